This is an optimization exercise on Yosys and OpenROAD, whose aim is small area, a short achievable clock period and few clock cycles, not a production implementation. RTL that was checked went through simulation tests only; none was proved equivalent to the original. Order is by start time. A run may have started before the one above it ended, and the first run may already hold edits. Not every run is shown, and edits may drop behaviour that the tests do not exercise. The RTL of runs 3, 4, 17 and 18 was laid out without a check of its function.

**flow/config.mk**
```make
export PLATFORM = sky130hd
export DESIGN_NAME = axi_matrix_accelerator
export DESIGN_NICKNAME = axi_matrix_accelerator
export VERILOG_FILES = /design/flow/design.v
export SDC_FILE = /design/flow/constraint.sdc
export NUM_CORES = 4
export LEC_CHECK = 0
export CAP_MARGIN = 20
export CORE_MARGIN = 2
export CORE_UTILIZATION = 45
export SLEW_MARGIN = 20
```
**flow/constraint.sdc**
```tcl
create_clock -name core_clock -period 11.0 [get_ports {clk}]
set_input_delay 2.2000 -clock core_clock [delete_from_list [all_inputs] [get_ports {clk}]]
set_output_delay 2.2000 -clock core_clock [all_outputs]
set_load 0.01 [all_outputs]
```
**flow/design.v**
```verilog
module mac #(
    parameter DATA_W = 8,
    parameter ACC_W = 32
)(
    input  logic clk,
    input  logic rst_n,         
    input  logic en,
    input  logic clear,
    input  logic signed [DATA_W-1:0] a,
    input  logic signed [DATA_W-1:0] b,
    output logic signed [ACC_W-1:0] acc
);
    logic signed [2*DATA_W-1:0] mul;
    logic signed [ACC_W-1:0] acc_next;
    assign mul = a * b;
    assign acc_next = acc + mul[ACC_W-1:0];
    always_ff @(posedge clk) begin
        if (!rst_n || clear) begin
            acc <= '0;
        end else if(en) begin
            acc <= acc_next;
        end
    end
endmodule
module mac_array_mxn #(
    parameter DATA_W = 8,
    parameter ACC_W = 32,
    parameter M = 2,          
    parameter N = 2
)(
    input  logic clk,
    input  logic rst_n,         
    input  logic en,
    input  logic clear,
    input  logic [M-1:0][N-1:0][DATA_W-1:0] a,
    input  logic [M-1:0][N-1:0][DATA_W-1:0] b,
    output logic [M-1:0][N-1:0][ACC_W-1:0]  acc
);
    genvar i, j;
    generate
        for (i=0; i<M; i++) begin : g_row
            for (j=0; j<N; j++) begin : g_col
                mac #(.DATA_W(DATA_W), .ACC_W(ACC_W)) u_mac (
                    .clk(clk),
                    .rst_n(rst_n),
                    .en(en),
                    .clear(clear),
                    .a(a[i][j]),
                    .b(b[i][j]),
                    .acc(acc[i][j])
                );
            end
        end
    endgenerate
endmodule
module matmul_datapath #(
    parameter DATA_W = 16,
    parameter ACC_W = 32,
    parameter M = 2,
    parameter N = 2,
    parameter K = 2
)(
    input logic clk,
    input logic rst_n,
    input logic en,
    input logic clear,
    input logic [$clog2(K)-1:0] k,
    input  logic [M-1:0][K-1:0][DATA_W-1:0] A,
    input  logic [K-1:0][N-1:0][DATA_W-1:0] B,
    output logic [M-1:0][N-1:0][ACC_W-1:0]  C
);
    logic [M-1:0][N-1:0][DATA_W-1:0] a_mac;
    logic [M-1:0][N-1:0][DATA_W-1:0] b_mac;
    always_comb begin
        for (int i=0; i<M; ++i) begin
            for (int j=0; j<N; ++j) begin
                a_mac[i][j] = A[i][k];
                b_mac[i][j] = B[k][j];
            end
        end
    end
    mac_array_mxn #(
        .DATA_W(DATA_W), .ACC_W(ACC_W), .M(M), .N(N)
    ) mac_array (
        .clk(clk),
        .rst_n(rst_n),
        .en(en),
        .clear(clear),
        .a(a_mac),
        .b(b_mac),
        .acc(C)
    );
endmodule
module compute_wrapper #(
    parameter DATA_W = 32,
    parameter M_MAX =  2,
    parameter K_MAX =  4,
    parameter N_MAX =  2
) (
    input logic clk,
    input logic rst_n,
    input logic [DATA_W-1:0] s_axis_a_tdata,
    input logic             s_axis_a_tvalid,
    output logic            s_axis_a_tready,
    input logic             s_axis_a_tlast,
    input logic [DATA_W-1:0] s_axis_b_tdata,
    input logic             s_axis_b_tvalid,
    output logic            s_axis_b_tready,
    input logic             s_axis_b_tlast,
    output logic [DATA_W-1:0] m_axis_c_tdata,
    output logic             m_axis_c_tvalid,
    input logic              m_axis_c_tready,
    output logic             m_axis_c_tlast,
    input logic [DATA_W-1:0] cfg_m,
    input logic [DATA_W-1:0] cfg_k,
    input logic [DATA_W-1:0] cfg_n,
    input logic        start,
    output logic       done
);
    localparam MW = $clog2(M_MAX);
    localparam KW = $clog2(K_MAX);
    localparam NW = $clog2(N_MAX);
    logic [M_MAX-1:0][K_MAX-1:0][DATA_W-1:0] A_buf;
    logic [K_MAX-1:0][N_MAX-1:0][DATA_W-1:0] B_buf;
    logic [M_MAX-1:0][N_MAX-1:0][DATA_W-1:0] C_buf;
    logic [KW-1:0] k_cnt;
    logic [MW-1:0] a_row;
    logic [KW-1:0] a_col;
    logic [KW-1:0] b_row;
    logic [NW-1:0] b_col;
    logic [MW-1:0] c_row;
    logic [NW-1:0] c_col;
    logic [DATA_W-1:0] c_data_reg;
    logic              c_valid_reg;
    logic              c_last_reg;
    logic done_pulse;        
    logic done_reg;          
    typedef enum logic [2:0] {
        IDLE,
        LOAD_A,
        LOAD_B,
        PREPARE,
        COMPUTE,
        OUTPUT,
        DONE
    } state_t;
    state_t state, next_state;
    always_ff @(posedge clk or negedge rst_n) begin
        if (!rst_n) begin
            state <= IDLE;
        end else begin
            state <= next_state;
        end
    end
    always_comb begin
        s_axis_a_tready =   0;
        s_axis_b_tready =   0;
        next_state = state;
        case (state)
            IDLE    :   begin
                if (start)
                    next_state = LOAD_A;
            end
            LOAD_A  :   begin
                s_axis_a_tready = 1;
                s_axis_b_tready = 0;
                if (s_axis_a_tvalid && s_axis_a_tready && s_axis_a_tlast)
                    next_state = LOAD_B;
            end
            LOAD_B  :   begin
                s_axis_a_tready = 0;
                s_axis_b_tready = 1;
                if (s_axis_b_tvalid && s_axis_b_tready && s_axis_b_tlast)
                    next_state = PREPARE;
            end
            PREPARE :   begin
                next_state = COMPUTE;
            end
            COMPUTE :   begin
                if ({{(DATA_W-KW){1'b0}}, k_cnt} == cfg_k-1)
                    next_state = OUTPUT;
            end
            OUTPUT  :   begin
                if (m_axis_c_tready &&  m_axis_c_tvalid && m_axis_c_tlast) begin
                    next_state = DONE;
                end
            end
            DONE    :   begin
                if (!start)
                    next_state = IDLE;
            end
            default :   next_state = IDLE;
        endcase
    end
    always_ff @(posedge clk or negedge rst_n) begin
        if (!rst_n) begin
            a_row <= 0;
            a_col <= 0;
            b_row <= 0;
            b_col <= 0;
            c_row <= 0;
            c_col <= 0;
            k_cnt <= 0;
        end else begin
            case (state)
                LOAD_A  :
                    if (s_axis_a_tvalid && s_axis_a_tready) begin
                        if (s_axis_a_tlast) begin
                            a_row <= 0;
                            a_col <= 0;
                        end else if ({{(DATA_W-KW){1'b0}}, a_col} == cfg_k-1) begin
                            a_row <= a_row + 1;
                            a_col <= 0;
                        end else
                            a_col <= a_col + 1;
                    end
                LOAD_B  :
                    if (s_axis_b_tvalid && s_axis_b_tready) begin
                        if (s_axis_b_tlast) begin
                            b_row <= 0;
                            b_col <= 0;
                        end else if ({{(DATA_W-NW){1'b0}}, b_col} == cfg_n-1) begin
                            b_row <= b_row + 1;
                            b_col <= 0;
                        end else
                            b_col <= b_col + 1;
                    end
                COMPUTE :
                    k_cnt   <=  k_cnt + 1;
                OUTPUT  :
                    if (m_axis_c_tvalid && m_axis_c_tready) begin
                        if ({{(DATA_W-NW){1'b0}}, c_col} == cfg_n-1) begin
                            c_row <= c_row + 1;
                            c_col <= 0;
                        end else
                            c_col <= c_col + 1;
                    end
                default: begin
                    a_row <= 0;
                    a_col <= 0;
                    b_row <= 0;
                    b_col <= 0;
                    c_row <= 0;
                    c_col <= 0;
                    k_cnt <= 0;
                end
            endcase
        end
    end
    always_ff @(posedge clk) begin
        if (state == LOAD_A && s_axis_a_tvalid && s_axis_a_tready)
            A_buf[a_row][a_col] <= s_axis_a_tdata;
        if (state == LOAD_B && s_axis_b_tvalid && s_axis_b_tready)
            B_buf[b_row][b_col] <= s_axis_b_tdata;
    end
    always_ff @(posedge clk or negedge rst_n) begin
        if (!rst_n) begin
            c_data_reg  <= '0;
            c_valid_reg <= 0;
            c_last_reg  <= 0;
        end else begin
            if (state == OUTPUT && !c_valid_reg && m_axis_c_tready) begin
                c_data_reg  <= C_buf[c_row][c_col];
                c_valid_reg <= 1;
                c_last_reg  <= ({{(DATA_W-MW){1'b0}}, c_row} == cfg_m-1) &&
                               ({{(DATA_W-NW){1'b0}}, c_col} == cfg_n-1);
            end
            else if (c_valid_reg && m_axis_c_tready) begin
                c_valid_reg <= 0;
                c_last_reg  <= 0;
            end
        end
    end
    assign m_axis_c_tdata   = c_data_reg;
    assign m_axis_c_tvalid  = c_valid_reg;
    assign m_axis_c_tlast   = c_last_reg;
    always_ff @(posedge clk or negedge rst_n) begin
        if (!rst_n)
            done_pulse <= 0;
        else
            done_pulse <= (state == OUTPUT) && m_axis_c_tvalid && m_axis_c_tready && m_axis_c_tlast;
    end
    always_ff @(posedge clk or negedge rst_n) begin
        if (!rst_n) begin
            done_reg <= 1'b0;
        end else if (start) begin
            done_reg <= 1'b0;
        end else if (done_pulse) begin
            done_reg <= 1'b1;
        end
    end
    assign done = done_reg;
    matmul_datapath #(
        .DATA_W (DATA_W),
        .ACC_W  (DATA_W),
        .M(M_MAX),
        .N(N_MAX),
        .K(K_MAX)
    ) u_matmul (
        .clk   (clk),
        .rst_n (rst_n),
        .en    (state == COMPUTE),
        .clear (state == PREPARE),
        .k     (k_cnt),
        .A     (A_buf),
        .B     (B_buf),
        .C     (C_buf)
    );
endmodule
module axi_lite_ctrl_wrapper #(
    parameter DATA_W = 32,
    parameter ADDR_W = 32
)(
    input   logic   clk,
    input   logic   rst_n,
    input   logic [ADDR_W-1:0]  s_axi_awaddr,
    input   logic s_axi_awvalid,
    output   logic s_axi_awready,
    input   logic [DATA_W-1:0]  s_axi_wdata,
    input   logic s_axi_wvalid,
    output   logic s_axi_wready,
    output   logic s_axi_bvalid,
    output   logic [1:0] s_axi_bresp,
    input   logic s_axi_bready,
    input  logic [ADDR_W-1:0]    s_axi_araddr,
    input  logic       s_axi_arvalid,
    output logic       s_axi_arready,
    output logic [DATA_W-1:0]    s_axi_rdata,
    output logic [1:0] s_axi_rresp,
    output logic       s_axi_rvalid,
    input  logic       s_axi_rready,
    output logic [DATA_W-1:0] cfg_m,
    output logic [DATA_W-1:0] cfg_k,
    output logic [DATA_W-1:0] cfg_n,
    output logic    start,
    input  logic    done
);
    logic [DATA_W-1:0] ctrl_reg;
    logic [DATA_W-1:0] status_reg;
    logic [DATA_W-1:0] cfg_m_reg;
    logic [DATA_W-1:0] cfg_n_reg;
    logic [DATA_W-1:0] cfg_k_reg;
    logic write_fire, write_ok, read_ok;
    logic aw_hs, w_hs, ar_hs;
    logic [DATA_W-1:0] read_data;
    always_comb begin
        aw_hs = s_axi_awvalid &&  s_axi_awready;
        w_hs = s_axi_wvalid &&  s_axi_wready;
        write_fire = aw_hs && w_hs;
        write_ok =  (s_axi_awaddr == 32'h00) ||
                    (s_axi_awaddr == 32'h08) ||
                    (s_axi_awaddr == 32'h0C) ||
                    (s_axi_awaddr == 32'h10);
        ar_hs = s_axi_arvalid &&  s_axi_arready;
    end
    always_ff @(posedge clk or negedge rst_n) begin
        if (!rst_n) begin
            ctrl_reg    <= 32'd0;
            cfg_m_reg   <= 32'd0;
            cfg_n_reg   <= 32'd0;
            cfg_k_reg   <= 32'd0;
        end
        else begin
            if (start)
                ctrl_reg[0] <= 1'b0;
            if (aw_hs && w_hs) begin
                case (s_axi_awaddr[7:0])
                    8'h00   : ctrl_reg <= s_axi_wdata;
                    8'h08   : cfg_m_reg <= s_axi_wdata;
                    8'h0C   : cfg_k_reg <= s_axi_wdata;
                    8'h10   : cfg_n_reg <= s_axi_wdata;
                    default : ;
                endcase
            end
        end
    end
    typedef enum logic [1:0] {
        W_IDLE,
        W_RESP
    } wstate_t;
    wstate_t wstate, next_wstate;
    always_ff @(posedge clk or negedge rst_n) begin
        if (!rst_n) begin
            wstate <= W_IDLE;
        end else begin
            wstate <= next_wstate;
        end
    end
    always_comb begin
        s_axi_awready   =   0;
        s_axi_wready    =   0;
        s_axi_bvalid    =   0;
        next_wstate     = wstate;
        case (wstate)
            W_IDLE  :   begin
                s_axi_awready   = 1;
                s_axi_wready    = 1;
                if (aw_hs && w_hs) begin
                    next_wstate = W_RESP;
                end
            end
            W_RESP  :   begin
                s_axi_bvalid    = 1;
                if (s_axi_bready) begin
                    next_wstate = W_IDLE;
                end
            end
            default :   next_wstate = W_IDLE;
        endcase
    end
    logic [1:0] bresp_reg;
    always_ff @(posedge clk or negedge rst_n) begin
        if (!rst_n) begin
            bresp_reg   <= 2'b0;
        end
        else if (write_fire) begin
            bresp_reg   <= write_ok ? 2'b00 : 2'b10;
        end
    end
    assign s_axi_bresp = bresp_reg;
    always_comb begin
        read_data = 32'd0;
        read_ok   = 1'b1;
        case (s_axi_araddr[7:0])
            8'h00: read_data = ctrl_reg;
            8'h04: read_data = status_reg;
            8'h08: read_data = cfg_m_reg;
            8'h0C: read_data = cfg_k_reg;
            8'h10: read_data = cfg_n_reg;
            default: begin
            read_data = 32'd0;
            read_ok   = 1'b0;
            end
        endcase
    end
    typedef enum logic {
        R_IDLE,
        R_DATA
    } rstate_t;
    rstate_t rstate, next_rstate;
    always_ff @(posedge clk or negedge rst_n) begin
        if (!rst_n)
            rstate <= R_IDLE;
        else
            rstate <= next_rstate;
    end
    always_comb begin
        s_axi_arready = 0;
        s_axi_rvalid  = 0;
        next_rstate      = rstate;
        case (rstate)
            R_IDLE: begin
                s_axi_arready = 1;
                if (ar_hs) begin
                    next_rstate = R_DATA;
                end
            end
            R_DATA: begin
                s_axi_rvalid = 1;
                if (s_axi_rready) begin
                    next_rstate = R_IDLE;
                end
            end
        endcase
    end
    logic [1:0] rresp_reg;
    always_ff @(posedge clk or negedge rst_n) begin
        if (!rst_n) begin
            rresp_reg   <= 2'b0;
            s_axi_rdata <= 32'd0;
        end
        else if (ar_hs) begin
            rresp_reg   <= read_ok ? 2'b00 : 2'b10;
            s_axi_rdata <= read_data;
        end
    end
    assign s_axi_rresp = rresp_reg;
    assign cfg_m = cfg_m_reg;
    assign cfg_k = cfg_k_reg;
    assign cfg_n = cfg_n_reg;
    assign start = ctrl_reg[0];
    always_ff @(posedge clk or negedge rst_n) begin
        if (!rst_n)
            status_reg      <= 32'd0;
        else if (start)
            status_reg[0]   <= 1'b0;     
        else if (done)
            status_reg[0]   <= 1'b1;       
    end
endmodule
module axi_matrix_accelerator #(
    parameter ADDR_W = 32,
    parameter DATA_W = 32
) (
    input  logic clk,
    input  logic rst_n,
    input  logic [ADDR_W-1:0] s_axi_awaddr,
    input  logic        s_axi_awvalid,
    output logic        s_axi_awready,
    input  logic [DATA_W-1:0] s_axi_wdata,
    input  logic        s_axi_wvalid,
    output logic        s_axi_wready,
    output logic        s_axi_bvalid,
    output logic [1:0]  s_axi_bresp,
    input  logic        s_axi_bready,
    input  logic [ADDR_W-1:0] s_axi_araddr,
    input  logic        s_axi_arvalid,
    output logic        s_axi_arready,
    output logic [DATA_W-1:0] s_axi_rdata,
    output logic [1:0]  s_axi_rresp,
    output logic        s_axi_rvalid,
    input  logic        s_axi_rready,
    input  logic [DATA_W-1:0] s_axis_a_tdata,
    input  logic        s_axis_a_tvalid,
    output logic        s_axis_a_tready,
    input  logic        s_axis_a_tlast,
    input  logic [DATA_W-1:0] s_axis_b_tdata,
    input  logic        s_axis_b_tvalid,
    output logic        s_axis_b_tready,
    input  logic        s_axis_b_tlast,
    output logic [DATA_W-1:0] m_axis_c_tdata,
    output logic        m_axis_c_tvalid,
    input  logic        m_axis_c_tready,
    output logic        m_axis_c_tlast
);
    logic        start;
    logic        done;
    logic [DATA_W-1:0] cfg_m;
    logic [DATA_W-1:0] cfg_n;
    logic [DATA_W-1:0] cfg_k;
    axi_lite_ctrl_wrapper #(
        .DATA_W (DATA_W),
        .ADDR_W (ADDR_W)
    ) u_ctrl (
        .clk            (clk),
        .rst_n          (rst_n),
        .s_axi_awaddr   (s_axi_awaddr),
        .s_axi_awvalid  (s_axi_awvalid),
        .s_axi_awready  (s_axi_awready),
        .s_axi_wdata    (s_axi_wdata),
        .s_axi_wvalid   (s_axi_wvalid),
        .s_axi_wready   (s_axi_wready),
        .s_axi_bvalid   (s_axi_bvalid),
        .s_axi_bresp    (s_axi_bresp),
        .s_axi_bready   (s_axi_bready),
        .s_axi_araddr   (s_axi_araddr),
        .s_axi_arvalid  (s_axi_arvalid),
        .s_axi_arready  (s_axi_arready),
        .s_axi_rdata    (s_axi_rdata),
        .s_axi_rresp    (s_axi_rresp),
        .s_axi_rvalid   (s_axi_rvalid),
        .s_axi_rready   (s_axi_rready),
        .cfg_m          (cfg_m),
        .cfg_k          (cfg_k),
        .cfg_n          (cfg_n),
        .start          (start),
        .done           (done)
    );
    compute_wrapper #(
        .DATA_W (DATA_W)
    ) u_compute (
        .clk                (clk),
        .rst_n              (rst_n),
        .s_axis_a_tdata     (s_axis_a_tdata),
        .s_axis_a_tvalid    (s_axis_a_tvalid),
        .s_axis_a_tready    (s_axis_a_tready),
        .s_axis_a_tlast     (s_axis_a_tlast),
        .s_axis_b_tdata     (s_axis_b_tdata),
        .s_axis_b_tvalid    (s_axis_b_tvalid),
        .s_axis_b_tready    (s_axis_b_tready),
        .s_axis_b_tlast     (s_axis_b_tlast),
        .m_axis_c_tdata     (m_axis_c_tdata),
        .m_axis_c_tvalid    (m_axis_c_tvalid),
        .m_axis_c_tready    (m_axis_c_tready),
        .m_axis_c_tlast     (m_axis_c_tlast),
        .cfg_m          (cfg_m),
        .cfg_k          (cfg_k),
        .cfg_n          (cfg_n),
        .start          (start),
        .done           (done)
    );
endmodule
```
**flow/run.sh**
```bash
#!/bin/bash
# synth_recipe.tcl (not shown) runs the flow's synth.tcl, then flattens the netlist and writes it again
# the make line also repeats each setting of config.mk as NAME=value (left out here)
make -C /OpenROAD-flow-scripts/flow DESIGN_CONFIG=/design/flow/config.mk WORK_HOME=/design/flow/orfs CLKGATE_MAP_FILE= SYNTH_SCRIPT=/design/flow/synth_recipe.tcl finish
```
==> reports/summary.txt, run 1 <==
clock tree from TritonCTS: yes
vias in the first global route: 85.7k
chip height: 494 um
EDFF count, synth: 512
Slew HR: 17.3%
HP Class: reg -> reg
IO Pins: 249
# clock sinks: 854
Worst setup EP type: flip-flop
post-route clock period utilization: 94.8%
Mapped Cells: 11.2k
pin count of the biggest net entering global routing: 165
Area growth syn-to-layout: 9.88%
Synth async-reset ratio: 25.1%
Slew @ Worst Pin: 1240 ps
Mapped Avg Cell Area: 9.67 um2
Final Skew: 149 ps
WHS Path Cells: 2
Via Count: 83.9k
PortBufs: 222
drt total wl: 393,000 um
1st-iter DRT viols: 9,123
Max Cap Viol: 0
register area share after synthesis: 21.6%
# setup viols final: 0
fmax: 0.0959 GHz
hold_buf cts: 0
Fin. Hold Viols: 0
Clock Latency Late Sink: 870 ps
Finished Core Util: 49.8%
die area: 244,000 um2
post-DR vias/cell: 5.82
H-tree levels: 3
Critical Path Fanout Max: 30
Netlist cell types: 82
drc violations: 0
CP peak stage delay: 840 ps
synth top area cells: fa_1 32%, edfxtp_1 14%, inv_1 7.5%
share of cells above drive strength 1: 9.04%
cell taking the most area after synthesis: fa_1
die width: 494 um
Layout Nets: 13.7k
TritonCTS buffer count: 104
Clock Tree Buf Depth: 3
final cell count without fillers: 14.4k
Yosys reg bits: 854
Std-Cell Rows: 179
Worst-path clk slew: 70 ps
core area: 238,000 um2
global-route wire length before repair: 578,000 um
RSZ-0062 raised after global routing: false
Avg WL per Cell: 27.2 um
type of origin of the critical path: flip-flop
CP most frequent cell: fa_1
YS warnings: 4
CTS Root Cell: clkbuf_16
setup tns final: 0 ps
initial antenna violation count: 31
Tmin final: 10,430 ps
Yosys top cell area share: 32.5%
Starting Density: 45.3%
Worst R2R Start: u_compute.k_cnt[0]
critical path class: reg -> reg
placed cells: 14.2k
CTS resizes: 0
Slew Viols, Final: 0
reg2reg setup slack: 570 ps
Synth Flop Type: edfxtp_1
setup bufs post-CTS: 0
detailed placement HPWL: 295,000 um
FF-to-FF path depth: 30
Routed Antenna Nets: 0
GRT Total Usage: 32.5%
status: timing/DRC/antenna clean
CP Data Arrival Time: 11,230 ps
Synth Cell Area: 108,000 um2
GRT overflow: 0
Slowest cell on crit path: dfrtp_4
Placer Congestion: 0.990
fill cell count: 22.1k
TritonRoute pass-1 iters: 7
worst path required time: 11,800 ps
## cell usage after synthesis (6+ instances only)
library cell,n
inv_1,2151
fa_1,1752
nand2_1,1413
nor2_1,1342
ha_1,619
clkbuf_1,518
edfxtp_1,512
a22o_1,402
xnor2_1,272
o21ai_0,257
mux2_2,253
dfrtp_1,214
a21oi_1,189
mux4_2,154
dfxtp_1,128
mux2i_1,122
buf_1,86
and2_1,69
xor2_1,62
o21ai_1,61
nor2b_1,58
nor3_1,50
nand3_1,49
a21o_1,46
nand2b_1,45
a222oi_1,31
nor4_1,25
o21a_1,24
a211oi_1,23
buf_2,21
or3_1,20
and3_1,18
a31oi_1,14
nand4_1,14
or2_2,14
o21bai_1,13
buf_4,12
o31ai_1,11
xnor3_1,10
or4_1,7
nand3b_1,6
o211ai_1,6
## cell type report
type | count | area, um2 | area share [%]
sequential | 854 | 23300 | 19.6
multi-input combinational | 7524 | 74900 | 63.1
tap | 3167 | 3960 | 3.34
timing repair buffer | 517 | 4790 | 4.04
inverter | 2152 | 8090 | 6.82
clock buffer | 136 | 2910 | 2.45
antenna | 21 | 52.6 | 0.0443
clock inverter | 55 | 651 | 0.548
## logic make-up after synthesis
family | count (synthesis) | share of synthesized area (%)
buf+inv | 2790 | 9.77
fa+ha+maj | 2372 | 39.7
simple gates | 3150 | 11.8
flops | 854 | 21.6
xor+xnor | 344 | 2.92
compound gates | 1126 | 7.23
other cells | 1 | 0.00347
mux | 530 | 7.00
## critical path, delay by kind of cell, from the launching register on
family	cells	cell delay [ps]
buffers and inverters	8	1310
AO/OA/AOI/OAI	8	3080
XOR/XNOR	1	580
AND/OR/NAND/NOR	3	430
adder cells (fa/ha/maj)	9	3640
multiplexers	1	400
flip-flops	1	840
## stage by stage
stage               hold slack (ps)  cell area [um2]  setup WS (ps)
floorplan                       437           108000           1680
global placement                447           115000           1120
detailed placement              461           115000           1050
CTS                             471           119000           1010
global route                    488           119000            347
finish                          475           119000            574
## per-layer routing
| metal | track usage (%) | vias up | wire [um] |
|---|---|---|---|
| met5 | 0 | - | 160 |
| met4 | 17.6 | 22 | 26400 |
| met3 | 9.77 | 878 | 48700 |
| met2 | 47.6 | 4858 | 168000 |
| met1 | 43.4 | 43100 | 150000 |
| li1 | - | 35000 | - |
## layout by cell type, fill, tap and decap left out, types with 21 or more instances in the layout
cell	instances
a211oi_1	23
a21o_1	46
a21oi_1	189
a222oi_1	31
a22o_1	402
and2_1	69
buf_12	27
buf_4	266
clkbuf_16	109
clkdlybuf4s50_1	221
dfrtp_1	210
dfxtp_1	128
diode_2	21
edfxtp_1	512
fa_1	1752
ha_1	618
inv_1	2150
mux2_2	253
mux2i_1	118
mux4_2	154
nand2_1	1406
nand2b_1	45
nand3_1	45
nor2_1	1332
nor2b_1	58
nor3_1	40
nor4_1	23
o21a_1	24
o21ai_0	228
o21ai_2	45
o21ai_4	33
xnor2_1	272
xor2_1	62
## how the worst max path moves through the flow
stage          cells past startpoint          startpoint        end  slack, ps
2_1_floorplan                     35  u_compute.k_cnt[0]  flip-flop       1680
3_3_place_gp                      30  u_compute.k_cnt[0]  flip-flop       1120
3_5_place_dp                      30  u_compute.k_cnt[0]  flip-flop       1050
4_1_cts                           31  u_compute.k_cnt[0]  flip-flop       1010
5_1_grt                           30  u_compute.k_cnt[0]  flip-flop        350
6_report                          30  u_compute.k_cnt[0]  flip-flop        570
Testbench counts, summed over its fixed seeds: cycles 15,226.
Power of run 1 is left out: the tool's default activity adds up to more than one toggle a clock period on the data nets, which glitch-free logic cannot reach.
==> run 2: changes to the inputs <==
==> flow/design.v (replaced) <==
module mac (
    input  logic [31:0] a,
    input  logic [15:0] one,
    input  logic [15:0] two,
    input  logic [15:0] neg,
    output logic [2-1:0][31:0] rows
);
    wire pp_0_0 = ((one[0] & a[0]) | (two[0] & 1'b0)) ^ neg[0];
    wire pp_0_1 = ((one[0] & a[1]) | (two[0] & a[0])) ^ neg[0];
    wire pp_0_2 = ((one[0] & a[2]) | (two[0] & a[1])) ^ neg[0];
    wire pp_0_3 = ((one[0] & a[3]) | (two[0] & a[2])) ^ neg[0];
    wire pp_0_4 = ((one[0] & a[4]) | (two[0] & a[3])) ^ neg[0];
    wire pp_0_5 = ((one[0] & a[5]) | (two[0] & a[4])) ^ neg[0];
    wire pp_0_6 = ((one[0] & a[6]) | (two[0] & a[5])) ^ neg[0];
    wire pp_0_7 = ((one[0] & a[7]) | (two[0] & a[6])) ^ neg[0];
    wire pp_0_8 = ((one[0] & a[8]) | (two[0] & a[7])) ^ neg[0];
    wire pp_0_9 = ((one[0] & a[9]) | (two[0] & a[8])) ^ neg[0];
    wire pp_0_10 = ((one[0] & a[10]) | (two[0] & a[9])) ^ neg[0];
    wire pp_0_11 = ((one[0] & a[11]) | (two[0] & a[10])) ^ neg[0];
    wire pp_0_12 = ((one[0] & a[12]) | (two[0] & a[11])) ^ neg[0];
    wire pp_0_13 = ((one[0] & a[13]) | (two[0] & a[12])) ^ neg[0];
    wire pp_0_14 = ((one[0] & a[14]) | (two[0] & a[13])) ^ neg[0];
    wire pp_0_15 = ((one[0] & a[15]) | (two[0] & a[14])) ^ neg[0];
    wire pp_0_16 = ((one[0] & a[16]) | (two[0] & a[15])) ^ neg[0];
    wire pp_0_17 = ((one[0] & a[17]) | (two[0] & a[16])) ^ neg[0];
    wire pp_0_18 = ((one[0] & a[18]) | (two[0] & a[17])) ^ neg[0];
    wire pp_0_19 = ((one[0] & a[19]) | (two[0] & a[18])) ^ neg[0];
    wire pp_0_20 = ((one[0] & a[20]) | (two[0] & a[19])) ^ neg[0];
    wire pp_0_21 = ((one[0] & a[21]) | (two[0] & a[20])) ^ neg[0];
    wire pp_0_22 = ((one[0] & a[22]) | (two[0] & a[21])) ^ neg[0];
    wire pp_0_23 = ((one[0] & a[23]) | (two[0] & a[22])) ^ neg[0];
    wire pp_0_24 = ((one[0] & a[24]) | (two[0] & a[23])) ^ neg[0];
    wire pp_0_25 = ((one[0] & a[25]) | (two[0] & a[24])) ^ neg[0];
    wire pp_0_26 = ((one[0] & a[26]) | (two[0] & a[25])) ^ neg[0];
    wire pp_0_27 = ((one[0] & a[27]) | (two[0] & a[26])) ^ neg[0];
    wire pp_0_28 = ((one[0] & a[28]) | (two[0] & a[27])) ^ neg[0];
    wire pp_0_29 = ((one[0] & a[29]) | (two[0] & a[28])) ^ neg[0];
    wire pp_0_30 = ((one[0] & a[30]) | (two[0] & a[29])) ^ neg[0];
    wire pp_0_31 = ((one[0] & a[31]) | (two[0] & a[30])) ^ neg[0];
    wire pp_1_0 = ((one[1] & a[0]) | (two[1] & 1'b0)) ^ neg[1];
    wire pp_1_1 = ((one[1] & a[1]) | (two[1] & a[0])) ^ neg[1];
    wire pp_1_2 = ((one[1] & a[2]) | (two[1] & a[1])) ^ neg[1];
    wire pp_1_3 = ((one[1] & a[3]) | (two[1] & a[2])) ^ neg[1];
    wire pp_1_4 = ((one[1] & a[4]) | (two[1] & a[3])) ^ neg[1];
    wire pp_1_5 = ((one[1] & a[5]) | (two[1] & a[4])) ^ neg[1];
    wire pp_1_6 = ((one[1] & a[6]) | (two[1] & a[5])) ^ neg[1];
    wire pp_1_7 = ((one[1] & a[7]) | (two[1] & a[6])) ^ neg[1];
    wire pp_1_8 = ((one[1] & a[8]) | (two[1] & a[7])) ^ neg[1];
    wire pp_1_9 = ((one[1] & a[9]) | (two[1] & a[8])) ^ neg[1];
    wire pp_1_10 = ((one[1] & a[10]) | (two[1] & a[9])) ^ neg[1];
    wire pp_1_11 = ((one[1] & a[11]) | (two[1] & a[10])) ^ neg[1];
    wire pp_1_12 = ((one[1] & a[12]) | (two[1] & a[11])) ^ neg[1];
    wire pp_1_13 = ((one[1] & a[13]) | (two[1] & a[12])) ^ neg[1];
    wire pp_1_14 = ((one[1] & a[14]) | (two[1] & a[13])) ^ neg[1];
    wire pp_1_15 = ((one[1] & a[15]) | (two[1] & a[14])) ^ neg[1];
    wire pp_1_16 = ((one[1] & a[16]) | (two[1] & a[15])) ^ neg[1];
    wire pp_1_17 = ((one[1] & a[17]) | (two[1] & a[16])) ^ neg[1];
    wire pp_1_18 = ((one[1] & a[18]) | (two[1] & a[17])) ^ neg[1];
    wire pp_1_19 = ((one[1] & a[19]) | (two[1] & a[18])) ^ neg[1];
    wire pp_1_20 = ((one[1] & a[20]) | (two[1] & a[19])) ^ neg[1];
    wire pp_1_21 = ((one[1] & a[21]) | (two[1] & a[20])) ^ neg[1];
    wire pp_1_22 = ((one[1] & a[22]) | (two[1] & a[21])) ^ neg[1];
    wire pp_1_23 = ((one[1] & a[23]) | (two[1] & a[22])) ^ neg[1];
    wire pp_1_24 = ((one[1] & a[24]) | (two[1] & a[23])) ^ neg[1];
    wire pp_1_25 = ((one[1] & a[25]) | (two[1] & a[24])) ^ neg[1];
    wire pp_1_26 = ((one[1] & a[26]) | (two[1] & a[25])) ^ neg[1];
    wire pp_1_27 = ((one[1] & a[27]) | (two[1] & a[26])) ^ neg[1];
    wire pp_1_28 = ((one[1] & a[28]) | (two[1] & a[27])) ^ neg[1];
    wire pp_1_29 = ((one[1] & a[29]) | (two[1] & a[28])) ^ neg[1];
    wire pp_2_0 = ((one[2] & a[0]) | (two[2] & 1'b0)) ^ neg[2];
    wire pp_2_1 = ((one[2] & a[1]) | (two[2] & a[0])) ^ neg[2];
    wire pp_2_2 = ((one[2] & a[2]) | (two[2] & a[1])) ^ neg[2];
    wire pp_2_3 = ((one[2] & a[3]) | (two[2] & a[2])) ^ neg[2];
    wire pp_2_4 = ((one[2] & a[4]) | (two[2] & a[3])) ^ neg[2];
    wire pp_2_5 = ((one[2] & a[5]) | (two[2] & a[4])) ^ neg[2];
    wire pp_2_6 = ((one[2] & a[6]) | (two[2] & a[5])) ^ neg[2];
    wire pp_2_7 = ((one[2] & a[7]) | (two[2] & a[6])) ^ neg[2];
    wire pp_2_8 = ((one[2] & a[8]) | (two[2] & a[7])) ^ neg[2];
    wire pp_2_9 = ((one[2] & a[9]) | (two[2] & a[8])) ^ neg[2];
    wire pp_2_10 = ((one[2] & a[10]) | (two[2] & a[9])) ^ neg[2];
    wire pp_2_11 = ((one[2] & a[11]) | (two[2] & a[10])) ^ neg[2];
    wire pp_2_12 = ((one[2] & a[12]) | (two[2] & a[11])) ^ neg[2];
    wire pp_2_13 = ((one[2] & a[13]) | (two[2] & a[12])) ^ neg[2];
    wire pp_2_14 = ((one[2] & a[14]) | (two[2] & a[13])) ^ neg[2];
    wire pp_2_15 = ((one[2] & a[15]) | (two[2] & a[14])) ^ neg[2];
    wire pp_2_16 = ((one[2] & a[16]) | (two[2] & a[15])) ^ neg[2];
    wire pp_2_17 = ((one[2] & a[17]) | (two[2] & a[16])) ^ neg[2];
    wire pp_2_18 = ((one[2] & a[18]) | (two[2] & a[17])) ^ neg[2];
    wire pp_2_19 = ((one[2] & a[19]) | (two[2] & a[18])) ^ neg[2];
    wire pp_2_20 = ((one[2] & a[20]) | (two[2] & a[19])) ^ neg[2];
    wire pp_2_21 = ((one[2] & a[21]) | (two[2] & a[20])) ^ neg[2];
    wire pp_2_22 = ((one[2] & a[22]) | (two[2] & a[21])) ^ neg[2];
    wire pp_2_23 = ((one[2] & a[23]) | (two[2] & a[22])) ^ neg[2];
    wire pp_2_24 = ((one[2] & a[24]) | (two[2] & a[23])) ^ neg[2];
    wire pp_2_25 = ((one[2] & a[25]) | (two[2] & a[24])) ^ neg[2];
    wire pp_2_26 = ((one[2] & a[26]) | (two[2] & a[25])) ^ neg[2];
    wire pp_2_27 = ((one[2] & a[27]) | (two[2] & a[26])) ^ neg[2];
    wire pp_3_0 = ((one[3] & a[0]) | (two[3] & 1'b0)) ^ neg[3];
    wire pp_3_1 = ((one[3] & a[1]) | (two[3] & a[0])) ^ neg[3];
    wire pp_3_2 = ((one[3] & a[2]) | (two[3] & a[1])) ^ neg[3];
    wire pp_3_3 = ((one[3] & a[3]) | (two[3] & a[2])) ^ neg[3];
    wire pp_3_4 = ((one[3] & a[4]) | (two[3] & a[3])) ^ neg[3];
    wire pp_3_5 = ((one[3] & a[5]) | (two[3] & a[4])) ^ neg[3];
    wire pp_3_6 = ((one[3] & a[6]) | (two[3] & a[5])) ^ neg[3];
    wire pp_3_7 = ((one[3] & a[7]) | (two[3] & a[6])) ^ neg[3];
    wire pp_3_8 = ((one[3] & a[8]) | (two[3] & a[7])) ^ neg[3];
    wire pp_3_9 = ((one[3] & a[9]) | (two[3] & a[8])) ^ neg[3];
    wire pp_3_10 = ((one[3] & a[10]) | (two[3] & a[9])) ^ neg[3];
    wire pp_3_11 = ((one[3] & a[11]) | (two[3] & a[10])) ^ neg[3];
    wire pp_3_12 = ((one[3] & a[12]) | (two[3] & a[11])) ^ neg[3];
    wire pp_3_13 = ((one[3] & a[13]) | (two[3] & a[12])) ^ neg[3];
    wire pp_3_14 = ((one[3] & a[14]) | (two[3] & a[13])) ^ neg[3];
    wire pp_3_15 = ((one[3] & a[15]) | (two[3] & a[14])) ^ neg[3];
    wire pp_3_16 = ((one[3] & a[16]) | (two[3] & a[15])) ^ neg[3];
    wire pp_3_17 = ((one[3] & a[17]) | (two[3] & a[16])) ^ neg[3];
    wire pp_3_18 = ((one[3] & a[18]) | (two[3] & a[17])) ^ neg[3];
    wire pp_3_19 = ((one[3] & a[19]) | (two[3] & a[18])) ^ neg[3];
    wire pp_3_20 = ((one[3] & a[20]) | (two[3] & a[19])) ^ neg[3];
    wire pp_3_21 = ((one[3] & a[21]) | (two[3] & a[20])) ^ neg[3];
    wire pp_3_22 = ((one[3] & a[22]) | (two[3] & a[21])) ^ neg[3];
    wire pp_3_23 = ((one[3] & a[23]) | (two[3] & a[22])) ^ neg[3];
    wire pp_3_24 = ((one[3] & a[24]) | (two[3] & a[23])) ^ neg[3];
    wire pp_3_25 = ((one[3] & a[25]) | (two[3] & a[24])) ^ neg[3];
    wire pp_4_0 = ((one[4] & a[0]) | (two[4] & 1'b0)) ^ neg[4];
    wire pp_4_1 = ((one[4] & a[1]) | (two[4] & a[0])) ^ neg[4];
    wire pp_4_2 = ((one[4] & a[2]) | (two[4] & a[1])) ^ neg[4];
    wire pp_4_3 = ((one[4] & a[3]) | (two[4] & a[2])) ^ neg[4];
    wire pp_4_4 = ((one[4] & a[4]) | (two[4] & a[3])) ^ neg[4];
    wire pp_4_5 = ((one[4] & a[5]) | (two[4] & a[4])) ^ neg[4];
    wire pp_4_6 = ((one[4] & a[6]) | (two[4] & a[5])) ^ neg[4];
    wire pp_4_7 = ((one[4] & a[7]) | (two[4] & a[6])) ^ neg[4];
    wire pp_4_8 = ((one[4] & a[8]) | (two[4] & a[7])) ^ neg[4];
    wire pp_4_9 = ((one[4] & a[9]) | (two[4] & a[8])) ^ neg[4];
    wire pp_4_10 = ((one[4] & a[10]) | (two[4] & a[9])) ^ neg[4];
    wire pp_4_11 = ((one[4] & a[11]) | (two[4] & a[10])) ^ neg[4];
    wire pp_4_12 = ((one[4] & a[12]) | (two[4] & a[11])) ^ neg[4];
    wire pp_4_13 = ((one[4] & a[13]) | (two[4] & a[12])) ^ neg[4];
    wire pp_4_14 = ((one[4] & a[14]) | (two[4] & a[13])) ^ neg[4];
    wire pp_4_15 = ((one[4] & a[15]) | (two[4] & a[14])) ^ neg[4];
    wire pp_4_16 = ((one[4] & a[16]) | (two[4] & a[15])) ^ neg[4];
    wire pp_4_17 = ((one[4] & a[17]) | (two[4] & a[16])) ^ neg[4];
    wire pp_4_18 = ((one[4] & a[18]) | (two[4] & a[17])) ^ neg[4];
    wire pp_4_19 = ((one[4] & a[19]) | (two[4] & a[18])) ^ neg[4];
    wire pp_4_20 = ((one[4] & a[20]) | (two[4] & a[19])) ^ neg[4];
    wire pp_4_21 = ((one[4] & a[21]) | (two[4] & a[20])) ^ neg[4];
    wire pp_4_22 = ((one[4] & a[22]) | (two[4] & a[21])) ^ neg[4];
    wire pp_4_23 = ((one[4] & a[23]) | (two[4] & a[22])) ^ neg[4];
    wire pp_5_0 = ((one[5] & a[0]) | (two[5] & 1'b0)) ^ neg[5];
    wire pp_5_1 = ((one[5] & a[1]) | (two[5] & a[0])) ^ neg[5];
    wire pp_5_2 = ((one[5] & a[2]) | (two[5] & a[1])) ^ neg[5];
    wire pp_5_3 = ((one[5] & a[3]) | (two[5] & a[2])) ^ neg[5];
    wire pp_5_4 = ((one[5] & a[4]) | (two[5] & a[3])) ^ neg[5];
    wire pp_5_5 = ((one[5] & a[5]) | (two[5] & a[4])) ^ neg[5];
    wire pp_5_6 = ((one[5] & a[6]) | (two[5] & a[5])) ^ neg[5];
    wire pp_5_7 = ((one[5] & a[7]) | (two[5] & a[6])) ^ neg[5];
    wire pp_5_8 = ((one[5] & a[8]) | (two[5] & a[7])) ^ neg[5];
    wire pp_5_9 = ((one[5] & a[9]) | (two[5] & a[8])) ^ neg[5];
    wire pp_5_10 = ((one[5] & a[10]) | (two[5] & a[9])) ^ neg[5];
    wire pp_5_11 = ((one[5] & a[11]) | (two[5] & a[10])) ^ neg[5];
    wire pp_5_12 = ((one[5] & a[12]) | (two[5] & a[11])) ^ neg[5];
    wire pp_5_13 = ((one[5] & a[13]) | (two[5] & a[12])) ^ neg[5];
    wire pp_5_14 = ((one[5] & a[14]) | (two[5] & a[13])) ^ neg[5];
    wire pp_5_15 = ((one[5] & a[15]) | (two[5] & a[14])) ^ neg[5];
    wire pp_5_16 = ((one[5] & a[16]) | (two[5] & a[15])) ^ neg[5];
    wire pp_5_17 = ((one[5] & a[17]) | (two[5] & a[16])) ^ neg[5];
    wire pp_5_18 = ((one[5] & a[18]) | (two[5] & a[17])) ^ neg[5];
    wire pp_5_19 = ((one[5] & a[19]) | (two[5] & a[18])) ^ neg[5];
    wire pp_5_20 = ((one[5] & a[20]) | (two[5] & a[19])) ^ neg[5];
    wire pp_5_21 = ((one[5] & a[21]) | (two[5] & a[20])) ^ neg[5];
    wire pp_6_0 = ((one[6] & a[0]) | (two[6] & 1'b0)) ^ neg[6];
    wire pp_6_1 = ((one[6] & a[1]) | (two[6] & a[0])) ^ neg[6];
    wire pp_6_2 = ((one[6] & a[2]) | (two[6] & a[1])) ^ neg[6];
    wire pp_6_3 = ((one[6] & a[3]) | (two[6] & a[2])) ^ neg[6];
    wire pp_6_4 = ((one[6] & a[4]) | (two[6] & a[3])) ^ neg[6];
    wire pp_6_5 = ((one[6] & a[5]) | (two[6] & a[4])) ^ neg[6];
    wire pp_6_6 = ((one[6] & a[6]) | (two[6] & a[5])) ^ neg[6];
    wire pp_6_7 = ((one[6] & a[7]) | (two[6] & a[6])) ^ neg[6];
    wire pp_6_8 = ((one[6] & a[8]) | (two[6] & a[7])) ^ neg[6];
    wire pp_6_9 = ((one[6] & a[9]) | (two[6] & a[8])) ^ neg[6];
    wire pp_6_10 = ((one[6] & a[10]) | (two[6] & a[9])) ^ neg[6];
    wire pp_6_11 = ((one[6] & a[11]) | (two[6] & a[10])) ^ neg[6];
    wire pp_6_12 = ((one[6] & a[12]) | (two[6] & a[11])) ^ neg[6];
    wire pp_6_13 = ((one[6] & a[13]) | (two[6] & a[12])) ^ neg[6];
    wire pp_6_14 = ((one[6] & a[14]) | (two[6] & a[13])) ^ neg[6];
    wire pp_6_15 = ((one[6] & a[15]) | (two[6] & a[14])) ^ neg[6];
    wire pp_6_16 = ((one[6] & a[16]) | (two[6] & a[15])) ^ neg[6];
    wire pp_6_17 = ((one[6] & a[17]) | (two[6] & a[16])) ^ neg[6];
    wire pp_6_18 = ((one[6] & a[18]) | (two[6] & a[17])) ^ neg[6];
    wire pp_6_19 = ((one[6] & a[19]) | (two[6] & a[18])) ^ neg[6];
    wire pp_7_0 = ((one[7] & a[0]) | (two[7] & 1'b0)) ^ neg[7];
    wire pp_7_1 = ((one[7] & a[1]) | (two[7] & a[0])) ^ neg[7];
    wire pp_7_2 = ((one[7] & a[2]) | (two[7] & a[1])) ^ neg[7];
    wire pp_7_3 = ((one[7] & a[3]) | (two[7] & a[2])) ^ neg[7];
    wire pp_7_4 = ((one[7] & a[4]) | (two[7] & a[3])) ^ neg[7];
    wire pp_7_5 = ((one[7] & a[5]) | (two[7] & a[4])) ^ neg[7];
    wire pp_7_6 = ((one[7] & a[6]) | (two[7] & a[5])) ^ neg[7];
    wire pp_7_7 = ((one[7] & a[7]) | (two[7] & a[6])) ^ neg[7];
    wire pp_7_8 = ((one[7] & a[8]) | (two[7] & a[7])) ^ neg[7];
    wire pp_7_9 = ((one[7] & a[9]) | (two[7] & a[8])) ^ neg[7];
    wire pp_7_10 = ((one[7] & a[10]) | (two[7] & a[9])) ^ neg[7];
    wire pp_7_11 = ((one[7] & a[11]) | (two[7] & a[10])) ^ neg[7];
    wire pp_7_12 = ((one[7] & a[12]) | (two[7] & a[11])) ^ neg[7];
    wire pp_7_13 = ((one[7] & a[13]) | (two[7] & a[12])) ^ neg[7];
    wire pp_7_14 = ((one[7] & a[14]) | (two[7] & a[13])) ^ neg[7];
    wire pp_7_15 = ((one[7] & a[15]) | (two[7] & a[14])) ^ neg[7];
    wire pp_7_16 = ((one[7] & a[16]) | (two[7] & a[15])) ^ neg[7];
    wire pp_7_17 = ((one[7] & a[17]) | (two[7] & a[16])) ^ neg[7];
    wire pp_8_0 = ((one[8] & a[0]) | (two[8] & 1'b0)) ^ neg[8];
    wire pp_8_1 = ((one[8] & a[1]) | (two[8] & a[0])) ^ neg[8];
    wire pp_8_2 = ((one[8] & a[2]) | (two[8] & a[1])) ^ neg[8];
    wire pp_8_3 = ((one[8] & a[3]) | (two[8] & a[2])) ^ neg[8];
    wire pp_8_4 = ((one[8] & a[4]) | (two[8] & a[3])) ^ neg[8];
    wire pp_8_5 = ((one[8] & a[5]) | (two[8] & a[4])) ^ neg[8];
    wire pp_8_6 = ((one[8] & a[6]) | (two[8] & a[5])) ^ neg[8];
    wire pp_8_7 = ((one[8] & a[7]) | (two[8] & a[6])) ^ neg[8];
    wire pp_8_8 = ((one[8] & a[8]) | (two[8] & a[7])) ^ neg[8];
    wire pp_8_9 = ((one[8] & a[9]) | (two[8] & a[8])) ^ neg[8];
    wire pp_8_10 = ((one[8] & a[10]) | (two[8] & a[9])) ^ neg[8];
    wire pp_8_11 = ((one[8] & a[11]) | (two[8] & a[10])) ^ neg[8];
    wire pp_8_12 = ((one[8] & a[12]) | (two[8] & a[11])) ^ neg[8];
    wire pp_8_13 = ((one[8] & a[13]) | (two[8] & a[12])) ^ neg[8];
    wire pp_8_14 = ((one[8] & a[14]) | (two[8] & a[13])) ^ neg[8];
    wire pp_8_15 = ((one[8] & a[15]) | (two[8] & a[14])) ^ neg[8];
    wire pp_9_0 = ((one[9] & a[0]) | (two[9] & 1'b0)) ^ neg[9];
    wire pp_9_1 = ((one[9] & a[1]) | (two[9] & a[0])) ^ neg[9];
    wire pp_9_2 = ((one[9] & a[2]) | (two[9] & a[1])) ^ neg[9];
    wire pp_9_3 = ((one[9] & a[3]) | (two[9] & a[2])) ^ neg[9];
    wire pp_9_4 = ((one[9] & a[4]) | (two[9] & a[3])) ^ neg[9];
    wire pp_9_5 = ((one[9] & a[5]) | (two[9] & a[4])) ^ neg[9];
    wire pp_9_6 = ((one[9] & a[6]) | (two[9] & a[5])) ^ neg[9];
    wire pp_9_7 = ((one[9] & a[7]) | (two[9] & a[6])) ^ neg[9];
    wire pp_9_8 = ((one[9] & a[8]) | (two[9] & a[7])) ^ neg[9];
    wire pp_9_9 = ((one[9] & a[9]) | (two[9] & a[8])) ^ neg[9];
    wire pp_9_10 = ((one[9] & a[10]) | (two[9] & a[9])) ^ neg[9];
    wire pp_9_11 = ((one[9] & a[11]) | (two[9] & a[10])) ^ neg[9];
    wire pp_9_12 = ((one[9] & a[12]) | (two[9] & a[11])) ^ neg[9];
    wire pp_9_13 = ((one[9] & a[13]) | (two[9] & a[12])) ^ neg[9];
    wire pp_10_0 = ((one[10] & a[0]) | (two[10] & 1'b0)) ^ neg[10];
    wire pp_10_1 = ((one[10] & a[1]) | (two[10] & a[0])) ^ neg[10];
    wire pp_10_2 = ((one[10] & a[2]) | (two[10] & a[1])) ^ neg[10];
    wire pp_10_3 = ((one[10] & a[3]) | (two[10] & a[2])) ^ neg[10];
    wire pp_10_4 = ((one[10] & a[4]) | (two[10] & a[3])) ^ neg[10];
    wire pp_10_5 = ((one[10] & a[5]) | (two[10] & a[4])) ^ neg[10];
    wire pp_10_6 = ((one[10] & a[6]) | (two[10] & a[5])) ^ neg[10];
    wire pp_10_7 = ((one[10] & a[7]) | (two[10] & a[6])) ^ neg[10];
    wire pp_10_8 = ((one[10] & a[8]) | (two[10] & a[7])) ^ neg[10];
    wire pp_10_9 = ((one[10] & a[9]) | (two[10] & a[8])) ^ neg[10];
    wire pp_10_10 = ((one[10] & a[10]) | (two[10] & a[9])) ^ neg[10];
    wire pp_10_11 = ((one[10] & a[11]) | (two[10] & a[10])) ^ neg[10];
    wire pp_11_0 = ((one[11] & a[0]) | (two[11] & 1'b0)) ^ neg[11];
    wire pp_11_1 = ((one[11] & a[1]) | (two[11] & a[0])) ^ neg[11];
    wire pp_11_2 = ((one[11] & a[2]) | (two[11] & a[1])) ^ neg[11];
    wire pp_11_3 = ((one[11] & a[3]) | (two[11] & a[2])) ^ neg[11];
    wire pp_11_4 = ((one[11] & a[4]) | (two[11] & a[3])) ^ neg[11];
    wire pp_11_5 = ((one[11] & a[5]) | (two[11] & a[4])) ^ neg[11];
    wire pp_11_6 = ((one[11] & a[6]) | (two[11] & a[5])) ^ neg[11];
    wire pp_11_7 = ((one[11] & a[7]) | (two[11] & a[6])) ^ neg[11];
    wire pp_11_8 = ((one[11] & a[8]) | (two[11] & a[7])) ^ neg[11];
    wire pp_11_9 = ((one[11] & a[9]) | (two[11] & a[8])) ^ neg[11];
    wire pp_12_0 = ((one[12] & a[0]) | (two[12] & 1'b0)) ^ neg[12];
    wire pp_12_1 = ((one[12] & a[1]) | (two[12] & a[0])) ^ neg[12];
    wire pp_12_2 = ((one[12] & a[2]) | (two[12] & a[1])) ^ neg[12];
    wire pp_12_3 = ((one[12] & a[3]) | (two[12] & a[2])) ^ neg[12];
    wire pp_12_4 = ((one[12] & a[4]) | (two[12] & a[3])) ^ neg[12];
    wire pp_12_5 = ((one[12] & a[5]) | (two[12] & a[4])) ^ neg[12];
    wire pp_12_6 = ((one[12] & a[6]) | (two[12] & a[5])) ^ neg[12];
    wire pp_12_7 = ((one[12] & a[7]) | (two[12] & a[6])) ^ neg[12];
    wire pp_13_0 = ((one[13] & a[0]) | (two[13] & 1'b0)) ^ neg[13];
    wire pp_13_1 = ((one[13] & a[1]) | (two[13] & a[0])) ^ neg[13];
    wire pp_13_2 = ((one[13] & a[2]) | (two[13] & a[1])) ^ neg[13];
    wire pp_13_3 = ((one[13] & a[3]) | (two[13] & a[2])) ^ neg[13];
    wire pp_13_4 = ((one[13] & a[4]) | (two[13] & a[3])) ^ neg[13];
    wire pp_13_5 = ((one[13] & a[5]) | (two[13] & a[4])) ^ neg[13];
    wire pp_14_0 = ((one[14] & a[0]) | (two[14] & 1'b0)) ^ neg[14];
    wire pp_14_1 = ((one[14] & a[1]) | (two[14] & a[0])) ^ neg[14];
    wire pp_14_2 = ((one[14] & a[2]) | (two[14] & a[1])) ^ neg[14];
    wire pp_14_3 = ((one[14] & a[3]) | (two[14] & a[2])) ^ neg[14];
    wire pp_15_0 = ((one[15] & a[0]) | (two[15] & 1'b0)) ^ neg[15];
    wire pp_15_1 = ((one[15] & a[1]) | (two[15] & a[0])) ^ neg[15];
    wire s1 = pp_0_24 ^ pp_1_22;
    wire c2 = pp_0_24 & pp_1_22;
    wire s3 = pp_0_25 ^ pp_1_23;
    wire c4 = pp_0_25 & pp_1_23;
    wire s5 = pp_0_26 ^ pp_1_24 ^ pp_2_22;
    wire c6 = (pp_0_26 & pp_1_24) | (pp_0_26 & pp_2_22) | (pp_1_24 & pp_2_22);
    wire s7 = pp_3_20 ^ pp_4_18;
    wire c8 = pp_3_20 & pp_4_18;
    wire s9 = pp_0_27 ^ pp_1_25 ^ pp_2_23;
    wire c10 = (pp_0_27 & pp_1_25) | (pp_0_27 & pp_2_23) | (pp_1_25 & pp_2_23);
    wire s11 = pp_3_21 ^ pp_4_19;
    wire c12 = pp_3_21 & pp_4_19;
    wire s13 = pp_0_28 ^ pp_1_26 ^ pp_2_24;
    wire c14 = (pp_0_28 & pp_1_26) | (pp_0_28 & pp_2_24) | (pp_1_26 & pp_2_24);
    wire s15 = pp_3_22 ^ pp_4_20 ^ pp_5_18;
    wire c16 = (pp_3_22 & pp_4_20) | (pp_3_22 & pp_5_18) | (pp_4_20 & pp_5_18);
    wire s17 = pp_6_16 ^ pp_7_14;
    wire c18 = pp_6_16 & pp_7_14;
    wire s19 = pp_0_29 ^ pp_1_27 ^ pp_2_25;
    wire c20 = (pp_0_29 & pp_1_27) | (pp_0_29 & pp_2_25) | (pp_1_27 & pp_2_25);
    wire s21 = pp_3_23 ^ pp_4_21 ^ pp_5_19;
    wire c22 = (pp_3_23 & pp_4_21) | (pp_3_23 & pp_5_19) | (pp_4_21 & pp_5_19);
    wire s23 = pp_6_17 ^ pp_7_15;
    wire c24 = pp_6_17 & pp_7_15;
    wire s25 = pp_0_30 ^ pp_1_28 ^ pp_2_26;
    wire c26 = (pp_0_30 & pp_1_28) | (pp_0_30 & pp_2_26) | (pp_1_28 & pp_2_26);
    wire s27 = pp_3_24 ^ pp_4_22 ^ pp_5_20;
    wire c28 = (pp_3_24 & pp_4_22) | (pp_3_24 & pp_5_20) | (pp_4_22 & pp_5_20);
    wire s29 = pp_6_18 ^ pp_7_16 ^ pp_8_14;
    wire c30 = (pp_6_18 & pp_7_16) | (pp_6_18 & pp_8_14) | (pp_7_16 & pp_8_14);
    wire s31 = pp_9_12 ^ pp_10_10;
    wire c32 = pp_9_12 & pp_10_10;
    wire s33 = pp_0_31 ^ pp_1_29 ^ pp_2_27;
    wire s34 = pp_3_25 ^ pp_4_23 ^ pp_5_21;
    wire s35 = pp_6_19 ^ pp_7_17 ^ pp_8_15;
    wire s36 = pp_9_13 ^ pp_10_11;
    wire s37 = pp_0_16 ^ pp_1_14;
    wire c38 = pp_0_16 & pp_1_14;
    wire s39 = pp_0_17 ^ pp_1_15;
    wire c40 = pp_0_17 & pp_1_15;
    wire s41 = pp_0_18 ^ pp_1_16 ^ pp_2_14;
    wire c42 = (pp_0_18 & pp_1_16) | (pp_0_18 & pp_2_14) | (pp_1_16 & pp_2_14);
    wire s43 = pp_3_12 ^ pp_4_10;
    wire c44 = pp_3_12 & pp_4_10;
    wire s45 = pp_0_19 ^ pp_1_17 ^ pp_2_15;
    wire c46 = (pp_0_19 & pp_1_17) | (pp_0_19 & pp_2_15) | (pp_1_17 & pp_2_15);
    wire s47 = pp_3_13 ^ pp_4_11;
    wire c48 = pp_3_13 & pp_4_11;
    wire s49 = pp_0_20 ^ pp_1_18 ^ pp_2_16;
    wire c50 = (pp_0_20 & pp_1_18) | (pp_0_20 & pp_2_16) | (pp_1_18 & pp_2_16);
    wire s51 = pp_3_14 ^ pp_4_12 ^ pp_5_10;
    wire c52 = (pp_3_14 & pp_4_12) | (pp_3_14 & pp_5_10) | (pp_4_12 & pp_5_10);
    wire s53 = pp_6_8 ^ pp_7_6;
    wire c54 = pp_6_8 & pp_7_6;
    wire s55 = pp_0_21 ^ pp_1_19 ^ pp_2_17;
    wire c56 = (pp_0_21 & pp_1_19) | (pp_0_21 & pp_2_17) | (pp_1_19 & pp_2_17);
    wire s57 = pp_3_15 ^ pp_4_13 ^ pp_5_11;
    wire c58 = (pp_3_15 & pp_4_13) | (pp_3_15 & pp_5_11) | (pp_4_13 & pp_5_11);
    wire s59 = pp_6_9 ^ pp_7_7;
    wire c60 = pp_6_9 & pp_7_7;
    wire s61 = pp_0_22 ^ pp_1_20 ^ pp_2_18;
    wire c62 = (pp_0_22 & pp_1_20) | (pp_0_22 & pp_2_18) | (pp_1_20 & pp_2_18);
    wire s63 = pp_3_16 ^ pp_4_14 ^ pp_5_12;
    wire c64 = (pp_3_16 & pp_4_14) | (pp_3_16 & pp_5_12) | (pp_4_14 & pp_5_12);
    wire s65 = pp_6_10 ^ pp_7_8 ^ pp_8_6;
    wire c66 = (pp_6_10 & pp_7_8) | (pp_6_10 & pp_8_6) | (pp_7_8 & pp_8_6);
    wire s67 = pp_9_4 ^ pp_10_2;
    wire c68 = pp_9_4 & pp_10_2;
    wire s69 = pp_0_23 ^ pp_1_21 ^ pp_2_19;
    wire c70 = (pp_0_23 & pp_1_21) | (pp_0_23 & pp_2_19) | (pp_1_21 & pp_2_19);
    wire s71 = pp_3_17 ^ pp_4_15 ^ pp_5_13;
    wire c72 = (pp_3_17 & pp_4_15) | (pp_3_17 & pp_5_13) | (pp_4_15 & pp_5_13);
    wire s73 = pp_6_11 ^ pp_7_9 ^ pp_8_7;
    wire c74 = (pp_6_11 & pp_7_9) | (pp_6_11 & pp_8_7) | (pp_7_9 & pp_8_7);
    wire s75 = pp_9_5 ^ pp_10_3;
    wire c76 = pp_9_5 & pp_10_3;
    wire s77 = s1 ^ pp_2_20 ^ pp_3_18;
    wire c78 = (s1 & pp_2_20) | (s1 & pp_3_18) | (pp_2_20 & pp_3_18);
    wire s79 = pp_4_16 ^ pp_5_14 ^ pp_6_12;
    wire c80 = (pp_4_16 & pp_5_14) | (pp_4_16 & pp_6_12) | (pp_5_14 & pp_6_12);
    wire s81 = pp_7_10 ^ pp_8_8 ^ pp_9_6;
    wire c82 = (pp_7_10 & pp_8_8) | (pp_7_10 & pp_9_6) | (pp_8_8 & pp_9_6);
    wire s83 = pp_10_4 ^ pp_11_2 ^ pp_12_0;
    wire c84 = (pp_10_4 & pp_11_2) | (pp_10_4 & pp_12_0) | (pp_11_2 & pp_12_0);
    wire s85 = c2 ^ s3 ^ pp_2_21;
    wire c86 = (c2 & s3) | (c2 & pp_2_21) | (s3 & pp_2_21);
    wire s87 = pp_3_19 ^ pp_4_17 ^ pp_5_15;
    wire c88 = (pp_3_19 & pp_4_17) | (pp_3_19 & pp_5_15) | (pp_4_17 & pp_5_15);
    wire s89 = pp_6_13 ^ pp_7_11 ^ pp_8_9;
    wire c90 = (pp_6_13 & pp_7_11) | (pp_6_13 & pp_8_9) | (pp_7_11 & pp_8_9);
    wire s91 = pp_9_7 ^ pp_10_5 ^ pp_11_3;
    wire c92 = (pp_9_7 & pp_10_5) | (pp_9_7 & pp_11_3) | (pp_10_5 & pp_11_3);
    wire s93 = c4 ^ s5 ^ s7;
    wire c94 = (c4 & s5) | (c4 & s7) | (s5 & s7);
    wire s95 = pp_5_16 ^ pp_6_14 ^ pp_7_12;
    wire c96 = (pp_5_16 & pp_6_14) | (pp_5_16 & pp_7_12) | (pp_6_14 & pp_7_12);
    wire s97 = pp_8_10 ^ pp_9_8 ^ pp_10_6;
    wire c98 = (pp_8_10 & pp_9_8) | (pp_8_10 & pp_10_6) | (pp_9_8 & pp_10_6);
    wire s99 = pp_11_4 ^ pp_12_2 ^ pp_13_0;
    wire c100 = (pp_11_4 & pp_12_2) | (pp_11_4 & pp_13_0) | (pp_12_2 & pp_13_0);
    wire s101 = c6 ^ c8 ^ s9;
    wire c102 = (c6 & c8) | (c6 & s9) | (c8 & s9);
    wire s103 = s11 ^ pp_5_17 ^ pp_6_15;
    wire c104 = (s11 & pp_5_17) | (s11 & pp_6_15) | (pp_5_17 & pp_6_15);
    wire s105 = pp_7_13 ^ pp_8_11 ^ pp_9_9;
    wire c106 = (pp_7_13 & pp_8_11) | (pp_7_13 & pp_9_9) | (pp_8_11 & pp_9_9);
    wire s107 = pp_10_7 ^ pp_11_5 ^ pp_12_3;
    wire c108 = (pp_10_7 & pp_11_5) | (pp_10_7 & pp_12_3) | (pp_11_5 & pp_12_3);
    wire s109 = c10 ^ c12 ^ s13;
    wire c110 = (c10 & c12) | (c10 & s13) | (c12 & s13);
    wire s111 = s15 ^ s17 ^ pp_8_12;
    wire c112 = (s15 & s17) | (s15 & pp_8_12) | (s17 & pp_8_12);
    wire s113 = pp_9_10 ^ pp_10_8 ^ pp_11_6;
    wire c114 = (pp_9_10 & pp_10_8) | (pp_9_10 & pp_11_6) | (pp_10_8 & pp_11_6);
    wire s115 = pp_12_4 ^ pp_13_2 ^ pp_14_0;
    wire c116 = (pp_12_4 & pp_13_2) | (pp_12_4 & pp_14_0) | (pp_13_2 & pp_14_0);
    wire s117 = c14 ^ c16 ^ c18;
    wire c118 = (c14 & c16) | (c14 & c18) | (c16 & c18);
    wire s119 = s19 ^ s21 ^ s23;
    wire c120 = (s19 & s21) | (s19 & s23) | (s21 & s23);
    wire s121 = pp_8_13 ^ pp_9_11 ^ pp_10_9;
    wire c122 = (pp_8_13 & pp_9_11) | (pp_8_13 & pp_10_9) | (pp_9_11 & pp_10_9);
    wire s123 = pp_11_7 ^ pp_12_5 ^ pp_13_3;
    wire c124 = (pp_11_7 & pp_12_5) | (pp_11_7 & pp_13_3) | (pp_12_5 & pp_13_3);
    wire s125 = c20 ^ c22 ^ c24;
    wire c126 = (c20 & c22) | (c20 & c24) | (c22 & c24);
    wire s127 = s25 ^ s27 ^ s29;
    wire c128 = (s25 & s27) | (s25 & s29) | (s27 & s29);
    wire s129 = s31 ^ pp_11_8 ^ pp_12_6;
    wire c130 = (s31 & pp_11_8) | (s31 & pp_12_6) | (pp_11_8 & pp_12_6);
    wire s131 = pp_13_4 ^ pp_14_2 ^ pp_15_0;
    wire c132 = (pp_13_4 & pp_14_2) | (pp_13_4 & pp_15_0) | (pp_14_2 & pp_15_0);
    wire s133 = c26 ^ c28 ^ c30;
    wire s134 = c32 ^ s33 ^ s34;
    wire s135 = s35 ^ s36 ^ pp_11_9;
    wire s136 = pp_12_7 ^ pp_13_5 ^ pp_14_3;
    wire s137 = pp_0_10 ^ pp_1_8;
    wire c138 = pp_0_10 & pp_1_8;
    wire s139 = pp_0_11 ^ pp_1_9;
    wire c140 = pp_0_11 & pp_1_9;
    wire s141 = pp_0_12 ^ pp_1_10 ^ pp_2_8;
    wire c142 = (pp_0_12 & pp_1_10) | (pp_0_12 & pp_2_8) | (pp_1_10 & pp_2_8);
    wire s143 = pp_3_6 ^ pp_4_4;
    wire c144 = pp_3_6 & pp_4_4;
    wire s145 = pp_0_13 ^ pp_1_11 ^ pp_2_9;
    wire c146 = (pp_0_13 & pp_1_11) | (pp_0_13 & pp_2_9) | (pp_1_11 & pp_2_9);
    wire s147 = pp_3_7 ^ pp_4_5;
    wire c148 = pp_3_7 & pp_4_5;
    wire s149 = pp_0_14 ^ pp_1_12 ^ pp_2_10;
    wire c150 = (pp_0_14 & pp_1_12) | (pp_0_14 & pp_2_10) | (pp_1_12 & pp_2_10);
    wire s151 = pp_3_8 ^ pp_4_6 ^ pp_5_4;
    wire c152 = (pp_3_8 & pp_4_6) | (pp_3_8 & pp_5_4) | (pp_4_6 & pp_5_4);
    wire s153 = pp_6_2 ^ pp_7_0;
    wire c154 = pp_6_2 & pp_7_0;
    wire s155 = pp_0_15 ^ pp_1_13 ^ pp_2_11;
    wire c156 = (pp_0_15 & pp_1_13) | (pp_0_15 & pp_2_11) | (pp_1_13 & pp_2_11);
    wire s157 = pp_3_9 ^ pp_4_7 ^ pp_5_5;
    wire c158 = (pp_3_9 & pp_4_7) | (pp_3_9 & pp_5_5) | (pp_4_7 & pp_5_5);
    wire s159 = pp_6_3 ^ pp_7_1;
    wire c160 = pp_6_3 & pp_7_1;
    wire s161 = s37 ^ pp_2_12 ^ pp_3_10;
    wire c162 = (s37 & pp_2_12) | (s37 & pp_3_10) | (pp_2_12 & pp_3_10);
    wire s163 = pp_4_8 ^ pp_5_6 ^ pp_6_4;
    wire c164 = (pp_4_8 & pp_5_6) | (pp_4_8 & pp_6_4) | (pp_5_6 & pp_6_4);
    wire s165 = pp_7_2 ^ pp_8_0 ^ neg[8];
    wire c166 = (pp_7_2 & pp_8_0) | (pp_7_2 & neg[8]) | (pp_8_0 & neg[8]);
    wire s167 = c38 ^ s39 ^ pp_2_13;
    wire c168 = (c38 & s39) | (c38 & pp_2_13) | (s39 & pp_2_13);
    wire s169 = pp_3_11 ^ pp_4_9 ^ pp_5_7;
    wire c170 = (pp_3_11 & pp_4_9) | (pp_3_11 & pp_5_7) | (pp_4_9 & pp_5_7);
    wire s171 = pp_6_5 ^ pp_7_3 ^ pp_8_1;
    wire c172 = (pp_6_5 & pp_7_3) | (pp_6_5 & pp_8_1) | (pp_7_3 & pp_8_1);
    wire s173 = c40 ^ s41 ^ s43;
    wire c174 = (c40 & s41) | (c40 & s43) | (s41 & s43);
    wire s175 = pp_5_8 ^ pp_6_6 ^ pp_7_4;
    wire c176 = (pp_5_8 & pp_6_6) | (pp_5_8 & pp_7_4) | (pp_6_6 & pp_7_4);
    wire s177 = pp_8_2 ^ pp_9_0 ^ neg[9];
    wire c178 = (pp_8_2 & pp_9_0) | (pp_8_2 & neg[9]) | (pp_9_0 & neg[9]);
    wire s179 = c42 ^ c44 ^ s45;
    wire c180 = (c42 & c44) | (c42 & s45) | (c44 & s45);
    wire s181 = s47 ^ pp_5_9 ^ pp_6_7;
    wire c182 = (s47 & pp_5_9) | (s47 & pp_6_7) | (pp_5_9 & pp_6_7);
    wire s183 = pp_7_5 ^ pp_8_3 ^ pp_9_1;
    wire c184 = (pp_7_5 & pp_8_3) | (pp_7_5 & pp_9_1) | (pp_8_3 & pp_9_1);
    wire s185 = c46 ^ c48 ^ s49;
    wire c186 = (c46 & c48) | (c46 & s49) | (c48 & s49);
    wire s187 = s51 ^ s53 ^ pp_8_4;
    wire c188 = (s51 & s53) | (s51 & pp_8_4) | (s53 & pp_8_4);
    wire s189 = pp_9_2 ^ pp_10_0 ^ neg[10];
    wire c190 = (pp_9_2 & pp_10_0) | (pp_9_2 & neg[10]) | (pp_10_0 & neg[10]);
    wire s191 = c50 ^ c52 ^ c54;
    wire c192 = (c50 & c52) | (c50 & c54) | (c52 & c54);
    wire s193 = s55 ^ s57 ^ s59;
    wire c194 = (s55 & s57) | (s55 & s59) | (s57 & s59);
    wire s195 = pp_8_5 ^ pp_9_3 ^ pp_10_1;
    wire c196 = (pp_8_5 & pp_9_3) | (pp_8_5 & pp_10_1) | (pp_9_3 & pp_10_1);
    wire s197 = c56 ^ c58 ^ c60;
    wire c198 = (c56 & c58) | (c56 & c60) | (c58 & c60);
    wire s199 = s61 ^ s63 ^ s65;
    wire c200 = (s61 & s63) | (s61 & s65) | (s63 & s65);
    wire s201 = s67 ^ pp_11_0 ^ neg[11];
    wire c202 = (s67 & pp_11_0) | (s67 & neg[11]) | (pp_11_0 & neg[11]);
    wire s203 = c62 ^ c64 ^ c66;
    wire c204 = (c62 & c64) | (c62 & c66) | (c64 & c66);
    wire s205 = c68 ^ s69 ^ s71;
    wire c206 = (c68 & s69) | (c68 & s71) | (s69 & s71);
    wire s207 = s73 ^ s75 ^ pp_11_1;
    wire c208 = (s73 & s75) | (s73 & pp_11_1) | (s75 & pp_11_1);
    wire s209 = c70 ^ c72 ^ c74;
    wire c210 = (c70 & c72) | (c70 & c74) | (c72 & c74);
    wire s211 = c76 ^ s77 ^ s79;
    wire c212 = (c76 & s77) | (c76 & s79) | (s77 & s79);
    wire s213 = s81 ^ s83 ^ neg[12];
    wire c214 = (s81 & s83) | (s81 & neg[12]) | (s83 & neg[12]);
    wire s215 = c78 ^ c80 ^ c82;
    wire c216 = (c78 & c80) | (c78 & c82) | (c80 & c82);
    wire s217 = c84 ^ s85 ^ s87;
    wire c218 = (c84 & s85) | (c84 & s87) | (s85 & s87);
    wire s219 = s89 ^ s91 ^ pp_12_1;
    wire c220 = (s89 & s91) | (s89 & pp_12_1) | (s91 & pp_12_1);
    wire s221 = c86 ^ c88 ^ c90;
    wire c222 = (c86 & c88) | (c86 & c90) | (c88 & c90);
    wire s223 = c92 ^ s93 ^ s95;
    wire c224 = (c92 & s93) | (c92 & s95) | (s93 & s95);
    wire s225 = s97 ^ s99 ^ neg[13];
    wire c226 = (s97 & s99) | (s97 & neg[13]) | (s99 & neg[13]);
    wire s227 = c94 ^ c96 ^ c98;
    wire c228 = (c94 & c96) | (c94 & c98) | (c96 & c98);
    wire s229 = c100 ^ s101 ^ s103;
    wire c230 = (c100 & s101) | (c100 & s103) | (s101 & s103);
    wire s231 = s105 ^ s107 ^ pp_13_1;
    wire c232 = (s105 & s107) | (s105 & pp_13_1) | (s107 & pp_13_1);
    wire s233 = c102 ^ c104 ^ c106;
    wire c234 = (c102 & c104) | (c102 & c106) | (c104 & c106);
    wire s235 = c108 ^ s109 ^ s111;
    wire c236 = (c108 & s109) | (c108 & s111) | (s109 & s111);
    wire s237 = s113 ^ s115 ^ neg[14];
    wire c238 = (s113 & s115) | (s113 & neg[14]) | (s115 & neg[14]);
    wire s239 = c110 ^ c112 ^ c114;
    wire c240 = (c110 & c112) | (c110 & c114) | (c112 & c114);
    wire s241 = c116 ^ s117 ^ s119;
    wire c242 = (c116 & s117) | (c116 & s119) | (s117 & s119);
    wire s243 = s121 ^ s123 ^ pp_14_1;
    wire c244 = (s121 & s123) | (s121 & pp_14_1) | (s123 & pp_14_1);
    wire s245 = c118 ^ c120 ^ c122;
    wire c246 = (c118 & c120) | (c118 & c122) | (c120 & c122);
    wire s247 = c124 ^ s125 ^ s127;
    wire c248 = (c124 & s125) | (c124 & s127) | (s125 & s127);
    wire s249 = s129 ^ s131 ^ neg[15];
    wire c250 = (s129 & s131) | (s129 & neg[15]) | (s131 & neg[15]);
    wire s251 = c126 ^ c128 ^ c130;
    wire s252 = c132 ^ s133 ^ s134;
    wire s253 = s135 ^ s136 ^ pp_15_1;
    wire s254 = pp_0_6 ^ pp_1_4;
    wire c255 = pp_0_6 & pp_1_4;
    wire s256 = pp_0_7 ^ pp_1_5;
    wire c257 = pp_0_7 & pp_1_5;
    wire s258 = pp_0_8 ^ pp_1_6 ^ pp_2_4;
    wire c259 = (pp_0_8 & pp_1_6) | (pp_0_8 & pp_2_4) | (pp_1_6 & pp_2_4);
    wire s260 = pp_3_2 ^ pp_4_0;
    wire c261 = pp_3_2 & pp_4_0;
    wire s262 = pp_0_9 ^ pp_1_7 ^ pp_2_5;
    wire c263 = (pp_0_9 & pp_1_7) | (pp_0_9 & pp_2_5) | (pp_1_7 & pp_2_5);
    wire s264 = pp_3_3 ^ pp_4_1;
    wire c265 = pp_3_3 & pp_4_1;
    wire s266 = s137 ^ pp_2_6 ^ pp_3_4;
    wire c267 = (s137 & pp_2_6) | (s137 & pp_3_4) | (pp_2_6 & pp_3_4);
    wire s268 = pp_4_2 ^ pp_5_0 ^ neg[5];
    wire c269 = (pp_4_2 & pp_5_0) | (pp_4_2 & neg[5]) | (pp_5_0 & neg[5]);
    wire s270 = c138 ^ s139 ^ pp_2_7;
    wire c271 = (c138 & s139) | (c138 & pp_2_7) | (s139 & pp_2_7);
    wire s272 = pp_3_5 ^ pp_4_3 ^ pp_5_1;
    wire c273 = (pp_3_5 & pp_4_3) | (pp_3_5 & pp_5_1) | (pp_4_3 & pp_5_1);
    wire s274 = c140 ^ s141 ^ s143;
    wire c275 = (c140 & s141) | (c140 & s143) | (s141 & s143);
    wire s276 = pp_5_2 ^ pp_6_0 ^ neg[6];
    wire c277 = (pp_5_2 & pp_6_0) | (pp_5_2 & neg[6]) | (pp_6_0 & neg[6]);
    wire s278 = c142 ^ c144 ^ s145;
    wire c279 = (c142 & c144) | (c142 & s145) | (c144 & s145);
    wire s280 = s147 ^ pp_5_3 ^ pp_6_1;
    wire c281 = (s147 & pp_5_3) | (s147 & pp_6_1) | (pp_5_3 & pp_6_1);
    wire s282 = c146 ^ c148 ^ s149;
    wire c283 = (c146 & c148) | (c146 & s149) | (c148 & s149);
    wire s284 = s151 ^ s153 ^ neg[7];
    wire c285 = (s151 & s153) | (s151 & neg[7]) | (s153 & neg[7]);
    wire s286 = c150 ^ c152 ^ c154;
    wire c287 = (c150 & c152) | (c150 & c154) | (c152 & c154);
    wire s288 = s155 ^ s157 ^ s159;
    wire c289 = (s155 & s157) | (s155 & s159) | (s157 & s159);
    wire s290 = c156 ^ c158 ^ c160;
    wire c291 = (c156 & c158) | (c156 & c160) | (c158 & c160);
    wire s292 = s161 ^ s163 ^ s165;
    wire c293 = (s161 & s163) | (s161 & s165) | (s163 & s165);
    wire s294 = c162 ^ c164 ^ c166;
    wire c295 = (c162 & c164) | (c162 & c166) | (c164 & c166);
    wire s296 = s167 ^ s169 ^ s171;
    wire c297 = (s167 & s169) | (s167 & s171) | (s169 & s171);
    wire s298 = c168 ^ c170 ^ c172;
    wire c299 = (c168 & c170) | (c168 & c172) | (c170 & c172);
    wire s300 = s173 ^ s175 ^ s177;
    wire c301 = (s173 & s175) | (s173 & s177) | (s175 & s177);
    wire s302 = c174 ^ c176 ^ c178;
    wire c303 = (c174 & c176) | (c174 & c178) | (c176 & c178);
    wire s304 = s179 ^ s181 ^ s183;
    wire c305 = (s179 & s181) | (s179 & s183) | (s181 & s183);
    wire s306 = c180 ^ c182 ^ c184;
    wire c307 = (c180 & c182) | (c180 & c184) | (c182 & c184);
    wire s308 = s185 ^ s187 ^ s189;
    wire c309 = (s185 & s187) | (s185 & s189) | (s187 & s189);
    wire s310 = c186 ^ c188 ^ c190;
    wire c311 = (c186 & c188) | (c186 & c190) | (c188 & c190);
    wire s312 = s191 ^ s193 ^ s195;
    wire c313 = (s191 & s193) | (s191 & s195) | (s193 & s195);
    wire s314 = c192 ^ c194 ^ c196;
    wire c315 = (c192 & c194) | (c192 & c196) | (c194 & c196);
    wire s316 = s197 ^ s199 ^ s201;
    wire c317 = (s197 & s199) | (s197 & s201) | (s199 & s201);
    wire s318 = c198 ^ c200 ^ c202;
    wire c319 = (c198 & c200) | (c198 & c202) | (c200 & c202);
    wire s320 = s203 ^ s205 ^ s207;
    wire c321 = (s203 & s205) | (s203 & s207) | (s205 & s207);
    wire s322 = c204 ^ c206 ^ c208;
    wire c323 = (c204 & c206) | (c204 & c208) | (c206 & c208);
    wire s324 = s209 ^ s211 ^ s213;
    wire c325 = (s209 & s211) | (s209 & s213) | (s211 & s213);
    wire s326 = c210 ^ c212 ^ c214;
    wire c327 = (c210 & c212) | (c210 & c214) | (c212 & c214);
    wire s328 = s215 ^ s217 ^ s219;
    wire c329 = (s215 & s217) | (s215 & s219) | (s217 & s219);
    wire s330 = c216 ^ c218 ^ c220;
    wire c331 = (c216 & c218) | (c216 & c220) | (c218 & c220);
    wire s332 = s221 ^ s223 ^ s225;
    wire c333 = (s221 & s223) | (s221 & s225) | (s223 & s225);
    wire s334 = c222 ^ c224 ^ c226;
    wire c335 = (c222 & c224) | (c222 & c226) | (c224 & c226);
    wire s336 = s227 ^ s229 ^ s231;
    wire c337 = (s227 & s229) | (s227 & s231) | (s229 & s231);
    wire s338 = c228 ^ c230 ^ c232;
    wire c339 = (c228 & c230) | (c228 & c232) | (c230 & c232);
    wire s340 = s233 ^ s235 ^ s237;
    wire c341 = (s233 & s235) | (s233 & s237) | (s235 & s237);
    wire s342 = c234 ^ c236 ^ c238;
    wire c343 = (c234 & c236) | (c234 & c238) | (c236 & c238);
    wire s344 = s239 ^ s241 ^ s243;
    wire c345 = (s239 & s241) | (s239 & s243) | (s241 & s243);
    wire s346 = c240 ^ c242 ^ c244;
    wire c347 = (c240 & c242) | (c240 & c244) | (c242 & c244);
    wire s348 = s245 ^ s247 ^ s249;
    wire c349 = (s245 & s247) | (s245 & s249) | (s247 & s249);
    wire s350 = c246 ^ c248 ^ c250;
    wire s351 = s251 ^ s252 ^ s253;
    wire s352 = pp_0_4 ^ pp_1_2;
    wire c353 = pp_0_4 & pp_1_2;
    wire s354 = pp_0_5 ^ pp_1_3;
    wire c355 = pp_0_5 & pp_1_3;
    wire s356 = s254 ^ pp_2_2 ^ pp_3_0;
    wire c357 = (s254 & pp_2_2) | (s254 & pp_3_0) | (pp_2_2 & pp_3_0);
    wire s358 = c255 ^ s256 ^ pp_2_3;
    wire c359 = (c255 & s256) | (c255 & pp_2_3) | (s256 & pp_2_3);
    wire s360 = c257 ^ s258 ^ s260;
    wire c361 = (c257 & s258) | (c257 & s260) | (s258 & s260);
    wire s362 = c259 ^ c261 ^ s262;
    wire c363 = (c259 & c261) | (c259 & s262) | (c261 & s262);
    wire s364 = c263 ^ c265 ^ s266;
    wire c365 = (c263 & c265) | (c263 & s266) | (c265 & s266);
    wire s366 = c267 ^ c269 ^ s270;
    wire c367 = (c267 & c269) | (c267 & s270) | (c269 & s270);
    wire s368 = c271 ^ c273 ^ s274;
    wire c369 = (c271 & c273) | (c271 & s274) | (c273 & s274);
    wire s370 = c275 ^ c277 ^ s278;
    wire c371 = (c275 & c277) | (c275 & s278) | (c277 & s278);
    wire s372 = c279 ^ c281 ^ s282;
    wire c373 = (c279 & c281) | (c279 & s282) | (c281 & s282);
    wire s374 = c283 ^ c285 ^ s286;
    wire c375 = (c283 & c285) | (c283 & s286) | (c285 & s286);
    wire s376 = c287 ^ c289 ^ s290;
    wire c377 = (c287 & c289) | (c287 & s290) | (c289 & s290);
    wire s378 = c291 ^ c293 ^ s294;
    wire c379 = (c291 & c293) | (c291 & s294) | (c293 & s294);
    wire s380 = c295 ^ c297 ^ s298;
    wire c381 = (c295 & c297) | (c295 & s298) | (c297 & s298);
    wire s382 = c299 ^ c301 ^ s302;
    wire c383 = (c299 & c301) | (c299 & s302) | (c301 & s302);
    wire s384 = c303 ^ c305 ^ s306;
    wire c385 = (c303 & c305) | (c303 & s306) | (c305 & s306);
    wire s386 = c307 ^ c309 ^ s310;
    wire c387 = (c307 & c309) | (c307 & s310) | (c309 & s310);
    wire s388 = c311 ^ c313 ^ s314;
    wire c389 = (c311 & c313) | (c311 & s314) | (c313 & s314);
    wire s390 = c315 ^ c317 ^ s318;
    wire c391 = (c315 & c317) | (c315 & s318) | (c317 & s318);
    wire s392 = c319 ^ c321 ^ s322;
    wire c393 = (c319 & c321) | (c319 & s322) | (c321 & s322);
    wire s394 = c323 ^ c325 ^ s326;
    wire c395 = (c323 & c325) | (c323 & s326) | (c325 & s326);
    wire s396 = c327 ^ c329 ^ s330;
    wire c397 = (c327 & c329) | (c327 & s330) | (c329 & s330);
    wire s398 = c331 ^ c333 ^ s334;
    wire c399 = (c331 & c333) | (c331 & s334) | (c333 & s334);
    wire s400 = c335 ^ c337 ^ s338;
    wire c401 = (c335 & c337) | (c335 & s338) | (c337 & s338);
    wire s402 = c339 ^ c341 ^ s342;
    wire c403 = (c339 & c341) | (c339 & s342) | (c341 & s342);
    wire s404 = c343 ^ c345 ^ s346;
    wire c405 = (c343 & c345) | (c343 & s346) | (c345 & s346);
    wire s406 = c347 ^ c349 ^ s350;
    wire s407 = pp_0_2 ^ pp_1_0;
    wire c408 = pp_0_2 & pp_1_0;
    wire s409 = pp_0_3 ^ pp_1_1;
    wire c410 = pp_0_3 & pp_1_1;
    wire s411 = s352 ^ pp_2_0 ^ neg[2];
    wire c412 = (s352 & pp_2_0) | (s352 & neg[2]) | (pp_2_0 & neg[2]);
    wire s413 = c353 ^ s354 ^ pp_2_1;
    wire c414 = (c353 & s354) | (c353 & pp_2_1) | (s354 & pp_2_1);
    wire s415 = c355 ^ s356 ^ neg[3];
    wire c416 = (c355 & s356) | (c355 & neg[3]) | (s356 & neg[3]);
    wire s417 = c357 ^ s358 ^ pp_3_1;
    wire c418 = (c357 & s358) | (c357 & pp_3_1) | (s358 & pp_3_1);
    wire s419 = c359 ^ s360 ^ neg[4];
    wire c420 = (c359 & s360) | (c359 & neg[4]) | (s360 & neg[4]);
    wire s421 = c361 ^ s362 ^ s264;
    wire c422 = (c361 & s362) | (c361 & s264) | (s362 & s264);
    wire s423 = c363 ^ s364 ^ s268;
    wire c424 = (c363 & s364) | (c363 & s268) | (s364 & s268);
    wire s425 = c365 ^ s366 ^ s272;
    wire c426 = (c365 & s366) | (c365 & s272) | (s366 & s272);
    wire s427 = c367 ^ s368 ^ s276;
    wire c428 = (c367 & s368) | (c367 & s276) | (s368 & s276);
    wire s429 = c369 ^ s370 ^ s280;
    wire c430 = (c369 & s370) | (c369 & s280) | (s370 & s280);
    wire s431 = c371 ^ s372 ^ s284;
    wire c432 = (c371 & s372) | (c371 & s284) | (s372 & s284);
    wire s433 = c373 ^ s374 ^ s288;
    wire c434 = (c373 & s374) | (c373 & s288) | (s374 & s288);
    wire s435 = c375 ^ s376 ^ s292;
    wire c436 = (c375 & s376) | (c375 & s292) | (s376 & s292);
    wire s437 = c377 ^ s378 ^ s296;
    wire c438 = (c377 & s378) | (c377 & s296) | (s378 & s296);
    wire s439 = c379 ^ s380 ^ s300;
    wire c440 = (c379 & s380) | (c379 & s300) | (s380 & s300);
    wire s441 = c381 ^ s382 ^ s304;
    wire c442 = (c381 & s382) | (c381 & s304) | (s382 & s304);
    wire s443 = c383 ^ s384 ^ s308;
    wire c444 = (c383 & s384) | (c383 & s308) | (s384 & s308);
    wire s445 = c385 ^ s386 ^ s312;
    wire c446 = (c385 & s386) | (c385 & s312) | (s386 & s312);
    wire s447 = c387 ^ s388 ^ s316;
    wire c448 = (c387 & s388) | (c387 & s316) | (s388 & s316);
    wire s449 = c389 ^ s390 ^ s320;
    wire c450 = (c389 & s390) | (c389 & s320) | (s390 & s320);
    wire s451 = c391 ^ s392 ^ s324;
    wire c452 = (c391 & s392) | (c391 & s324) | (s392 & s324);
    wire s453 = c393 ^ s394 ^ s328;
    wire c454 = (c393 & s394) | (c393 & s328) | (s394 & s328);
    wire s455 = c395 ^ s396 ^ s332;
    wire c456 = (c395 & s396) | (c395 & s332) | (s396 & s332);
    wire s457 = c397 ^ s398 ^ s336;
    wire c458 = (c397 & s398) | (c397 & s336) | (s398 & s336);
    wire s459 = c399 ^ s400 ^ s340;
    wire c460 = (c399 & s400) | (c399 & s340) | (s400 & s340);
    wire s461 = c401 ^ s402 ^ s344;
    wire c462 = (c401 & s402) | (c401 & s344) | (s402 & s344);
    wire s463 = c403 ^ s404 ^ s348;
    wire c464 = (c403 & s404) | (c403 & s348) | (s404 & s348);
    wire s465 = c405 ^ s406 ^ s351;
    assign rows[0] = {c464, c462, c460, c458, c456, c454, c452, c450, c448, c446, c444, c442, c440, c438, c436, c434, c432, c430, c428, c426, c424, c422, c420, c418, c416, c414, c412, c410, c408, s407, pp_0_1, pp_0_0};
    assign rows[1] = {s465, s463, s461, s459, s457, s455, s453, s451, s449, s447, s445, s443, s441, s439, s437, s435, s433, s431, s429, s427, s425, s423, s421, s419, s417, s415, s413, s411, s409, neg[1], 1'b0, neg[0]};
endmodule
module mac_array_mxn (
    input  logic        clk,
    input  logic        we,
    input  logic        n2,
    input  logic [31:0] d,
    output logic [31:0] cur
);
    logic [31:0] oth;
    always_ff @(posedge clk) begin
        if (we) begin
            cur <= n2 ? oth : d;
            oth <= d;
        end
    end
endmodule
module matmul_datapath (
    input  logic        clk,
    input  logic        adv,
    input  logic        v2,       
    input  logic        n2,       
    input  logic        f2,       
    input  logic [31:0] a,
    input  logic [15:0] one,
    input  logic [15:0] two,
    input  logic [15:0] neg,
    output logic [31:0] res       
);
    logic [1:0][31:0] rows, rows_q;
    logic [31:0] acc_cur;
    mac u_mul (
        .a    (a),
        .one  (one),
        .two  (two),
        .neg  (neg),
        .rows (rows)
    );
    always_ff @(posedge clk)
        if (adv) rows_q <= rows;
    wire [31:0] base = f2 ? 32'd0 : acc_cur;
    assign res = base + rows_q[0] + rows_q[1];
    mac_array_mxn u_acc (
        .clk (clk),
        .we  (adv & v2),
        .n2  (n2),
        .d   (res),
        .cur (acc_cur)
    );
endmodule
module compute_wrapper (
    input  logic        clk,
    input  logic        rst_n,
    input  logic [31:0] s_axis_a_tdata,
    input  logic        s_axis_a_tvalid,
    output logic        s_axis_a_tready,
    input  logic        s_axis_a_tlast,
    input  logic [31:0] s_axis_b_tdata,
    input  logic        s_axis_b_tvalid,
    output logic        s_axis_b_tready,
    input  logic        s_axis_b_tlast,
    output logic [31:0] m_axis_c_tdata,
    output logic        m_axis_c_tvalid,
    input  logic        m_axis_c_tready,
    output logic        m_axis_c_tlast,
    input  logic [31:0] cfg_m,
    input  logic [31:0] cfg_k,
    input  logic [31:0] cfg_n,
    output logic        job_end
);
    wire       m2    = cfg_m[1];
    wire       n2    = cfg_n[1];
    wire [1:0] klast = cfg_k[1:0] - 2'd1;
    wire [3:0] kn    = n2 ? {cfg_k[2:0], 1'b0} : {1'b0, cfg_k[2:0]};
    logic       i_q, j_q, idone_q, a_have_q, a_rdy_q, b_rdy_q;
    logic [1:0] k_q;
    logic [3:0] b_cnt_q;
    logic       v1_q, f1_q, l1_q, t1_q;
    logic       v2_q, f2_q, l2_q, t2_q;
    logic       ov_q, ol_q, sv_q, sl_q;
    logic [31:0] bstore [8];
    logic [31:0] op_a;
    logic [15:0] one_q, two_q, neg_q;
    logic [31:0] out_q, skid_q;
    wire adv = ~sv_q;
    wire a_hs  = s_axis_a_tvalid & a_rdy_q;
    wire b_hs  = s_axis_b_tvalid & b_rdy_q;
    wire [2:0] idx     = n2 ? {k_q, j_q} : {1'b0, k_q};
    wire       b_port  = (b_cnt_q == {1'b0, idx});
    wire       b_ok    = (b_cnt_q > {1'b0, idx}) | (b_port & b_hs);
    wire       a_ok    = a_have_q | a_hs;
    wire       issue   = adv & ~idone_q & a_ok & b_ok;
    wire       j_end   = ~n2 | j_q;
    wire       k_end   = (k_q == klast);
    wire       i_end   = ~m2 | i_q;
    wire pop  = ov_q & m_axis_c_tready;
    assign job_end = pop & ol_q;
    logic       i_d, j_d, idone_d, a_have_d, b_rdy_d, sv_d;
    logic [1:0] k_d;
    logic [3:0] b_cnt_d;
    always_comb begin
        i_d = i_q; j_d = j_q; k_d = k_q; idone_d = idone_q;
        a_have_d = a_have_q; b_cnt_d = b_cnt_q;
        if (issue) begin
            if (!j_end)
                j_d = 1'b1;
            else begin
                j_d = 1'b0;
                if (!k_end)
                    k_d = k_q + 2'd1;
                else begin
                    k_d = 2'd0;
                    if (!i_end) i_d = 1'b1;
                    else        idone_d = 1'b1;
                end
            end
        end
        if (issue & j_end)
            a_have_d = 1'b0;
        else if (a_hs)
            a_have_d = 1'b1;
        if (b_hs)
            b_cnt_d = b_cnt_q + 4'd1;
        b_rdy_d = b_cnt_d < kn;
        if (job_end) begin
            i_d = 1'b0; j_d = 1'b0; k_d = 2'd0; idone_d = 1'b0;
            a_have_d = 1'b0; b_cnt_d = 4'd0; b_rdy_d = 1'b1;
        end
    end
    always_ff @(posedge clk or negedge rst_n) begin
        if (!rst_n) begin
            i_q <= 1'b0; j_q <= 1'b0; k_q <= 2'd0; idone_q <= 1'b0;
            a_have_q <= 1'b0; b_cnt_q <= 4'd0; b_rdy_q <= 1'b0;
            a_rdy_q <= 1'b1;
        end else begin
            i_q <= i_d; j_q <= j_d; k_q <= k_d; idone_q <= idone_d;
            a_have_q <= a_have_d; b_cnt_q <= b_cnt_d; b_rdy_q <= b_rdy_d;
            a_rdy_q <= ~idone_d & ~a_have_d & ~sv_d;
        end
    end
    always_ff @(posedge clk) begin
        if (b_hs)
            bstore[b_cnt_q[2:0]] <= s_axis_b_tdata;
        if (a_hs)
            op_a <= s_axis_a_tdata;
    end
    wire [31:0] b_op = b_port ? s_axis_b_tdata : bstore[idx];
    logic [15:0] one_d, two_d, neg_d;
    always_comb begin
        for (int r = 0; r < 16; r++) begin
            logic x2, x1, x0;
            x2 = b_op[2*r+1];
            x1 = b_op[2*r];
            x0 = (r == 0) ? 1'b0 : b_op[2*r-1];
            one_d[r] = x1 ^ x0;
            two_d[r] = (x2 & ~x1 & ~x0) | (~x2 & x1 & x0);
            neg_d[r] = x2 & ~(x1 & x0);
        end
    end
    always_ff @(posedge clk) begin
        if (adv) begin
            one_q <= one_d;
            two_q <= two_d;
            neg_q <= neg_d;
        end
    end
    always_ff @(posedge clk or negedge rst_n) begin
        if (!rst_n) begin
            v1_q <= 1'b0; f1_q <= 1'b0; l1_q <= 1'b0; t1_q <= 1'b0;
            v2_q <= 1'b0; f2_q <= 1'b0; l2_q <= 1'b0; t2_q <= 1'b0;
        end else if (adv) begin
            v1_q <= issue;
            f1_q <= (k_q == 2'd0);
            l1_q <= k_end;
            t1_q <= k_end & j_end & i_end;
            v2_q <= v1_q;
            f2_q <= f1_q;
            l2_q <= l1_q;
            t2_q <= t1_q;
        end
    end
    logic [31:0] res;
    matmul_datapath u_dp (
        .clk   (clk),
        .adv   (adv),
        .v2    (v2_q),
        .n2    (n2),
        .f2    (f2_q),
        .a     (op_a),
        .one   (one_q),
        .two   (two_q),
        .neg   (neg_q),
        .res   (res)
    );
    wire push = adv & v2_q & l2_q;
    assign sv_d = sv_q ? ~pop : (push & ov_q & ~pop);
    always_ff @(posedge clk or negedge rst_n) begin
        if (!rst_n) begin
            ov_q <= 1'b0; ol_q <= 1'b0; sv_q <= 1'b0; sl_q <= 1'b0;
        end else begin
            sv_q <= sv_d;
            if (sv_q) begin
                if (pop) ol_q <= sl_q;
            end else if (push) begin
                if (!ov_q || pop) begin
                    ov_q <= 1'b1;
                    ol_q <= t2_q;
                end else
                    sl_q <= t2_q;
            end else if (pop)
                ov_q <= 1'b0;
        end
    end
    always_ff @(posedge clk) begin
        if (sv_q) begin
            if (pop) out_q <= skid_q;
        end else if (push) begin
            if (!ov_q || pop) out_q <= res;
            else              skid_q <= res;
        end
    end
    assign s_axis_a_tready = a_rdy_q;
    assign s_axis_b_tready = b_rdy_q;
    assign m_axis_c_tvalid = ov_q;
    assign m_axis_c_tdata  = out_q;
    assign m_axis_c_tlast  = ol_q;
endmodule
module axi_lite_ctrl_wrapper (
    input  logic        clk,
    input  logic        rst_n,
    input  logic [31:0] s_axi_awaddr,
    input  logic        s_axi_awvalid,
    output logic        s_axi_awready,
    input  logic [31:0] s_axi_wdata,
    input  logic        s_axi_wvalid,
    output logic        s_axi_wready,
    output logic        s_axi_bvalid,
    output logic [1:0]  s_axi_bresp,
    input  logic        s_axi_bready,
    input  logic [31:0] s_axi_araddr,
    input  logic        s_axi_arvalid,
    output logic        s_axi_arready,
    output logic [31:0] s_axi_rdata,
    output logic [1:0]  s_axi_rresp,
    output logic        s_axi_rvalid,
    input  logic        s_axi_rready,
    output logic [31:0] cfg_m,
    output logic [31:0] cfg_k,
    output logic [31:0] cfg_n,
    input  logic        job_end       
);
    logic [31:1] ctrl_q;
    logic [31:0] cfg_m_q, cfg_k_q, cfg_n_q;
    logic        done_q;
    logic        bvalid_q, bresp_q, awready_q, arready_q;
    logic        rpend_q, rvalid_q, rresp_q, rdone_q;
    logic [4:0]  rsel_q;      
    logic [31:0] rdata_q;
    wire wr = s_axi_awvalid & s_axi_wvalid & awready_q;
    wire [7:0] wa = s_axi_awaddr[7:0];
    wire full_ok = (s_axi_awaddr[31:5] == 27'd0) &&
                   (s_axi_awaddr[4:0] == 5'h00 || s_axi_awaddr[4:0] == 5'h08 ||
                    s_axi_awaddr[4:0] == 5'h0C || s_axi_awaddr[4:0] == 5'h10);
    wire start = wr && wa == 8'h00 && s_axi_wdata[0];
    always_ff @(posedge clk or negedge rst_n) begin
        if (!rst_n) begin
            ctrl_q  <= '0;
            cfg_m_q <= '0;
            cfg_k_q <= '0;
            cfg_n_q <= '0;
        end else if (wr) begin
            case (wa)
                8'h00: ctrl_q  <= s_axi_wdata[31:1];
                8'h08: cfg_m_q <= s_axi_wdata;
                8'h0C: cfg_k_q <= s_axi_wdata;
                8'h10: cfg_n_q <= s_axi_wdata;
                default: ;
            endcase
        end
    end
    always_ff @(posedge clk or negedge rst_n) begin
        if (!rst_n) begin
            bvalid_q  <= 1'b0;
            awready_q <= 1'b1;
            bresp_q   <= 1'b0;
            done_q    <= 1'b0;
        end else begin
            if (wr) begin
                bvalid_q  <= 1'b1;
                awready_q <= 1'b0;
                bresp_q   <= ~full_ok;
            end else if (s_axi_bready) begin
                bvalid_q  <= 1'b0;
                awready_q <= 1'b1;
            end
            if (start)
                done_q <= 1'b0;
            else if (job_end)
                done_q <= 1'b1;
        end
    end
    wire ar = s_axi_arvalid & arready_q;
    wire rvalid_d = rpend_q | (rvalid_q & ~s_axi_rready);
    wire [7:0] ra = s_axi_araddr[7:0];
    always_ff @(posedge clk or negedge rst_n) begin
        if (!rst_n) begin
            rpend_q   <= 1'b0;
            rvalid_q  <= 1'b0;
            arready_q <= 1'b1;
        end else begin
            rpend_q   <= ar;
            rvalid_q  <= rvalid_d;
            arready_q <= ~ar & ~rvalid_d;
        end
    end
    always_ff @(posedge clk) begin
        if (ar) begin
            rsel_q  <= {ra == 8'h10, ra == 8'h0C, ra == 8'h08, ra == 8'h04, ra == 8'h00};
            rdone_q <= done_q;
        end
        if (rpend_q) begin
            rdata_q <= ({32{rsel_q[0]}} & {ctrl_q, 1'b0}) |
                       ({32{rsel_q[1]}} & {31'd0, rdone_q}) |
                       ({32{rsel_q[2]}} & cfg_m_q) |
                       ({32{rsel_q[3]}} & cfg_k_q) |
                       ({32{rsel_q[4]}} & cfg_n_q);
            rresp_q <= ~|rsel_q;
        end
    end
    assign s_axi_awready = awready_q;
    assign s_axi_wready  = awready_q;
    assign s_axi_bvalid  = bvalid_q;
    assign s_axi_bresp   = {bresp_q, 1'b0};
    assign s_axi_arready = arready_q;
    assign s_axi_rvalid  = rvalid_q;
    assign s_axi_rdata   = rdata_q;
    assign s_axi_rresp   = {rresp_q, 1'b0};
    assign cfg_m = cfg_m_q;
    assign cfg_k = cfg_k_q;
    assign cfg_n = cfg_n_q;
endmodule
module axi_matrix_accelerator #(
    parameter ADDR_W = 32,
    parameter DATA_W = 32
) (
    input  logic clk,
    input  logic rst_n,
    input  logic [ADDR_W-1:0] s_axi_awaddr,
    input  logic        s_axi_awvalid,
    output logic        s_axi_awready,
    input  logic [DATA_W-1:0] s_axi_wdata,
    input  logic        s_axi_wvalid,
    output logic        s_axi_wready,
    output logic        s_axi_bvalid,
    output logic [1:0]  s_axi_bresp,
    input  logic        s_axi_bready,
    input  logic [ADDR_W-1:0] s_axi_araddr,
    input  logic        s_axi_arvalid,
    output logic        s_axi_arready,
    output logic [DATA_W-1:0] s_axi_rdata,
    output logic [1:0]  s_axi_rresp,
    output logic        s_axi_rvalid,
    input  logic        s_axi_rready,
    input  logic [DATA_W-1:0] s_axis_a_tdata,
    input  logic        s_axis_a_tvalid,
    output logic        s_axis_a_tready,
    input  logic        s_axis_a_tlast,
    input  logic [DATA_W-1:0] s_axis_b_tdata,
    input  logic        s_axis_b_tvalid,
    output logic        s_axis_b_tready,
    input  logic        s_axis_b_tlast,
    output logic [DATA_W-1:0] m_axis_c_tdata,
    output logic        m_axis_c_tvalid,
    input  logic        m_axis_c_tready,
    output logic        m_axis_c_tlast
);
    logic [DATA_W-1:0] cfg_m;
    logic [DATA_W-1:0] cfg_k;
    logic [DATA_W-1:0] cfg_n;
    logic              job_end;
    axi_lite_ctrl_wrapper u_ctrl (
        .clk            (clk),
        .rst_n          (rst_n),
        .s_axi_awaddr   (s_axi_awaddr),
        .s_axi_awvalid  (s_axi_awvalid),
        .s_axi_awready  (s_axi_awready),
        .s_axi_wdata    (s_axi_wdata),
        .s_axi_wvalid   (s_axi_wvalid),
        .s_axi_wready   (s_axi_wready),
        .s_axi_bvalid   (s_axi_bvalid),
        .s_axi_bresp    (s_axi_bresp),
        .s_axi_bready   (s_axi_bready),
        .s_axi_araddr   (s_axi_araddr),
        .s_axi_arvalid  (s_axi_arvalid),
        .s_axi_arready  (s_axi_arready),
        .s_axi_rdata    (s_axi_rdata),
        .s_axi_rresp    (s_axi_rresp),
        .s_axi_rvalid   (s_axi_rvalid),
        .s_axi_rready   (s_axi_rready),
        .cfg_m          (cfg_m),
        .cfg_k          (cfg_k),
        .cfg_n          (cfg_n),
        .job_end        (job_end)
    );
    compute_wrapper u_compute (
        .clk                (clk),
        .rst_n              (rst_n),
        .s_axis_a_tdata     (s_axis_a_tdata),
        .s_axis_a_tvalid    (s_axis_a_tvalid),
        .s_axis_a_tready    (s_axis_a_tready),
        .s_axis_a_tlast     (s_axis_a_tlast),
        .s_axis_b_tdata     (s_axis_b_tdata),
        .s_axis_b_tvalid    (s_axis_b_tvalid),
        .s_axis_b_tready    (s_axis_b_tready),
        .s_axis_b_tlast     (s_axis_b_tlast),
        .m_axis_c_tdata     (m_axis_c_tdata),
        .m_axis_c_tvalid    (m_axis_c_tvalid),
        .m_axis_c_tready    (m_axis_c_tready),
        .m_axis_c_tlast     (m_axis_c_tlast),
        .cfg_m              (cfg_m),
        .cfg_k              (cfg_k),
        .cfg_n              (cfg_n),
        .job_end            (job_end)
    );
endmodule
==> flow/flow/run.sh (new file) <==
#!/bin/bash
set -euo pipefail
MARGIN=$(cat flow/margin.txt)
bash standard.sh SETUP_SLACK_MARGIN=$MARGIN finish > make_finish.log 2>&1
==> flow/flow/margin.txt (new file) <==
7.5
==> flow/standard.sh (new file) <==
#!/bin/bash
# synth_recipe.tcl (not shown) runs the flow's synth.tcl, then flattens the netlist and writes it again
# the make line also repeats each setting of config.mk as NAME=value (left out here)
make -C /OpenROAD-flow-scripts/flow DESIGN_CONFIG=/design/flow/config.mk WORK_HOME=/design/flow/orfs CLKGATE_MAP_FILE= SYNTH_SCRIPT=/design/flow/synth_recipe.tcl "${@:-finish}"
--- a/flow/config.mk
+++ b/flow/config.mk
@@ -5,6 +5,7 @@
 export SDC_FILE = /design/flow/constraint.sdc
 export NUM_CORES = 4
 export LEC_CHECK = 0
+export ABC_CLOCK_PERIOD_IN_PS = 3500
 export CAP_MARGIN = 20
 export CORE_MARGIN = 2
 export CORE_UTILIZATION = 45
removed: flow/run.sh
==> reports/summary.txt, run 2 <==
Fin. Hold Viols: 0 (unchanged)
chip height: 304 um (-38%)
critical path class: reg -> reg
post-DR vias/cell: 5.76 (-0.97%)
status: timing/DRC/antenna clean
share of cells above drive strength 1: 29.6% (+21 points)
drc violations: 0 (unchanged)
cell taking the most area after synthesis: edfxtp_1
# clock sinks: 724 (-15%)
setup tns final: 0 ps (unchanged)
Starting Density: 45.2% (-0.059 points)
Critical Path Fanout Max: 7 (-77%)
RSZ-0062 raised after global routing: true
H-tree levels: 3 (unchanged)
type of origin of the critical path: flip-flop
Clock Latency Late Sink: 640 ps (-230 ps)
M1 GR Usage: 31.8% (-12 points)
# setup viols final: 0 (unchanged)
CP Data Arrival Time: 4960 ps (-6270 ps)
GRT Total Usage: 24.4% (-8.1 points)
most frequent cells in the layout: 566 x edfxtp_1, 271 x a22oi_1, 185 x xnor2_1
HP Class: reg -> reg
Mapped Avg Cell Area: 13.4 um2 (+39%)
most frequent cell after synthesis: edfxtp_1
global-route wire length before repair: 173,000 um (-70%)
1st-iter DRT viols: 2,412 (-74%)
Synth top cells by count: 566 x edfxtp_1, 320 x a22oi_1, 231 x inv_1
Placer Congestion: 0.886 (-10%)
GRT overflow: 0 (unchanged)
die area: 92,600 um2 (-62%)
clock tree from TritonCTS: yes
Std-Cell Rows: 110 (-39%)
pin count of the biggest net entering global routing: 82 (-50%)
Yosys top cell area share: 41.9% (+9.4 points)
CTS Root Cell: clkbuf_16
Netlist cell types: 66 (-20%)
Slew @ Worst Pin: 1060 ps (-176 ps)
die width: 304 um (-38%)
post-route clock period utilization: 41.7% (-53 points)
Max Cap Viol: 0 (unchanged)
Final Skew: 32.8 ps (-116 ps)
Via Count: 26.8k (-68%)
register area share after synthesis: 51.6% (+30 points)
vias in the first global route: 27.9k (-67%)
PortBufs: 220 (-0.90%)
drt total wl: 116,000 um (-70%)
worst path required time: 11,370 ps (-430 ps)
Clock Tree Buf Depth: 3 (unchanged)
Slew HR: 29.3% (+12 points)
max reg flops: 256
synth top area cells: edfxtp_1 42%, fa_1 11%, dfrtp_1 9.6%
Routed Antenna Nets: 0 (unchanged)
Layout Nets: 3,877 (-72%)
TritonCTS buffer count: 80 (-23%)
Area growth syn-to-layout: 25.9%
Synth Flop Type: edfxtp_1
EDFF count, synth: 566 (+11%)
Yosys reg bits: 724 (-15%)
IO Pins: 249 (unchanged)
Tmin final: 4590 ps (-5840 ps)
grt peak-use layer: met2
TritonRoute pass-1 iters: 6 (-1)
detailed placement HPWL: 68,700 um (-77%)
Worst-path clk slew: 60 ps (about the same)
initial antenna violation count: 7 (-77%)
most common cell after layout, fill and taps aside: edfxtp_1
YS warnings: 4 (unchanged)
Synth async-reset ratio: 21.8% (-3.2 points)
reg2reg setup slack: 6410 ps (+5840 ps)
met3 Usage GRT: 3.87% (-5.9 points)
grt met2 use: 41.3% (-6.3 points)
Worst setup EP type: flip-flop
Finished Core Util: 57.0% (+7.2 points)
core area: 89,700 um2 (-62%)
Mapped Cells: 3,032 (-73%)
hold_buf cts: 0 (unchanged)
fmax: 0.218 GHz (+130%)
Slew Viols, Final: 0 (unchanged)
Avg WL per Cell: 25.0 um (-8.2%)
Synth Cell Area: 40,600 um2 (-62%)
[run 2: changes by cell type after synthesis, sizes merged, moves of 368 or more]
cell and delta:
ha -536, fa -1532, inv -1921, a22o -402
nor2 -1246, nand2 -1279, clkbuf -368
[run 2: logic make-up (layout without fill, tap and decap cells)]
group / Yosys count / in the layout / share of synthesized area (%)
AND/OR/NAND/NOR: 395 / 400 / 4.53
buffers and inverters: 456 / 885 / 4.46
XOR/XNOR: 330 / 330 / 7.12
adder cells (fa/ha/maj): 303 / 303 / 13.4
flip-flops: 724 / 724 / 51.6
other: 1 / 5 / 0.00924
multiplexers: 260 / 260 / 9.12
AO/OA/AOI/OAI: 563 / 563 / 9.74
[run 2: per-stage QoR]
stage                     cell area [um2]  hold slack, ps  cells  setup WS (ps)
after global placement              44300             443   4265           5400
after floorplan                     41400             424   3033           6640
final                               51100             440   4646           6410
after detailed placement            44400             447   4268           5650
after global routing                51100             449   4646           6240
after CTS                           49600             437   4572           6360
[run 2: worst paths after layout]
path / start / endpoint / depth (start not counted)
max in group asynchronous: rst_n / u_compute.a_rdy_q / 3
hold / removal: u_ctrl.done_q / u_ctrl.rdone_q / 0
min in group asynchronous: rst_n / u_ctrl.cfg_k_q[7] / 1
setup reg to reg: u_compute.two_q[5] / u_compute.u_dp.rows_q[63] / 16
hold reg to reg: u_ctrl.done_q / u_ctrl.rdone_q / 0
setup / recovery: u_compute.two_q[5] / u_compute.u_dp.rows_q[63] / 16
[run 2: per-layer routing]
metal / share of wire, % / vias up / routed length [um]
li1: - / 11700 / -
met1: 40 / 13900 / 46500
met2: 50 / 906 / 58500
met3: 5.6 / 268 / 6550
met4: 3.9 / 6 / 4510
met5: 0.033 / - / 38
[run 2: what timing repair did]
| action | CTS | global route |
|---|---|---|
| setup buffers | 140 | 66 |
| cloned | 17 | 4 |
| setup endpoints to repair | 382 | 285 |
| pin swaps | 96 | 166 |
| gates resized for setup | 482 | 281 |
[run 2: area by class of cell]
| class | count | area, um2 |
|---|---|---|
| fillers | 7180 | 38600 |
| flip-flops and latches | 724 | 21000 |
| multi-input cells | 1858 | 19900 |
| repair buffers | 506 | 5260 |
| clock buffers | 105 | 2190 |
| well taps | 1176 | 1470 |
| inverters | 232 | 886 |
| clock inverters | 42 | 427 |
| diodes | 3 | 7.51 |
[run 2: worst max-delay path, stage by stage (launching register included)]
cell and delay, ps:
edfxtp_1 430, buf_12 170, a22oi_2 160, xor2_1 210, fa_1 460, fa_1 520, inv_1 50, fa_2 520
inv_2 40, fa_2 390, fa_2 350, xor2_1 170, xnor2_1 220, xnor2_1 160, xnor2_1 160, xnor2_1 160
xnor2_1 120
Testbench counts for the RTL of run 2, summed over its fixed seeds: cycles 9,492.
Power of run 2 is left out for the same reason.
==> run 3: too many edits to list; what changed since run 2 <==
flow/design.v: 1170 -> 1554 lines; modules unchanged: 4
  mac: edited, 747 -> 688 lines, shown in part
  mac_sum: new, 438 lines, not shown
  matmul_datapath: edited, 33 -> 38 lines
==> module mac as of run 3, first 33 of 688 lines <==
module mac (
    input  logic [31:0] a,
    input  logic [15:0] one,
    input  logic [15:0] two,
    input  logic [15:0] neg,
    output logic [89:0] cs
);
    wire m1 = ((one[0] & a[0]) | (two[0] & 1'b0)) ^ neg[0];
    wire m2 = ((one[0] & a[1]) | (two[0] & a[0])) ^ neg[0];
    wire m3 = ((one[0] & a[2]) | (two[0] & a[1])) ^ neg[0];
    wire m4 = ((one[0] & a[3]) | (two[0] & a[2])) ^ neg[0];
    wire m5 = ((one[0] & a[4]) | (two[0] & a[3])) ^ neg[0];
    wire m6 = ((one[0] & a[5]) | (two[0] & a[4])) ^ neg[0];
    wire m7 = ((one[0] & a[6]) | (two[0] & a[5])) ^ neg[0];
    wire m8 = ((one[0] & a[7]) | (two[0] & a[6])) ^ neg[0];
    wire m9 = ((one[0] & a[8]) | (two[0] & a[7])) ^ neg[0];
    wire m10 = ((one[0] & a[9]) | (two[0] & a[8])) ^ neg[0];
    wire m11 = ((one[0] & a[10]) | (two[0] & a[9])) ^ neg[0];
    wire m12 = ((one[0] & a[11]) | (two[0] & a[10])) ^ neg[0];
    wire m13 = ((one[0] & a[12]) | (two[0] & a[11])) ^ neg[0];
    wire m14 = ((one[0] & a[13]) | (two[0] & a[12])) ^ neg[0];
    wire m15 = ((one[0] & a[14]) | (two[0] & a[13])) ^ neg[0];
    wire m16 = ((one[0] & a[15]) | (two[0] & a[14])) ^ neg[0];
    wire m17 = ((one[0] & a[16]) | (two[0] & a[15])) ^ neg[0];
    wire m18 = ((one[0] & a[17]) | (two[0] & a[16])) ^ neg[0];
    wire m19 = ((one[0] & a[18]) | (two[0] & a[17])) ^ neg[0];
    wire m20 = ((one[0] & a[19]) | (two[0] & a[18])) ^ neg[0];
    wire m21 = ((one[0] & a[20]) | (two[0] & a[19])) ^ neg[0];
    wire m22 = ((one[0] & a[21]) | (two[0] & a[20])) ^ neg[0];
    wire m23 = ((one[0] & a[22]) | (two[0] & a[21])) ^ neg[0];
    wire m24 = ((one[0] & a[23]) | (two[0] & a[22])) ^ neg[0];
    wire m25 = ((one[0] & a[24]) | (two[0] & a[23])) ^ neg[0];
    wire m26 = ((one[0] & a[25]) | (two[0] & a[24])) ^ neg[0];
==> module matmul_datapath as of run 3 <==
module matmul_datapath (
    input  logic        clk,
    input  logic        adv,
    input  logic        v2,       
    input  logic        n2,       
    input  logic        f2,       
    input  logic [31:0] a,
    input  logic [15:0] one,
    input  logic [15:0] two,
    input  logic [15:0] neg,
    output logic [31:0] res       
);
    localparam int NB = 90;    
    logic [NB-1:0] cs, cs_q;
    logic [31:0] acc_cur;
    mac u_mul (
        .a    (a),
        .one  (one),
        .two  (two),
        .neg  (neg),
        .cs   (cs)
    );
    always_ff @(posedge clk)
        if (adv) cs_q <= cs;
    wire [31:0] base = f2 ? 32'd0 : acc_cur;
    mac_sum u_sum (
        .base (base),
        .cs   (cs_q),
        .sum  (res)
    );
    mac_array_mxn u_acc (
        .clk (clk),
        .we  (adv & v2),
        .n2  (n2),
        .d   (res),
        .cur (acc_cur)
    );
endmodule
==> reports/summary.txt, run 3 <==
Slew HR: 35.1% (+5.8 points)
Post-Synth Adder-Cell Area: 13.3% (-0.11 points)
type of origin of the critical path: flip-flop
share of cells above drive strength 1: 29.2% (-0.34 points)
synth top area cells: edfxtp_1 43%, fa_1 11%, dfrtp_1 9.4%
Worst-path clk slew: 70 ps (about the same)
die area: 93,800 um2 (+1.3%)
Std-Cell Rows: 110 (unchanged)
HP Start: u_ctrl.done_q
Netlist cell types: 70 (+6.1%)
register area share after synthesis: 52.9% (+1.3 points)
critical path class: reg -> reg
Synth async-reset ratio: 21.0% (-0.78 points)
Placer Congestion: 0.870 (-1.8%)
detailed placement HPWL: 68,600 um (-0.14%)
Critical Path Fanout Max: 4 (-3)
max reg flops: 256 (unchanged)
Yosys reg bits: 751 (+3.7%)
status: timing/DRC/antenna clean
hold_buf cts: 0 (unchanged)
Avg WL per Cell: 25.1 um (+0.41%)
pin count of the biggest net entering global routing: 107 (+30%)
delay-heaviest family, CP: adder cells
mux cell area share after synthesis: 8.53% (-0.58 points)
TritonCTS buffer count: 82 (+2.5%)
most frequent cell after synthesis: edfxtp_1
most frequent cells in the layout: 593 x edfxtp_1, 293 x a22oi_1, 192 x xnor2_1
HP Class: reg -> reg
post-route clock period utilization: 40.6% (-1.1 points)
GRT Total Usage: 24.7% (+0.33 points)
cell taking the most area after synthesis: edfxtp_1
chip height: 306 um (+0.62%)
drc violations: 0 (unchanged)
CP peak stage delay: 530 ps (about the same)
last element of the critical path: u_compute.u_dp.cs_q[89]
XOR/XNOR share of the synthesized area: 7.14% (+0.017 points)
PortBufs: 220 (unchanged)
TritonRoute pass-1 iters: 8 (+2)
Routed Antenna Nets: 0 (unchanged)
Via Count: 26.5k (-0.89%)
# setup viols final: 0 (unchanged)
GRT overflow: 0 (unchanged)
post-DR vias/cell: 5.75 (about the same)
EDFF count, synth: 593 (+4.8%)
post-synthesis simple-gate area fraction: 4.17% (-0.36 points)
fmax: 0.224 GHz (+2.7%)
Clock Tree Buf Depth: 3 (unchanged)
Mapped Cells: 3,010 (-0.73%)
Clock Latency Late Sink: 670 ps (+30 ps)
Worst setup EP type: flip-flop
Synth top cells by count: 593 x edfxtp_1, 321 x a22oi_1, 220 x fa_1
Tmin final: 4470 ps (-121 ps)
Slew @ Worst Pin: 974 ps (-84.7 ps)
Critical Path, Cell by Cell: buf_6, a22oi_2, xnor2_2, fa_1, fa_2, fa_1, fa_2, fa_2, xor2_1, xnor2_1, xnor2_1, xnor2_1, xnor2_1, xnor2_2
Crit Reg-Reg Endpoint: u_compute.u_dp.cs_q[89]
clock tree from TritonCTS: yes
CP Data Arrival Time: 4860 ps (-100 ps)
Final Skew: 31.4 ps (-1.32 ps)
drt total wl: 116,000 um (-0.39%)
post-synthesis compound-gate area fraction: 9.63% (-0.12 points)
largest family of logic cells by synthesized area: adder cells
RSZ-0062 raised after global routing: true
fill cell count: 7,161 (-0.26%)
vias in the first global route: 28.0k (+0.22%)
Worst R2R Start: u_compute.op_a[24]
Fin. Hold Viols: 0 (unchanged)
Max Cap Viol: 0 (unchanged)
1st-iter DRT viols: 2,208 (-8.5%)
WP depth: 14 (-2)
CP Launch Point: u_compute.op_a[24]
H-tree levels: 3 (unchanged)
# clock sinks: 751 (+3.7%)
most common cell after layout, fill and taps aside: edfxtp_1
IO Pins: 249 (unchanged)
Buf/Inv on CP: 1 (-2)
setup tns final: 0 ps (unchanged)
Synth Cell Area: 41,100 um2 (+1.3%)
reg2reg setup slack: 6530 ps (+120 ps)
Layout Nets: 3,838 (-1.0%)
Yosys top cell area share: 43.3% (+1.4 points)
Area growth syn-to-layout: 25.0%
CP most frequent cell: xnor2_1
initial antenna violation count: 6 (-1)
Synth Flop Type: edfxtp_1
CTS Root Cell: clkbuf_16
worst path required time: 11,390 ps (+20 ps)
Mapped Avg Cell Area: 13.7 um2 (+2.0%)
die width: 306 um (+0.62%)
YS warnings: 4 (unchanged)
FF-to-FF path depth: 14 (-2)
Slowest cell on crit path: fa_1
core area: 90,300 um2 (+0.61%)
Starting Density: 45.5% (+0.30 points)
global-route wire length before repair: 175,000 um (+1.3%)
Slew Viols, Final: 0 (unchanged)
[run 3: kinds of logic after synthesis]
| logic type | count (synthesis) |
|---|---|
| adder cells (fa/ha/maj) | 305 |
| XOR/XNOR | 335 |
| buffers and inverters | 447 |
| AO/OA/AOI/OAI | 548 |
| AND/OR/NAND/NOR | 371 |
| other | 1 |
| flip-flops | 751 |
| multiplexers | 252 |
[run 3: what timing repair did]
action | 4_1_cts | 5_1_grt
setup buffers | 142 | 37
endpoints found under the setup margin | 403 | 266
resized for setup | 620 | 125
pin swaps | 104 | 95
gates cloned | 25 | 0
[run 3: routing by layer]
metal / global-route usage [%] / vias to the layer above / wire, um / share of wire [%]
li1: - / 11600 / - / -
met1: 31.7 / 13700 / 45400 / 39
met2: 42.4 / 993 / 59000 / 51
met3: 3.63 / 251 / 6590 / 5.7
met4: 9.69 / 2 / 4560 / 3.9
met5: 0 / - / 13 / 0.011
[run 3: final cells by class]
| cell class | instances | area [um2] | area share [%] |
|---|---|---|---|
| sequential | 751 | 21800 | 42.3 |
| multi-input combinational | 1818 | 19600 | 38.2 |
| timing repair buffer | 479 | 4950 | 9.62 |
| clock buffer | 97 | 2130 | 4.14 |
| tap | 1176 | 1470 | 2.86 |
| inverter | 229 | 873 | 1.70 |
| clock inverter | 55 | 594 | 1.16 |
| antenna | 4 | 10.0 | 0.0195 |
[run 3: through the flow]
stage | hold WS, ps | instance area (um2) | std cells | setup slack, ps | utilization (%)
after floorplan | 424 | 42100 | 3011 | 6800 | -
after global placement | 442 | 45100 | 4249 | 5820 | 49.9
after global routing | 466 | 51400 | 4609 | 6390 | 56.9
final | 456 | 51400 | 4609 | 6530 | 56.9
after detailed placement | 449 | 45100 | 4249 | 5710 | 49.9
after CTS | 457 | 50600 | 4568 | 6560 | 56.1
[run 3: how the worst min path moves through the flow]
stage / endpoint / cells past startpoint
finish: u_ctrl.rdone_q / 0
CTS: u_ctrl.rdone_q / 0
global route: u_ctrl.rdone_q / 0
floorplan: u_compute.u_dp.cs_q[16] / 0
detailed placement: u_ctrl.rdone_q / 0
global placement: u_ctrl.rdone_q / 0
Power of run 3 is left out for the same reason.
==> run 4: changes to the inputs <==
--- a/flow/design.v
+++ b/flow/design.v
@@ -3,7 +3,7 @@
     input  logic [15:0] one,
     input  logic [15:0] two,
     input  logic [15:0] neg,
-    output logic [89:0] cs
+    output logic [61:0] cs
 );
     wire m1 = ((one[0] & a[0]) | (two[0] & 1'b0)) ^ neg[0];
     wire m2 = ((one[0] & a[1]) | (two[0] & a[0])) ^ neg[0];
@@ -670,459 +670,460 @@
     wire m663 = (m601 & m603) | (m601 & m604) | (m603 & m604);
     wire m664 = m605 ^ m607 ^ m608;
     wire m665 = (m605 & m607) | (m605 & m608) | (m607 & m608);
-    wire m666 = m299 ^ m301;
-    wire m667 = m303 ^ m305;
-    wire m668 = m666 ^ m667;
-    wire m669 = m273 ^ m395;
-    wire m670 = m397 ^ m399;
-    wire m671 = m401 ^ m668;
-    wire m672 = m669 ^ m670;
-    wire m673 = m671 ^ m511;
-    wire m674 = m513 ^ m515;
-    wire m675 = m672 ^ m673;
-    wire m676 = m674 ^ m609;
-    wire m677 = m611 ^ m675;
-    wire m678 = m676 ^ m677;
-    wire m679 = m665 ^ m678;
-    assign cs = {m679, m610, m664, m663, m606, m662, m661, m602, m660, m659, m598, m658, m657, m594, m656, m655, m590, m654, m653, m586, m652, m651, m582, m650, m649, m578, m648, m647, m574, m646, m645, m570, m644, m643, m566, m642, m641, m562, m640, m639, m558, m638, m637, m554, m636, m635, m550, m634, m633, m546, m632, m631, m542, m630, m629, m538, m628, m627, m534, m626, m625, m530, m624, m623, m526, m622, m621, neg[4], m620, m619, m92, m618, m617, neg[3], m616, m615, m64, m614, m613, neg[2], m63, m612, m34, m4, neg[1], m33, m3, m2, neg[0], m1};
+    wire m666 = m3 ^ m33;
+    wire m667 = m3 & m33;
+    wire m668 = m4 ^ m34;
+    wire m669 = m4 & m34;
+    wire m670 = m612 ^ m63 ^ neg[2];
+    wire m671 = (m612 & m63) | (m612 & neg[2]) | (m63 & neg[2]);
+    wire m672 = m613 ^ m614 ^ m64;
+    wire m673 = (m613 & m614) | (m613 & m64) | (m614 & m64);
+    wire m674 = m615 ^ m616 ^ neg[3];
+    wire m675 = (m615 & m616) | (m615 & neg[3]) | (m616 & neg[3]);
+    wire m676 = m617 ^ m618 ^ m92;
+    wire m677 = (m617 & m618) | (m617 & m92) | (m618 & m92);
+    wire m678 = m619 ^ m620 ^ neg[4];
+    wire m679 = (m619 & m620) | (m619 & neg[4]) | (m620 & neg[4]);
+    wire m680 = m621 ^ m622 ^ m526;
+    wire m681 = (m621 & m622) | (m621 & m526) | (m622 & m526);
+    wire m682 = m623 ^ m624 ^ m530;
+    wire m683 = (m623 & m624) | (m623 & m530) | (m624 & m530);
+    wire m684 = m625 ^ m626 ^ m534;
+    wire m685 = (m625 & m626) | (m625 & m534) | (m626 & m534);
+    wire m686 = m627 ^ m628 ^ m538;
+    wire m687 = (m627 & m628) | (m627 & m538) | (m628 & m538);
+    wire m688 = m629 ^ m630 ^ m542;
+    wire m689 = (m629 & m630) | (m629 & m542) | (m630 & m542);
+    wire m690 = m631 ^ m632 ^ m546;
+    wire m691 = (m631 & m632) | (m631 & m546) | (m632 & m546);
+    wire m692 = m633 ^ m634 ^ m550;
+    wire m693 = (m633 & m634) | (m633 & m550) | (m634 & m550);
+    wire m694 = m635 ^ m636 ^ m554;
+    wire m695 = (m635 & m636) | (m635 & m554) | (m636 & m554);
+    wire m696 = m637 ^ m638 ^ m558;
+    wire m697 = (m637 & m638) | (m637 & m558) | (m638 & m558);
+    wire m698 = m639 ^ m640 ^ m562;
+    wire m699 = (m639 & m640) | (m639 & m562) | (m640 & m562);
+    wire m700 = m641 ^ m642 ^ m566;
+    wire m701 = (m641 & m642) | (m641 & m566) | (m642 & m566);
+    wire m702 = m643 ^ m644 ^ m570;
+    wire m703 = (m643 & m644) | (m643 & m570) | (m644 & m570);
+    wire m704 = m645 ^ m646 ^ m574;
+    wire m705 = (m645 & m646) | (m645 & m574) | (m646 & m574);
+    wire m706 = m647 ^ m648 ^ m578;
+    wire m707 = (m647 & m648) | (m647 & m578) | (m648 & m578);
+    wire m708 = m649 ^ m650 ^ m582;
+    wire m709 = (m649 & m650) | (m649 & m582) | (m650 & m582);
+    wire m710 = m651 ^ m652 ^ m586;
+    wire m711 = (m651 & m652) | (m651 & m586) | (m652 & m586);
+    wire m712 = m653 ^ m654 ^ m590;
+    wire m713 = (m653 & m654) | (m653 & m590) | (m654 & m590);
+    wire m714 = m655 ^ m656 ^ m594;
+    wire m715 = (m655 & m656) | (m655 & m594) | (m656 & m594);
+    wire m716 = m657 ^ m658 ^ m598;
+    wire m717 = (m657 & m658) | (m657 & m598) | (m658 & m598);
+    wire m718 = m659 ^ m660 ^ m602;
+    wire m719 = (m659 & m660) | (m659 & m602) | (m660 & m602);
+    wire m720 = m661 ^ m662 ^ m606;
+    wire m721 = (m661 & m662) | (m661 & m606) | (m662 & m606);
+    wire m722 = m663 ^ m664 ^ m610;
+    wire m723 = (m663 & m664) | (m663 & m610) | (m664 & m610);
+    wire m724 = m299 ^ m301;
+    wire m725 = m303 ^ m305;
+    wire m726 = m724 ^ m725;
+    wire m727 = m273 ^ m395;
+    wire m728 = m397 ^ m399;
+    wire m729 = m401 ^ m726;
+    wire m730 = m727 ^ m728;
+    wire m731 = m729 ^ m511;
+    wire m732 = m513 ^ m515;
+    wire m733 = m730 ^ m731;
+    wire m734 = m732 ^ m609;
+    wire m735 = m611 ^ m733;
+    wire m736 = m734 ^ m735;
+    wire m737 = m665 ^ m736;
+    wire m738 = m737 ^ m723;
+    assign cs = {m738, m722, m721, m720, m719, m718, m717, m716, m715, m714, m713, m712, m711, m710, m709, m708, m707, m706, m705, m704, m703, m702, m701, m700, m699, m698, m697, m696, m695, m694, m693, m692, m691, m690, m689, m688, m687, m686, m685, m684, m683, m682, m681, m680, m679, m678, m677, m676, m675, m674, m673, m672, m671, m670, m669, m668, m667, neg[1], m666, m2, neg[0], m1};
 endmodule
 module mac_sum (
     input  logic [31:0] base,
-    input  logic [89:0] cs,
+    input  logic [61:0] cs,
     output logic [31:0] sum
 );
-    wire t1 = base[2] ^ cs[3];
-    wire t2 = base[2] & cs[3];
-    wire t3 = base[3] ^ cs[6];
-    wire t4 = base[3] & cs[6];
-    wire t5 = base[4] ^ cs[8] ^ cs[9];
-    wire t6 = (base[4] & cs[8]) | (base[4] & cs[9]) | (cs[8] & cs[9]);
-    wire t7 = base[5] ^ cs[11] ^ cs[12];
-    wire t8 = (base[5] & cs[11]) | (base[5] & cs[12]) | (cs[11] & cs[12]);
-    wire t9 = base[6] ^ cs[14] ^ cs[15];
-    wire t10 = (base[6] & cs[14]) | (base[6] & cs[15]) | (cs[14] & cs[15]);
-    wire t11 = base[7] ^ cs[17] ^ cs[18];
-    wire t12 = (base[7] & cs[17]) | (base[7] & cs[18]) | (cs[17] & cs[18]);
-    wire t13 = base[8] ^ cs[20] ^ cs[21];
-    wire t14 = (base[8] & cs[20]) | (base[8] & cs[21]) | (cs[20] & cs[21]);
-    wire t15 = base[9] ^ cs[23] ^ cs[24];
-    wire t16 = (base[9] & cs[23]) | (base[9] & cs[24]) | (cs[23] & cs[24]);
-    wire t17 = base[10] ^ cs[26] ^ cs[27];
-    wire t18 = (base[10] & cs[26]) | (base[10] & cs[27]) | (cs[26] & cs[27]);
-    wire t19 = base[11] ^ cs[29] ^ cs[30];
-    wire t20 = (base[11] & cs[29]) | (base[11] & cs[30]) | (cs[29] & cs[30]);
-    wire t21 = base[12] ^ cs[32] ^ cs[33];
-    wire t22 = (base[12] & cs[32]) | (base[12] & cs[33]) | (cs[32] & cs[33]);
-    wire t23 = base[13] ^ cs[35] ^ cs[36];
-    wire t24 = (base[13] & cs[35]) | (base[13] & cs[36]) | (cs[35] & cs[36]);
-    wire t25 = base[14] ^ cs[38] ^ cs[39];
-    wire t26 = (base[14] & cs[38]) | (base[14] & cs[39]) | (cs[38] & cs[39]);
-    wire t27 = base[15] ^ cs[41] ^ cs[42];
-    wire t28 = (base[15] & cs[41]) | (base[15] & cs[42]) | (cs[41] & cs[42]);
-    wire t29 = base[16] ^ cs[44] ^ cs[45];
-    wire t30 = (base[16] & cs[44]) | (base[16] & cs[45]) | (cs[44] & cs[45]);
-    wire t31 = base[17] ^ cs[47] ^ cs[48];
-    wire t32 = (base[17] & cs[47]) | (base[17] & cs[48]) | (cs[47] & cs[48]);
-    wire t33 = base[18] ^ cs[50] ^ cs[51];
-    wire t34 = (base[18] & cs[50]) | (base[18] & cs[51]) | (cs[50] & cs[51]);
-    wire t35 = base[19] ^ cs[53] ^ cs[54];
-    wire t36 = (base[19] & cs[53]) | (base[19] & cs[54]) | (cs[53] & cs[54]);
-    wire t37 = base[20] ^ cs[56] ^ cs[57];
-    wire t38 = (base[20] & cs[56]) | (base[20] & cs[57]) | (cs[56] & cs[57]);
-    wire t39 = base[21] ^ cs[59] ^ cs[60];
-    wire t40 = (base[21] & cs[59]) | (base[21] & cs[60]) | (cs[59] & cs[60]);
-    wire t41 = base[22] ^ cs[62] ^ cs[63];
-    wire t42 = (base[22] & cs[62]) | (base[22] & cs[63]) | (cs[62] & cs[63]);
-    wire t43 = base[23] ^ cs[65] ^ cs[66];
-    wire t44 = (base[23] & cs[65]) | (base[23] & cs[66]) | (cs[65] & cs[66]);
-    wire t45 = base[24] ^ cs[68] ^ cs[69];
-    wire t46 = (base[24] & cs[68]) | (base[24] & cs[69]) | (cs[68] & cs[69]);
-    wire t47 = base[25] ^ cs[71] ^ cs[72];
-    wire t48 = (base[25] & cs[71]) | (base[25] & cs[72]) | (cs[71] & cs[72]);
-    wire t49 = base[26] ^ cs[74] ^ cs[75];
-    wire t50 = (base[26] & cs[74]) | (base[26] & cs[75]) | (cs[74] & cs[75]);
-    wire t51 = base[27] ^ cs[77] ^ cs[78];
-    wire t52 = (base[27] & cs[77]) | (base[27] & cs[78]) | (cs[77] & cs[78]);
-    wire t53 = base[28] ^ cs[80] ^ cs[81];
-    wire t54 = (base[28] & cs[80]) | (base[28] & cs[81]) | (cs[80] & cs[81]);
-    wire t55 = base[29] ^ cs[83] ^ cs[84];
-    wire t56 = (base[29] & cs[83]) | (base[29] & cs[84]) | (cs[83] & cs[84]);
-    wire t57 = base[30] ^ cs[86] ^ cs[87];
-    wire t58 = (base[30] & cs[86]) | (base[30] & cs[87]) | (cs[86] & cs[87]);
-    wire t59 = base[0] ^ cs[0];
-    wire t60 = base[0] & cs[0];
-    wire t61 = base[1] ^ cs[2];
-    wire t62 = base[1] & cs[2];
-    wire t63 = t1 ^ cs[4] ^ cs[5];
-    wire t64 = (t1 & cs[4]) | (t1 & cs[5]) | (cs[4] & cs[5]);
-    wire t65 = t2 ^ t3 ^ cs[7];
-    wire t66 = (t2 & t3) | (t2 & cs[7]) | (t3 & cs[7]);
-    wire t67 = t4 ^ t5 ^ cs[10];
-    wire t68 = (t4 & t5) | (t4 & cs[10]) | (t5 & cs[10]);
-    wire t69 = t6 ^ t7 ^ cs[13];
-    wire t70 = (t6 & t7) | (t6 & cs[13]) | (t7 & cs[13]);
-    wire t71 = t8 ^ t9 ^ cs[16];
-    wire t72 = (t8 & t9) | (t8 & cs[16]) | (t9 & cs[16]);
-    wire t73 = t10 ^ t11 ^ cs[19];
-    wire t74 = (t10 & t11) | (t10 & cs[19]) | (t11 & cs[19]);
-    wire t75 = t12 ^ t13 ^ cs[22];
-    wire t76 = (t12 & t13) | (t12 & cs[22]) | (t13 & cs[22]);
-    wire t77 = t14 ^ t15 ^ cs[25];
-    wire t78 = (t14 & t15) | (t14 & cs[25]) | (t15 & cs[25]);
-    wire t79 = t16 ^ t17 ^ cs[28];
-    wire t80 = (t16 & t17) | (t16 & cs[28]) | (t17 & cs[28]);
-    wire t81 = t18 ^ t19 ^ cs[31];
-    wire t82 = (t18 & t19) | (t18 & cs[31]) | (t19 & cs[31]);
-    wire t83 = t20 ^ t21 ^ cs[34];
-    wire t84 = (t20 & t21) | (t20 & cs[34]) | (t21 & cs[34]);
-    wire t85 = t22 ^ t23 ^ cs[37];
-    wire t86 = (t22 & t23) | (t22 & cs[37]) | (t23 & cs[37]);
-    wire t87 = t24 ^ t25 ^ cs[40];
-    wire t88 = (t24 & t25) | (t24 & cs[40]) | (t25 & cs[40]);
-    wire t89 = t26 ^ t27 ^ cs[43];
-    wire t90 = (t26 & t27) | (t26 & cs[43]) | (t27 & cs[43]);
-    wire t91 = t28 ^ t29 ^ cs[46];
-    wire t92 = (t28 & t29) | (t28 & cs[46]) | (t29 & cs[46]);
-    wire t93 = t30 ^ t31 ^ cs[49];
-    wire t94 = (t30 & t31) | (t30 & cs[49]) | (t31 & cs[49]);
-    wire t95 = t32 ^ t33 ^ cs[52];
-    wire t96 = (t32 & t33) | (t32 & cs[52]) | (t33 & cs[52]);
-    wire t97 = t34 ^ t35 ^ cs[55];
-    wire t98 = (t34 & t35) | (t34 & cs[55]) | (t35 & cs[55]);
-    wire t99 = t36 ^ t37 ^ cs[58];
-    wire t100 = (t36 & t37) | (t36 & cs[58]) | (t37 & cs[58]);
-    wire t101 = t38 ^ t39 ^ cs[61];
-    wire t102 = (t38 & t39) | (t38 & cs[61]) | (t39 & cs[61]);
-    wire t103 = t40 ^ t41 ^ cs[64];
-    wire t104 = (t40 & t41) | (t40 & cs[64]) | (t41 & cs[64]);
-    wire t105 = t42 ^ t43 ^ cs[67];
-    wire t106 = (t42 & t43) | (t42 & cs[67]) | (t43 & cs[67]);
-    wire t107 = t44 ^ t45 ^ cs[70];
-    wire t108 = (t44 & t45) | (t44 & cs[70]) | (t45 & cs[70]);
-    wire t109 = t46 ^ t47 ^ cs[73];
-    wire t110 = (t46 & t47) | (t46 & cs[73]) | (t47 & cs[73]);
-    wire t111 = t48 ^ t49 ^ cs[76];
-    wire t112 = (t48 & t49) | (t48 & cs[76]) | (t49 & cs[76]);
-    wire t113 = t50 ^ t51 ^ cs[79];
-    wire t114 = (t50 & t51) | (t50 & cs[79]) | (t51 & cs[79]);
-    wire t115 = t52 ^ t53 ^ cs[82];
-    wire t116 = (t52 & t53) | (t52 & cs[82]) | (t53 & cs[82]);
-    wire t117 = t54 ^ t55 ^ cs[85];
-    wire t118 = (t54 & t55) | (t54 & cs[85]) | (t55 & cs[85]);
-    wire t119 = t56 ^ t57 ^ cs[88];
-    wire t120 = (t56 & t57) | (t56 & cs[88]) | (t57 & cs[88]);
-    wire t121 = t59 & cs[1];
-    wire t122 = t59 ^ cs[1];
+    wire t1 = base[0] ^ cs[0];
+    wire t2 = base[0] & cs[0];
+    wire t3 = base[1] ^ cs[2];
+    wire t4 = base[1] & cs[2];
+    wire t5 = base[2] ^ cs[3] ^ cs[4];
+    wire t6 = (base[2] & cs[3]) | (base[2] & cs[4]) | (cs[3] & cs[4]);
+    wire t7 = base[3] ^ cs[5] ^ cs[6];
+    wire t8 = (base[3] & cs[5]) | (base[3] & cs[6]) | (cs[5] & cs[6]);
+    wire t9 = base[4] ^ cs[7] ^ cs[8];
+    wire t10 = (base[4] & cs[7]) | (base[4] & cs[8]) | (cs[7] & cs[8]);
+    wire t11 = base[5] ^ cs[9] ^ cs[10];
+    wire t12 = (base[5] & cs[9]) | (base[5] & cs[10]) | (cs[9] & cs[10]);
+    wire t13 = base[6] ^ cs[11] ^ cs[12];
+    wire t14 = (base[6] & cs[11]) | (base[6] & cs[12]) | (cs[11] & cs[12]);
+    wire t15 = base[7] ^ cs[13] ^ cs[14];
+    wire t16 = (base[7] & cs[13]) | (base[7] & cs[14]) | (cs[13] & cs[14]);
+    wire t17 = base[8] ^ cs[15] ^ cs[16];
+    wire t18 = (base[8] & cs[15]) | (base[8] & cs[16]) | (cs[15] & cs[16]);
+    wire t19 = base[9] ^ cs[17] ^ cs[18];
+    wire t20 = (base[9] & cs[17]) | (base[9] & cs[18]) | (cs[17] & cs[18]);
+    wire t21 = base[10] ^ cs[19] ^ cs[20];
+    wire t22 = (base[10] & cs[19]) | (base[10] & cs[20]) | (cs[19] & cs[20]);
+    wire t23 = base[11] ^ cs[21] ^ cs[22];
+    wire t24 = (base[11] & cs[21]) | (base[11] & cs[22]) | (cs[21] & cs[22]);
+    wire t25 = base[12] ^ cs[23] ^ cs[24];
+    wire t26 = (base[12] & cs[23]) | (base[12] & cs[24]) | (cs[23] & cs[24]);
+    wire t27 = base[13] ^ cs[25] ^ cs[26];
+    wire t28 = (base[13] & cs[25]) | (base[13] & cs[26]) | (cs[25] & cs[26]);
+    wire t29 = base[14] ^ cs[27] ^ cs[28];
+    wire t30 = (base[14] & cs[27]) | (base[14] & cs[28]) | (cs[27] & cs[28]);
+    wire t31 = base[15] ^ cs[29] ^ cs[30];
+    wire t32 = (base[15] & cs[29]) | (base[15] & cs[30]) | (cs[29] & cs[30]);
+    wire t33 = base[16] ^ cs[31] ^ cs[32];
+    wire t34 = (base[16] & cs[31]) | (base[16] & cs[32]) | (cs[31] & cs[32]);
+    wire t35 = base[17] ^ cs[33] ^ cs[34];
+    wire t36 = (base[17] & cs[33]) | (base[17] & cs[34]) | (cs[33] & cs[34]);
+    wire t37 = base[18] ^ cs[35] ^ cs[36];
+    wire t38 = (base[18] & cs[35]) | (base[18] & cs[36]) | (cs[35] & cs[36]);
+    wire t39 = base[19] ^ cs[37] ^ cs[38];
+    wire t40 = (base[19] & cs[37]) | (base[19] & cs[38]) | (cs[37] & cs[38]);
+    wire t41 = base[20] ^ cs[39] ^ cs[40];
+    wire t42 = (base[20] & cs[39]) | (base[20] & cs[40]) | (cs[39] & cs[40]);
+    wire t43 = base[21] ^ cs[41] ^ cs[42];
+    wire t44 = (base[21] & cs[41]) | (base[21] & cs[42]) | (cs[41] & cs[42]);
+    wire t45 = base[22] ^ cs[43] ^ cs[44];
+    wire t46 = (base[22] & cs[43]) | (base[22] & cs[44]) | (cs[43] & cs[44]);
+    wire t47 = base[23] ^ cs[45] ^ cs[46];
+    wire t48 = (base[23] & cs[45]) | (base[23] & cs[46]) | (cs[45] & cs[46]);
+    wire t49 = base[24] ^ cs[47] ^ cs[48];
+    wire t50 = (base[24] & cs[47]) | (base[24] & cs[48]) | (cs[47] & cs[48]);
+    wire t51 = base[25] ^ cs[49] ^ cs[50];
+    wire t52 = (base[25] & cs[49]) | (base[25] & cs[50]) | (cs[49] & cs[50]);
+    wire t53 = base[26] ^ cs[51] ^ cs[52];
+    wire t54 = (base[26] & cs[51]) | (base[26] & cs[52]) | (cs[51] & cs[52]);
+    wire t55 = base[27] ^ cs[53] ^ cs[54];
+    wire t56 = (base[27] & cs[53]) | (base[27] & cs[54]) | (cs[53] & cs[54]);
+    wire t57 = base[28] ^ cs[55] ^ cs[56];
+    wire t58 = (base[28] & cs[55]) | (base[28] & cs[56]) | (cs[55] & cs[56]);
+    wire t59 = base[29] ^ cs[57] ^ cs[58];
+    wire t60 = (base[29] & cs[57]) | (base[29] & cs[58]) | (cs[57] & cs[58]);
+    wire t61 = base[30] ^ cs[59] ^ cs[60];
+    wire t62 = (base[30] & cs[59]) | (base[30] & cs[60]) | (cs[59] & cs[60]);
+    wire t63 = t1 & cs[1];
+    wire t64 = t1 ^ cs[1];
+    wire t65 = t2 & t3;
+    wire t66 = t2 ^ t3;
+    wire t67 = t4 & t5;
+    wire t68 = t4 ^ t5;
+    wire t69 = t6 & t7;
+    wire t70 = t6 ^ t7;
+    wire t71 = t8 & t9;
+    wire t72 = t8 ^ t9;
+    wire t73 = t10 & t11;
+    wire t74 = t10 ^ t11;
+    wire t75 = t12 & t13;
+    wire t76 = t12 ^ t13;
+    wire t77 = t14 & t15;
+    wire t78 = t14 ^ t15;
+    wire t79 = t16 & t17;
+    wire t80 = t16 ^ t17;
+    wire t81 = t18 & t19;
+    wire t82 = t18 ^ t19;
+    wire t83 = t20 & t21;
+    wire t84 = t20 ^ t21;
+    wire t85 = t22 & t23;
+    wire t86 = t22 ^ t23;
+    wire t87 = t24 & t25;
+    wire t88 = t24 ^ t25;
+    wire t89 = t26 & t27;
+    wire t90 = t26 ^ t27;
+    wire t91 = t28 & t29;
+    wire t92 = t28 ^ t29;
+    wire t93 = t30 & t31;
+    wire t94 = t30 ^ t31;
+    wire t95 = t32 & t33;
+    wire t96 = t32 ^ t33;
+    wire t97 = t34 & t35;
+    wire t98 = t34 ^ t35;
+    wire t99 = t36 & t37;
+    wire t100 = t36 ^ t37;
+    wire t101 = t38 & t39;
+    wire t102 = t38 ^ t39;
+    wire t103 = t40 & t41;
+    wire t104 = t40 ^ t41;
+    wire t105 = t42 & t43;
+    wire t106 = t42 ^ t43;
+    wire t107 = t44 & t45;
+    wire t108 = t44 ^ t45;
+    wire t109 = t46 & t47;
+    wire t110 = t46 ^ t47;
+    wire t111 = t48 & t49;
+    wire t112 = t48 ^ t49;
+    wire t113 = t50 & t51;
+    wire t114 = t50 ^ t51;
+    wire t115 = t52 & t53;
+    wire t116 = t52 ^ t53;
+    wire t117 = t54 & t55;
+    wire t118 = t54 ^ t55;
+    wire t119 = t56 & t57;
+    wire t120 = t56 ^ t57;
+    wire t121 = t58 & t59;
+    wire t122 = t58 ^ t59;
     wire t123 = t60 & t61;
     wire t124 = t60 ^ t61;
-    wire t125 = t62 & t63;
-    wire t126 = t62 ^ t63;
-    wire t127 = t64 & t65;
-    wire t128 = t64 ^ t65;
-    wire t129 = t66 & t67;
-    wire t130 = t66 ^ t67;
-    wire t131 = t68 & t69;
-    wire t132 = t68 ^ t69;
-    wire t133 = t70 & t71;
-    wire t134 = t70 ^ t71;
-    wire t135 = t72 & t73;
-    wire t136 = t72 ^ t73;
-    wire t137 = t74 & t75;
-    wire t138 = t74 ^ t75;
-    wire t139 = t76 & t77;
-    wire t140 = t76 ^ t77;
-    wire t141 = t78 & t79;
-    wire t142 = t78 ^ t79;
-    wire t143 = t80 & t81;
-    wire t144 = t80 ^ t81;
-    wire t145 = t82 & t83;
-    wire t146 = t82 ^ t83;
-    wire t147 = t84 & t85;
-    wire t148 = t84 ^ t85;
-    wire t149 = t86 & t87;
-    wire t150 = t86 ^ t87;
-    wire t151 = t88 & t89;
-    wire t152 = t88 ^ t89;
-    wire t153 = t90 & t91;
-    wire t154 = t90 ^ t91;
-    wire t155 = t92 & t93;
-    wire t156 = t92 ^ t93;
-    wire t157 = t94 & t95;
-    wire t158 = t94 ^ t95;
-    wire t159 = t96 & t97;
-    wire t160 = t96 ^ t97;
-    wire t161 = t98 & t99;
-    wire t162 = t98 ^ t99;
-    wire t163 = t100 & t101;
-    wire t164 = t100 ^ t101;
-    wire t165 = t102 & t103;
-    wire t166 = t102 ^ t103;
-    wire t167 = t104 & t105;
-    wire t168 = t104 ^ t105;
-    wire t169 = t106 & t107;
-    wire t170 = t106 ^ t107;
-    wire t171 = t108 & t109;
-    wire t172 = t108 ^ t109;
-    wire t173 = t110 & t111;
-    wire t174 = t110 ^ t111;
-    wire t175 = t112 & t113;
-    wire t176 = t112 ^ t113;
-    wire t177 = t114 & t115;
-    wire t178 = t114 ^ t115;
-    wire t179 = t116 & t117;
-    wire t180 = t116 ^ t117;
-    wire t181 = t118 & t119;
-    wire t182 = t118 ^ t119;
-    wire t183 = t123 | (t124 & t121);
-    wire t184 = t125 | (t126 & t123);
-    wire t185 = t126 & t124;
-    wire t186 = t127 | (t128 & t125);
-    wire t187 = t128 & t126;
-    wire t188 = t129 | (t130 & t127);
-    wire t189 = t130 & t128;
-    wire t190 = t131 | (t132 & t129);
-    wire t191 = t132 & t130;
-    wire t192 = t133 | (t134 & t131);
-    wire t193 = t134 & t132;
-    wire t194 = t135 | (t136 & t133);
-    wire t195 = t136 & t134;
-    wire t196 = t137 | (t138 & t135);
-    wire t197 = t138 & t136;
-    wire t198 = t139 | (t140 & t137);
-    wire t199 = t140 & t138;
-    wire t200 = t141 | (t142 & t139);
-    wire t201 = t142 & t140;
-    wire t202 = t143 | (t144 & t141);
-    wire t203 = t144 & t142;
-    wire t204 = t145 | (t146 & t143);
-    wire t205 = t146 & t144;
-    wire t206 = t147 | (t148 & t145);
-    wire t207 = t148 & t146;
-    wire t208 = t149 | (t150 & t147);
-    wire t209 = t150 & t148;
-    wire t210 = t151 | (t152 & t149);
-    wire t211 = t152 & t150;
-    wire t212 = t153 | (t154 & t151);
-    wire t213 = t154 & t152;
-    wire t214 = t155 | (t156 & t153);
-    wire t215 = t156 & t154;
-    wire t216 = t157 | (t158 & t155);
-    wire t217 = t158 & t156;
-    wire t218 = t159 | (t160 & t157);
-    wire t219 = t160 & t158;
-    wire t220 = t161 | (t162 & t159);
-    wire t221 = t162 & t160;
-    wire t222 = t163 | (t164 & t161);
-    wire t223 = t164 & t162;
-    wire t224 = t165 | (t166 & t163);
-    wire t225 = t166 & t164;
-    wire t226 = t167 | (t168 & t165);
-    wire t227 = t168 & t166;
-    wire t228 = t169 | (t170 & t167);
-    wire t229 = t170 & t168;
-    wire t230 = t171 | (t172 & t169);
-    wire t231 = t172 & t170;
-    wire t232 = t173 | (t174 & t171);
-    wire t233 = t174 & t172;
-    wire t234 = t175 | (t176 & t173);
-    wire t235 = t176 & t174;
-    wire t236 = t177 | (t178 & t175);
-    wire t237 = t178 & t176;
-    wire t238 = t179 | (t180 & t177);
-    wire t239 = t180 & t178;
-    wire t240 = t181 | (t182 & t179);
-    wire t241 = t182 & t180;
-    wire t242 = t184 | (t185 & t121);
-    wire t243 = t186 | (t187 & t183);
-    wire t244 = t188 | (t189 & t184);
-    wire t245 = t189 & t185;
-    wire t246 = t190 | (t191 & t186);
-    wire t247 = t191 & t187;
-    wire t248 = t192 | (t193 & t188);
-    wire t249 = t193 & t189;
-    wire t250 = t194 | (t195 & t190);
-    wire t251 = t195 & t191;
-    wire t252 = t196 | (t197 & t192);
-    wire t253 = t197 & t193;
-    wire t254 = t198 | (t199 & t194);
-    wire t255 = t199 & t195;
-    wire t256 = t200 | (t201 & t196);
-    wire t257 = t201 & t197;
-    wire t258 = t202 | (t203 & t198);
-    wire t259 = t203 & t199;
-    wire t260 = t204 | (t205 & t200);
-    wire t261 = t205 & t201;
-    wire t262 = t206 | (t207 & t202);
-    wire t263 = t207 & t203;
-    wire t264 = t208 | (t209 & t204);
-    wire t265 = t209 & t205;
-    wire t266 = t210 | (t211 & t206);
-    wire t267 = t211 & t207;
-    wire t268 = t212 | (t213 & t208);
-    wire t269 = t213 & t209;
-    wire t270 = t214 | (t215 & t210);
-    wire t271 = t215 & t211;
-    wire t272 = t216 | (t217 & t212);
-    wire t273 = t217 & t213;
-    wire t274 = t218 | (t219 & t214);
-    wire t275 = t219 & t215;
-    wire t276 = t220 | (t221 & t216);
-    wire t277 = t221 & t217;
-    wire t278 = t222 | (t223 & t218);
-    wire t279 = t223 & t219;
-    wire t280 = t224 | (t225 & t220);
-    wire t281 = t225 & t221;
-    wire t282 = t226 | (t227 & t222);
-    wire t283 = t227 & t223;
-    wire t284 = t228 | (t229 & t224);
-    wire t285 = t229 & t225;
-    wire t286 = t230 | (t231 & t226);
-    wire t287 = t231 & t227;
-    wire t288 = t232 | (t233 & t228);
-    wire t289 = t233 & t229;
-    wire t290 = t234 | (t235 & t230);
-    wire t291 = t235 & t231;
-    wire t292 = t236 | (t237 & t232);
-    wire t293 = t237 & t233;
-    wire t294 = t238 | (t239 & t234);
-    wire t295 = t239 & t235;
-    wire t296 = t240 | (t241 & t236);
-    wire t297 = t241 & t237;
-    wire t298 = t244 | (t245 & t121);
-    wire t299 = t246 | (t247 & t183);
-    wire t300 = t248 | (t249 & t242);
-    wire t301 = t250 | (t251 & t243);
-    wire t302 = t252 | (t253 & t244);
-    wire t303 = t253 & t245;
-    wire t304 = t254 | (t255 & t246);
-    wire t305 = t255 & t247;
-    wire t306 = t256 | (t257 & t248);
-    wire t307 = t257 & t249;
-    wire t308 = t258 | (t259 & t250);
-    wire t309 = t259 & t251;
-    wire t310 = t260 | (t261 & t252);
-    wire t311 = t261 & t253;
-    wire t312 = t262 | (t263 & t254);
-    wire t313 = t263 & t255;
-    wire t314 = t264 | (t265 & t256);
-    wire t315 = t265 & t257;
-    wire t316 = t266 | (t267 & t258);
-    wire t317 = t267 & t259;
-    wire t318 = t268 | (t269 & t260);
-    wire t319 = t269 & t261;
-    wire t320 = t270 | (t271 & t262);
-    wire t321 = t271 & t263;
-    wire t322 = t272 | (t273 & t264);
-    wire t323 = t273 & t265;
-    wire t324 = t274 | (t275 & t266);
-    wire t325 = t275 & t267;
-    wire t326 = t276 | (t277 & t268);
-    wire t327 = t277 & t269;
-    wire t328 = t278 | (t279 & t270);
-    wire t329 = t279 & t271;
-    wire t330 = t280 | (t281 & t272);
-    wire t331 = t281 & t273;
-    wire t332 = t282 | (t283 & t274);
-    wire t333 = t283 & t275;
-    wire t334 = t284 | (t285 & t276);
-    wire t335 = t285 & t277;
-    wire t336 = t286 | (t287 & t278);
-    wire t337 = t287 & t279;
-    wire t338 = t288 | (t289 & t280);
-    wire t339 = t289 & t281;
-    wire t340 = t290 | (t291 & t282);
-    wire t341 = t291 & t283;
-    wire t342 = t292 | (t293 & t284);
-    wire t343 = t293 & t285;
-    wire t344 = t294 | (t295 & t286);
-    wire t345 = t295 & t287;
-    wire t346 = t296 | (t297 & t288);
-    wire t347 = t297 & t289;
-    wire t348 = t302 | (t303 & t121);
-    wire t349 = t304 | (t305 & t183);
-    wire t350 = t306 | (t307 & t242);
-    wire t351 = t308 | (t309 & t243);
-    wire t352 = t310 | (t311 & t298);
-    wire t353 = t312 | (t313 & t299);
-    wire t354 = t314 | (t315 & t300);
-    wire t355 = t316 | (t317 & t301);
-    wire t356 = t318 | (t319 & t302);
-    wire t357 = t319 & t303;
-    wire t358 = t320 | (t321 & t304);
-    wire t359 = t321 & t305;
-    wire t360 = t322 | (t323 & t306);
-    wire t361 = t323 & t307;
-    wire t362 = t324 | (t325 & t308);
-    wire t363 = t325 & t309;
-    wire t364 = t326 | (t327 & t310);
-    wire t365 = t327 & t311;
-    wire t366 = t328 | (t329 & t312);
-    wire t367 = t329 & t313;
-    wire t368 = t330 | (t331 & t314);
-    wire t369 = t331 & t315;
-    wire t370 = t332 | (t333 & t316);
-    wire t371 = t333 & t317;
-    wire t372 = t334 | (t335 & t318);
-    wire t373 = t335 & t319;
-    wire t374 = t336 | (t337 & t320);
-    wire t375 = t337 & t321;
-    wire t376 = t338 | (t339 & t322);
-    wire t377 = t339 & t323;
-    wire t378 = t340 | (t341 & t324);
-    wire t379 = t341 & t325;
-    wire t380 = t342 | (t343 & t326);
-    wire t381 = t343 & t327;
-    wire t382 = t344 | (t345 & t328);
-    wire t383 = t345 & t329;
-    wire t384 = t346 | (t347 & t330);
-    wire t385 = t347 & t331;
-    wire t386 = t356 | (t357 & t121);
-    wire t387 = t358 | (t359 & t183);
-    wire t388 = t360 | (t361 & t242);
-    wire t389 = t362 | (t363 & t243);
-    wire t390 = t364 | (t365 & t298);
-    wire t391 = t366 | (t367 & t299);
-    wire t392 = t368 | (t369 & t300);
-    wire t393 = t370 | (t371 & t301);
-    wire t394 = t372 | (t373 & t348);
-    wire t395 = t374 | (t375 & t349);
-    wire t396 = t376 | (t377 & t350);
-    wire t397 = t378 | (t379 & t351);
-    wire t398 = t380 | (t381 & t352);
-    wire t399 = t382 | (t383 & t353);
-    wire t400 = t384 | (t385 & t354);
-    wire t401 = t124 ^ t121;
-    wire t402 = t126 ^ t183;
-    wire t403 = t128 ^ t242;
-    wire t404 = t130 ^ t243;
-    wire t405 = t132 ^ t298;
-    wire t406 = t134 ^ t299;
-    wire t407 = t136 ^ t300;
-    wire t408 = t138 ^ t301;
-    wire t409 = t140 ^ t348;
-    wire t410 = t142 ^ t349;
-    wire t411 = t144 ^ t350;
-    wire t412 = t146 ^ t351;
-    wire t413 = t148 ^ t352;
-    wire t414 = t150 ^ t353;
-    wire t415 = t152 ^ t354;
-    wire t416 = t154 ^ t355;
-    wire t417 = t156 ^ t386;
-    wire t418 = t158 ^ t387;
-    wire t419 = t160 ^ t388;
-    wire t420 = t162 ^ t389;
-    wire t421 = t164 ^ t390;
-    wire t422 = t166 ^ t391;
-    wire t423 = t168 ^ t392;
-    wire t424 = t170 ^ t393;
-    wire t425 = t172 ^ t394;
-    wire t426 = t174 ^ t395;
-    wire t427 = t176 ^ t396;
-    wire t428 = t178 ^ t397;
-    wire t429 = t180 ^ t398;
-    wire t430 = t182 ^ t399;
-    wire t431 = base[31] ^ cs[89] ^ t58 ^ t120 ^ t400;
-    assign sum = {t431, t430, t429, t428, t427, t426, t425, t424, t423, t422, t421, t420, t419, t418, t417, t416, t415, t414, t413, t412, t411, t410, t409, t408, t407, t406, t405, t404, t403, t402, t401, t122};
+    wire t125 = t65 | (t66 & t63);
+    wire t126 = t67 | (t68 & t65);
+    wire t127 = t68 & t66;
+    wire t128 = t69 | (t70 & t67);
+    wire t129 = t70 & t68;
+    wire t130 = t71 | (t72 & t69);
+    wire t131 = t72 & t70;
+    wire t132 = t73 | (t74 & t71);
+    wire t133 = t74 & t72;
+    wire t134 = t75 | (t76 & t73);
+    wire t135 = t76 & t74;
+    wire t136 = t77 | (t78 & t75);
+    wire t137 = t78 & t76;
+    wire t138 = t79 | (t80 & t77);
+    wire t139 = t80 & t78;
+    wire t140 = t81 | (t82 & t79);
+    wire t141 = t82 & t80;
+    wire t142 = t83 | (t84 & t81);
+    wire t143 = t84 & t82;
+    wire t144 = t85 | (t86 & t83);
+    wire t145 = t86 & t84;
+    wire t146 = t87 | (t88 & t85);
+    wire t147 = t88 & t86;
+    wire t148 = t89 | (t90 & t87);
+    wire t149 = t90 & t88;
+    wire t150 = t91 | (t92 & t89);
+    wire t151 = t92 & t90;
+    wire t152 = t93 | (t94 & t91);
+    wire t153 = t94 & t92;
+    wire t154 = t95 | (t96 & t93);
+    wire t155 = t96 & t94;
+    wire t156 = t97 | (t98 & t95);
+    wire t157 = t98 & t96;
+    wire t158 = t99 | (t100 & t97);
+    wire t159 = t100 & t98;
+    wire t160 = t101 | (t102 & t99);
+    wire t161 = t102 & t100;
+    wire t162 = t103 | (t104 & t101);
+    wire t163 = t104 & t102;
+    wire t164 = t105 | (t106 & t103);
+    wire t165 = t106 & t104;
+    wire t166 = t107 | (t108 & t105);
+    wire t167 = t108 & t106;
+    wire t168 = t109 | (t110 & t107);
+    wire t169 = t110 & t108;
+    wire t170 = t111 | (t112 & t109);
+    wire t171 = t112 & t110;
+    wire t172 = t113 | (t114 & t111);
+    wire t173 = t114 & t112;
+    wire t174 = t115 | (t116 & t113);
+    wire t175 = t116 & t114;
+    wire t176 = t117 | (t118 & t115);
+    wire t177 = t118 & t116;
+    wire t178 = t119 | (t120 & t117);
+    wire t179 = t120 & t118;
+    wire t180 = t121 | (t122 & t119);
+    wire t181 = t122 & t120;
+    wire t182 = t123 | (t124 & t121);
+    wire t183 = t124 & t122;
+    wire t184 = t126 | (t127 & t63);
+    wire t185 = t128 | (t129 & t125);
+    wire t186 = t130 | (t131 & t126);
+    wire t187 = t131 & t127;
+    wire t188 = t132 | (t133 & t128);
+    wire t189 = t133 & t129;
+    wire t190 = t134 | (t135 & t130);
+    wire t191 = t135 & t131;
+    wire t192 = t136 | (t137 & t132);
+    wire t193 = t137 & t133;
+    wire t194 = t138 | (t139 & t134);
+    wire t195 = t139 & t135;
+    wire t196 = t140 | (t141 & t136);
+    wire t197 = t141 & t137;
+    wire t198 = t142 | (t143 & t138);
+    wire t199 = t143 & t139;
+    wire t200 = t144 | (t145 & t140);
+    wire t201 = t145 & t141;
+    wire t202 = t146 | (t147 & t142);
+    wire t203 = t147 & t143;
+    wire t204 = t148 | (t149 & t144);
+    wire t205 = t149 & t145;
+    wire t206 = t150 | (t151 & t146);
+    wire t207 = t151 & t147;
+    wire t208 = t152 | (t153 & t148);
+    wire t209 = t153 & t149;
+    wire t210 = t154 | (t155 & t150);
+    wire t211 = t155 & t151;
+    wire t212 = t156 | (t157 & t152);
+    wire t213 = t157 & t153;
+    wire t214 = t158 | (t159 & t154);
+    wire t215 = t159 & t155;
+    wire t216 = t160 | (t161 & t156);
+    wire t217 = t161 & t157;
+    wire t218 = t162 | (t163 & t158);
+    wire t219 = t163 & t159;
+    wire t220 = t164 | (t165 & t160);
+    wire t221 = t165 & t161;
+    wire t222 = t166 | (t167 & t162);
+    wire t223 = t167 & t163;
+    wire t224 = t168 | (t169 & t164);
+    wire t225 = t169 & t165;
+    wire t226 = t170 | (t171 & t166);
+    wire t227 = t171 & t167;
+    wire t228 = t172 | (t173 & t168);
+    wire t229 = t173 & t169;
+    wire t230 = t174 | (t175 & t170);
+    wire t231 = t175 & t171;
+    wire t232 = t176 | (t177 & t172);
+    wire t233 = t177 & t173;
+    wire t234 = t178 | (t179 & t174);
+    wire t235 = t179 & t175;
+    wire t236 = t180 | (t181 & t176);
+    wire t237 = t181 & t177;
+    wire t238 = t182 | (t183 & t178);
+    wire t239 = t183 & t179;
+    wire t240 = t186 | (t187 & t63);
+    wire t241 = t188 | (t189 & t125);
+    wire t242 = t190 | (t191 & t184);
+    wire t243 = t192 | (t193 & t185);
+    wire t244 = t194 | (t195 & t186);
+    wire t245 = t195 & t187;
+    wire t246 = t196 | (t197 & t188);
+    wire t247 = t197 & t189;
+    wire t248 = t198 | (t199 & t190);
+    wire t249 = t199 & t191;
+    wire t250 = t200 | (t201 & t192);
+    wire t251 = t201 & t193;
+    wire t252 = t202 | (t203 & t194);
+    wire t253 = t203 & t195;
+    wire t254 = t204 | (t205 & t196);
+    wire t255 = t205 & t197;
+    wire t256 = t206 | (t207 & t198);
+    wire t257 = t207 & t199;
+    wire t258 = t208 | (t209 & t200);
+    wire t259 = t209 & t201;
+    wire t260 = t210 | (t211 & t202);
+    wire t261 = t211 & t203;
+    wire t262 = t212 | (t213 & t204);
+    wire t263 = t213 & t205;
+    wire t264 = t214 | (t215 & t206);
+    wire t265 = t215 & t207;
+    wire t266 = t216 | (t217 & t208);
+    wire t267 = t217 & t209;
+    wire t268 = t218 | (t219 & t210);
+    wire t269 = t219 & t211;
+    wire t270 = t220 | (t221 & t212);
+    wire t271 = t221 & t213;
+    wire t272 = t222 | (t223 & t214);
+    wire t273 = t223 & t215;
+    wire t274 = t224 | (t225 & t216);
+    wire t275 = t225 & t217;
+    wire t276 = t226 | (t227 & t218);
+    wire t277 = t227 & t219;
+    wire t278 = t228 | (t229 & t220);
+    wire t279 = t229 & t221;
+    wire t280 = t230 | (t231 & t222);
+    wire t281 = t231 & t223;
+    wire t282 = t232 | (t233 & t224);
+    wire t283 = t233 & t225;
+    wire t284 = t234 | (t235 & t226);
+    wire t285 = t235 & t227;
+    wire t286 = t236 | (t237 & t228);
+    wire t287 = t237 & t229;
+    wire t288 = t238 | (t239 & t230);
+    wire t289 = t239 & t231;
+    wire t290 = t244 | (t245 & t63);
+    wire t291 = t246 | (t247 & t125);
+    wire t292 = t248 | (t249 & t184);
+    wire t293 = t250 | (t251 & t185);
+    wire t294 = t252 | (t253 & t240);
+    wire t295 = t254 | (t255 & t241);
+    wire t296 = t256 | (t257 & t242);
+    wire t297 = t258 | (t259 & t243);
+    wire t298 = t260 | (t261 & t244);
+    wire t299 = t261 & t245;
+    wire t300 = t262 | (t263 & t246);
+    wire t301 = t263 & t247;
+    wire t302 = t264 | (t265 & t248);
+    wire t303 = t265 & t249;
+    wire t304 = t266 | (t267 & t250);
+    wire t305 = t267 & t251;
+    wire t306 = t268 | (t269 & t252);
+    wire t307 = t269 & t253;
+    wire t308 = t270 | (t271 & t254);
+    wire t309 = t271 & t255;
+    wire t310 = t272 | (t273 & t256);
+    wire t311 = t273 & t257;
+    wire t312 = t274 | (t275 & t258);
+    wire t313 = t275 & t259;
+    wire t314 = t276 | (t277 & t260);
+    wire t315 = t277 & t261;
+    wire t316 = t278 | (t279 & t262);
+    wire t317 = t279 & t263;
+    wire t318 = t280 | (t281 & t264);
+    wire t319 = t281 & t265;
+    wire t320 = t282 | (t283 & t266);
+    wire t321 = t283 & t267;
+    wire t322 = t284 | (t285 & t268);
+    wire t323 = t285 & t269;
+    wire t324 = t286 | (t287 & t270);
+    wire t325 = t287 & t271;
+    wire t326 = t288 | (t289 & t272);
+    wire t327 = t289 & t273;
+    wire t328 = t298 | (t299 & t63);
+    wire t329 = t300 | (t301 & t125);
+    wire t330 = t302 | (t303 & t184);
+    wire t331 = t304 | (t305 & t185);
+    wire t332 = t306 | (t307 & t240);
+    wire t333 = t308 | (t309 & t241);
+    wire t334 = t310 | (t311 & t242);
+    wire t335 = t312 | (t313 & t243);
+    wire t336 = t314 | (t315 & t290);
+    wire t337 = t316 | (t317 & t291);
+    wire t338 = t318 | (t319 & t292);
+    wire t339 = t320 | (t321 & t293);
+    wire t340 = t322 | (t323 & t294);
+    wire t341 = t324 | (t325 & t295);
+    wire t342 = t326 | (t327 & t296);
+    wire t343 = t66 ^ t63;
+    wire t344 = t68 ^ t125;
+    wire t345 = t70 ^ t184;
+    wire t346 = t72 ^ t185;
+    wire t347 = t74 ^ t240;
+    wire t348 = t76 ^ t241;
+    wire t349 = t78 ^ t242;
+    wire t350 = t80 ^ t243;
+    wire t351 = t82 ^ t290;
+    wire t352 = t84 ^ t291;
+    wire t353 = t86 ^ t292;
+    wire t354 = t88 ^ t293;
+    wire t355 = t90 ^ t294;
+    wire t356 = t92 ^ t295;
+    wire t357 = t94 ^ t296;
+    wire t358 = t96 ^ t297;
+    wire t359 = t98 ^ t328;
+    wire t360 = t100 ^ t329;
+    wire t361 = t102 ^ t330;
+    wire t362 = t104 ^ t331;
+    wire t363 = t106 ^ t332;
+    wire t364 = t108 ^ t333;
+    wire t365 = t110 ^ t334;
+    wire t366 = t112 ^ t335;
+    wire t367 = t114 ^ t336;
+    wire t368 = t116 ^ t337;
+    wire t369 = t118 ^ t338;
+    wire t370 = t120 ^ t339;
+    wire t371 = t122 ^ t340;
+    wire t372 = t124 ^ t341;
+    wire t373 = base[31] ^ cs[61] ^ t62 ^ t342;
+    assign sum = {t373, t372, t371, t370, t369, t368, t367, t366, t365, t364, t363, t362, t361, t360, t359, t358, t357, t356, t355, t354, t353, t352, t351, t350, t349, t348, t347, t346, t345, t344, t343, t64};
 endmodule
 module mac_array_mxn (
     input  logic        clk,
@@ -1151,7 +1152,7 @@
     input  logic [15:0] neg,
     output logic [31:0] res       
 );
-    localparam int NB = 90;    
+    localparam int NB = 62;    
     logic [NB-1:0] cs, cs_q;
     logic [31:0] acc_cur;
     mac u_mul (
==> reports/summary.txt, run 4 <==
status: timing/DRC/antenna clean
fill cell count: 7,142 (-0.27%)
H-tree levels: 3 (unchanged)
synth top area cells: edfxtp_1 42%, fa_1 11%, dfrtp_1 9.6%
worst path required time: 11,370 ps (-20 ps)
Synth async-reset ratio: 21.9% (+0.81 points)
Slew Viols, Final: 0 (unchanged)
detailed placement HPWL: 66,400 um (-3.2%)
Mapped Avg Cell Area: 13.4 um2 (-2.0%)
grt met2 use: 40.1% (-2.3 points)
Tmin final: 5050 ps (+587 ps)
TritonRoute pass-1 iters: 5 (-3)
critical path class: reg -> reg
setup tns final: 0 ps (unchanged)
CP Data Arrival Time: 5420 ps (+560 ps)
register area: 20,900 um2 (-3.9%)
FF-to-FF path depth: 16 (+2)
Slowest cell on crit path: edfxtp_1
CTS Root Cell: clkbuf_16
chip height: 304 um (-0.89%)
die width: 304 um (-0.89%)
grt peak-use layer: met2
# clock sinks: 723 (-3.7%)
vias in the first global route: 27.5k (-1.7%)
EDFF count, synth: 565 (-4.7%)
HP Class: reg -> reg
clock tree from TritonCTS: yes
Crit Reg-Reg Endpoint: u_compute.u_dp.cs_q[61]
GRT Total Usage: 23.6% (-1.2 points)
die area: 92,100 um2 (-1.8%)
Yosys top cell area share: 42.0% (-1.3 points)
met3 Usage GRT: 3.78% (+0.15 points)
post-DR vias/cell: 5.65 (-1.8%)
Avg WL per Cell: 23.6 um (-5.8%)
Max Cap Viol: 0 (unchanged)
IO Pins: 249 (unchanged)
Slew @ Worst Pin: 1150 ps (+172 ps)
CP peak stage delay: 550 ps (+20 ps)
Final Skew: 36.2 ps (+4.78 ps)
most frequent cells in the layout: 565 x edfxtp_1, 257 x a22oi_1, 225 x inv_1
Netlist cell types: 72 (+2.9%)
most common cell after layout, fill and taps aside: edfxtp_1
PortBufs: 220 (unchanged)
CP Launch Point: u_compute.op_a[26]
max reg flops: 256 (unchanged)
Worst-path clk slew: 60 ps (about the same)
TritonCTS buffer count: 80 (-2.4%)
Mapped Cells: 3,016 (+0.20%)
Area growth syn-to-layout: 24.3%
M1 GR Usage: 29.9% (-1.8 points)
post-route clock period utilization: 45.9% (+5.3 points)
register area share after synthesis: 51.8% (-1.1 points)
core area: 88,600 um2 (-1.8%)
most frequent cell after synthesis: edfxtp_1
Clock Tree Buf Depth: 3 (unchanged)
Starting Density: 45.5% (about the same)
Worst R2R Start: u_compute.op_a[26]
initial antenna violation count: 13 (+7)
Synth Cell Area: 40,400 um2 (-1.8%)
cell taking the most area after synthesis: edfxtp_1
1st-iter DRT viols: 1,864 (-16%)
Finished Core Util: 56.6% (-0.31 points)
CP most frequent cell: xnor2_1
Critical Path Fanout Max: 6 (+2)
Fin. Hold Viols: 0 (unchanged)
Std-Cell Rows: 109 (-0.91%)
fmax: 0.198 GHz (-12%)
GRT overflow: 0 (unchanged)
Placer Congestion: 0.855 (-1.7%)
Layout Nets: 3,834 (-0.10%)
reg2reg setup slack: 5950 ps (-590 ps)
Slew HR: 23.6% (-11 points)
share of cells above drive strength 1: 28.9% (-0.35 points)
Worst setup EP type: flip-flop
type of origin of the critical path: flip-flop
global-route wire length before repair: 164,000 um (-5.9%)
# setup viols final: 0 (unchanged)
Synth top cells by count: 565 x edfxtp_1, 320 x a22oi_1, 272 x inv_1
last element of the critical path: u_compute.u_dp.cs_q[61]
Clock Latency Late Sink: 660 ps (about the same)
Critical Path, Cell by Cell: a22oi_1, xor2_1, fa_1, fa_1, inv_2, fa_2, inv_2, fa_2, fa_1, fa_2, xnor2_2, xnor2_1, xnor2_1, xnor2_1, xnor2_1, xnor2_2
YS warnings: 4 (unchanged)
Yosys reg bits: 723 (-3.7%)
drt total wl: 108,000 um (-6.2%)
RSZ-0062 raised after global routing: true
multi-input logic area: 19,500 um2 (-0.53%)
Via Count: 25.9k (-2.2%)
Synth Flop Type: edfxtp_1
pin count of the biggest net entering global routing: 89 (-17%)
drc violations: 0 (unchanged)
Routed Antenna Nets: 0 (unchanged)
WHS Path Cells: 0 (unchanged)
[run 4: cell count changes in the layout (fill, tap and decap cells not counted), moves of 20 or more]
cell,before,now
inv_1,184,225
fa_1,186,146
fa_2,34,73
a22oi_1,293,257
a22oi_2,28,63
edfxtp_1,593,565
buf_2,60,36
o21ai_0,24,47
clkdlybuf4s15_1,5,25
mux2_2,72,52
mux2_4,76,96
[run 4: final cells by class]
class | count | share of cell area, %
clock inverter | 36 | 0.673
clock buffer | 110 | 4.31
multi-input combinational | 1808 | 38.9
timing repair buffer | 471 | 9.41
inverter | 274 | 2.11
sequential | 723 | 41.7
antenna | 6 | 0.0299
tap | 1165 | 2.90
[run 4: timing repair]
action,4_1_cts,5_1_grt
gates resized for setup,536,170
hold buffers,0,0
gates cloned,18,0
endpoints found under the setup margin,355,265
pin swaps,123,83
buffers inserted,146,36
[run 4: worst min path at each step]
stage	slack, ps	to	startpoint
final	460	u_ctrl.rdone_q	u_ctrl.done_q
after global routing	470	u_ctrl.rdone_q	u_ctrl.done_q
after CTS	460	u_ctrl.rdone_q	u_ctrl.done_q
after detailed placement	460	u_ctrl.rdone_q	u_ctrl.done_q
after global placement	460	u_ctrl.rdone_q	u_ctrl.done_q
after floorplan	420	u_compute.u_dp.cs_q[1]	u_compute.neg_q[0]
[run 4: cell families after synthesis]
| kind of cell | Yosys count | share of synthesized area [%] |
|---|---|---|
| DFF | 723 | 51.8 |
| AOI/OAI and AO/OA | 539 | 9.40 |
| buffers and inverters | 490 | 4.74 |
| and+or+nand+nor | 375 | 4.36 |
| xor gates and xnor gates | 329 | 7.14 |
| adders and majority gates | 304 | 13.5 |
| muxes | 255 | 9.04 |
| other | 1 | 0.00929 |
[run 4: worst max-delay path: cells and delay by family (launching register included)]
kind | cells | cell delay [ps]
xor gates and xnor gates | 7 | 1150
AOI/OAI and AO/OA | 1 | 280
buffers and inverters | 2 | 90
DFF | 1 | 550
adders and majority gates | 6 | 2700
[run 4: per-layer routing]
layer | share of wire, % | routed length [um] | vias to the layer above
met3 | 5.8 | 6300 | 257
li1 | - | - | 11500
met4 | 4.2 | 4510 | 4
met2 | 50 | 54400 | 876
met5 | 0.028 | 30 | -
met1 | 40 | 43200 | 13300
[run 4: metrics by stage]
stage / hold slack [ps] / std cells / area (um2) / setup slack [ps]
final: 460 / 4593 / 50200 / 5950
after global routing: 474 / 4593 / 50200 / 5800
after CTS: 458 / 4551 / 49400 / 6000
after detailed placement: 462 / 4241 / 44300 / 5280
after global placement: 456 / 4238 / 44200 / 5240
after floorplan: 424 / 3017 / 41500 / 6310
Power of run 4 is left out for the same reason.
==> run 5: changes to the inputs <==
--- a/flow/design.v
+++ b/flow/design.v
@@ -3,7 +3,7 @@
     input  logic [15:0] one,
     input  logic [15:0] two,
     input  logic [15:0] neg,
-    output logic [61:0] cs
+    output logic [95:0] cs
 );
     wire m1 = ((one[0] & a[0]) | (two[0] & 1'b0)) ^ neg[0];
     wire m2 = ((one[0] & a[1]) | (two[0] & a[0])) ^ neg[0];
@@ -670,489 +670,482 @@
     wire m663 = (m601 & m603) | (m601 & m604) | (m603 & m604);
     wire m664 = m605 ^ m607 ^ m608;
     wire m665 = (m605 & m607) | (m605 & m608) | (m607 & m608);
-    wire m666 = m3 ^ m33;
-    wire m667 = m3 & m33;
-    wire m668 = m4 ^ m34;
-    wire m669 = m4 & m34;
-    wire m670 = m612 ^ m63 ^ neg[2];
-    wire m671 = (m612 & m63) | (m612 & neg[2]) | (m63 & neg[2]);
-    wire m672 = m613 ^ m614 ^ m64;
-    wire m673 = (m613 & m614) | (m613 & m64) | (m614 & m64);
-    wire m674 = m615 ^ m616 ^ neg[3];
-    wire m675 = (m615 & m616) | (m615 & neg[3]) | (m616 & neg[3]);
-    wire m676 = m617 ^ m618 ^ m92;
-    wire m677 = (m617 & m618) | (m617 & m92) | (m618 & m92);
-    wire m678 = m619 ^ m620 ^ neg[4];
-    wire m679 = (m619 & m620) | (m619 & neg[4]) | (m620 & neg[4]);
-    wire m680 = m621 ^ m622 ^ m526;
-    wire m681 = (m621 & m622) | (m621 & m526) | (m622 & m526);
-    wire m682 = m623 ^ m624 ^ m530;
-    wire m683 = (m623 & m624) | (m623 & m530) | (m624 & m530);
-    wire m684 = m625 ^ m626 ^ m534;
-    wire m685 = (m625 & m626) | (m625 & m534) | (m626 & m534);
-    wire m686 = m627 ^ m628 ^ m538;
-    wire m687 = (m627 & m628) | (m627 & m538) | (m628 & m538);
-    wire m688 = m629 ^ m630 ^ m542;
-    wire m689 = (m629 & m630) | (m629 & m542) | (m630 & m542);
-    wire m690 = m631 ^ m632 ^ m546;
-    wire m691 = (m631 & m632) | (m631 & m546) | (m632 & m546);
-    wire m692 = m633 ^ m634 ^ m550;
-    wire m693 = (m633 & m634) | (m633 & m550) | (m634 & m550);
-    wire m694 = m635 ^ m636 ^ m554;
-    wire m695 = (m635 & m636) | (m635 & m554) | (m636 & m554);
-    wire m696 = m637 ^ m638 ^ m558;
-    wire m697 = (m637 & m638) | (m637 & m558) | (m638 & m558);
-    wire m698 = m639 ^ m640 ^ m562;
-    wire m699 = (m639 & m640) | (m639 & m562) | (m640 & m562);
-    wire m700 = m641 ^ m642 ^ m566;
-    wire m701 = (m641 & m642) | (m641 & m566) | (m642 & m566);
-    wire m702 = m643 ^ m644 ^ m570;
-    wire m703 = (m643 & m644) | (m643 & m570) | (m644 & m570);
-    wire m704 = m645 ^ m646 ^ m574;
-    wire m705 = (m645 & m646) | (m645 & m574) | (m646 & m574);
-    wire m706 = m647 ^ m648 ^ m578;
-    wire m707 = (m647 & m648) | (m647 & m578) | (m648 & m578);
-    wire m708 = m649 ^ m650 ^ m582;
-    wire m709 = (m649 & m650) | (m649 & m582) | (m650 & m582);
-    wire m710 = m651 ^ m652 ^ m586;
-    wire m711 = (m651 & m652) | (m651 & m586) | (m652 & m586);
-    wire m712 = m653 ^ m654 ^ m590;
-    wire m713 = (m653 & m654) | (m653 & m590) | (m654 & m590);
-    wire m714 = m655 ^ m656 ^ m594;
-    wire m715 = (m655 & m656) | (m655 & m594) | (m656 & m594);
-    wire m716 = m657 ^ m658 ^ m598;
-    wire m717 = (m657 & m658) | (m657 & m598) | (m658 & m598);
-    wire m718 = m659 ^ m660 ^ m602;
-    wire m719 = (m659 & m660) | (m659 & m602) | (m660 & m602);
-    wire m720 = m661 ^ m662 ^ m606;
-    wire m721 = (m661 & m662) | (m661 & m606) | (m662 & m606);
-    wire m722 = m663 ^ m664 ^ m610;
-    wire m723 = (m663 & m664) | (m663 & m610) | (m664 & m610);
-    wire m724 = m299 ^ m301;
-    wire m725 = m303 ^ m305;
-    wire m726 = m724 ^ m725;
-    wire m727 = m273 ^ m395;
-    wire m728 = m397 ^ m399;
-    wire m729 = m401 ^ m726;
-    wire m730 = m727 ^ m728;
-    wire m731 = m729 ^ m511;
-    wire m732 = m513 ^ m515;
-    wire m733 = m730 ^ m731;
-    wire m734 = m732 ^ m609;
-    wire m735 = m611 ^ m733;
-    wire m736 = m734 ^ m735;
-    wire m737 = m665 ^ m736;
-    wire m738 = m737 ^ m723;
-    assign cs = {m738, m722, m721, m720, m719, m718, m717, m716, m715, m714, m713, m712, m711, m710, m709, m708, m707, m706, m705, m704, m703, m702, m701, m700, m699, m698, m697, m696, m695, m694, m693, m692, m691, m690, m689, m688, m687, m686, m685, m684, m683, m682, m681, m680, m679, m678, m677, m676, m675, m674, m673, m672, m671, m670, m669, m668, m667, neg[1], m666, m2, neg[0], m1};
+    wire m666 = m273 ^ m299 ^ m301 ^ m303 ^ m305 ^ m395 ^ m397 ^ m399 ^ m401;
+    assign cs = {m665, m611, m609, m515, m513, m511, m666, m610, m664, m663, m606, m662, m661, m602, m660, m659, m598, m658, m657, m594, m656, m655, m590, m654, m653, m586, m652, m651, m582, m650, m649, m578, m648, m647, m574, m646, m645, m570, m644, m643, m566, m642, m641, m562, m640, m639, m558, m638, m637, m554, m636, m635, m550, m634, m633, m546, m632, m631, m542, m630, m629, m538, m628, m627, m534, m626, m625, m530, m624, m623, m526, m622, m621, neg[4], m620, m619, m92, m618, m617, neg[3], m616, m615, m64, m614, m613, neg[2], m63, m612, m34, m4, neg[1], m33, m3, m2, neg[0], m1};
 endmodule
 module mac_sum (
     input  logic [31:0] base,
-    input  logic [61:0] cs,
+    input  logic [95:0] cs,
     output logic [31:0] sum
 );
-    wire t1 = base[0] ^ cs[0];
-    wire t2 = base[0] & cs[0];
-    wire t3 = base[1] ^ cs[2];
-    wire t4 = base[1] & cs[2];
-    wire t5 = base[2] ^ cs[3] ^ cs[4];
-    wire t6 = (base[2] & cs[3]) | (base[2] & cs[4]) | (cs[3] & cs[4]);
-    wire t7 = base[3] ^ cs[5] ^ cs[6];
-    wire t8 = (base[3] & cs[5]) | (base[3] & cs[6]) | (cs[5] & cs[6]);
-    wire t9 = base[4] ^ cs[7] ^ cs[8];
-    wire t10 = (base[4] & cs[7]) | (base[4] & cs[8]) | (cs[7] & cs[8]);
-    wire t11 = base[5] ^ cs[9] ^ cs[10];
-    wire t12 = (base[5] & cs[9]) | (base[5] & cs[10]) | (cs[9] & cs[10]);
-    wire t13 = base[6] ^ cs[11] ^ cs[12];
-    wire t14 = (base[6] & cs[11]) | (base[6] & cs[12]) | (cs[11] & cs[12]);
-    wire t15 = base[7] ^ cs[13] ^ cs[14];
-    wire t16 = (base[7] & cs[13]) | (base[7] & cs[14]) | (cs[13] & cs[14]);
-    wire t17 = base[8] ^ cs[15] ^ cs[16];
-    wire t18 = (base[8] & cs[15]) | (base[8] & cs[16]) | (cs[15] & cs[16]);
-    wire t19 = base[9] ^ cs[17] ^ cs[18];
-    wire t20 = (base[9] & cs[17]) | (base[9] & cs[18]) | (cs[17] & cs[18]);
-    wire t21 = base[10] ^ cs[19] ^ cs[20];
-    wire t22 = (base[10] & cs[19]) | (base[10] & cs[20]) | (cs[19] & cs[20]);
-    wire t23 = base[11] ^ cs[21] ^ cs[22];
-    wire t24 = (base[11] & cs[21]) | (base[11] & cs[22]) | (cs[21] & cs[22]);
-    wire t25 = base[12] ^ cs[23] ^ cs[24];
-    wire t26 = (base[12] & cs[23]) | (base[12] & cs[24]) | (cs[23] & cs[24]);
-    wire t27 = base[13] ^ cs[25] ^ cs[26];
-    wire t28 = (base[13] & cs[25]) | (base[13] & cs[26]) | (cs[25] & cs[26]);
-    wire t29 = base[14] ^ cs[27] ^ cs[28];
-    wire t30 = (base[14] & cs[27]) | (base[14] & cs[28]) | (cs[27] & cs[28]);
-    wire t31 = base[15] ^ cs[29] ^ cs[30];
-    wire t32 = (base[15] & cs[29]) | (base[15] & cs[30]) | (cs[29] & cs[30]);
-    wire t33 = base[16] ^ cs[31] ^ cs[32];
-    wire t34 = (base[16] & cs[31]) | (base[16] & cs[32]) | (cs[31] & cs[32]);
-    wire t35 = base[17] ^ cs[33] ^ cs[34];
-    wire t36 = (base[17] & cs[33]) | (base[17] & cs[34]) | (cs[33] & cs[34]);
-    wire t37 = base[18] ^ cs[35] ^ cs[36];
-    wire t38 = (base[18] & cs[35]) | (base[18] & cs[36]) | (cs[35] & cs[36]);
-    wire t39 = base[19] ^ cs[37] ^ cs[38];
-    wire t40 = (base[19] & cs[37]) | (base[19] & cs[38]) | (cs[37] & cs[38]);
-    wire t41 = base[20] ^ cs[39] ^ cs[40];
-    wire t42 = (base[20] & cs[39]) | (base[20] & cs[40]) | (cs[39] & cs[40]);
-    wire t43 = base[21] ^ cs[41] ^ cs[42];
-    wire t44 = (base[21] & cs[41]) | (base[21] & cs[42]) | (cs[41] & cs[42]);
-    wire t45 = base[22] ^ cs[43] ^ cs[44];
-    wire t46 = (base[22] & cs[43]) | (base[22] & cs[44]) | (cs[43] & cs[44]);
-    wire t47 = base[23] ^ cs[45] ^ cs[46];
-    wire t48 = (base[23] & cs[45]) | (base[23] & cs[46]) | (cs[45] & cs[46]);
-    wire t49 = base[24] ^ cs[47] ^ cs[48];
-    wire t50 = (base[24] & cs[47]) | (base[24] & cs[48]) | (cs[47] & cs[48]);
-    wire t51 = base[25] ^ cs[49] ^ cs[50];
-    wire t52 = (base[25] & cs[49]) | (base[25] & cs[50]) | (cs[49] & cs[50]);
-    wire t53 = base[26] ^ cs[51] ^ cs[52];
-    wire t54 = (base[26] & cs[51]) | (base[26] & cs[52]) | (cs[51] & cs[52]);
-    wire t55 = base[27] ^ cs[53] ^ cs[54];
-    wire t56 = (base[27] & cs[53]) | (base[27] & cs[54]) | (cs[53] & cs[54]);
-    wire t57 = base[28] ^ cs[55] ^ cs[56];
-    wire t58 = (base[28] & cs[55]) | (base[28] & cs[56]) | (cs[55] & cs[56]);
-    wire t59 = base[29] ^ cs[57] ^ cs[58];
-    wire t60 = (base[29] & cs[57]) | (base[29] & cs[58]) | (cs[57] & cs[58]);
-    wire t61 = base[30] ^ cs[59] ^ cs[60];
-    wire t62 = (base[30] & cs[59]) | (base[30] & cs[60]) | (cs[59] & cs[60]);
-    wire t63 = t1 & cs[1];
-    wire t64 = t1 ^ cs[1];
-    wire t65 = t2 & t3;
-    wire t66 = t2 ^ t3;
-    wire t67 = t4 & t5;
-    wire t68 = t4 ^ t5;
-    wire t69 = t6 & t7;
-    wire t70 = t6 ^ t7;
-    wire t71 = t8 & t9;
-    wire t72 = t8 ^ t9;
-    wire t73 = t10 & t11;
-    wire t74 = t10 ^ t11;
-    wire t75 = t12 & t13;
-    wire t76 = t12 ^ t13;
-    wire t77 = t14 & t15;
-    wire t78 = t14 ^ t15;
-    wire t79 = t16 & t17;
-    wire t80 = t16 ^ t17;
-    wire t81 = t18 & t19;
-    wire t82 = t18 ^ t19;
-    wire t83 = t20 & t21;
-    wire t84 = t20 ^ t21;
-    wire t85 = t22 & t23;
-    wire t86 = t22 ^ t23;
-    wire t87 = t24 & t25;
-    wire t88 = t24 ^ t25;
-    wire t89 = t26 & t27;
-    wire t90 = t26 ^ t27;
-    wire t91 = t28 & t29;
-    wire t92 = t28 ^ t29;
-    wire t93 = t30 & t31;
-    wire t94 = t30 ^ t31;
-    wire t95 = t32 & t33;
-    wire t96 = t32 ^ t33;
-    wire t97 = t34 & t35;
-    wire t98 = t34 ^ t35;
-    wire t99 = t36 & t37;
-    wire t100 = t36 ^ t37;
-    wire t101 = t38 & t39;
-    wire t102 = t38 ^ t39;
-    wire t103 = t40 & t41;
-    wire t104 = t40 ^ t41;
-    wire t105 = t42 & t43;
-    wire t106 = t42 ^ t43;
-    wire t107 = t44 & t45;
-    wire t108 = t44 ^ t45;
-    wire t109 = t46 & t47;
-    wire t110 = t46 ^ t47;
-    wire t111 = t48 & t49;
-    wire t112 = t48 ^ t49;
-    wire t113 = t50 & t51;
-    wire t114 = t50 ^ t51;
-    wire t115 = t52 & t53;
-    wire t116 = t52 ^ t53;
-    wire t117 = t54 & t55;
-    wire t118 = t54 ^ t55;
-    wire t119 = t56 & t57;
-    wire t120 = t56 ^ t57;
-    wire t121 = t58 & t59;
-    wire t122 = t58 ^ t59;
+    wire t1 = base[2] ^ cs[3];
+    wire t2 = base[2] & cs[3];
+    wire t3 = base[3] ^ cs[6];
+    wire t4 = base[3] & cs[6];
+    wire t5 = base[4] ^ cs[8] ^ cs[9];
+    wire t6 = (base[4] & cs[8]) | (base[4] & cs[9]) | (cs[8] & cs[9]);
+    wire t7 = base[5] ^ cs[11] ^ cs[12];
+    wire t8 = (base[5] & cs[11]) | (base[5] & cs[12]) | (cs[11] & cs[12]);
+    wire t9 = base[6] ^ cs[14] ^ cs[15];
+    wire t10 = (base[6] & cs[14]) | (base[6] & cs[15]) | (cs[14] & cs[15]);
+    wire t11 = base[7] ^ cs[17] ^ cs[18];
+    wire t12 = (base[7] & cs[17]) | (base[7] & cs[18]) | (cs[17] & cs[18]);
+    wire t13 = base[8] ^ cs[20] ^ cs[21];
+    wire t14 = (base[8] & cs[20]) | (base[8] & cs[21]) | (cs[20] & cs[21]);
+    wire t15 = base[9] ^ cs[23] ^ cs[24];
+    wire t16 = (base[9] & cs[23]) | (base[9] & cs[24]) | (cs[23] & cs[24]);
+    wire t17 = base[10] ^ cs[26] ^ cs[27];
+    wire t18 = (base[10] & cs[26]) | (base[10] & cs[27]) | (cs[26] & cs[27]);
+    wire t19 = base[11] ^ cs[29] ^ cs[30];
+    wire t20 = (base[11] & cs[29]) | (base[11] & cs[30]) | (cs[29] & cs[30]);
+    wire t21 = base[12] ^ cs[32] ^ cs[33];
+    wire t22 = (base[12] & cs[32]) | (base[12] & cs[33]) | (cs[32] & cs[33]);
+    wire t23 = base[13] ^ cs[35] ^ cs[36];
+    wire t24 = (base[13] & cs[35]) | (base[13] & cs[36]) | (cs[35] & cs[36]);
+    wire t25 = base[14] ^ cs[38] ^ cs[39];
+    wire t26 = (base[14] & cs[38]) | (base[14] & cs[39]) | (cs[38] & cs[39]);
+    wire t27 = base[15] ^ cs[41] ^ cs[42];
+    wire t28 = (base[15] & cs[41]) | (base[15] & cs[42]) | (cs[41] & cs[42]);
+    wire t29 = base[16] ^ cs[44] ^ cs[45];
+    wire t30 = (base[16] & cs[44]) | (base[16] & cs[45]) | (cs[44] & cs[45]);
+    wire t31 = base[17] ^ cs[47] ^ cs[48];
+    wire t32 = (base[17] & cs[47]) | (base[17] & cs[48]) | (cs[47] & cs[48]);
+    wire t33 = base[18] ^ cs[50] ^ cs[51];
+    wire t34 = (base[18] & cs[50]) | (base[18] & cs[51]) | (cs[50] & cs[51]);
+    wire t35 = base[19] ^ cs[53] ^ cs[54];
+    wire t36 = (base[19] & cs[53]) | (base[19] & cs[54]) | (cs[53] & cs[54]);
+    wire t37 = base[20] ^ cs[56] ^ cs[57];
+    wire t38 = (base[20] & cs[56]) | (base[20] & cs[57]) | (cs[56] & cs[57]);
+    wire t39 = base[21] ^ cs[59] ^ cs[60];
+    wire t40 = (base[21] & cs[59]) | (base[21] & cs[60]) | (cs[59] & cs[60]);
+    wire t41 = base[22] ^ cs[62] ^ cs[63];
+    wire t42 = (base[22] & cs[62]) | (base[22] & cs[63]) | (cs[62] & cs[63]);
+    wire t43 = base[23] ^ cs[65] ^ cs[66];
+    wire t44 = (base[23] & cs[65]) | (base[23] & cs[66]) | (cs[65] & cs[66]);
+    wire t45 = base[24] ^ cs[68] ^ cs[69];
+    wire t46 = (base[24] & cs[68]) | (base[24] & cs[69]) | (cs[68] & cs[69]);
+    wire t47 = base[25] ^ cs[71] ^ cs[72];
+    wire t48 = (base[25] & cs[71]) | (base[25] & cs[72]) | (cs[71] & cs[72]);
+    wire t49 = base[26] ^ cs[74] ^ cs[75];
+    wire t50 = (base[26] & cs[74]) | (base[26] & cs[75]) | (cs[74] & cs[75]);
+    wire t51 = base[27] ^ cs[77] ^ cs[78];
+    wire t52 = (base[27] & cs[77]) | (base[27] & cs[78]) | (cs[77] & cs[78]);
+    wire t53 = base[28] ^ cs[80] ^ cs[81];
+    wire t54 = (base[28] & cs[80]) | (base[28] & cs[81]) | (cs[80] & cs[81]);
+    wire t55 = base[29] ^ cs[83] ^ cs[84];
+    wire t56 = (base[29] & cs[83]) | (base[29] & cs[84]) | (cs[83] & cs[84]);
+    wire t57 = base[30] ^ cs[86] ^ cs[87];
+    wire t58 = (base[30] & cs[86]) | (base[30] & cs[87]) | (cs[86] & cs[87]);
+    wire t59 = base[0] ^ cs[0];
+    wire t60 = base[0] & cs[0];
+    wire t61 = base[1] ^ cs[2];
+    wire t62 = base[1] & cs[2];
+    wire t63 = t1 ^ cs[4] ^ cs[5];
+    wire t64 = (t1 & cs[4]) | (t1 & cs[5]) | (cs[4] & cs[5]);
+    wire t65 = t2 ^ t3 ^ cs[7];
+    wire t66 = (t2 & t3) | (t2 & cs[7]) | (t3 & cs[7]);
+    wire t67 = t4 ^ t5 ^ cs[10];
+    wire t68 = (t4 & t5) | (t4 & cs[10]) | (t5 & cs[10]);
+    wire t69 = t6 ^ t7 ^ cs[13];
+    wire t70 = (t6 & t7) | (t6 & cs[13]) | (t7 & cs[13]);
+    wire t71 = t8 ^ t9 ^ cs[16];
+    wire t72 = (t8 & t9) | (t8 & cs[16]) | (t9 & cs[16]);
+    wire t73 = t10 ^ t11 ^ cs[19];
+    wire t74 = (t10 & t11) | (t10 & cs[19]) | (t11 & cs[19]);
+    wire t75 = t12 ^ t13 ^ cs[22];
+    wire t76 = (t12 & t13) | (t12 & cs[22]) | (t13 & cs[22]);
+    wire t77 = t14 ^ t15 ^ cs[25];
+    wire t78 = (t14 & t15) | (t14 & cs[25]) | (t15 & cs[25]);
+    wire t79 = t16 ^ t17 ^ cs[28];
+    wire t80 = (t16 & t17) | (t16 & cs[28]) | (t17 & cs[28]);
+    wire t81 = t18 ^ t19 ^ cs[31];
+    wire t82 = (t18 & t19) | (t18 & cs[31]) | (t19 & cs[31]);
+    wire t83 = t20 ^ t21 ^ cs[34];
+    wire t84 = (t20 & t21) | (t20 & cs[34]) | (t21 & cs[34]);
+    wire t85 = t22 ^ t23 ^ cs[37];
+    wire t86 = (t22 & t23) | (t22 & cs[37]) | (t23 & cs[37]);
+    wire t87 = t24 ^ t25 ^ cs[40];
+    wire t88 = (t24 & t25) | (t24 & cs[40]) | (t25 & cs[40]);
+    wire t89 = t26 ^ t27 ^ cs[43];
+    wire t90 = (t26 & t27) | (t26 & cs[43]) | (t27 & cs[43]);
+    wire t91 = t28 ^ t29 ^ cs[46];
+    wire t92 = (t28 & t29) | (t28 & cs[46]) | (t29 & cs[46]);
+    wire t93 = t30 ^ t31 ^ cs[49];
+    wire t94 = (t30 & t31) | (t30 & cs[49]) | (t31 & cs[49]);
+    wire t95 = t32 ^ t33 ^ cs[52];
+    wire t96 = (t32 & t33) | (t32 & cs[52]) | (t33 & cs[52]);
+    wire t97 = t34 ^ t35 ^ cs[55];
+    wire t98 = (t34 & t35) | (t34 & cs[55]) | (t35 & cs[55]);
+    wire t99 = t36 ^ t37 ^ cs[58];
+    wire t100 = (t36 & t37) | (t36 & cs[58]) | (t37 & cs[58]);
+    wire t101 = t38 ^ t39 ^ cs[61];
+    wire t102 = (t38 & t39) | (t38 & cs[61]) | (t39 & cs[61]);
+    wire t103 = t40 ^ t41 ^ cs[64];
+    wire t104 = (t40 & t41) | (t40 & cs[64]) | (t41 & cs[64]);
+    wire t105 = t42 ^ t43 ^ cs[67];
+    wire t106 = (t42 & t43) | (t42 & cs[67]) | (t43 & cs[67]);
+    wire t107 = t44 ^ t45 ^ cs[70];
+    wire t108 = (t44 & t45) | (t44 & cs[70]) | (t45 & cs[70]);
+    wire t109 = t46 ^ t47 ^ cs[73];
+    wire t110 = (t46 & t47) | (t46 & cs[73]) | (t47 & cs[73]);
+    wire t111 = t48 ^ t49 ^ cs[76];
+    wire t112 = (t48 & t49) | (t48 & cs[76]) | (t49 & cs[76]);
+    wire t113 = t50 ^ t51 ^ cs[79];
+    wire t114 = (t50 & t51) | (t50 & cs[79]) | (t51 & cs[79]);
+    wire t115 = t52 ^ t53 ^ cs[82];
+    wire t116 = (t52 & t53) | (t52 & cs[82]) | (t53 & cs[82]);
+    wire t117 = t54 ^ t55 ^ cs[85];
+    wire t118 = (t54 & t55) | (t54 & cs[85]) | (t55 & cs[85]);
+    wire t119 = t56 ^ t57 ^ cs[88];
+    wire t120 = (t56 & t57) | (t56 & cs[88]) | (t57 & cs[88]);
+    wire t121 = t59 & cs[1];
+    wire t122 = t59 ^ cs[1];
     wire t123 = t60 & t61;
     wire t124 = t60 ^ t61;
-    wire t125 = t65 | (t66 & t63);
-    wire t126 = t67 | (t68 & t65);
-    wire t127 = t68 & t66;
-    wire t128 = t69 | (t70 & t67);
-    wire t129 = t70 & t68;
-    wire t130 = t71 | (t72 & t69);
-    wire t131 = t72 & t70;
-    wire t132 = t73 | (t74 & t71);
-    wire t133 = t74 & t72;
-    wire t134 = t75 | (t76 & t73);
-    wire t135 = t76 & t74;
-    wire t136 = t77 | (t78 & t75);
-    wire t137 = t78 & t76;
-    wire t138 = t79 | (t80 & t77);
-    wire t139 = t80 & t78;
-    wire t140 = t81 | (t82 & t79);
-    wire t141 = t82 & t80;
-    wire t142 = t83 | (t84 & t81);
-    wire t143 = t84 & t82;
-    wire t144 = t85 | (t86 & t83);
-    wire t145 = t86 & t84;
-    wire t146 = t87 | (t88 & t85);
-    wire t147 = t88 & t86;
-    wire t148 = t89 | (t90 & t87);
-    wire t149 = t90 & t88;
-    wire t150 = t91 | (t92 & t89);
-    wire t151 = t92 & t90;
-    wire t152 = t93 | (t94 & t91);
-    wire t153 = t94 & t92;
-    wire t154 = t95 | (t96 & t93);
-    wire t155 = t96 & t94;
-    wire t156 = t97 | (t98 & t95);
-    wire t157 = t98 & t96;
-    wire t158 = t99 | (t100 & t97);
-    wire t159 = t100 & t98;
-    wire t160 = t101 | (t102 & t99);
-    wire t161 = t102 & t100;
-    wire t162 = t103 | (t104 & t101);
-    wire t163 = t104 & t102;
-    wire t164 = t105 | (t106 & t103);
-    wire t165 = t106 & t104;
-    wire t166 = t107 | (t108 & t105);
-    wire t167 = t108 & t106;
-    wire t168 = t109 | (t110 & t107);
-    wire t169 = t110 & t108;
-    wire t170 = t111 | (t112 & t109);
-    wire t171 = t112 & t110;
-    wire t172 = t113 | (t114 & t111);
-    wire t173 = t114 & t112;
-    wire t174 = t115 | (t116 & t113);
-    wire t175 = t116 & t114;
-    wire t176 = t117 | (t118 & t115);
-    wire t177 = t118 & t116;
-    wire t178 = t119 | (t120 & t117);
-    wire t179 = t120 & t118;
-    wire t180 = t121 | (t122 & t119);
-    wire t181 = t122 & t120;
-    wire t182 = t123 | (t124 & t121);
-    wire t183 = t124 & t122;
-    wire t184 = t126 | (t127 & t63);
-    wire t185 = t128 | (t129 & t125);
-    wire t186 = t130 | (t131 & t126);
-    wire t187 = t131 & t127;
-    wire t188 = t132 | (t133 & t128);
-    wire t189 = t133 & t129;
-    wire t190 = t134 | (t135 & t130);
-    wire t191 = t135 & t131;
-    wire t192 = t136 | (t137 & t132);
-    wire t193 = t137 & t133;
-    wire t194 = t138 | (t139 & t134);
-    wire t195 = t139 & t135;
-    wire t196 = t140 | (t141 & t136);
-    wire t197 = t141 & t137;
-    wire t198 = t142 | (t143 & t138);
-    wire t199 = t143 & t139;
-    wire t200 = t144 | (t145 & t140);
-    wire t201 = t145 & t141;
-    wire t202 = t146 | (t147 & t142);
-    wire t203 = t147 & t143;
-    wire t204 = t148 | (t149 & t144);
-    wire t205 = t149 & t145;
-    wire t206 = t150 | (t151 & t146);
-    wire t207 = t151 & t147;
-    wire t208 = t152 | (t153 & t148);
-    wire t209 = t153 & t149;
-    wire t210 = t154 | (t155 & t150);
-    wire t211 = t155 & t151;
-    wire t212 = t156 | (t157 & t152);
-    wire t213 = t157 & t153;
-    wire t214 = t158 | (t159 & t154);
-    wire t215 = t159 & t155;
-    wire t216 = t160 | (t161 & t156);
-    wire t217 = t161 & t157;
-    wire t218 = t162 | (t163 & t158);
-    wire t219 = t163 & t159;
-    wire t220 = t164 | (t165 & t160);
-    wire t221 = t165 & t161;
-    wire t222 = t166 | (t167 & t162);
-    wire t223 = t167 & t163;
-    wire t224 = t168 | (t169 & t164);
-    wire t225 = t169 & t165;
-    wire t226 = t170 | (t171 & t166);
-    wire t227 = t171 & t167;
-    wire t228 = t172 | (t173 & t168);
-    wire t229 = t173 & t169;
-    wire t230 = t174 | (t175 & t170);
-    wire t231 = t175 & t171;
-    wire t232 = t176 | (t177 & t172);
-    wire t233 = t177 & t173;
-    wire t234 = t178 | (t179 & t174);
-    wire t235 = t179 & t175;
-    wire t236 = t180 | (t181 & t176);
-    wire t237 = t181 & t177;
-    wire t238 = t182 | (t183 & t178);
-    wire t239 = t183 & t179;
-    wire t240 = t186 | (t187 & t63);
-    wire t241 = t188 | (t189 & t125);
-    wire t242 = t190 | (t191 & t184);
-    wire t243 = t192 | (t193 & t185);
-    wire t244 = t194 | (t195 & t186);
-    wire t245 = t195 & t187;
-    wire t246 = t196 | (t197 & t188);
-    wire t247 = t197 & t189;
-    wire t248 = t198 | (t199 & t190);
-    wire t249 = t199 & t191;
-    wire t250 = t200 | (t201 & t192);
-    wire t251 = t201 & t193;
-    wire t252 = t202 | (t203 & t194);
-    wire t253 = t203 & t195;
-    wire t254 = t204 | (t205 & t196);
-    wire t255 = t205 & t197;
-    wire t256 = t206 | (t207 & t198);
-    wire t257 = t207 & t199;
-    wire t258 = t208 | (t209 & t200);
-    wire t259 = t209 & t201;
-    wire t260 = t210 | (t211 & t202);
-    wire t261 = t211 & t203;
-    wire t262 = t212 | (t213 & t204);
-    wire t263 = t213 & t205;
-    wire t264 = t214 | (t215 & t206);
-    wire t265 = t215 & t207;
-    wire t266 = t216 | (t217 & t208);
-    wire t267 = t217 & t209;
-    wire t268 = t218 | (t219 & t210);
-    wire t269 = t219 & t211;
-    wire t270 = t220 | (t221 & t212);
-    wire t271 = t221 & t213;
-    wire t272 = t222 | (t223 & t214);
-    wire t273 = t223 & t215;
-    wire t274 = t224 | (t225 & t216);
-    wire t275 = t225 & t217;
-    wire t276 = t226 | (t227 & t218);
-    wire t277 = t227 & t219;
-    wire t278 = t228 | (t229 & t220);
-    wire t279 = t229 & t221;
-    wire t280 = t230 | (t231 & t222);
-    wire t281 = t231 & t223;
-    wire t282 = t232 | (t233 & t224);
-    wire t283 = t233 & t225;
-    wire t284 = t234 | (t235 & t226);
-    wire t285 = t235 & t227;
-    wire t286 = t236 | (t237 & t228);
-    wire t287 = t237 & t229;
-    wire t288 = t238 | (t239 & t230);
-    wire t289 = t239 & t231;
-    wire t290 = t244 | (t245 & t63);
-    wire t291 = t246 | (t247 & t125);
-    wire t292 = t248 | (t249 & t184);
-    wire t293 = t250 | (t251 & t185);
-    wire t294 = t252 | (t253 & t240);
-    wire t295 = t254 | (t255 & t241);
-    wire t296 = t256 | (t257 & t242);
-    wire t297 = t258 | (t259 & t243);
-    wire t298 = t260 | (t261 & t244);
-    wire t299 = t261 & t245;
-    wire t300 = t262 | (t263 & t246);
-    wire t301 = t263 & t247;
-    wire t302 = t264 | (t265 & t248);
-    wire t303 = t265 & t249;
-    wire t304 = t266 | (t267 & t250);
-    wire t305 = t267 & t251;
-    wire t306 = t268 | (t269 & t252);
-    wire t307 = t269 & t253;
-    wire t308 = t270 | (t271 & t254);
-    wire t309 = t271 & t255;
-    wire t310 = t272 | (t273 & t256);
-    wire t311 = t273 & t257;
-    wire t312 = t274 | (t275 & t258);
-    wire t313 = t275 & t259;
-    wire t314 = t276 | (t277 & t260);
-    wire t315 = t277 & t261;
-    wire t316 = t278 | (t279 & t262);
-    wire t317 = t279 & t263;
-    wire t318 = t280 | (t281 & t264);
-    wire t319 = t281 & t265;
-    wire t320 = t282 | (t283 & t266);
-    wire t321 = t283 & t267;
-    wire t322 = t284 | (t285 & t268);
-    wire t323 = t285 & t269;
-    wire t324 = t286 | (t287 & t270);
-    wire t325 = t287 & t271;
-    wire t326 = t288 | (t289 & t272);
-    wire t327 = t289 & t273;
-    wire t328 = t298 | (t299 & t63);
-    wire t329 = t300 | (t301 & t125);
-    wire t330 = t302 | (t303 & t184);
-    wire t331 = t304 | (t305 & t185);
-    wire t332 = t306 | (t307 & t240);
-    wire t333 = t308 | (t309 & t241);
-    wire t334 = t310 | (t311 & t242);
-    wire t335 = t312 | (t313 & t243);
-    wire t336 = t314 | (t315 & t290);
-    wire t337 = t316 | (t317 & t291);
-    wire t338 = t318 | (t319 & t292);
-    wire t339 = t320 | (t321 & t293);
-    wire t340 = t322 | (t323 & t294);
-    wire t341 = t324 | (t325 & t295);
-    wire t342 = t326 | (t327 & t296);
-    wire t343 = t66 ^ t63;
-    wire t344 = t68 ^ t125;
-    wire t345 = t70 ^ t184;
-    wire t346 = t72 ^ t185;
-    wire t347 = t74 ^ t240;
-    wire t348 = t76 ^ t241;
-    wire t349 = t78 ^ t242;
-    wire t350 = t80 ^ t243;
-    wire t351 = t82 ^ t290;
-    wire t352 = t84 ^ t291;
-    wire t353 = t86 ^ t292;
-    wire t354 = t88 ^ t293;
-    wire t355 = t90 ^ t294;
-    wire t356 = t92 ^ t295;
-    wire t357 = t94 ^ t296;
-    wire t358 = t96 ^ t297;
-    wire t359 = t98 ^ t328;
-    wire t360 = t100 ^ t329;
-    wire t361 = t102 ^ t330;
-    wire t362 = t104 ^ t331;
-    wire t363 = t106 ^ t332;
-    wire t364 = t108 ^ t333;
-    wire t365 = t110 ^ t334;
-    wire t366 = t112 ^ t335;
-    wire t367 = t114 ^ t336;
-    wire t368 = t116 ^ t337;
-    wire t369 = t118 ^ t338;
-    wire t370 = t120 ^ t339;
-    wire t371 = t122 ^ t340;
-    wire t372 = t124 ^ t341;
-    wire t373 = base[31] ^ cs[61] ^ t62 ^ t342;
-    assign sum = {t373, t372, t371, t370, t369, t368, t367, t366, t365, t364, t363, t362, t361, t360, t359, t358, t357, t356, t355, t354, t353, t352, t351, t350, t349, t348, t347, t346, t345, t344, t343, t64};
+    wire t125 = t62 & t63;
+    wire t126 = t62 ^ t63;
+    wire t127 = t64 & t65;
+    wire t128 = t64 ^ t65;
+    wire t129 = t66 & t67;
+    wire t130 = t66 ^ t67;
+    wire t131 = t68 & t69;
+    wire t132 = t68 ^ t69;
+    wire t133 = t70 & t71;
+    wire t134 = t70 ^ t71;
+    wire t135 = t72 & t73;
+    wire t136 = t72 ^ t73;
+    wire t137 = t74 & t75;
+    wire t138 = t74 ^ t75;
+    wire t139 = t76 & t77;
+    wire t140 = t76 ^ t77;
+    wire t141 = t78 & t79;
+    wire t142 = t78 ^ t79;
+    wire t143 = t80 & t81;
+    wire t144 = t80 ^ t81;
+    wire t145 = t82 & t83;
+    wire t146 = t82 ^ t83;
+    wire t147 = t84 & t85;
+    wire t148 = t84 ^ t85;
+    wire t149 = t86 & t87;
+    wire t150 = t86 ^ t87;
+    wire t151 = t88 & t89;
+    wire t152 = t88 ^ t89;
+    wire t153 = t90 & t91;
+    wire t154 = t90 ^ t91;
+    wire t155 = t92 & t93;
+    wire t156 = t92 ^ t93;
+    wire t157 = t94 & t95;
+    wire t158 = t94 ^ t95;
+    wire t159 = t96 & t97;
+    wire t160 = t96 ^ t97;
+    wire t161 = t98 & t99;
+    wire t162 = t98 ^ t99;
+    wire t163 = t100 & t101;
+    wire t164 = t100 ^ t101;
+    wire t165 = t102 & t103;
+    wire t166 = t102 ^ t103;
+    wire t167 = t104 & t105;
+    wire t168 = t104 ^ t105;
+    wire t169 = t106 & t107;
+    wire t170 = t106 ^ t107;
+    wire t171 = t108 & t109;
+    wire t172 = t108 ^ t109;
+    wire t173 = t110 & t111;
+    wire t174 = t110 ^ t111;
+    wire t175 = t112 & t113;
+    wire t176 = t112 ^ t113;
+    wire t177 = t114 & t115;
+    wire t178 = t114 ^ t115;
+    wire t179 = t116 & t117;
+    wire t180 = t116 ^ t117;
+    wire t181 = t118 & t119;
+    wire t182 = t118 ^ t119;
+    wire t183 = t123 | (t124 & t121);
+    wire t184 = t125 | (t126 & t123);
+    wire t185 = t126 & t124;
+    wire t186 = t127 | (t128 & t125);
+    wire t187 = t128 & t126;
+    wire t188 = t129 | (t130 & t127);
+    wire t189 = t130 & t128;
+    wire t190 = t131 | (t132 & t129);
+    wire t191 = t132 & t130;
+    wire t192 = t133 | (t134 & t131);
+    wire t193 = t134 & t132;
+    wire t194 = t135 | (t136 & t133);
+    wire t195 = t136 & t134;
+    wire t196 = t137 | (t138 & t135);
+    wire t197 = t138 & t136;
+    wire t198 = t139 | (t140 & t137);
+    wire t199 = t140 & t138;
+    wire t200 = t141 | (t142 & t139);
+    wire t201 = t142 & t140;
+    wire t202 = t143 | (t144 & t141);
+    wire t203 = t144 & t142;
+    wire t204 = t145 | (t146 & t143);
+    wire t205 = t146 & t144;
+    wire t206 = t147 | (t148 & t145);
+    wire t207 = t148 & t146;
+    wire t208 = t149 | (t150 & t147);
+    wire t209 = t150 & t148;
+    wire t210 = t151 | (t152 & t149);
+    wire t211 = t152 & t150;
+    wire t212 = t153 | (t154 & t151);
+    wire t213 = t154 & t152;
+    wire t214 = t155 | (t156 & t153);
+    wire t215 = t156 & t154;
+    wire t216 = t157 | (t158 & t155);
+    wire t217 = t158 & t156;
+    wire t218 = t159 | (t160 & t157);
+    wire t219 = t160 & t158;
+    wire t220 = t161 | (t162 & t159);
+    wire t221 = t162 & t160;
+    wire t222 = t163 | (t164 & t161);
+    wire t223 = t164 & t162;
+    wire t224 = t165 | (t166 & t163);
+    wire t225 = t166 & t164;
+    wire t226 = t167 | (t168 & t165);
+    wire t227 = t168 & t166;
+    wire t228 = t169 | (t170 & t167);
+    wire t229 = t170 & t168;
+    wire t230 = t171 | (t172 & t169);
+    wire t231 = t172 & t170;
+    wire t232 = t173 | (t174 & t171);
+    wire t233 = t174 & t172;
+    wire t234 = t175 | (t176 & t173);
+    wire t235 = t176 & t174;
+    wire t236 = t177 | (t178 & t175);
+    wire t237 = t178 & t176;
+    wire t238 = t179 | (t180 & t177);
+    wire t239 = t180 & t178;
+    wire t240 = t181 | (t182 & t179);
+    wire t241 = t182 & t180;
+    wire t242 = t184 | (t185 & t121);
+    wire t243 = t186 | (t187 & t183);
+    wire t244 = t188 | (t189 & t184);
+    wire t245 = t189 & t185;
+    wire t246 = t190 | (t191 & t186);
+    wire t247 = t191 & t187;
+    wire t248 = t192 | (t193 & t188);
+    wire t249 = t193 & t189;
+    wire t250 = t194 | (t195 & t190);
+    wire t251 = t195 & t191;
+    wire t252 = t196 | (t197 & t192);
+    wire t253 = t197 & t193;
+    wire t254 = t198 | (t199 & t194);
+    wire t255 = t199 & t195;
+    wire t256 = t200 | (t201 & t196);
+    wire t257 = t201 & t197;
+    wire t258 = t202 | (t203 & t198);
+    wire t259 = t203 & t199;
+    wire t260 = t204 | (t205 & t200);
+    wire t261 = t205 & t201;
+    wire t262 = t206 | (t207 & t202);
+    wire t263 = t207 & t203;
+    wire t264 = t208 | (t209 & t204);
+    wire t265 = t209 & t205;
+    wire t266 = t210 | (t211 & t206);
+    wire t267 = t211 & t207;
+    wire t268 = t212 | (t213 & t208);
+    wire t269 = t213 & t209;
+    wire t270 = t214 | (t215 & t210);
+    wire t271 = t215 & t211;
+    wire t272 = t216 | (t217 & t212);
+    wire t273 = t217 & t213;
+    wire t274 = t218 | (t219 & t214);
+    wire t275 = t219 & t215;
+    wire t276 = t220 | (t221 & t216);
+    wire t277 = t221 & t217;
+    wire t278 = t222 | (t223 & t218);
+    wire t279 = t223 & t219;
+    wire t280 = t224 | (t225 & t220);
+    wire t281 = t225 & t221;
+    wire t282 = t226 | (t227 & t222);
+    wire t283 = t227 & t223;
+    wire t284 = t228 | (t229 & t224);
+    wire t285 = t229 & t225;
+    wire t286 = t230 | (t231 & t226);
+    wire t287 = t231 & t227;
+    wire t288 = t232 | (t233 & t228);
+    wire t289 = t233 & t229;
+    wire t290 = t234 | (t235 & t230);
+    wire t291 = t235 & t231;
+    wire t292 = t236 | (t237 & t232);
+    wire t293 = t237 & t233;
+    wire t294 = t238 | (t239 & t234);
+    wire t295 = t239 & t235;
+    wire t296 = t240 | (t241 & t236);
+    wire t297 = t241 & t237;
+    wire t298 = t244 | (t245 & t121);
+    wire t299 = t246 | (t247 & t183);
+    wire t300 = t248 | (t249 & t242);
+    wire t301 = t250 | (t251 & t243);
+    wire t302 = t252 | (t253 & t244);
+    wire t303 = t253 & t245;
+    wire t304 = t254 | (t255 & t246);
+    wire t305 = t255 & t247;
+    wire t306 = t256 | (t257 & t248);
+    wire t307 = t257 & t249;
+    wire t308 = t258 | (t259 & t250);
+    wire t309 = t259 & t251;
+    wire t310 = t260 | (t261 & t252);
+    wire t311 = t261 & t253;
+    wire t312 = t262 | (t263 & t254);
+    wire t313 = t263 & t255;
+    wire t314 = t264 | (t265 & t256);
+    wire t315 = t265 & t257;
+    wire t316 = t266 | (t267 & t258);
+    wire t317 = t267 & t259;
+    wire t318 = t268 | (t269 & t260);
+    wire t319 = t269 & t261;
+    wire t320 = t270 | (t271 & t262);
+    wire t321 = t271 & t263;
+    wire t322 = t272 | (t273 & t264);
+    wire t323 = t273 & t265;
+    wire t324 = t274 | (t275 & t266);
+    wire t325 = t275 & t267;
+    wire t326 = t276 | (t277 & t268);
+    wire t327 = t277 & t269;
+    wire t328 = t278 | (t279 & t270);
+    wire t329 = t279 & t271;
+    wire t330 = t280 | (t281 & t272);
+    wire t331 = t281 & t273;
+    wire t332 = t282 | (t283 & t274);
+    wire t333 = t283 & t275;
+    wire t334 = t284 | (t285 & t276);
+    wire t335 = t285 & t277;
+    wire t336 = t286 | (t287 & t278);
+    wire t337 = t287 & t279;
+    wire t338 = t288 | (t289 & t280);
+    wire t339 = t289 & t281;
+    wire t340 = t290 | (t291 & t282);
+    wire t341 = t291 & t283;
+    wire t342 = t292 | (t293 & t284);
+    wire t343 = t293 & t285;
+    wire t344 = t294 | (t295 & t286);
+    wire t345 = t295 & t287;
+    wire t346 = t296 | (t297 & t288);
+    wire t347 = t297 & t289;
+    wire t348 = t302 | (t303 & t121);
+    wire t349 = t304 | (t305 & t183);
+    wire t350 = t306 | (t307 & t242);
+    wire t351 = t308 | (t309 & t243);
+    wire t352 = t310 | (t311 & t298);
+    wire t353 = t312 | (t313 & t299);
+    wire t354 = t314 | (t315 & t300);
+    wire t355 = t316 | (t317 & t301);
+    wire t356 = t318 | (t319 & t302);
+    wire t357 = t319 & t303;
+    wire t358 = t320 | (t321 & t304);
+    wire t359 = t321 & t305;
+    wire t360 = t322 | (t323 & t306);
+    wire t361 = t323 & t307;
+    wire t362 = t324 | (t325 & t308);
+    wire t363 = t325 & t309;
+    wire t364 = t326 | (t327 & t310);
+    wire t365 = t327 & t311;
+    wire t366 = t328 | (t329 & t312);
+    wire t367 = t329 & t313;
+    wire t368 = t330 | (t331 & t314);
+    wire t369 = t331 & t315;
+    wire t370 = t332 | (t333 & t316);
+    wire t371 = t333 & t317;
+    wire t372 = t334 | (t335 & t318);
+    wire t373 = t335 & t319;
+    wire t374 = t336 | (t337 & t320);
+    wire t375 = t337 & t321;
+    wire t376 = t338 | (t339 & t322);
+    wire t377 = t339 & t323;
+    wire t378 = t340 | (t341 & t324);
+    wire t379 = t341 & t325;
+    wire t380 = t342 | (t343 & t326);
+    wire t381 = t343 & t327;
+    wire t382 = t344 | (t345 & t328);
+    wire t383 = t345 & t329;
+    wire t384 = t346 | (t347 & t330);
+    wire t385 = t347 & t331;
+    wire t386 = t356 | (t357 & t121);
+    wire t387 = t358 | (t359 & t183);
+    wire t388 = t360 | (t361 & t242);
+    wire t389 = t362 | (t363 & t243);
+    wire t390 = t364 | (t365 & t298);
+    wire t391 = t366 | (t367 & t299);
+    wire t392 = t368 | (t369 & t300);
+    wire t393 = t370 | (t371 & t301);
+    wire t394 = t372 | (t373 & t348);
+    wire t395 = t374 | (t375 & t349);
+    wire t396 = t376 | (t377 & t350);
+    wire t397 = t378 | (t379 & t351);
+    wire t398 = t380 | (t381 & t352);
+    wire t399 = t382 | (t383 & t353);
+    wire t400 = t384 | (t385 & t354);
+    wire t401 = t124 ^ t121;
+    wire t402 = t126 ^ t183;
+    wire t403 = t128 ^ t242;
+    wire t404 = t130 ^ t243;
+    wire t405 = t132 ^ t298;
+    wire t406 = t134 ^ t299;
+    wire t407 = t136 ^ t300;
+    wire t408 = t138 ^ t301;
+    wire t409 = t140 ^ t348;
+    wire t410 = t142 ^ t349;
+    wire t411 = t144 ^ t350;
+    wire t412 = t146 ^ t351;
+    wire t413 = t148 ^ t352;
+    wire t414 = t150 ^ t353;
+    wire t415 = t152 ^ t354;
+    wire t416 = t154 ^ t355;
+    wire t417 = t156 ^ t386;
+    wire t418 = t158 ^ t387;
+    wire t419 = t160 ^ t388;
+    wire t420 = t162 ^ t389;
+    wire t421 = t164 ^ t390;
+    wire t422 = t166 ^ t391;
+    wire t423 = t168 ^ t392;
+    wire t424 = t170 ^ t393;
+    wire t425 = t172 ^ t394;
+    wire t426 = t174 ^ t395;
+    wire t427 = t176 ^ t396;
+    wire t428 = t178 ^ t397;
+    wire t429 = t180 ^ t398;
+    wire t430 = t182 ^ t399;
+    wire t431 = base[31] ^ cs[89] ^ cs[90] ^ cs[91] ^ cs[92] ^ cs[93] ^ cs[94] ^ cs[95] ^ t58 ^ t120 ^ t400;
+    assign sum = {t431, t430, t429, t428, t427, t426, t425, t424, t423, t422, t421, t420, t419, t418, t417, t416, t415, t414, t413, t412, t411, t410, t409, t408, t407, t406, t405, t404, t403, t402, t401, t122};
 endmodule
 module mac_array_mxn (
     input  logic        clk,
+    input  logic        rst_n,
     input  logic        we,
     input  logic        n2,
+    input  logic        clr,
     input  logic [31:0] d,
     output logic [31:0] cur
 );
     logic [31:0] oth;
-    always_ff @(posedge clk) begin
-        if (we) begin
-            cur <= n2 ? oth : d;
-            oth <= d;
+    wire  [31:0] dz = clr ? 32'd0 : d;
+    always_ff @(posedge clk or negedge rst_n) begin
+        if (!rst_n) begin
+            cur <= '0;
+            oth <= '0;
+        end else if (we) begin
+            cur <= n2 ? oth : dz;
+            oth <= dz;
         end
     end
 endmodule
 module matmul_datapath (
     input  logic        clk,
+    input  logic        rst_n,
     input  logic        adv,
     input  logic        v2,       
     input  logic        n2,       
-    input  logic        f2,       
+    input  logic        l2,       
     input  logic [31:0] a,
     input  logic [15:0] one,
     input  logic [15:0] two,
     input  logic [15:0] neg,
     output logic [31:0] res       
 );
-    localparam int NB = 62;    
+    localparam int NB = 96;    
     logic [NB-1:0] cs, cs_q;
     logic [31:0] acc_cur;
     mac u_mul (
@@ -1164,16 +1157,17 @@
     );
     always_ff @(posedge clk)
         if (adv) cs_q <= cs;
-    wire [31:0] base = f2 ? 32'd0 : acc_cur;
     mac_sum u_sum (
-        .base (base),
+        .base (acc_cur),
         .cs   (cs_q),
         .sum  (res)
     );
     mac_array_mxn u_acc (
         .clk (clk),
+        .rst_n (rst_n),
         .we  (adv & v2),
         .n2  (n2),
+        .clr (l2),
         .d   (res),
         .cur (acc_cur)
     );
@@ -1205,8 +1199,8 @@
     logic       i_q, j_q, idone_q, a_have_q, a_rdy_q, b_rdy_q;
     logic [1:0] k_q;
     logic [3:0] b_cnt_q;
-    logic       v1_q, f1_q, l1_q, t1_q;
-    logic       v2_q, f2_q, l2_q, t2_q;
+    logic       v1_q, l1_q, t1_q;
+    logic       v2_q, l2_q, t2_q;
     logic       ov_q, ol_q, sv_q, sl_q;
     logic [31:0] bstore [8];
     logic [31:0] op_a;
@@ -1296,15 +1290,13 @@
     end
     always_ff @(posedge clk or negedge rst_n) begin
         if (!rst_n) begin
-            v1_q <= 1'b0; f1_q <= 1'b0; l1_q <= 1'b0; t1_q <= 1'b0;
-            v2_q <= 1'b0; f2_q <= 1'b0; l2_q <= 1'b0; t2_q <= 1'b0;
+            v1_q <= 1'b0; l1_q <= 1'b0; t1_q <= 1'b0;
+            v2_q <= 1'b0; l2_q <= 1'b0; t2_q <= 1'b0;
         end else if (adv) begin
             v1_q <= issue;
-            f1_q <= (k_q == 2'd0);
             l1_q <= k_end;
             t1_q <= k_end & j_end & i_end;
             v2_q <= v1_q;
-            f2_q <= f1_q;
             l2_q <= l1_q;
             t2_q <= t1_q;
         end
@@ -1312,10 +1304,11 @@
     logic [31:0] res;
     matmul_datapath u_dp (
         .clk   (clk),
+        .rst_n (rst_n),
         .adv   (adv),
         .v2    (v2_q),
         .n2    (n2),
-        .f2    (f2_q),
+        .l2    (l2_q),
         .a     (op_a),
         .one   (one_q),
         .two   (two_q),
@@ -1391,21 +1384,28 @@
     wire full_ok = (s_axi_awaddr[31:5] == 27'd0) &&
                    (s_axi_awaddr[4:0] == 5'h00 || s_axi_awaddr[4:0] == 5'h08 ||
                     s_axi_awaddr[4:0] == 5'h0C || s_axi_awaddr[4:0] == 5'h10);
-    wire start = wr && wa == 8'h00 && s_axi_wdata[0];
+    logic [3:0]  wsel_q;      
+    logic [31:0] wd_q;
+    wire start = wsel_q[0] & wd_q[0];
+    always_ff @(posedge clk or negedge rst_n) begin
+        if (!rst_n)
+            wsel_q <= '0;
+        else
+            wsel_q <= {wr && wa == 8'h10, wr && wa == 8'h0C, wr && wa == 8'h08, wr && wa == 8'h00};
+    end
+    always_ff @(posedge clk)
+        wd_q <= s_axi_wdata;
     always_ff @(posedge clk or negedge rst_n) begin
         if (!rst_n) begin
             ctrl_q  <= '0;
             cfg_m_q <= '0;
             cfg_k_q <= '0;
             cfg_n_q <= '0;
-        end else if (wr) begin
-            case (wa)
-                8'h00: ctrl_q  <= s_axi_wdata[31:1];
-                8'h08: cfg_m_q <= s_axi_wdata;
-                8'h0C: cfg_k_q <= s_axi_wdata;
-                8'h10: cfg_n_q <= s_axi_wdata;
-                default: ;
-            endcase
+        end else begin
+            if (wsel_q[0]) ctrl_q  <= wd_q[31:1];
+            if (wsel_q[1]) cfg_m_q <= wd_q;
+            if (wsel_q[2]) cfg_k_q <= wd_q;
+            if (wsel_q[3]) cfg_n_q <= wd_q;
         end
     end
     always_ff @(posedge clk or negedge rst_n) begin
==> reports/summary.txt, run 5 <==
post-synthesis compound-gate area fraction: 9.80% (+0.40 points)
type of origin of the critical path: flip-flop
YS warnings: 4 (unchanged)
Clock Tree Buf Depth: 3 (unchanged)
pin count of the biggest net entering global routing: 99 (+11%)
Via Count: 26.4k (+1.9%)
worst path required time: 11,410 ps (+40 ps)
Yosys reg bits: 791 (+9.4%)
Fin. Hold Viols: 0 (unchanged)
chip height: 309 um (+1.9%)
Buf/Inv on CP: 3 (+1)
TritonCTS buffer count: 85 (+6.3%)
Synth top cells by count: 535 x edfxtp_1, 320 x a22oi_1, 221 x dfrtp_1
most frequent cells in the layout: 535 x edfxtp_1, 283 x a22oi_1, 213 x dfrtp_1
Mapped Cells: 3,115 (+3.3%)
1st-iter DRT viols: 2,253 (+21%)
GRT Total Usage: 22.7% (-0.86 points)
Max Cap Viol: 0 (unchanged)
status: timing/DRC/antenna clean
Slew Viols, Final: 0 (unchanged)
Slew HR: 27.6% (+4.0 points)
Crit Reg-Reg Endpoint: u_compute.skid_q[29]
CTS Root Cell: clkbuf_16
Area growth syn-to-layout: 21.4%
mux cell area share after synthesis: 8.48% (-0.56 points)
Worst R2R Start: u_compute.u_dp.cs_q[23]
Std-Cell Rows: 111 (+1.8%)
Yosys top cell area share: 38.3% (-3.7 points)
Final Skew: 17.7 ps (-18.6 ps)
Critical Path Fanout Max: 4 (-2)
Synth Flop Type: edfxtp_1
fill cell count: 7,448 (+4.3%)
Synth Cell Area: 42,000 um2 (+3.9%)
most common cell after layout, fill and taps aside: edfxtp_1
share of cells above drive strength 1: 25.4% (-3.5 points)
most frequent cell after synthesis: edfxtp_1
Slew @ Worst Pin: 1080 ps (-67.2 ps)
XOR/XNOR share of the synthesized area: 6.95% (-0.19 points)
synth top area cells: edfxtp_1 38%, dfrtp_1 13%, fa_1 10%
PortBufs: 220 (unchanged)
detailed placement HPWL: 68,300 um (+2.9%)
global-route wire length before repair: 166,000 um (+0.75%)
post-route clock period utilization: 34.2% (-12 points)
last element of the critical path: u_compute.skid_q[29]
FF-to-FF path depth: 13 (-3)
initial antenna violation count: 5 (-8)
max reg flops: 256 (unchanged)
die width: 309 um (+1.9%)
critical path class: reg -> reg
drt total wl: 108,000 um (-0.87%)
IO Pins: 249 (unchanged)
TritonRoute pass-1 iters: 7 (+2)
EDFF count, synth: 535 (-5.3%)
Synth async-reset ratio: 28.3% (+6.5 points)
drc violations: 0 (unchanged)
cell taking the most area after synthesis: edfxtp_1
fmax: 0.265 GHz (+34%)
Avg WL per Cell: 22.7 um (-3.8%)
Critical Path, Cell by Cell: fa_2, fa_1, ha_4, a2111oi_4, nand2_1, o211ai_4, nand4_1, buf_6, a31oi_4, mux2i_1, nor2_2, buf_4, inv_2
post-DR vias/cell: 5.58 (-1.1%)
GRT overflow: 0 (unchanged)
H-tree levels: 3 (unchanged)
largest family of logic cells by synthesized area: adder cells
reg2reg setup slack: 7230 ps (+1290 ps)
register area share after synthesis: 53.2% (+1.4 points)
WP depth: 13 (-3)
die area: 95,700 um2 (+3.9%)
HP Class: reg -> reg
Layout Nets: 3,891 (+1.5%)
RSZ-0062 raised after global routing: true
Tmin final: 3770 ps (-1290 ps)
core area: 92,100 um2 (+3.9%)
Starting Density: 45.6% (about the same)
# setup viols final: 0 (unchanged)
CP Launch Point: u_compute.u_dp.cs_q[23]
vias in the first global route: 27.6k (+0.26%)
# clock sinks: 791 (+9.4%)
Netlist cell types: 77 (+6.9%)
CP peak stage delay: 590 ps (+40 ps)
Placer Congestion: 0.852 (-0.34%)
post-synthesis simple-gate area fraction: 4.54% (+0.18 points)
setup tns final: 0 ps (unchanged)
Worst-path clk slew: 60 ps (about the same)
CP Data Arrival Time: 4180 ps (-1240 ps)
Post-Synth Adder-Cell Area: 13.0% (-0.49 points)
Routed Antenna Nets: 0 (unchanged)
delay-heaviest family, CP: adder cells
Slowest cell on crit path: fa_1
Clock Latency Late Sink: 650 ps (about the same)
Mapped Avg Cell Area: 13.5 um2 (+0.61%)
clock tree from TritonCTS: yes
Worst setup EP type: flip-flop
==> run 5: cell types whose count changed after synthesis, moves of 29 or more <==
cell and change:
dfxtp_1 +32, mux2_2 +37, mux2_4 -29, dfrtp_1 +66, inv_1 -66, edfxtp_1 -30
==> run 5: cell type report <==
cell class	instances	area, um2	share of cell area [%]
diodes	3	7.51	0.0147
clock buffers	111	2390	4.70
clock inverters	48	500	0.983
inverters	208	793	1.56
multi-input cells	1891	19200	37.7
flip-flops and latches	791	22300	43.8
well taps	1243	1560	3.05
repair buffers	437	4150	8.14
repair inverters	1	7.51	0.0147
==> run 5: cells by family (layout without fill, tap and decap cells) <==
logic type                 count (synthesis)  after routing
DFF                                      791            791
AOI/OAI and AO/OA                        584            584
buffers and inverters                    435            805
and+or+nand+nor                          414            415
xor gates and xnor gates                 331            331
adders and majority gates                304            304
muxes                                    255            255
other                                      1              5
==> run 5: stage by stage <==
step	instance area (um2)	hold slack, ps	worst slack (ps)	util, %	cells
after global placement	45400	438	6530	49.3	4398
final	50900	461	7230	55.3	4733
after CTS	50000	459	7250	54.3	4667
after detailed placement	45400	446	6490	49.3	4399
after floorplan	42300	424	6380	-	3116
after global routing	50900	473	7090	55.3	4733
==> run 5: worst min path at each step <==
stage | startpoint | endpoint | slack (ps) | depth (start not counted)
5_1_grt | u_ctrl.done_q | u_ctrl.rdone_q | 470 | 0
3_5_place_dp | u_ctrl.done_q | u_ctrl.rdone_q | 450 | 0
3_3_place_gp | u_ctrl.done_q | u_ctrl.rdone_q | 440 | 0
6_report | u_ctrl.done_q | u_ctrl.rdone_q | 460 | 0
4_1_cts | u_ctrl.done_q | u_ctrl.rdone_q | 460 | 0
2_1_floorplan | u_compute.neg_q[0] | u_compute.u_dp.cs_q[1] | 420 | 0
==> run 5: layer usage <==
metal | wire length [um] | track usage [%]
met4 | 4080 | 7.97
met5 | 14 | 0
met3 | 6400 | 3.79
met1 | 45100 | 30.7
met2 | 51900 | 37.3
==> run 5: repair_timing <==
| item | in CTS | in global routing |
|---|---|---|
| hold buffers | 0 | 0 |
| resized for setup | 380 | 170 |
| setup buffers | 103 | 60 |
| gates cloned | 6 | 3 |
| endpoints found under the setup margin | 421 | 332 |
| pin swaps | 86 | 113 |
Testbench counts for the RTL of run 5, summed over its fixed seeds: cycles 9,492.
Power of run 5 is left out for the same reason.
==> run 6: changes to the inputs <==
--- a/flow/design.v
+++ b/flow/design.v
@@ -1113,21 +1113,18 @@
 endmodule
 module mac_array_mxn (
     input  logic        clk,
-    input  logic        rst_n,
     input  logic        we,
     input  logic        n2,
     input  logic        clr,
+    input  logic        clr_all,
     input  logic [31:0] d,
     output logic [31:0] cur
 );
     logic [31:0] oth;
-    wire  [31:0] dz = clr ? 32'd0 : d;
-    always_ff @(posedge clk or negedge rst_n) begin
-        if (!rst_n) begin
-            cur <= '0;
-            oth <= '0;
-        end else if (we) begin
-            cur <= n2 ? oth : dz;
+    wire  [31:0] dz = (clr | clr_all) ? 32'd0 : d;
+    always_ff @(posedge clk) begin
+        if (we | clr_all) begin
+            cur <= (n2 & ~clr_all) ? oth : dz;
             oth <= dz;
         end
     end
@@ -1148,6 +1145,11 @@
     localparam int NB = 96;    
     logic [NB-1:0] cs, cs_q;
     logic [31:0] acc_cur;
+    logic        fresh_q;    
+    always_ff @(posedge clk or negedge rst_n) begin
+        if (!rst_n) fresh_q <= 1'b1;
+        else        fresh_q <= 1'b0;
+    end
     mac u_mul (
         .a    (a),
         .one  (one),
@@ -1164,10 +1166,10 @@
     );
     mac_array_mxn u_acc (
         .clk (clk),
-        .rst_n (rst_n),
         .we  (adv & v2),
         .n2  (n2),
         .clr (l2),
+        .clr_all (fresh_q),
         .d   (res),
         .cur (acc_cur)
     );
@@ -1374,6 +1376,7 @@
 );
     logic [31:1] ctrl_q;
     logic [31:0] cfg_m_q, cfg_k_q, cfg_n_q;
+    logic [3:0]  wrote_q;     
     logic        done_q;
     logic        bvalid_q, bresp_q, awready_q, arready_q;
     logic        rpend_q, rvalid_q, rresp_q, rdone_q;
@@ -1396,18 +1399,21 @@
     always_ff @(posedge clk)
         wd_q <= s_axi_wdata;
     always_ff @(posedge clk or negedge rst_n) begin
-        if (!rst_n) begin
-            ctrl_q  <= '0;
-            cfg_m_q <= '0;
-            cfg_k_q <= '0;
-            cfg_n_q <= '0;
-        end else begin
-            if (wsel_q[0]) ctrl_q  <= wd_q[31:1];
-            if (wsel_q[1]) cfg_m_q <= wd_q;
-            if (wsel_q[2]) cfg_k_q <= wd_q;
-            if (wsel_q[3]) cfg_n_q <= wd_q;
-        end
+        if (!rst_n)
+            wrote_q <= '0;
+        else
+            wrote_q <= wrote_q | wsel_q;
     end
+    always_ff @(posedge clk) begin
+        if (wsel_q[0]) ctrl_q  <= wd_q[31:1];
+        if (wsel_q[1]) cfg_m_q <= wd_q;
+        if (wsel_q[2]) cfg_k_q <= wd_q;
+        if (wsel_q[3]) cfg_n_q <= wd_q;
+    end
+    wire [31:1] ctrl_v  = wrote_q[0] ? ctrl_q  : '0;
+    wire [31:0] cfg_m_v = wrote_q[1] ? cfg_m_q : '0;
+    wire [31:0] cfg_k_v = wrote_q[2] ? cfg_k_q : '0;
+    wire [31:0] cfg_n_v = wrote_q[3] ? cfg_n_q : '0;
     always_ff @(posedge clk or negedge rst_n) begin
         if (!rst_n) begin
             bvalid_q  <= 1'b0;
@@ -1449,11 +1455,11 @@
             rdone_q <= done_q;
         end
         if (rpend_q) begin
-            rdata_q <= ({32{rsel_q[0]}} & {ctrl_q, 1'b0}) |
+            rdata_q <= ({32{rsel_q[0]}} & {ctrl_v, 1'b0}) |
                        ({32{rsel_q[1]}} & {31'd0, rdone_q}) |
-                       ({32{rsel_q[2]}} & cfg_m_q) |
-                       ({32{rsel_q[3]}} & cfg_k_q) |
-                       ({32{rsel_q[4]}} & cfg_n_q);
+                       ({32{rsel_q[2]}} & cfg_m_v) |
+                       ({32{rsel_q[3]}} & cfg_k_v) |
+                       ({32{rsel_q[4]}} & cfg_n_v);
             rresp_q <= ~|rsel_q;
         end
     end
@@ -1465,9 +1471,9 @@
     assign s_axi_rvalid  = rvalid_q;
     assign s_axi_rdata   = rdata_q;
     assign s_axi_rresp   = {rresp_q, 1'b0};
-    assign cfg_m = cfg_m_q;
-    assign cfg_k = cfg_k_q;
-    assign cfg_n = cfg_n_q;
+    assign cfg_m = cfg_m_v;
+    assign cfg_k = cfg_k_v;
+    assign cfg_n = cfg_n_v;
 endmodule
 module axi_matrix_accelerator #(
     parameter ADDR_W = 32,
==> flow/flow/run.sh (replaced) <==
#!/bin/bash
# The standard layout (standard.sh, unchanged synthesis), with
#  - the port buffers made of sky130_fd_sc_hd__buf_2 (ORFS otherwise picks a
#    delay cell); every port still gets its buffer.
# make's output goes to make_finish.log; each step's full log stays in orfs/logs/.
set -euo pipefail
MARGIN=$(cat flow/margin.txt)
bash standard.sh SETUP_SLACK_MARGIN=$MARGIN \
    "BUFFER_PORTS_ARGS=-buffer_cell sky130_fd_sc_hd__buf_2" finish > make_finish.log 2>&1
==> reports/summary.txt, run 6 <==
status: timing/DRC/antenna clean
fmax: 0.250 GHz (-5.9%)
initial antenna violation count: 13 (+8)
vias in the first global route: 26.4k (-4.5%)
H-tree levels: 3 (unchanged)
# clock sinks: 796 (+0.63%)
grt peak-use layer: met2
Slowest cell on crit path: fa_1
post-DR vias/cell: 5.62 (+0.59%)
worst path required time: 11,400 ps (about the same)
hold_buf cts: 0 (unchanged)
register area share after synthesis: 57.2% (+4.0 points)
Routed Antenna Nets: 0 (unchanged)
1st-iter DRT viols: 2,006 (-11%)
setup tns final: 0 ps (unchanged)
Slew Viols, Final: 0 (unchanged)
fill cell count: 7,332 (-1.6%)
Worst-path clk slew: 60 ps (about the same)
CP peak stage delay: 570 ps (-20 ps)
RSZ-0062 raised after global routing: true
FF-to-FF path depth: 13 (unchanged)
Final Skew: 27.1 ps (+9.43 ps)
most frequent cells in the layout: 726 x edfxtp_1, 281 x a22oi_1, 216 x buf_2
pin count of the biggest net entering global routing: 85 (-14%)
critical path class: reg -> reg
Worst R2R Start: u_compute.u_dp.u_acc.cur[15]
Worst setup EP type: flip-flop
Slew @ Worst Pin: 1170 ps (+87.1 ps)
GRT Total Usage: 22.5% (-0.25 points)
M1 GR Usage: 28.6% (-2.0 points)
core area: 90,000 um2 (-2.2%)
Max Cap Viol: 0 (unchanged)
# setup viols final: 0 (unchanged)
cell taking the most area after synthesis: edfxtp_1
Via Count: 25.1k (-5.0%)
EDFF count, synth: 726 (+36%)
Critical Path, Cell by Cell: fa_1, fa_1, ha_4, a21o_1, a21o_1, a2111oi_4, o211ai_2, o21a_2, a41o_1, a21oi_4, xor2_4, buf_12, o21ai_2
type of origin of the critical path: flip-flop
HP Class: reg -> reg
CTS Root Cell: clkbuf_16
Area growth syn-to-layout: 21.3% (about the same)
Synth async-reset ratio: 4.77% (-24 points)
Yosys reg bits: 796 (+0.63%)
Tmin final: 4000 ps (+237 ps)
Mapped Avg Cell Area: 14.2 um2 (+5.7%)
Slew HR: 22.3% (-5.3 points)
Crit Reg-Reg Endpoint: u_compute.out_q[30]
Netlist cell types: 70 (-9.1%)
Starting Density: 45.5% (-0.093 points)
post-route clock period utilization: 36.4% (+2.2 points)
share of cells above drive strength 1: 28.9% (+3.6 points)
die area: 93,400 um2 (-2.4%)
Synth top cells by count: 726 x edfxtp_1, 321 x a22oi_1, 220 x fa_1
drc violations: 0 (unchanged)
WHS Path Cells: 1 (+1)
max reg flops: 256 (unchanged)
Std-Cell Rows: 110 (-0.90%)
Clock Tree Buf Depth: 3 (unchanged)
chip height: 306 um (-1.2%)
clock tree from TritonCTS: yes
GRT overflow: 0 (unchanged)
drt total wl: 105,000 um (-2.0%)
PortBufs: 220 (unchanged)
Layout Nets: 3,694 (-5.1%)
detailed placement HPWL: 64,500 um (-5.6%)
TritonCTS buffer count: 87 (+2.4%)
most common cell after layout, fill and taps aside: edfxtp_1
reg2reg setup slack: 7000 ps (-240 ps)
Avg WL per Cell: 23.6 um (+3.8%)
Yosys top cell area share: 53.3% (+15 points)
die width: 306 um (-1.2%)
TritonRoute pass-1 iters: 5 (-2)
WHS Endpoint: u_ctrl.done_q
Fin. Hold Viols: 0 (unchanged)
global-route wire length before repair: 160,000 um (-3.7%)
Critical Path Fanout Max: 3 (-1)
met3 Usage GRT: 3.64% (-0.15 points)
most frequent cell after synthesis: edfxtp_1
HP Start: u_ctrl.wd_q[0]
Placer Congestion: 0.862 (+1.2%)
CP Data Arrival Time: 4410 ps (+230 ps)
Clock Latency Late Sink: 690 ps (+40 ps)
Mapped Cells: 2,876 (-7.7%)
Synth Cell Area: 40,900 um2 (-2.4%)
IO Pins: 249 (unchanged)
grt met2 use: 37.8% (+0.55 points)
synth top area cells: edfxtp_1 53%, fa_1 11%, a22oi_1 5.9%
Synth Flop Type: edfxtp_1
YS warnings: 4 (unchanged)
[run 6: critical path: cells and delay by family (launching register included)]
| kind | cells | cell delay (ps) |
|---|---|---|
| flip-flops | 1 | 430 |
| AO/OA/AOI/OAI | 8 | 1650 |
| XOR/XNOR | 1 | 210 |
| adder cells (fa/ha/maj) | 3 | 1300 |
| buffers and inverters | 1 | 160 |
[run 6: cell families after synthesis]
logic type / synth area share (%)
adder cells (fa/ha/maj): 13.3
multiplexers: 5.06
AO/OA/AOI/OAI: 9.24
other: 0.00916
XOR/XNOR: 7.25
flip-flops: 57.2
AND/OR/NAND/NOR: 3.97
buffers and inverters: 3.98
[run 6: metrics by stage]
stage	util [%]	area, um2	instances	hold slack, ps	worst slack [ps]
after global placement	48.2	43400	4120	436	6350
after CTS	54.1	48700	4422	468	7010
final	55.1	49600	4468	463	7000
after global routing	55.1	49600	4467	493	6860
after detailed placement	48.2	43400	4120	443	6350
after floorplan	-	41400	2878	424	7180
[run 6: repair_timing]
item | CTS | global route
endpoints found under the setup margin | 305 | 260
gates cloned | 7 | 2
setup buffers | 135 | 41
pin swaps | 93 | 88
resized for setup | 211 | 121
[run 6: cell type report]
class	count	area [um2]	share of cell area [%]
diodes	3	7.51	0.0151
clock buffers	98	2270	4.57
clock inverters	62	642	1.29
inverters	220	842	1.70
multi-input cells	1662	17400	35.1
flip-flops and latches	796	23400	47.2
well taps	1176	1470	2.96
repair buffers	451	3570	7.20
[run 6: worst max path at each step]
stage	end	cells after the start	start
2_1_floorplan	u_compute.b_rdy_q	6	s_axis_b_tvalid
3_3_place_gp	u_compute.out_q[31]	12	u_compute.u_dp.u_acc.cur[10]
3_5_place_dp	u_compute.out_q[31]	12	u_compute.u_dp.u_acc.cur[10]
4_1_cts	u_compute.out_q[30]	13	u_compute.u_dp.u_acc.cur[15]
5_1_grt	u_compute.u_dp.u_acc.cur[24]	13	u_compute.u_dp.u_acc.cur[15]
6_report	u_compute.out_q[30]	13	u_compute.u_dp.u_acc.cur[15]
[run 6: metal layers]
metal  vias up  share of wire, %
li1      11100                 -
met1     12800                40
met2       920                50
met3       277               5.8
met4         4               4.5
met5         -             0.023
Testbench counts for the RTL of run 6, summed over its fixed seeds: cycles 9,492.
Power of run 6 is left out for the same reason.
==> run 7: changes to the inputs <==
--- a/flow/config.mk
+++ b/flow/config.mk
@@ -5,7 +5,7 @@
 export SDC_FILE = /design/flow/constraint.sdc
 export NUM_CORES = 4
 export LEC_CHECK = 0
-export ABC_CLOCK_PERIOD_IN_PS = 3500
+export ABC_CLOCK_PERIOD_IN_PS = 1200
 export CAP_MARGIN = 20
 export CORE_MARGIN = 2
 export CORE_UTILIZATION = 45
==> reports/summary.txt, run 7 <==
global-route wire length before repair: 160,000 um (unchanged)
Finished Core Util: 55.1% (unchanged)
EDFF count, synth: 726 (unchanged)
HP Class: reg -> reg
# clock sinks: 796 (unchanged)
Mapped Avg Cell Area: 14.2 um2 (unchanged)
Synth Cell Area: 40,900 um2 (unchanged)
pin count of the biggest net entering global routing: 85 (unchanged)
multi-input logic area: 17,400 um2 (unchanged)
Tmin final: 4000 ps (unchanged)
Placed Area: 43,400 um2 (unchanged)
final worst slack: 7000 ps (unchanged)
synth top area cells: edfxtp_1 53%, fa_1 11%, a22oi_1 5.9%
Crit Reg-Reg Endpoint: u_compute.out_q[30]
post-route clock period utilization: 36.4% (unchanged)
Worst R2R Start: u_compute.u_dp.u_acc.cur[15]
YS warnings: 4 (unchanged)
initial antenna violation count: 13 (unchanged)
Worst setup EP type: flip-flop
WHS Path Cells: 1 (unchanged)
Starting Density: 45.5% (unchanged)
H-tree levels: 3 (unchanged)
Slew Viols, Final: 0 (unchanged)
Via Count: 25.1k (unchanged)
GRT overflow: 0 (unchanged)
Routed Antenna Nets: 0 (unchanged)
WHS Endpoint: u_ctrl.done_q
Placer Congestion: 0.862 (unchanged)
Finished Cell Area: 49,600 um2 (unchanged)
Mapped Cells: 2,876 (unchanged)
fill cell count: 7,332 (unchanged)
CTS Root Cell: clkbuf_16
FF-to-FF path depth: 13 (unchanged)
register area share after synthesis: 57.2% (unchanged)
Netlist cell types: 70 (unchanged)
CP Data Arrival Time: 4410 ps (about the same)
cell taking the most area after synthesis: edfxtp_1
most common cell after layout, fill and taps aside: edfxtp_1
Synth Flop Type: edfxtp_1
Max Cap Viol: 0 (unchanged)
TritonCTS buffer count: 87 (unchanged)
reg2reg setup slack: 7000 ps (about the same)
Avg WL per Cell: 23.6 um (unchanged)
Layout Nets: 3,694 (unchanged)
Synth async-reset ratio: 4.77% (unchanged)
RSZ-0062 raised after global routing: true
Setup WS pre-CTS: 6350 ps (unchanged)
# setup viols final: 0 (unchanged)
die width: 306 um (unchanged)
1st-iter DRT viols: 2,006 (unchanged)
type of origin of the critical path: flip-flop
share of cells above drive strength 1: 28.9% (unchanged)
Slew @ Worst Pin: 1170 ps (unchanged)
Final Skew: 27.1 ps (unchanged)
max reg flops: 256 (unchanged)
drc violations: 0 (unchanged)
TritonRoute pass-1 iters: 5 (unchanged)
Slew HR: 22.3% (unchanged)
Worst-path clk slew: 60 ps (about the same)
PortBufs: 220 (unchanged)
register area: 23,400 um2 (unchanged)
detailed placement HPWL: 64,500 um (unchanged)
fmax: 0.250 GHz (unchanged)
Yosys reg bits: 796 (unchanged)
Synth top cells by count: 726 x edfxtp_1, 321 x a22oi_1, 220 x fa_1
GRT Total Usage: 22.5% (unchanged)
Fin. Hold Viols: 0 (unchanged)
Area growth syn-to-layout: 21.3% (unchanged)
status: timing/DRC/antenna clean
CP Launch Point: u_compute.u_dp.u_acc.cur[15]
Clock Tree Buf Depth: 3 (unchanged)
HP Start: u_ctrl.wd_q[0]
drt total wl: 105,000 um (unchanged)
Yosys top cell area share: 53.3% (unchanged)
IO Pins: 249 (unchanged)
vias in the first global route: 26.4k (unchanged)
clock tree from TritonCTS: yes
critical path class: reg -> reg
post-DR vias/cell: 5.62 (unchanged)
die area: 93,400 um2 (unchanged)
core area: 90,000 um2 (unchanged)
worst path required time: 11,400 ps (about the same)
setup tns final: 0 ps (unchanged)
most frequent cell after synthesis: edfxtp_1
most frequent cells in the layout: 726 x edfxtp_1, 281 x a22oi_1, 216 x buf_2
Clock Latency Late Sink: 690 ps (about the same)
chip height: 306 um (unchanged)
Critical Path Fanout Max: 3 (unchanged)
Std-Cell Rows: 110 (unchanged)
[run 7: cell counts after synthesis]
No cell type changed its count.
[run 7: per-stage QoR]
step                      hold WS [ps]  instances
after global placement             436       4120
after floorplan                    424       2878
after global routing               493       4467
after CTS                          468       4422
final                              463       4468
after detailed placement           443       4120
[run 7: how the worst max path moves through the flow]
stage	to	slack [ps]	cells after the start
after CTS	u_compute.out_q[30]	7010	13
after floorplan	u_compute.b_rdy_q	7180	6
after detailed placement	u_compute.out_q[31]	6350	12
after global routing	u_compute.u_dp.u_acc.cur[24]	6860	13
after global placement	u_compute.out_q[31]	6350	12
final	u_compute.out_q[30]	7000	13
[run 7: logic make-up (layout without fill, tap and decap cells)]
group                    Yosys count  count (layout)  synth area share (%)
flip-flops                       796             796                  57.2
AO/OA/AOI/OAI                    534             534                  9.24
buffers and inverters            421             831                  3.98
AND/OR/NAND/NOR                  359             360                  3.97
XOR/XNOR                         337             337                  7.25
adder cells (fa/ha/maj)          304             304                  13.3
multiplexers                     124             124                  5.06
other                              1               6               0.00916
[run 7: cell type report]
type | count | area share [%]
Sequential cell | 796 | 47.2
Multi-Input combinational cell | 1662 | 35.1
Inverter | 220 | 1.70
Clock inverter | 62 | 1.29
Tap cell | 1176 | 2.96
Timing Repair Buffer | 451 | 7.20
Clock buffer | 98 | 4.57
Antenna cell | 3 | 0.0151
[run 7: timing repair]
| item | CTS | global route |
|---|---|---|
| setup endpoints to repair | 305 | 260 |
| gates cloned | 7 | 2 |
| setup buffers | 135 | 41 |
| hold buffers | 0 | 0 |
| gates resized for setup | 211 | 121 |
| pin swaps | 93 | 88 |
[run 7: critical path: stages, from the launching register on]
cell and delay [ps]:
edfxtp_1 430, fa_1 570, fa_1 460, ha_4 270
a21o_1 160, a21o_1 200, a2111oi_4 400, o211ai_2 110
o21a_2 280, a41o_1 270, a21oi_4 180, xor2_4 210
buf_12 160, o21ai_2 50
[run 7: layer usage]
metal	wire, um	vias up	GRT usage [%]
met5	24	-	0
met4	4720	4	10.2
met3	6160	277	3.64
met2	52400	920	37.8
met1	42200	12800	28.6
li1	-	11100	-
Power of run 7 is left out for the same reason.
==> run 8: changes to the inputs <==
--- a/flow/config.mk
+++ b/flow/config.mk
@@ -5,7 +5,7 @@
 export SDC_FILE = /design/flow/constraint.sdc
 export NUM_CORES = 4
 export LEC_CHECK = 0
-export ABC_CLOCK_PERIOD_IN_PS = 1200
+export ABC_CLOCK_PERIOD_IN_PS = 2000
 export CAP_MARGIN = 20
 export CORE_MARGIN = 2
 export CORE_UTILIZATION = 45
==> reports/summary.txt, run 8 <==
Slew @ Worst Pin: 1170 ps (unchanged)
Synth Flop Type: edfxtp_1
Slew HR: 22.3% (unchanged)
Final Skew: 27.1 ps (unchanged)
status: timing/DRC/antenna clean
most frequent cells in the layout: 726 x edfxtp_1, 281 x a22oi_1, 216 x buf_2
Finished Core Util: 55.1% (unchanged)
detailed placement HPWL: 64,500 um (unchanged)
most common cell after layout, fill and taps aside: edfxtp_1
Routed Antenna Nets: 0 (unchanged)
max layer used: met5
post-DR vias/cell: 5.62 (unchanged)
Synth top cells by count: 726 x edfxtp_1, 321 x a22oi_1, 220 x fa_1
H-tree levels: 3 (unchanged)
critical path class: reg -> reg
Layout Nets: 3,694 (unchanged)
# setup viols final: 0 (unchanged)
chip height: 306 um (unchanged)
Netlist cell types: 70 (unchanged)
GRT overflow: 0 (unchanged)
Mapped Cells: 2,876 (unchanged)
Mapped Avg Cell Area: 14.2 um2 (unchanged)
drc violations: 0 (unchanged)
Max Cap Viol: 0 (unchanged)
clock tree from TritonCTS: yes
global-route wire length before repair: 160,000 um (unchanged)
Area growth syn-to-layout: 21.3% (unchanged)
Worst-path clk slew: 60 ps (about the same)
Std-Cell Rows: 110 (unchanged)
TritonRoute pass-1 iters: 5 (unchanged)
Critical Path Fanout Max: 3 (unchanged)
fill cell count: 7,332 (unchanged)
max reg flops: 256 (unchanged)
delay-heaviest family, CP: compound AO/OA/AOI/OAI gates
core area: 90,000 um2 (unchanged)
type of origin of the critical path: flip-flop
Worst setup EP type: flip-flop
RSZ-0062 raised after global routing: true
Avg WL per Cell: 23.6 um (unchanged)
CP Data Arrival Time: 4410 ps (about the same)
synth top area cells: edfxtp_1 53%, fa_1 11%, a22oi_1 5.9%
most frequent cell after synthesis: edfxtp_1
met3 WL post-DR: 6160 um (unchanged)
PortBufs: 220 (unchanged)
Synth Cell Area: 40,900 um2 (unchanged)
Placer Congestion: 0.862 (unchanged)
register area share after synthesis: 57.2% (unchanged)
initial antenna violation count: 13 (unchanged)
Clock Latency Late Sink: 690 ps (about the same)
die area: 93,400 um2 (unchanged)
drt total wl: 105,000 um (unchanged)
GRT Total Usage: 22.5% (unchanged)
Via Count: 25.1k (unchanged)
Yosys reg bits: 796 (unchanged)
# clock sinks: 796 (unchanged)
YS warnings: 4 (unchanged)
Synth async-reset ratio: 4.77% (unchanged)
Fin. Hold Viols: 0 (unchanged)
cell taking the most area after synthesis: edfxtp_1
vias in the first global route: 26.4k (unchanged)
setup tns final: 0 ps (unchanged)
Slowest cell on crit path: fa_1
CTS Root Cell: clkbuf_16
Yosys top cell area share: 53.3% (unchanged)
worst path required time: 11,400 ps (about the same)
post-route clock period utilization: 36.4% (unchanged)
Clock Tree Buf Depth: 3 (unchanged)
Slew Viols, Final: 0 (unchanged)
WL met1: 42,200 um (unchanged)
HP Class: reg -> reg
Buf/Inv on CP: 1 (unchanged)
TritonCTS buffer count: 87 (unchanged)
share of cells above drive strength 1: 28.9% (unchanged)
routed wl met2: 52,400 um (unchanged)
EDFF count, synth: 726 (unchanged)
pin count of the biggest net entering global routing: 85 (unchanged)
Tmin final: 4000 ps (unchanged)
IO Pins: 249 (unchanged)
CP peak stage delay: 570 ps (about the same)
Starting Density: 45.5% (unchanged)
1st-iter DRT viols: 2,006 (unchanged)
die width: 306 um (unchanged)
fmax: 0.250 GHz (unchanged)
Critical Path, Cell by Cell: fa_1, fa_1, ha_4, a21o_1, a21o_1, a2111oi_4, o211ai_2, o21a_2, a41o_1, a21oi_4, xor2_4, buf_12, o21ai_2
## run 8: cell counts in the layout (fill, tap and decap cells not counted)
No cell type changed its count.
## run 8: final timing paths
check / startpoint / to / slack [ps] / cells after the start
worst min-delay path: u_ctrl.wd_q[0] / u_ctrl.done_q / 460 / 1
worst max-delay path: u_compute.u_dp.u_acc.cur[15] / u_compute.out_q[30] / 7000 / 13
worst min register to register: u_ctrl.wd_q[0] / u_ctrl.done_q / 460 / 1
max in group asynchronous: rst_n / u_compute.ov_q / 8660 / 1
min in group asynchronous: rst_n / u_ctrl.rvalid_q / 1660 / 1
worst max register to register: u_compute.u_dp.u_acc.cur[15] / u_compute.out_q[30] / 7000 / 13
## run 8: timing repair
item                       4_1_cts  5_1_grt
gates resized for setup        211      121
setup endpoints to repair      305      260
pin swaps                       93       88
gates cloned                     7        2
hold buffers                     0        0
setup buffers                  135       41
## run 8: worst reg2reg max path, delay by kind of cell, from the launching register on
| family | cells | cell delay [ps] |
|---|---|---|
| xor gates and xnor gates | 1 | 210 |
| DFF | 1 | 430 |
| AOI/OAI and AO/OA | 8 | 1650 |
| adders and majority gates | 3 | 1300 |
| buffers and inverters | 1 | 160 |
## run 8: cells by family (layout without fill, tap and decap cells)
group | count (synthesis) | count (layout) | synth area share, %
DFF | 796 | 796 | 57.2
AOI/OAI and AO/OA | 534 | 534 | 9.24
buffers and inverters | 421 | 831 | 3.98
and+or+nand+nor | 359 | 360 | 3.97
xor gates and xnor gates | 337 | 337 | 7.25
adders and majority gates | 304 | 304 | 13.3
muxes | 124 | 124 | 5.06
other | 1 | 6 | 0.00916
## run 8: routing by layer
layer | track usage (%) | vias up
met2 | 37.8 | 920
met5 | 0 | -
met4 | 10.2 | 4
met3 | 3.64 | 277
met1 | 28.6 | 12800
li1 | - | 11100
## run 8: stage by stage
step	area (um2)	hold slack (ps)	std cells	setup slack, ps
after floorplan	41400	424	2878	7180
after global placement	43400	436	4120	6350
after detailed placement	43400	443	4120	6350
after CTS	48700	468	4422	7010
after global routing	49600	493	4467	6860
final	49600	463	4468	7000
## run 8: area by class of cell
| cell class | count | area [um2] | area share (%) |
|---|---|---|---|
| well taps | 1176 | 1470 | 2.96 |
| multi-input cells | 1662 | 17400 | 35.1 |
| clock inverters | 62 | 642 | 1.29 |
| inverters | 220 | 842 | 1.70 |
| diodes | 3 | 7.51 | 0.0151 |
| clock buffers | 98 | 2270 | 4.57 |
| flip-flops and latches | 796 | 23400 | 47.2 |
| repair buffers | 451 | 3570 | 7.20 |
Power of run 8 is left out for the same reason.
==> run 9: changes to the inputs <==
==> flow/flow/margin.txt (replaced) <==
7.0
--- a/flow/config.mk
+++ b/flow/config.mk
@@ -5,7 +5,7 @@
 export SDC_FILE = /design/flow/constraint.sdc
 export NUM_CORES = 4
 export LEC_CHECK = 0
-export ABC_CLOCK_PERIOD_IN_PS = 2000
+export ABC_CLOCK_PERIOD_IN_PS = 3500
 export CAP_MARGIN = 20
 export CORE_MARGIN = 2
 export CORE_UTILIZATION = 45
==> reports/summary.txt, run 9 <==
clock tree from TritonCTS: yes
synth top area cells: edfxtp_1 53%, fa_1 11%, a22oi_1 5.9%
Clock Latency Late Sink: 680 ps (about the same)
fmax: 0.246 GHz (-1.3%)
pin count of the biggest net entering global routing: 79 (-7.1%)
Routed Antenna Nets: 0 (unchanged)
Setup WS pre-CTS: 6170 ps (-174 ps)
global-route wire length before repair: 153,000 um (-4.2%)
Synth top cells by count: 726 x edfxtp_1, 321 x a22oi_1, 220 x fa_1
Layout Nets: 3,552 (-3.8%)
Synth Cell Area: 40,900 um2 (unchanged)
die width: 306 um (unchanged)
vias in the first global route: 25.4k (-3.5%)
Std-Cell Rows: 110 (unchanged)
Worst setup EP type: flip-flop
# clock sinks: 796 (unchanged)
Yosys reg bits: 796 (unchanged)
drc violations: 0 (unchanged)
Starting Density: 45.5% (unchanged)
1st-iter DRT viols: 1,775 (-12%)
CTS Root Cell: clkbuf_16
Tmin final: 4060 ps (+53.3 ps)
PortBufs: 220 (unchanged)
chip height: 306 um (unchanged)
YS warnings: 4 (unchanged)
detailed placement HPWL: 65,000 um (+0.70%)
TritonCTS buffer count: 86 (-1.1%)
Slowest cell on crit path: fa_1
initial antenna violation count: 14 (+1)
Max Cap Viol: 0 (unchanged)
Worst-path clk slew: 60 ps (about the same)
Mapped Cells: 2,876 (unchanged)
setup tns final: 0 ps (unchanged)
post-route clock period utilization: 36.9% (+0.48 points)
most frequent cell after synthesis: edfxtp_1
GRT overflow: 0 (unchanged)
critical path class: reg -> reg
Via Count: 24.2k (-3.5%)
Placer Congestion: 0.847 (-1.7%)
post-DR vias/cell: 5.60 (-0.37%)
RSZ-0062 raised after global routing: true
register area share after synthesis: 57.2% (unchanged)
Slew @ Worst Pin: 1180 ps (+18.5 ps)
Clock Tree Buf Depth: 3 (unchanged)
Final Skew: 34.8 ps (+7.67 ps)
share of cells above drive strength 1: 20.3% (-8.6 points)
Critical Path, Cell by Cell: fa_1, fa_1, ha_4, a21oi_2, o211ai_1, a21oi_2, nand4_1, a211oi_2, o21ai_2, a31oi_4, xnor2_4, mux2_2
drt total wl: 100,000 um (-5.1%)
H-tree levels: 3 (unchanged)
Fin. Hold Viols: 0 (unchanged)
Finished Core Util: 52.5% (-2.7 points)
TritonRoute pass-1 iters: 6 (+1)
Mapped Avg Cell Area: 14.2 um2 (unchanged)
IO Pins: 249 (unchanged)
worst path required time: 11,410 ps (about the same)
final worst slack: 6940 ps (-53.3 ps)
final hold slack: 461 ps (-2.52 ps)
most common cell after layout, fill and taps aside: edfxtp_1
Synth Flop Type: edfxtp_1
Avg WL per Cell: 23.1 um (-2.0%)
die area: 93,400 um2 (unchanged)
GRT Total Usage: 21.4% (-1.1 points)
Slew HR: 21.0% (-1.2 points)
Area growth syn-to-layout: 15.3%
Netlist cell types: 70 (unchanged)
CP peak stage delay: 570 ps (about the same)
# setup viols final: 0 (unchanged)
most frequent cells in the layout: 726 x edfxtp_1, 317 x a22oi_1, 220 x fa_1, 220 x buf_2, 215 x inv_1
Slew Viols, Final: 0 (unchanged)
EDFF count, synth: 726 (unchanged)
core area: 90,000 um2 (unchanged)
status: timing/DRC/antenna clean
HP Class: reg -> reg
CP Data Arrival Time: 4470 ps (+60 ps)
Yosys top cell area share: 53.3% (unchanged)
max reg flops: 256 (unchanged)
Critical Path Fanout Max: 8 (+5)
type of origin of the critical path: flip-flop
cell taking the most area after synthesis: edfxtp_1
Synth async-reset ratio: 4.77% (unchanged)
run 9: timing repair:
action,CTS,global route
buffers inserted,25,22
gates cloned,0,0
endpoints found under the hold margin,0,0
pin swaps,29,17
endpoints found under the setup margin,112,70
hold buffers,0,0
gates resized for setup,57,47
run 9: per-stage QoR:
step	std cells	cell area [um2]
floorplan	2878	41000
detailed placement	4115	43200
global route	4325	47200
CTS	4299	46800
finish	4327	47200
global placement	4115	43200
run 9: layout make-up:
type	count	area [um2]
Fill cell	7522	42800
Sequential cell	796	23400
Multi-Input combinational cell	1661	16600
Clock buffer	105	2280
Timing Repair Buffer	311	1900
Tap cell	1176	1470
Inverter	220	835
Clock inverter	54	764
Antenna cell	4	10.0
run 9: path summary, 6_finish.rpt:
kind	start	depth (start not counted)	slack [ps]	endpoint
setup / recovery	u_compute.u_dp.cs_q[27]	12	6940	u_compute.out_q[31]
hold / removal	u_ctrl.done_q	0	460	u_ctrl.rdone_q
setup reg to reg	u_compute.u_dp.cs_q[27]	12	6940	u_compute.out_q[31]
hold reg to reg	u_ctrl.done_q	0	460	u_ctrl.rdone_q
max in group asynchronous	rst_n	1	8670	u_compute.sv_q
min in group asynchronous	rst_n	1	1660	u_ctrl.rvalid_q
run 9: cell families after synthesis:
family	Yosys count	share of synthesized area [%]
muxes	124	5.06
DFF	796	57.2
xor gates and xnor gates	337	7.25
AOI/OAI and AO/OA	534	9.24
other	1	0.00916
buffers and inverters	421	3.98
and+or+nand+nor	359	3.97
adders and majority gates	304	13.3
run 9: metal layers:
| metal | vias up | GRT usage (%) | wire [um] |
|---|---|---|---|
| met4 | 8 | 6.45 | 2990 |
| met1 | 12400 | 27.8 | 41000 |
| met2 | 803 | 37.1 | 50600 |
| met3 | 203 | 3.33 | 5480 |
| met5 | - | 0 | 57 |
| li1 | 10800 | - | - |
run 9: worst max-delay path: cells and delay by family, from the launching register on:
| family | cells | cell delay (ps) |
|---|---|---|
| adders and majority gates | 3 | 1310 |
| AOI/OAI and AO/OA | 6 | 1310 |
| DFF | 1 | 400 |
| and+or+nand+nor | 1 | 310 |
| muxes | 1 | 300 |
| xor gates and xnor gates | 1 | 170 |
Power of run 9 is left out for the same reason.
==> run 10: changes to the inputs <==
==> flow/flow/margin.txt (replaced) <==
7.5
--- a/flow/config.mk
+++ b/flow/config.mk
@@ -5,8 +5,9 @@
 export SDC_FILE = /design/flow/constraint.sdc
 export NUM_CORES = 4
 export LEC_CHECK = 0
-export ABC_CLOCK_PERIOD_IN_PS = 3500
 export CAP_MARGIN = 20
 export CORE_MARGIN = 2
 export CORE_UTILIZATION = 45
+export CTS_BUF_LIST = sky130_fd_sc_hd__clkbuf_8
+export CTS_CLUSTER_SIZE = 24
 export SLEW_MARGIN = 20
==> reports/summary.txt, run 10 <==
Slew @ Worst Pin: 1150 ps (-36.0 ps)
fmax: 0.250 GHz (+1.6%)
most common cell after layout, fill and taps aside: edfxtp_1
register area share after synthesis: 57.2% (unchanged)
H-tree levels: 4 (+1)
Clock Tree Buf Depth: 3 (unchanged)
core area: 90,000 um2 (unchanged)
Clock Latency Late Sink: 840 ps (+160 ps)
GRT Total Usage: 22.6% (+1.2 points)
fill cell count: 7,348 (-2.3%)
chip height: 306 um (unchanged)
drc violations: 0 (unchanged)
share of cells above drive strength 1: 30.6% (+10 points)
Mapped Cells: 2,876 (unchanged)
Std-Cell Rows: 110 (unchanged)
TritonCTS buffer count: 136 (+58%)
Synth async-reset ratio: 4.77% (unchanged)
initial antenna violation count: 14 (unchanged)
Slowest cell on crit path: fa_1
Critical Path, Cell by Cell: fa_1, fa_1, ha_4, a21oi_2, o211ai_1, a21oi_2, nand4_1, buf_6, a211oi_4, o21ai_2, a31oi_4, xnor2_4, mux2_4
IO Pins: 249 (unchanged)
Critical Path Fanout Max: 8 (unchanged)
Max Cap Viol: 0 (unchanged)
# setup viols final: 0 (unchanged)
detailed placement HPWL: 64,500 um (-0.69%)
drt total wl: 106,000 um (+5.7%)
CP Data Arrival Time: 4560 ps (+90 ps)
Setup WS pre-CTS: 6350 ps (+174 ps)
Final Skew: 40.4 ps (+5.63 ps)
YS warnings: 4 (unchanged)
worst path required time: 11,560 ps (+150 ps)
CTS Root Cell: clkbuf_8
max reg flops: 256 (unchanged)
final worst slack: 7010 ps (+63.5 ps)
Yosys reg bits: 796 (unchanged)
EDFF count, synth: 726 (unchanged)
CP Launch Point: u_compute.u_dp.cs_q[24]
Fin. Hold Viols: 0 (unchanged)
clock tree from TritonCTS: yes
die area: 93,400 um2 (unchanged)
Slew Viols, Final: 0 (unchanged)
GRT overflow: 0 (unchanged)
Yosys top cell area share: 53.3% (unchanged)
status: timing/DRC/antenna clean
# clock sinks: 796 (unchanged)
critical path class: reg -> reg
Netlist cell types: 70 (unchanged)
Avg WL per Cell: 23.1 um (about the same)
Slew HR: 23.4% (+2.4 points)
Worst R2R Start: u_compute.u_dp.cs_q[24]
Starting Density: 45.5% (unchanged)
die width: 306 um (unchanged)
RSZ-0062 raised after global routing: true
CP peak stage delay: 600 ps (+30 ps)
Synth Cell Area: 40,900 um2 (unchanged)
Worst-path clk slew: 60 ps (about the same)
synth top area cells: edfxtp_1 53%, fa_1 11%, a22oi_1 5.9%
Synth Flop Type: edfxtp_1
Area growth syn-to-layout: 21.2%
cell taking the most area after synthesis: edfxtp_1
most frequent cell after synthesis: edfxtp_1
multi-input logic area: 17,500 um2 (+5.8%)
pin count of the biggest net entering global routing: 85 (+7.6%)
TritonRoute pass-1 iters: 5 (-1)
vias in the first global route: 26.8k (+5.3%)
type of origin of the critical path: flip-flop
1st-iter DRT viols: 1,955 (+10%)
setup tns final: 0 ps (unchanged)
post-DR vias/cell: 5.55 (-0.76%)
post-route clock period utilization: 36.3% (-0.58 points)
HP Class: reg -> reg
HP Start: u_ctrl.done_q
Routed Antenna Nets: 0 (unchanged)
PortBufs: 220 (unchanged)
Via Count: 25.4k (+4.8%)
register area: 23,400 um2 (about the same)
Tmin final: 3990 ps (-63.5 ps)
Synth top cells by count: 726 x edfxtp_1, 321 x a22oi_1, 220 x fa_1
most frequent cells in the layout: 726 x edfxtp_1, 278 x a22oi_1, 231 x inv_1
Worst setup EP type: flip-flop
Placer Congestion: 0.862 (+1.7%)
Mapped Avg Cell Area: 14.2 um2 (unchanged)
global-route wire length before repair: 160,000 um (+4.8%)
Layout Nets: 3,751 (+5.6%)
==> run 10: cell counts after synthesis <==
No cell type changed its count.
==> run 10: cell type report <==
| class | instances | share of cell area (%) |
|---|---|---|
| antenna | 9 | 0.0454 |
| clock buffer | 142 | 3.94 |
| inverter | 220 | 1.71 |
| timing repair buffer | 460 | 7.50 |
| tap | 1176 | 2.97 |
| multi-input combinational | 1661 | 35.3 |
| sequential | 796 | 47.2 |
| clock inverter | 107 | 1.32 |
==> run 10: timing repair <==
action,in CTS,in global routing
setup endpoints to repair,372,312
gates cloned,7,1
hold buffers,0,0
buffers inserted,149,36
pin swaps,81,116
gates resized for setup,214,182
==> run 10: cells by family after synthesis <==
kind of cell / count (synthesis) / share of synthesized area [%]
other: 1 / 0.00916
AND/OR/NAND/NOR: 359 / 3.97
multiplexers: 124 / 5.06
XOR/XNOR: 337 / 7.25
buffers and inverters: 421 / 3.98
flip-flops: 796 / 57.2
AO/OA/AOI/OAI: 534 / 9.24
adder cells (fa/ha/maj): 304 / 13.3
==> run 10: metrics by stage <==
stage	utilization, %	hold slack [ps]	instance area [um2]	instances
floorplan	-	424	41400	2878
global placement	48.2	436	43400	4120
detailed placement	48.2	443	43400	4120
CTS	53.9	463	48500	4525
global route	55.1	484	49600	4568
finish	55.1	468	49600	4571
==> run 10: per-layer routing <==
metal / wire (um) / GRT usage (%) / vias to the layer above
li1: - / - / 11200
met1: 42000 / 28.5 / 12900
met2: 52500 / 37.6 / 957
met3: 6710 / 4.44 / 260
met5: 13 / 0 / -
met4: 4520 / 10.9 / 2
==> run 10: final timing paths <==
| kind | cells after the start | slack (ps) | endpoint |
|---|---|---|---|
| max in group asynchronous | 1 | 8790 | u_compute.ov_q |
| max reg2reg | 13 | 7010 | u_compute.out_q[31] |
| min | 0 | 470 | u_ctrl.rdone_q |
| max | 13 | 7010 | u_compute.out_q[31] |
| min in group asynchronous | 1 | 1520 | u_ctrl.rvalid_q |
| min reg2reg | 0 | 470 | u_ctrl.rdone_q |
==> run 10: worst max-delay path, delay by kind of cell (launching register included) <==
kind | cells | cell delay, ps
compound gates | 6 | 1270
buf+inv | 1 | 160
fa+ha+maj | 3 | 1320
flops | 1 | 400
xor+xnor | 1 | 160
simple gates | 1 | 130
mux | 1 | 290
Power of run 10 is left out for the same reason.
==> run 11: changes to the inputs <==
==> flow/flow/margin.txt (replaced) <==
6.5
--- a/flow/config.mk
+++ b/flow/config.mk
@@ -5,9 +5,8 @@
 export SDC_FILE = /design/flow/constraint.sdc
 export NUM_CORES = 4
 export LEC_CHECK = 0
+export ABC_CLOCK_PERIOD_IN_PS = 3500
 export CAP_MARGIN = 20
 export CORE_MARGIN = 2
 export CORE_UTILIZATION = 45
-export CTS_BUF_LIST = sky130_fd_sc_hd__clkbuf_8
-export CTS_CLUSTER_SIZE = 24
 export SLEW_MARGIN = 20
==> reports/summary.txt, run 11 <==
status: timing/DRC/antenna clean
PortBufs: 220 (unchanged)
GRT Total Usage: 21.2% (-1.4 points)
GRT overflow: 0 (unchanged)
WHS Path Cells: 0 (unchanged)
post-route clock period utilization: 39.3% (+3.0 points)
max layer used: met5
Via Count: 24.0k (-5.4%)
vias in the first global route: 24.8k (-7.4%)
Tmin final: 4320 ps (+329 ps)
Synth async-reset ratio: 4.77% (unchanged)
HP Start: u_ctrl.done_q
Buf/Inv on CP: 0 (-1)
core area: 90,000 um2 (unchanged)
drc violations: 0 (unchanged)
# clock sinks: 796 (unchanged)
share of cells above drive strength 1: 17.4% (-13 points)
WL met1: 40,700 um (-3.1%)
Critical Path Fanout Max: 8 (unchanged)
met3 WL post-DR: 5950 um (-11%)
pin count of the biggest net entering global routing: 91 (+7.1%)
Slew @ Worst Pin: 1210 ps (+64.9 ps)
Fin. Hold Viols: 0 (unchanged)
initial antenna violation count: 13 (-1)
HP Class: reg -> reg
setup tns final: 0 ps (unchanged)
Slew HR: 19.1% (-4.3 points)
RSZ-0062 raised after global routing: false
Layout Nets: 3,513 (-6.3%)
die area: 93,400 um2 (unchanged)
Crit Reg-Reg Endpoint: u_compute.u_dp.u_acc.cur[30]
Worst R2R Start: u_compute.u_dp.cs_q[26]
Yosys reg bits: 796 (unchanged)
most common cell after layout, fill and taps aside: edfxtp_1
fill cell count: 7,586 (+3.2%)
Yosys top cell area share: 53.3% (unchanged)
delay-heaviest family, CP: compound AO/OA/AOI/OAI gates
# setup viols final: 0 (unchanged)
chip height: 306 um (unchanged)
most frequent cell after synthesis: edfxtp_1
Slowest cell on crit path: fa_1
FF-to-FF path depth: 12 (-1)
CP peak stage delay: 580 ps (-20 ps)
Final Skew: 30.3 ps (-10.0 ps)
Netlist cell types: 70 (unchanged)
die width: 306 um (unchanged)
Clock Tree Buf Depth: 3 (unchanged)
Avg WL per Cell: 23.0 um (-0.56%)
Routed Antenna Nets: 0 (unchanged)
hold_buf cts: 0 (unchanged)
drt total wl: 98,700 um (-6.7%)
Synth Flop Type: edfxtp_1
Worst setup EP type: flip-flop
Mapped Cells: 2,876 (unchanged)
CTS Root Cell: clkbuf_16
fmax: 0.231 GHz (-7.6%)
Synth top cells by count: 726 x edfxtp_1, 321 x a22oi_1, 220 x fa_1
H-tree levels: 3 (-1)
post-DR vias/cell: 5.60 (+0.86%)
WHS Endpoint: u_ctrl.rdone_q
IO Pins: 249 (unchanged)
1st-iter DRT viols: 1,996 (+2.1%)
most frequent cells in the layout: 726 x edfxtp_1, 320 x a22oi_1, 220 x fa_1, 220 x buf_2, 219 x inv_1
register area share after synthesis: 57.2% (unchanged)
Critical Path, Cell by Cell: fa_1, fa_1, ha_1, o2111ai_1, nor4_1, o2111ai_1, o21ai_0, o21a_1, a41o_1, a21oi_2, xor2_2, o21ai_1
Slew Viols, Final: 0 (unchanged)
TritonCTS buffer count: 87 (-36%)
type of origin of the critical path: flip-flop
routed wl met2: 48,700 um (-7.3%)
CP Data Arrival Time: 4710 ps (+150 ps)
Starting Density: 45.5% (unchanged)
clock tree from TritonCTS: yes
Placer Congestion: 0.855 (-0.82%)
Area growth syn-to-layout: 12.9%
reg2reg setup slack: 6680 ps (-330 ps)
Worst-path clk slew: 60 ps (about the same)
Clock Latency Late Sink: 670 ps (-170 ps)
cell taking the most area after synthesis: edfxtp_1
worst path required time: 11,390 ps (-170 ps)
Max Cap Viol: 0 (unchanged)
EDFF count, synth: 726 (unchanged)
TritonRoute pass-1 iters: 6 (+1)
YS warnings: 4 (unchanged)
Synth Cell Area: 40,900 um2 (unchanged)
detailed placement HPWL: 64,700 um (+0.34%)
synth top area cells: edfxtp_1 53%, fa_1 11%, a22oi_1 5.9%
critical path class: reg -> reg
CP Launch Point: u_compute.u_dp.cs_q[26]
Std-Cell Rows: 110 (unchanged)
max reg flops: 256 (unchanged)
global-route wire length before repair: 150,000 um (-6.1%)
Mapped Avg Cell Area: 14.2 um2 (unchanged)
## run 11: cell counts after synthesis
Identical to the previous run, type by type.
## run 11: timing repair
action | 4_1_cts | 5_1_grt
gates resized for setup | 3 | 7
setup endpoints to repair | 10 | 12
buffers inserted | 1 | 3
## run 11: final cells by class
cell class	count	area [um2]	share of cell area [%]
clock inverter	66	643	1.39
antenna	4	10.0	0.0217
multi-input combinational	1661	16100	34.8
clock buffer	95	2240	4.84
tap	1176	1470	3.18
timing repair buffer	271	1530	3.31
inverter	220	831	1.80
sequential	796	23400	50.6
## run 11: worst max path at each step
stage / to / slack [ps] / depth (start not counted)
floorplan: u_compute.bstore[1][0] / 5910 / 2
global placement: u_compute.out_q[31] / 6280 / 14
detailed placement: u_compute.out_q[31] / 6270 / 14
CTS: u_compute.out_q[31] / 6500 / 14
global route: u_compute.out_q[31] / 6500 / 12
finish: u_compute.u_dp.u_acc.cur[30] / 6680 / 12
## run 11: cells by family (layout without fill, tap and decap cells)
family	count (synthesis)	in the layout	synth area share (%)
compound gates	534	534	9.24
xor+xnor	337	337	7.25
fa+ha+maj	304	304	13.3
buf+inv	421	652	3.98
flops	796	796	57.2
mux	124	124	5.06
other cells	1	7	0.00916
simple gates	359	359	3.97
## run 11: metrics by stage
stage | hold slack [ps] | cells | cell area [um2] | worst slack (ps) | util (%)
after CTS | 434 | 4281 | 46100 | 6500 | 51.2
after detailed placement | 440 | 4119 | 43200 | 6270 | 48.0
after floorplan | 424 | 2878 | 41000 | 5910 | -
after global placement | 440 | 4116 | 43200 | 6280 | 47.9
final | 433 | 4289 | 46200 | 6680 | 51.3
after global routing | 460 | 4289 | 46200 | 6500 | 51.3
## run 11: routing by layer
metal / vias to the layer above / global-route usage, %
met4: 8 / 8.48
met5: - / 0
met3: 224 / 3.63
met2: 855 / 35.4
li1: 10800 / -
met1: 12200 / 27.6
Power of run 11 is left out for the same reason.
==> run 12: changes to the inputs <==
==> flow/flow/margin.txt (replaced) <==
6.0
==> reports/summary.txt, run 12 <==
# clock sinks: 796 (unchanged)
RSZ-0062 raised after global routing: false
Slew HR: 21.8% (+2.6 points)
most common cell after layout, fill and taps aside: edfxtp_1
register area share after synthesis: 57.2% (unchanged)
CTS resizes: 0 (-3)
initial antenna violation count: 17 (+4)
setup bufs post-CTS: 0 (-1)
drc violations: 0 (unchanged)
critical path class: reg -> reg
Netlist cell types: 70 (unchanged)
pin count of the biggest net entering global routing: 78 (-14%)
most frequent cell after synthesis: edfxtp_1
Setup WS pre-CTS: 6220 ps (-51.5 ps)
TritonCTS buffer count: 84 (-3.4%)
final worst slack: 6200 ps (-481 ps)
H-tree levels: 3 (unchanged)
setup tns final: 0 ps (unchanged)
Slew @ Worst Pin: 1170 ps (-39.6 ps)
final cell count without fillers: 4,284 (-0.12%)
synth top area cells: edfxtp_1 53%, fa_1 11%, a22oi_1 5.9%
Yosys reg bits: 796 (unchanged)
clock tree from TritonCTS: yes
CP Data Arrival Time: 5210 ps (+500 ps)
Clock Tree Buf Depth: 3 (unchanged)
Synth Flop Type: edfxtp_1
hold_buf cts: 0 (unchanged)
Critical Path Fanout Max: 5 (-3)
Synth top cells by count: 726 x edfxtp_1, 321 x a22oi_1, 220 x fa_1
IO Pins: 249 (unchanged)
Mapped Cells: 2,876 (unchanged)
Placer Congestion: 0.872 (+2.0%)
Final Skew: 33.7 ps (+3.33 ps)
drt total wl: 98,000 um (-0.72%)
Worst-path clk slew: 60 ps (about the same)
fmax: 0.208 GHz (-10%)
Std-Cell Rows: 110 (unchanged)
Synth Cell Area: 40,900 um2 (unchanged)
chip height: 306 um (unchanged)
max reg flops: 256 (unchanged)
HP Class: reg -> reg
Yosys top cell area share: 53.3% (unchanged)
post-DR vias/cell: 5.57 (-0.53%)
Mapped Avg Cell Area: 14.2 um2 (unchanged)
worst path required time: 11,400 ps (about the same)
TritonRoute pass-1 iters: 6 (unchanged)
YS warnings: 4 (unchanged)
Max Cap Viol: 0 (unchanged)
type of origin of the critical path: flip-flop
PortBufs: 220 (unchanged)
die width: 306 um (unchanged)
Layout Nets: 3,509 (-0.11%)
FF-to-FF path depth: 14 (+2)
Worst setup EP type: flip-flop
Avg WL per Cell: 22.9 um (-0.60%)
Routed Antenna Nets: 0 (unchanged)
most frequent cells in the layout: 726 x edfxtp_1, 320 x a22oi_1, 220 x fa_1, 220 x buf_2, 219 x inv_1
vias in the first global route: 24.9k (+0.46%)
GRT Total Usage: 20.9% (-0.26 points)
reg2reg setup slack: 6200 ps (-480 ps)
1st-iter DRT viols: 2,045 (+2.5%)
fill cell count: 7,631 (+0.59%)
Area growth syn-to-layout: 12.4%
Synth async-reset ratio: 4.77% (unchanged)
Via Count: 23.9k (-0.65%)
Starting Density: 45.5% (unchanged)
Fin. Hold Viols: 0 (unchanged)
share of cells above drive strength 1: 17.0% (-0.37 points)
EDFF count, synth: 726 (unchanged)
detailed placement HPWL: 65,200 um (+0.66%)
GRT overflow: 0 (unchanged)
global-route wire length before repair: 150,000 um (-0.34%)
placed cells: 4,120 (+0.024%)
# setup viols final: 0 (unchanged)
Slew Viols, Final: 0 (unchanged)
cell taking the most area after synthesis: edfxtp_1
WHS Path Cells: 0 (unchanged)
Clock Latency Late Sink: 660 ps (about the same)
Tmin final: 4800 ps (+481 ps)
status: timing/DRC/antenna clean
core area: 90,000 um2 (unchanged)
CTS Root Cell: clkbuf_16
post-route clock period utilization: 43.7% (+4.4 points)
die area: 93,400 um2 (unchanged)
[run 12: logic make-up (layout without fill, tap and decap cells)]
kind of cell             count (synthesis)  count (layout)  share of synthesized area (%)
other                                    1              10                        0.00916
AO/OA/AOI/OAI                          534             534                           9.24
flip-flops                             796             796                           57.2
AND/OR/NAND/NOR                        359             359                           3.97
adder cells (fa/ha/maj)                304             304                           13.3
multiplexers                           124             124                           5.06
buffers and inverters                  421             644                           3.98
XOR/XNOR                               337             337                           7.25
[run 12: worst paths after layout]
| kind | from | end |
|---|---|---|
| setup / recovery | u_compute.u_dp.cs_q[8] | u_compute.out_q[31] |
| hold / removal | u_ctrl.wd_q[30] | u_ctrl.ctrl_q[30] |
| setup reg to reg | u_compute.u_dp.cs_q[8] | u_compute.out_q[31] |
| hold reg to reg | u_ctrl.wd_q[30] | u_ctrl.ctrl_q[30] |
| max in group asynchronous | rst_n | u_compute.sv_q |
| min in group asynchronous | rst_n | u_ctrl.rvalid_q |
[run 12: metal layers]
| metal | vias to the layer above | GRT usage, % | part of all wire, % |
|---|---|---|---|
| met2 | 806 | 34.7 | 49 |
| li1 | 10700 | - | - |
| met5 | - | 0 | 0.046 |
| met3 | 203 | 3.52 | 5.9 |
| met4 | 8 | 7.63 | 3.1 |
| met1 | 12100 | 27.8 | 42 |
[run 12: layout make-up]
type	instances	area (um2)	share of cell area [%]
inverters	220	831	1.81
diodes	7	17.5	0.0381
well taps	1176	1470	3.20
clock inverters	53	548	1.19
multi-input cells	1661	16000	34.8
clock buffers	101	2190	4.75
repair buffers	270	1530	3.33
flip-flops and latches	796	23400	50.9
[run 12: metrics by stage]
step	util, %	area, um2	hold WS (ps)
finish	51.1	46000	463
global route	51.1	46000	488
CTS	51.1	46000	463
detailed placement	48.0	43200	455
global placement	48.0	43200	435
floorplan	-	41000	424
[run 12: critical path, stage by stage (launching register included)]
cell and delay (ps):
edfxtp_1 400, fa_1 540, inv_1 50, fa_1 490
inv_1 40, ha_1 340, nand4_1 130, o22ai_1 150
o21ai_1 350, nand4_1 300, a211oi_1 440, o21ai_1 170
a31oi_1 470, xnor2_1 330, mux2_2 360
Power of run 12 is left out for the same reason.
==> run 13: changes to the inputs <==
==> flow/flow/margin.txt (replaced) <==
7.2
==> reports/summary.txt, run 13 <==
initial antenna violation count: 14 (-3)
die width: 306 um (unchanged)
Critical Path, Cell by Cell: fa_1, fa_1, ha_4, and4_1, and3_1, o21ai_2, nand4_1, a211oi_2, o21ai_2, a31oi_4, xnor2_4, mux2_4
Synth Cell Area: 40,900 um2 (unchanged)
worst path required time: 11,420 ps (+20 ps)
global-route wire length before repair: 156,000 um (+4.4%)
fill cell count: 7,416 (-2.8%)
EDFF count, synth: 726 (unchanged)
Slew Viols, Final: 0 (unchanged)
core area: 90,000 um2 (unchanged)
fmax: 0.247 GHz (+19%)
met3 Usage GRT: 3.80% (+0.28 points)
most frequent cell after synthesis: edfxtp_1
detailed placement HPWL: 65,100 um (about the same)
grt peak-use layer: met2
WHS Endpoint: u_ctrl.rdone_q
grt met2 use: 37.0% (+2.3 points)
Placer Congestion: 0.867 (-0.65%)
most common cell after layout, fill and taps aside: edfxtp_1
Via Count: 24.5k (+2.7%)
final hold slack: 465 ps (+2.04 ps)
Fin. Hold Viols: 0 (unchanged)
H-tree levels: 3 (unchanged)
cell taking the most area after synthesis: edfxtp_1
Crit Reg-Reg Endpoint: u_compute.out_q[31]
pin count of the biggest net entering global routing: 80 (+2.6%)
IO Pins: 249 (unchanged)
CTS Root Cell: clkbuf_16
Slew HR: 33.2% (+11 points)
1st-iter DRT viols: 1,840 (-10%)
Std-Cell Rows: 110 (unchanged)
Synth Flop Type: edfxtp_1
register area share after synthesis: 57.2% (unchanged)
Max Cap Viol: 0 (unchanged)
Mapped Avg Cell Area: 14.2 um2 (unchanged)
YS warnings: 4 (unchanged)
max reg flops: 256 (unchanged)
Synth top cells by count: 726 x edfxtp_1, 321 x a22oi_1, 220 x fa_1
Slowest cell on crit path: fa_1
# setup viols final: 0 (unchanged)
placed cells: 4,120 (unchanged)
Critical Path Fanout Max: 6 (+1)
HP Class: reg -> reg
M1 GR Usage: 28.8% (+0.94 points)
critical path class: reg -> reg
Synth async-reset ratio: 4.77% (unchanged)
HP Start: u_ctrl.done_q
GRT Total Usage: 22.0% (+1.1 points)
Area growth syn-to-layout: 17.4%
Slew @ Worst Pin: 1000 ps (-172 ps)
chip height: 306 um (unchanged)
die area: 93,400 um2 (unchanged)
final cell count without fillers: 4,392 (+2.5%)
reg2reg setup slack: 6950 ps (+760 ps)
drt total wl: 103,000 um (+4.6%)
Worst R2R Start: u_compute.u_dp.cs_q[27]
CP Data Arrival Time: 4460 ps (-750 ps)
Avg WL per Cell: 23.3 um (+2.1%)
TritonCTS buffer count: 87 (+3.6%)
PortBufs: 220 (unchanged)
GRT overflow: 0 (unchanged)
Netlist cell types: 70 (unchanged)
setup tns final: 0 ps (unchanged)
CP peak stage delay: 610 ps (+70 ps)
Yosys top cell area share: 53.3% (unchanged)
Final Skew: 51.0 ps (+17.3 ps)
type of origin of the critical path: flip-flop
FF-to-FF path depth: 12 (-2)
RSZ-0062 raised after global routing: true
WHS Path Cells: 0 (unchanged)
Clock Latency Late Sink: 700 ps (+40 ps)
Mapped Cells: 2,876 (unchanged)
Routed Antenna Nets: 0 (unchanged)
hold_buf cts: 0 (unchanged)
clock tree from TritonCTS: yes
post-DR vias/cell: 5.58 (+0.14%)
Worst-path clk slew: 60 ps (about the same)
# clock sinks: 796 (unchanged)
drc violations: 0 (unchanged)
Layout Nets: 3,622 (+3.2%)
Starting Density: 45.5% (unchanged)
post-route clock period utilization: 36.8% (-6.9 points)
Worst setup EP type: flip-flop
synth top area cells: edfxtp_1 53%, fa_1 11%, a22oi_1 5.9%
Clock Tree Buf Depth: 3 (unchanged)
status: timing/DRC/antenna clean
share of cells above drive strength 1: 23.6% (+6.6 points)
vias in the first global route: 25.6k (+2.7%)
TritonRoute pass-1 iters: 6 (unchanged)
Tmin final: 4050 ps (-758 ps)
Yosys reg bits: 796 (unchanged)
most frequent cells in the layout: 726 x edfxtp_1, 306 x a22oi_1, 220 x buf_2
==> run 13: cell counts after synthesis <==
Identical to the previous run, type by type.
==> run 13: layout make-up <==
cell class	count	area [um2]	area share, %
inverter	220	835	1.74
clock inverter	47	533	1.11
multi-input combinational	1661	16800	34.9
sequential	796	23400	48.7
tap	1176	1470	3.06
timing repair buffer	380	2760	5.73
clock buffer	110	2290	4.77
antenna	2	5.00	0.0104
==> run 13: layer usage <==
layer / vias up / share of wire (%) / wire, um
met5: - / 0.050 / 51
met4: 8 / 3.4 / 3450
met3: 201 / 5.7 / 5830
met2: 832 / 50 / 51000
met1: 12500 / 41 / 42200
li1: 11000 / - / -
==> run 13: metrics by stage <==
stage	instance area, um2	utilization, %	setup slack [ps]
floorplan	41000	-	6850
global placement	43200	48.0	6220
detailed placement	43300	48.1	6170
CTS	47300	52.5	6890
global route	48100	53.4	6840
finish	48100	53.4	6950
==> run 13: what timing repair did <==
action,in CTS,in global routing
endpoints found under the setup margin,140,107
gates resized for setup,100,88
cloned,1,2
buffers inserted,64,46
pin swaps,36,44
==> run 13: worst max-delay path by stage <==
stage / start / to / slack [ps] / depth (start not counted)
5_1_grt: u_compute.u_dp.cs_q[32] / u_compute.out_q[31] / 6840 / 12
4_1_cts: u_compute.u_dp.cs_q[9] / u_compute.out_q[31] / 6890 / 12
6_report: u_compute.u_dp.cs_q[27] / u_compute.out_q[31] / 6950 / 12
3_3_place_gp: u_compute.u_dp.cs_q[17] / u_compute.out_q[31] / 6220 / 12
2_1_floorplan: s_axis_b_tvalid / u_compute.bstore[6][0] / 6850 / 2
3_5_place_dp: u_compute.u_dp.cs_q[17] / u_compute.out_q[31] / 6170 / 12
==> run 13: cells by family after synthesis <==
group | after synthesis | share of synthesized area [%]
xor gates and xnor gates | 337 | 7.25
AOI/OAI and AO/OA | 534 | 9.24
adders and majority gates | 304 | 13.3
and+or+nand+nor | 359 | 3.97
DFF | 796 | 57.2
muxes | 124 | 5.06
buffers and inverters | 421 | 3.98
other | 1 | 0.00916
==> run 13: critical path, delay by kind of cell, from the launching register on <==
family	cells	cell delay, ps
compound gates	4	880
xor+xnor	1	180
fa+ha+maj	3	1320
flops	1	400
mux	1	280
simple gates	3	710
Power of run 13 is left out for the same reason.
==> run 14: changes to the inputs <==
==> flow/flow/margin.txt (replaced) <==
7.0
--- a/flow/config.mk
+++ b/flow/config.mk
@@ -5,8 +5,10 @@
 export SDC_FILE = /design/flow/constraint.sdc
 export NUM_CORES = 4
 export LEC_CHECK = 0
-export ABC_CLOCK_PERIOD_IN_PS = 3500
 export CAP_MARGIN = 20
 export CORE_MARGIN = 2
 export CORE_UTILIZATION = 45
+export CTS_BUF_LIST = sky130_fd_sc_hd__clkbuf_16
+export CTS_CLUSTER_DIAMETER = 150
+export CTS_CLUSTER_SIZE = 30
 export SLEW_MARGIN = 20
==> reports/summary.txt, run 14 <==
Std-Cell Rows: 110 (unchanged)
type of origin of the critical path: flip-flop
critical path class: reg -> reg
Final Skew: 37.9 ps (-13.0 ps)
Routed Antenna Nets: 0 (unchanged)
detailed placement HPWL: 65,000 um (-0.24%)
# clock sinks: 796 (unchanged)
register area share after synthesis: 57.2% (unchanged)
most common cell after layout, fill and taps aside: edfxtp_1
TritonRoute pass-1 iters: 5 (-1)
setup tns final: 0 ps (unchanged)
final hold slack: 459 ps (-6.17 ps)
reg2reg setup slack: 6950 ps (about the same)
Placer Congestion: 0.847 (-2.2%)
1st-iter DRT viols: 1,912 (+3.9%)
cell taking the most area after synthesis: edfxtp_1
fill cell count: 7,698 (+3.8%)
# setup viols final: 0 (unchanged)
Slew @ Worst Pin: 1170 ps (+164 ps)
Finished Core Util: 50.0% (-3.4 points)
fmax: 0.247 GHz (about the same)
RSZ-0062 raised after global routing: true
Synth Cell Area: 40,900 um2 (unchanged)
Mapped Cells: 2,876 (unchanged)
synth top area cells: edfxtp_1 53%, fa_1 11%, a22oi_1 5.9%
post-route clock period utilization: 36.8% (about the same)
core area: 90,000 um2 (unchanged)
Crit Reg-Reg Endpoint: u_compute.out_q[31]
Clock Tree Buf Depth: 3 (unchanged)
max reg flops: 256 (unchanged)
initial antenna violation count: 14 (unchanged)
Avg WL per Cell: 23.3 um (-0.38%)
most frequent cell after synthesis: edfxtp_1
Slew Viols, Final: 0 (unchanged)
HP Class: reg -> reg
FF-to-FF path depth: 12 (unchanged)
most frequent cells in the layout: 726 x edfxtp_1, 318 x a22oi_1, 227 x inv_1
Yosys top cell area share: 53.3% (unchanged)
Clock Latency Late Sink: 680 ps (-20 ps)
Area growth syn-to-layout: 10.0%
Max Cap Viol: 0 (unchanged)
Layout Nets: 3,498 (-3.4%)
Netlist cell types: 70 (unchanged)
YS warnings: 4 (unchanged)
vias in the first global route: 24.9k (-2.9%)
Tmin final: 4050 ps (+1.77 ps)
Synth Flop Type: edfxtp_1
WHS Endpoint: u_ctrl.done_q
IO Pins: 249 (unchanged)
Synth async-reset ratio: 4.77% (unchanged)
Worst-path clk slew: 120 ps (+60 ps)
clock tree from TritonCTS: yes
PortBufs: 220 (unchanged)
hold_buf cts: 0 (unchanged)
die width: 306 um (unchanged)
multi-input logic area: 16,500 um2 (-1.4%)
chip height: 306 um (unchanged)
Yosys reg bits: 796 (unchanged)
Fin. Hold Viols: 0 (unchanged)
drc violations: 0 (unchanged)
EDFF count, synth: 726 (unchanged)
Starting Density: 45.5% (unchanged)
register area: 23,400 um2 (about the same)
Synth top cells by count: 726 x edfxtp_1, 321 x a22oi_1, 220 x fa_1
HP Start: u_ctrl.wd_q[0]
worst path required time: 11,450 ps (+30 ps)
H-tree levels: 1 (-2)
Worst R2R Start: u_compute.u_dp.cs_q[23]
post-DR vias/cell: 5.63 (+0.85%)
drt total wl: 98,000 um (-4.4%)
CP Data Arrival Time: 4500 ps (+40 ps)
pin count of the biggest net entering global routing: 79 (-1.3%)
GRT Total Usage: 20.8% (-1.2 points)
share of cells above drive strength 1: 18.0% (-5.6 points)
TritonCTS buffer count: 30 (-66%)
Slew HR: 22.2% (-11 points)
die area: 93,400 um2 (unchanged)
global-route wire length before repair: 150,000 um (-4.2%)
WHS Path Cells: 1 (+1)
GRT overflow: 0 (unchanged)
Worst setup EP type: flip-flop
Mapped Avg Cell Area: 14.2 um2 (unchanged)
CTS Root Cell: clkbuf_16
Critical Path Fanout Max: 6 (unchanged)
Via Count: 23.7k (-3.2%)
status: timing/DRC/antenna clean
-- run 14: cell counts after synthesis --
Identical to the previous run, type by type.
-- run 14: layout make-up --
type,count,share of cell area [%]
inverter,220,1.85
antenna,2,0.0111
multi-input combinational,1661,36.7
clock inverter,17,0.222
tap,1176,3.27
timing repair buffer,313,4.25
sequential,796,52.0
clock buffer,30,1.67
-- run 14: cells by family after synthesis --
group	after synthesis	share of synthesized area, %
adders and majority gates	304	13.3
muxes	124	5.06
and+or+nand+nor	359	3.97
buffers and inverters	421	3.98
AOI/OAI and AO/OA	534	9.24
other	1	0.00916
xor gates and xnor gates	337	7.25
DFF	796	57.2
-- run 14: worst max path at each step --
stage / slack (ps) / startpoint / to
finish: 6950 / u_compute.u_dp.cs_q[23] / u_compute.out_q[31]
global route: 6840 / u_compute.u_dp.u_acc.cur[4] / u_compute.out_q[31]
CTS: 6880 / u_compute.u_dp.u_acc.cur[4] / u_compute.out_q[31]
detailed placement: 6170 / u_compute.u_dp.cs_q[26] / u_compute.out_q[31]
global placement: 6190 / u_compute.u_dp.cs_q[8] / u_compute.out_q[31]
floorplan: 6780 / s_axis_b_tvalid / u_compute.b_rdy_q
-- run 14: per-stage QoR --
stage          setup slack [ps]  std cells  instance area [um2]
2_1_floorplan              6780       2878                41000
3_3_place_gp               6190       4115                43200
3_5_place_dp               6170       4115                43200
4_1_cts                    6880       4189                44600
5_1_grt                    6840       4215                45000
6_report                   6950       4215                45000
-- run 14: worst max-delay path: stages, from the launching register on --
cell      delay [ps]
edfxtp_1         430
fa_2             600
fa_1             460
ha_4             260
and2_1           200
and3_1           200
o21ai_2           90
nand4_1          320
a211oi_2         360
o21ai_2          120
a31oi_4          290
xnor2_4          180
mux2_2           290
-- run 14: repair_timing --
item / CTS / global route
resized for setup: 58 / 46
endpoints found under the setup margin: 112 / 68
pin swaps: 35 / 11
cloned: 0 / 0
setup buffers: 27 / 22
-- run 14: routing by layer --
layer  up-vias  track usage [%]  routed length (um)
li1      10600                -                   -
met1     12200             27.4               41100
met2       683             36.9               50100
met3       158             2.26                4500
met4        10             4.71                2260
met5         -                0                  67
Power of run 14 is left out for the same reason.
==> run 15: changes to the inputs <==
--- a/flow/config.mk
+++ b/flow/config.mk
@@ -7,8 +7,8 @@
 export LEC_CHECK = 0
 export CAP_MARGIN = 20
 export CORE_MARGIN = 2
-export CORE_UTILIZATION = 45
+export CORE_UTILIZATION = 60
 export CTS_BUF_LIST = sky130_fd_sc_hd__clkbuf_16
-export CTS_CLUSTER_DIAMETER = 150
-export CTS_CLUSTER_SIZE = 30
+export CTS_CLUSTER_DIAMETER = 120
+export CTS_CLUSTER_SIZE = 22
 export SLEW_MARGIN = 20
==> reports/summary.txt, run 15 <==
status: timing/DRC/antenna clean
Synth top cells by count: 726 x edfxtp_1, 321 x a22oi_1, 220 x fa_1
TritonCTS buffer count: 42 (+40%)
most frequent cells in the layout: 726 x edfxtp_1, 320 x a22oi_1, 236 x inv_1
CP Launch Point: u_compute.u_dp.cs_q[42]
Tmin final: 4100 ps (+52.6 ps)
FF-to-FF path depth: 13 (+1)
core area: 67,400 um2 (-25%)
register area: 23,400 um2 (about the same)
drt total wl: 96,100 um (-2.0%)
chip height: 265 um (-13%)
EDFF count, synth: 726 (unchanged)
vias in the first global route: 24.9k (-0.016%)
CP Data Arrival Time: 4440 ps (-60 ps)
most common cell after layout, fill and taps aside: edfxtp_1
Final Skew: 22.5 ps (-15.4 ps)
Buf/Inv on CP: 1 (+1)
Worst R2R Start: u_compute.u_dp.cs_q[42]
most frequent cell after synthesis: edfxtp_1
YS warnings: 4 (unchanged)
post-route clock period utilization: 37.3% (+0.48 points)
GRT Total Usage: 27.4% (+6.6 points)
Netlist cell types: 70 (unchanged)
worst path required time: 11,340 ps (-110 ps)
Worst-path clk slew: 90 ps (-30 ps)
critical path class: reg -> reg
WHS Path Cells: 0 (-1)
type of origin of the critical path: flip-flop
GRT overflow: 0 (unchanged)
pin count of the biggest net entering global routing: 80 (+1.3%)
post-synthesis compound-gate area fraction: 9.24% (unchanged)
fill cell count: 4,799 (-38%)
Setup WS pre-CTS: 6010 ps (-168 ps)
Fin. Hold Viols: 0 (unchanged)
Placer Congestion: 0.868 (+2.4%)
# setup viols final: 0 (unchanged)
reg2reg setup slack: 6900 ps (-50 ps)
setup tns final: 0 ps (unchanged)
Avg WL per Cell: 24.4 um (+4.7%)
IO Pins: 249 (unchanged)
H-tree levels: 2 (+1)
CTS Root Cell: clkbuf_16
Post-Synth Adder-Cell Area: 13.3% (unchanged)
max reg flops: 256 (unchanged)
Yosys top cell area share: 53.3% (unchanged)
mux cell area share after synthesis: 5.06% (unchanged)
Slew Viols, Final: 0 (unchanged)
synth top area cells: edfxtp_1 53%, fa_1 11%, a22oi_1 5.9%
drc violations: 0 (unchanged)
Mapped Cells: 2,876 (unchanged)
WP depth: 13 (+1)
CP peak stage delay: 600 ps (about the same)
Critical Path, Cell by Cell: fa_1, fa_1, ha_4, a21o_1, a21o_1, a2111oi_4, o211ai_2, o21a_4, a41o_1, a21oi_4, xor2_4, buf_4, o21ai_1
Routed Antenna Nets: 0 (unchanged)
TritonRoute pass-1 iters: 6 (+1)
Clock Latency Late Sink: 620 ps (-60 ps)
final cell count without fillers: 3,945 (-6.4%)
Starting Density: 60.7% (+15 points)
multi-input logic area: 16,600 um2 (+0.32%)
Area growth syn-to-layout: 10.4%
Slew HR: 23.7% (+1.4 points)
detailed placement HPWL: 62,800 um (-3.4%)
Synth Flop Type: edfxtp_1
cell taking the most area after synthesis: edfxtp_1
share of cells above drive strength 1: 18.6% (+0.59 points)
Slew @ Worst Pin: 1140 ps (-21.6 ps)
hold_buf cts: 0 (unchanged)
XOR/XNOR share of the synthesized area: 7.25% (unchanged)
register area share after synthesis: 57.2% (unchanged)
1st-iter DRT viols: 2,027 (+6.0%)
Clock Tree Buf Depth: 3 (unchanged)
Mapped Avg Cell Area: 14.2 um2 (unchanged)
initial antenna violation count: 10 (-4)
Via Count: 24.0k (+1.4%)
post-synthesis simple-gate area fraction: 3.97% (unchanged)
Std-Cell Rows: 95 (-14%)
delay-heaviest family, CP: compound AO/OA/AOI/OAI gates
die area: 70,300 um2 (-25%)
Crit Reg-Reg Endpoint: u_compute.u_dp.u_acc.cur[30]
Layout Nets: 3,525 (+0.77%)
fmax: 0.244 GHz (-1.3%)
final hold slack: 453 ps (-6.72 ps)
Slowest cell on crit path: fa_1
clock tree from TritonCTS: yes
die width: 265 um (-13%)
Yosys reg bits: 796 (unchanged)
post-DR vias/cell: 6.09 (+8.3%)
Critical Path Fanout Max: 3 (-3)
RSZ-0062 raised after global routing: true
largest family of logic cells by synthesized area: adder cells
last element of the critical path: u_compute.u_dp.u_acc.cur[30]
Worst setup EP type: flip-flop
final worst slack: 6900 ps (-52.6 ps)
Max Cap Viol: 0 (unchanged)
Synth async-reset ratio: 4.77% (unchanged)
HP Class: reg -> reg
Synth Cell Area: 40,900 um2 (unchanged)
placed cells: 3,813 (-7.3%)
PortBufs: 220 (unchanged)
global-route wire length before repair: 146,000 um (-2.5%)
# clock sinks: 796 (unchanged)
==> run 15: worst min path at each step <==
stage                       startpoint                      end
finish                   u_ctrl.done_q           u_ctrl.rdone_q
global placement         u_ctrl.done_q           u_ctrl.rdone_q
CTS                      u_ctrl.done_q           u_ctrl.rdone_q
global route             u_ctrl.done_q           u_ctrl.rdone_q
detailed placement       u_ctrl.done_q           u_ctrl.rdone_q
floorplan           u_compute.neg_q[2]  u_compute.u_dp.cs_q[10]
==> run 15: cells by family after synthesis <==
| group | after synthesis |
|---|---|
| and+or+nand+nor | 359 |
| muxes | 124 |
| AOI/OAI and AO/OA | 534 |
| DFF | 796 |
| buffers and inverters | 421 |
| xor gates and xnor gates | 337 |
| adders and majority gates | 304 |
| other | 1 |
==> run 15: cell type report <==
type | instances | share of cell area [%]
sequential | 796 | 51.8
multi-input combinational | 1661 | 36.7
timing repair buffer | 328 | 4.49
tap | 873 | 2.42
clock buffer | 42 | 2.33
inverter | 220 | 1.84
clock inverter | 22 | 0.371
antenna | 3 | 0.0166
==> run 15: worst register-to-register path: stages, from the launching register on <==
cell and delay (ps):
edfxtp_1 410, fa_1 530, fa_1 600, ha_4 230
a21o_1 160, a21o_1 190, a2111oi_4 490, o211ai_2 120
o21a_4 260, a41o_1 270, a21oi_4 180, xor2_4 190
buf_4 140, o21ai_1 60
==> run 15: metrics by stage <==
step | cell area (um2) | utilization (%)
final | 45200 | 67.0
after global placement | 42800 | 63.5
after global routing | 45200 | 67.0
after CTS | 44900 | 66.6
after detailed placement | 42800 | 63.5
after floorplan | 41000 | -
==> run 15: layer usage <==
metal | part of all wire (%) | global-route usage, %
met1 | 40 | 36.0
met2 | 50 | 47.1
met3 | 5.4 | 3.58
met4 | 4.1 | 9.96
met5 | 0.035 | 0
==> run 15: what timing repair did <==
action	in CTS	in global routing
pin swaps	26	15
hold endpoints to repair	0	0
setup endpoints to repair	121	45
gates resized for setup	68	31
setup buffers	45	20
Power of run 15 is left out for the same reason.
==> run 16: changes to the inputs <==
--- a/flow/config.mk
+++ b/flow/config.mk
@@ -7,7 +7,7 @@
 export LEC_CHECK = 0
 export CAP_MARGIN = 20
 export CORE_MARGIN = 2
-export CORE_UTILIZATION = 60
+export CORE_UTILIZATION = 45
 export CTS_BUF_LIST = sky130_fd_sc_hd__clkbuf_16
 export CTS_CLUSTER_DIAMETER = 120
 export CTS_CLUSTER_SIZE = 22
==> reports/summary.txt, run 16 <==
Yosys top cell area share: 53.3% (unchanged)
Max Cap Viol: 0 (unchanged)
reg2reg setup slack: 6930 ps (+30 ps)
chip height: 306 um (+15%)
Critical Path Fanout Max: 5 (+2)
drc violations: 0 (unchanged)
IO Pins: 249 (unchanged)
GRT overflow: 0 (unchanged)
met3 Usage GRT: 2.50% (-1.1 points)
Crit Reg-Reg Endpoint: u_compute.out_q[31]
Placer Congestion: 0.847 (-2.4%)
Fin. Hold Viols: 0 (unchanged)
share of cells above drive strength 1: 18.1% (-0.52 points)
core area: 90,000 um2 (+34%)
die area: 93,400 um2 (+33%)
die width: 306 um (+15%)
Worst-path clk slew: 90 ps (about the same)
initial antenna violation count: 15 (+5)
Tmin final: 4070 ps (-29.9 ps)
TritonRoute pass-1 iters: 5 (-1)
PortBufs: 220 (unchanged)
fmax: 0.246 GHz (+0.73%)
Area growth syn-to-layout: 10.8%
grt peak-use layer: met2
status: timing/DRC/antenna clean
post-route clock period utilization: 37.0% (-0.27 points)
Clock Latency Late Sink: 640 ps (+20 ps)
EDFF count, synth: 726 (unchanged)
Slew @ Worst Pin: 1180 ps (+31.7 ps)
TritonCTS buffer count: 43 (+2.4%)
final worst slack: 6930 ps (+29.9 ps)
most common cell after layout, fill and taps aside: edfxtp_1
H-tree levels: 2 (unchanged)
most frequent cells in the layout: 726 x edfxtp_1, 318 x a22oi_1, 238 x inv_1
register area share after synthesis: 57.2% (unchanged)
Slew HR: 21.6% (-2.1 points)
# clock sinks: 796 (unchanged)
Mapped Cells: 2,876 (unchanged)
cell taking the most area after synthesis: edfxtp_1
FF-to-FF path depth: 12 (-1)
Mapped Avg Cell Area: 14.2 um2 (unchanged)
post-DR vias/cell: 5.61 (-7.8%)
Synth async-reset ratio: 4.77% (unchanged)
Critical Path, Cell by Cell: fa_1, fa_1, ha_4, a21oi_2, o211ai_1, a21oi_2, nand4_1, a211oi_2, o21ai_2, a31oi_4, xnor2_4, mux2_4
CP Data Arrival Time: 4450 ps (about the same)
Placed Area: 43,200 um2 (+0.87%)
RSZ-0062 raised after global routing: true
detailed placement HPWL: 65,000 um (+3.5%)
most frequent cell after synthesis: edfxtp_1
CP Launch Point: u_compute.u_dp.u_acc.cur[7]
M1 GR Usage: 27.4% (-8.5 points)
Avg WL per Cell: 23.3 um (-4.4%)
Slew Viols, Final: 0 (unchanged)
Routed Antenna Nets: 0 (unchanged)
pin count of the biggest net entering global routing: 79 (-1.3%)
critical path class: reg -> reg
Layout Nets: 3,508 (-0.48%)
global-route wire length before repair: 151,000 um (+3.1%)
vias in the first global route: 25.0k (+0.49%)
max reg flops: 256 (unchanged)
Synth Flop Type: edfxtp_1
HP Class: reg -> reg
1st-iter DRT viols: 1,694 (-16%)
YS warnings: 4 (unchanged)
Slowest cell on crit path: fa_1
synth top area cells: edfxtp_1 53%, fa_1 11%, a22oi_1 5.9%
GRT Total Usage: 20.9% (-6.4 points)
Via Count: 23.8k (-1.0%)
Std-Cell Rows: 110 (+16%)
Finished Cell Area: 45,400 um2 (+0.42%)
last element of the critical path: u_compute.out_q[31]
Clock Tree Buf Depth: 3 (unchanged)
Yosys reg bits: 796 (unchanged)
Setup WS pre-CTS: 6170 ps (+168 ps)
fill cell count: 7,700 (+60%)
Synth top cells by count: 726 x edfxtp_1, 321 x a22oi_1, 220 x fa_1
type of origin of the critical path: flip-flop
grt met2 use: 36.8% (-10 points)
clock tree from TritonCTS: yes
Worst setup EP type: flip-flop
Synth Cell Area: 40,900 um2 (unchanged)
setup tns final: 0 ps (unchanged)
worst path required time: 11,370 ps (+30 ps)
Starting Density: 45.5% (-15 points)
drt total wl: 98,700 um (+2.7%)
Netlist cell types: 70 (unchanged)
# setup viols final: 0 (unchanged)
Worst R2R Start: u_compute.u_dp.u_acc.cur[7]
Final Skew: 39.2 ps (+16.6 ps)
Finished Core Util: 50.4% (-17 points)
CTS Root Cell: clkbuf_16
CP peak stage delay: 570 ps (-30 ps)
[run 16: area by class of cell]
type                    instances  area [um2]  area share, %
diodes                          4        10.0         0.0221
clock buffers                  43        1080           2.37
clock inverters                27         181          0.400
inverters                     220         835           1.84
multi-input cells            1661       16500           36.4
flip-flops and latches        796       23400           51.6
well taps                    1176        1470           3.24
repair buffers                310        1870           4.13
[run 16: worst min path at each step]
stage | from | to | slack (ps) | depth (start not counted)
floorplan | u_compute.neg_q[2] | u_compute.u_dp.cs_q[10] | 420 | 0
global placement | u_ctrl.done_q | u_ctrl.rdone_q | 440 | 0
detailed placement | u_ctrl.wd_q[19] | u_ctrl.cfg_k_q[19] | 450 | 0
CTS | u_ctrl.wd_q[0] | u_ctrl.done_q | 460 | 1
global route | u_ctrl.wd_q[12] | u_ctrl.cfg_n_q[12] | 490 | 0
finish | u_ctrl.wd_q[0] | u_ctrl.done_q | 460 | 1
[run 16: timing repair]
item | 4_1_cts | 5_1_grt
pin swaps | 30 | 23
resized for setup | 51 | 47
buffers inserted | 22 | 24
hold endpoints to repair | 0 | 0
hold buffers | 0 | 0
endpoints found under the setup margin | 110 | 73
[run 16: critical path, delay by kind of cell (launching register included)]
family                     cells  cell delay, ps
adders and majority gates      3            1290
muxes                          1             290
AOI/OAI and AO/OA              6            1310
xor gates and xnor gates       1             170
and+or+nand+nor                1             320
DFF                            1             430
[run 16: routing by layer]
metal | vias to the layer above | routed length (um)
met5 | - | 82
met4 | 12 | 2790
met3 | 183 | 4900
met2 | 756 | 50200
met1 | 12200 | 40700
li1 | 10700 | -
[run 16: logic make-up after synthesis]
kind of cell,Yosys count,share of synthesized area (%)
other,1,0.00916
muxes,124,5.06
DFF,796,57.2
AOI/OAI and AO/OA,534,9.24
xor gates and xnor gates,337,7.25
adders and majority gates,304,13.3
buffers and inverters,421,3.98
and+or+nand+nor,359,3.97
[run 16: through the flow]
step | cells | hold WS (ps)
after CTS | 4207 | 456
final | 4237 | 457
after floorplan | 2878 | 424
after global routing | 4235 | 490
after detailed placement | 4115 | 455
after global placement | 4115 | 435
Power of run 16 is left out for the same reason.
==> run 17: changes to the inputs <==
--- a/flow/design.v
+++ b/flow/design.v
@@ -1137,9 +1137,7 @@
     input  logic        n2,       
     input  logic        l2,       
     input  logic [31:0] a,
-    input  logic [15:0] one,
-    input  logic [15:0] two,
-    input  logic [15:0] neg,
+    input  logic [31:0] b,
     output logic [31:0] res       
 );
     localparam int NB = 96;    
@@ -1150,6 +1148,18 @@
         if (!rst_n) fresh_q <= 1'b1;
         else        fresh_q <= 1'b0;
     end
+    logic [15:0] one, two, neg;
+    always_comb begin
+        for (int r = 0; r < 16; r++) begin
+            logic x2, x1, x0;
+            x2 = b[2*r+1];
+            x1 = b[2*r];
+            x0 = (r == 0) ? 1'b0 : b[2*r-1];
+            one[r] = x1 ^ x0;
+            two[r] = (x2 & ~x1 & ~x0) | (~x2 & x1 & x0);
+            neg[r] = x2 & ~(x1 & x0);
+        end
+    end
     mac u_mul (
         .a    (a),
         .one  (one),
@@ -1206,14 +1216,14 @@
     logic       ov_q, ol_q, sv_q, sl_q;
     logic [31:0] bstore [8];
     logic [31:0] op_a;
-    logic [15:0] one_q, two_q, neg_q;
+    logic [31:0] op_b;
     logic [31:0] out_q, skid_q;
     wire adv = ~sv_q;
     wire a_hs  = s_axis_a_tvalid & a_rdy_q;
     wire b_hs  = s_axis_b_tvalid & b_rdy_q;
-    wire [2:0] idx     = n2 ? {k_q, j_q} : {1'b0, k_q};
-    wire       b_port  = (b_cnt_q == {1'b0, idx});
-    wire       b_ok    = (b_cnt_q > {1'b0, idx}) | (b_port & b_hs);
+    logic [2:0] idx_q;
+    logic       bp_q, bs_q;
+    wire       b_ok    = bs_q | (bp_q & b_hs);
     wire       a_ok    = a_have_q | a_hs;
     wire       issue   = adv & ~idone_q & a_ok & b_ok;
     wire       j_end   = ~n2 | j_q;
@@ -1224,6 +1234,7 @@
     logic       i_d, j_d, idone_d, a_have_d, b_rdy_d, sv_d;
     logic [1:0] k_d;
     logic [3:0] b_cnt_d;
+    wire  [2:0] idx_d = n2 ? {k_d, j_d} : {1'b0, k_d};
     always_comb begin
         i_d = i_q; j_d = j_q; k_d = k_q; idone_d = idone_q;
         a_have_d = a_have_q; b_cnt_d = b_cnt_q;
@@ -1258,10 +1269,14 @@
             i_q <= 1'b0; j_q <= 1'b0; k_q <= 2'd0; idone_q <= 1'b0;
             a_have_q <= 1'b0; b_cnt_q <= 4'd0; b_rdy_q <= 1'b0;
             a_rdy_q <= 1'b1;
+            idx_q <= 3'd0; bp_q <= 1'b1; bs_q <= 1'b0;
         end else begin
             i_q <= i_d; j_q <= j_d; k_q <= k_d; idone_q <= idone_d;
             a_have_q <= a_have_d; b_cnt_q <= b_cnt_d; b_rdy_q <= b_rdy_d;
             a_rdy_q <= ~idone_d & ~a_have_d & ~sv_d;
+            idx_q <= idx_d;
+            bp_q  <= (b_cnt_d == {1'b0, idx_d});
+            bs_q  <= (b_cnt_d > {1'b0, idx_d});
         end
     end
     always_ff @(posedge clk) begin
@@ -1270,25 +1285,10 @@
         if (a_hs)
             op_a <= s_axis_a_tdata;
     end
-    wire [31:0] b_op = b_port ? s_axis_b_tdata : bstore[idx];
-    logic [15:0] one_d, two_d, neg_d;
-    always_comb begin
-        for (int r = 0; r < 16; r++) begin
-            logic x2, x1, x0;
-            x2 = b_op[2*r+1];
-            x1 = b_op[2*r];
-            x0 = (r == 0) ? 1'b0 : b_op[2*r-1];
-            one_d[r] = x1 ^ x0;
-            two_d[r] = (x2 & ~x1 & ~x0) | (~x2 & x1 & x0);
-            neg_d[r] = x2 & ~(x1 & x0);
-        end
-    end
+    wire [31:0] b_op = bp_q ? s_axis_b_tdata : bstore[idx_q];
     always_ff @(posedge clk) begin
-        if (adv) begin
-            one_q <= one_d;
-            two_q <= two_d;
-            neg_q <= neg_d;
-        end
+        if (adv)
+            op_b <= b_op;
     end
     always_ff @(posedge clk or negedge rst_n) begin
         if (!rst_n) begin
@@ -1312,9 +1312,7 @@
         .n2    (n2),
         .l2    (l2_q),
         .a     (op_a),
-        .one   (one_q),
-        .two   (two_q),
-        .neg   (neg_q),
+        .b     (op_b),
         .res   (res)
     );
     wire push = adv & v2_q & l2_q;
==> reports/summary.txt, run 17 <==
status: timing/DRC/antenna clean
synth top area cells: edfxtp_1 52%, fa_1 11%, a22oi_1 5.3%
most frequent cell after synthesis: edfxtp_1
Clock Tree Buf Depth: 3 (unchanged)
Critical Path Fanout Max: 5 (unchanged)
most common cell after layout, fill and taps aside: edfxtp_1
IO Pins: 249 (unchanged)
HP Class: reg -> reg
register area share after synthesis: 56.5% (-0.63 points)
Placed Area: 43,200 um2 (about the same)
post-DR vias/cell: 5.63 (+0.26%)
final cell count without fillers: 4,379 (+3.4%)
Synth top cells by count: 710 x edfxtp_1, 290 x a22oi_1, 226 x inv_1
detailed placement HPWL: 64,400 um (-0.88%)
CP peak stage delay: 590 ps (+20 ps)
delay-heaviest family, CP: compound AO/OA/AOI/OAI gates
YS warnings: 4 (unchanged)
Synth Flop Type: edfxtp_1
Yosys top cell area share: 52.3% (-0.96 points)
Mapped Cells: 2,947 (+2.5%)
share of cells above drive strength 1: 21.9% (+3.8 points)
Tmin final: 4130 ps (+58.7 ps)
drt total wl: 100,000 um (+1.3%)
Slew Viols, Final: 0 (unchanged)
Slowest cell on crit path: fa_2
Via Count: 24.7k (+3.6%)
# clock sinks: 785 (-1.4%)
Final Skew: 31.7 ps (-7.50 ps)
most frequent cells in the layout: 710 x edfxtp_1, 268 x a22oi_1, 229 x inv_1
CTS Root Cell: clkbuf_16
drc violations: 0 (unchanged)
Slew @ Worst Pin: 1180 ps (+7.45 ps)
CP Data Arrival Time: 4510 ps (+60 ps)
worst path required time: 11,380 ps (about the same)
Yosys reg bits: 785 (-1.4%)
fmax: 0.242 GHz (-1.4%)
TritonRoute pass-1 iters: 6 (+1)
hold_buf cts: 0 (unchanged)
Worst setup EP type: flip-flop
critical path class: reg -> reg
type of origin of the critical path: flip-flop
vias in the first global route: 25.6k (+2.4%)
chip height: 305 um (-0.20%)
Critical Path, Cell by Cell: fa_2, fa_1, ha_4, a21o_1, a221o_1, a21oi_2, nand3_4, a31oi_4, nor3_4, o41a_1, xor2_1, buf_6, mux2_4
1st-iter DRT viols: 2,019 (+19%)
Worst-path clk slew: 90 ps (about the same)
Max Cap Viol: 0 (unchanged)
pin count of the biggest net entering global routing: 79 (unchanged)
TritonCTS buffer count: 42 (-2.3%)
global-route wire length before repair: 152,000 um (+0.89%)
EDFF count, synth: 710 (-2.2%)
max reg flops: 256 (unchanged)
Std-Cell Rows: 110 (unchanged)
placed cells: 4,200 (+2.1%)
Mapped Avg Cell Area: 13.8 um2 (-2.8%)
GRT overflow: 0 (unchanged)
setup tns final: 0 ps (unchanged)
cell taking the most area after synthesis: edfxtp_1
Starting Density: 45.4% (-0.12 points)
Routed Antenna Nets: 0 (unchanged)
Avg WL per Cell: 22.8 um (-2.0%)
Synth async-reset ratio: 5.48% (+0.70 points)
PortBufs: 220 (unchanged)
Area growth syn-to-layout: 14.3%
initial antenna violation count: 16 (+1)
Netlist cell types: 70 (unchanged)
die width: 305 um (-0.20%)
Buf/Inv on CP: 1 (+1)
core area: 89,900 um2 (-0.15%)
GRT Total Usage: 21.2% (+0.24 points)
Fin. Hold Viols: 0 (unchanged)
# setup viols final: 0 (unchanged)
Placer Congestion: 0.869 (+2.5%)
die area: 93,000 um2 (-0.41%)
H-tree levels: 2 (unchanged)
Layout Nets: 3,652 (+4.1%)
Slew HR: 21.1% (-0.50 points)
RSZ-0062 raised after global routing: true
Clock Latency Late Sink: 630 ps (about the same)
Synth Cell Area: 40,800 um2 (-0.41%)
clock tree from TritonCTS: yes
Finished Cell Area: 46,600 um2 (+2.7%)
post-route clock period utilization: 37.5% (+0.53 points)
run 17: routing by layer:
layer  track usage (%)  up-vias  wire, um
li1                  -    11000         -
met1              27.9    12600     41400
met2              36.4      837     49700
met3              3.07      205      5700
met4              6.45       14      3120
met5                 0        -        84
run 17: kinds of logic after synthesis:
family | synth area share, %
and+or+nand+nor | 4.75
adders and majority gates | 13.4
AOI/OAI and AO/OA | 9.31
DFF | 56.5
buffers and inverters | 4.05
xor gates and xnor gates | 7.16
other | 0.00920
muxes | 4.82
run 17: final cells by class:
class / instances / area [um2]
inverters: 229 / 902
well taps: 1176 / 1470
multi-input cells: 1733 / 17100
fillers: 7640 / 43300
repair inverters: 1 / 6.26
clock inverters: 23 / 176
diodes: 5 / 12.5
repair buffers: 384 / 2820
clock buffers: 43 / 1080
flip-flops and latches: 785 / 23100
run 17: stage by stage:
step	hold slack (ps)	utilization (%)	worst slack, ps
4_1_cts	462	50.9	6880
3_3_place_gp	439	48.1	5650
3_5_place_dp	441	48.1	5620
5_1_grt	471	51.8	6770
2_1_floorplan	426	-	6470
6_report	464	51.8	6870
run 17: worst paths after layout:
check | startpoint | end | slack (ps) | depth (start not counted)
max | u_compute.u_dp.cs_q[39] | u_compute.out_q[29] | 6870 | 13
min | u_ctrl.done_q | u_ctrl.rdone_q | 460 | 0
max reg2reg | u_compute.u_dp.cs_q[39] | u_compute.out_q[29] | 6870 | 13
min reg2reg | u_ctrl.done_q | u_ctrl.rdone_q | 460 | 0
max in group asynchronous | rst_n | u_compute.idx_q[0] | 8960 | 1
min in group asynchronous | rst_n | u_ctrl.wsel_q[1] | 1550 | 1
run 17: timing repair:
action	CTS	global route
pin swaps	41	80
gates resized for setup	118	104
gates cloned	12	3
buffers inserted	50	43
setup endpoints to repair	106	69
run 17: worst reg2reg max path, stage by stage, from the launching register on:
cell and delay [ps]:
edfxtp_1 420, fa_2 590, fa_1 450, ha_4 280
a21o_1 180, a221o_1 330, a21oi_2 200, nand3_4 140
a31oi_4 320, nor3_4 70, o41a_1 330, xor2_1 160
buf_6 160, mux2_4 270
Power of run 17 is left out for the same reason.
==> run 18: changes to the inputs <==
--- a/flow/design.v
+++ b/flow/design.v
@@ -1137,7 +1137,9 @@
     input  logic        n2,       
     input  logic        l2,       
     input  logic [31:0] a,
-    input  logic [31:0] b,
+    input  logic [15:0] one,
+    input  logic [15:0] two,
+    input  logic [15:0] neg,
     output logic [31:0] res       
 );
     localparam int NB = 96;    
@@ -1148,18 +1150,6 @@
         if (!rst_n) fresh_q <= 1'b1;
         else        fresh_q <= 1'b0;
     end
-    logic [15:0] one, two, neg;
-    always_comb begin
-        for (int r = 0; r < 16; r++) begin
-            logic x2, x1, x0;
-            x2 = b[2*r+1];
-            x1 = b[2*r];
-            x0 = (r == 0) ? 1'b0 : b[2*r-1];
-            one[r] = x1 ^ x0;
-            two[r] = (x2 & ~x1 & ~x0) | (~x2 & x1 & x0);
-            neg[r] = x2 & ~(x1 & x0);
-        end
-    end
     mac u_mul (
         .a    (a),
         .one  (one),
@@ -1216,7 +1206,7 @@
     logic       ov_q, ol_q, sv_q, sl_q;
     logic [31:0] bstore [8];
     logic [31:0] op_a;
-    logic [31:0] op_b;
+    logic [15:0] one_q, two_q, neg_q;
     logic [31:0] out_q, skid_q;
     wire adv = ~sv_q;
     wire a_hs  = s_axis_a_tvalid & a_rdy_q;
@@ -1286,9 +1276,24 @@
             op_a <= s_axis_a_tdata;
     end
     wire [31:0] b_op = bp_q ? s_axis_b_tdata : bstore[idx_q];
+    logic [15:0] one_d, two_d, neg_d;
+    always_comb begin
+        for (int r = 0; r < 16; r++) begin
+            logic x2, x1, x0;
+            x2 = b_op[2*r+1];
+            x1 = b_op[2*r];
+            x0 = (r == 0) ? 1'b0 : b_op[2*r-1];
+            one_d[r] = x1 ^ x0;
+            two_d[r] = (x2 & ~x1 & ~x0) | (~x2 & x1 & x0);
+            neg_d[r] = x2 & ~(x1 & x0);
+        end
+    end
     always_ff @(posedge clk) begin
-        if (adv)
-            op_b <= b_op;
+        if (adv) begin
+            one_q <= one_d;
+            two_q <= two_d;
+            neg_q <= neg_d;
+        end
     end
     always_ff @(posedge clk or negedge rst_n) begin
         if (!rst_n) begin
@@ -1312,7 +1317,9 @@
         .n2    (n2),
         .l2    (l2_q),
         .a     (op_a),
-        .b     (op_b),
+        .one   (one_q),
+        .two   (two_q),
+        .neg   (neg_q),
         .res   (res)
     );
     wire push = adv & v2_q & l2_q;
==> reports/summary.txt, run 18 <==
reg2reg setup slack: 6970 ps (+100 ps)
fill cell count: 7,716 (+0.99%)
worst path required time: 11,530 ps (+150 ps)
Critical Path Fanout Max: 4 (-1)
max reg flops: 256 (unchanged)
Fin. Hold Viols: 0 (unchanged)
YS warnings: 4 (unchanged)
die area: 93,900 um2 (+0.98%)
WHS Endpoint: u_ctrl.wrote_q[0]
cell taking the most area after synthesis: edfxtp_1
post-DR vias/cell: 5.62 (-0.15%)
share of cells above drive strength 1: 17.6% (-4.3 points)
final worst slack: 6960 ps (+85.0 ps)
TritonCTS buffer count: 42 (unchanged)
HP Start: u_ctrl.wrote_q[0]
GRT overflow: 0 (unchanged)
most frequent cells in the layout: 726 x edfxtp_1, 317 x a22oi_1, 234 x inv_1
CP Data Arrival Time: 4570 ps (+60 ps)
fmax: 0.247 GHz (+2.1%)
Clock Tree Buf Depth: 3 (unchanged)
RSZ-0062 raised after global routing: true
Routed Antenna Nets: 0 (unchanged)
Final Skew: 35.5 ps (+3.85 ps)
Yosys top cell area share: 53.0% (+0.65 points)
Layout Nets: 3,569 (-2.3%)
drc violations: 0 (unchanged)
Tmin final: 4040 ps (-85.0 ps)
Synth top cells by count: 726 x edfxtp_1, 320 x a22oi_1, 222 x inv_1
EDFF count, synth: 726 (+2.3%)
routed wl met2: 48,200 um (-3.0%)
core area: 90,300 um2 (+0.46%)
Max Cap Viol: 0 (unchanged)
IO Pins: 249 (unchanged)
post-route clock period utilization: 36.8% (-0.77 points)
Synth Cell Area: 41,200 um2 (+0.99%)
vias in the first global route: 25.2k (-1.4%)
status: timing/DRC/antenna clean
most common cell after layout, fill and taps aside: edfxtp_1
type of origin of the critical path: input port
clock tree from TritonCTS: yes
pin count of the biggest net entering global routing: 80 (+1.3%)
detailed placement HPWL: 64,000 um (-0.58%)
Crit Reg-Reg Endpoint: u_compute.u_dp.u_acc.cur[28]
met3 WL post-DR: 5000 um (-12%)
Synth Flop Type: edfxtp_1
Setup WS pre-CTS: 5740 ps (+114 ps)
register area share after synthesis: 57.1% (+0.61 points)
Placed Area: 43,400 um2 (+0.48%)
Worst R2R Start: u_compute.u_dp.cs_q[9]
Mapped Cells: 2,921 (-0.88%)
Finished Cell Area: 45,600 um2 (-2.2%)
most frequent cell after synthesis: edfxtp_1
Finished Core Util: 50.5% (-1.4 points)
Via Count: 24.1k (-2.2%)
synth top area cells: edfxtp_1 53%, fa_1 11%, a22oi_1 5.8%
WHS Path Cells: 1 (+1)
Placer Congestion: 0.885 (+1.9%)
# clock sinks: 801 (+2.0%)
Avg WL per Cell: 22.8 um (about the same)
Worst setup EP type: flip-flop
Starting Density: 45.6% (+0.24 points)
Worst-path clk slew: 90 ps (about the same)
multi-input logic area: 16,400 um2 (-3.6%)
# setup viols final: 0 (unchanged)
Netlist cell types: 69 (-1.4%)
Std-Cell Rows: 110 (unchanged)
TritonRoute pass-1 iters: 8 (+2)
HP Class: reg -> reg
max layer used: met5
Synth async-reset ratio: 5.37% (-0.11 points)
CTS Root Cell: clkbuf_16
register area: 23,500 um2 (+2.1%)
die width: 306 um (+0.49%)
setup tns final: 0 ps (unchanged)
Area growth syn-to-layout: 10.7%
critical path class: in -> reg
chip height: 306 um (+0.49%)
WL met1: 41,900 um (+1.2%)
PortBufs: 220 (unchanged)
Slew @ Worst Pin: 1060 ps (-125 ps)
Slew HR: 29.4% (+8.4 points)
Slew Viols, Final: 0 (unchanged)
Yosys reg bits: 801 (+2.0%)
Mapped Avg Cell Area: 14.1 um2 (+1.9%)
global-route wire length before repair: 152,000 um (-0.28%)
GRT Total Usage: 21.0% (-0.23 points)
H-tree levels: 2 (unchanged)
FF-to-FF path depth: 14 (+1)
initial antenna violation count: 7 (-9)
1st-iter DRT viols: 2,037 (+0.89%)
drt total wl: 98,000 um (-2.0%)
Clock Latency Late Sink: 630 ps (about the same)
## run 18: cell types whose count changed after synthesis, sizes merged, moves of 12 or more
cell,previous run,this run
edfxtp,710,726
o21a,7,19
a22oi,290,320
a21oi,76,35
o21ai,109,76
o31ai,21,34
nand2,201,180
buf,47,59
clkbuf,156,144
nand3,14,27
## run 18: cells by family (layout without fill, tap and decap cells)
logic type,count (synthesis),in the layout,synth area share [%]
AND/OR/NAND/NOR,393,394,4.31
buffers and inverters,426,614,3.96
multiplexers,119,119,4.90
adder cells (fa/ha/maj),304,304,13.3
XOR/XNOR,333,333,7.08
other,1,5,0.00911
flip-flops,801,801,57.1
AO/OA/AOI/OAI,544,544,9.34
## run 18: worst max-delay path: stages
cell      delay, ps
buf_4           120
a31oi_4          90
or4_4           620
nor2_4          110
nand2_1          60
or3_4           340
a21oi_4         150
a21oi_2          70
ha_1            320
nor2b_1         140
o21a_1          170
o21ai_1         110
nand2b_1         60
## run 18: worst max-delay path by stage
| stage | startpoint | end | cells past startpoint |
|---|---|---|---|
| after floorplan | s_axis_a_tvalid | u_compute.bs_q | 14 |
| after global placement | s_axis_a_tvalid | u_compute.bs_q | 14 |
| after detailed placement | s_axis_a_tvalid | u_compute.bs_q | 14 |
| after CTS | s_axis_a_tvalid | u_compute.bs_q | 14 |
| after global routing | u_compute.u_dp.cs_q[9] | u_compute.out_q[30] | 14 |
| final | s_axis_b_tvalid | u_compute.bs_q | 13 |
## run 18: area by class of cell
type                    count  share of cell area (%)
well taps                1176                    3.23
repair buffers            328                    4.50
clock inverters            19                   0.261
clock buffers              44                    2.42
flip-flops and latches    801                    51.6
multi-input cells        1697                    36.1
inverters                 223                    1.85
diodes                      2                  0.0110
## run 18: repair_timing
action / CTS / global route
resized for setup: 20 / 56
hold buffers: 0 / 0
gates cloned: 1 / 0
pin swaps: 12 / 14
endpoints found under the setup margin: 83 / 52
buffers inserted: 32 / 32
## run 18: per-layer routing
metal | vias to the layer above | GRT usage (%)
met5 | - | 0
met4 | 8 | 5.94
met2 | 726 | 35.7
met3 | 157 | 2.78
met1 | 12400 | 28.2
li1 | 10900 | -
## run 18: metrics by stage
step                      cells  hold WS [ps]
after floorplan            2923           424
after global placement     4156           443
after detailed placement   4157           444
after CTS                  4253           466
after global routing       4289           487
final                      4290           464
Power of run 18 is left out for the same reason.
==> run 19: changes to the inputs <==
--- a/flow/design.v
+++ b/flow/design.v
@@ -1211,9 +1211,9 @@
     wire adv = ~sv_q;
     wire a_hs  = s_axis_a_tvalid & a_rdy_q;
     wire b_hs  = s_axis_b_tvalid & b_rdy_q;
-    logic [2:0] idx_q;
-    logic       bp_q, bs_q;
-    wire       b_ok    = bs_q | (bp_q & b_hs);
+    wire [2:0] idx     = n2 ? {k_q, j_q} : {1'b0, k_q};
+    wire       b_port  = (b_cnt_q == {1'b0, idx});
+    wire       b_ok    = (b_cnt_q > {1'b0, idx}) | (b_port & b_hs);
     wire       a_ok    = a_have_q | a_hs;
     wire       issue   = adv & ~idone_q & a_ok & b_ok;
     wire       j_end   = ~n2 | j_q;
@@ -1224,7 +1224,6 @@
     logic       i_d, j_d, idone_d, a_have_d, b_rdy_d, sv_d;
     logic [1:0] k_d;
     logic [3:0] b_cnt_d;
-    wire  [2:0] idx_d = n2 ? {k_d, j_d} : {1'b0, k_d};
     always_comb begin
         i_d = i_q; j_d = j_q; k_d = k_q; idone_d = idone_q;
         a_have_d = a_have_q; b_cnt_d = b_cnt_q;
@@ -1259,14 +1258,10 @@
             i_q <= 1'b0; j_q <= 1'b0; k_q <= 2'd0; idone_q <= 1'b0;
             a_have_q <= 1'b0; b_cnt_q <= 4'd0; b_rdy_q <= 1'b0;
             a_rdy_q <= 1'b1;
-            idx_q <= 3'd0; bp_q <= 1'b1; bs_q <= 1'b0;
         end else begin
             i_q <= i_d; j_q <= j_d; k_q <= k_d; idone_q <= idone_d;
             a_have_q <= a_have_d; b_cnt_q <= b_cnt_d; b_rdy_q <= b_rdy_d;
             a_rdy_q <= ~idone_d & ~a_have_d & ~sv_d;
-            idx_q <= idx_d;
-            bp_q  <= (b_cnt_d == {1'b0, idx_d});
-            bs_q  <= (b_cnt_d > {1'b0, idx_d});
         end
     end
     always_ff @(posedge clk) begin
@@ -1275,7 +1270,7 @@
         if (a_hs)
             op_a <= s_axis_a_tdata;
     end
-    wire [31:0] b_op = bp_q ? s_axis_b_tdata : bstore[idx_q];
+    wire [31:0] b_op = b_port ? s_axis_b_tdata : bstore[idx];
     logic [15:0] one_d, two_d, neg_d;
     always_comb begin
         for (int r = 0; r < 16; r++) begin
--- a/flow/config.mk
+++ b/flow/config.mk
@@ -9,6 +9,6 @@
 export CORE_MARGIN = 2
 export CORE_UTILIZATION = 45
 export CTS_BUF_LIST = sky130_fd_sc_hd__clkbuf_16
-export CTS_CLUSTER_DIAMETER = 120
-export CTS_CLUSTER_SIZE = 22
+export CTS_CLUSTER_DIAMETER = 135
+export CTS_CLUSTER_SIZE = 26
 export SLEW_MARGIN = 20
==> reports/summary.txt, run 19 <==
Slew @ Worst Pin: 1140 ps (+82.4 ps)
largest family of logic cells by synthesized area: adder cells
final worst slack: 6920 ps (-37.4 ps)
Critical Path Fanout Max: 5 (+1)
WHS Endpoint: u_ctrl.done_q
GRT Total Usage: 20.9% (-0.040 points)
Slowest cell on crit path: fa_1
share of cells above drive strength 1: 18.3% (+0.73 points)
Placer Congestion: 0.847 (-4.2%)
Crit Reg-Reg Endpoint: u_compute.out_q[31]
worst path required time: 11,370 ps (-160 ps)
most frequent cells in the layout: 726 x edfxtp_1, 317 x a22oi_1, 228 x inv_1
Synth Cell Area: 40,900 um2 (-0.57%)
max reg flops: 256 (unchanged)
initial antenna violation count: 14 (+7)
drt total wl: 98,600 um (+0.62%)
IO Pins: 249 (unchanged)
Slew Viols, Final: 0 (unchanged)
mux cell area share after synthesis: 5.06% (+0.16 points)
Clock Latency Late Sink: 620 ps (about the same)
post-synthesis compound-gate area fraction: 9.24% (-0.096 points)
Mapped Cells: 2,876 (-1.5%)
Post-Synth Adder-Cell Area: 13.3% (+0.077 points)
final hold slack: 466 ps (+2.12 ps)
HP Class: reg -> reg
Synth async-reset ratio: 4.77% (-0.59 points)
Synth Flop Type: edfxtp_1
CP most frequent cell: fa_1
1st-iter DRT viols: 2,002 (-1.7%)
Fin. Hold Viols: 0 (unchanged)
Worst R2R Start: u_compute.u_dp.cs_q[42]
FF-to-FF path depth: 13 (-1)
setup tns final: 0 ps (unchanged)
# clock sinks: 796 (-0.62%)
YS warnings: 4 (unchanged)
die width: 306 um (-0.28%)
Area growth syn-to-layout: 10.6%
GRT overflow: 0 (unchanged)
Netlist cell types: 70 (+1.4%)
status: timing/DRC/antenna clean
global-route wire length before repair: 150,000 um (-0.78%)
Finished Cell Area: 45,300 um2 (-0.69%)
Clock Tree Buf Depth: 3 (unchanged)
Placed Area: 43,200 um2 (-0.55%)
Yosys reg bits: 796 (-0.62%)
most common cell after layout, fill and taps aside: edfxtp_1
CTS Root Cell: clkbuf_16
type of origin of the critical path: flip-flop
Starting Density: 45.5% (-0.12 points)
Tmin final: 4080 ps (+37.4 ps)
most frequent cell after synthesis: edfxtp_1
Worst setup EP type: flip-flop
Worst-path clk slew: 100 ps (about the same)
TritonRoute pass-1 iters: 6 (-2)
fmax: 0.245 GHz (-0.92%)
H-tree levels: 2 (unchanged)
HP Start: u_ctrl.wd_q[0]
register area share after synthesis: 57.2% (about the same)
Max Cap Viol: 0 (unchanged)
XOR/XNOR share of the synthesized area: 7.25% (+0.16 points)
Layout Nets: 3,503 (-1.8%)
post-DR vias/cell: 5.62 (about the same)
detailed placement HPWL: 65,000 um (+1.5%)
post-synthesis simple-gate area fraction: 3.97% (-0.34 points)
post-route clock period utilization: 37.1% (+0.34 points)
Slew HR: 23.9% (-5.5 points)
RSZ-0062 raised after global routing: true
pin count of the biggest net entering global routing: 79 (-1.3%)
WHS Path Cells: 1 (unchanged)
Std-Cell Rows: 110 (unchanged)
synth top area cells: edfxtp_1 53%, fa_1 11%, a22oi_1 5.9%
# setup viols final: 0 (unchanged)
reg2reg setup slack: 6920 ps (-50 ps)
Final Skew: 23.6 ps (-11.9 ps)
chip height: 306 um (-0.28%)
Critical Path, Cell by Cell: fa_1, fa_1, ha_4, buf_4, nor3_1, o31ai_2, nand2_2, nor3b_4, a211oi_2, o21ai_2, a31oi_4, xnor2_4, mux2_4
CP peak stage delay: 570 ps (-50 ps)
EDFF count, synth: 726 (unchanged)
drc violations: 0 (unchanged)
cell taking the most area after synthesis: edfxtp_1
Setup WS pre-CTS: 6170 ps (+438 ps)
clock tree from TritonCTS: yes
Yosys top cell area share: 53.3% (+0.31 points)
TritonCTS buffer count: 36 (-14%)
die area: 93,400 um2 (-0.57%)
vias in the first global route: 24.9k (-1.5%)
core area: 90,000 um2 (-0.30%)
Avg WL per Cell: 23.3 um (+2.2%)
Via Count: 23.7k (-1.6%)
CP Data Arrival Time: 4450 ps (-120 ps)
Synth top cells by count: 726 x edfxtp_1, 321 x a22oi_1, 220 x fa_1
Routed Antenna Nets: 0 (unchanged)
Mapped Avg Cell Area: 14.2 um2 (+0.98%)
PortBufs: 220 (unchanged)
critical path class: reg -> reg
## run 19: cell count changes after synthesis, sizes merged, moves of 4 or more
cell,previous run,this run
a21oi,35,49
nor2,83,108
a31oi,10,2
o21ai,76,62
dfrtp,38,34
nor3,18,12
o21a,19,6
o31ai,34,30
a21o,19,34
nand2b,12,6
nand2,180,138
## run 19: cell families (layout without fill, tap and decap cells)
kind of cell    Yosys count  count (layout)
flops                   796             796
compound gates          534             534
buf+inv                 421             586
simple gates            359             359
xor+xnor                337             337
fa+ha+maj               304             304
mux                     124             124
other cells               1               6
## run 19: metrics by stage
stage / util (%) / cells
finish: 50.3 / 4222
global route: 50.3 / 4222
CTS: 49.7 / 4191
detailed placement: 48.0 / 4115
global placement: 48.0 / 4115
floorplan: - / 2878
## run 19: final cells by class
cell class | instances | area, um2
multi-input combinational | 1661 | 16600
sequential | 796 | 23400
inverter | 220 | 835
timing repair buffer | 312 | 1910
antenna | 3 | 7.51
fill | 7688 | 44800
tap | 1176 | 1470
clock inverter | 17 | 110
clock buffer | 37 | 926
## run 19: timing repair
action | CTS | global route
hold buffers | 0 | 0
pin swaps | 35 | 20
buffers inserted | 22 | 26
gates resized for setup | 60 | 49
setup endpoints to repair | 110 | 64
## run 19: metal layers
metal / global-route usage (%) / vias to the layer above / wire length [um]
li1: - / 10600 / -
met1: 27.6 / 12200 / 40900
met2: 36.7 / 741 / 50000
met3: 2.47 / 175 / 4820
met4: 5.48 / 10 / 2860
met5: 0 / - / 66
## run 19: worst max path at each step
stage,startpoint,end,cells after the start
global placement,u_compute.u_dp.cs_q[8],u_compute.out_q[31],14
detailed placement,u_compute.u_dp.cs_q[26],u_compute.out_q[31],12
CTS,u_compute.u_dp.cs_q[47],u_compute.out_q[31],12
finish,u_compute.u_dp.cs_q[42],u_compute.out_q[31],13
floorplan,s_axis_b_tvalid,u_compute.b_rdy_q,6
global route,u_compute.u_dp.cs_q[42],u_compute.out_q[31],13
## run 19: worst max-delay path: cells and delay by family, from the launching register on
family,cells,cell delay (ps)
and+or+nand+nor,3,620
buffers and inverters,1,150
adders and majority gates,3,1300
xor gates and xnor gates,1,180
AOI/OAI and AO/OA,4,870
muxes,1,290
DFF,1,420
Testbench counts for the RTL of run 19, summed over its fixed seeds: cycles 9,492.
Power of run 19 is left out for the same reason.
==> run 20: changes to the inputs <==
--- a/flow/config.mk
+++ b/flow/config.mk
@@ -5,10 +5,11 @@
 export SDC_FILE = /design/flow/constraint.sdc
 export NUM_CORES = 4
 export LEC_CHECK = 0
+export ABC_AREA = 1
 export CAP_MARGIN = 20
 export CORE_MARGIN = 2
 export CORE_UTILIZATION = 45
 export CTS_BUF_LIST = sky130_fd_sc_hd__clkbuf_16
-export CTS_CLUSTER_DIAMETER = 135
-export CTS_CLUSTER_SIZE = 26
+export CTS_CLUSTER_DIAMETER = 120
+export CTS_CLUSTER_SIZE = 22
 export SLEW_MARGIN = 20
==> reports/summary.txt, run 20 <==
status: timing/DRC/antenna clean
Fin. Hold Viols: 0 (unchanged)
drt total wl: 107,000 um (+8.9%)
CTS Root Cell: clkbuf_16
multi-input logic area: 16,600 um2 (about the same)
synth top area cells: edfxtp_1 51%, fa_1 10%, nand2_1 8.0%
largest family of logic cells by synthesized area: simple AND/OR/NAND/NOR gates
pin count of the biggest net entering global routing: 115 (+46%)
max layer used: met5
Synth Cell Area: 42,800 um2 (+4.7%)
Via Count: 28.2k (+19%)
global-route wire length before repair: 164,000 um (+9.2%)
post-route clock period utilization: 35.5% (-1.6 points)
Critical Path Fanout Max: 14 (+9)
Clock Tree Buf Depth: 3 (unchanged)
Slew Viols, Final: 0 (unchanged)
max reg flops: 256 (unchanged)
Netlist cell types: 48 (-31%)
RSZ-0062 raised after global routing: true
initial antenna violation count: 12 (-2)
Slew HR: 34.7% (+11 points)
GRT Total Usage: 21.7% (+0.82 points)
# setup viols final: 0 (unchanged)
worst path required time: 11,330 ps (-40 ps)
Worst-path clk slew: 90 ps (about the same)
Final Skew: 41.4 ps (+17.7 ps)
Layout Nets: 4,604 (+31%)
Std-Cell Rows: 113 (+2.7%)
WL met1: 46,700 um (+14%)
Yosys top cell area share: 50.9% (-2.4 points)
XOR/XNOR share of the synthesized area: 5.83% (-1.4 points)
clock tree from TritonCTS: yes
Post-Synth Adder-Cell Area: 12.7% (-0.59 points)
CP most frequent cell: fa_1
Clock Latency Late Sink: 630 ps (about the same)
mux cell area share after synthesis: 0.131% (-4.9 points)
vias in the first global route: 27.2k (+9.5%)
# clock sinks: 796 (unchanged)
YS warnings: 4 (unchanged)
Worst setup EP type: flip-flop
CP peak stage delay: 550 ps (-20 ps)
Tmin final: 3910 ps (-173 ps)
final cell count without fillers: 5,423 (+28%)
share of cells above drive strength 1: 11.6% (-6.7 points)
setup tns final: 0 ps (unchanged)
post-DR vias/cell: 5.21 (-7.3%)
Synth top cells by count: 915 x nand2_1, 726 x edfxtp_1, 493 x inv_1
die width: 313 um (+2.3%)
register area share after synthesis: 54.6% (-2.5 points)
fmax: 0.256 GHz (+4.4%)
type of origin of the critical path: flip-flop
post-synthesis compound-gate area fraction: 6.64% (-2.6 points)
Slowest cell on crit path: fa_1
Routed Antenna Nets: 0 (unchanged)
drc violations: 0 (unchanged)
Placer Congestion: 0.899 (+6.1%)
Avg WL per Cell: 19.8 um (-15%)
Synth Flop Type: edfxtp_1
detailed placement HPWL: 73,500 um (+13%)
CP Launch Point: u_compute.op_a[17]
HP Class: reg -> reg
PortBufs: 220 (unchanged)
TritonCTS buffer count: 43 (+19%)
Mapped Avg Cell Area: 10.9 um2 (-24%)
most frequent cells in the layout: 914 x nand2_1, 726 x edfxtp_1, 492 x inv_1
TritonRoute pass-1 iters: 7 (+1)
most frequent cell after synthesis: nand2_1
GRT overflow: 0 (unchanged)
routed wl met2: 51,600 um (+3.3%)
register area: 23,400 um2 (about the same)
Slew @ Worst Pin: 979 ps (-162 ps)
post-synthesis simple-gate area fraction: 13.1% (+9.1 points)
H-tree levels: 2 (unchanged)
HP Start: u_ctrl.wrote_q[0]
Area growth syn-to-layout: 9.61%
die area: 97,700 um2 (+4.6%)
1st-iter DRT viols: 2,404 (+20%)
chip height: 313 um (+2.3%)
met3 WL post-DR: 6370 um (+32%)
fill cell count: 8,585 (+12%)
core area: 94,700 um2 (+5.2%)
Mapped Cells: 3,944 (+37%)
IO Pins: 249 (unchanged)
Max Cap Viol: 0 (unchanged)
placed cells: 5,287 (+28%)
Synth async-reset ratio: 4.77% (unchanged)
delay-heaviest family, CP: adder cells
most common cell after layout, fill and taps aside: nand2_1
EDFF count, synth: 726 (unchanged)
cell taking the most area after synthesis: edfxtp_1
Buf/Inv on CP: 2 (+1)
Critical Path, Cell by Cell: clkinvlp_4, o22ai_1, xor2_1, fa_1, inv_1, fa_1, fa_1, fa_1, fa_1
CP Data Arrival Time: 4240 ps (-210 ps)
Yosys reg bits: 796 (unchanged)
Starting Density: 45.2% (-0.25 points)
Worst R2R Start: u_compute.op_a[17]
critical path class: reg -> reg
## run 20: final cells by class
cell class | instances | share of cell area, %
tap | 1265 | 3.37
multi-input combinational | 2424 | 35.3
timing repair buffer | 311 | 4.06
clock buffer | 44 | 2.34
sequential | 796 | 49.8
timing repair inverter | 10 | 0.107
inverter | 542 | 4.59
clock inverter | 24 | 0.344
antenna | 7 | 0.0373
## run 20: final timing paths
path	to	slack, ps	cells past startpoint
setup / recovery	u_compute.u_dp.cs_q[84]	7090	9
hold / removal	u_ctrl.wrote_q[0]	480	1
setup reg to reg	u_compute.u_dp.cs_q[84]	7090	9
hold reg to reg	u_ctrl.wrote_q[0]	480	1
max in group asynchronous	u_compute.ol_q	8700	1
min in group asynchronous	u_ctrl.rvalid_q	1700	1
## run 20: per-stage QoR
stage	area (um2)	worst slack, ps	hold slack, ps	util [%]
2_1_floorplan	42900	6680	421	-
3_3_place_gp	45000	6480	452	47.5
3_5_place_dp	45000	6440	458	47.5
4_1_cts	46500	6970	481	49.1
5_1_grt	47000	6970	500	49.6
6_report	47000	7090	480	49.6
## run 20: worst register-to-register path, cell delays in order (launching register included)
cell	delay, ps
edfxtp_1	480
clkinvlp_4	330
o22ai_1	230
xor2_1	110
fa_1	500
inv_1	60
fa_1	550
fa_1	440
fa_1	430
fa_1	510
## run 20: repair_timing
| action | CTS | global route |
|---|---|---|
| setup endpoints to repair | 46 | 20 |
| gates resized for setup | 27 | 43 |
| gates cloned | 6 | 5 |
| hold buffers | 0 | 0 |
| pin swaps | 0 | 2 |
| buffers inserted | 18 | 30 |
## run 20: cells by family (layout without fill, tap and decap cells)
| logic type | count (synthesis) | count (layout) |
|---|---|---|
| xor gates and xnor gates | 285 | 285 |
| other | 1 | 10 |
| and+or+nand+nor | 1349 | 1349 |
| buffers and inverters | 726 | 931 |
| DFF | 796 | 796 |
| adders and majority gates | 304 | 304 |
| AOI/OAI and AO/OA | 478 | 478 |
| muxes | 5 | 5 |
## run 20: layer usage
layer  track usage [%]  vias to the layer above
li1                  -                    13600
met4              5.80                        8
met3              2.93                      140
met2              35.9                      848
met5                 0                        -
met1              30.4                    13700
Power of run 20 is left out for the same reason.
==> run 21: changes to the inputs <==
==> flow/flow/margin.txt (replaced) <==
6.7
==> reports/summary.txt, run 21 <==
Slew HR: 28.5% (-6.2 points)
post-DR vias/cell: 5.22 (+0.21%)
RSZ-0062 raised after global routing: false
IO Pins: 249 (unchanged)
Worst-path clk slew: 90 ps (about the same)
type of origin of the critical path: flip-flop
PortBufs: 220 (unchanged)
Worst setup EP type: flip-flop
Fin. Hold Viols: 0 (unchanged)
Synth Cell Area: 42,800 um2 (unchanged)
GRT Total Usage: 21.7% (-0.036 points)
Avg WL per Cell: 19.9 um (+0.51%)
Slew @ Worst Pin: 1070 ps (+91.7 ps)
critical path class: reg -> reg
drc violations: 0 (unchanged)
Tmin final: 4200 ps (+290 ps)
GRT overflow: 0 (unchanged)
cell taking the most area after synthesis: edfxtp_1
Yosys top cell area share: 50.9% (unchanged)
placed cells: 5,288 (+0.019%)
global-route wire length before repair: 164,000 um (-0.37%)
Synth Flop Type: edfxtp_1
worst path required time: 11,340 ps (about the same)
Mapped Cells: 3,944 (unchanged)
HP Class: reg -> reg
1st-iter DRT viols: 2,455 (+2.1%)
Clock Latency Late Sink: 620 ps (about the same)
Slew Viols, Final: 0 (unchanged)
TritonCTS buffer count: 43 (unchanged)
Via Count: 28.0k (-0.86%)
status: timing/DRC/antenna clean
chip height: 313 um (unchanged)
Critical Path Fanout Max: 11 (-3)
reg2reg setup slack: 6800 ps (-290 ps)
Finished Core Util: 48.9% (-0.65 points)
detailed placement HPWL: 73,700 um (+0.34%)
Area growth syn-to-layout: 8.17%
Crit Reg-Reg Endpoint: u_compute.u_dp.cs_q[87]
Clock Tree Buf Depth: 3 (unchanged)
initial antenna violation count: 9 (-3)
Final Skew: 20.1 ps (-21.2 ps)
setup tns final: 0 ps (unchanged)
Synth async-reset ratio: 4.77% (unchanged)
most frequent cell after synthesis: nand2_1
hold_buf cts: 0 (unchanged)
TritonRoute pass-1 iters: 5 (-2)
EDFF count, synth: 726 (unchanged)
register area share after synthesis: 54.6% (unchanged)
FF-to-FF path depth: 9 (unchanged)
die width: 313 um (unchanged)
CTS Root Cell: clkbuf_16
Yosys reg bits: 796 (unchanged)
Netlist cell types: 48 (unchanged)
CP Data Arrival Time: 4540 ps (+300 ps)
drt total wl: 107,000 um (-0.57%)
Routed Antenna Nets: 0 (unchanged)
clock tree from TritonCTS: yes
most common cell after layout, fill and taps aside: nand2_1
post-route clock period utilization: 38.2% (+2.6 points)
max reg flops: 256 (unchanged)
fmax: 0.238 GHz (-6.9%)
die area: 97,700 um2 (unchanged)
Starting Density: 45.2% (unchanged)
YS warnings: 4 (unchanged)
CP Launch Point: u_compute.one_q[4]
# clock sinks: 796 (unchanged)
Std-Cell Rows: 113 (unchanged)
most frequent cells in the layout: 914 x nand2_1, 726 x edfxtp_1, 500 x inv_1
vias in the first global route: 27.0k (-0.64%)
Max Cap Viol: 0 (unchanged)
Synth top cells by count: 915 x nand2_1, 726 x edfxtp_1, 493 x inv_1
Worst R2R Start: u_compute.one_q[4]
core area: 94,700 um2 (unchanged)
Placer Congestion: 0.910 (+1.2%)
# setup viols final: 0 (unchanged)
synth top area cells: edfxtp_1 51%, fa_1 10%, nand2_1 8.0%
Layout Nets: 4,551 (-1.2%)
final cell count without fillers: 5,365 (-1.1%)
Mapped Avg Cell Area: 10.9 um2 (unchanged)
pin count of the biggest net entering global routing: 112 (-2.6%)
share of cells above drive strength 1: 9.96% (-1.7 points)
last element of the critical path: u_compute.u_dp.cs_q[87]
H-tree levels: 2 (unchanged)
run 21: cell counts after synthesis:
Identical to the previous run, type by type.
run 21: area by class of cell:
cell class | count | area [um2]
fill | 8647 | 48400
sequential | 796 | 23400
multi-input combinational | 2424 | 16600
inverter | 542 | 2070
tap | 1265 | 1580
timing repair buffer | 266 | 1470
clock buffer | 44 | 1100
clock inverter | 23 | 141
timing repair inverter | 2 | 10.0
antenna | 3 | 7.51
run 21: cell families after synthesis:
logic type               count (synthesis)  synth area share [%]
XOR/XNOR                               285                  5.83
other                                    1               0.00875
flip-flops                             796                  54.6
AO/OA/AOI/OAI                          478                  6.64
AND/OR/NAND/NOR                       1349                  13.1
multiplexers                             5                 0.131
adder cells (fa/ha/maj)                304                  12.7
buffers and inverters                  726                  6.96
run 21: timing repair:
action,4_1_cts,5_1_grt
resized for setup,6,8
gates cloned,0,2
endpoints found under the setup margin,55,47
buffers inserted,1,3
run 21: worst min path at each step:
stage | startpoint | endpoint | depth (start not counted)
final | u_ctrl.wrote_q[0] | u_ctrl.wrote_q[0] | 1
after global routing | u_ctrl.done_q | u_ctrl.rdone_q | 0
after CTS | u_ctrl.wd_q[20] | u_ctrl.ctrl_q[20] | 0
after detailed placement | u_ctrl.wd_q[20] | u_ctrl.ctrl_q[20] | 0
after global placement | u_ctrl.wrote_q[0] | u_ctrl.wrote_q[0] | 1
after floorplan | u_compute.neg_q[2] | u_compute.u_dp.cs_q[10] | 0
run 21: worst max-delay path, cell delays in order, from the launching register on:
cell and delay [ps]:
edfxtp_1 580, clkinvlp_4 370, o22ai_1 270, xor2_1 130, fa_1 520, inv_1 50, fa_1 560, fa_1 460
fa_1 450, fa_1 530
run 21: metal layers:
layer | vias to the layer above | global-route usage [%] | wire length, um
li1 | 13400 | - | -
met3 | 133 | 2.71 | 6230
met1 | 13600 | 30.3 | 46200
met5 | - | 0 | 38
met4 | 6 | 5.69 | 2630
met2 | 796 | 36.1 | 51600
run 21: through the flow:
step | hold slack, ps | instance area [um2] | setup slack [ps]
finish | 483 | 46300 | 6800
global route | 489 | 46300 | 6700
CTS | 474 | 46200 | 6690
detailed placement | 453 | 45000 | 6420
global placement | 453 | 45000 | 6460
floorplan | 421 | 42900 | 6680
Power of run 21 is left out for the same reason.
==> run 22: changes to the inputs <==
==> flow/flow/margin.txt (replaced) <==
7.3
==> reports/summary.txt, run 22 <==
Worst R2R Start: u_compute.one_q[0]
max reg flops: 256 (unchanged)
die area: 97,700 um2 (unchanged)
type of origin of the critical path: flip-flop
Area growth syn-to-layout: 11.6%
Finished Cell Area: 47,800 um2 (+3.1%)
fmax: 0.260 GHz (+9.2%)
CP Data Arrival Time: 4230 ps (-310 ps)
Netlist cell types: 48 (unchanged)
Routed Antenna Nets: 0 (unchanged)
Starting Density: 45.2% (unchanged)
Synth Cell Area: 42,800 um2 (unchanged)
RSZ-0062 raised after global routing: true
Yosys top cell area share: 50.9% (unchanged)
Avg WL per Cell: 20.7 um (+3.9%)
initial antenna violation count: 6 (-3)
detailed placement HPWL: 73,800 um (+0.14%)
vias in the first global route: 27.5k (+1.7%)
core area: 94,700 um2 (unchanged)
Clock Latency Late Sink: 650 ps (+30 ps)
Std-Cell Rows: 113 (unchanged)
most frequent cells in the layout: 907 x nand2_1, 726 x edfxtp_1, 470 x inv_1
post-synthesis simple-gate area fraction: 13.1% (unchanged)
Tmin final: 3840 ps (-355 ps)
EDFF count, synth: 726 (unchanged)
Synth top cells by count: 915 x nand2_1, 726 x edfxtp_1, 493 x inv_1
Layout Nets: 4,653 (+2.2%)
1st-iter DRT viols: 2,818 (+15%)
Mapped Cells: 3,944 (unchanged)
register area share after synthesis: 54.6% (unchanged)
Via Count: 28.9k (+3.3%)
critical path class: reg -> reg
post-DR vias/cell: 5.29 (+1.3%)
Mapped Avg Cell Area: 10.9 um2 (unchanged)
PortBufs: 220 (unchanged)
Worst setup EP type: flip-flop
Slew Viols, Final: 0 (unchanged)
WHS Path Cells: 1 (unchanged)
cell taking the most area after synthesis: edfxtp_1
final hold slack: 477 ps (-6.25 ps)
status: timing/DRC/antenna clean
Placed Area: 45,000 um2 (about the same)
Synth Flop Type: edfxtp_1
XOR/XNOR share of the synthesized area: 5.83% (unchanged)
# clock sinks: 796 (unchanged)
IO Pins: 249 (unchanged)
Max Cap Viol: 0 (unchanged)
pin count of the biggest net entering global routing: 84 (-25%)
most frequent cell after synthesis: nand2_1
synth top area cells: edfxtp_1 51%, fa_1 10%, nand2_1 8.0%
setup tns final: 0 ps (unchanged)
Final Skew: 33.3 ps (+13.2 ps)
share of cells above drive strength 1: 14.6% (+4.6 points)
drt total wl: 113,000 um (+5.9%)
CTS Root Cell: clkbuf_16
drc violations: 0 (unchanged)
HP Class: reg -> reg
most common cell after layout, fill and taps aside: nand2_1
worst path required time: 11,380 ps (+40 ps)
Yosys reg bits: 796 (unchanged)
global-route wire length before repair: 169,000 um (+3.1%)
HP Start: u_ctrl.wrote_q[0]
Clock Tree Buf Depth: 3 (unchanged)
chip height: 313 um (unchanged)
clock tree from TritonCTS: yes
Post-Synth Adder-Cell Area: 12.7% (unchanged)
Crit Reg-Reg Endpoint: u_compute.u_dp.cs_q[51]
Placer Congestion: 0.883 (-3.0%)
mux cell area share after synthesis: 0.131% (unchanged)
post-synthesis compound-gate area fraction: 6.64% (unchanged)
Setup WS pre-CTS: 6150 ps (-269 ps)
final worst slack: 7160 ps (+355 ps)
TritonCTS buffer count: 42 (-2.3%)
YS warnings: 4 (unchanged)
Slew HR: 28.7% (+0.20 points)
GRT overflow: 0 (unchanged)
# setup viols final: 0 (unchanged)
post-route clock period utilization: 34.9% (-3.2 points)
reg2reg setup slack: 7160 ps (+350 ps)
H-tree levels: 2 (unchanged)
WHS Endpoint: u_ctrl.wrote_q[0]
Critical Path Fanout Max: 7 (-4)
GRT Total Usage: 22.6% (+0.91 points)
Slew @ Worst Pin: 1070 ps (-3.05 ps)
Worst-path clk slew: 100 ps (about the same)
Synth async-reset ratio: 4.77% (unchanged)
fill cell count: 8,560 (-1.0%)
CP Launch Point: u_compute.one_q[0]
TritonRoute pass-1 iters: 5 (unchanged)
Fin. Hold Viols: 0 (unchanged)
die width: 313 um (unchanged)
FF-to-FF path depth: 15 (+6)
largest family of logic cells by synthesized area: simple AND/OR/NAND/NOR gates
run 22: through the flow:
| step | std cells | utilization (%) |
|---|---|---|
| final | 5468 | 50.4 |
| after CTS | 5430 | 49.9 |
| after floorplan | 3946 | - |
| after global placement | 5289 | 47.5 |
| after detailed placement | 5289 | 47.5 |
| after global routing | 5466 | 50.4 |
run 22: worst max-delay path: stages (launching register included):
cell and delay, ps:
edfxtp_1 420, clkinvlp_4 220, buf_6 170, buf_6 100, buf_6 100, buf_6 100
buf_6 100, buf_6 100, buf_6 100, buf_6 110, o22ai_4 140, xor2_1 160
ha_2 300, fa_2 430, fa_2 570, fa_2 450
run 22: worst max path at each step:
stage | to | slack, ps
2_1_floorplan | u_compute.bstore[0][0] | 6800
3_3_place_gp | u_compute.one_q[1] | 6210
3_5_place_dp | u_compute.one_q[1] | 6150
4_1_cts | u_compute.u_dp.cs_q[84] | 7220
5_1_grt | u_compute.u_dp.cs_q[87] | 7100
6_report | u_compute.u_dp.cs_q[51] | 7160
run 22: final cells by class:
type | count | area (um2) | share of cell area, %
sequential | 796 | 23400 | 49.0
timing repair inverter | 15 | 85.1 | 0.178
timing repair buffer | 353 | 2450 | 5.13
clock buffer | 42 | 1050 | 2.20
tap | 1265 | 1580 | 3.31
clock inverter | 24 | 156 | 0.327
multi-input combinational | 2427 | 16900 | 35.3
antenna | 4 | 10.0 | 0.0209
inverter | 542 | 2180 | 4.56
run 22: what timing repair did:
action / in CTS / in global routing
resized for setup: 120 / 61
setup buffers: 56 / 28
endpoints found under the setup margin: 93 / 66
cloned: 19 / 6
pin swaps: 30 / 25
hold buffers: 0 / 0
run 22: cell families after synthesis:
family,count (synthesis)
AND/OR/NAND/NOR,1349
AO/OA/AOI/OAI,478
XOR/XNOR,285
other,1
flip-flops,796
buffers and inverters,726
multiplexers,5
adder cells (fa/ha/maj),304
run 22: routing by layer:
layer,wire length [um],track usage [%],vias up
li1,-,-,13700
met1,47500,30.9,14100
met2,54500,37.4,956
met3,7210,3.15,191
met4,3820,7.22,2
met5,11,0,-
Power of run 22 is left out for the same reason.
==> run 23: changes to the inputs <==
--- a/flow/config.mk
+++ b/flow/config.mk
@@ -12,4 +12,5 @@
 export CTS_BUF_LIST = sky130_fd_sc_hd__clkbuf_16
 export CTS_CLUSTER_DIAMETER = 120
 export CTS_CLUSTER_SIZE = 22
+export PLACE_DENSITY = 0.7
 export SLEW_MARGIN = 20
==> reports/summary.txt, run 23 <==
Worst-path clk slew: 90 ps (about the same)
die width: 313 um (unchanged)
H-tree levels: 2 (unchanged)
Final Skew: 53.6 ps (+20.3 ps)
critical path class: reg -> reg
reg2reg setup slack: 7140 ps (about the same)
Placer Congestion: 0.969 (+9.8%)
CP Data Arrival Time: 4200 ps (-30 ps)
pin count of the biggest net entering global routing: 92 (+9.5%)
CP peak stage delay: 680 ps (+110 ps)
HP Start: u_ctrl.wd_q[26]
max reg flops: 256 (unchanged)
chip height: 313 um (unchanged)
XOR/XNOR share of the synthesized area: 5.83% (unchanged)
Post-Synth Adder-Cell Area: 12.7% (unchanged)
post-synthesis simple-gate area fraction: 13.1% (unchanged)
Synth async-reset ratio: 4.77% (unchanged)
Area growth syn-to-layout: 12.3%
final cell count without fillers: 5,480 (+0.22%)
Fin. Hold Viols: 0 (unchanged)
initial antenna violation count: 15 (+9)
HP Class: reg -> reg
RSZ-0062 raised after global routing: true
placed cells: 5,291 (+0.038%)
Synth Flop Type: edfxtp_1
CP most frequent cell: fa_2
TritonRoute pass-1 iters: 8 (+3)
hold_buf cts: 0 (unchanged)
mux cell area share after synthesis: 0.131% (unchanged)
Clock Tree Buf Depth: 3 (unchanged)
worst path required time: 11,340 ps (-40 ps)
PortBufs: 220 (unchanged)
most frequent cell after synthesis: nand2_1
cell taking the most area after synthesis: edfxtp_1
Synth Cell Area: 42,800 um2 (unchanged)
GRT overflow: 0 (unchanged)
Buf/Inv on CP: 2 (-7)
largest family of logic cells by synthesized area: simple AND/OR/NAND/NOR gates
Std-Cell Rows: 113 (unchanged)
Synth top cells by count: 915 x nand2_1, 726 x edfxtp_1, 493 x inv_1
fmax: 0.259 GHz (-0.32%)
WHS Endpoint: u_ctrl.ctrl_q[26]
drt total wl: 109,000 um (-3.3%)
CTS Root Cell: clkbuf_16
Worst setup EP type: flip-flop
die area: 97,700 um2 (unchanged)
Max Cap Viol: 0 (unchanged)
post-route clock period utilization: 35.1% (+0.11 points)
# clock sinks: 796 (unchanged)
type of origin of the critical path: flip-flop
TritonCTS buffer count: 42 (unchanged)
drc violations: 0 (unchanged)
1st-iter DRT viols: 2,661 (-5.6%)
status: timing/DRC/antenna clean
setup tns final: 0 ps (unchanged)
Slew Viols, Final: 0 (unchanged)
post-DR vias/cell: 5.39 (+2.0%)
Critical Path Fanout Max: 7 (unchanged)
Yosys top cell area share: 50.9% (unchanged)
Mapped Avg Cell Area: 10.9 um2 (unchanged)
# setup viols final: 0 (unchanged)
clock tree from TritonCTS: yes
Slowest cell on crit path: fa_1
Routed Antenna Nets: 0 (unchanged)
global-route wire length before repair: 167,000 um (-1.3%)
Critical Path, Cell by Cell: clkinv_4, o22ai_2, xor2_2, fa_1, inv_1, fa_2, fa_2, fa_2, fa_1
EDFF count, synth: 726 (unchanged)
detailed placement HPWL: 72,200 um (-2.2%)
Starting Density: 45.2% (unchanged)
synth top area cells: edfxtp_1 51%, fa_1 10%, nand2_1 8.0%
register area share after synthesis: 54.6% (unchanged)
delay-heaviest family, CP: adder cells
Netlist cell types: 48 (unchanged)
Via Count: 29.6k (+2.3%)
most common cell after layout, fill and taps aside: nand2_1
Layout Nets: 4,666 (+0.28%)
IO Pins: 249 (unchanged)
post-synthesis compound-gate area fraction: 6.64% (unchanged)
Slew HR: 25.1% (-3.6 points)
FF-to-FF path depth: 9 (-6)
Crit Reg-Reg Endpoint: u_compute.u_dp.cs_q[87]
most frequent cells in the layout: 904 x nand2_1, 726 x edfxtp_1, 464 x inv_1
YS warnings: 4 (unchanged)
Avg WL per Cell: 19.9 um (-3.5%)
share of cells above drive strength 1: 15.3% (+0.78 points)
WHS Path Cells: 0 (-1)
vias in the first global route: 28.6k (+3.9%)
Slew @ Worst Pin: 1120 ps (+56.3 ps)
Worst R2R Start: u_compute.one_q[2]
Tmin final: 3860 ps (+12.4 ps)
Yosys reg bits: 796 (unchanged)
GRT Total Usage: 21.9% (-0.70 points)
Mapped Cells: 3,944 (unchanged)
Clock Latency Late Sink: 640 ps (about the same)
core area: 94,700 um2 (unchanged)
## run 23: layer usage
metal	vias to the layer above	wire length, um	track usage (%)
met5	-	63	0
met1	14400	44100	29.3
li1	13700	-	-
met2	1276	52200	36.3
met4	10	4250	7.73
met3	235	8750	3.59
## run 23: worst max path at each step
| stage | startpoint | endpoint | depth (start not counted) | slack (ps) |
|---|---|---|---|---|
| global placement | u_compute.one_q[2] | u_compute.u_dp.cs_q[87] | 9 | 6500 |
| CTS | u_compute.neg_q[2] | u_compute.u_dp.cs_q[87] | 9 | 7260 |
| finish | u_compute.one_q[2] | u_compute.u_dp.cs_q[87] | 9 | 7140 |
| global route | u_compute.one_q[2] | u_compute.u_dp.cs_q[87] | 11 | 7110 |
| floorplan | s_axis_b_tvalid | u_compute.bstore[0][0] | 4 | 6800 |
| detailed placement | u_compute.one_q[2] | u_compute.u_dp.cs_q[87] | 9 | 6490 |
## run 23: metrics by stage
step	util [%]	hold WS, ps	setup WS, ps	cell area, um2
2_1_floorplan	-	421	6800	42900
3_3_place_gp	47.5	451	6500	45000
3_5_place_dp	47.6	455	6490	45100
4_1_cts	50.2	476	7260	47600
5_1_grt	50.8	491	7110	48100
6_report	50.8	468	7140	48100
## run 23: cell families (layout without fill, tap and decap cells)
family | after synthesis | in the layout
other cells | 1 | 11
mux | 5 | 5
fa+ha+maj | 304 | 304
buf+inv | 726 | 985
compound gates | 478 | 478
flops | 796 | 796
xor+xnor | 285 | 285
simple gates | 1349 | 1351
## run 23: layout make-up
class,count,area [um2]
antenna,8,20.0
clock buffer,42,1050
clock inverter,19,149
fill,8218,46600
inverter,542,2190
multi-input combinational,2426,17000
sequential,796,23400
tap,1265,1580
timing repair buffer,371,2670
timing repair inverter,11,62.6
## run 23: timing repair
item	CTS	global route
endpoints found under the setup margin	47	50
pin swaps	25	38
gates resized for setup	116	85
hold endpoints to repair	0	0
gates cloned	20	1
setup buffers	77	22
Power of run 23 is left out for the same reason.
==> run 24: changes to the inputs <==
--- a/flow/config.mk
+++ b/flow/config.mk
@@ -12,5 +12,5 @@
 export CTS_BUF_LIST = sky130_fd_sc_hd__clkbuf_16
 export CTS_CLUSTER_DIAMETER = 120
 export CTS_CLUSTER_SIZE = 22
-export PLACE_DENSITY = 0.7
+export PLACE_DENSITY = 0.8
 export SLEW_MARGIN = 20
==> reports/summary.txt, run 24 <==
critical path class: reg -> reg
setup tns final: 0 ps (unchanged)
Via Count: 30.0k (+1.4%)
post-DR vias/cell: 5.51 (+2.2%)
Slew @ Worst Pin: 1000 ps (-121 ps)
Worst-path clk slew: 90 ps (about the same)
Slew Viols, Final: 0 (unchanged)
Synth Cell Area: 42,800 um2 (unchanged)
GRT Total Usage: 21.7% (-0.24 points)
1st-iter DRT viols: 3,555 (+34%)
drc violations: 0 (unchanged)
Synth Flop Type: edfxtp_1
post-route clock period utilization: 34.8% (-0.23 points)
Synth top cells by count: 915 x nand2_1, 726 x edfxtp_1, 493 x inv_1
pin count of the biggest net entering global routing: 106 (+15%)
YS warnings: 4 (unchanged)
Layout Nets: 4,624 (-0.90%)
core area: 94,700 um2 (unchanged)
drt total wl: 109,000 um (-0.70%)
RSZ-0062 raised after global routing: true
Critical Path Fanout Max: 6 (-1)
placed cells: 5,282 (-0.17%)
Area growth syn-to-layout: 10.9%
Synth async-reset ratio: 4.77% (unchanged)
type of origin of the critical path: flip-flop
initial antenna violation count: 21 (+6)
die area: 97,700 um2 (unchanged)
Placer Congestion: 0.971 (+0.21%)
Mapped Cells: 3,944 (unchanged)
fill cell count: 8,095 (-1.5%)
Yosys reg bits: 796 (unchanged)
Final Skew: 45.6 ps (-8.02 ps)
Avg WL per Cell: 19.9 um (about the same)
most frequent cells in the layout: 906 x nand2_1, 726 x edfxtp_1, 466 x inv_1
register area share after synthesis: 54.6% (unchanged)
Worst setup EP type: flip-flop
Clock Tree Buf Depth: 3 (unchanged)
detailed placement HPWL: 72,200 um (about the same)
Mapped Avg Cell Area: 10.9 um2 (unchanged)
clock tree from TritonCTS: yes
Setup WS pre-CTS: 6400 ps (-85.5 ps)
CP Data Arrival Time: 4200 ps (about the same)
Starting Density: 45.2% (unchanged)
EDFF count, synth: 726 (unchanged)
final cell count without fillers: 5,441 (-0.71%)
final worst slack: 7170 ps (+25.7 ps)
max reg flops: 256 (unchanged)
synth top area cells: edfxtp_1 51%, fa_1 10%, nand2_1 8.0%
Fin. Hold Viols: 0 (unchanged)
status: timing/DRC/antenna clean
H-tree levels: 2 (unchanged)
# setup viols final: 0 (unchanged)
GRT overflow: 0 (unchanged)
IO Pins: 249 (unchanged)
worst path required time: 11,370 ps (+30 ps)
Tmin final: 3830 ps (-25.7 ps)
final hold slack: 476 ps (+7.85 ps)
Std-Cell Rows: 113 (unchanged)
CTS Root Cell: clkbuf_16
Clock Latency Late Sink: 650 ps (about the same)
global-route wire length before repair: 166,000 um (-0.61%)
register area: 23,400 um2 (unchanged)
HP Class: reg -> reg
Yosys top cell area share: 50.9% (unchanged)
Routed Antenna Nets: 0 (unchanged)
PortBufs: 220 (unchanged)
# clock sinks: 796 (unchanged)
Max Cap Viol: 0 (unchanged)
share of cells above drive strength 1: 14.4% (-0.95 points)
Netlist cell types: 48 (unchanged)
multi-input logic area: 16,900 um2 (-0.34%)
cell taking the most area after synthesis: edfxtp_1
TritonCTS buffer count: 42 (unchanged)
most frequent cell after synthesis: nand2_1
fmax: 0.261 GHz (+0.67%)
die width: 313 um (unchanged)
TritonRoute pass-1 iters: 8 (unchanged)
most common cell after layout, fill and taps aside: nand2_1
Slew HR: 33.2% (+8.1 points)
chip height: 313 um (unchanged)
vias in the first global route: 28.9k (+1.3%)
## run 24: cell counts after synthesis
Identical to the previous run, type by type.
## run 24: worst paths after layout
| check | slack (ps) | to | cells past startpoint | startpoint |
|---|---|---|---|---|
| min reg2reg | 480 | u_ctrl.rdone_q | 0 | u_ctrl.done_q |
| min in group asynchronous | 1710 | u_ctrl.rvalid_q | 1 | rst_n |
| max | 7170 | u_compute.u_dp.cs_q[84] | 11 | u_compute.one_q[0] |
| max in group asynchronous | 8640 | u_ctrl.wsel_q[0] | 1 | rst_n |
| min | 480 | u_ctrl.rdone_q | 0 | u_ctrl.done_q |
| max reg2reg | 7170 | u_compute.u_dp.cs_q[84] | 11 | u_compute.one_q[0] |
## run 24: kinds of logic (layout without fill, tap and decap cells)
family	after synthesis	after routing	synth area share, %
mux	5	5	0.131
flops	796	796	54.6
xor+xnor	285	285	5.83
compound gates	478	478	6.64
buf+inv	726	946	6.96
simple gates	1349	1349	13.1
fa+ha+maj	304	304	12.7
other cells	1	13	0.00875
## run 24: per-stage QoR
step	cell area, um2	utilization, %
2_1_floorplan	42900	-
3_3_place_gp	45000	47.5
3_5_place_dp	45000	47.5
4_1_cts	46900	49.5
5_1_grt	47500	50.1
6_report	47500	50.1
## run 24: worst max-delay path: stages (launching register included)
cell,delay [ps]
edfxtp_1,430
clkinvlp_4,240
o22ai_4,250
xor2_2,200
fa_1,480
fa_2,580
inv_2,40
fa_2,320
inv_2,60
fa_1,410
inv_1,80
fa_2,460
## run 24: layout make-up
type,instances,area share (%)
flip-flops and latches,796,49.3
clock buffers,43,2.27
multi-input cells,2424,35.6
repair buffers,326,4.39
clock inverters,19,0.295
diodes,10,0.0527
well taps,1265,3.33
repair inverters,16,0.190
inverters,542,4.58
## run 24: layer usage
metal,up-vias,GRT usage (%),share of wire (%)
met4,10,8.56,4.5
met5,-,0,0.051
met3,347,3.76,9.6
met2,1643,35.4,47
met1,14400,28.9,39
li1,13600,-,-
## run 24: what timing repair did
action | in CTS | in global routing
endpoints found under the setup margin | 94 | 104
cloned | 14 | 4
pin swaps | 28 | 35
gates resized for setup | 99 | 73
hold buffers | 0 | 0
setup buffers | 36 | 33
Power of run 24 is left out for the same reason.
==> run 25: changes to the inputs <==
==> flow/flow/run.sh (replaced) <==
#!/bin/bash
# The standard layout (standard.sh), with three changes to how it is made:
#  - after the standard synthesis, flow/fapol.py removes inverters between full
#    adders by choosing for each full adder whether it computes its outputs or
#    their complements (a full adder with all inputs inverted gives both outputs
#    inverted); registers and all other logic are unchanged;
#  - the timing repair steps are asked to leave MARGIN ns of setup slack at
#    the design's clock period (flow/margin.txt);
#  - the port buffers are sky130_fd_sc_hd__buf_2 (ORFS otherwise picks a delay
#    cell); every port still gets its buffer.
# Logs: make_synth.log, fapol.log, make_finish.log here; each step's full log in orfs/logs/.
set -euo pipefail
MARGIN=$(cat flow/margin.txt)
KNOBS=(SETUP_SLACK_MARGIN=$MARGIN "BUFFER_PORTS_ARGS=-buffer_cell sky130_fd_sc_hd__buf_2")
bash standard.sh "${KNOBS[@]}" synth > make_synth.log 2>&1
R=orfs/results/${FLOW_PLATFORM}/axi_matrix_accelerator/base
cp $R/1_2_yosys.v std_1_2_yosys.v
python3 flow/fapol.py std_1_2_yosys.v $R/1_2_yosys.v > fapol.log 2>&1
rm -f $R/1_synth.odb $R/1_synth.sdc
bash standard.sh "${KNOBS[@]}" finish > make_finish.log 2>&1
==> flow/flow/fapol.py (new file) <==
#!/usr/bin/env python3
"""Remove inverters between full adders of a Yosys netlist by choosing, for
each full adder, whether it computes its outputs or their complements
(fa(~a,~b,~c) = ~fa(a,b,c) for both outputs). Registers and all other cells
are kept; only inverters next to full adders are removed or added.

usage: fapol.py IN.v OUT.v
"""
import re, sys, random

src = open(sys.argv[1]).read()
m = re.search(r'^module\s+(\S+)\s*\(', src, re.M)
body_start = src.index(';', m.end()) + 1
end = src.rindex('endmodule')
header = src[:body_start]
body = src[body_start:end]

# split the body into statements
stmts = []
for s in re.finditer(r'(.*?;)', body, re.S):
    stmts.append(s.group(1))
tail = body[sum(len(s) for s in stmts):]

cell_re = re.compile(r'^\s*(sky130_fd_sc_hd__\w+)\s+(\S+)\s*\((.*)\)\s*;\s*$', re.S)
pin_re = re.compile(r'\.(\w+)\(\s*((?:\\\S+\s)|[^()\s]+)\s*\)')
OUTPINS = {'X', 'Y', 'Q', 'Q_N', 'COUT', 'SUM', 'HI', 'LO'}

cells = []       # (index, type, name, {pin: net})
decls = []       # statement indices of declarations / others
ports_out = set(); ports_in = set()
for i, st in enumerate(stmts):
    c = cell_re.match(st)
    if c:
        pins = {p: n.strip() for p, n in pin_re.findall(c.group(3))}
        cells.append([i, c.group(1), c.group(2), pins])
    else:
        t = st.strip()
        mm = re.match(r'(input|output)\s+(?:\[[^\]]*\]\s*)?(.+);', t, re.S)
        if mm:
            for nm in mm.group(2).split(','):
                (ports_in if mm.group(1) == 'input' else ports_out).add(nm.strip())

def esc(n):
    return n + ' ' if n.startswith('\\') else n

def base_name(n):
    # bus bit "x[3]" -> "x" for port lookups
    return re.sub(r'\[\d+\]$', '', n.strip())

driver = {}
loads = {}
for ci, (i, typ, name, pins) in enumerate(cells):
    for p, n in pins.items():
        if p in OUTPINS:
            driver[n] = (ci, p)
        else:
            loads.setdefault(n, []).append((ci, p))

def is_fa(ci): return re.match(r'sky130_fd_sc_hd__fa_\d+$', cells[ci][1]) is not None
def is_inv(ci): return re.match(r'sky130_fd_sc_hd__inv_\d+$', cells[ci][1]) is not None
def is_port(n): return base_name(n) in ports_out or base_name(n) in ports_in

# managed inverters: next to a full adder, output not a port
managed = set()
for ci, (i, typ, name, pins) in enumerate(cells):
    if not is_inv(ci): continue
    a, y = pins['A'], pins['Y']
    if is_port(y): continue
    d = driver.get(a)
    nearfa = (d is not None and (is_fa(d[0]) or is_inv(d[0]))) or any(is_fa(l[0]) for l in loads.get(y, []))
    if nearfa:
        managed.add(ci)
# close over chains: an inverter feeding a managed inverter, or fed by one
changed = True
while changed:
    changed = False
    for ci in list(managed):
        a, y = cells[ci][3]['A'], cells[ci][3]['Y']
        d = driver.get(a)
        if d and is_inv(d[0]) and d[0] not in managed and not is_port(cells[d[0]][3]['Y']):
            managed.add(d[0]); changed = True

def resolve(n):
    inv = 0
    while n in driver and driver[n][0] in managed:
        inv ^= 1
        n = cells[driver[n][0]][3]['A']
    return n, inv

# every load pin reached through a managed inverter, or on a full adder input
# or on a full adder output net: (src, inv, load cell, pin)
edges = []
for n, ls in loads.items():
    for (ci, p) in ls:
        if ci in managed: continue
        src, inv = resolve(n)
        d = driver.get(src)
        src_fa = d is not None and is_fa(d[0])
        if inv or is_fa(ci) or src_fa:
            edges.append([src, inv, ci, p])

fas = [ci for ci in range(len(cells)) if is_fa(ci)]
flip = {ci: 0 for ci in fas}
def src_flip(src):
    d = driver.get(src)
    return flip[d[0]] if d is not None and d[0] in flip else 0
def need(e):
    src, inv, ci, p = e
    return inv ^ src_flip(src) ^ (flip[ci] if ci in flip else 0)
def weight(e):
    d = driver.get(e[0])
    return 3 if (d is not None and is_fa(d[0]) and is_fa(e[2])) else 1
W = [weight(e) for e in edges]
def cost():
    return sum(W[k] * need(e) for k, e in enumerate(edges))

# incident edges per full adder
inc = {ci: [] for ci in fas}
for k, e in enumerate(edges):
    if e[2] in inc: inc[e[2]].append(k)
    d = driver.get(e[0])
    if d is not None and d[0] in inc: inc[d[0]].append(k)

before = cost()
rng = random.Random(1)
order = list(fas)
def descend():
    for it in range(100):
        improved = False
        rng.shuffle(order)
        for ci in order:
            ks = set(inc[ci])
            c0 = sum(W[k] * need(edges[k]) for k in ks)
            flip[ci] ^= 1
            c1 = sum(W[k] * need(edges[k]) for k in ks)
            if c1 < c0:
                improved = True
            else:
                flip[ci] ^= 1
        if not improved:
            break
best = None
for restart in range(40):
    for ci in fas:
        flip[ci] = rng.randint(0, 1) if restart else 0
    descend()
    # a few perturbations from the local minimum
    for kick in range(20):
        saved = dict(flip); c_saved = cost()
        for ci in rng.sample(fas, 5):
            flip[ci] ^= 1
        descend()
        if cost() > c_saved:
            flip.update(saved)
    c = cost()
    if best is None or c < best[0]:
        best = (c, dict(flip))
flip.update(best[1])
after = cost()

# a source net driven by an XOR/XNOR gate whose loads all want its complement:
# swap the gate for its complement instead of adding an inverter
SWAP = {'xor2': 'xnor2', 'xnor2': 'xor2'}
swapped = 0
swapped_cells = []
bysrc = {}
for k2, e in enumerate(edges):
    bysrc.setdefault(e[0], []).append(k2)
for src, ks in bysrc.items():
    d = driver.get(src)
    if d is None: continue
    mt = re.match(r'sky130_fd_sc_hd__(xor2|xnor2)_(\d+)$', cells[d[0]][1])
    if not mt or is_port(src): continue
    other = [l for l in loads.get(src, []) if l[0] not in managed and
             not any(edges[k2][2] == l[0] and edges[k2][3] == l[1] for k2 in ks)]
    if other: continue
    if all(need(edges[k2]) for k2 in ks):
        cells[d[0]][1] = f'sky130_fd_sc_hd__{SWAP[mt.group(1)]}_{mt.group(2)}'
        # xor2 drives X, xnor2 drives Y
        pins = cells[d[0]][3]
        if mt.group(1) == 'xor2':
            pins['Y'] = pins.pop('X')
        else:
            pins['X'] = pins.pop('Y')
        for k2 in ks:
            edges[k2][1] ^= 1
        swapped += 1
        swapped_cells.append(d[0])

# rewrite: drop managed inverters, reconnect loads, one new inverter per
# source net whose loads need the complement
newinv = {}
def inv_net(src):
    if src not in newinv:
        newinv[src] = f'_fapol_n{len(newinv) + 1}_'
    return newinv[src]
for e in edges:
    src, inv, ci, p = e
    net = inv_net(src) if need(e) else src
    cells[ci][3][p] = net

# nets that now carry the complement of their old value get new names
rename = {}
def newname(n):
    return (n + '_fapol') if not n.startswith('\\') else (n + '_fapol')
for ci in fas:
    if flip[ci]:
        for p in ('COUT', 'SUM'):
            n = cells[ci][3].get(p)
            if n is not None:
                rename[n] = newname(n)
for ci in swapped_cells:
    for p in ('X', 'Y'):
        n = cells[ci][3].get(p)
        if n is not None:
            rename[n] = newname(n)
for ci in range(len(cells)):
    pins = cells[ci][3]
    for p in pins:
        if pins[p] in rename:
            pins[p] = rename[pins[p]]
# and so do the cells that drive them
for ci in set(swapped_cells) | {c for c in fas if flip[c]}:
    cells[ci][2] = newname(cells[ci][2])
decl_re = re.compile(r'^(\s*wire\s+)(\S+)(\s*;\s*)$', re.S)
for i, st in enumerate(stmts):
    md = decl_re.match(st)
    if md and md.group(2) in rename:
        stmts[i] = md.group(1) + rename[md.group(2)] + (' ' if rename[md.group(2)].startswith('\\') else '') + ';'
extra = []
for k2, (src, nn) in enumerate(newinv.items()):
    a = rename.get(src, src)
    extra.append(f'  wire {nn};')
    extra.append(f'  sky130_fd_sc_hd__inv_1 _fapol_i{k2 + 1}_ (\n    .A({esc(a)}),\n    .Y({nn})\n  );')
idx_of = {cells[ci][0]: ci for ci in range(len(cells))}
res = []
for i, st in enumerate(stmts):
    if i in idx_of:
        ci = idx_of[i]
        if ci in managed:
            continue
        typ, name, pins = cells[ci][1], cells[ci][2], cells[ci][3]
        pl = ",\n".join(f"    .{p}({esc(n)})" for p, n in pins.items())
        res.append(f"\n  {typ} {esc(name)} (\n{pl}\n  );")
    else:
        res.append(st)
text = header + "".join(res) + "\n" + "\n".join(extra) + "\n" + tail + "endmodule\n"
open(sys.argv[2], 'w').write(text)
print(f"full adders {len(fas)}, flipped {sum(flip.values())}, managed inverters {len(managed)}, "
      f"weighted inverted connections {before} -> {after}, xor/xnor swapped {swapped}, new inverters {len(newinv)}")
--- a/flow/config.mk
+++ b/flow/config.mk
@@ -12,5 +12,4 @@
 export CTS_BUF_LIST = sky130_fd_sc_hd__clkbuf_16
 export CTS_CLUSTER_DIAMETER = 120
 export CTS_CLUSTER_SIZE = 22
-export PLACE_DENSITY = 0.8
 export SLEW_MARGIN = 20
==> reports/summary.txt, run 25 <==
Layout Nets: 4,493 (-2.8%)
Clock Tree Buf Depth: 3 (unchanged)
drc violations: 0 (unchanged)
detailed placement HPWL: 72,900 um (+0.96%)
post-route clock period utilization: 34.9% (+0.10 points)
GRT Total Usage: 22.4% (+0.70 points)
GRT overflow: 0 (unchanged)
YS warnings: 4 (unchanged)
Starting Density: 45.4% (+0.13 points)
Tmin final: 3840 ps (+11.2 ps)
FF-to-FF path depth: 10 (-1)
H-tree levels: 2 (unchanged)
# clock sinks: 796 (unchanged)
Crit Reg-Reg Endpoint: u_compute.u_dp.cs_q[87]
max reg flops: 256 (unchanged)
Slew @ Worst Pin: 1050 ps (+48.2 ps)
# setup viols final: 0 (unchanged)
setup tns final: 0 ps (unchanged)
Critical Path Fanout Max: 18 (+12)
critical path class: reg -> reg
Finished Cell Area: 46,900 um2 (-1.3%)
Fin. Hold Viols: 0 (unchanged)
CP Data Arrival Time: 4220 ps (+20 ps)
Mapped Cells: 3,808 (-3.4%)
Slew Viols, Final: 0 (unchanged)
reg2reg setup slack: 7160 ps (about the same)
core area: 93,300 um2 (-1.5%)
Via Count: 28.3k (-5.7%)
Worst setup EP type: flip-flop
share of cells above drive strength 1: 14.1% (-0.32 points)
Mapped Avg Cell Area: 11.1 um2 (+2.3%)
Worst R2R Start: u_compute.one_q[6]
initial antenna violation count: 10 (-52%)
most common cell after layout, fill and taps aside: nand2_1
most frequent cells in the layout: 908 x nand2_1, 726 x edfxtp_1, 337 x inv_1
Std-Cell Rows: 112 (-0.88%)
Slew HR: 29.8% (-3.4 points)
HP Start: u_ctrl.done_q
clock tree from TritonCTS: yes
fmax: 0.260 GHz (-0.29%)
IO Pins: 249 (unchanged)
Placer Congestion: 0.914 (-5.9%)
TritonCTS buffer count: 42 (unchanged)
Placed Area: 44,500 um2 (-1.1%)
die width: 311 um (-0.59%)
placed cells: 5,144 (-2.6%)
HP Class: reg -> reg
chip height: 311 um (-0.59%)
1st-iter DRT viols: 2,643 (-26%)
Final Skew: 28.5 ps (-17.1 ps)
Routed Antenna Nets: 0 (unchanged)
Worst-path clk slew: 90 ps (about the same)
RSZ-0062 raised after global routing: true
CTS Root Cell: clkbuf_16
vias in the first global route: 27.4k (-5.3%)
drt total wl: 110,000 um (+1.2%)
PortBufs: 220 (unchanged)
final cell count without fillers: 5,296 (-2.7%)
die area: 96,500 um2 (-1.2%)
global-route wire length before repair: 167,000 um (+0.84%)
Clock Latency Late Sink: 640 ps (about the same)
TritonRoute pass-1 iters: 9 (+1)
WHS Path Cells: 0 (unchanged)
Avg WL per Cell: 20.7 um (+4.0%)
worst path required time: 11,380 ps (about the same)
Synth Cell Area: 42,300 um2 (-1.2%)
pin count of the biggest net entering global routing: 80 (-25%)
type of origin of the critical path: flip-flop
hold_buf cts: 0 (unchanged)
Area growth syn-to-layout: 10.7%
WHS Endpoint: u_ctrl.rdone_q
post-DR vias/cell: 5.34 (-3.1%)
Max Cap Viol: 0 (unchanged)
status: timing/DRC/antenna clean
==> run 25: worst max-delay path, stage by stage (launching register included) <==
cell and delay [ps]:
edfxtp_1 520, clkinv_4 240, o22ai_1 280, xor2_1 120, ha_1 300, inv_1 60, fa_1 600, fa_2 470
fa_2 360, fa_1 580, inv_1 50
==> run 25: cell type report <==
cell class	instances	area (um2)
multi-input cells	2426	16800
repair buffers	333	2140
clock buffers	42	1050
fillers	8338	46500
clock inverters	24	145
inverters	406	1690
well taps	1254	1570
diodes	3	7.51
repair inverters	12	57.6
flip-flops and latches	796	23400
==> run 25: repair_timing <==
item                                    4_1_cts  5_1_grt
resized for setup                           114       34
endpoints found under the setup margin       92       70
pin swaps                                    32       13
cloned                                       14        3
buffers inserted                             46       20
==> run 25: layer usage <==
| layer | track usage, % | wire [um] | part of all wire [%] |
|---|---|---|---|
| met1 | 30.7 | 46400 | 42 |
| met2 | 36.8 | 53200 | 48 |
| met3 | 3.08 | 6660 | 6.1 |
| met4 | 7.45 | 3550 | 3.2 |
| met5 | 0 | 31 | 0.028 |
==> run 25: metrics by stage <==
stage          hold WS, ps  setup slack, ps  util, %
2_1_floorplan          421             6800        -
3_3_place_gp           439             6190     47.7
3_5_place_dp           444             6180     47.7
4_1_cts                467             7210     49.9
5_1_grt                479             7090     50.2
6_report               464             7160     50.2
==> run 25: how the worst max path moves through the flow <==
stage | startpoint | end | slack (ps) | cells after the start
floorplan | s_axis_b_tvalid | u_compute.bstore[0][0] | 6800 | 4
global placement | u_ctrl.cfg_n_q[1] | u_compute.one_q[1] | 6190 | 14
detailed placement | u_ctrl.cfg_n_q[1] | u_compute.one_q[1] | 6180 | 14
CTS | u_compute.one_q[0] | u_compute.u_dp.cs_q[87] | 7210 | 9
global route | u_compute.one_q[5] | u_compute.u_dp.cs_q[87] | 7090 | 9
finish | u_compute.one_q[6] | u_compute.u_dp.cs_q[87] | 7160 | 10
Power of run 25 is left out for the same reason.
==> run 26: changes to the inputs <==
--- a/flow/design.v
+++ b/flow/design.v
@@ -1387,28 +1387,19 @@
     wire full_ok = (s_axi_awaddr[31:5] == 27'd0) &&
                    (s_axi_awaddr[4:0] == 5'h00 || s_axi_awaddr[4:0] == 5'h08 ||
                     s_axi_awaddr[4:0] == 5'h0C || s_axi_awaddr[4:0] == 5'h10);
-    logic [3:0]  wsel_q;      
-    logic [31:0] wd_q;
-    wire start = wsel_q[0] & wd_q[0];
-    always_ff @(posedge clk or negedge rst_n) begin
-        if (!rst_n)
-            wsel_q <= '0;
-        else
-            wsel_q <= {wr && wa == 8'h10, wr && wa == 8'h0C, wr && wa == 8'h08, wr && wa == 8'h00};
-    end
-    always_ff @(posedge clk)
-        wd_q <= s_axi_wdata;
+    wire [3:0] wsel = {wr && wa == 8'h10, wr && wa == 8'h0C, wr && wa == 8'h08, wr && wa == 8'h00};
+    wire start = wsel[0] & s_axi_wdata[0];
     always_ff @(posedge clk or negedge rst_n) begin
         if (!rst_n)
             wrote_q <= '0;
         else
-            wrote_q <= wrote_q | wsel_q;
+            wrote_q <= wrote_q | wsel;
     end
     always_ff @(posedge clk) begin
-        if (wsel_q[0]) ctrl_q  <= wd_q[31:1];
-        if (wsel_q[1]) cfg_m_q <= wd_q;
-        if (wsel_q[2]) cfg_k_q <= wd_q;
-        if (wsel_q[3]) cfg_n_q <= wd_q;
+        if (wsel[0]) ctrl_q  <= s_axi_wdata[31:1];
+        if (wsel[1]) cfg_m_q <= s_axi_wdata;
+        if (wsel[2]) cfg_k_q <= s_axi_wdata;
+        if (wsel[3]) cfg_n_q <= s_axi_wdata;
     end
     wire [31:1] ctrl_v  = wrote_q[0] ? ctrl_q  : '0;
     wire [31:0] cfg_m_v = wrote_q[1] ? cfg_m_q : '0;
==> reports/summary.txt, run 26 <==
status: timing/DRC/antenna clean
final worst slack: 7160 ps (+0.930 ps)
die area: 93,800 um2 (-2.8%)
H-tree levels: 2 (unchanged)
chip height: 306 um (-1.4%)
Slew @ Worst Pin: 1020 ps (-29.3 ps)
Max Cap Viol: 0 (unchanged)
GRT overflow: 0 (unchanged)
Routed Antenna Nets: 0 (unchanged)
setup tns final: 0 ps (unchanged)
final hold slack: 473 ps (+8.81 ps)
# setup viols final: 0 (unchanged)
Via Count: 27.5k (-2.7%)
GRT Total Usage: 22.5% (+0.14 points)
Slowest cell on crit path: fa_2
type of origin of the critical path: flip-flop
CP Data Arrival Time: 4160 ps (-60 ps)
HP Start: u_ctrl.done_q
Std-Cell Rows: 110 (-1.8%)
Synth Cell Area: 41,100 um2 (-2.9%)
Slew HR: 31.7% (+2.0 points)
HP Class: reg -> reg
most common cell after layout, fill and taps aside: edfxtp_1
Worst R2R Start: u_compute.one_q[0]
Avg WL per Cell: 21.2 um (+2.2%)
Critical Path Fanout Max: 6 (-12)
Worst setup EP type: flip-flop
CP most frequent cell: fa_1
drt total wl: 107,000 um (-2.5%)
Area growth syn-to-layout: 12.0%
vias in the first global route: 26.9k (-1.8%)
Placer Congestion: 0.917 (+0.34%)
Critical Path, Cell by Cell: clkinvlp_4, o22ai_4, xor2_2, fa_1, fa_2, inv_2, fa_2, fa_1, fa_1
Final Skew: 37.3 ps (+8.86 ps)
# clock sinks: 760 (-4.5%)
drc violations: 0 (unchanged)
CP peak stage delay: 580 ps (-20 ps)
Clock Latency Late Sink: 610 ps (-30 ps)
CP Launch Point: u_compute.one_q[0]
delay-heaviest family, CP: adder cells
IO Pins: 249 (unchanged)
Starting Density: 45.5% (+0.18 points)
fmax: 0.260 GHz (about the same)
Layout Nets: 4,335 (-3.5%)
Clock Tree Buf Depth: 3 (unchanged)
post-route clock period utilization: 34.9% (about the same)
TritonRoute pass-1 iters: 8 (-1)
share of cells above drive strength 1: 15.0% (+0.96 points)
global-route wire length before repair: 163,000 um (-2.6%)
die width: 306 um (-1.4%)
Buf/Inv on CP: 2 (-1)
RSZ-0062 raised after global routing: true
PortBufs: 220 (unchanged)
critical path class: reg -> reg
Mapped Cells: 3,644 (-4.3%)
YS warnings: 4 (unchanged)
Fin. Hold Viols: 0 (unchanged)
initial antenna violation count: 6 (-4)
CTS Root Cell: clkbuf_16
TritonCTS buffer count: 41 (-2.4%)
Slew Viols, Final: 0 (unchanged)
worst path required time: 11,320 ps (-60 ps)
most frequent cells in the layout: 726 x edfxtp_1, 682 x nand2_1, 374 x inv_1
pin count of the biggest net entering global routing: 114 (+43%)
Tmin final: 3840 ps (-0.930 ps)
1st-iter DRT viols: 2,324 (-12%)
core area: 90,300 um2 (-3.3%)
Worst-path clk slew: 90 ps (about the same)
detailed placement HPWL: 71,500 um (-1.9%)
Setup WS pre-CTS: 6290 ps (+111 ps)
clock tree from TritonCTS: yes
Mapped Avg Cell Area: 11.3 um2 (+1.5%)
max reg flops: 256 (unchanged)
post-DR vias/cell: 5.45 (+2.0%)
run 26: stage by stage:
step	utilization, %	cells	area, um2
after global placement	48.1	4903	43400
final	51.0	5051	46100
after CTS	50.5	5025	45600
after detailed placement	48.1	4904	43400
after floorplan	-	3646	41300
after global routing	51.0	5051	46100
run 26: final timing paths:
kind	endpoint	slack (ps)	cells past startpoint
max	u_compute.u_dp.cs_q[84]	7160	9
min	u_ctrl.rdone_q	470	0
max reg2reg	u_compute.u_dp.cs_q[84]	7160	9
min reg2reg	u_ctrl.rdone_q	470	0
max in group asynchronous	u_compute.sv_q	8710	1
min in group asynchronous	u_ctrl.rvalid_q	1690	1
run 26: layer usage:
| layer | up-vias | global-route usage (%) | wire length, um |
|---|---|---|---|
| met5 | - | 0 | 29 |
| met4 | 4 | 5.86 | 3050 |
| met3 | 163 | 2.72 | 6130 |
| met2 | 898 | 37.3 | 51400 |
| met1 | 13600 | 31.5 | 46500 |
| li1 | 12900 | - | - |
run 26: final cells by class:
type,instances,area (um2)
tap,1176,1470
antenna,1,2.50
clock inverter,15,129
multi-input combinational,2280,16600
timing repair buffer,338,2270
sequential,760,22700
clock buffer,43,1080
fill,8075,44200
inverter,427,1740
timing repair inverter,11,55.1
run 26: repair_timing:
| action | 4_1_cts | 5_1_grt |
|---|---|---|
| hold buffers | 0 | 0 |
| gates resized for setup | 103 | 79 |
| endpoints found under the setup margin | 94 | 75 |
| pin swaps | 25 | 53 |
| setup buffers | 49 | 21 |
| hold endpoints to repair | 0 | 0 |
| cloned | 14 | 4 |
Testbench counts for the RTL of run 26, summed over its fixed seeds: cycles 9,492.
Power of run 26 is left out for the same reason.
==> run 27: changes to the inputs <==
--- a/flow/flow/fapol.py
+++ b/flow/flow/fapol.py
@@ -109,7 +109,7 @@
     return inv ^ src_flip(src) ^ (flip[ci] if ci in flip else 0)
 def weight(e):
     d = driver.get(e[0])
-    return 3 if (d is not None and is_fa(d[0]) and is_fa(e[2])) else 1
+    return 10 if (d is not None and is_fa(d[0]) and is_fa(e[2])) else 1
 W = [weight(e) for e in edges]
 def cost():
     return sum(W[k] * need(e) for k, e in enumerate(edges))
==> reports/summary.txt, run 27 <==
Mapped Cells: 3,634 (-0.27%)
Clock Latency Late Sink: 640 ps (+30 ps)
Synth Cell Area: 41,100 um2 (about the same)
Area growth syn-to-layout: 12.2%
die width: 306 um (about the same)
most common cell after layout, fill and taps aside: edfxtp_1
status: timing/DRC/antenna clean
setup tns final: 0 ps (unchanged)
GRT overflow: 0 (unchanged)
global-route wire length before repair: 163,000 um (+0.54%)
Mapped Avg Cell Area: 11.3 um2 (+0.18%)
Fin. Hold Viols: 0 (unchanged)
share of cells above drive strength 1: 14.9% (-0.093 points)
# clock sinks: 760 (unchanged)
Slew HR: 35.4% (+3.7 points)
register area: 22,700 um2 (unchanged)
Avg WL per Cell: 21.2 um (-0.17%)
type of origin of the critical path: flip-flop
Slew @ Worst Pin: 962 ps (-59.2 ps)
HP Class: reg -> reg
GRT Total Usage: 22.7% (+0.19 points)
Setup WS pre-CTS: 6050 ps (-234 ps)
H-tree levels: 2 (unchanged)
fill cell count: 7,963 (-1.4%)
# setup viols final: 0 (unchanged)
YS warnings: 4 (unchanged)
Tmin final: 3750 ps (-89.1 ps)
RSZ-0062 raised after global routing: true
TritonRoute pass-1 iters: 7 (-1)
TritonCTS buffer count: 43 (+4.9%)
initial antenna violation count: 5 (-1)
Slew Viols, Final: 0 (unchanged)
Std-Cell Rows: 110 (unchanged)
post-route clock period utilization: 34.1% (-0.81 points)
Critical Path Fanout Max: 5 (-1)
post-DR vias/cell: 5.45 (about the same)
Finished Core Util: 51.1% (about the same)
Worst setup EP type: flip-flop
pin count of the biggest net entering global routing: 97 (-15%)
IO Pins: 249 (unchanged)
CTS Root Cell: clkbuf_16
detailed placement HPWL: 71,700 um (+0.20%)
drc violations: 0 (unchanged)
Starting Density: 45.5% (about the same)
Placer Congestion: 0.937 (+2.1%)
Final Skew: 44.3 ps (+6.96 ps)
max reg flops: 256 (unchanged)
reg2reg setup slack: 7250 ps (+90 ps)
die area: 93,700 um2 (about the same)
fmax: 0.267 GHz (+2.4%)
most frequent cells in the layout: 726 x edfxtp_1, 683 x nand2_1, 371 x inv_1
critical path class: reg -> reg
vias in the first global route: 26.7k (-0.76%)
Clock Tree Buf Depth: 3 (unchanged)
final worst slack: 7250 ps (+89.1 ps)
PortBufs: 220 (unchanged)
placed cells: 4,895 (-0.18%)
clock tree from TritonCTS: yes
Max Cap Viol: 0 (unchanged)
CP Data Arrival Time: 4080 ps (-80 ps)
Worst-path clk slew: 90 ps (about the same)
chip height: 306 um (about the same)
Routed Antenna Nets: 0 (unchanged)
Layout Nets: 4,330 (-0.12%)
core area: 90,300 um2 (unchanged)
hold_buf cts: 0 (unchanged)
1st-iter DRT viols: 2,491 (+7.2%)
drt total wl: 107,000 um (about the same)
Via Count: 27.6k (+0.16%)
multi-input logic area: 16,600 um2 (-0.25%)
worst path required time: 11,330 ps (about the same)
final cell count without fillers: 5,056 (+0.099%)
-- run 27: stage by stage --
stage          cell area, um2  hold WS, ps
5_1_grt                 46100          474
6_report                46100          476
2_1_floorplan           41200          420
4_1_cts                 45800          472
3_3_place_gp            43400          445
3_5_place_dp            43400          448
-- run 27: critical path, stage by stage (launching register included) --
cell and delay (ps):
edfxtp_1 390, inv_2 80, buf_4 160, o22ai_2 240, xnor2_2 150, fa_1 500, fa_1 450, fa_2 410
fa_1 570, fa_1 480
-- run 27: layout make-up --
class | count | share of cell area, %
Multi-Input combinational cell | 2280 | 36.0
Clock buffer | 43 | 2.33
Clock inverter | 26 | 0.440
Timing Repair inverter | 10 | 0.109
Timing Repair Buffer | 342 | 4.99
Sequential cell | 760 | 49.2
Antenna cell | 2 | 0.0109
Inverter | 417 | 3.74
Tap cell | 1176 | 3.19
-- run 27: worst paths after layout --
kind | depth (start not counted) | start | endpoint
worst min register to register | 0 | u_ctrl.done_q | u_ctrl.rdone_q
worst max register to register | 9 | u_compute.op_a[24] | u_compute.u_dp.cs_q[87]
worst min-delay path | 0 | u_ctrl.done_q | u_ctrl.rdone_q
min in group asynchronous | 1 | rst_n | u_ctrl.bresp_q
worst max-delay path | 9 | u_compute.op_a[24] | u_compute.u_dp.cs_q[87]
max in group asynchronous | 1 | rst_n | u_compute.sv_q
-- run 27: routing by layer --
layer | wire, um | up-vias | global-route usage, % | part of all wire, %
met3 | 6980 | 171 | 3.62 | 6.5
met4 | 3240 | 4 | 6.55 | 3.0
met5 | 31 | - | 0 | 0.029
li1 | - | 12900 | - | -
met2 | 50900 | 947 | 37.1 | 48
met1 | 45800 | 13500 | 31.5 | 43
-- run 27: what timing repair did --
action,CTS,global route
setup endpoints to repair,94,91
pin swaps,34,13
gates resized for setup,122,53
cloned,15,2
setup buffers,63,9
Power of run 27 is left out for the same reason.
==> run 28: changes to the inputs <==
--- a/flow/config.mk
+++ b/flow/config.mk
@@ -5,7 +5,6 @@
 export SDC_FILE = /design/flow/constraint.sdc
 export NUM_CORES = 4
 export LEC_CHECK = 0
-export ABC_AREA = 1
 export CAP_MARGIN = 20
 export CORE_MARGIN = 2
 export CORE_UTILIZATION = 45
==> reports/summary.txt, run 28 <==
status: timing/DRC/antenna clean
grt peak-use layer: met2
Std-Cell Rows: 109 (-0.91%)
placed cells: 4,088 (-16%)
Mapped Avg Cell Area: 14.0 um2 (+24%)
post-DR vias/cell: 5.90 (+8.2%)
# setup viols final: 0 (unchanged)
die area: 91,600 um2 (-2.3%)
HP Class: reg -> reg
Worst R2R Start: u_compute.u_dp.u_acc.cur[5]
share of cells above drive strength 1: 20.4% (+5.5 points)
drt total wl: 106,000 um (-0.67%)
die width: 303 um (-1.1%)
YS warnings: 4 (unchanged)
initial antenna violation count: 11 (+6)
Final Skew: 37.7 ps (-6.63 ps)
Crit Reg-Reg Endpoint: u_compute.out_q[31]
core area: 88,400 um2 (-2.1%)
chip height: 303 um (-1.1%)
WHS Endpoint: u_ctrl.rdone_q
max reg flops: 256 (unchanged)
FF-to-FF path depth: 11 (+2)
Placer Congestion: 0.942 (+0.57%)
Starting Density: 45.4% (-0.080 points)
Fin. Hold Viols: 0 (unchanged)
Placed Area: 42,400 um2 (-2.2%)
hold_buf cts: 0 (unchanged)
Tmin final: 3870 ps (+117 ps)
critical path class: reg -> reg
Critical Path Fanout Max: 4 (-1)
Critical Path, Cell by Cell: fa_1, fa_1, ha_4, o21a_1, o2111ai_2, o22a_2, a211o_4, a2111oi_4, buf_4, o21ai_4, a31oi_4
type of origin of the critical path: flip-flop
PortBufs: 220 (unchanged)
WHS Path Cells: 0 (unchanged)
Slowest cell on crit path: fa_1
Max Cap Viol: 0 (unchanged)
Clock Latency Late Sink: 620 ps (-20 ps)
Clock Tree Buf Depth: 3 (unchanged)
CP peak stage delay: 580 ps (about the same)
CTS Root Cell: clkbuf_16
H-tree levels: 2 (unchanged)
pin count of the biggest net entering global routing: 99 (+2.1%)
GRT Total Usage: 23.0% (+0.28 points)
Avg WL per Cell: 24.9 um (+18%)
drc violations: 0 (unchanged)
Area growth syn-to-layout: 13.4%
Via Count: 25.1k (-8.8%)
most common cell after layout, fill and taps aside: edfxtp_1
RSZ-0062 raised after global routing: true
Worst-path clk slew: 90 ps (about the same)
final cell count without fillers: 4,265 (-16%)
M1 GR Usage: 31.0% (-0.52 points)
GRT overflow: 0 (unchanged)
IO Pins: 249 (unchanged)
global-route wire length before repair: 159,000 um (-2.7%)
CP most frequent cell: fa_1
reg2reg setup slack: 7130 ps (-120 ps)
# clock sinks: 760 (unchanged)
Slew @ Worst Pin: 1000 ps (+39.5 ps)
fmax: 0.258 GHz (-3.0%)
Routed Antenna Nets: 0 (unchanged)
clock tree from TritonCTS: yes
most frequent cells in the layout: 726 x edfxtp_1, 306 x a22oi_1, 288 x xnor2_1
Slew HR: 33.2% (-2.2 points)
detailed placement HPWL: 67,500 um (-5.8%)
worst path required time: 11,460 ps (+130 ps)
post-route clock period utilization: 35.2% (+1.1 points)
TritonCTS buffer count: 42 (-2.3%)
1st-iter DRT viols: 2,142 (-14%)
setup tns final: 0 ps (unchanged)
Slew Viols, Final: 0 (unchanged)
Layout Nets: 3,543 (-18%)
HP Start: u_ctrl.done_q
vias in the first global route: 25.5k (-4.4%)
Mapped Cells: 2,863 (-21%)
Synth Cell Area: 40,100 um2 (-2.3%)
Finished Cell Area: 45,500 um2 (-1.2%)
grt met2 use: 37.9% (+0.78 points)
TritonRoute pass-1 iters: 6 (-1)
Worst setup EP type: flip-flop
met3 Usage GRT: 3.77% (+0.15 points)
CP Data Arrival Time: 4330 ps (+250 ps)
run 28: how the worst max path moves through the flow:
stage / from / end / slack (ps) / cells after the start
5_1_grt: u_compute.u_dp.u_acc.cur[14] / u_compute.out_q[31] / 7030 / 12
3_5_place_dp: u_ctrl.wrote_q[3] / u_compute.one_q[3] / 5990 / 8
2_1_floorplan: s_axi_awaddr[7] / u_ctrl.cfg_n_q[0] / 6330 / 3
4_1_cts: u_compute.u_dp.u_acc.cur[14] / u_compute.out_q[31] / 7040 / 12
6_report: u_compute.u_dp.u_acc.cur[5] / u_compute.out_q[31] / 7130 / 11
3_3_place_gp: u_ctrl.wrote_q[3] / u_compute.one_q[3] / 6140 / 8
run 28: layer usage:
layer / vias to the layer above / wire, um
li1: 11100 / -
met1: 12800 / 43600
met2: 1038 / 51200
met3: 216 / 7300
met4: 8 / 4060
met5: - / 53
run 28: what timing repair did:
action	CTS	global route
setup endpoints to repair	158	161
cloned	6	0
buffers inserted	74	20
resized for setup	102	78
pin swaps	46	48
run 28: cell type report:
| cell class | instances | area, um2 |
|---|---|---|
| multi-input combinational | 1820 | 17200 |
| clock inverter | 28 | 178 |
| timing repair buffer | 376 | 2680 |
| inverter | 67 | 260 |
| sequential | 760 | 22700 |
| antenna | 7 | 17.5 |
| clock buffer | 42 | 1050 |
| tap | 1165 | 1460 |
| fill | 7453 | 42800 |
run 28: through the flow:
step / hold slack (ps) / util [%] / setup WS (ps)
after global placement: 438 / 48.0 / 6140
after CTS: 469 / 50.9 / 7040
final: 472 / 51.5 / 7130
after floorplan: 424 / - / 6330
after global routing: 493 / 51.5 / 7030
after detailed placement: 449 / 48.0 / 5990
run 28: worst max-delay path: cells and delay by family, from the launching register on:
kind	cells	cell delay, ps
AO/OA/AOI/OAI	7	1740
adder cells (fa/ha/maj)	3	1360
flip-flops	1	410
buffers and inverters	1	200
Power of run 28 is left out for the same reason.
==> run 29: changes to the inputs <==
--- a/flow/config.mk
+++ b/flow/config.mk
@@ -5,10 +5,12 @@
 export SDC_FILE = /design/flow/constraint.sdc
 export NUM_CORES = 4
 export LEC_CHECK = 0
+export ABC_AREA = 1
 export CAP_MARGIN = 20
 export CORE_MARGIN = 2
 export CORE_UTILIZATION = 45
 export CTS_BUF_LIST = sky130_fd_sc_hd__clkbuf_16
 export CTS_CLUSTER_DIAMETER = 120
 export CTS_CLUSTER_SIZE = 22
+export PLACE_DENSITY = 0.8
 export SLEW_MARGIN = 20
==> reports/summary.txt, run 29 <==
Worst setup EP type: flip-flop
reg2reg setup slack: 7290 ps (+150 ps)
PortBufs: 220 (unchanged)
drc violations: 0 (unchanged)
detailed placement HPWL: 68,700 um (+1.7%)
drt total wl: 103,000 um (-2.9%)
hold_buf cts: 0 (unchanged)
Worst R2R Start: u_compute.op_a[7]
clock tree from TritonCTS: yes
GRT overflow: 0 (unchanged)
type of origin of the critical path: flip-flop
Tmin final: 3710 ps (-154 ps)
met3 Usage GRT: 3.47% (-0.30 points)
H-tree levels: 2 (unchanged)
Fin. Hold Viols: 0 (unchanged)
chip height: 306 um (+1.1%)
post-DR vias/cell: 5.64 (-4.4%)
TritonRoute pass-1 iters: 9 (+3)
most frequent cells in the layout: 726 x edfxtp_1, 687 x nand2_1, 368 x inv_1
fmax: 0.269 GHz (+4.2%)
IO Pins: 249 (unchanged)
Crit Reg-Reg Endpoint: u_compute.u_dp.cs_q[69]
Critical Path Fanout Max: 24 (+20)
grt peak-use layer: met2
initial antenna violation count: 20 (+9)
Slew Viols, Final: 0 (unchanged)
WHS Endpoint: u_ctrl.rdone_q
final cell count without fillers: 5,035 (+18%)
Placer Congestion: 0.904 (-4.1%)
die width: 306 um (+1.1%)
Worst-path clk slew: 90 ps (about the same)
# setup viols final: 0 (unchanged)
status: timing/DRC/antenna clean
Avg WL per Cell: 20.5 um (-18%)
setup tns final: 0 ps (unchanged)
critical path class: reg -> reg
# clock sinks: 760 (unchanged)
Clock Latency Late Sink: 620 ps (about the same)
Starting Density: 45.5% (+0.080 points)
Slew HR: 31.5% (-1.7 points)
YS warnings: 4 (unchanged)
CTS Root Cell: clkbuf_16
Clock Tree Buf Depth: 3 (unchanged)
most common cell after layout, fill and taps aside: edfxtp_1
Std-Cell Rows: 110 (+0.92%)
Final Skew: 24.0 ps (-13.7 ps)
max reg flops: 256 (unchanged)
share of cells above drive strength 1: 13.9% (-6.5 points)
core area: 90,300 um2 (+2.2%)
HP Class: reg -> reg
Mapped Avg Cell Area: 11.3 um2 (-19%)
die area: 93,700 um2 (+2.3%)
Synth Cell Area: 41,100 um2 (+2.3%)
grt met2 use: 34.9% (-3.0 points)
Area growth syn-to-layout: 11.2%
Routed Antenna Nets: 0 (unchanged)
1st-iter DRT viols: 3,060 (+43%)
CP Data Arrival Time: 4070 ps (-260 ps)
M1 GR Usage: 28.9% (-2.1 points)
placed cells: 4,887 (+20%)
Layout Nets: 4,308 (+22%)
pin count of the biggest net entering global routing: 123 (+24%)
HP Start: u_ctrl.done_q
Mapped Cells: 3,634 (+27%)
post-route clock period utilization: 33.8% (-1.4 points)
FF-to-FF path depth: 7 (-4)
WHS Path Cells: 0 (unchanged)
Slew @ Worst Pin: 1030 ps (+25.6 ps)
global-route wire length before repair: 157,000 um (-1.1%)
Via Count: 28.4k (+13%)
RSZ-0062 raised after global routing: true
GRT Total Usage: 21.6% (-1.4 points)
TritonCTS buffer count: 40 (-4.8%)
vias in the first global route: 27.5k (+7.5%)
Max Cap Viol: 0 (unchanged)
worst path required time: 11,350 ps (-110 ps)
run 29: metrics by stage:
| step | cell area, um2 | setup slack (ps) | hold WS [ps] | util (%) |
|---|---|---|---|---|
| after CTS | 45100 | 7270 | 467 | 50.0 |
| after floorplan | 41200 | 6790 | 420 | - |
| after detailed placement | 43400 | 6550 | 435 | 48.1 |
| after global routing | 45700 | 7200 | 500 | 50.6 |
| after global placement | 43300 | 6590 | 437 | 48.0 |
| final | 45700 | 7290 | 477 | 50.6 |
run 29: how the worst max path moves through the flow:
stage,from,end,cells past startpoint
floorplan,s_axi_awvalid,u_ctrl.cfg_k_q[0],3
global placement,u_compute.one_q[0],u_compute.u_dp.cs_q[87],8
detailed placement,u_compute.one_q[0],u_compute.u_dp.cs_q[87],8
CTS,u_compute.one_q[1],u_compute.u_dp.cs_q[87],8
global route,u_compute.one_q[0],u_compute.u_dp.cs_q[81],8
finish,u_compute.op_a[7],u_compute.u_dp.cs_q[69],7
run 29: repair_timing:
item,CTS,global route
resized for setup,67,72
cloned,16,2
pin swaps,4,29
endpoints found under the setup margin,112,94
buffers inserted,38,21
run 29: layout make-up:
class                           instances  area (um2)
Antenna cell                           13        32.5
Clock buffer                           40        1000
Clock inverter                         16         124
Fill cell                            7544       44600
Inverter                              417        1720
Multi-Input combinational cell       2280       16500
Sequential cell                       760       22700
Tap cell                             1176        1470
Timing Repair Buffer                  319        2060
Timing Repair inverter                 14        82.6
run 29: per-layer routing:
layer	part of all wire, %	routed length (um)	up-vias
met2	47	48300	1459
li1	-	-	12900
met5	0.056	58	-
met4	4.8	4980	10
met3	9.0	9280	317
met1	39	40500	13700
run 29: critical path, stage by stage, from the launching register on:
cell	delay, ps
edfxtp_1	450
clkinvlp_4	500
o22ai_1	410
xnor2_1	180
fa_1	490
fa_1	510
fa_1	420
fa_1	470
Power of run 29 is left out for the same reason.
==> run 30: changes to the inputs <==
==> flow/flow/margin.txt (replaced) <==
7.6
==> reports/summary.txt, run 30 <==
status: timing/DRC/antenna clean
PortBufs: 220 (unchanged)
Final Skew: 27.5 ps (+3.46 ps)
multi-input logic area: 17,700 um2 (+6.8%)
post-DR vias/cell: 5.70 (+1.1%)
chip height: 306 um (unchanged)
Slew @ Worst Pin: 998 ps (-29.5 ps)
Placer Congestion: 0.899 (-0.54%)
HP Class: reg -> reg
Fin. Hold Viols: 0 (unchanged)
most common cell after layout, fill and taps aside: edfxtp_1
H-tree levels: 2 (unchanged)
FF-to-FF path depth: 9 (+2)
GRT Total Usage: 22.0% (+0.42 points)
1st-iter DRT viols: 3,282 (+7.3%)
Clock Latency Late Sink: 620 ps (about the same)
Layout Nets: 4,381 (+1.7%)
Critical Path Fanout Max: 7 (-71%)
Mapped Cells: 3,634 (unchanged)
Worst-path clk slew: 90 ps (about the same)
fmax: 0.255 GHz (-5.4%)
Area growth syn-to-layout: 15.9%
YS warnings: 4 (unchanged)
core area: 90,300 um2 (unchanged)
critical path class: reg -> reg
Routed Antenna Nets: 0 (unchanged)
share of cells above drive strength 1: 20.7% (+6.8 points)
initial antenna violation count: 20 (unchanged)
detailed placement HPWL: 68,200 um (-0.75%)
register area: 22,700 um2 (unchanged)
die width: 306 um (unchanged)
Mapped Avg Cell Area: 11.3 um2 (unchanged)
Slew HR: 33.3% (+1.8 points)
# setup viols final: 0 (unchanged)
Clock Tree Buf Depth: 3 (unchanged)
Max Cap Viol: 0 (unchanged)
clock tree from TritonCTS: yes
CTS Root Cell: clkbuf_16
Slew Viols, Final: 0 (unchanged)
TritonCTS buffer count: 41 (+2.5%)
drt total wl: 110,000 um (+6.6%)
CP Data Arrival Time: 4290 ps (+220 ps)
# clock sinks: 760 (unchanged)
Worst setup EP type: flip-flop
vias in the first global route: 27.9k (+1.5%)
Via Count: 29.1k (+2.7%)
post-route clock period utilization: 35.7% (+1.9 points)
TritonRoute pass-1 iters: 8 (-1)
drc violations: 0 (unchanged)
Starting Density: 45.5% (unchanged)
worst path required time: 11,360 ps (about the same)
Tmin final: 3930 ps (+213 ps)
GRT overflow: 0 (unchanged)
pin count of the biggest net entering global routing: 114 (-7.3%)
Std-Cell Rows: 110 (unchanged)
type of origin of the critical path: flip-flop
IO Pins: 249 (unchanged)
global-route wire length before repair: 160,000 um (+1.8%)
setup tns final: 0 ps (unchanged)
WHS Path Cells: 0 (unchanged)
max reg flops: 256 (unchanged)
most frequent cells in the layout: 726 x edfxtp_1, 649 x nand2_1, 362 x inv_1
RSZ-0062 raised after global routing: true
Avg WL per Cell: 21.5 um (+5.0%)
die area: 93,700 um2 (unchanged)
Synth Cell Area: 41,100 um2 (unchanged)
fill cell count: 7,298 (-3.3%)
## run 30: changes by cell type in the layout (fill, tap and decap cells not counted), sizes merged
cell and change:
buf +62, bufbuf +2, bufinv -1, clkbuf +4, clkinv +1, clkinvlp +8
diode -2, inv +3, nor2 +1
## run 30: final timing paths
kind / from / to / slack (ps)
worst min-delay path: u_ctrl.done_q / u_ctrl.rdone_q / 470
min in group asynchronous: rst_n / u_ctrl.rvalid_q / 1710
worst min register to register: u_ctrl.done_q / u_ctrl.rdone_q / 470
max in group asynchronous: rst_n / u_compute.sv_q / 8680
worst max-delay path: u_compute.one_q[3] / u_compute.u_dp.cs_q[75] / 7070
worst max register to register: u_compute.one_q[3] / u_compute.u_dp.cs_q[75] / 7070
## run 30: timing repair
item,CTS,global route
pin swaps,39,99
setup endpoints to repair,208,256
buffers inserted,93,34
gates cloned,25,2
gates resized for setup,185,236
hold buffers,0,0
## run 30: stage by stage
step	cell area, um2	setup WS [ps]	util (%)	hold slack, ps	std cells
2_1_floorplan	41500	6790	-	420	3636
3_3_place_gp	43400	6650	48.1	432	4884
3_5_place_dp	43400	6610	48.1	435	4884
4_1_cts	46200	7350	51.2	448	5066
5_1_grt	47600	7010	52.7	470	5110
6_report	47600	7070	52.7	465	5113
## run 30: critical path, cell delays in order (launching register included)
cell and delay, ps:
edfxtp_1 490, clkinvlp_4 190, buf_6 150, buf_4 210, o22ai_1 120, xnor2_1 610, fa_1 570, fa_2 370
fa_1 530, fa_2 430
## run 30: final cells by class
class,count,share of cell area [%]
Timing Repair inverter,19,0.268
Inverter,417,3.71
Antenna cell,11,0.0578
Timing Repair Buffer,385,5.73
Sequential cell,760,47.6
Clock buffer,42,2.21
Clock inverter,22,0.286
Multi-Input combinational cell,2281,37.1
Tap cell,1176,3.09
## run 30: layer usage
| layer | share of wire, % | track usage (%) | vias to the layer above |
|---|---|---|---|
| met5 | 0.085 | 0 | - |
| li1 | - | - | 13000 |
| met4 | 5.7 | 10.6 | 14 |
| met3 | 9.4 | 3.93 | 439 |
| met2 | 47 | 34.9 | 1586 |
| met1 | 38 | 29.4 | 14100 |
Power of run 30 is left out for the same reason.
==> run 31: changes to the inputs <==
==> flow/flow/margin.txt (replaced) <==
7.3
--- a/flow/config.mk
+++ b/flow/config.mk
@@ -10,7 +10,7 @@
 export CORE_MARGIN = 2
 export CORE_UTILIZATION = 45
 export CTS_BUF_LIST = sky130_fd_sc_hd__clkbuf_16
-export CTS_CLUSTER_DIAMETER = 120
-export CTS_CLUSTER_SIZE = 22
+export CTS_CLUSTER_DIAMETER = 135
+export CTS_CLUSTER_SIZE = 26
 export PLACE_DENSITY = 0.8
 export SLEW_MARGIN = 20
==> reports/summary.txt, run 31 <==
status: timing/DRC/antenna clean
Avg WL per Cell: 20.6 um (-4.3%)
IO Pins: 249 (unchanged)
WHS Path Cells: 0 (unchanged)
Tmin final: 3750 ps (-176 ps)
CP Data Arrival Time: 4120 ps (-170 ps)
vias in the first global route: 27.2k (-2.3%)
Slew HR: 32.1% (-1.2 points)
share of cells above drive strength 1: 14.0% (-6.7 points)
initial antenna violation count: 21 (+5.0%)
Worst setup EP type: flip-flop
# setup viols final: 0 (unchanged)
type of origin of the critical path: flip-flop
TritonCTS buffer count: 35 (-15%)
setup tns final: 0 ps (unchanged)
clock tree from TritonCTS: yes
pin count of the biggest net entering global routing: 123 (+7.9%)
Starting Density: 45.5% (unchanged)
Placer Congestion: 0.904 (+0.55%)
die area: 93,700 um2 (unchanged)
Clock Tree Buf Depth: 3 (unchanged)
YS warnings: 4 (unchanged)
fmax: 0.267 GHz (+4.7%)
drc violations: 0 (unchanged)
Clock Latency Late Sink: 620 ps (about the same)
Mapped Cells: 3,634 (unchanged)
chip height: 306 um (unchanged)
global-route wire length before repair: 157,000 um (-2.0%)
Slew @ Worst Pin: 1020 ps (+20.5 ps)
Routed Antenna Nets: 0 (unchanged)
hold_buf cts: 0 (unchanged)
1st-iter DRT viols: 3,650 (+11%)
Worst-path clk slew: 100 ps (about the same)
most frequent cells in the layout: 726 x edfxtp_1, 687 x nand2_1, 367 x inv_1
GRT Total Usage: 21.5% (-0.49 points)
Slew Viols, Final: 0 (unchanged)
final worst slack: 7250 ps (+176 ps)
HP Class: reg -> reg
max reg flops: 256 (unchanged)
CTS Root Cell: clkbuf_16
FF-to-FF path depth: 9 (unchanged)
critical path class: reg -> reg
Setup WS pre-CTS: 6550 ps (-53.0 ps)
Synth Cell Area: 41,100 um2 (unchanged)
die width: 306 um (unchanged)
placed cells: 4,887 (+0.061%)
Final Skew: 40.2 ps (+12.8 ps)
GRT overflow: 0 (unchanged)
core area: 90,300 um2 (unchanged)
post-DR vias/cell: 5.65 (-0.88%)
# clock sinks: 760 (unchanged)
PortBufs: 220 (unchanged)
Max Cap Viol: 0 (unchanged)
detailed placement HPWL: 68,700 um (+0.75%)
Std-Cell Rows: 110 (unchanged)
Layout Nets: 4,312 (-1.6%)
final hold slack: 472 ps (+6.71 ps)
Critical Path Fanout Max: 4 (-3)
H-tree levels: 2 (unchanged)
Via Count: 28.5k (-2.3%)
Area growth syn-to-layout: 11.1%
post-route clock period utilization: 34.1% (-1.6 points)
worst path required time: 11,360 ps (about the same)
drt total wl: 104,000 um (-5.6%)
RSZ-0062 raised after global routing: true
Fin. Hold Viols: 0 (unchanged)
Mapped Avg Cell Area: 11.3 um2 (unchanged)
most common cell after layout, fill and taps aside: edfxtp_1
final cell count without fillers: 5,040 (-1.4%)
TritonRoute pass-1 iters: 6 (-2)
==> run 31: worst paths after layout <==
| check | from | slack (ps) | to |
|---|---|---|---|
| worst max register to register | u_compute.two_q[0] | 7250 | u_compute.u_dp.cs_q[87] |
| max in group asynchronous | rst_n | 8630 | u_ctrl.rpend_q |
| min in group asynchronous | rst_n | 1720 | u_ctrl.bresp_q |
| worst min-delay path | u_ctrl.done_q | 470 | u_ctrl.rdone_q |
| worst min register to register | u_ctrl.done_q | 470 | u_ctrl.rdone_q |
| worst max-delay path | u_compute.two_q[0] | 7250 | u_compute.u_dp.cs_q[87] |
==> run 31: final cells by class <==
cell class                      count  area (um2)
Fill cell                        7547       44700
Sequential cell                   760       22700
Multi-Input combinational cell   2280       16500
Timing Repair Buffer              326        2130
Inverter                          417        1720
Tap cell                         1176        1470
Clock buffer                       35         876
Clock inverter                     16         103
Timing Repair inverter             16        97.6
Antenna cell                       14        35.0
==> run 31: layer usage <==
layer  track usage, %  routed length, um
met5                0                 52
met3             3.23               9230
met2             34.6              48600
met1             29.1              41000
met4             9.42               4910
==> run 31: through the flow <==
| step | util (%) | area [um2] |
|---|---|---|
| finish | 50.5 | 45600 |
| global route | 50.5 | 45600 |
| CTS | 49.9 | 45000 |
| detailed placement | 48.1 | 43400 |
| global placement | 48.0 | 43300 |
| floorplan | - | 41200 |
==> run 31: critical path, stage by stage (launching register included) <==
cell,delay (ps)
edfxtp_1,440
clkinvlp_4,200
buf_4,200
o22ai_4,140
xnor2_2,150
fa_2,510
fa_2,610
fa_2,460
fa_2,350
fa_1,440
==> run 31: timing repair <==
| item | 4_1_cts | 5_1_grt |
|---|---|---|
| setup buffers | 37 | 28 |
| pin swaps | 4 | 35 |
| endpoints found under the setup margin | 111 | 94 |
| gates cloned | 16 | 5 |
| gates resized for setup | 72 | 74 |
Power of run 31 is left out for the same reason.
==> run 32: changes to the inputs <==
--- a/flow/config.mk
+++ b/flow/config.mk
@@ -8,9 +8,9 @@
 export ABC_AREA = 1
 export CAP_MARGIN = 20
 export CORE_MARGIN = 2
-export CORE_UTILIZATION = 45
+export CORE_UTILIZATION = 55
 export CTS_BUF_LIST = sky130_fd_sc_hd__clkbuf_16
-export CTS_CLUSTER_DIAMETER = 135
-export CTS_CLUSTER_SIZE = 26
+export CTS_CLUSTER_DIAMETER = 120
+export CTS_CLUSTER_SIZE = 22
 export PLACE_DENSITY = 0.8
 export SLEW_MARGIN = 20
==> reports/summary.txt, run 32 <==
routed wl met2: 50,600 um (+4.2%)
Mapped Cells: 3,634 (unchanged)
TritonCTS buffer count: 40 (+14%)
Mapped Avg Cell Area: 11.3 um2 (unchanged)
drt total wl: 106,000 um (+2.3%)
RSZ-0062 raised after global routing: true
Final Skew: 36.2 ps (-4.00 ps)
WL met1: 39,300 um (-4.2%)
worst path required time: 11,360 ps (about the same)
GRT overflow: 0 (unchanged)
hold_buf cts: 0 (unchanged)
Std-Cell Rows: 100 (-9.1%)
Routed Antenna Nets: 0 (unchanged)
die width: 277 um (-9.4%)
1st-iter DRT viols: 3,078 (-16%)
chip height: 277 um (-9.4%)
met3 WL post-DR: 10,700 um (+16%)
share of cells above drive strength 1: 14.4% (+0.37 points)
fmax: 0.261 GHz (-2.2%)
setup tns final: 0 ps (unchanged)
# setup viols final: 0 (unchanged)
post-DR vias/cell: 5.98 (+5.8%)
Slew Viols, Final: 0 (unchanged)
Critical Path Fanout Max: 12 (+8)
Clock Tree Buf Depth: 3 (unchanged)
global-route wire length before repair: 160,000 um (+1.8%)
GRT Total Usage: 26.8% (+5.3 points)
Avg WL per Cell: 21.9 um (+6.5%)
critical path class: reg -> reg
detailed placement HPWL: 68,400 um (-0.32%)
die area: 76,900 um2 (-18%)
Worst setup EP type: flip-flop
Clock Latency Late Sink: 630 ps (about the same)
Slew @ Worst Pin: 1030 ps (+8.05 ps)
Layout Nets: 4,325 (+0.30%)
Worst-path clk slew: 90 ps (about the same)
H-tree levels: 2 (unchanged)
Placer Congestion: 0.940 (+4.1%)
Slew HR: 31.4% (-0.70 points)
most common cell after layout, fill and taps aside: edfxtp_1
HP Class: reg -> reg
# clock sinks: 760 (unchanged)
YS warnings: 4 (unchanged)
Synth Cell Area: 41,100 um2 (unchanged)
drc violations: 0 (unchanged)
Max Cap Viol: 0 (unchanged)
post-route clock period utilization: 34.9% (+0.77 points)
Tmin final: 3840 ps (+85.0 ps)
Fin. Hold Viols: 0 (unchanged)
type of origin of the critical path: flip-flop
pin count of the biggest net entering global routing: 119 (-3.3%)
max reg flops: 256 (unchanged)
clock tree from TritonCTS: yes
CTS Root Cell: clkbuf_16
vias in the first global route: 28.1k (+3.2%)
most frequent cells in the layout: 726 x edfxtp_1, 684 x nand2_1, 373 x inv_1
PortBufs: 220 (unchanged)
initial antenna violation count: 5 (-76%)
core area: 74,200 um2 (-18%)
Area growth syn-to-layout: 11.1% (about the same)
Starting Density: 55.4% (+9.9 points)
Via Count: 28.9k (+1.6%)
status: timing/DRC/antenna clean
CP Data Arrival Time: 4190 ps (+70 ps)
TritonRoute pass-1 iters: 7 (+1)
max layer used: met5
IO Pins: 249 (unchanged)
==> run 32: area by class of cell <==
type                       instances  area (um2)
antenna                            3        7.51
clock buffer                      41        1030
clock inverter                    20         114
fill                            5525       28600
inverter                         417        1700
multi-input combinational       2280       16600
sequential                       760       22700
tap                              969        1210
timing repair buffer             338        2270
timing repair inverter            12        70.1
==> run 32: repair_timing <==
action	in CTS	in global routing
gates resized for setup	85	75
setup buffers	47	25
pin swaps	12	35
setup endpoints to repair	87	72
cloned	13	6
==> run 32: routing by layer <==
metal	GRT usage, %	vias to the layer above
li1	-	12900
met1	35.1	14000
met2	44.4	1666
met3	5.16	421
met4	10.2	4
met5	0	-
==> run 32: final timing paths <==
check                      cells past startpoint                 endpoint  slack, ps          startpoint
min in group asynchronous                      1          u_ctrl.rvalid_q       1700               rst_n
setup reg to reg                               9  u_compute.u_dp.cs_q[84]       7160  u_compute.two_q[3]
setup / recovery                               9  u_compute.u_dp.cs_q[84]       7160  u_compute.two_q[3]
hold / removal                                 1        u_ctrl.wrote_q[0]        490   u_ctrl.wrote_q[0]
max in group asynchronous                      1           u_compute.sv_q       8700               rst_n
hold reg to reg                                1        u_ctrl.wrote_q[0]        490   u_ctrl.wrote_q[0]
==> run 32: critical path: stages (launching register included) <==
cell and delay [ps]:
edfxtp_1 420, inv_2 160, buf_12 160, o22ai_1 100, xnor2_1 280, fa_1 520, fa_2 600, fa_2 450
fa_2 380, fa_1 500
==> run 32: per-stage QoR <==
| stage | hold slack [ps] | instances | cell area (um2) | setup slack, ps | utilization [%] |
|---|---|---|---|---|---|
| after global routing | 510 | 4840 | 45600 | 7150 | 61.5 |
| after floorplan | 420 | 3636 | 41200 | 6790 | - |
| after global placement | 447 | 4684 | 43100 | 6550 | 58.1 |
| final | 491 | 4840 | 45600 | 7160 | 61.5 |
| after detailed placement | 450 | 4684 | 43100 | 6510 | 58.1 |
| after CTS | 472 | 4805 | 45100 | 7260 | 60.8 |
Power of run 32 is left out for the same reason.

[what the ideal ports hide]
The results above use ideal ports. As a check the final layouts listed here were re-extracted and re-timed, cells and wires unchanged. Step 1 assumes that a clkbuf_16 drives the clock port and a buf_2 every other input. Step 2 moves the port delays by t, midway between the first and last clock arrival at a register: inputs arrive t later, outputs are due t later. That takes back most of the time a late clock gives input paths. a / b / c = no drivers / after step 1 / after step 2; a / b = the first two.
run | t (ns) | slack for setup (ns) | hold slack, ns | worst setup path at the end
run 1 | 0.904 | 0.574 / 0.574 / 0.574 | 0.475 / 0.475 / 0.475 | register to register
run 2 | 0.692 | 6.413 / 6.413 / 6.402 | 0.440 / 0.440 / 0.440 | input to register
run 3 | 0.726 | 6.534 / 6.534 / 6.534 | 0.456 / 0.456 / 0.456 | register to register
run 4 | 0.714 | 5.947 / 5.947 / 5.947 | 0.460 / 0.460 / 0.460 | register to register
run 5 | 0.716 | 7.233 / 7.233 / 6.856 | 0.461 / 0.461 / 0.461 | input to register
run 6 | 0.740 | 6.995 / 6.995 / 6.826 | 0.463 / 0.463 / 0.463 | input to register
run 7 | 0.740 | 6.995 / 6.995 / 6.826 | 0.463 / 0.463 / 0.463 | input to register
run 8 | 0.740 | 6.995 / 6.995 / 6.826 | 0.463 / 0.463 / 0.463 | input to register
run 9 | 0.724 | 6.942 / 6.942 / 6.427 | 0.461 / 0.461 / 0.461 | input to register
run 10 | 0.887 | 7.006 / 7.006 / 6.680 | 0.468 / 0.468 / 0.468 | input to register
run 11 | 0.725 | 6.677 / 6.677 / 6.237 | 0.433 / 0.433 / 0.433 | input to register
run 12 | 0.712 | 6.196 / 6.196 / 6.196 | 0.463 / 0.463 / 0.463 | register to register
run 13 | 0.738 | 6.954 / 6.954 / 6.735 | 0.465 / 0.465 / 0.465 | input to register
run 14 | 0.730 | 6.952 / 6.952 / 6.457 | 0.459 / 0.459 / 0.459 | input to register
run 15 | 0.673 | 6.899 / 6.899 / 6.453 | 0.453 / 0.453 / 0.453 | input to register
run 16 | 0.686 | 6.929 / 6.929 / 6.495 | 0.457 / 0.457 / 0.457 | input to register
run 17 | 0.681 | 6.871 / 6.871 / 6.271 | 0.464 / 0.464 / 0.464 | input to register
run 18 | 0.676 | 6.956 / 6.930 / 6.254 | 0.464 / 0.464 / 0.464 | input to register
run 19 | 0.673 | 6.918 / 6.918 / 6.527 | 0.466 / 0.466 / 0.466 | input to register
run 20 | 0.679 | 7.091 / 7.091 / 6.767 | 0.480 / 0.480 / 0.480 | input to register
run 21 | 0.675 | 6.801 / 6.801 / 6.778 | 0.483 / 0.483 / 0.483 | input to register
run 22 | 0.699 | 7.156 / 7.156 / 7.038 | 0.477 / 0.477 / 0.477 | input to register
run 23 | 0.679 | 7.144 / 7.144 / 6.901 | 0.468 / 0.468 / 0.468 | input to register
run 24 | 0.691 | 7.169 / 7.169 / 6.729 | 0.476 / 0.476 / 0.476 | input to register
run 25 | 0.694 | 7.158 / 7.158 / 6.873 | 0.464 / 0.464 / 0.464 | input to register
run 26 | 0.665 | 7.159 / 7.159 / 6.899 | 0.473 / 0.473 / 0.473 | input to register
run 27 | 0.688 | 7.248 / 7.248 / 6.922 | 0.476 / 0.476 / 0.476 | input to register
run 28 | 0.668 | 7.131 / 7.131 / 6.775 | 0.472 / 0.472 / 0.472 | input to register
run 29 | 0.671 | 7.285 / 7.285 / 6.896 | 0.477 / 0.477 / 0.477 | input to register
run 30 | 0.674 | 7.072 / 7.072 / 7.016 | 0.465 / 0.465 / 0.465 | input to register
run 31 | 0.671 | 7.249 / 7.249 / 6.878 | 0.472 / 0.472 / 0.472 | input to register
run 32 | 0.676 | 7.164 / 7.164 / 6.892 | 0.491 / 0.491 / 0.491 | input to register
After both steps every run listed still meets setup and hold. The setup slack of run 18, which loses most, moves by -0.026 ns with the drivers and by -0.702 ns with both steps.
